From an optimization exercise on the open Yosys and OpenROAD flow, aimed at small area and a short achievable clock period; shortcuts taken in it are not production practice.
RTL that was checked went through simulation tests only; none was proved equivalent to the original.
The runs stand in the order in which they began. Some may have run side by side, so a run need not build on the results above it, and the first need not be the original design.
The series may have gaps, and a smaller design here may also do less where the tests do not look.
For runs 3 to 12, 17, 18, 24, 33 and 34, only the layout was checked, not whether the RTL still works.
Power is estimated from default activity; no workload was simulated.

==> design/flow/design.v <==
module register(data_out, data_in, clk, en, valid_out, rst);
	output reg [31:0] data_out;
	output reg valid_out;
	input [31:0] data_in;
	input clk,en,rst;
	always @(posedge clk)
	begin
	if (rst==1'b1 || en == 1'b0) begin
		data_out <= 32'b0;
		valid_out <= 1'b0;
		end
		else begin
		  	data_out <= data_in;
			valid_out <= 1'b1;
        end
	end
endmodule
module Floatmulti (data_out,x,y,valid_in,valid_out,clk,rst);
output reg [31:0] data_out;
output reg valid_out;
input [31:0] x,y;
input valid_in;
input clk, rst;
 reg [47:0] mz;
 reg [23:0] mx,my;
 reg [31:0] res;
 always @(*)
 begin
	res = 32'b0;
	mx = {1'b1,x[22:0]};
	my = {1'b1,y[22:0]};
	mz = mx * my;
	if (x[30:23] != 8'd0 && y[30:23] != 8'd0)
	begin
		if (x[31] == y[31] ) begin
			res[31] = 0;
			end
			else begin
			res[31] = 1;
			end
			res[30:23] = x [30:23] + y [30:23] - 8'd127;
			if (mz[47] == 0)
			begin
				res[22:0] = mz[45:23];
			end
			else
			begin
				res[30:23] = res[30:23] + 1;
				res[22:0] = mz[46:24];
			end
	end
 end
 always @(posedge clk)
 begin
	if (valid_in==1'b1)
		data_out <= res;
	else
		data_out <= 32'b0;
	valid_out <= valid_in & ~rst;
 end
endmodule
module Floatadder(data_out,x,y,valid_inx,valid_iny,valid_out,clk,rst);
  input [31:0] x,y;
  input clk, rst, valid_inx, valid_iny;
  output reg valid_out;
  output reg [31:0] data_out;
reg [7:0] ex, ey;
reg [23:0] mx, my;
reg [24:0] mout;
reg [7:0] bias;
reg [31:0] res;
always @(*)
begin
  res = 32'b0;
  bias = 8'd0;
  mout = 25'd0;
  mx = {1'd1, x[22:0]};
  my = {1'd1, y[22:0]};
  ex = x[30:23];
  ey = y[30:23];
if (ey == 8'd0)
  res = x;
else if (ex == 8'd0)
  res = y;
else begin
if (ex < ey) 
  begin
    bias = ey - ex;
    ex = ey;
    mx = mx >> bias;
  end
else 
  begin
    bias = ex - ey;
    ey = ex;
    my = my >> bias;
  end
if (x[31]==y[31]) 
  begin
    mout = mx + my;
    res[31] = x[31];
  end
else
    if (mx > my)
      begin
        mout = mx - my;
        res[31] = x[31];
      end
else
  if (mx < my) 
    begin
      mout = my - mx;
      res[31]= y[31];
    end
else
  begin
    mout = mx - my;
    res[31] = 1'd0;
  end
    if (mout[24] == 1) begin		
				res[22:0] = mout[23:1];
				res[30:23] = ex+8'd1;
		end
		else if(mout[23] == 1) begin 					
				res[22:0] = mout[22:0];
				res[30:23] = ex;
		end
		else if (mout[22] == 1) begin
					res[22:0] = {mout[21:0],1'd0};
					res[30:23] = ex - 1;
				end
		else if (mout[21] == 1) begin
					res[22:0] = {mout[20:0],2'd0};
					res[30:23] = ex - 2;	
				end
		else if (mout[20] == 1) begin
					res[22:0] = {mout[19:0],3'd0};
					res[30:23] = ex - 3;	
				end
		else if (mout[19] == 1) begin
					res[22:0] = {mout[18:0],4'd0};
					res[30:23] = ex - 4;
				end
		else if (mout[18] == 1) begin
					res[22:0] = {mout[17:0],5'd0};
					res[30:23] = ex - 5;
				end
		else if (mout[17] == 1) begin
					res[22:0] = {mout[16:0],6'd0};
					res[30:23] = ex - 6;
				end		
		else if (mout[16] == 1) begin
					res[22:0] = {mout[15:0],7'd0};
					res[30:23] = ex - 7;
				end		
		else if (mout[15] == 1) begin
					res[22:0] = {mout[14:0],8'd0};
					res[30:23] = ex - 8;
				end
		else if (mout[14] == 1) begin
					res[22:0] = {mout[13:0],9'd0};
					res[30:23] = ex - 9;
				end
		else if (mout[13] == 1) begin
					res[22:0] = {mout[12:0],10'd0};
					res[30:23] = ex - 10;
				end
		else if (mout[12] == 1) begin
					res[22:0] = {mout[11:0],11'd0};
					res[30:23] = ex - 11;
				end
		else if (mout[11] == 1) begin
					res[22:0] = {mout[10:0],12'd0};
					res[30:23] = ex - 12;
				end
		else if (mout[10] == 1) begin
					res[22:0] = {mout[9:0],13'd0};
					res[30:23] = ex - 13;
				end
		else if (mout[9] == 1) begin
					res[22:0] = {mout[8:0],14'd0};
					res[30:23] = ex - 14;
				end
		else if (mout[8] == 1) begin
					res[22:0] = {mout[7:0],15'd0};
					res[30:23] = ex - 15;
				end
		else if (mout[7] == 1) begin
					res[22:0] = {mout[6:0],16'd0};
					res[30:23] = ex - 16;
				end
		else if (mout[6] == 1) begin
					res[22:0] = {mout[5:0],17'd0};
					res[30:23] = ex - 17;
				end
		else if (mout[5] == 1) begin
					res[22:0] = {mout[4:0],18'd0};
					res[30:23] = ex - 18;
				end
		else if (mout[4] == 1) begin
					res[22:0] = {mout[3:0],19'd0};
					res[30:23] = ex - 19;
				end
		else if (mout[3] == 1) begin
					res[22:0] = {mout[2:0],20'd0};
					res[30:23] = ex - 20;
				end
		else if (mout[2] == 1) begin
					res[22:0] = {mout[1:0],21'd0};
					res[30:23] = ex - 21;
				end
		else if (mout[1] == 1) begin
					res[22:0] = {mout[0],22'd0};
					res[30:23] = ex - 22;
				end
		else if (mout[0] == 1) begin
					res[22:0] = {23'd0};
					res[30:23] = ex - 23;
				end
		else res[30:0] = 0;	
end
end
always @(posedge clk)
begin
if ((valid_inx == 1'b1) && (valid_iny == 1'b1))
  data_out <= res;
else
  data_out <= 32'b0;
valid_out <= valid_inx & valid_iny & ~rst;
end
endmodule
module ALU (r,g,b,clk,rst,valid_inr,valid_ing,valid_inb,gray,valid_gray);
input [31:0] r,g,b;
input clk, rst, valid_inr,valid_ing,valid_inb;
wire valid_outmulr, valid_outmulg, valid_outmulb;
wire valid_out, valid_bd;
output [31:0] gray;
output valid_gray;
wire [31:0] rout,gout,bout,bout_d,t;
Floatmulti multir (rout, 32'b00111110100110010001011010000111, r, valid_inr, valid_outmulr, clk, rst);
Floatmulti multig (gout, 32'b00111111000101100100010110100010, g, valid_ing, valid_outmulg, clk, rst);
Floatmulti multib (bout, 32'b00111101111010010111100011010101, b, valid_inb, valid_outmulb, clk, rst);
register regbd(bout_d, bout, clk, valid_outmulb, valid_bd, rst);
Floatadder addrg(t, gout, rout, valid_outmulg, valid_outmulr, valid_out, clk, rst);
Floatadder addrgb(gray, bout_d , t, valid_bd, valid_out, valid_gray, clk, rst);
endmodule
module RGBtoGray (r, g, b, valid_in, clk , rst , grayout, valid_out);
  input [31:0] r,g,b;
  wire [31:0] rout, gout, bout;
  input valid_in, clk, rst;
  output [31:0] grayout;
  output valid_out;
  wire valid_outr,valid_outg,valid_outb;
register regr(rout,r,clk,valid_in,valid_outr, rst);
register regg(gout,g,clk,valid_in,valid_outg, rst);
register regb(bout,b,clk,valid_in,valid_outb, rst);
ALU ALU1(rout,gout,bout,clk,rst,valid_outr,valid_outg,valid_outb, grayout, valid_out);
endmodule
==> design/flow/run.sh <==
#!/bin/bash
# synth_recipe.tcl (not shown) runs the flow's synth.tcl, then flattens the netlist and writes it again
# the make line also repeats each setting of config.mk as NAME=value (left out here)
make -C /OpenROAD-flow-scripts/flow DESIGN_CONFIG=/design/flow/config.mk WORK_HOME=/design/flow/orfs CLKGATE_MAP_FILE= SYNTH_SCRIPT=/design/flow/synth_recipe.tcl finish
==> design/flow/config.mk <==
export PLATFORM = sky130hd
export DESIGN_NAME = RGBtoGray
export DESIGN_NICKNAME = RGBtoGray
export VERILOG_FILES = /design/flow/design.v
export SDC_FILE = /design/flow/constraint.sdc
export NUM_CORES = 4
export LEC_CHECK = 0
export CAP_MARGIN = 20
export CORE_MARGIN = 2
export CORE_UTILIZATION = 40
export PLACE_DENSITY = 0.6
export SLEW_MARGIN = 20
==> design/flow/constraint.sdc <==
create_clock -name core_clock -period 12.0 [get_ports {clk}]
set_input_delay 2.4000 -clock core_clock [delete_from_list [all_inputs] [get_ports {clk}]]
set_output_delay 2.4000 -clock core_clock [all_outputs]
set_load 0.01 [all_outputs]
==> results of run 1 <==
[power by group through the flow]
stage          Sequential [mW]  Combinational (mW)  Clock, mW
6_report                  1.26                10.4       1.25
5_1_grt                   1.26                11.1       1.31
4_1_cts                   1.25                9.96       1.28
3_5_place_dp              1.27                9.89          0
3_3_place_gp              1.27                9.86          0
2_1_floorplan             1.15                6.86          0
[worst max path at each step]
| stage | endpoint | slack, ns | depth (start not counted) |
|---|---|---|---|
| after floorplan | ALU1.multib.data_out[17] | 4.13 | 31 |
| final | ALU1.addrgb.data_out[11] | 1.36 | 31 |
| after global routing | ALU1.addrgb.data_out[11] | 0.97 | 31 |
| after global placement | ALU1.addrgb.data_out[11] | 1.73 | 29 |
| after CTS | ALU1.addrgb.data_out[11] | 1.67 | 29 |
| after detailed placement | ALU1.addrgb.data_out[11] | 1.64 | 29 |
[per-stage QoR]
stage / hold WS [ns] / setup WS [ns]
3_5_place_dp: 0.4113 / 1.640
2_1_floorplan: 0.4057 / 4.131
4_1_cts: 0.3898 / 1.667
3_3_place_gp: 0.4087 / 1.729
5_1_grt: 0.4076 / 0.9706
6_report: 0.3787 / 1.356
[flip-flops by register name, summed over array words and instances, names as in the netlist]
| signal | count |
|---|---|
| ALU1.addrg.data_out | 32 |
| ALU1.multib.valid_out | 1 |
| ALU1.multir.data_out | 32 |
| ALU1.regbd.data_out | 32 |
| regb.data_out | 32 |
| ALU1.addrgb.valid_out | 1 |
| ALU1.addrgb.data_out | 32 |
| regr.data_out | 32 |
| ALU1.addrg.valid_out | 1 |
| regb.valid_out | 1 |
| regg.data_out | 32 |
| ALU1.multig.data_out | 32 |
| ALU1.multib.data_out | 32 |
[worst reg2reg max path: cells and delay by family (launching register included)]
kind / cells / cell delay [ns]
compound gates: 18 / 5.92
simple gates: 7 / 2.09
buf+inv: 3 / 0.89
flops: 1 / 0.42
fa+ha+maj: 3 / 1.19
[metal layers]
metal,part of all wire,track usage,vias to the layer above
met5,0.00025,0,-
met4,0.053,0.1410,8
met3,0.11,0.07290,847
met2,0.43,0.4718,3805
met1,0.41,0.4077,30990
li1,-,-,28730
[cell type report]
| type | count | area (sq um) |
|---|---|---|
| Clock inverter | 21 | 225.2 |
| Antenna cell | 5 | 12.51 |
| Timing Repair Buffer | 316 | 2713 |
| Fill cell | 16490 | 92080 |
| Sequential cell | 292 | 5846 |
| Clock buffer | 48 | 1092 |
| Tap cell | 2175 | 2721 |
| Multi-Input combinational cell | 6348 | 53530 |
| Inverter | 1115 | 4185 |
[cell usage in the layout, fill, tap and decap left out, drive strengths merged, types with 73 or more instances in the layout]
cell	instances
ha	1000
nor3	195
a21oi	572
inv	1115
nand3	163
a21o	98
dfxtp	292
fa	546
nand2	658
xnor2	199
o221ai	88
and2	170
buf	185
nor2	510
o211ai	112
clkdlybuf4s50	131
a31oi	112
o21ai	426
mux2i	73
a211oi	127
[kinds of logic (layout without fill, tap and decap cells)]
kind of cell             count (synthesis)  count (layout)
multiplexers                           132             132
XOR/XNOR                               256             256
AO/OA/AOI/OAI                         2296            2296
flip-flops                             292             292
buffers and inverters                 1633            1500
adder cells (fa/ha/maj)               1546            1546
other                                    0               5
AND/OR/NAND/NOR                       2118            2118
==> flow_summary_export.csv, run 1 <==
group,metric,value,unit
timing,post-route-period-util,0.8870,
timing,final_max_slew_viol_count,0,
synthesis,netlist_area,65200,sq um
clock_network,htree_levels,2,
power_and_ir_drop,switching_share,0.5859,
floorplanning,die-area,166200,sq um
synthesis,synthCells,8273,
setup_path,reg2reg_slack,1.36,ns
floorplanning,chipHeight,407.7,um
routing,detail-route-antenna-nets,0,
floorplanning,io_pins,132,
place,detailed_place_hpwl,201.6,mm
min_path,min_to,"ALU1.regbd.data_out[20]",
synthesis,yosysWarnings,3,
setup_path,cp-startpoint,"ALU1.regbd.data_out[23]",
clock_network,cts_tree,"yes",
global_routing,antenna_found_initial,12,
power_and_ir_drop,power_frac_comb,0.805,
global_routing,grt_start_max_net_pins,62,
synthesis,yosys.area.top_type,"ha_1",
synthesis,synth_common_cells,"inv_1, ha_1, nand2_1, a21oi_1, fa_1",
finish,nets,9758,
synthesis,synth_top_family_by_area,"adder cells",
clock_network,cts-root-buf,"clkbuf_16",
setup_path,r2r_cells,31,
setup_path,path_max_fanout,20,
synthesis,synthMuxAreaShare,0.02779,
setup_path,crit_family,"compound AO/OA/AOI/OAI gates",
finish,drive_gt1_frac,0.05688,
timing,clock.fmax,93.95,MHz
setup_path,r2r_end,"ALU1.addrgb.data_out[11]",
routing,viasPerCell,6.238,
setup_path,worstPathRequired,12.53,ns
synthesis,yosys.area.top_type_share,0.1919,
place,gp_congestion,1.066,
timing,rsz0062_at_grt,"false",
clock_network,numCtsBuffers,40,
synthesis,synth.most_common_cell,"inv_1",
timing,timing.setup.tns,0,ns
timing,hold_viol,0,
power_and_ir_drop,internal_power,5.332,mW
power_and_ir_drop,p_per_area,183.1,nW/um^2
timing,finalSetupViolCount,0,
clock_network,insertion_delay,0.66,ns
global_routing,grt_pass1_vias,62530,
synthesis,async_reset_ff_frac,0,
timing,relSlewSlack,0.2102,
outcome,outcome,"finished clean",
synthesis,synth.distinct_cells,107,
synthesis,synth-simple-area-share,0.1546,
routing,routed_wl,265.2,mm
floorplanning,rows,148,
timing,finalCriticalPeriod,10.64,ns
power_and_ir_drop,clkPwrFrac,0.097,
routing,drc,0,
clock_network,clkTransAtPathRegs,0.07,ns
power_and_ir_drop,max-vdd-ir-drop,0.0001545,V
place,postPlaceCellArea,68970,sq um
power_and_ir_drop,p_leak,33.10,nW
synthesis,syn_nets,9918,
finish,final_area,70320,sq um
clock_network,cts_setup_buffers,0,
setup_path,cp-start-kind,"flip-flop",
finish,fin_cells,10320,
synthesis,synth_area_leaders,"ha_1, fa_1, dfxtp_1, inv_1, a21oi_1",
synthesis,synth_xor_area_frac,0.03485,
synthesis,synth-edff-count,0,
floorplanning,floorplan.core_area,162400,sq um
floorplanning,fp.dieW,407.7,um
place,portBuffers,131,
setup_path,max_stage_delay,0.93,ns
setup_path,endpoint_kind,"flip-flop",
clock_network,clock_path_buffers,3,
routing,drt-initial-drc-count,7709,
power_and_ir_drop,p_switching,7.546,mW
synthesis,ys.flop_type,"dfxtp_1",
run,drv_cap,0,
synthesis,ys_seq_area_frac,0.08965,
floorplanning,initial_utilization,0.4015,
power_and_ir_drop,p_total,12.88,mW
synthesis,synth_compound_area_frac,0.2375,
routing,wl_per_cell,25.70,um
min_path,whs_path_depth,1,
routing,vias,64380,
routing,first_pass_iters,8,
clock_network,cts_sinks,292,
timing,worst_pin_slew,1.182,ns
min_path,hold_start,"ALU1.multib.data_out[20]",
clock_network,holdBufCountCts,0,
setup_path,r2r_start,"ALU1.regbd.data_out[23]",
global_routing,grtUsageTotal,0.3075,
synthesis,avgSynthCellArea,7.881,sq um
timing,skew,0.05326,ns
power_and_ir_drop,p_seq_frac,0.098,
global_routing,grt_overflow_total,0,
min_path,min_path_type,"flip-flop to flip-flop",
clock_network,cts_resized,0,
setup_path,critical_path_class,"flip-flop to flip-flop",
finish,fin_util,0.4330,
synthesis,synth_seq_cells,292,
setup_path,worst-path-buf-inv,3,
global_routing,grt_pass1_wl,396.9,mm
finish,area_growth,7.852,%
synthesis,synthAdderAreaFrac,0.3595,
place,placed_cells,10250,
setup_path,slowest_stage,"nand2_1",
setup_path,cp.arrival,11.17,ns
==> run 2: changes to the inputs <==
==> design/flow/design.v (replaced) <==
module mul_R(input [22:0] f, output [24:0] p);
  wire [22:0] fn = ~f;
  wire w1;
  wire w2;
  assign {w2,w1} = f[21] + f[17];
  wire w3;
  wire w4;
  assign {w4,w3} = f[22] + f[18] + fn[16];
  wire w5;
  wire w6;
  assign {w6,w5} = fn[16] + f[13];
  wire w7;
  wire w8;
  assign {w8,w7} = fn[17] + f[14] + f[10];
  wire w9;
  wire w10;
  assign {w10,w9} = fn[18] + f[15] + f[11];
  wire w11;
  wire w12;
  assign {w12,w11} = fn[19] + f[16] + f[12];
  wire w13;
  wire w14;
  assign {w14,w13} = fn[10] + fn[8] + f[6];
  wire w15;
  wire w16;
  assign {w16,w15} = fn[20] + f[17] + f[13];
  wire w17;
  wire w18;
  assign {w18,w17} = fn[11] + fn[9] + f[7];
  wire w19;
  wire w20;
  assign {w20,w19} = fn[21] + f[18] + f[14];
  wire w21;
  wire w22;
  assign {w22,w21} = fn[12] + fn[10] + f[8];
  wire w23;
  wire w24;
  assign {w24,w23} = f[5] + fn[2];
  wire w25;
  wire w26;
  assign {w26,w25} = fn[22] + f[19] + f[15];
  wire w27;
  wire w28;
  assign {w28,w27} = fn[13] + fn[11] + f[9];
  wire w29;
  wire w30;
  assign {w30,w29} = f[6] + fn[3] + f[1];
  wire w31;
  wire w32;
  assign {w32,w31} = f[20] + f[16] + fn[14];
  wire w33;
  wire w34;
  assign {w34,w33} = fn[12] + f[10] + f[7];
  wire w35;
  wire w36;
  assign {w36,w35} = fn[4] + f[2] + f[0];
  wire w37;
  wire w38;
  assign {w38,w37} = w1 + fn[15] + fn[13];
  wire w39;
  wire w40;
  assign {w40,w39} = f[11] + f[8] + fn[5];
  wire w41;
  wire w42;
  assign {w42,w41} = f[3] + f[1] + 1'b1;
  wire w43;
  wire w44;
  assign {w44,w43} = w2 + w3 + fn[14];
  wire w45;
  wire w46;
  assign {w46,w45} = f[12] + f[9] + fn[6];
  wire w47;
  wire w48;
  assign {w48,w47} = f[4] + f[2] + 1'b1;
  wire w49;
  wire w50;
  assign {w50,w49} = w4 + f[19] + fn[17];
  wire w51;
  wire w52;
  assign {w52,w51} = fn[15] + f[13] + f[10];
  wire w53;
  wire w54;
  assign {w54,w53} = fn[7] + f[5] + f[3];
  wire w55;
  wire w56;
  assign {w56,w55} = f[20] + fn[18] + fn[16];
  wire w57;
  wire w58;
  assign {w58,w57} = f[14] + f[11] + fn[8];
  wire w59;
  wire w60;
  assign {w60,w59} = f[6] + f[4];
  wire w61;
  wire w62;
  assign {w62,w61} = f[21] + fn[19] + fn[17];
  wire w63;
  wire w64;
  assign {w64,w63} = f[15] + f[12] + fn[9];
  wire w65;
  wire w66;
  assign {w66,w65} = f[7] + f[5];
  wire w67;
  wire w68;
  assign {w68,w67} = f[22] + fn[20] + fn[18];
  wire w69;
  wire w70;
  assign {w70,w69} = f[16] + f[13] + fn[10];
  wire w71;
  wire w72;
  assign {w72,w71} = f[8] + f[6];
  wire w73;
  wire w74;
  assign {w74,w73} = fn[21] + fn[19] + f[17];
  wire w75;
  wire w76;
  assign {w76,w75} = f[14] + fn[11] + f[9];
  wire w77;
  wire w78;
  assign {w78,w77} = f[7] + 1'b1;
  wire w79;
  wire w80;
  assign {w80,w79} = fn[22] + fn[20] + f[18];
  wire w81;
  wire w82;
  assign {w82,w81} = f[15] + fn[12] + f[10];
  wire w83;
  wire w84;
  assign {w84,w83} = fn[21] + f[19] + f[16];
  wire w85;
  wire w86;
  assign {w86,w85} = fn[22] + f[20] + f[17];
  wire w87;
  wire w88;
  assign {w88,w87} = f[21] + f[18];
  wire w89;
  wire w90;
  assign {w90,w89} = fn[9] + f[6];
  wire w91;
  wire w92;
  assign {w92,w91} = fn[10] + f[7];
  wire w93;
  wire w94;
  assign {w94,w93} = fn[11] + f[8] + f[4];
  wire w95;
  wire w96;
  assign {w96,w95} = fn[2] + fn[0];
  wire w97;
  wire w98;
  assign {w98,w97} = fn[12] + f[9] + f[5];
  wire w99;
  wire w100;
  assign {w100,w99} = fn[3] + fn[1];
  wire w101;
  wire w102;
  assign {w102,w101} = fn[13] + f[10] + f[6];
  wire w103;
  wire w104;
  assign {w104,w103} = fn[4] + fn[2] + f[0];
  wire w105;
  wire w106;
  assign {w106,w105} = fn[14] + f[11] + f[7];
  wire w107;
  wire w108;
  assign {w108,w107} = fn[5] + fn[3] + f[1];
  wire w109;
  wire w110;
  assign {w110,w109} = fn[15] + f[12] + f[8];
  wire w111;
  wire w112;
  assign {w112,w111} = fn[6] + fn[4] + f[2];
  wire w113;
  wire w114;
  assign {w114,w113} = w5 + f[9] + fn[7];
  wire w115;
  wire w116;
  assign {w116,w115} = fn[5] + f[3] + f[0];
  wire w117;
  wire w118;
  assign {w118,w117} = w6 + w7 + fn[8];
  wire w119;
  wire w120;
  assign {w120,w119} = fn[6] + f[4] + f[1];
  wire w121;
  wire w122;
  assign {w122,w121} = w8 + w9 + fn[9];
  wire w123;
  wire w124;
  assign {w124,w123} = fn[7] + f[5] + f[2];
  wire w125;
  wire w126;
  assign {w126,w125} = w10 + w11 + w13;
  wire w127;
  wire w128;
  assign {w128,w127} = f[3] + fn[0] + 1'b1;
  wire w129;
  wire w130;
  assign {w130,w129} = w12 + w14 + w15;
  wire w131;
  wire w132;
  assign {w132,w131} = w17 + f[4] + fn[1];
  wire w133;
  wire w134;
  assign {w134,w133} = w16 + w18 + w19;
  wire w135;
  wire w136;
  assign {w136,w135} = w21 + w23 + f[0];
  wire w137;
  wire w138;
  assign {w138,w137} = w20 + w22 + w24;
  wire w139;
  wire w140;
  assign {w140,w139} = w25 + w27 + w29;
  wire w141;
  wire w142;
  assign {w142,w141} = w26 + w28 + w30;
  wire w143;
  wire w144;
  assign {w144,w143} = w31 + w33 + w35;
  wire w145;
  wire w146;
  assign {w146,w145} = w32 + w34 + w36;
  wire w147;
  wire w148;
  assign {w148,w147} = w37 + w39 + w41;
  wire w149;
  wire w150;
  assign {w150,w149} = w38 + w40 + w42;
  wire w151;
  wire w152;
  assign {w152,w151} = w43 + w45 + w47;
  wire w153;
  wire w154;
  assign {w154,w153} = w44 + w46 + w48;
  wire w155;
  wire w156;
  assign {w156,w155} = w49 + w51 + w53;
  wire w157;
  wire w158;
  assign {w158,w157} = w50 + w52 + w54;
  wire w159;
  wire w160;
  assign {w160,w159} = w55 + w57 + w59;
  wire w161;
  wire w162;
  assign {w162,w161} = w56 + w58 + w60;
  wire w163;
  wire w164;
  assign {w164,w163} = w61 + w63 + w65;
  wire w165;
  wire w166;
  assign {w166,w165} = w62 + w64 + w66;
  wire w167;
  wire w168;
  assign {w168,w167} = w67 + w69 + w71;
  wire w169;
  wire w170;
  assign {w170,w169} = w68 + w70 + w72;
  wire w171;
  wire w172;
  assign {w172,w171} = w73 + w75 + w77;
  wire w173;
  wire w174;
  assign {w174,w173} = w74 + w76 + w78;
  wire w175;
  wire w176;
  assign {w176,w175} = w79 + w81 + f[8];
  wire w177;
  wire w178;
  assign {w178,w177} = w80 + w82 + w83;
  wire w179;
  wire w180;
  assign {w180,w179} = fn[13] + f[11] + f[9];
  wire w181;
  wire w182;
  assign {w182,w181} = w84 + w85 + fn[14];
  wire w183;
  wire w184;
  assign {w184,w183} = f[12] + f[10] + 1'b1;
  wire w185;
  wire w186;
  assign {w186,w185} = w86 + w87 + fn[15];
  wire w187;
  wire w188;
  assign {w188,w187} = f[13] + f[11] + 1'b1;
  wire w189;
  wire w190;
  assign {w190,w189} = w88 + f[22] + f[19];
  wire w191;
  wire w192;
  assign {w192,w191} = fn[16] + f[14] + f[12];
  wire w193;
  wire w194;
  assign {w194,w193} = f[20] + fn[17] + f[15];
  wire w195;
  wire w196;
  assign {w196,w195} = f[21] + fn[18];
  wire w197;
  wire w198;
  assign {w198,w197} = f[22] + fn[19];
  wire w199;
  wire w200;
  assign {w200,w199} = fn[20] + f[18];
  wire w201;
  wire w202;
  assign {w202,w201} = w89 + f[2];
  wire w203;
  wire w204;
  assign {w204,w203} = w90 + w91 + f[3];
  wire w205;
  wire w206;
  assign {w206,w205} = w92 + w93 + w95;
  wire w207;
  wire w208;
  assign {w208,w207} = w94 + w96 + w97;
  wire w209;
  wire w210;
  assign {w210,w209} = w98 + w100 + w101;
  wire w211;
  wire w212;
  assign {w212,w211} = w102 + w104 + w105;
  wire w213;
  wire w214;
  assign {w214,w213} = w106 + w108 + w109;
  wire w215;
  wire w216;
  assign {w216,w215} = w110 + w112 + w113;
  wire w217;
  wire w218;
  assign {w218,w217} = w114 + w116 + w117;
  wire w219;
  wire w220;
  assign {w220,w219} = w118 + w120 + w121;
  wire w221;
  wire w222;
  assign {w222,w221} = w122 + w124 + w125;
  wire w223;
  wire w224;
  assign {w224,w223} = w126 + w128 + w129;
  wire w225;
  wire w226;
  assign {w226,w225} = w130 + w132 + w133;
  wire w227;
  wire w228;
  assign {w228,w227} = w134 + w136 + w137;
  wire w229;
  wire w230;
  assign {w230,w229} = w138 + w140 + w141;
  wire w231;
  wire w232;
  assign {w232,w231} = w142 + w144 + w145;
  wire w233;
  wire w234;
  assign {w234,w233} = w146 + w148 + w149;
  wire w235;
  wire w236;
  assign {w236,w235} = w150 + w152 + w153;
  wire w237;
  wire w238;
  assign {w238,w237} = w154 + w156 + w157;
  wire w239;
  wire w240;
  assign {w240,w239} = w158 + w160 + w161;
  wire w241;
  wire w242;
  assign {w242,w241} = w162 + w164 + w165;
  wire w243;
  wire w244;
  assign {w244,w243} = w166 + w168 + w169;
  wire w245;
  wire w246;
  assign {w246,w245} = w170 + w172 + w173;
  wire w247;
  wire w248;
  assign {w248,w247} = w174 + w176 + w177;
  wire w249;
  wire w250;
  assign {w250,w249} = w178 + w180 + w181;
  wire w251;
  wire w252;
  assign {w252,w251} = w182 + w184 + w185;
  wire w253;
  wire w254;
  assign {w254,w253} = w186 + w188 + w189;
  wire w255;
  wire w256;
  assign {w256,w255} = w190 + w192 + w193;
  wire w257;
  wire w258;
  assign {w258,w257} = w194 + w195 + f[16];
  wire w259;
  wire w260;
  assign {w260,w259} = w196 + w197 + f[17];
  wire w261;
  wire w262;
  assign {w262,w261} = w198 + w199 + f[16];
  wire w263;
  wire w264;
  assign {w264,w263} = w200 + fn[21] + f[19];
  wire w265;
  wire w266;
  assign {w266,w265} = fn[22] + f[20];
  wire w267;
  wire w268;
  assign {w268,w267} = fn[7] + f[4];
  wire w269;
  wire w270;
  assign {w270,w269} = fn[8] + f[5] + f[1];
  wire w271;
  wire w272;
  assign {w272,w271} = w201 + fn[0] + 1'b1;
  wire w273;
  wire w274;
  assign {w274,w273} = w202 + w203 + fn[1];
  wire w275;
  wire w276;
  assign {w276,w275} = w204 + w205 + 1'b1;
  wire w277;
  wire w278;
  assign {w278,w277} = w206 + w207 + w99;
  wire w279;
  wire w280;
  assign {w280,w279} = w208 + w209 + w103;
  wire w281;
  wire w282;
  assign {w282,w281} = w210 + w211 + w107;
  wire w283;
  wire w284;
  assign {w284,w283} = w212 + w213 + w111;
  wire w285;
  wire w286;
  assign {w286,w285} = w214 + w215 + w115;
  wire w287;
  wire w288;
  assign {w288,w287} = w216 + w217 + w119;
  wire w289;
  wire w290;
  assign {w290,w289} = w218 + w219 + w123;
  wire w291;
  wire w292;
  assign {w292,w291} = w220 + w221 + w127;
  wire w293;
  wire w294;
  assign {w294,w293} = w222 + w223 + w131;
  wire w295;
  wire w296;
  assign {w296,w295} = w224 + w225 + w135;
  wire w297;
  wire w298;
  assign {w298,w297} = w226 + w227 + w139;
  wire w299;
  wire w300;
  assign {w300,w299} = w228 + w229 + w143;
  wire w301;
  wire w302;
  assign {w302,w301} = w230 + w231 + w147;
  wire w303;
  wire w304;
  assign {w304,w303} = w232 + w233 + w151;
  wire w305;
  wire w306;
  assign {w306,w305} = w234 + w235 + w155;
  wire w307;
  wire w308;
  assign {w308,w307} = w236 + w237 + w159;
  wire w309;
  wire w310;
  assign {w310,w309} = w238 + w239 + w163;
  wire w311;
  wire w312;
  assign {w312,w311} = w240 + w241 + w167;
  wire w313;
  wire w314;
  assign {w314,w313} = w242 + w243 + w171;
  wire w315;
  wire w316;
  assign {w316,w315} = w244 + w245 + w175;
  wire w317;
  wire w318;
  assign {w318,w317} = w246 + w247 + w179;
  wire w319;
  wire w320;
  assign {w320,w319} = w248 + w249 + w183;
  wire w321;
  wire w322;
  assign {w322,w321} = w250 + w251 + w187;
  wire w323;
  wire w324;
  assign {w324,w323} = w252 + w253 + w191;
  wire w325;
  wire w326;
  assign {w326,w325} = w254 + w255 + f[13];
  wire w327;
  wire w328;
  assign {w328,w327} = w256 + w257 + f[14];
  wire w329;
  wire w330;
  assign {w330,w329} = w258 + w259 + f[15];
  wire w331;
  wire w332;
  assign {w332,w331} = w260 + w261 + 1'b1;
  wire w333;
  wire w334;
  assign {w334,w333} = w262 + w263 + f[17];
  wire w335;
  wire w336;
  assign {w336,w335} = w264 + w265 + f[18];
  wire w337;
  wire w338;
  assign {w338,w337} = w266 + f[21] + f[19];
  wire w339;
  wire w340;
  assign {w340,w339} = f[22] + f[20] + 1'b1;
  wire [47:0] ra = {1'b0,1'b1,f[22],w340,w338,w336,w334,w332,w330,w328,w326,w324,w322,w320,w318,w316,w314,w312,w310,w308,w306,w304,w302,w300,w298,w296,w294,w292,w290,w288,w286,w284,w282,w280,w278,w276,w274,w272,w270,w268,w267,fn[6],fn[5],fn[4],fn[3],fn[2],fn[1],fn[0]};
  wire [47:0] rb = {1'b0,1'b0,1'b0,f[21],w339,w337,w335,w333,w331,w329,w327,w325,w323,w321,w319,w317,w315,w313,w311,w309,w307,w305,w303,w301,w299,w297,w295,w293,w291,w289,w287,w285,w283,w281,w279,w277,w275,w273,w271,w269,f[0],f[3],f[2],f[1],f[0],1'b0,1'b0,1'b1};
  wire [47:0] s = ra + rb;
  assign p = s[47:23];
endmodule
module mul_G(input [22:0] f, output [24:0] p);
  wire [22:0] fn = ~f;
  wire w1;
  wire w2;
  assign {w2,w1} = f[22] + f[18];
  wire w3;
  wire w4;
  assign {w4,w3} = f[19] + fn[17] + fn[15];
  wire w5;
  wire w6;
  assign {w6,w5} = f[20] + fn[18];
  wire w7;
  wire w8;
  assign {w8,w7} = f[21] + fn[19];
  wire w9;
  wire w10;
  assign {w10,w9} = f[22] + fn[20];
  wire w11;
  wire w12;
  assign {w12,w11} = fn[21] + fn[19];
  wire w13;
  wire w14;
  assign {w14,w13} = f[16] + f[12] + fn[10];
  wire w15;
  wire w16;
  assign {w16,w15} = f[17] + f[13] + fn[11];
  wire w17;
  wire w18;
  assign {w18,w17} = f[18] + f[14] + fn[12];
  wire w19;
  wire w20;
  assign {w20,w19} = fn[10] + f[8] + f[5];
  wire w21;
  wire w22;
  assign {w22,w21} = f[19] + f[15] + fn[13];
  wire w23;
  wire w24;
  assign {w24,w23} = fn[11] + f[9] + f[6];
  wire w25;
  wire w26;
  assign {w26,w25} = f[20] + f[16] + fn[14];
  wire w27;
  wire w28;
  assign {w28,w27} = fn[12] + f[10] + f[7];
  wire w29;
  wire w30;
  assign {w30,w29} = fn[4] + fn[2];
  wire w31;
  wire w32;
  assign {w32,w31} = f[21] + f[17] + fn[15];
  wire w33;
  wire w34;
  assign {w34,w33} = fn[13] + f[11] + f[8];
  wire w35;
  wire w36;
  assign {w36,w35} = fn[5] + fn[3] + f[1];
  wire w37;
  wire w38;
  assign {w38,w37} = w1 + fn[16] + fn[14];
  wire w39;
  wire w40;
  assign {w40,w39} = f[12] + f[9] + fn[6];
  wire w41;
  wire w42;
  assign {w42,w41} = fn[4] + f[2] + f[0];
  wire w43;
  wire w44;
  assign {w44,w43} = w2 + w3 + f[13];
  wire w45;
  wire w46;
  assign {w46,w45} = f[10] + fn[7] + fn[5];
  wire w47;
  wire w48;
  assign {w48,w47} = f[3] + f[1] + 1'b1;
  wire w49;
  wire w50;
  assign {w50,w49} = w4 + w5 + fn[16];
  wire w51;
  wire w52;
  assign {w52,w51} = f[14] + f[11] + fn[8];
  wire w53;
  wire w54;
  assign {w54,w53} = fn[6] + f[4] + f[2];
  wire w55;
  wire w56;
  assign {w56,w55} = w6 + w7 + fn[17];
  wire w57;
  wire w58;
  assign {w58,w57} = f[15] + f[12] + fn[9];
  wire w59;
  wire w60;
  assign {w60,w59} = fn[7] + f[5] + f[3];
  wire w61;
  wire w62;
  assign {w62,w61} = w8 + w9 + fn[18];
  wire w63;
  wire w64;
  assign {w64,w63} = f[16] + f[13] + fn[10];
  wire w65;
  wire w66;
  assign {w66,w65} = fn[8] + f[6] + f[4];
  wire w67;
  wire w68;
  assign {w68,w67} = w10 + w11 + f[17];
  wire w69;
  wire w70;
  assign {w70,w69} = f[14] + fn[11] + fn[9];
  wire w71;
  wire w72;
  assign {w72,w71} = f[7] + f[5] + 1'b1;
  wire w73;
  wire w74;
  assign {w74,w73} = w12 + fn[22] + fn[20];
  wire w75;
  wire w76;
  assign {w76,w75} = f[18] + f[15] + fn[12];
  wire w77;
  wire w78;
  assign {w78,w77} = fn[10] + f[8] + f[6];
  wire w79;
  wire w80;
  assign {w80,w79} = fn[21] + f[19] + f[16];
  wire w81;
  wire w82;
  assign {w82,w81} = fn[13] + fn[11] + f[9];
  wire w83;
  wire w84;
  assign {w84,w83} = fn[22] + f[20] + f[17];
  wire w85;
  wire w86;
  assign {w86,w85} = fn[14] + fn[12] + f[10];
  wire w87;
  wire w88;
  assign {w88,w87} = f[21] + f[18] + fn[15];
  wire w89;
  wire w90;
  assign {w90,w89} = fn[13] + f[11];
  wire w91;
  wire w92;
  assign {w92,w91} = f[22] + f[19] + fn[16];
  wire w93;
  wire w94;
  assign {w94,w93} = f[8] + f[4];
  wire w95;
  wire w96;
  assign {w96,w95} = f[9] + f[5];
  wire w97;
  wire w98;
  assign {w98,w97} = f[10] + f[6] + fn[4];
  wire w99;
  wire w100;
  assign {w100,w99} = f[11] + f[7] + fn[5];
  wire w101;
  wire w102;
  assign {w102,w101} = f[12] + f[8] + fn[6];
  wire w103;
  wire w104;
  assign {w104,w103} = f[13] + f[9] + fn[7];
  wire w105;
  wire w106;
  assign {w106,w105} = fn[5] + f[3];
  wire w107;
  wire w108;
  assign {w108,w107} = f[14] + f[10] + fn[8];
  wire w109;
  wire w110;
  assign {w110,w109} = fn[6] + f[4] + f[1];
  wire w111;
  wire w112;
  assign {w112,w111} = f[15] + f[11] + fn[9];
  wire w113;
  wire w114;
  assign {w114,w113} = fn[7] + f[5] + f[2];
  wire w115;
  wire w116;
  assign {w116,w115} = w13 + fn[8] + f[6];
  wire w117;
  wire w118;
  assign {w118,w117} = f[3] + fn[0] + 1'b1;
  wire w119;
  wire w120;
  assign {w120,w119} = w14 + w15 + fn[9];
  wire w121;
  wire w122;
  assign {w122,w121} = f[7] + f[4] + fn[1];
  wire w123;
  wire w124;
  assign {w124,w123} = w16 + w17 + w19;
  wire w125;
  wire w126;
  assign {w126,w125} = fn[2] + fn[0] + 1'b1;
  wire w127;
  wire w128;
  assign {w128,w127} = w18 + w20 + w21;
  wire w129;
  wire w130;
  assign {w130,w129} = w23 + fn[3] + fn[1];
  wire w131;
  wire w132;
  assign {w132,w131} = w22 + w24 + w25;
  wire w133;
  wire w134;
  assign {w134,w133} = w27 + w29 + f[0];
  wire w135;
  wire w136;
  assign {w136,w135} = w26 + w28 + w30;
  wire w137;
  wire w138;
  assign {w138,w137} = w31 + w33 + w35;
  wire w139;
  wire w140;
  assign {w140,w139} = w32 + w34 + w36;
  wire w141;
  wire w142;
  assign {w142,w141} = w37 + w39 + w41;
  wire w143;
  wire w144;
  assign {w144,w143} = w38 + w40 + w42;
  wire w145;
  wire w146;
  assign {w146,w145} = w43 + w45 + w47;
  wire w147;
  wire w148;
  assign {w148,w147} = w44 + w46 + w48;
  wire w149;
  wire w150;
  assign {w150,w149} = w49 + w51 + w53;
  wire w151;
  wire w152;
  assign {w152,w151} = w50 + w52 + w54;
  wire w153;
  wire w154;
  assign {w154,w153} = w55 + w57 + w59;
  wire w155;
  wire w156;
  assign {w156,w155} = w56 + w58 + w60;
  wire w157;
  wire w158;
  assign {w158,w157} = w61 + w63 + w65;
  wire w159;
  wire w160;
  assign {w160,w159} = w62 + w64 + w66;
  wire w161;
  wire w162;
  assign {w162,w161} = w67 + w69 + w71;
  wire w163;
  wire w164;
  assign {w164,w163} = w68 + w70 + w72;
  wire w165;
  wire w166;
  assign {w166,w165} = w73 + w75 + w77;
  wire w167;
  wire w168;
  assign {w168,w167} = w74 + w76 + w78;
  wire w169;
  wire w170;
  assign {w170,w169} = w79 + w81 + f[7];
  wire w171;
  wire w172;
  assign {w172,w171} = w80 + w82 + w83;
  wire w173;
  wire w174;
  assign {w174,w173} = w85 + f[8] + 1'b1;
  wire w175;
  wire w176;
  assign {w176,w175} = w84 + w86 + w87;
  wire w177;
  wire w178;
  assign {w178,w177} = w89 + f[9] + 1'b1;
  wire w179;
  wire w180;
  assign {w180,w179} = w88 + w90 + w91;
  wire w181;
  wire w182;
  assign {w182,w181} = fn[14] + f[12] + f[10];
  wire w183;
  wire w184;
  assign {w184,w183} = w92 + f[20] + fn[17];
  wire w185;
  wire w186;
  assign {w186,w185} = fn[15] + f[13] + f[11];
  wire w187;
  wire w188;
  assign {w188,w187} = f[21] + fn[18] + fn[16];
  wire w189;
  wire w190;
  assign {w190,w189} = f[14] + f[12];
  wire w191;
  wire w192;
  assign {w192,w191} = f[22] + fn[19] + fn[17];
  wire w193;
  wire w194;
  assign {w194,w193} = f[15] + f[13];
  wire w195;
  wire w196;
  assign {w196,w195} = fn[20] + fn[18] + f[16];
  wire w197;
  wire w198;
  assign {w198,w197} = f[14] + 1'b1;
  wire w199;
  wire w200;
  assign {w200,w199} = fn[21] + fn[19] + f[17];
  wire w201;
  wire w202;
  assign {w202,w201} = fn[22] + fn[20];
  wire w203;
  wire w204;
  assign {w204,w203} = f[6] + f[2];
  wire w205;
  wire w206;
  assign {w206,w205} = f[7] + f[3];
  wire w207;
  wire w208;
  assign {w208,w207} = w93 + fn[2] + fn[0];
  wire w209;
  wire w210;
  assign {w210,w209} = w94 + w95 + fn[3];
  wire w211;
  wire w212;
  assign {w212,w211} = w96 + w97 + fn[2];
  wire w213;
  wire w214;
  assign {w214,w213} = w98 + w99 + fn[3];
  wire w215;
  wire w216;
  assign {w216,w215} = w100 + w101 + fn[4];
  wire w217;
  wire w218;
  assign {w218,w217} = w102 + w103 + w105;
  wire w219;
  wire w220;
  assign {w220,w219} = w104 + w106 + w107;
  wire w221;
  wire w222;
  assign {w222,w221} = w108 + w110 + w111;
  wire w223;
  wire w224;
  assign {w224,w223} = w112 + w114 + w115;
  wire w225;
  wire w226;
  assign {w226,w225} = w116 + w118 + w119;
  wire w227;
  wire w228;
  assign {w228,w227} = w120 + w122 + w123;
  wire w229;
  wire w230;
  assign {w230,w229} = w124 + w126 + w127;
  wire w231;
  wire w232;
  assign {w232,w231} = w128 + w130 + w131;
  wire w233;
  wire w234;
  assign {w234,w233} = w132 + w134 + w135;
  wire w235;
  wire w236;
  assign {w236,w235} = w136 + w138 + w139;
  wire w237;
  wire w238;
  assign {w238,w237} = w140 + w142 + w143;
  wire w239;
  wire w240;
  assign {w240,w239} = w144 + w146 + w147;
  wire w241;
  wire w242;
  assign {w242,w241} = w148 + w150 + w151;
  wire w243;
  wire w244;
  assign {w244,w243} = w152 + w154 + w155;
  wire w245;
  wire w246;
  assign {w246,w245} = w156 + w158 + w159;
  wire w247;
  wire w248;
  assign {w248,w247} = w160 + w162 + w163;
  wire w249;
  wire w250;
  assign {w250,w249} = w164 + w166 + w167;
  wire w251;
  wire w252;
  assign {w252,w251} = w168 + w170 + w171;
  wire w253;
  wire w254;
  assign {w254,w253} = w172 + w174 + w175;
  wire w255;
  wire w256;
  assign {w256,w255} = w176 + w178 + w179;
  wire w257;
  wire w258;
  assign {w258,w257} = w180 + w182 + w183;
  wire w259;
  wire w260;
  assign {w260,w259} = w184 + w186 + w187;
  wire w261;
  wire w262;
  assign {w262,w261} = w188 + w190 + w191;
  wire w263;
  wire w264;
  assign {w264,w263} = w192 + w194 + w195;
  wire w265;
  wire w266;
  assign {w266,w265} = w196 + w198 + w199;
  wire w267;
  wire w268;
  assign {w268,w267} = w200 + w201 + f[18];
  wire w269;
  wire w270;
  assign {w270,w269} = w202 + fn[21] + f[19];
  wire w271;
  wire w272;
  assign {w272,w271} = fn[22] + f[20] + f[18];
  wire w273;
  wire w274;
  assign {w274,w273} = f[21] + f[19];
  wire w275;
  wire w276;
  assign {w276,w275} = w203 + fn[0];
  wire w277;
  wire w278;
  assign {w278,w277} = w204 + w205 + fn[1];
  wire w279;
  wire w280;
  assign {w280,w279} = w206 + w207 + 1'b1;
  wire w281;
  wire w282;
  assign {w282,w281} = w208 + w209 + fn[1];
  wire w283;
  wire w284;
  assign {w284,w283} = w210 + w211 + f[0];
  wire w285;
  wire w286;
  assign {w286,w285} = w212 + w213 + f[1];
  wire w287;
  wire w288;
  assign {w288,w287} = w214 + w215 + f[2];
  wire w289;
  wire w290;
  assign {w290,w289} = w216 + w217 + f[0];
  wire w291;
  wire w292;
  assign {w292,w291} = w218 + w219 + w109;
  wire w293;
  wire w294;
  assign {w294,w293} = w220 + w221 + w113;
  wire w295;
  wire w296;
  assign {w296,w295} = w222 + w223 + w117;
  wire w297;
  wire w298;
  assign {w298,w297} = w224 + w225 + w121;
  wire w299;
  wire w300;
  assign {w300,w299} = w226 + w227 + w125;
  wire w301;
  wire w302;
  assign {w302,w301} = w228 + w229 + w129;
  wire w303;
  wire w304;
  assign {w304,w303} = w230 + w231 + w133;
  wire w305;
  wire w306;
  assign {w306,w305} = w232 + w233 + w137;
  wire w307;
  wire w308;
  assign {w308,w307} = w234 + w235 + w141;
  wire w309;
  wire w310;
  assign {w310,w309} = w236 + w237 + w145;
  wire w311;
  wire w312;
  assign {w312,w311} = w238 + w239 + w149;
  wire w313;
  wire w314;
  assign {w314,w313} = w240 + w241 + w153;
  wire w315;
  wire w316;
  assign {w316,w315} = w242 + w243 + w157;
  wire w317;
  wire w318;
  assign {w318,w317} = w244 + w245 + w161;
  wire w319;
  wire w320;
  assign {w320,w319} = w246 + w247 + w165;
  wire w321;
  wire w322;
  assign {w322,w321} = w248 + w249 + w169;
  wire w323;
  wire w324;
  assign {w324,w323} = w250 + w251 + w173;
  wire w325;
  wire w326;
  assign {w326,w325} = w252 + w253 + w177;
  wire w327;
  wire w328;
  assign {w328,w327} = w254 + w255 + w181;
  wire w329;
  wire w330;
  assign {w330,w329} = w256 + w257 + w185;
  wire w331;
  wire w332;
  assign {w332,w331} = w258 + w259 + w189;
  wire w333;
  wire w334;
  assign {w334,w333} = w260 + w261 + w193;
  wire w335;
  wire w336;
  assign {w336,w335} = w262 + w263 + w197;
  wire w337;
  wire w338;
  assign {w338,w337} = w264 + w265 + f[15];
  wire w339;
  wire w340;
  assign {w340,w339} = w266 + w267 + f[16];
  wire w341;
  wire w342;
  assign {w342,w341} = w268 + w269 + f[17];
  wire w343;
  wire w344;
  assign {w344,w343} = w270 + w271 + 1'b1;
  wire w345;
  wire w346;
  assign {w346,w345} = w272 + w273 + 1'b1;
  wire w347;
  wire w348;
  assign {w348,w347} = w274 + f[22] + f[20];
  wire [47:0] ra = {1'b0,1'b1,f[22],w348,w346,w344,w342,w340,w338,w336,w334,w332,w330,w328,w326,w324,w322,w320,w318,w316,w314,w312,w310,w308,w306,w304,w302,w300,w298,w296,w294,w292,w290,w288,w286,w284,w282,w280,w278,w276,w275,f[5],f[4],f[3],f[2],f[1],f[0],1'b0};
  wire [47:0] rb = {1'b0,1'b0,1'b0,f[21],w347,w345,w343,w341,w339,w337,w335,w333,w331,w329,w327,w325,w323,w321,w319,w317,w315,w313,w311,w309,w307,w305,w303,w301,w299,w297,w295,w293,w291,w289,w287,w285,w283,w281,w279,w277,1'b1,f[1],f[0],1'b0,1'b0,1'b0,1'b0,1'b0};
  wire [47:0] s = ra + rb;
  assign p = s[47:23];
endmodule
module mul_B(input [22:0] f, output [24:0] p);
  wire [22:0] fn = ~f;
  wire w1;
  wire w2;
  assign {w2,w1} = f[21] + f[19] + f[17];
  wire w3;
  wire w4;
  assign {w4,w3} = f[22] + f[20] + f[18];
  wire w5;
  wire w6;
  assign {w6,w5} = f[21] + f[19] + fn[17];
  wire w7;
  wire w8;
  assign {w8,w7} = f[22] + f[20] + fn[18];
  wire w9;
  wire w10;
  assign {w10,w9} = f[21] + fn[19] + f[17];
  wire w11;
  wire w12;
  assign {w12,w11} = f[22] + fn[20];
  wire w13;
  wire w14;
  assign {w14,w13} = fn[21] + f[19];
  wire w15;
  wire w16;
  assign {w16,w15} = f[11] + f[9];
  wire w17;
  wire w18;
  assign {w18,w17} = f[12] + f[10];
  wire w19;
  wire w20;
  assign {w20,w19} = f[13] + f[11];
  wire w21;
  wire w22;
  assign {w22,w21} = f[14] + f[12];
  wire w23;
  wire w24;
  assign {w24,w23} = f[15] + f[13] + f[11];
  wire w25;
  wire w26;
  assign {w26,w25} = fn[9] + f[7];
  wire w27;
  wire w28;
  assign {w28,w27} = f[16] + f[14] + f[12];
  wire w29;
  wire w30;
  assign {w30,w29} = fn[10] + f[8];
  wire w31;
  wire w32;
  assign {w32,w31} = f[17] + f[15] + f[13];
  wire w33;
  wire w34;
  assign {w34,w33} = fn[11] + f[9] + fn[6];
  wire w35;
  wire w36;
  assign {w36,w35} = f[18] + f[16] + f[14];
  wire w37;
  wire w38;
  assign {w38,w37} = fn[12] + f[10] + fn[7];
  wire w39;
  wire w40;
  assign {w40,w39} = f[19] + f[17] + f[15];
  wire w41;
  wire w42;
  assign {w42,w41} = fn[13] + f[11] + fn[8];
  wire w43;
  wire w44;
  assign {w44,w43} = fn[4] + f[2];
  wire w45;
  wire w46;
  assign {w46,w45} = f[20] + f[18] + f[16];
  wire w47;
  wire w48;
  assign {w48,w47} = fn[14] + f[12] + fn[9];
  wire w49;
  wire w50;
  assign {w50,w49} = fn[5] + f[3] + f[1];
  wire w51;
  wire w52;
  assign {w52,w51} = w1 + fn[15] + f[13];
  wire w53;
  wire w54;
  assign {w54,w53} = fn[10] + fn[6] + f[4];
  wire w55;
  wire w56;
  assign {w56,w55} = f[2] + fn[0] + 1'b1;
  wire w57;
  wire w58;
  assign {w58,w57} = w2 + w3 + fn[16];
  wire w59;
  wire w60;
  assign {w60,w59} = f[14] + fn[11] + fn[7];
  wire w61;
  wire w62;
  assign {w62,w61} = f[5] + f[3] + fn[1];
  wire w63;
  wire w64;
  assign {w64,w63} = w4 + w5 + f[15];
  wire w65;
  wire w66;
  assign {w66,w65} = fn[12] + fn[8] + f[6];
  wire w67;
  wire w68;
  assign {w68,w67} = f[4] + fn[2] + 1'b1;
  wire w69;
  wire w70;
  assign {w70,w69} = w6 + w7 + f[16];
  wire w71;
  wire w72;
  assign {w72,w71} = fn[13] + fn[9] + f[7];
  wire w73;
  wire w74;
  assign {w74,w73} = f[5] + fn[3] + f[0];
  wire w75;
  wire w76;
  assign {w76,w75} = w8 + w9 + fn[14];
  wire w77;
  wire w78;
  assign {w78,w77} = fn[10] + f[8] + f[6];
  wire w79;
  wire w80;
  assign {w80,w79} = fn[4] + f[1] + 1'b1;
  wire w81;
  wire w82;
  assign {w82,w81} = w10 + w11 + f[18];
  wire w83;
  wire w84;
  assign {w84,w83} = fn[15] + fn[11] + f[9];
  wire w85;
  wire w86;
  assign {w86,w85} = f[7] + fn[5] + f[2];
  wire w87;
  wire w88;
  assign {w88,w87} = w12 + w13 + fn[16];
  wire w89;
  wire w90;
  assign {w90,w89} = fn[12] + f[10] + f[8];
  wire w91;
  wire w92;
  assign {w92,w91} = fn[6] + f[3] + 1'b1;
  wire w93;
  wire w94;
  assign {w94,w93} = w14 + fn[22] + f[20];
  wire w95;
  wire w96;
  assign {w96,w95} = fn[17] + fn[13] + f[11];
  wire w97;
  wire w98;
  assign {w98,w97} = f[9] + fn[7] + f[4];
  wire w99;
  wire w100;
  assign {w100,w99} = f[21] + fn[18] + fn[14];
  wire w101;
  wire w102;
  assign {w102,w101} = f[12] + f[10] + fn[8];
  wire w103;
  wire w104;
  assign {w104,w103} = f[22] + fn[19] + fn[15];
  wire w105;
  wire w106;
  assign {w106,w105} = f[13] + f[11] + fn[9];
  wire w107;
  wire w108;
  assign {w108,w107} = fn[20] + fn[16] + f[14];
  wire w109;
  wire w110;
  assign {w110,w109} = fn[21] + fn[17];
  wire w111;
  wire w112;
  assign {w112,w111} = fn[22] + fn[18];
  wire w113;
  wire w114;
  assign {w114,w113} = f[6] + f[4];
  wire w115;
  wire w116;
  assign {w116,w115} = f[7] + f[5];
  wire w117;
  wire w118;
  assign {w118,w117} = f[8] + f[6] + f[4];
  wire w119;
  wire w120;
  assign {w120,w119} = f[9] + f[7] + f[5];
  wire w121;
  wire w122;
  assign {w122,w121} = f[10] + f[8] + f[6];
  wire w123;
  wire w124;
  assign {w124,w123} = w15 + f[7] + fn[5];
  wire w125;
  wire w126;
  assign {w126,w125} = f[3] + fn[0];
  wire w127;
  wire w128;
  assign {w128,w127} = w16 + w17 + f[8];
  wire w129;
  wire w130;
  assign {w130,w129} = fn[6] + f[4] + fn[1];
  wire w131;
  wire w132;
  assign {w132,w131} = w18 + w19 + f[9];
  wire w133;
  wire w134;
  assign {w134,w133} = fn[7] + f[5] + fn[2];
  wire w135;
  wire w136;
  assign {w136,w135} = w20 + w21 + f[10];
  wire w137;
  wire w138;
  assign {w138,w137} = fn[8] + f[6] + fn[3];
  wire w139;
  wire w140;
  assign {w140,w139} = w22 + w23 + w25;
  wire w141;
  wire w142;
  assign {w142,w141} = fn[4] + fn[0] + 1'b1;
  wire w143;
  wire w144;
  assign {w144,w143} = w24 + w26 + w27;
  wire w145;
  wire w146;
  assign {w146,w145} = w29 + fn[5] + fn[1];
  wire w147;
  wire w148;
  assign {w148,w147} = w28 + w30 + w31;
  wire w149;
  wire w150;
  assign {w150,w149} = w33 + fn[2] + f[0];
  wire w151;
  wire w152;
  assign {w152,w151} = w32 + w34 + w35;
  wire w153;
  wire w154;
  assign {w154,w153} = w37 + fn[3] + f[1];
  wire w155;
  wire w156;
  assign {w156,w155} = w36 + w38 + w39;
  wire w157;
  wire w158;
  assign {w158,w157} = w41 + w43 + f[0];
  wire w159;
  wire w160;
  assign {w160,w159} = w40 + w42 + w44;
  wire w161;
  wire w162;
  assign {w162,w161} = w45 + w47 + w49;
  wire w163;
  wire w164;
  assign {w164,w163} = w46 + w48 + w50;
  wire w165;
  wire w166;
  assign {w166,w165} = w51 + w53 + w55;
  wire w167;
  wire w168;
  assign {w168,w167} = w52 + w54 + w56;
  wire w169;
  wire w170;
  assign {w170,w169} = w57 + w59 + w61;
  wire w171;
  wire w172;
  assign {w172,w171} = w58 + w60 + w62;
  wire w173;
  wire w174;
  assign {w174,w173} = w63 + w65 + w67;
  wire w175;
  wire w176;
  assign {w176,w175} = w64 + w66 + w68;
  wire w177;
  wire w178;
  assign {w178,w177} = w69 + w71 + w73;
  wire w179;
  wire w180;
  assign {w180,w179} = w70 + w72 + w74;
  wire w181;
  wire w182;
  assign {w182,w181} = w75 + w77 + w79;
  wire w183;
  wire w184;
  assign {w184,w183} = w76 + w78 + w80;
  wire w185;
  wire w186;
  assign {w186,w185} = w81 + w83 + w85;
  wire w187;
  wire w188;
  assign {w188,w187} = w82 + w84 + w86;
  wire w189;
  wire w190;
  assign {w190,w189} = w87 + w89 + w91;
  wire w191;
  wire w192;
  assign {w192,w191} = w88 + w90 + w92;
  wire w193;
  wire w194;
  assign {w194,w193} = w93 + w95 + w97;
  wire w195;
  wire w196;
  assign {w196,w195} = w94 + w96 + w98;
  wire w197;
  wire w198;
  assign {w198,w197} = w99 + w101 + f[5];
  wire w199;
  wire w200;
  assign {w200,w199} = w100 + w102 + w103;
  wire w201;
  wire w202;
  assign {w202,w201} = w105 + f[6] + 1'b1;
  wire w203;
  wire w204;
  assign {w204,w203} = w104 + w106 + w107;
  wire w205;
  wire w206;
  assign {w206,w205} = f[12] + fn[10] + f[7];
  wire w207;
  wire w208;
  assign {w208,w207} = w108 + w109 + f[15];
  wire w209;
  wire w210;
  assign {w210,w209} = f[13] + fn[11] + f[8];
  wire w211;
  wire w212;
  assign {w212,w211} = w110 + w111 + f[16];
  wire w213;
  wire w214;
  assign {w214,w213} = f[14] + fn[12] + f[9];
  wire w215;
  wire w216;
  assign {w216,w215} = w112 + fn[19] + f[17];
  wire w217;
  wire w218;
  assign {w218,w217} = f[15] + fn[13] + f[10];
  wire w219;
  wire w220;
  assign {w220,w219} = fn[20] + f[18] + f[16];
  wire w221;
  wire w222;
  assign {w222,w221} = fn[14] + f[11] + 1'b1;
  wire w223;
  wire w224;
  assign {w224,w223} = fn[21] + f[19] + f[17];
  wire w225;
  wire w226;
  assign {w226,w225} = fn[15] + f[12] + 1'b1;
  wire w227;
  wire w228;
  assign {w228,w227} = fn[22] + f[20] + f[18];
  wire w229;
  wire w230;
  assign {w230,w229} = fn[16] + f[13] + 1'b1;
  wire w231;
  wire w232;
  assign {w232,w231} = f[21] + f[19] + fn[17];
  wire w233;
  wire w234;
  assign {w234,w233} = f[14] + 1'b1;
  wire w235;
  wire w236;
  assign {w236,w235} = f[22] + f[20] + fn[18];
  wire w237;
  wire w238;
  assign {w238,w237} = w113 + f[2];
  wire w239;
  wire w240;
  assign {w240,w239} = w114 + w115 + f[3];
  wire w241;
  wire w242;
  assign {w242,w241} = w116 + w117 + fn[2];
  wire w243;
  wire w244;
  assign {w244,w243} = w118 + w119 + fn[3];
  wire w245;
  wire w246;
  assign {w246,w245} = w120 + w121 + fn[4];
  wire w247;
  wire w248;
  assign {w248,w247} = w122 + w123 + w125;
  wire w249;
  wire w250;
  assign {w250,w249} = w124 + w126 + w127;
  wire w251;
  wire w252;
  assign {w252,w251} = w128 + w130 + w131;
  wire w253;
  wire w254;
  assign {w254,w253} = w132 + w134 + w135;
  wire w255;
  wire w256;
  assign {w256,w255} = w136 + w138 + w139;
  wire w257;
  wire w258;
  assign {w258,w257} = w140 + w142 + w143;
  wire w259;
  wire w260;
  assign {w260,w259} = w144 + w146 + w147;
  wire w261;
  wire w262;
  assign {w262,w261} = w148 + w150 + w151;
  wire w263;
  wire w264;
  assign {w264,w263} = w152 + w154 + w155;
  wire w265;
  wire w266;
  assign {w266,w265} = w156 + w158 + w159;
  wire w267;
  wire w268;
  assign {w268,w267} = w160 + w162 + w163;
  wire w269;
  wire w270;
  assign {w270,w269} = w164 + w166 + w167;
  wire w271;
  wire w272;
  assign {w272,w271} = w168 + w170 + w171;
  wire w273;
  wire w274;
  assign {w274,w273} = w172 + w174 + w175;
  wire w275;
  wire w276;
  assign {w276,w275} = w176 + w178 + w179;
  wire w277;
  wire w278;
  assign {w278,w277} = w180 + w182 + w183;
  wire w279;
  wire w280;
  assign {w280,w279} = w184 + w186 + w187;
  wire w281;
  wire w282;
  assign {w282,w281} = w188 + w190 + w191;
  wire w283;
  wire w284;
  assign {w284,w283} = w192 + w194 + w195;
  wire w285;
  wire w286;
  assign {w286,w285} = w196 + w198 + w199;
  wire w287;
  wire w288;
  assign {w288,w287} = w200 + w202 + w203;
  wire w289;
  wire w290;
  assign {w290,w289} = w204 + w206 + w207;
  wire w291;
  wire w292;
  assign {w292,w291} = w208 + w210 + w211;
  wire w293;
  wire w294;
  assign {w294,w293} = w212 + w214 + w215;
  wire w295;
  wire w296;
  assign {w296,w295} = w216 + w218 + w219;
  wire w297;
  wire w298;
  assign {w298,w297} = w220 + w222 + w223;
  wire w299;
  wire w300;
  assign {w300,w299} = w224 + w226 + w227;
  wire w301;
  wire w302;
  assign {w302,w301} = w228 + w230 + w231;
  wire w303;
  wire w304;
  assign {w304,w303} = w232 + w234 + w235;
  wire w305;
  wire w306;
  assign {w306,w305} = w236 + f[21] + fn[19];
  wire w307;
  wire w308;
  assign {w308,w307} = f[22] + fn[20];
  wire w309;
  wire w310;
  assign {w310,w309} = fn[21] + f[18];
  wire w311;
  wire w312;
  assign {w312,w311} = f[4] + f[2];
  wire w313;
  wire w314;
  assign {w314,w313} = f[5] + f[3] + f[1];
  wire w315;
  wire w316;
  assign {w316,w315} = w237 + fn[0] + 1'b1;
  wire w317;
  wire w318;
  assign {w318,w317} = w238 + w239 + fn[1];
  wire w319;
  wire w320;
  assign {w320,w319} = w240 + w241 + f[0];
  wire w321;
  wire w322;
  assign {w322,w321} = w242 + w243 + f[1];
  wire w323;
  wire w324;
  assign {w324,w323} = w244 + w245 + f[2];
  wire w325;
  wire w326;
  assign {w326,w325} = w246 + w247 + 1'b1;
  wire w327;
  wire w328;
  assign {w328,w327} = w248 + w249 + w129;
  wire w329;
  wire w330;
  assign {w330,w329} = w250 + w251 + w133;
  wire w331;
  wire w332;
  assign {w332,w331} = w252 + w253 + w137;
  wire w333;
  wire w334;
  assign {w334,w333} = w254 + w255 + w141;
  wire w335;
  wire w336;
  assign {w336,w335} = w256 + w257 + w145;
  wire w337;
  wire w338;
  assign {w338,w337} = w258 + w259 + w149;
  wire w339;
  wire w340;
  assign {w340,w339} = w260 + w261 + w153;
  wire w341;
  wire w342;
  assign {w342,w341} = w262 + w263 + w157;
  wire w343;
  wire w344;
  assign {w344,w343} = w264 + w265 + w161;
  wire w345;
  wire w346;
  assign {w346,w345} = w266 + w267 + w165;
  wire w347;
  wire w348;
  assign {w348,w347} = w268 + w269 + w169;
  wire w349;
  wire w350;
  assign {w350,w349} = w270 + w271 + w173;
  wire w351;
  wire w352;
  assign {w352,w351} = w272 + w273 + w177;
  wire w353;
  wire w354;
  assign {w354,w353} = w274 + w275 + w181;
  wire w355;
  wire w356;
  assign {w356,w355} = w276 + w277 + w185;
  wire w357;
  wire w358;
  assign {w358,w357} = w278 + w279 + w189;
  wire w359;
  wire w360;
  assign {w360,w359} = w280 + w281 + w193;
  wire w361;
  wire w362;
  assign {w362,w361} = w282 + w283 + w197;
  wire w363;
  wire w364;
  assign {w364,w363} = w284 + w285 + w201;
  wire w365;
  wire w366;
  assign {w366,w365} = w286 + w287 + w205;
  wire w367;
  wire w368;
  assign {w368,w367} = w288 + w289 + w209;
  wire w369;
  wire w370;
  assign {w370,w369} = w290 + w291 + w213;
  wire w371;
  wire w372;
  assign {w372,w371} = w292 + w293 + w217;
  wire w373;
  wire w374;
  assign {w374,w373} = w294 + w295 + w221;
  wire w375;
  wire w376;
  assign {w376,w375} = w296 + w297 + w225;
  wire w377;
  wire w378;
  assign {w378,w377} = w298 + w299 + w229;
  wire w379;
  wire w380;
  assign {w380,w379} = w300 + w301 + w233;
  wire w381;
  wire w382;
  assign {w382,w381} = w302 + w303 + f[15];
  wire w383;
  wire w384;
  assign {w384,w383} = w304 + w305 + f[16];
  wire w385;
  wire w386;
  assign {w386,w385} = w306 + w307 + f[17];
  wire w387;
  wire w388;
  assign {w388,w387} = w308 + w309 + 1'b1;
  wire w389;
  wire w390;
  assign {w390,w389} = w310 + fn[22] + f[19];
  wire [47:0] ra = {1'b0,f[22],f[21],w390,w388,w386,w384,w382,w380,w378,w376,w374,w372,w370,w368,w366,w364,w362,w360,w358,w356,w354,w352,w350,w348,w346,w344,w342,w340,w338,w336,w334,w332,w330,w328,w326,w324,w322,w320,w318,w316,w314,w312,w311,f[3],f[2],f[1],f[0]};
  wire [47:0] rb = {1'b0,1'b1,1'b1,f[20],w389,w387,w385,w383,w381,w379,w377,w375,w373,w371,w369,w367,w365,w363,w361,w359,w357,w355,w353,w351,w349,w347,w345,w343,w341,w339,w337,w335,w333,w331,w329,w327,w325,w323,w321,w319,w317,w315,w313,f[0],f[1],f[0],1'b0,1'b0};
  wire [47:0] s = ra + rb;
  assign p = s[47:23];
endmodule
module fadd_u(input sx, input [7:0] ex, input [22:0] fx, input zx,
              input sy, input [7:0] ey, input [22:0] fy, input zy,
              output so, output [7:0] eo, output [22:0] fo, output zo);
  wire [31:0] cmp = {1'b0, ex, fx} - {1'b0, ey, fy};
  wire ylt = cmp[31];                   
  wire ybig = ~zy & (zx | ylt);
  wire [7:0] dxy = ex - ey;
  wire [7:0] dyx = ey - ex;
  wire [7:0] d = ybig ? dyx : dxy;
  wire [7:0] el = ybig ? ey : ex;
  wire [22:0] fl = ybig ? fy : fx;
  wire [22:0] fs = ybig ? fx : fy;
  wire sl = ybig ? sy : sx;
  wire kill = zx | zy | (d[7:5] != 3'd0) | (d[4:3] == 2'b11);
  wire [23:0] ms0 = {1'b1, fs} >> d[4:0];
  wire [23:0] ms = kill ? 24'd0 : ms0;
  wire sub = sx ^ sy;
  wire [24:0] m = sub ? ({1'b0, 1'b1, fl} - {1'b0, ms}) : ({1'b0, 1'b1, fl} + {1'b0, ms});
  wire mz = (m == 25'd0);
  wire [23:0] n0 = m[23:0];
  wire z16 = (n0[23:8] == 16'd0);
  wire [23:0] n1 = z16 ? {n0[7:0], 16'd0} : n0;
  wire z8 = (n1[23:16] == 8'd0);
  wire [23:0] n2 = z8 ? {n1[15:0], 8'd0} : n1;
  wire z4 = (n2[23:20] == 4'd0);
  wire [23:0] n3 = z4 ? {n2[19:0], 4'd0} : n2;
  wire z2 = (n3[23:22] == 2'd0);
  wire [23:0] n4 = z2 ? {n3[21:0], 2'd0} : n3;
  wire z1 = ~n4[23];
  wire [23:0] n5 = z1 ? {n4[22:0], 1'b0} : n4;
  wire [4:0] lz = {z16, z8, z4, z2, z1};
  assign fo = m[24] ? m[23:1] : n5[22:0];
  assign eo = m[24] ? el + 8'd1 : (mz ? 8'd0 : el - {3'd0, lz});
  assign so = mz ? 1'b0 : sl;
  assign zo = (zx & zy) | (~zx & ~zy & (eo == 8'd0));
endmodule
module RGBtoGray (r, g, b, valid_in, clk, rst, grayout, valid_out);
  input [31:0] r, g, b;
  input valid_in, clk, rst;
  output [31:0] grayout;
  output valid_out;
  reg [31:0] r1;
  always @(posedge clk) r1 <= r;
  reg [31:0] g1;
  always @(posedge clk) g1 <= g;
  reg [31:0] b1;
  always @(posedge clk) b1 <= b;
  wire [24:0] pR;
  mul_R umR(.f(r1[22:0]), .p(pR));
  wire hR = (r1[22:0] >= 23'd5639165);
  wire [7:0] eR = r1[30:23] + 8'd254 + {7'd0, hR};
  wire [22:0] fR = hR ? pR[23:1] : pR[22:0];
  wire sR = r1[31];
  wire ziR = (r1[30:23] == 8'd0);
  wire [24:0] pG;
  mul_G umG(.f(g1[22:0]), .p(pG));
  wire hG = (g1[22:0] >= 23'd5902036);
  wire [7:0] eG = g1[30:23] + 8'd255 + {7'd0, hG};
  wire [22:0] fG = hG ? pG[23:1] : pG[22:0];
  wire sG = g1[31];
  wire ziG = (g1[30:23] == 8'd0);
  wire [24:0] pB;
  mul_B umB(.f(b1[22:0]), .p(pB));
  wire hB = (b1[22:0] >= 23'd809428);
  wire [7:0] eB = b1[30:23] + 8'd252 + {7'd0, hB};
  wire [22:0] fB = hB ? pB[23:1] : pB[22:0];
  wire sB = b1[31];
  wire ziB = (b1[30:23] == 8'd0);
  wire zR = ziR | (eR == 8'd0);
  wire zG = ziG | (eG == 8'd0);
  wire [31:0] pb = ziB ? 32'd0 : {sB, eB, fB};
  reg [32:0] r2;
  always @(posedge clk) r2 <= {zR,sR,eR,fR};
  reg [32:0] g2;
  always @(posedge clk) g2 <= {zG,sG,eG,fG};
  reg [31:0] b2;
  always @(posedge clk) b2 <= pb;
  wire ts, tz; wire [7:0] te; wire [22:0] tf;
  fadd_u a1(.sx(g2[31]), .ex(g2[30:23]), .fx(g2[22:0]), .zx(g2[32]),
            .sy(r2[31]), .ey(r2[30:23]), .fy(r2[22:0]), .zy(r2[32]), .so(ts), .eo(te), .fo(tf), .zo(tz));
  reg [32:0] t3;
  always @(posedge clk) t3 <= {tz,ts,te,tf};
  reg [31:0] b3;
  always @(posedge clk) b3 <= b2;
  wire gs; wire [7:0] ge; wire [22:0] gf;
  fadd_u a2(.sx(b3[31]), .ex(b3[30:23]), .fx(b3[22:0]), .zx(b3[30:23]==8'd0),
            .sy(t3[31]), .ey(t3[30:23]), .fy(t3[22:0]), .zy(t3[32]), .so(gs), .eo(ge), .fo(gf), .zo());
  reg [31:0] o4;
  always @(posedge clk) o4 <= {gs,ge,gf};
  assign grayout = o4;
  reg [3:0] vp;
  always @(posedge clk) vp <= rst ? 4'd0 : {vp[2:0], valid_in};
  assign valid_out = vp[3];
endmodule
--- a/design/flow/config.mk
+++ b/design/flow/config.mk
@@ -5,6 +5,7 @@
 export SDC_FILE = /design/flow/constraint.sdc
 export NUM_CORES = 4
 export LEC_CHECK = 0
+export ABC_AREA = 1
 export CAP_MARGIN = 20
 export CORE_MARGIN = 2
 export CORE_UTILIZATION = 40
==> flow_summary_export.csv, run 2 <==
group,metric,value,unit
synthesis,syn_nets,5841,
min_path,hold_start,"b2[9]",
setup_path,r2r_cells,63,
routing,wl_per_cell,16.72,um
finish,mostFrequentLayoutCell,"nand2_1",
floorplanning,die-area,96750,sq um
synthesis,ys.flop_type,"dfxtp_1",
place,gp_congestion,0.9228,
floorplanning,io_pins,132,
floorplanning,chipHeight,311.1,um
setup_path,slowest_stage,"fa_1",
global_routing,gr-usage-met1,0.3109,
synthesis,synthCells,4932,
synthesis,synth.most_common_cell,"nand2_1",
routing,drt-initial-drc-count,2512,
synthesis,synth_area_leaders,"fa_1, dfxtp_1, ha_1, nand2_1, inv_1",
run,drv_cap,0,
timing,worst_pin_slew,1.109,ns
finish,multiInputGateArea,27900,sq um
timing,final_max_slew_viol_count,0,
clock_network,cts-root-buf,"clkbuf_16",
finish,area_growth,10.17,%
synthesis,synth-edff-count,0,
clock_network,clock_path_buffers,3,
finish,final_cell_mix,"nand2_1, inv_1, nand3_1, fa_1, ha_1",
global_routing,grt.busiest_layer,"met2",
synthesis,async_reset_ff_frac,0,
timing,whs,0.3226,ns
synthesis,avgSynthCellArea,7.646,sq um
timing,clock.fmax,92.10,MHz
finish,fill_cells,9566,
finish,top_regs,"g2 x33, r2 x33, t3 x33",
clock_network,htree_levels,2,
timing,rsz0062_at_grt,"false",
timing,finalSetupViolCount,0,
clock_network,cts_tree,"yes",
place,detailed_place_hpwl,87.16,mm
setup_path,critical_path.most_common_cell,"nand2_1",
global_routing,grt_overflow_total,0,
timing,skew,0.03538,ns
finish,seq_area,5906,sq um
setup_path,max_stage_delay,0.47,ns
outcome,outcome,"finished clean",
setup_path,reg2reg_slack,1.14,ns
clock_network,holdBufCountCts,0,
floorplanning,rows,112,
global_routing,gr-usage-met2,0.3419,
setup_path,cp-start-kind,"flip-flop",
setup_path,worstPathRequired,12.46,ns
synthesis,synth_common_cells,"nand2_1, inv_1, nand3_1, fa_1, ha_1",
setup_path,r2r_start,"b3[23]",
synthesis,yosys.area.top_type,"fa_1",
timing,relSlewSlack,0.2530,
timing,finalCriticalPeriod,10.86,ns
global_routing,grt_use_met3,0.03506,
routing,routed_wl,105.0,mm
finish,n_antenna_cell,0,
setup_path,critical_path_class,"flip-flop to flip-flop",
synthesis,yosysWarnings,1,
setup_path,r2r_end,"o4[29]",
synthesis,netlist_area,37710,sq um
clock_network,insertion_delay,0.62,ns
finish,drive_gt1_frac,0.05075,
routing,vias,31820,
synthesis,synth.distinct_cells,72,
routing,first_pass_iters,5,
floorplanning,initial_utilization,0.4041,
global_routing,grt_pass1_vias,31720,
floorplanning,fp.dieW,311.1,um
min_path,min_path_type,"flip-flop to flip-flop",
finish,fin_util,0.4452,
min_path,min_to,"b3[9]",
synthesis,synth_seq_cells,295,
min_path,whs_path_depth,0,
place,portBuffers,131,
routing,viasPerCell,5.068,
routing,drc,0,
clock_network,cts_sinks,295,
global_routing,grtUsageTotal,0.2183,
floorplanning,floorplan.core_area,93330,sq um
global_routing,grt_start_max_net_pins,80,
synthesis,ys_seq_area_frac,0.1566,
global_routing,grt_pass1_wl,170.1,mm
clock_network,numCtsBuffers,39,
setup_path,path_max_fanout,33,
finish,nets,5907,
setup_path,cp.arrival,11.32,ns
routing,detail-route-antenna-nets,0,
synthesis,yosys.area.top_type_share,0.2447,
timing,timing.setup.tns,0,ns
global_routing,antenna_found_initial,0,
timing,hold_viol,0,
clock_network,clkTransAtPathRegs,0.06,ns
setup_path,endpoint_kind,"flip-flop",
timing,post-route-period-util,0.9049,
run 2: cell types whose count changed after synthesis, sizes merged, moves of 113 or more:
cell	previous run	this run
o21ai	426	279
nand2	658	1085
nand3	163	573
ha	1000	349
and2	170	3
inv	1108	844
nor2	510	214
xnor2	199	58
nor3	195	21
clkbuf	399	54
a21oi	572	247
a211oi	127	14
run 2: cells by family after synthesis:
group | count (synthesis) | synth area share
multiplexers | 8 | 0.002123
buffers and inverters | 986 | 0.1053
XOR/XNOR | 165 | 0.03832
AO/OA/AOI/OAI | 644 | 0.09568
AND/OR/NAND/NOR | 2024 | 0.2415
flip-flops | 295 | 0.1566
adder cells (fa/ha/maj) | 810 | 0.3605
run 2: worst max path at each step:
stage	from	to	slack (ns)
floorplan	r2[26]	t3[32]	3.36
global placement	b3[23]	o4[30]	0.69
detailed placement	t3[26]	o4[30]	0.50
CTS	t3[26]	o4[30]	0.49
global route	b3[23]	o4[29]	0.007
finish	b3[23]	o4[29]	1.14
run 2: critical path: cells and delay by family, from the launching register on:
family | cells | cell delay (ns)
adders and majority gates | 6 | 2.03
xor gates and xnor gates | 1 | 0.22
and+or+nand+nor | 28 | 4.01
AOI/OAI and AO/OA | 19 | 2.72
buffers and inverters | 9 | 1.30
DFF | 1 | 0.38
run 2: metal layers:
layer | routed length (um) | vias to the layer above | part of all wire
li1 | - | 15900 | -
met1 | 50610 | 14900 | 0.48
met2 | 45550 | 879 | 0.43
met3 | 5987 | 146 | 0.057
met4 | 2864 | 0 | 0.027
met5 | 0 | - | 0
run 2: layout make-up:
type                       count  area share
timing repair buffer         163     0.03773
clock buffer                  51     0.02650
sequential                   295      0.1421
multi-input combinational   3652      0.6715
clock inverter                17    0.007589
inverter                     847     0.07673
tap                         1254     0.03776
run 2: per-stage QoR:
step           area, sq um  cells  setup slack [ns]
5_1_grt              41550   6279          0.006536
3_3_place_gp         39980   6198            0.6878
2_1_floorplan        37710   4932             3.361
4_1_cts              41390   6266            0.4876
3_5_place_dp         39980   6198            0.5005
6_report             41550   6279             1.142
run 2: what timing repair did:
item                       in CTS  in global routing
resized for setup               0                 15
buffers inserted                0                 11
setup endpoints to repair       0                  8
Power of run 2 is not shown: default switching activity piles up to over one toggle a cycle in this logic, so the estimate is an artifact.
--- run 3: outline of the changes from run 2 ---
design/flow/design.v: 1732 -> 2494 lines; modules unchanged: 0
  mul_R: edited, 517 -> 519 lines, not shown
  mul_G: edited, 529 -> 531 lines
  mul_B: edited, 592 -> 594 lines, not shown
  mul_R_ct: new, 45 lines, not shown
  mul_R_ad: new, 92 lines, not shown
  mul_G_ct: new, 45 lines, not shown
  mul_G_ad: new, 92 lines, not shown
  mul_B_ct: new, 45 lines, not shown
  mul_B_ad: new, 92 lines, not shown
  a1_ct31: new, 61 lines, not shown
  a2_ct31: new, 61 lines, not shown
  add8: new, 25 lines
  add24: new, 89 lines, not shown
  RGBtoGray: edited, 58 -> 203 lines, shown in part
  removed: fadd_u
==> module mul_G, changes in run 3 <==
@@ -524,6 +524,8 @@
   assign {w348,w347} = w274 + f[22] + f[20];
   wire [47:0] ra = {1'b0,1'b1,f[22],w348,w346,w344,w342,w340,w338,w336,w334,w332,w330,w328,w326,w324,w322,w320,w318,w316,w314,w312,w310,w308,w306,w304,w302,w300,w298,w296,w294,w292,w290,w288,w286,w284,w282,w280,w278,w276,w275,f[5],f[4],f[3],f[2],f[1],f[0],1'b0};
   wire [47:0] rb = {1'b0,1'b0,1'b0,f[21],w347,w345,w343,w341,w339,w337,w335,w333,w331,w329,w327,w325,w323,w321,w319,w317,w315,w313,w311,w309,w307,w305,w303,w301,w299,w297,w295,w293,w291,w289,w287,w285,w283,w281,w279,w277,1'b1,f[1],f[0],1'b0,1'b0,1'b0,1'b0,1'b0};
-  wire [47:0] s = ra + rb;
-  assign p = s[47:23];
+  wire cl;
+  mul_G_ct ulo(.a(ra[22:0]), .b(rb[22:0]), .ci(1'b0), .co(cl));
+  wire chi;
+  mul_G_ad uhi(.a(ra[47:23]), .b(rb[47:23]), .ci(cl), .s(p), .co(chi));
 endmodule
==> module add8 as of run 3 <==
module add8(input [7:0] a, input [7:0] b, input ci, output [7:0] s, output co);
  wire [7:0] p = a ^ b;
  wire [7:0] g = a & b;
  wire G0c = g[0] | (p[0] & ci);
  wire G1 = g[1] | (p[1] & G0c);
  wire G2 = g[3] | (p[3] & g[2]);
  wire P2 = p[3] & p[2];
  wire G3 = g[5] | (p[5] & g[4]);
  wire P3 = p[5] & p[4];
  wire G4 = g[7] | (p[7] & g[6]);
  wire P4 = p[7] & p[6];
  wire G5 = g[2] | (p[2] & G1);
  wire G6 = G2 | (P2 & G1);
  wire G7 = g[6] | (p[6] & G3);
  wire P7 = p[6] & P3;
  wire G8 = G4 | (P4 & G3);
  wire P8 = P4 & P3;
  wire G9 = g[4] | (p[4] & G6);
  wire G10 = G3 | (P3 & G6);
  wire G11 = G7 | (P7 & G6);
  wire G12 = G8 | (P8 & G6);
  wire [7:0] c = {G11,G10,G9,G6,G5,G1,G0c,ci};
  assign s = p ^ c;
  assign co = G12;
endmodule
==> module RGBtoGray, changes in run 3, first 52 of 248 lines <==
@@ -3,56 +3,201 @@
   input valid_in, clk, rst;
   output [31:0] grayout;
   output valid_out;
-  reg [31:0] r1;
-  always @(posedge clk) r1 <= r;
-  reg [31:0] g1;
-  always @(posedge clk) g1 <= g;
-  reg [31:0] b1;
-  always @(posedge clk) b1 <= b;
+  reg [31:0] r_q1;
+  always @(posedge clk) r_q1 <= r;
+  reg [31:0] g_q1;
+  always @(posedge clk) g_q1 <= g;
+  reg [31:0] b_q1;
+  always @(posedge clk) b_q1 <= b;
   wire [24:0] pR;
-  mul_R umR(.f(r1[22:0]), .p(pR));
-  wire hR = (r1[22:0] >= 23'd5639165);
-  wire [7:0] eR = r1[30:23] + 8'd254 + {7'd0, hR};
+  mul_R umR(.f(r_q1[22:0]), .p(pR));
+  wire hR = (r_q1[22:0] >= 23'd5639165);
+  wire [7:0] eR = r_q1[30:23] + 8'd254 + {7'd0, hR};
   wire [22:0] fR = hR ? pR[23:1] : pR[22:0];
-  wire sR = r1[31];
-  wire ziR = (r1[30:23] == 8'd0);
+  wire [0:0] sR = r_q1[31];
+  wire [0:0] ziR = (r_q1[30:23] == 8'd0);
   wire [24:0] pG;
-  mul_G umG(.f(g1[22:0]), .p(pG));
-  wire hG = (g1[22:0] >= 23'd5902036);
-  wire [7:0] eG = g1[30:23] + 8'd255 + {7'd0, hG};
+  mul_G umG(.f(g_q1[22:0]), .p(pG));
+  wire hG = (g_q1[22:0] >= 23'd5902036);
+  wire [7:0] eG = g_q1[30:23] + 8'd255 + {7'd0, hG};
   wire [22:0] fG = hG ? pG[23:1] : pG[22:0];
-  wire sG = g1[31];
-  wire ziG = (g1[30:23] == 8'd0);
+  wire [0:0] sG = g_q1[31];
+  wire [0:0] ziG = (g_q1[30:23] == 8'd0);
   wire [24:0] pB;
-  mul_B umB(.f(b1[22:0]), .p(pB));
-  wire hB = (b1[22:0] >= 23'd809428);
-  wire [7:0] eB = b1[30:23] + 8'd252 + {7'd0, hB};
+  mul_B umB(.f(b_q1[22:0]), .p(pB));
+  wire hB = (b_q1[22:0] >= 23'd809428);
+  wire [7:0] eB = b_q1[30:23] + 8'd252 + {7'd0, hB};
   wire [22:0] fB = hB ? pB[23:1] : pB[22:0];
-  wire sB = b1[31];
-  wire ziB = (b1[30:23] == 8'd0);
-  wire zR = ziR | (eR == 8'd0);
-  wire zG = ziG | (eG == 8'd0);
==> flow_summary_export.csv, run 3 <==
group,metric,value,unit
setup_path,cp.arrival,7.96,ns
timing,finalSetupViolCount,0,
clock_network,cts_setup_buffers,0,
finish,mostFrequentLayoutCell,"nand2_1",
synthesis,syn_nets,5439,
global_routing,grtUsageTotal,0.2016,
setup_path,r2r_cells,27,
finish,fill_cells,9178,
clock_network,insertion_delay,0.64,ns
clock_network,htree_levels,2,
routing,drc,0,
setup_path,path_max_fanout,7,
place,gp_congestion,0.9197,
routing,detail-route-antenna-nets,0,
synthesis,ys.flop_type,"dfxtp_1",
global_routing,grt_pass1_vias,28760,
min_path,hold_start,"eB2_q2[1]",
timing,post-route-period-util,0.6186,
finish,n_antenna_cell,0,
timing,finalCriticalPeriod,7.424,ns
routing,vias,28090,
run,drv_cap,0,
setup_path,critical_path_class,"flip-flop to flip-flop",
synthesis,synthCells,4503,
setup_path,worstPathRequired,12.54,ns
clock_network,cts_sinks,402,
min_path,min_to,"eB2_q3[1]",
synthesis,yosys.area.top_type,"fa_1",
place,portBuffers,131,
floorplanning,rows,111,
timing,timing.setup.tns,0,ns
floorplanning,fp.dieW,309.3,um
routing,drt-initial-drc-count,1723,
synthesis,netlist_area,37280,sq um
synthesis,yosys.area.top_type_share,0.2679,
finish,nets,5515,
clock_network,clkTransAtPathRegs,0.07,ns
global_routing,grt_pass1_wl,152.8,mm
global_routing,grt_overflow_total,0,
clock_network,cts-root-buf,"clkbuf_16",
outcome,outcome,"finished clean",
setup_path,r2r_start,"b_q1[19]",
synthesis,synth.most_common_cell,"nand2_1",
setup_path,endpoint_kind,"flip-flop",
synthesis,synth_seq_cells,402,
synthesis,async_reset_ff_frac,0,
global_routing,antenna_found_initial,0,
synthesis,synth.distinct_cells,66,
routing,routed_wl,92.97,mm
timing,relSlewSlack,0.2765,
clock_network,clock_path_buffers,3,
floorplanning,io_pins,132,
synthesis,avgSynthCellArea,8.279,sq um
synthesis,synth_area_leaders,"fa_1, dfxtp_1, ha_1, nand2_1, inv_1",
finish,area_growth,11.05,%
timing,skew,0.01535,ns
routing,first_pass_iters,5,
clock_network,cts_resized,0,
floorplanning,die-area,95660,sq um
timing,hold_viol,0,
timing,rsz0062_at_grt,"false",
global_routing,grt_start_max_net_pins,88,
setup_path,cp-start-kind,"flip-flop",
routing,wl_per_cell,15.86,um
floorplanning,chipHeight,309.3,um
setup_path,reg2reg_slack,4.58,ns
floorplanning,initial_utilization,0.4049,
min_path,whs_path_depth,0,
finish,drive_gt1_frac,0.04332,
min_path,min_path_type,"flip-flop to flip-flop",
place,detailed_place_hpwl,76.50,mm
synthesis,synth_common_cells,"nand2_1, inv_1, fa_1, dfxtp_1, nand3_1",
synthesis,synth-edff-count,0,
routing,viasPerCell,4.793,
clock_network,holdBufCountCts,0,
timing,clock.fmax,134.7,MHz
setup_path,r2r_end,"fB2_q2[17]",
clock_network,numCtsBuffers,48,
clock_network,cts_tree,"yes",
synthesis,ys_seq_area_frac,0.2159,
synthesis,yosysWarnings,1,
timing,final_max_slew_viol_count,0,
floorplanning,floorplan.core_area,92080,sq um
timing,worst_pin_slew,1.085,ns
finish,final_cell_mix,"nand2_1, inv_1, fa_1, dfxtp_1, nand3_1",
-- run 3: kinds of logic (layout without fill, tap and decap cells) --
family / Yosys count / in the layout / share of synthesized area
AO/OA/AOI/OAI: 479 / 479 / 0.07262
XOR/XNOR: 140 / 140 / 0.03339
adder cells (fa/ha/maj): 837 / 837 / 0.3814
buffers and inverters: 942 / 1056 / 0.09934
flip-flops: 402 / 402 / 0.2159
multiplexers: 8 / 8 / 0.002215
AND/OR/NAND/NOR: 1695 / 1695 / 0.1952
-- run 3: worst max-delay path, cell delays in order, from the launching register on --
cell      delay (ns)
dfxtp_1         0.64
inv_1           0.28
fa_1            0.56
fa_1            0.41
fa_1            0.50
fa_1            0.50
fa_1            0.49
inv_1           0.04
ha_1            0.29
nand3_1         0.09
nor3_1          0.05
a221o_1         0.34
fa_1            0.39
fa_1            0.42
nand3_1         0.10
nand2_1         0.10
nand3_1         0.10
nand2_1         0.08
a21o_1          0.19
nand2_1         0.06
nand2_1         0.10
a21boi_0        0.43
o21ai_0         0.27
fa_1            0.43
xnor2_1         0.22
a21oi_1         0.09
o21ai_0         0.09
inv_1           0.06
-- run 3: metal layers --
layer,track usage,routed length [um],vias to the layer above
li1,-,-,14180
met2,0.3253,41700,621
met3,0.03217,4776,116
met1,0.2812,44210,13170
met5,0,0,-
met4,0.05362,2277,0
-- run 3: cell type report --
cell class,count,area [sq um],area share
Tap cell,1243,1555,0.03757
Clock inverter,28,427.9,0.01034
Inverter,825,3100,0.07489
Sequential cell,402,8048,0.1944
Multi-Input combinational cell,3159,25550,0.6172
Clock buffer,60,1316,0.03179
Timing Repair Buffer,143,1401,0.03385
-- run 3: worst max-delay path by stage --
stage	startpoint	end	slack, ns
2_1_floorplan	b_q1[17]	fB2_q2[17]	5.37
3_3_place_gp	b_q1[15]	fB2_q2[17]	4.67
3_5_place_dp	b_q1[17]	fB2_q2[17]	4.56
4_1_cts	b_q1[15]	fB2_q2[17]	4.57
5_1_grt	eG_q2[0]	a1_m_q3[23]	3.99
6_report	b_q1[19]	fB2_q2[17]	4.58
-- run 3: metrics by stage --
stage | std cells | cell area, sq um | hold WS, ns | util | setup slack (ns)
floorplan | 4503 | 37280 | 0.3096 | - | 5.368
global placement | 5772 | 39660 | 0.3108 | 0.4307 | 4.672
detailed placement | 5772 | 39660 | 0.3121 | 0.4307 | 4.563
CTS | 5860 | 41400 | 0.3260 | 0.4496 | 4.565
global route | 5860 | 41400 | 0.3286 | 0.4496 | 3.991
finish | 5860 | 41400 | 0.3256 | 0.4496 | 4.576
Power of run 3 is not shown: the default activity estimate is doubtful for this run.
==> run 4: changes to the inputs <==
--- a/design/flow/design.v
+++ b/design/flow/design.v
@@ -2373,15 +2373,16 @@
   wire [23:0] a1_a4 = a1_d[3] ? {8'b0, a1_a3[23:8]} : a1_a3;
   wire [23:0] a1_a5 = a1_d[4] ? {16'b0, a1_a4[23:16]} : a1_a4;
   wire [23:0] a1_ms = a1_kill ? 24'd0 : a1_a5;
-  wire [23:0] a1_ma; wire a1_mc;
-  add24 a1_uadd(.a({1'b1, a1_fl}), .b(a1_ms ^ {24{a1_sub}}), .ci(a1_sub), .s(a1_ma), .co(a1_mc));
-  wire [24:0] a1_m = {a1_mc & ~a1_sub, a1_ma};
   reg [7:0] a1_el_q3;
   always @(posedge clk) a1_el_q3 <= a1_el;
-  reg [24:0] a1_m_q3;
-  always @(posedge clk) a1_m_q3 <= a1_m;
+  reg [22:0] a1_fl_q3;
+  always @(posedge clk) a1_fl_q3 <= a1_fl;
+  reg [23:0] a1_ms_q3;
+  always @(posedge clk) a1_ms_q3 <= a1_ms;
   reg [0:0] a1_sl_q3;
   always @(posedge clk) a1_sl_q3 <= a1_sl;
+  reg [0:0] a1_sub_q3;
+  always @(posedge clk) a1_sub_q3 <= a1_sub;
   reg [0:0] a1_zxy_q3;
   always @(posedge clk) a1_zxy_q3 <= a1_zxy;
   reg [0:0] a1_nz_q3;
@@ -2394,7 +2395,10 @@
   always @(posedge clk) fB2_q3 <= fB2_q2;
   reg [0:0] zB_q3;
   always @(posedge clk) zB_q3 <= zB_q2;
-  wire [23:0] a1_n0 = a1_m_q3[23:0];
+  wire [23:0] a1_ma; wire a1_mc;
+  add24 a1_uadd(.a({1'b1, a1_fl_q3}), .b(a1_ms_q3 ^ {24{a1_sub_q3}}), .ci(a1_sub_q3), .s(a1_ma), .co(a1_mc));
+  wire [24:0] a1_m = {a1_mc & ~a1_sub_q3, a1_ma};
+  wire [23:0] a1_n0 = a1_m[23:0];
   wire a1_z16 = (a1_n0[23:8] == 16'd0);
   wire [23:0] a1_n1 = a1_z16 ? {a1_n0[7:0], 16'd0} : a1_n0;
   wire a1_z8 = (a1_n1[23:16] == 8'd0);
@@ -2405,23 +2409,23 @@
   wire [23:0] a1_n4 = a1_z2 ? {a1_n3[21:0], 2'd0} : a1_n3;
   wire a1_z1 = ~a1_n4[23];
   wire [23:0] a1_n5 = a1_z1 ? {a1_n4[22:0], 1'b0} : a1_n4;
-  wire [0:0] a1_mz = ~a1_m_q3[24] & ~a1_n4[23] & ~a1_n4[22];
-  wire [22:0] a1_fo = a1_m_q3[24] ? a1_m_q3[23:1] : a1_n5[22:0];
-  wire [7:0] a1_lzn = a1_m_q3[24] ? 8'd0 : {3'b111, ~a1_z16, ~a1_z8, ~a1_z4, ~a1_z2, ~a1_z1};
-  wire [7:0] a1_eadd; wire a1_eco;
-  add8 a1_uexp(.a(a1_el_q3), .b(a1_lzn), .ci(1'b1), .s(a1_eadd), .co(a1_eco));
-  wire [7:0] a1_eo = a1_mz ? 8'd0 : a1_eadd;
-  wire [0:0] a1_so = a1_mz ? 1'b0 : a1_sl_q3;
-  wire [22:0] a1_fo2 = a1_fo;
-  wire [0:0] a1_zo = a1_zxy_q3 | (a1_nz_q3 & (a1_eo == 8'd0));
-  reg [0:0] a1_so_q4;
-  always @(posedge clk) a1_so_q4 <= a1_so;
-  reg [7:0] a1_eo_q4;
-  always @(posedge clk) a1_eo_q4 <= a1_eo;
-  reg [22:0] a1_fo2_q4;
-  always @(posedge clk) a1_fo2_q4 <= a1_fo2;
-  reg [0:0] a1_zo_q4;
-  always @(posedge clk) a1_zo_q4 <= a1_zo;
+  wire [0:0] a1_mz = ~a1_m[24] & ~a1_n4[23] & ~a1_n4[22];
+  wire [22:0] a1_fo = a1_m[24] ? a1_m[23:1] : a1_n5[22:0];
+  wire [7:0] a1_lzn = a1_m[24] ? 8'd0 : {3'b111, ~a1_z16, ~a1_z8, ~a1_z4, ~a1_z2, ~a1_z1};
+  reg [7:0] a1_el_q4;
+  always @(posedge clk) a1_el_q4 <= a1_el_q3;
+  reg [7:0] a1_lzn_q4;
+  always @(posedge clk) a1_lzn_q4 <= a1_lzn;
+  reg [22:0] a1_fo_q4;
+  always @(posedge clk) a1_fo_q4 <= a1_fo;
+  reg [0:0] a1_mz_q4;
+  always @(posedge clk) a1_mz_q4 <= a1_mz;
+  reg [0:0] a1_sl_q4;
+  always @(posedge clk) a1_sl_q4 <= a1_sl_q3;
+  reg [0:0] a1_zxy_q4;
+  always @(posedge clk) a1_zxy_q4 <= a1_zxy_q3;
+  reg [0:0] a1_nz_q4;
+  always @(posedge clk) a1_nz_q4 <= a1_nz_q3;
   reg [0:0] sB2_q4;
   always @(posedge clk) sB2_q4 <= sB2_q3;
   reg [7:0] eB2_q4;
@@ -2430,21 +2434,43 @@
   always @(posedge clk) fB2_q4 <= fB2_q3;
   reg [0:0] zB_q4;
   always @(posedge clk) zB_q4 <= zB_q3;
+  wire [7:0] a1_eadd; wire a1_eco;
+  add8 a1_uexp(.a(a1_el_q4), .b(a1_lzn_q4), .ci(1'b1), .s(a1_eadd), .co(a1_eco));
+  wire [7:0] a1_eo = a1_mz_q4 ? 8'd0 : a1_eadd;
+  wire [0:0] a1_so = a1_mz_q4 ? 1'b0 : a1_sl_q4;
+  wire [22:0] a1_fo2 = a1_fo_q4;
+  wire [0:0] a1_zo = a1_zxy_q4 | (a1_nz_q4 & (a1_eo == 8'd0));
+  reg [0:0] a1_so_q5;
+  always @(posedge clk) a1_so_q5 <= a1_so;
+  reg [7:0] a1_eo_q5;
+  always @(posedge clk) a1_eo_q5 <= a1_eo;
+  reg [22:0] a1_fo2_q5;
+  always @(posedge clk) a1_fo2_q5 <= a1_fo2;
+  reg [0:0] a1_zo_q5;
+  always @(posedge clk) a1_zo_q5 <= a1_zo;
+  reg [0:0] sB2_q5;
+  always @(posedge clk) sB2_q5 <= sB2_q4;
+  reg [7:0] eB2_q5;
+  always @(posedge clk) eB2_q5 <= eB2_q4;
+  reg [22:0] fB2_q5;
+  always @(posedge clk) fB2_q5 <= fB2_q4;
+  reg [0:0] zB_q5;
+  always @(posedge clk) zB_q5 <= zB_q4;
   wire a2_cmpc;
-  a2_ct31 a2_ucmp(.a({eB2_q4, fB2_q4}), .b(~{a1_eo_q4, a1_fo2_q4}), .ci(1'b1), .co(a2_cmpc));
-  wire [0:0] a2_ybig = ~a1_zo_q4 & (zB_q4 | ~a2_cmpc);
+  a2_ct31 a2_ucmp(.a({eB2_q5, fB2_q5}), .b(~{a1_eo_q5, a1_fo2_q5}), .ci(1'b1), .co(a2_cmpc));
+  wire [0:0] a2_ybig = ~a1_zo_q5 & (zB_q5 | ~a2_cmpc);
   wire [7:0] a2_dxy, a2_dyx; wire a2_cxy, a2_cyx;
-  add8 a2_usxy(.a(eB2_q4), .b(~a1_eo_q4), .ci(1'b1), .s(a2_dxy), .co(a2_cxy));
-  add8 a2_usyx(.a(a1_eo_q4), .b(~eB2_q4), .ci(1'b1), .s(a2_dyx), .co(a2_cyx));
+  add8 a2_usxy(.a(eB2_q5), .b(~a1_eo_q5), .ci(1'b1), .s(a2_dxy), .co(a2_cxy));
+  add8 a2_usyx(.a(a1_eo_q5), .b(~eB2_q5), .ci(1'b1), .s(a2_dyx), .co(a2_cyx));
   wire [7:0] a2_d = ~a2_cxy ? a2_dyx : a2_dxy;
-  wire [7:0] a2_el = a2_ybig ? a1_eo_q4 : eB2_q4;
-  wire [22:0] a2_fl = a2_ybig ? a1_fo2_q4 : fB2_q4;
-  wire [22:0] a2_fs = a2_ybig ? fB2_q4 : a1_fo2_q4;
-  wire [0:0] a2_sl = a2_ybig ? a1_so_q4 : sB2_q4;
-  wire [0:0] a2_sub = sB2_q4 ^ a1_so_q4;
-  wire [0:0] a2_zxy = zB_q4 & a1_zo_q4;
-  wire [0:0] a2_nz = ~zB_q4 & ~a1_zo_q4;
-  wire [0:0] a2_kill = zB_q4 | a1_zo_q4 | (a2_d[7:5] != 3'd0) | (a2_d[4:3] == 2'b11);
+  wire [7:0] a2_el = a2_ybig ? a1_eo_q5 : eB2_q5;
+  wire [22:0] a2_fl = a2_ybig ? a1_fo2_q5 : fB2_q5;
+  wire [22:0] a2_fs = a2_ybig ? fB2_q5 : a1_fo2_q5;
+  wire [0:0] a2_sl = a2_ybig ? a1_so_q5 : sB2_q5;
+  wire [0:0] a2_sub = sB2_q5 ^ a1_so_q5;
+  wire [0:0] a2_zxy = zB_q5 & a1_zo_q5;
+  wire [0:0] a2_nz = ~zB_q5 & ~a1_zo_q5;
+  wire [0:0] a2_kill = zB_q5 | a1_zo_q5 | (a2_d[7:5] != 3'd0) | (a2_d[4:3] == 2'b11);
   wire [23:0] a2_a0 = {1'b1, a2_fs};
   wire [23:0] a2_a1 = a2_d[0] ? {1'b0, a2_a0[23:1]} : a2_a0;
   wire [23:0] a2_a2 = a2_d[1] ? {2'b0, a2_a1[23:2]} : a2_a1;
@@ -2452,20 +2478,24 @@
   wire [23:0] a2_a4 = a2_d[3] ? {8'b0, a2_a3[23:8]} : a2_a3;
   wire [23:0] a2_a5 = a2_d[4] ? {16'b0, a2_a4[23:16]} : a2_a4;
   wire [23:0] a2_ms = a2_kill ? 24'd0 : a2_a5;
+  reg [7:0] a2_el_q6;
+  always @(posedge clk) a2_el_q6 <= a2_el;
+  reg [22:0] a2_fl_q6;
+  always @(posedge clk) a2_fl_q6 <= a2_fl;
+  reg [23:0] a2_ms_q6;
+  always @(posedge clk) a2_ms_q6 <= a2_ms;
+  reg [0:0] a2_sl_q6;
+  always @(posedge clk) a2_sl_q6 <= a2_sl;
+  reg [0:0] a2_sub_q6;
+  always @(posedge clk) a2_sub_q6 <= a2_sub;
+  reg [0:0] a2_zxy_q6;
+  always @(posedge clk) a2_zxy_q6 <= a2_zxy;
+  reg [0:0] a2_nz_q6;
+  always @(posedge clk) a2_nz_q6 <= a2_nz;
   wire [23:0] a2_ma; wire a2_mc;
-  add24 a2_uadd(.a({1'b1, a2_fl}), .b(a2_ms ^ {24{a2_sub}}), .ci(a2_sub), .s(a2_ma), .co(a2_mc));
-  wire [24:0] a2_m = {a2_mc & ~a2_sub, a2_ma};
-  reg [7:0] a2_el_q5;
-  always @(posedge clk) a2_el_q5 <= a2_el;
-  reg [24:0] a2_m_q5;
-  always @(posedge clk) a2_m_q5 <= a2_m;
-  reg [0:0] a2_sl_q5;
-  always @(posedge clk) a2_sl_q5 <= a2_sl;
-  reg [0:0] a2_zxy_q5;
-  always @(posedge clk) a2_zxy_q5 <= a2_zxy;
-  reg [0:0] a2_nz_q5;
-  always @(posedge clk) a2_nz_q5 <= a2_nz;
-  wire [23:0] a2_n0 = a2_m_q5[23:0];
+  add24 a2_uadd(.a({1'b1, a2_fl_q6}), .b(a2_ms_q6 ^ {24{a2_sub_q6}}), .ci(a2_sub_q6), .s(a2_ma), .co(a2_mc));
+  wire [24:0] a2_m = {a2_mc & ~a2_sub_q6, a2_ma};
+  wire [23:0] a2_n0 = a2_m[23:0];
   wire a2_z16 = (a2_n0[23:8] == 16'd0);
   wire [23:0] a2_n1 = a2_z16 ? {a2_n0[7:0], 16'd0} : a2_n0;
   wire a2_z8 = (a2_n1[23:16] == 8'd0);
@@ -2476,19 +2506,33 @@
   wire [23:0] a2_n4 = a2_z2 ? {a2_n3[21:0], 2'd0} : a2_n3;
   wire a2_z1 = ~a2_n4[23];
   wire [23:0] a2_n5 = a2_z1 ? {a2_n4[22:0], 1'b0} : a2_n4;
-  wire [0:0] a2_mz = ~a2_m_q5[24] & ~a2_n4[23] & ~a2_n4[22];
-  wire [22:0] a2_fo = a2_m_q5[24] ? a2_m_q5[23:1] : a2_n5[22:0];
-  wire [7:0] a2_lzn = a2_m_q5[24] ? 8'd0 : {3'b111, ~a2_z16, ~a2_z8, ~a2_z4, ~a2_z2, ~a2_z1};
+  wire [0:0] a2_mz = ~a2_m[24] & ~a2_n4[23] & ~a2_n4[22];
+  wire [22:0] a2_fo = a2_m[24] ? a2_m[23:1] : a2_n5[22:0];
+  wire [7:0] a2_lzn = a2_m[24] ? 8'd0 : {3'b111, ~a2_z16, ~a2_z8, ~a2_z4, ~a2_z2, ~a2_z1};
+  reg [7:0] a2_el_q7;
+  always @(posedge clk) a2_el_q7 <= a2_el_q6;
+  reg [7:0] a2_lzn_q7;
+  always @(posedge clk) a2_lzn_q7 <= a2_lzn;
+  reg [22:0] a2_fo_q7;
+  always @(posedge clk) a2_fo_q7 <= a2_fo;
+  reg [0:0] a2_mz_q7;
+  always @(posedge clk) a2_mz_q7 <= a2_mz;
+  reg [0:0] a2_sl_q7;
+  always @(posedge clk) a2_sl_q7 <= a2_sl_q6;
+  reg [0:0] a2_zxy_q7;
+  always @(posedge clk) a2_zxy_q7 <= a2_zxy_q6;
+  reg [0:0] a2_nz_q7;
+  always @(posedge clk) a2_nz_q7 <= a2_nz_q6;
   wire [7:0] a2_eadd; wire a2_eco;
-  add8 a2_uexp(.a(a2_el_q5), .b(a2_lzn), .ci(1'b1), .s(a2_eadd), .co(a2_eco));
-  wire [7:0] a2_eo = a2_mz ? 8'd0 : a2_eadd;
-  wire [0:0] a2_so = a2_mz ? 1'b0 : a2_sl_q5;
-  wire [22:0] a2_fo2 = a2_fo;
+  add8 a2_uexp(.a(a2_el_q7), .b(a2_lzn_q7), .ci(1'b1), .s(a2_eadd), .co(a2_eco));
+  wire [7:0] a2_eo = a2_mz_q7 ? 8'd0 : a2_eadd;
+  wire [0:0] a2_so = a2_mz_q7 ? 1'b0 : a2_sl_q7;
+  wire [22:0] a2_fo2 = a2_fo_q7;
   wire [31:0] gout = {a2_so, a2_eo, a2_fo2};
-  reg [31:0] gout_q6;
-  always @(posedge clk) gout_q6 <= gout;
-  assign grayout = gout_q6;
-  reg [5:0] vp;
-  always @(posedge clk) vp <= rst ? 6'd0 : {vp[4:0], valid_in};
-  assign valid_out = vp[5];
+  reg [31:0] gout_q8;
+  always @(posedge clk) gout_q8 <= gout;
+  assign grayout = gout_q8;
+  reg [7:0] vp;
+  always @(posedge clk) vp <= rst ? 8'd0 : {vp[6:0], valid_in};
+  assign valid_out = vp[7];
 endmodule
==> flow_summary_export.csv, run 4 <==
group,metric,value,unit
outcome,outcome,"finished clean",
clock_network,clock_path_buffers,3,
floorplanning,floorplan.core_area,100300,sq um
setup_path,path_max_fanout,7,
place,postPlaceCellArea,43170,sq um
clock_network,numCtsBuffers,66,
place,detailed_place_hpwl,78.67,mm
timing,post-route-period-util,0.6502,
synthesis,avgSynthCellArea,8.599,sq um
synthesis,async_reset_ff_frac,0,
clock_network,clkTransAtPathRegs,0.06,ns
synthesis,ys_seq_area_frac,0.2782,
global_routing,antenna_found_initial,2,
routing,viasPerCell,4.771,
min_path,min_path_type,"flip-flop to flip-flop",
place,portBuffers,131,
synthesis,yosysWarnings,1,
place,gp_congestion,0.9371,
finish,seq_area,11270,sq um
floorplanning,initial_utilization,0.4040,
timing,finalSetupViolCount,0,
global_routing,grt_start_max_net_pins,91,
run,drv_cap,0,
place,dp_slack,4.145,ns
clock_network,cts_resized,0,
floorplanning,chipHeight,322.3,um
clock_network,cts-root-buf,"clkbuf_16",
routing,first_pass_iters,5,
timing,hold_viol,0,
finish,area_growth,12.14,%
finish,nets,5751,
timing,final_max_slew_viol_count,0,
finish,fin_cells,6225,
timing,skew,0.03076,ns
synthesis,synth_common_cells,"nand2_1, inv_1, dfxtp_1, fa_1, nand3_1",
timing,timing.setup.tns,0,ns
synthesis,syn_nets,5648,
place,placed_cells,6104,
routing,routed_wl,95.53,mm
timing,clock.fmax,128.2,MHz
setup_path,critical_path_class,"flip-flop to flip-flop",
floorplanning,io_pins,132,
setup_path,max_stage_delay,0.65,ns
finish,mostFrequentLayoutCell,"nand2_1",
synthesis,ys.flop_type,"dfxtp_1",
floorplanning,fp.dieW,322.3,um
clock_network,holdBufCountCts,0,
synthesis,synth.distinct_cells,63,
clock_network,cts_sinks,563,
global_routing,grtUsageTotal,0.1917,
floorplanning,die-area,103900,sq um
clock_network,cts_tree,"yes",
setup_path,cp-start-kind,"flip-flop",
clock_network,insertion_delay,0.63,ns
setup_path,cp.arrival,8.32,ns
finish,final_cell_mix,"nand2_1, inv_1, dfxtp_1, fa_1, nand3_1",
setup_path,endpoint_kind,"flip-flop",
setup_path,slowest_stage,"dfxtp_1",
synthesis,netlist_area,40520,sq um
routing,detail-route-antenna-nets,0,
timing,relSlewSlack,0.3639,
timing,worst_pin_slew,0.9542,ns
clock_network,htree_levels,3,
timing,finalCriticalPeriod,7.803,ns
synthesis,synth_area_leaders,"dfxtp_1, fa_1, ha_1, nand2_1, inv_1",
routing,drc,0,
setup_path,worstPathRequired,12.52,ns
routing,vias,29700,
synthesis,synth.most_common_cell,"nand2_1",
routing,wl_per_cell,15.35,um
finish,fill_cells,9839,
setup_path,critical_path.most_common_cell,"fa_1",
finish,drive_gt1_frac,0.04787,
global_routing,grt_overflow_total,0,
global_routing,grt_pass1_vias,30330,
routing,drt-initial-drc-count,2216,
clock_network,cts_setup_buffers,0,
global_routing,grt_pass1_wl,158.5,mm
synthesis,yosys.area.top_type_share,0.2782,
synthesis,synthCells,4712,
floorplanning,rows,116,
finish,multiInputGateArea,25700,sq um
synthesis,synth-edff-count,0,
timing,rsz0062_at_grt,"false",
synthesis,yosys.area.top_type,"dfxtp_1",
finish,final_area,45430,sq um
synthesis,synth_seq_cells,563,
timing,setup_ws,4.197,ns
[run 4: area by class of cell]
| class | instances | share of cell area |
|---|---|---|
| Timing Repair Buffer | 145 | 0.03117 |
| Sequential cell | 563 | 0.2481 |
| Clock inverter | 36 | 0.01035 |
| Inverter | 823 | 0.06799 |
| Antenna cell | 1 | 0.00005508 |
| Multi-Input combinational cell | 3216 | 0.5656 |
| Clock buffer | 84 | 0.03938 |
| Tap cell | 1357 | 0.03737 |
[run 4: critical path: cells and delay by family, from the launching register on]
family	cells	cell delay, ns
adder cells (fa/ha/maj)	9	3.99
AO/OA/AOI/OAI	8	1.68
AND/OR/NAND/NOR	10	0.78
flip-flops	1	0.65
buffers and inverters	3	0.39
XOR/XNOR	1	0.20
[run 4: logic make-up after synthesis]
| family | share of synthesized area |
|---|---|
| AND/OR/NAND/NOR | 0.1907 |
| AO/OA/AOI/OAI | 0.06155 |
| multiplexers | 0.0005558 |
| flip-flops | 0.2782 |
| buffers and inverters | 0.08807 |
| XOR/XNOR | 0.03002 |
| adder cells (fa/ha/maj) | 0.3509 |
[run 4: per-layer routing]
layer  vias up  GRT usage  part of all wire
met5         -          0                 0
met1     14000     0.2694              0.48
li1      14880          -                 -
met4         0    0.05161             0.024
met3       128    0.02938             0.050
met2       690     0.3075              0.45
[run 4: worst paths after layout]
path	slack, ns	to	depth (start not counted)	from
max	4.20	fB2_q2[17]	31	b_q1[17]
max reg2reg	4.20	fB2_q2[17]	31	b_q1[17]
min reg2reg	0.30	fB2_q5[9]	0	fB2_q4[9]
min	0.30	fB2_q5[9]	0	fB2_q4[9]
[run 4: per-stage QoR]
stage	utilization	hold WS, ns
2_1_floorplan	-	0.3096
3_3_place_gp	0.4305	0.3102
3_5_place_dp	0.4305	0.3121
4_1_cts	0.4530	0.2941
5_1_grt	0.4530	0.3118
6_report	0.4530	0.2991
Power of run 4 is not shown: the default activity estimate is doubtful for this run.
==> run 5: changes to the inputs <==
==> design/flow/design.v: back to that of run 3 <==
--- a/design/flow/config.mk
+++ b/design/flow/config.mk
@@ -10,4 +10,5 @@
 export CORE_MARGIN = 2
 export CORE_UTILIZATION = 40
 export PLACE_DENSITY = 0.6
+export SETUP_SLACK_MARGIN = 5
 export SLEW_MARGIN = 20
==> flow_summary_export.csv, run 5 <==
group,metric,value,unit
finish,nets,5576,
setup_path,cp-startpoint,"b_q1[17]",
timing,finalCriticalPeriod,6.573,ns
timing,clock.fmax,152.1,MHz
synthesis,synth_common_cells,"nand2_1, inv_1, fa_1, dfxtp_1, nand3_1",
timing,skew,0.01554,ns
clock_network,cts-root-buf,"clkbuf_16",
synthesis,yosys.area.top_type_share,0.2679,
timing,worst_pin_slew,0.9277,ns
floorplanning,fp.dieW,309.3,um
synthesis,async_reset_ff_frac,0,
global_routing,grt_overflow_total,0,
setup_path,crit_family,"adder cells",
synthesis,synth.distinct_cells,66,
floorplanning,initial_utilization,0.4049,
synthesis,ys_seq_area_frac,0.2159,
routing,routed_wl,93.55,mm
min_path,min_path_type,"flip-flop to flip-flop",
timing,relSlewSlack,0.3815,
finish,final_cell_mix,"nand2_1, inv_1, fa_1, nand3_1, dfxtp_1",
routing,wl_per_cell,15.80,um
finish,n_antenna_cell,0,
clock_network,htree_levels,2,
finish,mostFrequentLayoutCell,"nand2_1",
floorplanning,chipHeight,309.3,um
setup_path,endpoint_kind,"flip-flop",
routing,vias,28340,
synthesis,yosys.area.top_type,"fa_1",
clock_network,insertion_delay,0.64,ns
setup_path,critical_path.most_common_cell,"fa_1",
synthesis,synth_area_leaders,"fa_1, dfxtp_1, ha_1, nand2_1, inv_1",
routing,detail-route-antenna-nets,0,
run,drv_cap,0,
setup_path,path_max_fanout,6,
clock_network,clock_path_buffers,3,
clock_network,clkTransAtPathRegs,0.06,ns
floorplanning,rows,111,
synthesis,netlist_area,37280,sq um
floorplanning,io_pins,132,
global_routing,antenna_found_initial,0,
timing,whs,0.3255,ns
timing,post-route-period-util,0.5477,
synthesis,synth-edff-count,0,
setup_path,max_stage_delay,0.54,ns
synthesis,syn_nets,5439,
synthesis,yosysWarnings,1,
floorplanning,die-area,95660,sq um
routing,drt-initial-drc-count,1822,
synthesis,avgSynthCellArea,8.279,sq um
setup_path,critical_path_class,"flip-flop to flip-flop",
global_routing,grt_pass1_vias,28770,
synthesis,synth.most_common_cell,"nand2_1",
routing,viasPerCell,4.787,
timing,final_max_slew_viol_count,0,
global_routing,grt_start_max_net_pins,88,
clock_network,numCtsBuffers,48,
place,gp_congestion,0.9197,
place,detailed_place_hpwl,76.50,mm
setup_path,cp-start-kind,"flip-flop",
place,postPlaceCellArea,39660,sq um
setup_path,worst-path-buf-inv,3,
finish,drive_gt1_frac,0.07033,
timing,timing.setup.tns,0,ns
timing,rsz0062_at_grt,"false",
synthesis,synthCells,4503,
outcome,outcome,"finished clean",
min_path,hold_start,"eB2_q2[1]",
routing,first_pass_iters,9,
routing,drc,0,
setup_path,worstPathRequired,12.53,ns
synthesis,synth_seq_cells,402,
floorplanning,floorplan.core_area,92080,sq um
clock_network,cts_tree,"yes",
synthesis,ys.flop_type,"dfxtp_1",
setup_path,slowest_stage,"fa_1",
global_routing,grt_pass1_wl,152.8,mm
clock_network,cts_sinks,402,
setup_path,r2r_start,"b_q1[17]",
timing,finalSetupViolCount,0,
finish,area_growth,12.95,%
place,portBuffers,131,
finish,final_area,42110,sq um
global_routing,grtUsageTotal,0.2017,
clock_network,holdBufCountCts,0,
setup_path,cp.arrival,7.11,ns
timing,hold_viol,0,
[run 5: changes by cell type in the layout (fill, tap and decap cells not counted), moves of 16 or more]
cell | before | now
dfxtp_2 | 0 | 22
clkbuf_16 | 66 | 48
dfxtp_1 | 563 | 365
nand3_1 | 401 | 371
buf_4 | 14 | 71
clkinvlp_4 | 5 | 21
inv_1 | 805 | 777
nand2_1 | 1035 | 995
[run 5: cell type report]
class	instances	area, sq um
inverters	825	3172
well taps	1243	1555
flip-flops and latches	402	8132
multi-input cells	3160	25640
clock inverters	28	427.9
repair buffers	203	1864
clock buffers	60	1316
fillers	9108	49970
[run 5: per-layer routing]
layer / global-route usage / part of all wire
met1: 0.2811 / 0.47
met2: 0.3256 / 0.45
met3: 0.03217 / 0.051
met4: 0.05362 / 0.024
met5: 0 / 0
[run 5: per-stage QoR]
stage	instances	utilization	setup WS [ns]
after floorplan	4503	-	5.368
after global placement	5772	0.4307	4.672
after detailed placement	5772	0.4307	4.563
after CTS	5863	0.4502	4.900
after global routing	5921	0.4573	5.013
final	5921	0.4573	5.427
[run 5: path summary, 6_finish.rpt]
check                                   to  slack [ns]  cells after the start
worst max register to register  fB2_q2[17]        5.43                     27
worst max-delay path            fB2_q2[17]        5.43                     27
worst min register to register   eB2_q3[1]        0.33                      0
worst min-delay path             eB2_q3[1]        0.33                      0
[run 5: repair_timing]
item | CTS | global route
setup buffers | 3 | 57
gates cloned | 0 | 1
gates resized for setup | 19 | 75
endpoints found under the setup margin | 20 | 50
pin swaps | 0 | 2
[run 5: logic make-up (layout without fill, tap and decap cells)]
family / count (synthesis) / after routing / share of synthesized area
and+or+nand+nor: 1695 / 1695 / 0.1952
buffers and inverters: 942 / 1116 / 0.09934
adders and majority gates: 837 / 837 / 0.3814
AOI/OAI and AO/OA: 479 / 479 / 0.07262
DFF: 402 / 402 / 0.2159
xor gates and xnor gates: 140 / 141 / 0.03339
muxes: 8 / 8 / 0.002215
Power of run 5 is not shown: the default activity estimate is doubtful for this run.
==> run 6: too many edits to list; what changed since run 5 <==
design/flow/design.v: 2494 -> 2400 lines; modules unchanged: 5
  mul_R: edited, 519 -> 519 lines, not shown
  mul_G: edited, 531 -> 531 lines
  mul_B: edited, 594 -> 594 lines
  add25: new, 92 lines, not shown
  a1_ct23: new, 45 lines, not shown
  a2_ct23: new, 45 lines, not shown
  RGBtoGray: edited, 203 -> 325 lines, shown in part
  removed: mul_R_ad, mul_G_ad, mul_B_ad, a1_ct31, a2_ct31
==> module mul_G, changes in run 6 <==
@@ -1,4 +1,4 @@
-module mul_G(input [22:0] f, output [24:0] p);
+module mul_G(input [22:0] f, output [24:0] ha, output [24:0] hb, output cl);
   wire [22:0] fn = ~f;
   wire w1;
   wire w2;
@@ -524,8 +524,8 @@
   assign {w348,w347} = w274 + f[22] + f[20];
   wire [47:0] ra = {1'b0,1'b1,f[22],w348,w346,w344,w342,w340,w338,w336,w334,w332,w330,w328,w326,w324,w322,w320,w318,w316,w314,w312,w310,w308,w306,w304,w302,w300,w298,w296,w294,w292,w290,w288,w286,w284,w282,w280,w278,w276,w275,f[5],f[4],f[3],f[2],f[1],f[0],1'b0};
   wire [47:0] rb = {1'b0,1'b0,1'b0,f[21],w347,w345,w343,w341,w339,w337,w335,w333,w331,w329,w327,w325,w323,w321,w319,w317,w315,w313,w311,w309,w307,w305,w303,w301,w299,w297,w295,w293,w291,w289,w287,w285,w283,w281,w279,w277,1'b1,f[1],f[0],1'b0,1'b0,1'b0,1'b0,1'b0};
-  wire cl;
+  wire [22:0] cs;
   mul_G_ct ulo(.a(ra[22:0]), .b(rb[22:0]), .ci(1'b0), .co(cl));
-  wire chi;
-  mul_G_ad uhi(.a(ra[47:23]), .b(rb[47:23]), .ci(cl), .s(p), .co(chi));
+  assign ha = ra[47:23];
+  assign hb = rb[47:23];
 endmodule
==> module mul_B, changes in run 6 <==
@@ -1,4 +1,4 @@
-module mul_B(input [22:0] f, output [24:0] p);
+module mul_B(input [22:0] f, output [24:0] ha, output [24:0] hb, output cl);
   wire [22:0] fn = ~f;
   wire w1;
   wire w2;
@@ -587,8 +587,8 @@
   assign {w390,w389} = w310 + fn[22] + f[19];
   wire [47:0] ra = {1'b0,f[22],f[21],w390,w388,w386,w384,w382,w380,w378,w376,w374,w372,w370,w368,w366,w364,w362,w360,w358,w356,w354,w352,w350,w348,w346,w344,w342,w340,w338,w336,w334,w332,w330,w328,w326,w324,w322,w320,w318,w316,w314,w312,w311,f[3],f[2],f[1],f[0]};
   wire [47:0] rb = {1'b0,1'b1,1'b1,f[20],w389,w387,w385,w383,w381,w379,w377,w375,w373,w371,w369,w367,w365,w363,w361,w359,w357,w355,w353,w351,w349,w347,w345,w343,w341,w339,w337,w335,w333,w331,w329,w327,w325,w323,w321,w319,w317,w315,w313,f[0],f[1],f[0],1'b0,1'b0};
-  wire cl;
+  wire [22:0] cs;
   mul_B_ct ulo(.a(ra[22:0]), .b(rb[22:0]), .ci(1'b0), .co(cl));
-  wire chi;
-  mul_B_ad uhi(.a(ra[47:23]), .b(rb[47:23]), .ci(cl), .s(p), .co(chi));
+  assign ha = ra[47:23];
+  assign hb = rb[47:23];
 endmodule
==> module RGBtoGray, changes in run 6, first 43 of 452 lines <==
@@ -9,101 +9,172 @@
   always @(posedge clk) g_q1 <= g;
   reg [31:0] b_q1;
   always @(posedge clk) b_q1 <= b;
-  wire [24:0] pR;
-  mul_R umR(.f(r_q1[22:0]), .p(pR));
-  wire hR = (r_q1[22:0] >= 23'd5639165);
+  wire [24:0] haR, hbR; wire clR;
+  mul_R umR(.f(r_q1[22:0]), .ha(haR), .hb(hbR), .cl(clR));
+  wire [0:0] hR = (r_q1[22:0] >= 23'd5639165);
   wire [7:0] eR = r_q1[30:23] + 8'd254 + {7'd0, hR};
-  wire [22:0] fR = hR ? pR[23:1] : pR[22:0];
   wire [0:0] sR = r_q1[31];
   wire [0:0] ziR = (r_q1[30:23] == 8'd0);
-  wire [24:0] pG;
-  mul_G umG(.f(g_q1[22:0]), .p(pG));
-  wire hG = (g_q1[22:0] >= 23'd5902036);
+  wire [24:0] haG, hbG; wire clG;
+  mul_G umG(.f(g_q1[22:0]), .ha(haG), .hb(hbG), .cl(clG));
+  wire [0:0] hG = (g_q1[22:0] >= 23'd5902036);
   wire [7:0] eG = g_q1[30:23] + 8'd255 + {7'd0, hG};
-  wire [22:0] fG = hG ? pG[23:1] : pG[22:0];
   wire [0:0] sG = g_q1[31];
   wire [0:0] ziG = (g_q1[30:23] == 8'd0);
-  wire [24:0] pB;
-  mul_B umB(.f(b_q1[22:0]), .p(pB));
-  wire hB = (b_q1[22:0] >= 23'd809428);
+  wire [24:0] haB, hbB; wire clB;
+  mul_B umB(.f(b_q1[22:0]), .ha(haB), .hb(hbB), .cl(clB));
+  wire [0:0] hB = (b_q1[22:0] >= 23'd809428);
   wire [7:0] eB = b_q1[30:23] + 8'd252 + {7'd0, hB};
-  wire [22:0] fB = hB ? pB[23:1] : pB[22:0];
   wire [0:0] sB = b_q1[31];
   wire [0:0] ziB = (b_q1[30:23] == 8'd0);
   wire [0:0] zR = ziR | (eR == 8'd0);
   wire [0:0] zG = ziG | (eG == 8'd0);
-  wire [0:0] sB2 = ziB ? 1'b0 : sB;
-  wire [7:0] eB2 = ziB ? 8'd0 : eB;
-  wire [22:0] fB2 = ziB ? 23'd0 : fB;
+  wire [7:0] a1_dxy, a1_dyx; wire a1_cxy, a1_cyx;
+  add8 a1_usxy(.a(eG), .b(~eR), .ci(1'b1), .s(a1_dxy), .co(a1_cxy));
+  add8 a1_usyx(.a(eR), .b(~eG), .ci(1'b1), .s(a1_dyx), .co(a1_cyx));
+  wire [0:0] a1_exlt = ~a1_cxy;
--- a/design/flow/config.mk
+++ b/design/flow/config.mk
@@ -10,5 +10,4 @@
 export CORE_MARGIN = 2
 export CORE_UTILIZATION = 40
 export PLACE_DENSITY = 0.6
-export SETUP_SLACK_MARGIN = 5
 export SLEW_MARGIN = 20
==> flow_summary_export.csv, run 6 <==
group,metric,value,unit
clock_network,htree_levels,3,
finish,final_cell_mix,"nand2_1, inv_1, dfxtp_1, fa_1, o21ai_0",
synthesis,syn_nets,5976,
synthesis,synth_common_cells,"nand2_1, inv_1, dfxtp_1, fa_1, o21ai_0",
clock_network,clkTransAtPathRegs,0.06,ns
setup_path,crit_family,"simple AND/OR/NAND/NOR gates",
routing,drc,0,
setup_path,max_stage_delay,0.44,ns
setup_path,critical_path.most_common_cell,"nand2_1",
timing,finalCriticalPeriod,5.686,ns
floorplanning,rows,123,
finish,nets,6075,
global_routing,antenna_found_initial,1,
timing,timing.setup.tns,0,ns
synthesis,synthCells,5043,
synthesis,synth-edff-count,0,
timing,clock.fmax,175.9,MHz
synthesis,async_reset_ff_frac,0,
routing,wl_per_cell,15.34,um
synthesis,avgSynthCellArea,8.976,sq um
place,detailed_place_hpwl,82.33,mm
setup_path,cp-startpoint,"a1_sub_q4",
global_routing,grt_pass1_wl,169.7,mm
floorplanning,floorplan.core_area,112300,sq um
synthesis,yosysWarnings,1,
outcome,outcome,"finished clean",
routing,drt-initial-drc-count,1626,
clock_network,cts_sinks,767,
routing,routed_wl,102.9,mm
finish,area_growth,12.61,%
min_path,min_path_type,"flip-flop to flip-flop",
setup_path,worst-path-buf-inv,6,
setup_path,r2r_start,"a1_sub_q4",
timing,relSlewSlack,0.2979,
setup_path,slowest_stage,"nand2_1",
global_routing,grtUsageTotal,0.1824,
global_routing,grt_pass1_vias,31840,
timing,worst_pin_slew,1.052,ns
clock_network,cts_resized,0,
clock_network,insertion_delay,0.66,ns
global_routing,grt_overflow_total,0,
routing,vias,31370,
synthesis,synth.distinct_cells,63,
floorplanning,io_pins,132,
routing,detail-route-antenna-nets,0,
routing,viasPerCell,4.676,
setup_path,crit_end,"a1_fo_q5[14]",
synthesis,ys.flop_type,"dfxtp_1",
synthesis,yosys.area.top_type,"dfxtp_1",
clock_network,clock_path_buffers,3,
setup_path,r2r_cells,32,
timing,final_max_slew_viol_count,0,
setup_path,critical_path_class,"flip-flop to flip-flop",
setup_path,cp-start-kind,"flip-flop",
timing,rsz0062_at_grt,"false",
setup_path,path_max_fanout,25,
synthesis,ys_seq_area_frac,0.3392,
floorplanning,chipHeight,340.4,um
setup_path,worstPathRequired,12.60,ns
setup_path,cp.arrival,6.29,ns
clock_network,cts_setup_buffers,0,
clock_network,cts-root-buf,"clkbuf_16",
setup_path,crit_cells,32,
place,gp_congestion,0.9112,
finish,drive_gt1_frac,0.04647,
synthesis,netlist_area,45270,sq um
clock_network,holdBufCountCts,0,
timing,hold_viol,0,
floorplanning,die-area,115900,sq um
synthesis,synth.most_common_cell,"nand2_1",
finish,mostFrequentLayoutCell,"nand2_1",
floorplanning,fp.dieW,340.4,um
setup_path,endpoint_kind,"flip-flop",
floorplanning,initial_utilization,0.4029,
timing,skew,0.05250,ns
clock_network,numCtsBuffers,84,
synthesis,synth_seq_cells,767,
setup_path,reg2reg_slack,6.31,ns
timing,finalSetupViolCount,0,
synthesis,yosys.area.top_type_share,0.3392,
routing,first_pass_iters,5,
synthesis,synth_area_leaders,"dfxtp_1, fa_1, ha_1, nand2_1, inv_1",
run,drv_cap,0,
timing,post-route-period-util,0.4738,
place,portBuffers,131,
setup_path,r2r_end,"a1_fo_q5[14]",
clock_network,cts_tree,"yes",
global_routing,grt_start_max_net_pins,103,
-- run 6: cell count changes in the layout (fill, tap and decap cells not counted), sizes merged, moves of 7 or more --
cell,before,now
nand2,1025,1079
nand3,375,151
mux2i,6,14
dfxtp,402,767
clkbuf,60,113
inv,806,909
mux2,2,18
buf,72,13
clkinvlp,21,5
clkinv,19,26
nor2,206,227
o21ai,226,383
o211ai,17,36
-- run 6: worst register-to-register path: cells and delay by family (launching register included) --
| family | cells | cell delay, ns |
|---|---|---|
| buffers and inverters | 6 | 0.93 |
| adder cells (fa/ha/maj) | 2 | 0.65 |
| AO/OA/AOI/OAI | 2 | 0.61 |
| flip-flops | 1 | 0.30 |
| XOR/XNOR | 2 | 0.42 |
| AND/OR/NAND/NOR | 20 | 2.75 |
-- run 6: cells by family (layout without fill, tap and decap cells) --
group | Yosys count | after routing | share of synthesized area
AND/OR/NAND/NOR | 1557 | 1557 | 0.1423
flip-flops | 767 | 767 | 0.3392
other | 0 | 1 | 0
XOR/XNOR | 142 | 142 | 0.02781
multiplexers | 32 | 32 | 0.007573
buffers and inverters | 1042 | 1207 | 0.08806
adder cells (fa/ha/maj) | 834 | 834 | 0.3133
AO/OA/AOI/OAI | 669 | 669 | 0.08181
-- run 6: per-layer routing --
layer  global-route usage  vias up  routed length [um]
li1                     -    15820                   -
met1               0.2516    14790               48580
met4              0.04681        0                2145
met5                    0        -                   0
met3              0.02826      140                4702
met2               0.2991      620               47470
-- run 6: per-stage QoR --
step | std cells | setup slack (ns) | utilization | instance area, sq um | hold WS [ns]
2_1_floorplan | 5043 | 7.263 | - | 45270 | 0.3096
6_report | 6709 | 6.314 | 0.4538 | 50980 | 0.3089
5_1_grt | 6708 | 5.631 | 0.4537 | 50980 | 0.3265
3_3_place_gp | 6555 | 6.457 | 0.4273 | 48000 | 0.3102
3_5_place_dp | 6555 | 6.342 | 0.4273 | 48000 | 0.3121
4_1_cts | 6707 | 6.357 | 0.4535 | 50950 | 0.3056
-- run 6: how the worst min path moves through the flow --
stage / depth (start not counted) / from / endpoint
global route: 0 / fB2_q4[5] / fB2_q5[5]
detailed placement: 0 / a1_eq_q2 / a1_eq_q3
finish: 0 / fB2_q5[22] / fB2_q6[22]
global placement: 0 / eB2_q3[4] / eB2_q4[4]
floorplan: 0 / a1_d_q2[0] / a1_d_q3[0]
CTS: 0 / fB2_q5[22] / fB2_q6[22]
-- run 6: cell type report --
type	count	area, sq um
multi-input combinational	3234	25950
inverter	911	3420
tap	1500	1877
clock inverter	39	540.5
sequential	767	15350
fill	10950	61370
timing repair buffer	144	1429
clock buffer	113	2406
antenna	1	2.502
Power of run 6 is not shown: the default activity estimate is doubtful for this run.
==> run 7: changes to the inputs <==
--- a/design/flow/design.v
+++ b/design/flow/design.v
@@ -2111,48 +2111,40 @@
   wire [0:0] a1_eq = a1_cxy & a1_cyx;
   wire [7:0] a1_d = ~a1_cxy ? a1_dyx : a1_dxy;
   wire [0:0] zB = ziB | (eB == 8'd0);
-  reg [24:0] haR_q2;
-  always @(posedge clk) haR_q2 <= haR;
-  reg [24:0] hbR_q2;
-  always @(posedge clk) hbR_q2 <= hbR;
-  reg [0:0] clR_q2;
-  always @(posedge clk) clR_q2 <= clR;
-  reg [0:0] hR_q2;
-  always @(posedge clk) hR_q2 <= hR;
-  reg [7:0] eR_q2;
-  always @(posedge clk) eR_q2 <= eR;
+  wire [24:0] pR; wire pcR;
+  add25 uadR(.a(haR), .b(hbR), .ci(clR), .s(pR), .co(pcR));
+  wire [22:0] fR = hR ? pR[23:1] : pR[22:0];
+  wire [24:0] pG; wire pcG;
+  add25 uadG(.a(haG), .b(hbG), .ci(clG), .s(pG), .co(pcG));
+  wire [22:0] fG = hG ? pG[23:1] : pG[22:0];
+  wire [24:0] pB; wire pcB;
+  add25 uadB(.a(haB), .b(hbB), .ci(clB), .s(pB), .co(pcB));
+  wire [22:0] fB = hB ? pB[23:1] : pB[22:0];
+  wire [0:0] sB2 = ziB ? 1'b0 : sB;
+  wire [7:0] eB2 = ziB ? 8'd0 : eB;
+  wire [22:0] fB2 = ziB ? 23'd0 : fB;
   reg [0:0] sR_q2;
   always @(posedge clk) sR_q2 <= sR;
-  reg [24:0] haG_q2;
-  always @(posedge clk) haG_q2 <= haG;
-  reg [24:0] hbG_q2;
-  always @(posedge clk) hbG_q2 <= hbG;
-  reg [0:0] clG_q2;
-  always @(posedge clk) clG_q2 <= clG;
-  reg [0:0] hG_q2;
-  always @(posedge clk) hG_q2 <= hG;
-  reg [7:0] eG_q2;
-  always @(posedge clk) eG_q2 <= eG;
-  reg [0:0] sG_q2;
-  always @(posedge clk) sG_q2 <= sG;
-  reg [24:0] haB_q2;
-  always @(posedge clk) haB_q2 <= haB;
-  reg [24:0] hbB_q2;
-  always @(posedge clk) hbB_q2 <= hbB;
-  reg [0:0] clB_q2;
-  always @(posedge clk) clB_q2 <= clB;
-  reg [0:0] hB_q2;
-  always @(posedge clk) hB_q2 <= hB;
-  reg [7:0] eB_q2;
-  always @(posedge clk) eB_q2 <= eB;
-  reg [0:0] sB_q2;
-  always @(posedge clk) sB_q2 <= sB;
-  reg [0:0] ziB_q2;
-  always @(posedge clk) ziB_q2 <= ziB;
+  reg [7:0] eR_q2;
+  always @(posedge clk) eR_q2 <= eR;
+  reg [22:0] fR_q2;
+  always @(posedge clk) fR_q2 <= fR;
   reg [0:0] zR_q2;
   always @(posedge clk) zR_q2 <= zR;
+  reg [0:0] sG_q2;
+  always @(posedge clk) sG_q2 <= sG;
+  reg [7:0] eG_q2;
+  always @(posedge clk) eG_q2 <= eG;
+  reg [22:0] fG_q2;
+  always @(posedge clk) fG_q2 <= fG;
   reg [0:0] zG_q2;
   always @(posedge clk) zG_q2 <= zG;
+  reg [0:0] sB2_q2;
+  always @(posedge clk) sB2_q2 <= sB2;
+  reg [7:0] eB2_q2;
+  always @(posedge clk) eB2_q2 <= eB2;
+  reg [22:0] fB2_q2;
+  always @(posedge clk) fB2_q2 <= fB2;
   reg [0:0] zB_q2;
   always @(posedge clk) zB_q2 <= zB;
   reg [7:0] a1_d_q2;
@@ -2161,95 +2153,49 @@
   always @(posedge clk) a1_exlt_q2 <= a1_exlt;
   reg [0:0] a1_eq_q2;
   always @(posedge clk) a1_eq_q2 <= a1_eq;
-  wire [24:0] pR; wire pcR;
-  add25 uadR(.a(haR_q2), .b(hbR_q2), .ci(clR_q2), .s(pR), .co(pcR));
-  wire [22:0] fR = hR_q2 ? pR[23:1] : pR[22:0];
-  wire [24:0] pG; wire pcG;
-  add25 uadG(.a(haG_q2), .b(hbG_q2), .ci(clG_q2), .s(pG), .co(pcG));
-  wire [22:0] fG = hG_q2 ? pG[23:1] : pG[22:0];
-  wire [24:0] pB; wire pcB;
-  add25 uadB(.a(haB_q2), .b(hbB_q2), .ci(clB_q2), .s(pB), .co(pcB));
-  wire [22:0] fB = hB_q2 ? pB[23:1] : pB[22:0];
-  wire [0:0] sB2 = ziB_q2 ? 1'b0 : sB_q2;
-  wire [7:0] eB2 = ziB_q2 ? 8'd0 : eB_q2;
-  wire [22:0] fB2 = ziB_q2 ? 23'd0 : fB;
-  reg [0:0] sR_q3;
-  always @(posedge clk) sR_q3 <= sR_q2;
-  reg [7:0] eR_q3;
-  always @(posedge clk) eR_q3 <= eR_q2;
-  reg [22:0] fR_q3;
-  always @(posedge clk) fR_q3 <= fR;
-  reg [0:0] zR_q3;
-  always @(posedge clk) zR_q3 <= zR_q2;
-  reg [0:0] sG_q3;
-  always @(posedge clk) sG_q3 <= sG_q2;
-  reg [7:0] eG_q3;
-  always @(posedge clk) eG_q3 <= eG_q2;
-  reg [22:0] fG_q3;
-  always @(posedge clk) fG_q3 <= fG;
-  reg [0:0] zG_q3;
-  always @(posedge clk) zG_q3 <= zG_q2;
-  reg [0:0] sB2_q3;
-  always @(posedge clk) sB2_q3 <= sB2;
-  reg [7:0] eB2_q3;
-  always @(posedge clk) eB2_q3 <= eB2;
-  reg [22:0] fB2_q3;
-  always @(posedge clk) fB2_q3 <= fB2;
-  reg [0:0] zB_q3;
-  always @(posedge clk) zB_q3 <= zB_q2;
-  reg [7:0] a1_d_q3;
-  always @(posedge clk) a1_d_q3 <= a1_d_q2;
-  reg [0:0] a1_exlt_q3;
-  always @(posedge clk) a1_exlt_q3 <= a1_exlt_q2;
-  reg [0:0] a1_eq_q3;
-  always @(posedge clk) a1_eq_q3 <= a1_eq_q2;
-  wire [0:0] a1_sely = ~zR_q3 & (zG_q3 | a1_exlt_q3);
-  wire [7:0] a1_el = a1_sely ? eR_q3 : eG_q3;
-  wire [22:0] a1_flE = a1_sely ? fR_q3 : fG_q3;
-  wire [22:0] a1_fsE = a1_sely ? fG_q3 : fR_q3;
-  wire [0:0] a1_nz = ~zG_q3 & ~zR_q3;
-  wire [0:0] a1_zxy = zG_q3 & zR_q3;
+  wire [0:0] a1_sely = ~zR_q2 & (zG_q2 | a1_exlt_q2);
+  wire [7:0] a1_el = a1_sely ? eR_q2 : eG_q2;
+  wire [22:0] a1_flE = a1_sely ? fR_q2 : fG_q2;
+  wire [22:0] a1_fsE = a1_sely ? fG_q2 : fR_q2;
+  wire [0:0] a1_nz = ~zG_q2 & ~zR_q2;
+  wire [0:0] a1_zxy = zG_q2 & zR_q2;
   wire a1_fxge;
-  a1_ct23 a1_ucmp(.a(fG_q3), .b(~fR_q3), .ci(1'b1), .co(a1_fxge));
-  wire [0:0] a1_swm = a1_nz & a1_eq_q3 & ~a1_fxge;
-  wire [0:0] a1_sl = (a1_sely | a1_swm) ? sR_q3 : sG_q3;
-  wire [0:0] a1_sub = sG_q3 ^ sR_q3;
-  wire [0:0] a1_kill = zG_q3 | zR_q3 | (a1_d_q3[7:5] != 3'd0) | (a1_d_q3[4:3] == 2'b11);
+  a1_ct23 a1_ucmp(.a(fG_q2), .b(~fR_q2), .ci(1'b1), .co(a1_fxge));
+  wire [0:0] a1_swm = a1_nz & a1_eq_q2 & ~a1_fxge;
+  wire [0:0] a1_sl = (a1_sely | a1_swm) ? sR_q2 : sG_q2;
+  wire [0:0] a1_sub = sG_q2 ^ sR_q2;
+  wire [0:0] a1_kill = zG_q2 | zR_q2 | (a1_d_q2[7:5] != 3'd0) | (a1_d_q2[4:3] == 2'b11);
   wire [23:0] a1_a0 = {1'b1, a1_fsE};
-  wire [23:0] a1_a1 = a1_d_q3[0] ? {1'b0, a1_a0[23:1]} : a1_a0;
-  wire [23:0] a1_a2 = a1_d_q3[1] ? {2'b0, a1_a1[23:2]} : a1_a1;
-  wire [23:0] a1_a3 = a1_d_q3[2] ? {4'b0, a1_a2[23:4]} : a1_a2;
-  wire [23:0] a1_a4 = a1_d_q3[3] ? {8'b0, a1_a3[23:8]} : a1_a3;
-  wire [23:0] a1_a5 = a1_d_q3[4] ? {16'b0, a1_a4[23:16]} : a1_a4;
+  wire [23:0] a1_a1 = a1_d_q2[0] ? {1'b0, a1_a0[23:1]} : a1_a0;
+  wire [23:0] a1_a2 = a1_d_q2[1] ? {2'b0, a1_a1[23:2]} : a1_a1;
+  wire [23:0] a1_a3 = a1_d_q2[2] ? {4'b0, a1_a2[23:4]} : a1_a2;
+  wire [23:0] a1_a4 = a1_d_q2[3] ? {8'b0, a1_a3[23:8]} : a1_a3;
+  wire [23:0] a1_a5 = a1_d_q2[4] ? {16'b0, a1_a4[23:16]} : a1_a4;
   wire [23:0] a1_msE = a1_kill ? 24'd0 : a1_a5;
   wire [22:0] a1_fl = a1_swm ? a1_msE[22:0] : a1_flE;
   wire [23:0] a1_ms = a1_swm ? {1'b1, a1_flE} : a1_msE;
-  reg [7:0] a1_el_q4;
-  always @(posedge clk) a1_el_q4 <= a1_el;
-  reg [22:0] a1_fl_q4;
-  always @(posedge clk) a1_fl_q4 <= a1_fl;
-  reg [23:0] a1_ms_q4;
-  always @(posedge clk) a1_ms_q4 <= a1_ms;
-  reg [0:0] a1_sl_q4;
-  always @(posedge clk) a1_sl_q4 <= a1_sl;
-  reg [0:0] a1_sub_q4;
-  always @(posedge clk) a1_sub_q4 <= a1_sub;
-  reg [0:0] a1_zxy_q4;
-  always @(posedge clk) a1_zxy_q4 <= a1_zxy;
-  reg [0:0] a1_nz_q4;
-  always @(posedge clk) a1_nz_q4 <= a1_nz;
-  reg [0:0] sB2_q4;
-  always @(posedge clk) sB2_q4 <= sB2_q3;
-  reg [7:0] eB2_q4;
-  always @(posedge clk) eB2_q4 <= eB2_q3;
-  reg [22:0] fB2_q4;
-  always @(posedge clk) fB2_q4 <= fB2_q3;
-  reg [0:0] zB_q4;
-  always @(posedge clk) zB_q4 <= zB_q3;
   wire [23:0] a1_ma; wire a1_mc;
-  add24 a1_uadd(.a({1'b1, a1_fl_q4}), .b(a1_ms_q4 ^ {24{a1_sub_q4}}), .ci(a1_sub_q4), .s(a1_ma), .co(a1_mc));
-  wire [24:0] a1_m = {a1_mc & ~a1_sub_q4, a1_ma};
-  wire [23:0] a1_n0 = a1_m[23:0];
+  add24 a1_uadd(.a({1'b1, a1_fl}), .b(a1_ms ^ {24{a1_sub}}), .ci(a1_sub), .s(a1_ma), .co(a1_mc));
+  wire [24:0] a1_m = {a1_mc & ~a1_sub, a1_ma};
+  reg [7:0] a1_el_q3;
+  always @(posedge clk) a1_el_q3 <= a1_el;
+  reg [24:0] a1_m_q3;
+  always @(posedge clk) a1_m_q3 <= a1_m;
+  reg [0:0] a1_sl_q3;
+  always @(posedge clk) a1_sl_q3 <= a1_sl;
+  reg [0:0] a1_zxy_q3;
+  always @(posedge clk) a1_zxy_q3 <= a1_zxy;
+  reg [0:0] a1_nz_q3;
+  always @(posedge clk) a1_nz_q3 <= a1_nz;
+  reg [0:0] sB2_q3;
+  always @(posedge clk) sB2_q3 <= sB2_q2;
+  reg [7:0] eB2_q3;
+  always @(posedge clk) eB2_q3 <= eB2_q2;
+  reg [22:0] fB2_q3;
+  always @(posedge clk) fB2_q3 <= fB2_q2;
+  reg [0:0] zB_q3;
+  always @(posedge clk) zB_q3 <= zB_q2;
+  wire [23:0] a1_n0 = a1_m_q3[23:0];
   wire a1_z16 = (a1_n0[23:8] == 16'd0);
   wire [23:0] a1_n1 = a1_z16 ? {a1_n0[7:0], 16'd0} : a1_n0;
   wire a1_z8 = (a1_n1[23:16] == 8'd0);
@@ -2260,104 +2206,78 @@
   wire [23:0] a1_n4 = a1_z2 ? {a1_n3[21:0], 2'd0} : a1_n3;
   wire a1_z1 = ~a1_n4[23];
   wire [23:0] a1_n5 = a1_z1 ? {a1_n4[22:0], 1'b0} : a1_n4;
-  wire [0:0] a1_mz = ~a1_m[24] & ~a1_n4[23] & ~a1_n4[22];
-  wire [22:0] a1_fo = a1_m[24] ? a1_m[23:1] : a1_n5[22:0];
-  wire [7:0] a1_lzn = a1_m[24] ? 8'd0 : {3'b111, ~a1_z16, ~a1_z8, ~a1_z4, ~a1_z2, ~a1_z1};
-  reg [7:0] a1_el_q5;
-  always @(posedge clk) a1_el_q5 <= a1_el_q4;
-  reg [7:0] a1_lzn_q5;
-  always @(posedge clk) a1_lzn_q5 <= a1_lzn;
-  reg [22:0] a1_fo_q5;
-  always @(posedge clk) a1_fo_q5 <= a1_fo;
-  reg [0:0] a1_mz_q5;
-  always @(posedge clk) a1_mz_q5 <= a1_mz;
-  reg [0:0] a1_sl_q5;
-  always @(posedge clk) a1_sl_q5 <= a1_sl_q4;
-  reg [0:0] a1_zxy_q5;
-  always @(posedge clk) a1_zxy_q5 <= a1_zxy_q4;
-  reg [0:0] a1_nz_q5;
-  always @(posedge clk) a1_nz_q5 <= a1_nz_q4;
-  reg [0:0] sB2_q5;
-  always @(posedge clk) sB2_q5 <= sB2_q4;
-  reg [7:0] eB2_q5;
-  always @(posedge clk) eB2_q5 <= eB2_q4;
-  reg [22:0] fB2_q5;
-  always @(posedge clk) fB2_q5 <= fB2_q4;
-  reg [0:0] zB_q5;
-  always @(posedge clk) zB_q5 <= zB_q4;
+  wire [0:0] a1_mz = ~a1_m_q3[24] & ~a1_n4[23] & ~a1_n4[22];
+  wire [22:0] a1_fo = a1_m_q3[24] ? a1_m_q3[23:1] : a1_n5[22:0];
+  wire [7:0] a1_lzn = a1_m_q3[24] ? 8'd0 : {3'b111, ~a1_z16, ~a1_z8, ~a1_z4, ~a1_z2, ~a1_z1};
   wire [7:0] a1_eadd; wire a1_eco;
-  add8 a1_uexp(.a(a1_el_q5), .b(a1_lzn_q5), .ci(1'b1), .s(a1_eadd), .co(a1_eco));
-  wire [7:0] a1_eo = a1_mz_q5 ? 8'd0 : a1_eadd;
-  wire [0:0] a1_so = a1_mz_q5 ? 1'b0 : a1_sl_q5;
-  wire [22:0] a1_fo2 = a1_fo_q5;
-  wire [0:0] a1_zo = a1_zxy_q5 | (a1_nz_q5 & (a1_eo == 8'd0));
+  add8 a1_uexp(.a(a1_el_q3), .b(a1_lzn), .ci(1'b1), .s(a1_eadd), .co(a1_eco));
+  wire [7:0] a1_eo = a1_mz ? 8'd0 : a1_eadd;
+  wire [0:0] a1_so = a1_mz ? 1'b0 : a1_sl_q3;
+  wire [22:0] a1_fo2 = a1_fo;
+  wire [0:0] a1_zo = a1_zxy_q3 | (a1_nz_q3 & (a1_eo == 8'd0));
   wire [7:0] a2_dxy, a2_dyx; wire a2_cxy, a2_cyx;
-  add8 a2_usxy(.a(eB2_q5), .b(~a1_eo), .ci(1'b1), .s(a2_dxy), .co(a2_cxy));
-  add8 a2_usyx(.a(a1_eo), .b(~eB2_q5), .ci(1'b1), .s(a2_dyx), .co(a2_cyx));
+  add8 a2_usxy(.a(eB2_q3), .b(~a1_eo), .ci(1'b1), .s(a2_dxy), .co(a2_cxy));
+  add8 a2_usyx(.a(a1_eo), .b(~eB2_q3), .ci(1'b1), .s(a2_dyx), .co(a2_cyx));
   wire [0:0] a2_exlt = ~a2_cxy;
   wire [0:0] a2_eq = a2_cxy & a2_cyx;
   wire [7:0] a2_d = ~a2_cxy ? a2_dyx : a2_dxy;
-  reg [0:0] a1_so_q6;
-  always @(posedge clk) a1_so_q6 <= a1_so;
-  reg [7:0] a1_eo_q6;
-  always @(posedge clk) a1_eo_q6 <= a1_eo;
-  reg [22:0] a1_fo2_q6;
-  always @(posedge clk) a1_fo2_q6 <= a1_fo2;
-  reg [0:0] a1_zo_q6;
-  always @(posedge clk) a1_zo_q6 <= a1_zo;
-  reg [0:0] sB2_q6;
-  always @(posedge clk) sB2_q6 <= sB2_q5;
-  reg [7:0] eB2_q6;
-  always @(posedge clk) eB2_q6 <= eB2_q5;
-  reg [22:0] fB2_q6;
-  always @(posedge clk) fB2_q6 <= fB2_q5;
-  reg [0:0] zB_q6;
-  always @(posedge clk) zB_q6 <= zB_q5;
-  reg [7:0] a2_d_q6;
-  always @(posedge clk) a2_d_q6 <= a2_d;
-  reg [0:0] a2_exlt_q6;
-  always @(posedge clk) a2_exlt_q6 <= a2_exlt;
-  reg [0:0] a2_eq_q6;
-  always @(posedge clk) a2_eq_q6 <= a2_eq;
-  wire [0:0] a2_sely = ~a1_zo_q6 & (zB_q6 | a2_exlt_q6);
-  wire [7:0] a2_el = a2_sely ? a1_eo_q6 : eB2_q6;
-  wire [22:0] a2_flE = a2_sely ? a1_fo2_q6 : fB2_q6;
-  wire [22:0] a2_fsE = a2_sely ? fB2_q6 : a1_fo2_q6;
-  wire [0:0] a2_nz = ~zB_q6 & ~a1_zo_q6;
-  wire [0:0] a2_zxy = zB_q6 & a1_zo_q6;
+  reg [0:0] a1_so_q4;
+  always @(posedge clk) a1_so_q4 <= a1_so;
+  reg [7:0] a1_eo_q4;
+  always @(posedge clk) a1_eo_q4 <= a1_eo;
+  reg [22:0] a1_fo2_q4;
+  always @(posedge clk) a1_fo2_q4 <= a1_fo2;
+  reg [0:0] a1_zo_q4;
+  always @(posedge clk) a1_zo_q4 <= a1_zo;
+  reg [0:0] sB2_q4;
+  always @(posedge clk) sB2_q4 <= sB2_q3;
+  reg [7:0] eB2_q4;
+  always @(posedge clk) eB2_q4 <= eB2_q3;
+  reg [22:0] fB2_q4;
+  always @(posedge clk) fB2_q4 <= fB2_q3;
+  reg [0:0] zB_q4;
+  always @(posedge clk) zB_q4 <= zB_q3;
+  reg [7:0] a2_d_q4;
+  always @(posedge clk) a2_d_q4 <= a2_d;
+  reg [0:0] a2_exlt_q4;
+  always @(posedge clk) a2_exlt_q4 <= a2_exlt;
+  reg [0:0] a2_eq_q4;
+  always @(posedge clk) a2_eq_q4 <= a2_eq;
+  wire [0:0] a2_sely = ~a1_zo_q4 & (zB_q4 | a2_exlt_q4);
+  wire [7:0] a2_el = a2_sely ? a1_eo_q4 : eB2_q4;
+  wire [22:0] a2_flE = a2_sely ? a1_fo2_q4 : fB2_q4;
+  wire [22:0] a2_fsE = a2_sely ? fB2_q4 : a1_fo2_q4;
+  wire [0:0] a2_nz = ~zB_q4 & ~a1_zo_q4;
+  wire [0:0] a2_zxy = zB_q4 & a1_zo_q4;
   wire a2_fxge;
-  a2_ct23 a2_ucmp(.a(fB2_q6), .b(~a1_fo2_q6), .ci(1'b1), .co(a2_fxge));
-  wire [0:0] a2_swm = a2_nz & a2_eq_q6 & ~a2_fxge;
-  wire [0:0] a2_sl = (a2_sely | a2_swm) ? a1_so_q6 : sB2_q6;
-  wire [0:0] a2_sub = sB2_q6 ^ a1_so_q6;
-  wire [0:0] a2_kill = zB_q6 | a1_zo_q6 | (a2_d_q6[7:5] != 3'd0) | (a2_d_q6[4:3] == 2'b11);
+  a2_ct23 a2_ucmp(.a(fB2_q4), .b(~a1_fo2_q4), .ci(1'b1), .co(a2_fxge));
+  wire [0:0] a2_swm = a2_nz & a2_eq_q4 & ~a2_fxge;
+  wire [0:0] a2_sl = (a2_sely | a2_swm) ? a1_so_q4 : sB2_q4;
+  wire [0:0] a2_sub = sB2_q4 ^ a1_so_q4;
+  wire [0:0] a2_kill = zB_q4 | a1_zo_q4 | (a2_d_q4[7:5] != 3'd0) | (a2_d_q4[4:3] == 2'b11);
   wire [23:0] a2_a0 = {1'b1, a2_fsE};
-  wire [23:0] a2_a1 = a2_d_q6[0] ? {1'b0, a2_a0[23:1]} : a2_a0;
-  wire [23:0] a2_a2 = a2_d_q6[1] ? {2'b0, a2_a1[23:2]} : a2_a1;
-  wire [23:0] a2_a3 = a2_d_q6[2] ? {4'b0, a2_a2[23:4]} : a2_a2;
-  wire [23:0] a2_a4 = a2_d_q6[3] ? {8'b0, a2_a3[23:8]} : a2_a3;
-  wire [23:0] a2_a5 = a2_d_q6[4] ? {16'b0, a2_a4[23:16]} : a2_a4;
+  wire [23:0] a2_a1 = a2_d_q4[0] ? {1'b0, a2_a0[23:1]} : a2_a0;
+  wire [23:0] a2_a2 = a2_d_q4[1] ? {2'b0, a2_a1[23:2]} : a2_a1;
+  wire [23:0] a2_a3 = a2_d_q4[2] ? {4'b0, a2_a2[23:4]} : a2_a2;
+  wire [23:0] a2_a4 = a2_d_q4[3] ? {8'b0, a2_a3[23:8]} : a2_a3;
+  wire [23:0] a2_a5 = a2_d_q4[4] ? {16'b0, a2_a4[23:16]} : a2_a4;
   wire [23:0] a2_msE = a2_kill ? 24'd0 : a2_a5;
   wire [22:0] a2_fl = a2_swm ? a2_msE[22:0] : a2_flE;
   wire [23:0] a2_ms = a2_swm ? {1'b1, a2_flE} : a2_msE;
-  reg [7:0] a2_el_q7;
-  always @(posedge clk) a2_el_q7 <= a2_el;
-  reg [22:0] a2_fl_q7;
-  always @(posedge clk) a2_fl_q7 <= a2_fl;
-  reg [23:0] a2_ms_q7;
-  always @(posedge clk) a2_ms_q7 <= a2_ms;
-  reg [0:0] a2_sl_q7;
-  always @(posedge clk) a2_sl_q7 <= a2_sl;
-  reg [0:0] a2_sub_q7;
-  always @(posedge clk) a2_sub_q7 <= a2_sub;
-  reg [0:0] a2_zxy_q7;
-  always @(posedge clk) a2_zxy_q7 <= a2_zxy;
-  reg [0:0] a2_nz_q7;
-  always @(posedge clk) a2_nz_q7 <= a2_nz;
   wire [23:0] a2_ma; wire a2_mc;
-  add24 a2_uadd(.a({1'b1, a2_fl_q7}), .b(a2_ms_q7 ^ {24{a2_sub_q7}}), .ci(a2_sub_q7), .s(a2_ma), .co(a2_mc));
-  wire [24:0] a2_m = {a2_mc & ~a2_sub_q7, a2_ma};
-  wire [23:0] a2_n0 = a2_m[23:0];
+  add24 a2_uadd(.a({1'b1, a2_fl}), .b(a2_ms ^ {24{a2_sub}}), .ci(a2_sub), .s(a2_ma), .co(a2_mc));
+  wire [24:0] a2_m = {a2_mc & ~a2_sub, a2_ma};
+  reg [7:0] a2_el_q5;
+  always @(posedge clk) a2_el_q5 <= a2_el;
+  reg [24:0] a2_m_q5;
+  always @(posedge clk) a2_m_q5 <= a2_m;
+  reg [0:0] a2_sl_q5;
+  always @(posedge clk) a2_sl_q5 <= a2_sl;
+  reg [0:0] a2_zxy_q5;
+  always @(posedge clk) a2_zxy_q5 <= a2_zxy;
+  reg [0:0] a2_nz_q5;
+  always @(posedge clk) a2_nz_q5 <= a2_nz;
+  wire [23:0] a2_n0 = a2_m_q5[23:0];
   wire a2_z16 = (a2_n0[23:8] == 16'd0);
   wire [23:0] a2_n1 = a2_z16 ? {a2_n0[7:0], 16'd0} : a2_n0;
   wire a2_z8 = (a2_n1[23:16] == 8'd0);
@@ -2368,33 +2288,19 @@
   wire [23:0] a2_n4 = a2_z2 ? {a2_n3[21:0], 2'd0} : a2_n3;
   wire a2_z1 = ~a2_n4[23];
   wire [23:0] a2_n5 = a2_z1 ? {a2_n4[22:0], 1'b0} : a2_n4;
-  wire [0:0] a2_mz = ~a2_m[24] & ~a2_n4[23] & ~a2_n4[22];
-  wire [22:0] a2_fo = a2_m[24] ? a2_m[23:1] : a2_n5[22:0];
-  wire [7:0] a2_lzn = a2_m[24] ? 8'd0 : {3'b111, ~a2_z16, ~a2_z8, ~a2_z4, ~a2_z2, ~a2_z1};
-  reg [7:0] a2_el_q8;
-  always @(posedge clk) a2_el_q8 <= a2_el_q7;
-  reg [7:0] a2_lzn_q8;
-  always @(posedge clk) a2_lzn_q8 <= a2_lzn;
-  reg [22:0] a2_fo_q8;
-  always @(posedge clk) a2_fo_q8 <= a2_fo;
-  reg [0:0] a2_mz_q8;
-  always @(posedge clk) a2_mz_q8 <= a2_mz;
-  reg [0:0] a2_sl_q8;
-  always @(posedge clk) a2_sl_q8 <= a2_sl_q7;
-  reg [0:0] a2_zxy_q8;
-  always @(posedge clk) a2_zxy_q8 <= a2_zxy_q7;
-  reg [0:0] a2_nz_q8;
-  always @(posedge clk) a2_nz_q8 <= a2_nz_q7;
+  wire [0:0] a2_mz = ~a2_m_q5[24] & ~a2_n4[23] & ~a2_n4[22];
+  wire [22:0] a2_fo = a2_m_q5[24] ? a2_m_q5[23:1] : a2_n5[22:0];
+  wire [7:0] a2_lzn = a2_m_q5[24] ? 8'd0 : {3'b111, ~a2_z16, ~a2_z8, ~a2_z4, ~a2_z2, ~a2_z1};
   wire [7:0] a2_eadd; wire a2_eco;
-  add8 a2_uexp(.a(a2_el_q8), .b(a2_lzn_q8), .ci(1'b1), .s(a2_eadd), .co(a2_eco));
-  wire [7:0] a2_eo = a2_mz_q8 ? 8'd0 : a2_eadd;
-  wire [0:0] a2_so = a2_mz_q8 ? 1'b0 : a2_sl_q8;
-  wire [22:0] a2_fo2 = a2_fo_q8;
+  add8 a2_uexp(.a(a2_el_q5), .b(a2_lzn), .ci(1'b1), .s(a2_eadd), .co(a2_eco));
+  wire [7:0] a2_eo = a2_mz ? 8'd0 : a2_eadd;
+  wire [0:0] a2_so = a2_mz ? 1'b0 : a2_sl_q5;
+  wire [22:0] a2_fo2 = a2_fo;
   wire [31:0] gout = {a2_so, a2_eo, a2_fo2};
-  reg [31:0] gout_q9;
-  always @(posedge clk) gout_q9 <= gout;
-  assign grayout = gout_q9;
-  reg [8:0] vp;
-  always @(posedge clk) vp <= rst ? 9'd0 : {vp[7:0], valid_in};
-  assign valid_out = vp[8];
+  reg [31:0] gout_q6;
+  always @(posedge clk) gout_q6 <= gout;
+  assign grayout = gout_q6;
+  reg [5:0] vp;
+  always @(posedge clk) vp <= rst ? 6'd0 : {vp[4:0], valid_in};
+  assign valid_out = vp[5];
 endmodule
==> design/flow/flow/run.sh (new file) <==
#!/bin/bash
set -euo pipefail
bash standard.sh SETUP_SLACK_MARGIN=7.5 finish > standard_flow.log 2>&1
==> design/flow/standard.sh (new file) <==
#!/bin/bash
# synth_recipe.tcl (not shown) runs the flow's synth.tcl, then flattens the netlist and writes it again
# the make line also repeats each setting of config.mk as NAME=value (left out here)
make -C /OpenROAD-flow-scripts/flow DESIGN_CONFIG=/design/flow/config.mk WORK_HOME=/design/flow/orfs CLKGATE_MAP_FILE= SYNTH_SCRIPT=/design/flow/synth_recipe.tcl "${@:-finish}"
removed: design/flow/run.sh
==> flow_summary_export.csv, run 7 <==
group,metric,value,unit
outcome,outcome,"finished clean",
floorplanning,chipHeight,310.5,um
clock_network,numCtsBuffers,50,
setup_path,max_stage_delay,0.60,ns
synthesis,async_reset_ff_frac,0,
setup_path,path_max_fanout,4,
timing,rsz0062_at_grt,"true",
place,gp_congestion,0.9438,
routing,detail-route-antenna-nets,0,
place,portBuffers,131,
setup_path,slowest_stage,"fa_2",
finish,nets,5790,
clock_network,cts_sinks,422,
synthesis,syn_nets,5430,
setup_path,critical_path_class,"flip-flop to flip-flop",
timing,final_max_slew_viol_count,0,
min_path,min_path_type,"flip-flop to flip-flop",
finish,area_growth,24.89,%
floorplanning,fp.dieW,310.5,um
routing,routed_wl,104.6,mm
timing,timing.setup.tns,0,ns
timing,hold_viol,0,
floorplanning,die-area,96420,sq um
global_routing,grtUsageTotal,0.2101,
clock_network,holdBufCountCts,0,
synthesis,synth_common_cells,"nand2_1, inv_1, fa_1, dfxtp_1, o21ai_0",
synthesis,ys_seq_area_frac,0.2248,
global_routing,antenna_found_initial,0,
finish,final_cell_mix,"nand2_1, inv_1, fa_1, dfxtp_1, ha_1",
finish,mostFrequentLayoutCell,"nand2_1",
finish,drive_gt1_frac,0.1986,
place,detailed_place_hpwl,79.26,mm
finish,n_antenna_cell,0,
floorplanning,io_pins,132,
synthesis,yosys.area.top_type,"fa_1",
global_routing,grt_pass1_vias,29710,
setup_path,crit_family,"adder cells",
run,drv_cap,0,
global_routing,grt_pass1_wl,160.7,mm
finish,multiInputGateArea,27350,sq um
floorplanning,floorplan.core_area,93190,sq um
synthesis,synthCells,4496,
clock_network,cts-root-buf,"clkbuf_16",
finish,seq_area,8685,sq um
timing,clock.fmax,169.0,MHz
synthesis,synth.distinct_cells,57,
timing,skew,0.03657,ns
finish,fin_cells,6149,
routing,vias,30080,
synthesis,synth-edff-count,0,
timing,relSlewSlack,0.4017,
setup_path,crit_cells,27,
finish,fin_util,0.5037,
setup_path,critical_path.most_common_cell,"fa_2",
clock_network,htree_levels,2,
setup_path,worstPathRequired,12.54,ns
routing,wl_per_cell,17.01,um
setup_path,endpoint_kind,"flip-flop",
setup_path,worst-path-buf-inv,3,
synthesis,synth_seq_cells,422,
clock_network,clkTransAtPathRegs,0.06,ns
synthesis,avgSynthCellArea,8.358,sq um
synthesis,synth_area_leaders,"fa_1, dfxtp_1, ha_1, nand2_1, inv_1",
synthesis,yosys.area.top_type_share,0.2658,
floorplanning,initial_utilization,0.4033,
timing,finalSetupViolCount,0,
routing,drc,0,
synthesis,synth.most_common_cell,"nand2_1",
clock_network,cts_tree,"yes",
global_routing,grt_start_max_net_pins,52,
routing,first_pass_iters,6,
setup_path,r2r_cells,27,
timing,worst_pin_slew,0.8963,ns
clock_network,clock_path_buffers,3,
place,placed_cells,5766,
min_path,whs_path_depth,0,
setup_path,cp.arrival,6.46,ns
synthesis,netlist_area,37580,sq um
synthesis,ys.flop_type,"dfxtp_1",
timing,post-route-period-util,0.4932,
synthesis,yosysWarnings,1,
timing,finalCriticalPeriod,5.918,ns
clock_network,insertion_delay,0.65,ns
finish,fill_cells,8788,
routing,viasPerCell,4.892,
floorplanning,rows,112,
setup_path,cp-start-kind,"flip-flop",
global_routing,grt_overflow_total,0,
routing,drt-initial-drc-count,1845,
## run 7: cell types whose count changed after synthesis, sizes merged, moves of 7 or more
| cell | change |
|---|---|
| dfxtp | -345 |
| nand2 | -153 |
| inv | -72 |
| a21oi | +35 |
| nand3 | -32 |
| xor2 | +32 |
| nor2 | +13 |
| o21ai | +12 |
| xnor2 | -8 |
| nand3b | -7 |
## run 7: metal layers
metal | part of all wire | global-route usage | vias up | wire length, um
met5 | 0 | 0 | - | 0
met4 | 0.033 | 0.06498 | 0 | 3497
met3 | 0.054 | 0.03244 | 164 | 5609
met2 | 0.47 | 0.3508 | 783 | 49390
met1 | 0.44 | 0.2798 | 14390 | 46110
li1 | - | - | 14740 | -
## run 7: per-stage QoR
step           cell area, sq um  setup slack (ns)  hold WS (ns)
2_1_floorplan             37960             6.305        0.3096
3_3_place_gp              40420             5.588        0.3113
3_5_place_dp              40420             5.479        0.3121
4_1_cts                   44440             5.866        0.3171
5_1_grt                   46940             5.795        0.3285
6_report                  46940             6.082        0.3251
## run 7: cells by family after synthesis
family | Yosys count | synth area share
AND/OR/NAND/NOR | 1363 | 0.1483
buffers and inverters | 963 | 0.09812
adder cells (fa/ha/maj) | 835 | 0.3777
AO/OA/AOI/OAI | 712 | 0.1025
flip-flops | 422 | 0.2248
XOR/XNOR | 166 | 0.03869
multiplexers | 35 | 0.009855
## run 7: path summary, 6_finish.rpt
path / from / to / slack [ns]
max: b_q1[21] / fB2_q2[17] / 6.08
min reg2reg: eB2_q2[1] / eB2_q3[1] / 0.33
max reg2reg: b_q1[21] / fB2_q2[17] / 6.08
min: eB2_q2[1] / eB2_q3[1] / 0.33
## run 7: repair_timing
item	4_1_cts	5_1_grt
gates resized for setup	332	363
gates cloned	17	11
setup buffers	131	133
pin swaps	137	189
setup endpoints to repair	128	111
## run 7: layout make-up
cell class,instances,area share
multi-input combinational,3116,0.5828
sequential,422,0.1850
timing repair buffer,423,0.08760
inverter,837,0.07230
tap,1254,0.03343
clock buffer,59,0.02911
clock inverter,32,0.008930
timing repair inverter,6,0.0007997
Power of run 7 is not shown: the default activity estimate is doubtful for this run.
==> run 8: changes to the inputs <==
==> design/flow/run.sh (new file) <==
#!/bin/bash
# synth_recipe.tcl (not shown) runs the flow's synth.tcl, then flattens the netlist and writes it again
# the make line also repeats each setting of config.mk as NAME=value (left out here)
make -C /OpenROAD-flow-scripts/flow DESIGN_CONFIG=/design/flow/config.mk WORK_HOME=/design/flow/orfs CLKGATE_MAP_FILE= SYNTH_SCRIPT=/design/flow/synth_recipe.tcl finish
removed: design/flow/flow/run.sh
removed: design/flow/standard.sh
==> flow_summary_export.csv, run 8 <==
group,metric,value,unit
synthesis,synth_seq_cells,422,
routing,drt-initial-drc-count,1772,
finish,final_area,41760,sq um
synthesis,synth.distinct_cells,57,
routing,drc,0,
timing,final_max_slew_viol_count,0,
synthesis,synth-simple-area-share,0.1483,
setup_path,cp-startpoint,"b_q1[17]",
routing,detail-route-antenna-nets,0,
timing,worst_pin_slew,0.8727,ns
floorplanning,floorplan.core_area,93190,sq um
synthesis,synth-edff-count,0,
timing,finalCriticalPeriod,7.073,ns
clock_network,insertion_delay,0.64,ns
clock_network,cts_resized,0,
global_routing,grt_pass1_vias,28570,
synthesis,synthAdderAreaFrac,0.3777,
setup_path,cp.arrival,7.58,ns
clock_network,cts_tree,"yes",
timing,clock.fmax,141.4,MHz
setup_path,worstPathRequired,12.51,ns
synthesis,synth_xor_area_frac,0.03869,
floorplanning,fp.dieW,310.5,um
setup_path,crit_end,"fB2_q2[17]",
finish,n_antenna_cell,0,
synthesis,ys.flop_type,"dfxtp_1",
synthesis,synth_top_family_by_area,"adder cells",
synthesis,syn_nets,5430,
min_path,min_path_type,"flip-flop to flip-flop",
routing,vias,28150,
routing,first_pass_iters,5,
timing,finalSetupViolCount,0,
routing,wl_per_cell,16.29,um
finish,fin_util,0.4481,
synthesis,async_reset_ff_frac,0,
global_routing,grt_start_max_net_pins,103,
finish,nets,5499,
timing,hold_viol,0,
run,drv_cap,0,
global_routing,grtUsageTotal,0.2012,
clock_network,cts_setup_buffers,0,
clock_network,numCtsBuffers,50,
setup_path,endpoint_kind,"flip-flop",
floorplanning,die-area,96420,sq um
finish,drive_gt1_frac,0.03713,
synthesis,synthCells,4496,
synthesis,avgSynthCellArea,8.358,sq um
finish,mostFrequentLayoutCell,"nand2_1",
setup_path,r2r_end,"fB2_q2[17]",
setup_path,critical_path_class,"flip-flop to flip-flop",
timing,skew,0.02969,ns
floorplanning,initial_utilization,0.4033,
routing,routed_wl,95.46,mm
place,portBuffers,131,
timing,whs,0.3059,ns
finish,final_cell_mix,"nand2_1, inv_1, fa_1, dfxtp_1, o21ai_0",
clock_network,cts_sinks,422,
setup_path,reg2reg_slack,4.93,ns
synthesis,yosys.area.top_type,"fa_1",
routing,viasPerCell,4.803,
setup_path,path_max_fanout,7,
timing,post-route-period-util,0.5894,
synthesis,yosys.area.top_type_share,0.2658,
synthesis,synth_area_leaders,"fa_1, dfxtp_1, ha_1, nand2_1, inv_1",
outcome,outcome,"finished clean",
clock_network,htree_levels,2,
timing,relSlewSlack,0.4182,
setup_path,r2r_cells,27,
setup_path,cp-start-kind,"flip-flop",
finish,area_growth,11.11,%
clock_network,holdBufCountCts,0,
synthesis,synth.most_common_cell,"nand2_1",
synthesis,netlist_area,37580,sq um
place,postPlaceCellArea,40040,sq um
synthesis,ys_seq_area_frac,0.2248,
synthesis,synthMuxAreaShare,0.009855,
global_routing,grt_overflow_total,0,
floorplanning,chipHeight,310.5,um
clock_network,clkTransAtPathRegs,0.06,ns
global_routing,antenna_found_initial,0,
synthesis,synth_common_cells,"nand2_1, inv_1, fa_1, dfxtp_1, o21ai_0",
clock_network,cts-root-buf,"clkbuf_16",
timing,rsz0062_at_grt,"false",
floorplanning,rows,112,
clock_network,clock_path_buffers,3,
floorplanning,io_pins,132,
setup_path,r2r_start,"b_q1[17]",
global_routing,grt_pass1_wl,154.6,mm
place,gp_congestion,0.9477,
synthesis,synth_compound_area_frac,0.1025,
place,detailed_place_hpwl,80.32,mm
synthesis,yosysWarnings,1,
timing,timing.setup.tns,0,ns
[run 8: cell type report]
cell class                 instances  area (sq um)
fill                            9277         51430
multi-input combinational       3111         25480
sequential                       422          8448
inverter                         837          3148
tap                             1254          1569
clock buffer                      65          1429
timing repair buffer             143          1401
clock inverter                    28         282.8
[run 8: cell families after synthesis]
| kind of cell | count (synthesis) |
|---|---|
| AO/OA/AOI/OAI | 712 |
| flip-flops | 422 |
| XOR/XNOR | 166 |
| buffers and inverters | 963 |
| multiplexers | 35 |
| AND/OR/NAND/NOR | 1363 |
| adder cells (fa/ha/maj) | 835 |
[run 8: per-layer routing]
metal | global-route usage | share of wire | up-vias
met3 | 0.02717 | 0.043 | 105
met4 | 0.05086 | 0.023 | 0
met2 | 0.3386 | 0.48 | 594
met5 | 0 | 0 | -
li1 | - | - | 14150
met1 | 0.2726 | 0.46 | 13300
[run 8: worst max-delay path, stage by stage, from the launching register on]
cell and delay [ns]:
dfxtp_1 0.63, inv_1 0.25, fa_1 0.59, fa_1 0.41, fa_1 0.50, fa_1 0.52
fa_1 0.49, inv_1 0.05, ha_1 0.28, nand3_1 0.12, nor3_1 0.05, nand2_1 0.06
o211ai_1 0.19, fa_1 0.45, fa_1 0.43, nand3_1 0.11, nand2_1 0.09, nand2_1 0.07
nand2_1 0.08, nand2_1 0.08, a21oi_1 0.11, a21oi_1 0.28, o21ai_0 0.22, fa_1 0.42
xor2_1 0.16, o21ai_0 0.15, o21bai_1 0.12, inv_1 0.06
[run 8: per-stage QoR]
stage,cells,setup WS (ns)
6_report,5860,4.927
3_3_place_gp,5767,5.078
3_5_place_dp,5767,4.924
2_1_floorplan,4496,5.722
5_1_grt,5860,4.335
4_1_cts,5860,4.899
[run 8: worst min path at each step]
stage,slack [ns],cells past startpoint,end,from
2_1_floorplan,0.31,0,eB2_q3[0],eB2_q2[0]
3_3_place_gp,0.31,0,fB2_q4[9],fB2_q3[9]
3_5_place_dp,0.31,0,eB2_q3[0],eB2_q2[0]
5_1_grt,0.31,0,fB2_q4[16],fB2_q3[16]
4_1_cts,0.30,0,fB2_q3[15],fB2_q2[15]
6_report,0.31,0,fB2_q3[15],fB2_q2[15]
Power of run 8 is not shown: the default activity estimate is doubtful for this run.
==> run 9: changes to the inputs <==
--- a/design/flow/config.mk
+++ b/design/flow/config.mk
@@ -8,6 +8,7 @@
 export ABC_AREA = 1
 export CAP_MARGIN = 20
 export CORE_MARGIN = 2
-export CORE_UTILIZATION = 40
-export PLACE_DENSITY = 0.6
+export CORE_UTILIZATION = 65
+export PLACE_DENSITY = 0.8
+export SETUP_SLACK_MARGIN = 5
 export SLEW_MARGIN = 20
==> flow_summary_export.csv, run 9 <==
group,metric,value,unit
outcome,outcome,"finished clean",
clock_network,cts-root-buf,"clkbuf_16",
synthesis,syn_nets,5430,
synthesis,async_reset_ff_frac,0,
synthesis,synth-edff-count,0,
setup_path,r2r_cells,30,
routing,wl_met3,5.427,mm
synthesis,synth_seq_cells,422,
setup_path,cp-start-kind,"flip-flop",
timing,post-route-period-util,0.5552,
clock_network,clkTransAtPathRegs,0.06,ns
setup_path,path_max_fanout,6,
synthesis,yosysWarnings,1,
place,postPlaceCellArea,39420,sq um
finish,mostFrequentLayoutCell,"nand2_1",
clock_network,clock_path_buffers,3,
setup_path,endpoint_kind,"flip-flop",
routing,drc,0,
place,detailed_place_hpwl,75.16,mm
synthesis,synthAdderAreaFrac,0.3777,
timing,finalCriticalPeriod,6.663,ns
setup_path,cp.arrival,7.13,ns
synthesis,ys_seq_area_frac,0.2248,
setup_path,max_stage_delay,0.55,ns
timing,whs,0.3132,ns
timing,skew,0.04952,ns
synthesis,yosys.area.top_type_share,0.2658,
global_routing,antenna_found_initial,4,
timing,finalSetupViolCount,0,
synthesis,synth_area_leaders,"fa_1, dfxtp_1, ha_1, nand2_1, inv_1",
synthesis,synth.most_common_cell,"nand2_1",
synthesis,synthCells,4496,
synthesis,avgSynthCellArea,8.358,sq um
routing,maxUsedRoutingLayer,"met5",
synthesis,synthMuxAreaShare,0.009855,
setup_path,crit_cells,30,
floorplanning,fp.dieW,244.4,um
clock_network,cts_sinks,422,
setup_path,crit_family,"adder cells",
setup_path,worstPathRequired,12.47,ns
place,gp_congestion,0.9710,
synthesis,netlist_area,37580,sq um
timing,clock.fmax,150.1,MHz
floorplanning,chipHeight,244.4,um
timing,timing.setup.tns,0,ns
clock_network,cts_tree,"yes",
finish,final_area,41450,sq um
floorplanning,io_pins,132,
clock_network,numCtsBuffers,47,
timing,rsz0062_at_grt,"true",
finish,area_growth,10.31,%
global_routing,grt_start_max_net_pins,103,
routing,viasPerCell,5.436,
run,drv_cap,0,
routing,first_pass_iters,6,
floorplanning,floorplan.core_area,57480,sq um
timing,final_max_slew_viol_count,0,
synthesis,synth_top_family_by_area,"adder cells",
global_routing,grt_pass1_wl,150.0,mm
routing,routed_wl,93.45,mm
synthesis,ys.flop_type,"dfxtp_1",
routing,wl_per_cell,17.31,um
synthesis,synth-simple-area-share,0.1483,
min_path,whs_path_depth,0,
floorplanning,rows,88,
clock_network,insertion_delay,0.61,ns
place,portBuffers,131,
global_routing,grt_pass1_vias,29440,
finish,fin_util,0.7213,
finish,final_cell_mix,"nand2_1, inv_1, fa_1, dfxtp_1, o21ai_0",
setup_path,critical_path_class,"flip-flop to flip-flop",
finish,nets,5534,
setup_path,slowest_stage,"fa_1",
synthesis,synth.distinct_cells,57,
finish,drive_gt1_frac,0.05351,
routing,drt-initial-drc-count,2383,
finish,n_antenna_cell,0,
routing,wl_met2,45.26,mm
global_routing,grt_overflow_total,0,
synthesis,synth_xor_area_frac,0.03869,
clock_network,htree_levels,2,
routing,m1WireLength,39.35,mm
floorplanning,initial_utilization,0.6538,
timing,relSlewSlack,0.4330,
timing,worst_pin_slew,0.8493,ns
synthesis,synth_common_cells,"nand2_1, inv_1, fa_1, dfxtp_1, o21ai_0",
timing,hold_viol,0,
global_routing,grtUsageTotal,0.3177,
synthesis,synth_compound_area_frac,0.1025,
min_path,min_path_type,"flip-flop to flip-flop",
setup_path,worst-path-buf-inv,3,
routing,detail-route-antenna-nets,0,
floorplanning,die-area,59750,sq um
routing,vias,29360,
synthesis,yosys.area.top_type,"fa_1",
==> run 9: cell count changes in the layout (fill, tap and decap cells not counted), moves of 2 or more <==
cell / delta
nor2_2: +2
dfxtp_2: +25
clkbuf_16: -3
inv_1: -14
dfxtp_1: -26
nor2_1: -2
clkinvlp_4: +19
clkinv_4: -5
clkbuf_1: -3
clkinv_8: -3
inv_6: -2
bufinv_16: +2
buf_4: +37
==> run 9: cell families after synthesis <==
logic type,count (synthesis)
buffers and inverters,963
AND/OR/NAND/NOR,1363
AO/OA/AOI/OAI,712
adder cells (fa/ha/maj),835
flip-flops,422
XOR/XNOR,166
multiplexers,35
==> run 9: layout make-up <==
type	instances	area, sq um
clock buffer	59	1343
tap	765	957.2
timing repair buffer	180	1679
fill	4447	16020
clock inverter	25	289.0
inverter	837	3201
sequential	422	8483
multi-input combinational	3112	25500
==> run 9: worst register-to-register path, delay by kind of cell (launching register included) <==
family                   cells  cell delay (ns)
flip-flops                   1             0.48
AO/OA/AOI/OAI                7             0.97
adder cells (fa/ha/maj)      8             3.62
XOR/XNOR                     1             0.18
AND/OR/NAND/NOR             11             0.94
buffers and inverters        3             0.38
==> run 9: metrics by stage <==
step                      cells  setup WS [ns]
after detailed placement   5277          5.033
after global placement     5277          5.146
after CTS                  5361          5.038
final                      5400          5.337
after global routing       5400          4.948
after floorplan            4496          5.722
==> run 9: worst paths after layout <==
check            start        end  slack (ns)
max            g_q1[5]  fG_q2[17]        5.34
min          fB2_q2[9]  fB2_q3[9]        0.31
max reg2reg    g_q1[5]  fG_q2[17]        5.34
min reg2reg  fB2_q2[9]  fB2_q3[9]        0.31
==> run 9: metal layers <==
metal | track usage | up-vias
met3 | 0.03347 | 210
met2 | 0.5417 | 977
li1 | - | 14200
met5 | 0 | -
met4 | 0.1148 | 2
met1 | 0.4218 | 13960
==> run 9: repair_timing <==
item,CTS,global route
setup endpoints to repair,0,34
gates resized for setup,0,50
buffers inserted,0,38
endpoints found under the hold margin,0,0
hold buffers,0,0
Power of run 9 is not shown: the default activity estimate is doubtful for this run.
==> run 10: changes to the inputs <==
==> design/flow/design.v: back to that of run 6 <==
==> design/flow/flow/run.sh (new file) <==
#!/bin/bash
set -euo pipefail
bash standard.sh SETUP_SLACK_MARGIN=7.5 finish > standard_flow.log 2>&1
==> design/flow/standard.sh (new file) <==
#!/bin/bash
# synth_recipe.tcl (not shown) runs the flow's synth.tcl, then flattens the netlist and writes it again
# the make line also repeats each setting of config.mk as NAME=value (left out here)
make -C /OpenROAD-flow-scripts/flow DESIGN_CONFIG=/design/flow/config.mk WORK_HOME=/design/flow/orfs CLKGATE_MAP_FILE= SYNTH_SCRIPT=/design/flow/synth_recipe.tcl "${@:-finish}"
--- a/design/flow/config.mk
+++ b/design/flow/config.mk
@@ -8,7 +8,6 @@
 export ABC_AREA = 1
 export CAP_MARGIN = 20
 export CORE_MARGIN = 2
-export CORE_UTILIZATION = 65
-export PLACE_DENSITY = 0.8
-export SETUP_SLACK_MARGIN = 5
+export CORE_UTILIZATION = 40
+export PLACE_DENSITY = 0.6
 export SLEW_MARGIN = 20
removed: design/flow/run.sh
==> flow_summary_export.csv, run 10 <==
group,metric,value,unit
outcome,outcome,"finished clean",
routing,detail-route-antenna-nets,0,
setup_path,r2r_cells,33,
floorplanning,chipHeight,340.4,um
setup_path,max_stage_delay,0.53,ns
floorplanning,initial_utilization,0.4029,
setup_path,crit_end,"a2_fo_q8[6]",
floorplanning,rows,123,
timing,relSlewSlack,0.2882,
finish,area_growth,20.08,%
timing,skew,0.03604,ns
timing,timing.setup.tns,0,ns
routing,drt-initial-drc-count,1894,
routing,drc,0,
setup_path,critical_path.most_common_cell,"nand2_1",
finish,mostFrequentLayoutCell,"nand2_1",
global_routing,grtUsageTotal,0.1882,
place,gp_congestion,0.9034,
global_routing,grt_pass1_wl,174.9,mm
synthesis,ys_seq_area_frac,0.3392,
synthesis,synth_common_cells,"nand2_1, inv_1, dfxtp_1, fa_1, o21ai_0",
run,drv_cap,0,
timing,final_max_slew_viol_count,0,
clock_network,clkTransAtPathRegs,0.06,ns
setup_path,slowest_stage,"fa_2",
place,detailed_place_hpwl,82.04,mm
finish,nets,6249,
clock_network,insertion_delay,0.68,ns
synthesis,avgSynthCellArea,8.976,sq um
routing,first_pass_iters,6,
setup_path,crit_family,"simple AND/OR/NAND/NOR gates",
synthesis,synth-edff-count,0,
floorplanning,floorplan.core_area,112300,sq um
global_routing,antenna_found_initial,1,
routing,viasPerCell,4.757,
place,portBuffers,131,
setup_path,worst-path-buf-inv,7,
setup_path,endpoint_kind,"flip-flop",
floorplanning,io_pins,132,
timing,post-route-period-util,0.4102,
timing,clock.fmax,203.2,MHz
clock_network,htree_levels,3,
routing,routed_wl,109.8,mm
floorplanning,fp.dieW,340.4,um
timing,rsz0062_at_grt,"true",
finish,drive_gt1_frac,0.1307,
setup_path,critical_path_class,"flip-flop to flip-flop",
synthesis,netlist_area,45270,sq um
timing,finalSetupViolCount,0,
global_routing,grt_start_max_net_pins,93,
setup_path,crit_cells,33,
setup_path,reg2reg_slack,7.08,ns
routing,vias,32730,
floorplanning,die-area,115900,sq um
timing,hold_viol,0,
synthesis,synth.most_common_cell,"nand2_1",
synthesis,synth_seq_cells,767,
setup_path,worstPathRequired,12.62,ns
timing,finalCriticalPeriod,4.922,ns
clock_network,cts_tree,"yes",
synthesis,yosys.area.top_type,"dfxtp_1",
routing,wl_per_cell,15.96,um
clock_network,cts_sinks,767,
global_routing,grt_pass1_vias,33120,
setup_path,r2r_start,"a2_sub_q7",
clock_network,cts-root-buf,"clkbuf_16",
synthesis,yosysWarnings,1,
synthesis,syn_nets,5976,
synthesis,synth.distinct_cells,63,
timing,worst_pin_slew,1.066,ns
synthesis,synthCells,5043,
synthesis,ys.flop_type,"dfxtp_1",
global_routing,grt_overflow_total,0,
setup_path,cp.arrival,5.54,ns
clock_network,holdBufCountCts,0,
setup_path,path_max_fanout,6,
setup_path,cp-startpoint,"a2_sub_q7",
min_path,min_path_type,"flip-flop to flip-flop",
setup_path,cp-start-kind,"flip-flop",
clock_network,numCtsBuffers,84,
clock_network,clock_path_buffers,3,
synthesis,async_reset_ff_frac,0,
synthesis,yosys.area.top_type_share,0.3392,
finish,final_cell_mix,"nand2_1, inv_1, dfxtp_1, fa_1, o21ai_0",
setup_path,r2r_end,"a2_fo_q8[6]",
finish,fill_cells,10600,
synthesis,synth_area_leaders,"dfxtp_1, fa_1, ha_1, nand2_1, inv_1",
## run 10: cell count changes after synthesis, sizes merged, moves of 5 or more
cell,delta
o31ai,-5
o21ai,-12
mux2i,-5
a211oi,+5
dfxtp,+345
nor2,-13
nand2,+153
nand3,+32
xnor2,+8
a21oi,-35
xor2,-32
inv,+72
nand3b,+7
## run 10: through the flow
| stage | setup slack [ns] | cells | util | hold slack, ns | cell area, sq um |
|---|---|---|---|---|---|
| 2_1_floorplan | 7.502 | 5043 | - | 0.3096 | 45280 |
| 3_3_place_gp | 6.459 | 6555 | 0.4273 | 0.3098 | 48000 |
| 3_5_place_dp | 6.313 | 6555 | 0.4273 | 0.3121 | 48000 |
| 4_1_cts | 7.126 | 6817 | 0.4701 | 0.3030 | 52820 |
| 5_1_grt | 6.759 | 6880 | 0.4838 | 0.3087 | 54360 |
| 6_report | 7.078 | 6881 | 0.4839 | 0.3084 | 54360 |
## run 10: layout make-up
| type | count | area, sq um | share of cell area |
|---|---|---|---|
| clock inverters | 50 | 663.1 | 0.01220 |
| well taps | 1500 | 1877 | 0.03453 |
| flip-flops and latches | 767 | 15420 | 0.2837 |
| clock buffers | 100 | 2212 | 0.04070 |
| repair inverters | 3 | 25.02 | 0.0004604 |
| diodes | 1 | 2.502 | 0.00004604 |
| repair buffers | 295 | 3082 | 0.05669 |
| inverters | 911 | 3503 | 0.06445 |
| multi-input cells | 3254 | 27570 | 0.5072 |
## run 10: worst min-delay path by stage
stage	startpoint	end	slack (ns)	cells past startpoint
after global placement	fB2_q4[11]	fB2_q5[11]	0.31	0
final	eB2_q4[5]	eB2_q5[5]	0.31	0
after CTS	fB2_q5[0]	fB2_q6[0]	0.30	0
after detailed placement	a1_d_q2[2]	a1_d_q3[2]	0.31	0
after floorplan	a1_d_q2[0]	a1_d_q3[0]	0.31	0
after global routing	fB2_q5[0]	fB2_q6[0]	0.31	0
## run 10: per-layer routing
metal,track usage,routed length (um)
met5,0,0
met4,0.05011,2921
met3,0.03223,5865
met2,0.3129,51560
met1,0.2534,49480
## run 10: cell families (layout without fill, tap and decap cells)
group                    after synthesis  in the layout  synth area share
other                                  0              1                 0
multiplexers                          32             32          0.007573
buffers and inverters               1042           1359           0.08806
AO/OA/AOI/OAI                        669            671           0.08181
adder cells (fa/ha/maj)              834            834            0.3133
XOR/XNOR                             142            142           0.02781
AND/OR/NAND/NOR                     1557           1575            0.1423
flip-flops                           767            767            0.3392
## run 10: timing repair
action	in CTS	in global routing
resized for setup	221	264
setup endpoints to repair	66	66
cloned	21	10
setup buffers	91	51
pin swaps	81	102
Power of run 10 is not shown: the default activity estimate is doubtful for this run.
==> run 11: changes to the inputs <==
--- a/design/flow/design.v
+++ b/design/flow/design.v
@@ -2249,28 +2249,10 @@
   wire [23:0] a1_ma; wire a1_mc;
   add24 a1_uadd(.a({1'b1, a1_fl_q4}), .b(a1_ms_q4 ^ {24{a1_sub_q4}}), .ci(a1_sub_q4), .s(a1_ma), .co(a1_mc));
   wire [24:0] a1_m = {a1_mc & ~a1_sub_q4, a1_ma};
-  wire [23:0] a1_n0 = a1_m[23:0];
-  wire a1_z16 = (a1_n0[23:8] == 16'd0);
-  wire [23:0] a1_n1 = a1_z16 ? {a1_n0[7:0], 16'd0} : a1_n0;
-  wire a1_z8 = (a1_n1[23:16] == 8'd0);
-  wire [23:0] a1_n2 = a1_z8 ? {a1_n1[15:0], 8'd0} : a1_n1;
-  wire a1_z4 = (a1_n2[23:20] == 4'd0);
-  wire [23:0] a1_n3 = a1_z4 ? {a1_n2[19:0], 4'd0} : a1_n2;
-  wire a1_z2 = (a1_n3[23:22] == 2'd0);
-  wire [23:0] a1_n4 = a1_z2 ? {a1_n3[21:0], 2'd0} : a1_n3;
-  wire a1_z1 = ~a1_n4[23];
-  wire [23:0] a1_n5 = a1_z1 ? {a1_n4[22:0], 1'b0} : a1_n4;
-  wire [0:0] a1_mz = ~a1_m[24] & ~a1_n4[23] & ~a1_n4[22];
-  wire [22:0] a1_fo = a1_m[24] ? a1_m[23:1] : a1_n5[22:0];
-  wire [7:0] a1_lzn = a1_m[24] ? 8'd0 : {3'b111, ~a1_z16, ~a1_z8, ~a1_z4, ~a1_z2, ~a1_z1};
   reg [7:0] a1_el_q5;
   always @(posedge clk) a1_el_q5 <= a1_el_q4;
-  reg [7:0] a1_lzn_q5;
-  always @(posedge clk) a1_lzn_q5 <= a1_lzn;
-  reg [22:0] a1_fo_q5;
-  always @(posedge clk) a1_fo_q5 <= a1_fo;
-  reg [0:0] a1_mz_q5;
-  always @(posedge clk) a1_mz_q5 <= a1_mz;
+  reg [24:0] a1_m_q5;
+  always @(posedge clk) a1_m_q5 <= a1_m;
   reg [0:0] a1_sl_q5;
   always @(posedge clk) a1_sl_q5 <= a1_sl_q4;
   reg [0:0] a1_zxy_q5;
@@ -2285,26 +2267,34 @@
   always @(posedge clk) fB2_q5 <= fB2_q4;
   reg [0:0] zB_q5;
   always @(posedge clk) zB_q5 <= zB_q4;
-  wire [7:0] a1_eadd; wire a1_eco;
-  add8 a1_uexp(.a(a1_el_q5), .b(a1_lzn_q5), .ci(1'b1), .s(a1_eadd), .co(a1_eco));
-  wire [7:0] a1_eo = a1_mz_q5 ? 8'd0 : a1_eadd;
-  wire [0:0] a1_so = a1_mz_q5 ? 1'b0 : a1_sl_q5;
-  wire [22:0] a1_fo2 = a1_fo_q5;
-  wire [0:0] a1_zo = a1_zxy_q5 | (a1_nz_q5 & (a1_eo == 8'd0));
-  wire [7:0] a2_dxy, a2_dyx; wire a2_cxy, a2_cyx;
-  add8 a2_usxy(.a(eB2_q5), .b(~a1_eo), .ci(1'b1), .s(a2_dxy), .co(a2_cxy));
-  add8 a2_usyx(.a(a1_eo), .b(~eB2_q5), .ci(1'b1), .s(a2_dyx), .co(a2_cyx));
-  wire [0:0] a2_exlt = ~a2_cxy;
-  wire [0:0] a2_eq = a2_cxy & a2_cyx;
-  wire [7:0] a2_d = ~a2_cxy ? a2_dyx : a2_dxy;
-  reg [0:0] a1_so_q6;
-  always @(posedge clk) a1_so_q6 <= a1_so;
-  reg [7:0] a1_eo_q6;
-  always @(posedge clk) a1_eo_q6 <= a1_eo;
-  reg [22:0] a1_fo2_q6;
-  always @(posedge clk) a1_fo2_q6 <= a1_fo2;
-  reg [0:0] a1_zo_q6;
-  always @(posedge clk) a1_zo_q6 <= a1_zo;
+  wire [23:0] a1_n0 = a1_m_q5[23:0];
+  wire a1_z16 = (a1_n0[23:8] == 16'd0);
+  wire [23:0] a1_n1 = a1_z16 ? {a1_n0[7:0], 16'd0} : a1_n0;
+  wire a1_z8 = (a1_n1[23:16] == 8'd0);
+  wire [23:0] a1_n2 = a1_z8 ? {a1_n1[15:0], 8'd0} : a1_n1;
+  wire a1_z4 = (a1_n2[23:20] == 4'd0);
+  wire [23:0] a1_n3 = a1_z4 ? {a1_n2[19:0], 4'd0} : a1_n2;
+  wire a1_z2 = (a1_n3[23:22] == 2'd0);
+  wire [23:0] a1_n4 = a1_z2 ? {a1_n3[21:0], 2'd0} : a1_n3;
+  wire a1_z1 = ~a1_n4[23];
+  wire [23:0] a1_n5 = a1_z1 ? {a1_n4[22:0], 1'b0} : a1_n4;
+  wire [0:0] a1_mz = ~a1_m_q5[24] & ~a1_n4[23] & ~a1_n4[22];
+  wire [22:0] a1_fo = a1_m_q5[24] ? a1_m_q5[23:1] : a1_n5[22:0];
+  wire [7:0] a1_lzn = a1_m_q5[24] ? 8'd0 : {3'b111, ~a1_z16, ~a1_z8, ~a1_z4, ~a1_z2, ~a1_z1};
+  reg [7:0] a1_el_q6;
+  always @(posedge clk) a1_el_q6 <= a1_el_q5;
+  reg [7:0] a1_lzn_q6;
+  always @(posedge clk) a1_lzn_q6 <= a1_lzn;
+  reg [22:0] a1_fo_q6;
+  always @(posedge clk) a1_fo_q6 <= a1_fo;
+  reg [0:0] a1_mz_q6;
+  always @(posedge clk) a1_mz_q6 <= a1_mz;
+  reg [0:0] a1_sl_q6;
+  always @(posedge clk) a1_sl_q6 <= a1_sl_q5;
+  reg [0:0] a1_zxy_q6;
+  always @(posedge clk) a1_zxy_q6 <= a1_zxy_q5;
+  reg [0:0] a1_nz_q6;
+  always @(posedge clk) a1_nz_q6 <= a1_nz_q5;
   reg [0:0] sB2_q6;
   always @(posedge clk) sB2_q6 <= sB2_q5;
   reg [7:0] eB2_q6;
@@ -2313,51 +2303,89 @@
   always @(posedge clk) fB2_q6 <= fB2_q5;
   reg [0:0] zB_q6;
   always @(posedge clk) zB_q6 <= zB_q5;
-  reg [7:0] a2_d_q6;
-  always @(posedge clk) a2_d_q6 <= a2_d;
-  reg [0:0] a2_exlt_q6;
-  always @(posedge clk) a2_exlt_q6 <= a2_exlt;
-  reg [0:0] a2_eq_q6;
-  always @(posedge clk) a2_eq_q6 <= a2_eq;
-  wire [0:0] a2_sely = ~a1_zo_q6 & (zB_q6 | a2_exlt_q6);
-  wire [7:0] a2_el = a2_sely ? a1_eo_q6 : eB2_q6;
-  wire [22:0] a2_flE = a2_sely ? a1_fo2_q6 : fB2_q6;
-  wire [22:0] a2_fsE = a2_sely ? fB2_q6 : a1_fo2_q6;
-  wire [0:0] a2_nz = ~zB_q6 & ~a1_zo_q6;
-  wire [0:0] a2_zxy = zB_q6 & a1_zo_q6;
+  wire [7:0] a1_eadd; wire a1_eco;
+  add8 a1_uexp(.a(a1_el_q6), .b(a1_lzn_q6), .ci(1'b1), .s(a1_eadd), .co(a1_eco));
+  wire [7:0] a1_eo = a1_mz_q6 ? 8'd0 : a1_eadd;
+  wire [0:0] a1_so = a1_mz_q6 ? 1'b0 : a1_sl_q6;
+  wire [22:0] a1_fo2 = a1_fo_q6;
+  wire [0:0] a1_zo = a1_zxy_q6 | (a1_nz_q6 & (a1_eo == 8'd0));
+  wire [7:0] a2_dxy, a2_dyx; wire a2_cxy, a2_cyx;
+  add8 a2_usxy(.a(eB2_q6), .b(~a1_eo), .ci(1'b1), .s(a2_dxy), .co(a2_cxy));
+  add8 a2_usyx(.a(a1_eo), .b(~eB2_q6), .ci(1'b1), .s(a2_dyx), .co(a2_cyx));
+  wire [0:0] a2_exlt = ~a2_cxy;
+  wire [0:0] a2_eq = a2_cxy & a2_cyx;
+  wire [7:0] a2_d = ~a2_cxy ? a2_dyx : a2_dxy;
+  reg [0:0] a1_so_q7;
+  always @(posedge clk) a1_so_q7 <= a1_so;
+  reg [7:0] a1_eo_q7;
+  always @(posedge clk) a1_eo_q7 <= a1_eo;
+  reg [22:0] a1_fo2_q7;
+  always @(posedge clk) a1_fo2_q7 <= a1_fo2;
+  reg [0:0] a1_zo_q7;
+  always @(posedge clk) a1_zo_q7 <= a1_zo;
+  reg [0:0] sB2_q7;
+  always @(posedge clk) sB2_q7 <= sB2_q6;
+  reg [7:0] eB2_q7;
+  always @(posedge clk) eB2_q7 <= eB2_q6;
+  reg [22:0] fB2_q7;
+  always @(posedge clk) fB2_q7 <= fB2_q6;
+  reg [0:0] zB_q7;
+  always @(posedge clk) zB_q7 <= zB_q6;
+  reg [7:0] a2_d_q7;
+  always @(posedge clk) a2_d_q7 <= a2_d;
+  reg [0:0] a2_exlt_q7;
+  always @(posedge clk) a2_exlt_q7 <= a2_exlt;
+  reg [0:0] a2_eq_q7;
+  always @(posedge clk) a2_eq_q7 <= a2_eq;
+  wire [0:0] a2_sely = ~a1_zo_q7 & (zB_q7 | a2_exlt_q7);
+  wire [7:0] a2_el = a2_sely ? a1_eo_q7 : eB2_q7;
+  wire [22:0] a2_flE = a2_sely ? a1_fo2_q7 : fB2_q7;
+  wire [22:0] a2_fsE = a2_sely ? fB2_q7 : a1_fo2_q7;
+  wire [0:0] a2_nz = ~zB_q7 & ~a1_zo_q7;
+  wire [0:0] a2_zxy = zB_q7 & a1_zo_q7;
   wire a2_fxge;
-  a2_ct23 a2_ucmp(.a(fB2_q6), .b(~a1_fo2_q6), .ci(1'b1), .co(a2_fxge));
-  wire [0:0] a2_swm = a2_nz & a2_eq_q6 & ~a2_fxge;
-  wire [0:0] a2_sl = (a2_sely | a2_swm) ? a1_so_q6 : sB2_q6;
-  wire [0:0] a2_sub = sB2_q6 ^ a1_so_q6;
-  wire [0:0] a2_kill = zB_q6 | a1_zo_q6 | (a2_d_q6[7:5] != 3'd0) | (a2_d_q6[4:3] == 2'b11);
+  a2_ct23 a2_ucmp(.a(fB2_q7), .b(~a1_fo2_q7), .ci(1'b1), .co(a2_fxge));
+  wire [0:0] a2_swm = a2_nz & a2_eq_q7 & ~a2_fxge;
+  wire [0:0] a2_sl = (a2_sely | a2_swm) ? a1_so_q7 : sB2_q7;
+  wire [0:0] a2_sub = sB2_q7 ^ a1_so_q7;
+  wire [0:0] a2_kill = zB_q7 | a1_zo_q7 | (a2_d_q7[7:5] != 3'd0) | (a2_d_q7[4:3] == 2'b11);
   wire [23:0] a2_a0 = {1'b1, a2_fsE};
-  wire [23:0] a2_a1 = a2_d_q6[0] ? {1'b0, a2_a0[23:1]} : a2_a0;
-  wire [23:0] a2_a2 = a2_d_q6[1] ? {2'b0, a2_a1[23:2]} : a2_a1;
-  wire [23:0] a2_a3 = a2_d_q6[2] ? {4'b0, a2_a2[23:4]} : a2_a2;
-  wire [23:0] a2_a4 = a2_d_q6[3] ? {8'b0, a2_a3[23:8]} : a2_a3;
-  wire [23:0] a2_a5 = a2_d_q6[4] ? {16'b0, a2_a4[23:16]} : a2_a4;
+  wire [23:0] a2_a1 = a2_d_q7[0] ? {1'b0, a2_a0[23:1]} : a2_a0;
+  wire [23:0] a2_a2 = a2_d_q7[1] ? {2'b0, a2_a1[23:2]} : a2_a1;
+  wire [23:0] a2_a3 = a2_d_q7[2] ? {4'b0, a2_a2[23:4]} : a2_a2;
+  wire [23:0] a2_a4 = a2_d_q7[3] ? {8'b0, a2_a3[23:8]} : a2_a3;
+  wire [23:0] a2_a5 = a2_d_q7[4] ? {16'b0, a2_a4[23:16]} : a2_a4;
   wire [23:0] a2_msE = a2_kill ? 24'd0 : a2_a5;
   wire [22:0] a2_fl = a2_swm ? a2_msE[22:0] : a2_flE;
   wire [23:0] a2_ms = a2_swm ? {1'b1, a2_flE} : a2_msE;
-  reg [7:0] a2_el_q7;
-  always @(posedge clk) a2_el_q7 <= a2_el;
-  reg [22:0] a2_fl_q7;
-  always @(posedge clk) a2_fl_q7 <= a2_fl;
-  reg [23:0] a2_ms_q7;
-  always @(posedge clk) a2_ms_q7 <= a2_ms;
-  reg [0:0] a2_sl_q7;
-  always @(posedge clk) a2_sl_q7 <= a2_sl;
-  reg [0:0] a2_sub_q7;
-  always @(posedge clk) a2_sub_q7 <= a2_sub;
-  reg [0:0] a2_zxy_q7;
-  always @(posedge clk) a2_zxy_q7 <= a2_zxy;
-  reg [0:0] a2_nz_q7;
-  always @(posedge clk) a2_nz_q7 <= a2_nz;
+  reg [7:0] a2_el_q8;
+  always @(posedge clk) a2_el_q8 <= a2_el;
+  reg [22:0] a2_fl_q8;
+  always @(posedge clk) a2_fl_q8 <= a2_fl;
+  reg [23:0] a2_ms_q8;
+  always @(posedge clk) a2_ms_q8 <= a2_ms;
+  reg [0:0] a2_sl_q8;
+  always @(posedge clk) a2_sl_q8 <= a2_sl;
+  reg [0:0] a2_sub_q8;
+  always @(posedge clk) a2_sub_q8 <= a2_sub;
+  reg [0:0] a2_zxy_q8;
+  always @(posedge clk) a2_zxy_q8 <= a2_zxy;
+  reg [0:0] a2_nz_q8;
+  always @(posedge clk) a2_nz_q8 <= a2_nz;
   wire [23:0] a2_ma; wire a2_mc;
-  add24 a2_uadd(.a({1'b1, a2_fl_q7}), .b(a2_ms_q7 ^ {24{a2_sub_q7}}), .ci(a2_sub_q7), .s(a2_ma), .co(a2_mc));
-  wire [24:0] a2_m = {a2_mc & ~a2_sub_q7, a2_ma};
-  wire [23:0] a2_n0 = a2_m[23:0];
+  add24 a2_uadd(.a({1'b1, a2_fl_q8}), .b(a2_ms_q8 ^ {24{a2_sub_q8}}), .ci(a2_sub_q8), .s(a2_ma), .co(a2_mc));
+  wire [24:0] a2_m = {a2_mc & ~a2_sub_q8, a2_ma};
+  reg [7:0] a2_el_q9;
+  always @(posedge clk) a2_el_q9 <= a2_el_q8;
+  reg [24:0] a2_m_q9;
+  always @(posedge clk) a2_m_q9 <= a2_m;
+  reg [0:0] a2_sl_q9;
+  always @(posedge clk) a2_sl_q9 <= a2_sl_q8;
+  reg [0:0] a2_zxy_q9;
+  always @(posedge clk) a2_zxy_q9 <= a2_zxy_q8;
+  reg [0:0] a2_nz_q9;
+  always @(posedge clk) a2_nz_q9 <= a2_nz_q8;
+  wire [23:0] a2_n0 = a2_m_q9[23:0];
   wire a2_z16 = (a2_n0[23:8] == 16'd0);
   wire [23:0] a2_n1 = a2_z16 ? {a2_n0[7:0], 16'd0} : a2_n0;
   wire a2_z8 = (a2_n1[23:16] == 8'd0);
@@ -2368,33 +2396,31 @@
   wire [23:0] a2_n4 = a2_z2 ? {a2_n3[21:0], 2'd0} : a2_n3;
   wire a2_z1 = ~a2_n4[23];
   wire [23:0] a2_n5 = a2_z1 ? {a2_n4[22:0], 1'b0} : a2_n4;
-  wire [0:0] a2_mz = ~a2_m[24] & ~a2_n4[23] & ~a2_n4[22];
-  wire [22:0] a2_fo = a2_m[24] ? a2_m[23:1] : a2_n5[22:0];
-  wire [7:0] a2_lzn = a2_m[24] ? 8'd0 : {3'b111, ~a2_z16, ~a2_z8, ~a2_z4, ~a2_z2, ~a2_z1};
-  reg [7:0] a2_el_q8;
-  always @(posedge clk) a2_el_q8 <= a2_el_q7;
-  reg [7:0] a2_lzn_q8;
-  always @(posedge clk) a2_lzn_q8 <= a2_lzn;
-  reg [22:0] a2_fo_q8;
-  always @(posedge clk) a2_fo_q8 <= a2_fo;
-  reg [0:0] a2_mz_q8;
-  always @(posedge clk) a2_mz_q8 <= a2_mz;
-  reg [0:0] a2_sl_q8;
-  always @(posedge clk) a2_sl_q8 <= a2_sl_q7;
-  reg [0:0] a2_zxy_q8;
-  always @(posedge clk) a2_zxy_q8 <= a2_zxy_q7;
-  reg [0:0] a2_nz_q8;
-  always @(posedge clk) a2_nz_q8 <= a2_nz_q7;
+  wire [0:0] a2_mz = ~a2_m_q9[24] & ~a2_n4[23] & ~a2_n4[22];
+  wire [22:0] a2_fo = a2_m_q9[24] ? a2_m_q9[23:1] : a2_n5[22:0];
+  wire [7:0] a2_lzn = a2_m_q9[24] ? 8'd0 : {3'b111, ~a2_z16, ~a2_z8, ~a2_z4, ~a2_z2, ~a2_z1};
+  reg [7:0] a2_el_q10;
+  always @(posedge clk) a2_el_q10 <= a2_el_q9;
+  reg [7:0] a2_lzn_q10;
+  always @(posedge clk) a2_lzn_q10 <= a2_lzn;
+  reg [22:0] a2_fo_q10;
+  always @(posedge clk) a2_fo_q10 <= a2_fo;
+  reg [0:0] a2_mz_q10;
+  always @(posedge clk) a2_mz_q10 <= a2_mz;
+  reg [0:0] a2_sl_q10;
+  always @(posedge clk) a2_sl_q10 <= a2_sl_q9;
+  reg [0:0] a2_zxy_q10;
+  always @(posedge clk) a2_zxy_q10 <= a2_zxy_q9;
+  reg [0:0] a2_nz_q10;
+  always @(posedge clk) a2_nz_q10 <= a2_nz_q9;
   wire [7:0] a2_eadd; wire a2_eco;
-  add8 a2_uexp(.a(a2_el_q8), .b(a2_lzn_q8), .ci(1'b1), .s(a2_eadd), .co(a2_eco));
-  wire [7:0] a2_eo = a2_mz_q8 ? 8'd0 : a2_eadd;
-  wire [0:0] a2_so = a2_mz_q8 ? 1'b0 : a2_sl_q8;
-  wire [22:0] a2_fo2 = a2_fo_q8;
+  add8 a2_uexp(.a(a2_el_q10), .b(a2_lzn_q10), .ci(1'b1), .s(a2_eadd), .co(a2_eco));
+  wire [7:0] a2_eo = a2_mz_q10 ? 8'd0 : a2_eadd;
+  wire [0:0] a2_so = a2_mz_q10 ? 1'b0 : a2_sl_q10;
+  wire [22:0] a2_fo2 = a2_fo_q10;
   wire [31:0] gout = {a2_so, a2_eo, a2_fo2};
-  reg [31:0] gout_q9;
-  always @(posedge clk) gout_q9 <= gout;
-  assign grayout = gout_q9;
-  reg [8:0] vp;
-  always @(posedge clk) vp <= rst ? 9'd0 : {vp[7:0], valid_in};
-  assign valid_out = vp[8];
+  assign grayout = gout;
+  reg [9:0] vp;
+  always @(posedge clk) vp <= rst ? 10'd0 : {vp[8:0], valid_in};
+  assign valid_out = vp[9];
 endmodule
==> design/flow/flow/run.sh (replaced) <==
#!/bin/bash
set -euo pipefail
bash standard.sh SETUP_SLACK_MARGIN=7 finish > standard_flow.log 2>&1
==> flow_summary_export.csv, run 11 <==
group,metric,value,unit
outcome,outcome,"finished clean",
setup_path,cp.arrival,2.46,ns
clock_network,clkTransAtPathRegs,0.07,ns
global_routing,antenna_found_initial,1,
synthesis,ys_seq_area_frac,0.3586,
floorplanning,fp.dieW,346.2,um
finish,mostFrequentLayoutCell,"nand2_1",
clock_network,cts-root-buf,"clkbuf_16",
global_routing,grt_pass1_vias,32060,
power_and_ir_drop,max-vdd-ir-drop,0.0001356,V
floorplanning,rows,125,
floorplanning,initial_utilization,0.4031,
min_path,min_path_type,"flip-flop to flip-flop",
setup_path,cp-start-kind,"flip-flop",
synthesis,synth_area_leaders,"dfxtp_1, fa_1, ha_1, nand2_1, inv_1",
timing,finalSetupViolCount,0,
synthesis,synth.distinct_cells,60,
finish,nets,6154,
timing,hold_viol,0,
power_and_ir_drop,p_switching,6.086,mW
place,portBuffers,131,
finish,final_cell_mix,"nand2_1, inv_1, dfxtp_1, fa_1, o21ai_0",
global_routing,grt_start_max_net_pins,97,
clock_network,holdBufCountCts,0,
synthesis,ys.flop_type,"dfxtp_1",
place,detailed_place_hpwl,83.29,mm
finish,area_growth,13.01,%
setup_path,path_max_fanout,2,
clock_network,insertion_delay,0.69,ns
finish,seq_area,16800,sq um
clock_network,htree_levels,3,
routing,wl_per_cell,15.14,um
setup_path,worstPathRequired,9.60,ns
finish,fill_cells,11130,
place,dp_slack,6.873,ns
setup_path,endpoint_kind,"output pin",
timing,clock.fmax,205.7,MHz
finish,multiInputGateArea,26070,sq um
power_and_ir_drop,clkPwrFrac,0.204,
power_and_ir_drop,internal_power,8.377,mW
routing,vias,31610,
power_and_ir_drop,p_seq_frac,0.309,
timing,post-route-period-util,0.4051,
synthesis,synth-edff-count,0,
routing,drc,0,
synthesis,async_reset_ff_frac,0,
synthesis,synth.most_common_cell,"nand2_1",
synthesis,yosys.area.top_type_share,0.3586,
timing,timing.setup.tns,0,ns
clock_network,clock_path_buffers,3,
floorplanning,floorplan.core_area,116200,sq um
setup_path,critical_path_class,"flip-flop to output pin",
synthesis,synth_seq_cells,839,
finish,top_regs,"b_q1 x32, g_q1 x32, r_q1 x32",
floorplanning,die-area,119900,sq um
routing,drt-initial-drc-count,1585,
global_routing,grt_pass1_wl,167.7,mm
run,drv_cap,0,
place,gp_congestion,0.9256,
routing,routed_wl,103.2,mm
clock_network,numCtsBuffers,91,
clock_network,cts_tree,"yes",
floorplanning,io_pins,132,
timing,finalCriticalPeriod,4.862,ns
synthesis,yosys.area.top_type,"dfxtp_1",
routing,detail-route-antenna-nets,0,
floorplanning,chipHeight,346.2,um
synthesis,syn_nets,6047,
synthesis,yosysWarnings,1,
clock_network,cts_sinks,839,
power_and_ir_drop,p_leak,25.48,nW
finish,n_antenna_cell,0,
power_and_ir_drop,switching_share,0.4208,
timing,whs,0.3118,ns
timing,worst_pin_slew,0.9766,ns
global_routing,grtUsageTotal,0.1750,
synthesis,synth_common_cells,"nand2_1, inv_1, dfxtp_1, fa_1, o21ai_0",
timing,setup_ws,7.138,ns
timing,relSlewSlack,0.3449,
power_and_ir_drop,p_per_area,273.2,nW/um^2
synthesis,netlist_area,46840,sq um
global_routing,grt_overflow_total,0,
routing,first_pass_iters,7,
routing,viasPerCell,4.635,
power_and_ir_drop,power_frac_comb,0.487,
timing,skew,0.08163,ns
synthesis,avgSynthCellArea,9.159,sq um
timing,rsz0062_at_grt,"true",
synthesis,synthCells,5114,
finish,drive_gt1_frac,0.05779,
timing,final_max_slew_viol_count,0,
==> run 11: cell count changes in the layout (fill, tap and decap cells not counted), sizes merged, moves of 8 or more <==
cell,previous run,this run
dfxtp,767,839
inv,901,909
clkbuf,104,117
buf,160,21
nand4,32,16
nand2,1086,1061
xor2,106,114
==> run 11: layout make-up <==
cell class	instances	area share
clock buffers	115	0.04718
repair buffers	151	0.02742
inverters	914	0.06521
multi-input cells	3224	0.4926
well taps	1524	0.03602
clock inverters	52	0.01416
flip-flops and latches	839	0.3174
==> run 11: final timing paths <==
path / from / endpoint / slack (ns) / depth (start not counted)
worst max-delay path: a2_el_q10[0] / grayout[26] / 7.14 / 7
worst min-delay path: a2_el_q9[2] / a2_el_q10[2] / 0.31 / 0
worst min register to register: a2_el_q9[2] / a2_el_q10[2] / 0.31 / 0
worst max register to register: g_q1[3] / a1_d_q2[6] / 7.46 / 21
==> run 11: metrics by stage <==
stage / total power [mW] / instance area [sq um] / util / instances
CTS: 14.64 / 52790 / 0.4543 / 6811
detailed placement: 11.61 / 49530 / 0.4263 / 6644
finish: 14.46 / 52930 / 0.4555 / 6819
global placement: 11.49 / 49530 / 0.4263 / 6644
floorplan: 9.612 / 46840 / - / 5114
global route: 15.97 / 52930 / 0.4555 / 6819
==> run 11: what timing repair did <==
action                     in CTS  in global routing
setup endpoints to repair      12                 14
gates resized for setup        13                 31
gates cloned                    0                  0
setup buffers                   0                  7
pin swaps                       2                  7
==> run 11: routing by layer <==
layer,global-route usage,routed length [um],up-vias,part of all wire
met4,0.06550,3828,2,0.037
met5,0,18,-,0.00017
met3,0.02879,4076,209,0.039
met1,0.2264,46960,14780,0.45
met2,0.2937,48350,599,0.47
li1,-,-,16010,-
==> run 11: power groups by stage <==
stage / registers (mW) / clock network (mW) / logic [mW]
final: 4.47 / 2.95 / 7.04
after global routing: 4.59 / 3.16 / 8.22
after CTS: 4.48 / 3.05 / 7.10
after detailed placement: 4.54 / 0 / 7.07
after global placement: 4.53 / 0 / 6.96
after floorplan: 4.27 / 0 / 5.34
==> run 11: logic make-up after synthesis <==
logic type,Yosys count,synth area share
buf+inv,1051,0.08690
compound gates,660,0.07755
fa+ha+maj,834,0.3028
flops,839,0.3586
simple gates,1541,0.1373
xor+xnor,150,0.02805
mux,39,0.008842
==> run 11: worst max-delay path, cell delays in order (launching register included) <==
cell and delay (ns):
dfxtp_1 0.31, inv_1 0.04, ha_2 0.18, fa_2 0.39, fa_1 0.39, xor2_1 0.16, nor2_1 0.09, clkdlybuf4s15_1 0.24
==> run 12: changes to the inputs <==
==> design/flow/flow/run.sh (replaced) <==
#!/bin/bash
set -euo pipefail
bash standard.sh SETUP_SLACK_MARGIN=8 finish > standard_flow.log 2>&1
==> flow_summary_export.csv, run 12 <==
group,metric,value,unit
setup_path,cp-start-kind,"flip-flop",
routing,routed_wl,105.4,mm
synthesis,synthMuxAreaShare,0.008842,
clock_network,clkTransAtPathRegs,0.06,ns
finish,n_antenna_cell,0,
clock_network,clock_path_buffers,3,
setup_path,reg2reg_slack,8.07,ns
timing,relSlewSlack,0.3308,
clock_network,htree_levels,3,
clock_network,holdBufCountCts,0,
synthesis,async_reset_ff_frac,0,
synthesis,ys_seq_area_frac,0.3586,
routing,vias,32080,
routing,viasPerCell,4.635,
clock_network,cts_tree,"yes",
synthesis,netlist_area,46840,sq um
power_and_ir_drop,power_frac_comb,0.489,
timing,post-route-period-util,0.4077,
timing,clock.fmax,204.4,MHz
setup_path,r2r_cells,22,
setup_path,r2r_end,"a1_d_q2[3]",
synthesis,yosys.area.top_type,"dfxtp_1",
clock_network,cts_sinks,839,
global_routing,grt_pass1_vias,32250,
clock_network,cts-root-buf,"clkbuf_16",
timing,final_max_slew_viol_count,0,
finish,top_regs,"b_q1 x32, g_q1 x32, r_q1 x32",
clock_network,numCtsBuffers,92,
min_path,min_path_type,"flip-flop to flip-flop",
global_routing,grt_pass1_wl,170.3,mm
synthesis,synth.most_common_cell,"nand2_1",
synthesis,synth_top_family_by_area,"adder cells",
power_and_ir_drop,switching_share,0.4199,
global_routing,grt_start_max_net_pins,97,
setup_path,critical_path_class,"flip-flop to output pin",
global_routing,antenna_found_initial,0,
synthesis,synth-edff-count,0,
floorplanning,floorplan.core_area,116200,sq um
routing,first_pass_iters,7,
floorplanning,io_pins,132,
floorplanning,die-area,119900,sq um
setup_path,r2r_start,"g_q1[2]",
timing,worst_pin_slew,0.9947,ns
finish,nets,6254,
synthesis,synth-simple-area-share,0.1373,
place,portBuffers,131,
routing,drc,0,
routing,drt-initial-drc-count,1749,
power_and_ir_drop,p_switching,6.147,mW
finish,drive_gt1_frac,0.1021,
outcome,outcome,"finished clean",
timing,hold_viol,0,
min_path,hold_start,"fB2_q6[8]",
clock_network,insertion_delay,0.69,ns
synthesis,yosys.area.top_type_share,0.3586,
global_routing,grt_overflow_total,0,
power_and_ir_drop,p_per_area,269.2,nW/um^2
synthesis,synthAdderAreaFrac,0.3028,
synthesis,synthCells,5114,
synthesis,synth_area_leaders,"dfxtp_1, fa_1, ha_1, nand2_1, inv_1",
place,dp_slack,6.944,ns
min_path,min_to,"fB2_q7[8]",
floorplanning,initial_utilization,0.4031,
floorplanning,fp.dieW,346.2,um
synthesis,synth.distinct_cells,60,
place,gp_congestion,0.9287,
finish,mostFrequentLayoutCell,"nand2_1",
power_and_ir_drop,clkPwrFrac,0.205,
setup_path,path_max_fanout,2,
synthesis,synth_xor_area_frac,0.02805,
global_routing,grtUsageTotal,0.1774,
setup_path,worstPathRequired,9.60,ns
synthesis,ys.flop_type,"dfxtp_1",
power_and_ir_drop,internal_power,8.494,mW
finish,area_growth,16.12,%
power_and_ir_drop,max-vdd-ir-drop,0.0001617,V
floorplanning,rows,125,
synthesis,avgSynthCellArea,9.159,sq um
timing,rsz0062_at_grt,"true",
synthesis,syn_nets,6047,
synthesis,synth_compound_area_frac,0.07755,
power_and_ir_drop,p_leak,25.94,nW
routing,detail-route-antenna-nets,0,
synthesis,synth_common_cells,"nand2_1, inv_1, dfxtp_1, fa_1, o21ai_0",
synthesis,synth_seq_cells,839,
finish,final_cell_mix,"nand2_1, inv_1, dfxtp_1, fa_1, o21ai_0",
synthesis,yosysWarnings,1,
routing,wl_per_cell,15.23,um
timing,skew,0.04825,ns
place,detailed_place_hpwl,83.80,mm
setup_path,endpoint_kind,"output pin",
timing,timing.setup.tns,0,ns
timing,finalSetupViolCount,0,
min_path,whs_path_depth,0,
timing,finalCriticalPeriod,4.892,ns
setup_path,cp.arrival,2.49,ns
run,drv_cap,0,
finish,fin_cells,6922,
place,placed_cells,6642,
power_and_ir_drop,p_seq_frac,0.306,
timing,whs,0.2907,ns
floorplanning,chipHeight,346.2,um
timing,setup_ws,7.108,ns
## run 12: worst max-delay path by stage
stage | start | endpoint | slack [ns]
floorplan | a2_el_q10[3] | grayout[30] | 8.00
global placement | g_q1[2] | a1_d_q2[7] | 7.05
detailed placement | g_q1[2] | a1_d_q2[3] | 6.94
CTS | a2_el_q10[0] | grayout[30] | 7.00
global route | a2_el_q10[0] | grayout[30] | 6.98
finish | a2_lzn_q10[0] | grayout[26] | 7.11
## run 12: cells by family (layout without fill, tap and decap cells)
family / after synthesis / after routing
mux: 39 / 39
flops: 839 / 839
compound gates: 660 / 660
buf+inv: 1051 / 1335
simple gates: 1541 / 1541
xor+xnor: 150 / 150
fa+ha+maj: 834 / 834
## run 12: routing by layer
layer  vias to the layer above  wire, um  GRT usage
met1                     15070     47520     0.2317
met4                         0      2668    0.05374
met2                       608     51010     0.3024
met5                         -         0          0
li1                      16240         -          -
met3                       162      4227    0.02713
## run 12: critical path: stages (launching register included)
cell	delay, ns
dfxtp_2	0.32
inv_2	0.04
ha_4	0.15
fa_2	0.36
buf_4	0.15
buf_6	0.10
fa_2	0.32
xor2_1	0.14
nor2_1	0.10
buf_2	0.14
## run 12: metrics by stage
stage / utilization / power (mW) / area, sq um
2_1_floorplan: - / 9.623 / 46850
3_3_place_gp: 0.4263 / 11.52 / 49530
3_5_place_dp: 0.4263 / 11.64 / 49530
4_1_cts: 0.4596 / 14.74 / 53410
5_1_grt: 0.4680 / 16.12 / 54390
6_report: 0.4680 / 14.64 / 54390
## run 12: cell type report
class / instances / area (sq um)
Fill cell: 10950 / 61820
Multi-Input combinational cell: 3224 / 26490
Sequential cell: 839 / 16920
Inverter: 914 / 3550
Clock buffer: 120 / 2567
Timing Repair Buffer: 250 / 2195
Tap cell: 1524 / 1907
Clock inverter: 51 / 757.0
## run 12: timing repair
item                                    4_1_cts  5_1_grt
pin swaps                                    19       52
resized for setup                           136      121
endpoints found under the setup margin       30       28
buffers inserted                             36       73
## run 12: power groups by stage
stage / combinational [mW] / sequential, mW / clock (mW)
floorplan: 5.35 / 4.27 / 0
global placement: 6.98 / 4.53 / 0
detailed placement: 7.10 / 4.54 / 0
CTS: 7.15 / 4.49 / 3.10
global route: 8.31 / 4.60 / 3.21
finish: 7.16 / 4.48 / 3.00
==> run 13: changes to the inputs <==
--- a/design/flow/design.v
+++ b/design/flow/design.v
@@ -2104,12 +2104,6 @@
   wire [0:0] ziB = (b_q1[30:23] == 8'd0);
   wire [0:0] zR = ziR | (eR == 8'd0);
   wire [0:0] zG = ziG | (eG == 8'd0);
-  wire [7:0] a1_dxy, a1_dyx; wire a1_cxy, a1_cyx;
-  add8 a1_usxy(.a(eG), .b(~eR), .ci(1'b1), .s(a1_dxy), .co(a1_cxy));
-  add8 a1_usyx(.a(eR), .b(~eG), .ci(1'b1), .s(a1_dyx), .co(a1_cyx));
-  wire [0:0] a1_exlt = ~a1_cxy;
-  wire [0:0] a1_eq = a1_cxy & a1_cyx;
-  wire [7:0] a1_d = ~a1_cxy ? a1_dyx : a1_dxy;
   wire [0:0] zB = ziB | (eB == 8'd0);
   reg [24:0] haR_q2;
   always @(posedge clk) haR_q2 <= haR;
@@ -2155,12 +2149,12 @@
   always @(posedge clk) zG_q2 <= zG;
   reg [0:0] zB_q2;
   always @(posedge clk) zB_q2 <= zB;
-  reg [7:0] a1_d_q2;
-  always @(posedge clk) a1_d_q2 <= a1_d;
-  reg [0:0] a1_exlt_q2;
-  always @(posedge clk) a1_exlt_q2 <= a1_exlt;
-  reg [0:0] a1_eq_q2;
-  always @(posedge clk) a1_eq_q2 <= a1_eq;
+  wire [7:0] a1_dxy, a1_dyx; wire a1_cxy, a1_cyx;
+  add8 a1_usxy(.a(eG_q2), .b(~eR_q2), .ci(1'b1), .s(a1_dxy), .co(a1_cxy));
+  add8 a1_usyx(.a(eR_q2), .b(~eG_q2), .ci(1'b1), .s(a1_dyx), .co(a1_cyx));
+  wire [0:0] a1_exlt = ~a1_cxy;
+  wire [0:0] a1_eq = a1_cxy & a1_cyx;
+  wire [7:0] a1_d = ~a1_cxy ? a1_dyx : a1_dxy;
   wire [24:0] pR; wire pcR;
   add25 uadR(.a(haR_q2), .b(hbR_q2), .ci(clR_q2), .s(pR), .co(pcR));
   wire [22:0] fR = hR_q2 ? pR[23:1] : pR[22:0];
@@ -2198,11 +2192,11 @@
   reg [0:0] zB_q3;
   always @(posedge clk) zB_q3 <= zB_q2;
   reg [7:0] a1_d_q3;
-  always @(posedge clk) a1_d_q3 <= a1_d_q2;
+  always @(posedge clk) a1_d_q3 <= a1_d;
   reg [0:0] a1_exlt_q3;
-  always @(posedge clk) a1_exlt_q3 <= a1_exlt_q2;
+  always @(posedge clk) a1_exlt_q3 <= a1_exlt;
   reg [0:0] a1_eq_q3;
-  always @(posedge clk) a1_eq_q3 <= a1_eq_q2;
+  always @(posedge clk) a1_eq_q3 <= a1_eq;
   wire [0:0] a1_sely = ~zR_q3 & (zG_q3 | a1_exlt_q3);
   wire [7:0] a1_el = a1_sely ? eR_q3 : eG_q3;
   wire [22:0] a1_flE = a1_sely ? fR_q3 : fG_q3;
@@ -2419,8 +2413,10 @@
   wire [0:0] a2_so = a2_mz_q10 ? 1'b0 : a2_sl_q10;
   wire [22:0] a2_fo2 = a2_fo_q10;
   wire [31:0] gout = {a2_so, a2_eo, a2_fo2};
-  assign grayout = gout;
-  reg [9:0] vp;
-  always @(posedge clk) vp <= rst ? 10'd0 : {vp[8:0], valid_in};
-  assign valid_out = vp[9];
+  reg [31:0] gout_q11;
+  always @(posedge clk) gout_q11 <= gout;
+  assign grayout = gout_q11;
+  reg [10:0] vp;
+  always @(posedge clk) vp <= rst ? 11'd0 : {vp[9:0], valid_in};
+  assign valid_out = vp[10];
 endmodule
==> design/flow/flow/run.sh (replaced) <==
#!/bin/bash
set -euo pipefail
bash standard.sh SETUP_SLACK_MARGIN=7.5 finish > standard_flow.log 2>&1
==> flow_summary_export.csv, run 13 <==
group,metric,value,unit
synthesis,synth.most_common_cell,"nand2_1",
timing,finalSetupViolCount,0,
setup_path,cp-startpoint,"b_q1[19]",
setup_path,cp-start-kind,"flip-flop",
synthesis,syn_nets,5997,
timing,hold_viol,0,
timing,finalCriticalPeriod,4.202,ns
clock_network,holdBufCountCts,0,
setup_path,cp.arrival,4.80,ns
synthesis,ys_seq_area_frac,0.3665,
setup_path,r2r_cells,10,
finish,mostFrequentLayoutCell,"nand2_1",
setup_path,r2r_end,"clB_q2",
min_path,min_path_type,"flip-flop to flip-flop",
clock_network,insertion_delay,0.71,ns
timing,rsz0062_at_grt,"false",
clock_network,cts_sinks,862,
clock_network,cts_tree,"yes",
timing,timing.setup.tns,0,ns
setup_path,r2r_start,"b_q1[19]",
floorplanning,die-area,120500,sq um
floorplanning,initial_utilization,0.4041,
global_routing,antenna_found_initial,2,
power_and_ir_drop,p_per_area,274.8,nW/um^2
synthesis,avgSynthCellArea,9.296,sq um
floorplanning,fp.dieW,347.1,um
synthesis,synth-edff-count,0,
outcome,outcome,"finished clean",
synthesis,netlist_area,47090,sq um
finish,drive_gt1_frac,0.05057,
routing,viasPerCell,4.623,
routing,drt-initial-drc-count,1559,
clock_network,numCtsBuffers,94,
global_routing,grt_overflow_total,0,
finish,fin_cells,6784,
finish,final_cell_mix,"nand2_1, inv_1, dfxtp_1, fa_1, ha_1",
timing,worst_pin_slew,1.066,ns
synthesis,synth.distinct_cells,59,
global_routing,grtUsageTotal,0.1752,
synthesis,yosysWarnings,1,
place,detailed_place_hpwl,82.94,mm
clock_network,clkTransAtPathRegs,0.07,ns
floorplanning,floorplan.core_area,116500,sq um
power_and_ir_drop,p_leak,25.58,nW
setup_path,endpoint_kind,"flip-flop",
min_path,whs_path_depth,0,
global_routing,grt_pass1_wl,168.4,mm
routing,wl_per_cell,15.20,um
routing,vias,31370,
clock_network,clock_path_buffers,3,
timing,post-route-period-util,0.3501,
synthesis,ys.flop_type,"dfxtp_1",
floorplanning,io_pins,132,
routing,drc,0,
run,drv_cap,0,
place,gp_congestion,0.9056,
global_routing,grt_start_max_net_pins,93,
finish,fin_util,0.4568,
synthesis,synthCells,5065,
timing,final_max_slew_viol_count,0,
clock_network,cts_setup_buffers,0,
synthesis,yosys.area.top_type,"dfxtp_1",
setup_path,reg2reg_slack,7.80,ns
routing,first_pass_iters,5,
setup_path,worstPathRequired,12.60,ns
timing,relSlewSlack,0.2829,
routing,detail-route-antenna-nets,0,
power_and_ir_drop,max-vdd-ir-drop,0.0001574,V
clock_network,cts-root-buf,"clkbuf_16",
floorplanning,rows,125,
clock_network,cts_resized,0,
setup_path,critical_path_class,"flip-flop to flip-flop",
synthesis,yosys.area.top_type_share,0.3665,
synthesis,async_reset_ff_frac,0,
place,portBuffers,131,
timing,clock.fmax,238.0,MHz
finish,area_growth,13.04,%
timing,skew,0.06585,ns
min_path,hold_start,"fB2_q4[3]",
floorplanning,chipHeight,347.1,um
routing,routed_wl,103.1,mm
setup_path,path_max_fanout,7,
clock_network,htree_levels,3,
synthesis,synth_seq_cells,862,
min_path,min_to,"fB2_q5[3]",
global_routing,grt_pass1_vias,31840,
finish,n_antenna_cell,0,
finish,nets,6112,
place,placed_cells,6607,
synthesis,synth_common_cells,"nand2_1, inv_1, dfxtp_1, fa_1, ha_1",
synthesis,synth_area_leaders,"dfxtp_1, fa_1, ha_1, nand2_1, inv_1",
[run 13: critical path, stage by stage (launching register included)]
cell and delay, ns:
dfxtp_1 0.54, inv_1 0.26, fa_1 0.57, fa_1 0.43, fa_1 0.51, inv_1 0.05
fa_1 0.56, fa_1 0.44, ha_1 0.32, nand3_1 0.07, o41ai_1 0.34
[run 13: worst max-delay path by stage]
| stage | endpoint | slack, ns | cells past startpoint |
|---|---|---|---|
| floorplan | clB_q2 | 8.05 | 10 |
| global placement | clB_q2 | 7.68 | 10 |
| detailed placement | clB_q2 | 7.61 | 10 |
| CTS | clB_q2 | 7.62 | 10 |
| global route | clB_q2 | 7.58 | 10 |
| finish | clB_q2 | 7.80 | 10 |
[run 13: kinds of logic (layout without fill, tap and decap cells)]
family	after synthesis	in the layout	share of synthesized area
and+or+nand+nor	1513	1513	0.1344
buffers and inverters	1018	1213	0.08485
DFF	862	862	0.3665
adders and majority gates	833	833	0.3007
AOI/OAI and AO/OA	637	637	0.07435
xor gates and xnor gates	156	156	0.02902
muxes	46	46	0.01020
[run 13: cell type report]
class / instances / area, sq um
Clock inverter: 51 / 744.5
Tap cell: 1524 / 1907
Sequential cell: 862 / 17260
Inverter: 893 / 3357
Multi-Input combinational cell: 3185 / 25860
Fill cell: 11200 / 63290
Clock buffer: 125 / 2679
Timing Repair Buffer: 144 / 1426
[run 13: report_power, final]
group	internal [mW]	leakage [nW]	switching, mW	total [mW]
combinational	2.71	16.7	4.21	6.92
clock	1.84	1.66	1.24	3.07
sequential	4.00	7.24	0.628	4.63
[run 13: per-layer routing]
metal | routed length [um] | global-route usage | share of wire
met5 | 0 | 0 | 0
met4 | 2617 | 0.04871 | 0.025
met3 | 4514 | 0.03450 | 0.044
met1 | 46970 | 0.2285 | 0.46
met2 | 48980 | 0.2950 | 0.48
[run 13: metrics by stage]
step | setup WS [ns] | hold slack [ns] | total power [mW] | instance area [sq um]
6_report | 7.798 | 0.2747 | 14.63 | 53230
3_5_place_dp | 7.614 | 0.3121 | 11.68 | 49780
2_1_floorplan | 8.053 | 0.3096 | 9.725 | 47090
3_3_place_gp | 7.677 | 0.3103 | 11.56 | 49780
4_1_cts | 7.617 | 0.2783 | 14.84 | 53200
5_1_grt | 7.578 | 0.2814 | 16.12 | 53230
==> run 14: changes to the inputs <==
==> design/flow/flow/run.sh (replaced) <==
#!/bin/bash
# 1. the standard synthesis (standard.sh synth), unchanged.
# 2. flow/invpush.py: full adders are self-dual, so an fa cell can take complemented inputs and
#    give complemented outputs; it flips fa cells where that needs fewer inverters. Registers,
#    ports and every register's and port's logic function stay as synthesis made them.
set -euo pipefail
R=orfs/results/${FLOW_PLATFORM}/RGBtoGray/base
bash standard.sh SETUP_SLACK_MARGIN=7.5 synth > synth.log 2>&1
python3 flow/invpush.py $R/1_2_yosys.v $R/1_2_yosys.inv.v > invpush.log 2>&1
mv $R/1_2_yosys.inv.v $R/1_2_yosys.v
rm -f $R/1_synth.odb
bash standard.sh SETUP_SLACK_MARGIN=7.5 finish > standard_flow.log 2>&1
==> design/flow/flow/invpush.py (new file) <==
#!/usr/bin/env python3
"""Push inverters through full-adder cells in a flat sky130 netlist written by Yosys.
A full adder is self-dual: FA(~a,~b,~c) = (~sum, ~cout). Each fa cell may be flipped to take
complemented inputs and give complemented outputs; the flips are chosen greedily to need the
fewest inverters. The logic function of every net that is a port or a register pin is unchanged.
Usage: invpush.py IN.v OUT.v"""
import re, sys
from collections import defaultdict

src = open(sys.argv[1]).read()
inst_re = re.compile(r'^  (sky130_fd_sc_hd__\w+) (\S+)\s+\((.*?)\n  \);\n', re.S | re.M)
pin_re = re.compile(r'\.(\w+)\(([^()]*)\)')
OUTS = {'X', 'Y', 'Q', 'Q_N', 'SUM', 'COUT', 'HI', 'LO'}
insts = []
for m in inst_re.finditer(src):
    typ, name, body = m.group(1), m.group(2), m.group(3)
    pins = [(p, n.strip()) for p, n in pin_re.findall(body)]
    insts.append(dict(typ=typ, name=name, pins=pins, span=m.span()))
# ports
ports = set()
for m in re.finditer(r'^\s*(input|output)\s+(\[\d+:\d+\])?\s*(\S+);', src, re.M):
    w, n = m.group(2), m.group(3)
    if w:
        hi, lo = map(int, w[1:-1].split(':'))
        for i in range(min(hi, lo), max(hi, lo) + 1): ports.add(f"{n}[{i}]")
    ports.add(n)
def is_inv(t): return re.match(r'sky130_fd_sc_hd__(clk)?inv_\d+$', t) is not None
def is_fa(t): return re.match(r'sky130_fd_sc_hd__fa_\d+$', t) is not None
driver = {}
for k, it in enumerate(insts):
    for p, n in it['pins']:
        if p in OUTS: driver[n] = (k, p)
inv_in = {}
for k, it in enumerate(insts):
    if is_inv(it['typ']):
        d = dict(it['pins']); inv_in[d['Y']] = d['A']
# protected inverters: output is a port
def base(n):
    pol = 0
    seen = 0
    while n in inv_in and n not in ports and seen < 100:
        n = inv_in[n]; pol ^= 1; seen += 1
    return n, pol
removable = set()
for k, it in enumerate(insts):
    if is_inv(it['typ']):
        y = dict(it['pins'])['Y']
        if y not in ports: removable.add(k)
# loads: (inst k, pin p) for input pins of non-removable cells, on net n -> (base, pol)
loads = []
for k, it in enumerate(insts):
    if k in removable: continue
    for p, n in it['pins']:
        if p in OUTS: continue
        if n.startswith("1'") or n == '': continue
        b, pol = base(n)
        loads.append((k, p, b, pol))
fa = [k for k, it in enumerate(insts) if is_fa(it['typ'])
      and not any(p in OUTS and n in ports for p, n in it['pins'])]
flip = defaultdict(int)
def drvflip(b):
    d = driver.get(b)
    return flip[d[0]] if d and is_fa(insts[d[0]]['typ']) else 0
# per base: list of (load k, pol)
byb = defaultdict(list)
for k, p, b, pol in loads: byb[b].append((k, pol))
fa_in = defaultdict(set); fa_out = defaultdict(set)
for k, p, b, pol in loads:
    if is_fa(insts[k]['typ']): fa_in[k].add(b)
for b, (k, p) in driver.items():
    if is_fa(insts[k]['typ']): fa_out[k].add(b)
def cost_b(b):
    av = drvflip(b)
    return 1 if any((pol ^ flip[k]) != av for k, pol in byb[b]) else 0
def local(k):
    return sum(cost_b(b) for b in fa_in[k] | fa_out[k])
before = sum(cost_b(b) for b in byb)
for it_ in range(20):
    changed = 0
    for k in fa:
        c0 = local(k); flip[k] ^= 1; c1 = local(k)
        if c1 < c0: changed += 1
        else: flip[k] ^= 1
    if not changed: break
after = sum(cost_b(b) for b in byb)
# rewrite
newinv = {}
cnt = [0]
def inv_net(b):
    if b not in newinv:
        cnt[0] += 1
        newinv[b] = f"_invp{cnt[0]}_"
    return newinv[b]
repl = {}
for k, p, b, pol in loads:
    need = pol ^ flip[k]
    repl[(k, p)] = b if need == drvflip(b) else inv_net(b)
def esc(n):
    return n + ' ' if n.startswith('\\') else n
out = []
pos = 0
for k, it in enumerate(insts):
    s, e = it['span']
    out.append(src[pos:s]); pos = e
    if k in removable: continue
    lines = [f"  {it['typ']} {esc(it['name'])} ("]
    pl = []
    for p, n in it['pins']:
        pl.append(f"    .{p}({esc(repl.get((k, p), n))})")
    lines.append(",\n".join(pl))
    lines.append("  );\n")
    out.append("\n".join(lines))
rest = src[pos:]
extra = []
for b, n in newinv.items():
    extra.append(f"  sky130_fd_sc_hd__inv_1 {n}c (\n    .A({esc(b)}),\n    .Y({n})\n  );\n")
rest = rest.replace("endmodule", "".join(extra) + "endmodule", 1)
out.append(rest)
text = "".join(out)
decl = "".join(f"  wire {n};\n" for n in newinv.values())
text = re.sub(r'(module RGBtoGray\([^)]*\);\n)', lambda m: m.group(1) + decl, text, count=1)
open(sys.argv[2], 'w').write(text)
sys.stderr.write(f"invpush: inverters {len(removable)} -> {len(newinv)} (model {before} -> {after}), flipped {sum(flip[k] for k in fa)} of {len(fa)} fa\n")
==> flow_summary_export.csv, run 14 <==
group,metric,value,unit
outcome,outcome,"finished clean",
clock_network,clock_path_buffers,3,
setup_path,reg2reg_slack,7.80,ns
floorplanning,die-area,118200,sq um
timing,finalSetupViolCount,0,
clock_network,cts_tree,"yes",
setup_path,critical_path_class,"flip-flop to flip-flop",
place,gp_congestion,0.9296,
timing,timing.setup.tns,0,ns
setup_path,cp-start-kind,"flip-flop",
floorplanning,chipHeight,343.8,um
routing,drt-initial-drc-count,1576,
finish,mostFrequentLayoutCell,"nand2_1",
finish,n_antenna_cell,0,
finish,drive_gt1_frac,0.05088,
routing,routed_wl,101.8,mm
timing,clock.fmax,238.2,MHz
routing,detail-route-antenna-nets,0,
min_path,whs_path_depth,0,
setup_path,cp.arrival,4.75,ns
synthesis,synthCells,4823,
routing,first_pass_iters,5,
floorplanning,fp.dieW,343.8,um
clock_network,htree_levels,3,
global_routing,grtUsageTotal,0.1773,
synthesis,netlist_area,46170,sq um
setup_path,max_stage_delay,0.56,ns
floorplanning,initial_utilization,0.4038,
setup_path,r2r_cells,10,
min_path,min_path_type,"flip-flop to flip-flop",
setup_path,crit_chain,"inv_1 -> fa_1 -> fa_1 -> fa_1 -> fa_1 -> fa_1 -> inv_1 -> ha_1 -> nand3_1 -> o41ai_1",
clock_network,cts-root-buf,"clkbuf_16",
clock_network,insertion_delay,0.68,ns
power_and_ir_drop,p_leak,24.33,nW
place,placed_cells,6351,
routing,drc,0,
clock_network,cts_resized,0,
global_routing,grt_pass1_vias,31460,
timing,post-route-period-util,0.3499,
power_and_ir_drop,power_frac_comb,0.467,
setup_path,r2r_end,"clB_q2",
global_routing,grt_pass1_wl,166.3,mm
timing,relSlewSlack,0.4012,
timing,final_max_slew_viol_count,0,
power_and_ir_drop,switching_share,0.4102,
setup_path,worstPathRequired,12.55,ns
finish,multiInputGateArea,25860,sq um
synthesis,syn_nets,5755,
clock_network,cts_sinks,862,
setup_path,endpoint_kind,"flip-flop",
power_and_ir_drop,p_switching,5.967,mW
routing,vias,30630,
global_routing,grt_overflow_total,0,
finish,final_cell_mix,"nand2_1, dfxtp_1, inv_1, fa_1, ha_1",
finish,nets,5868,
clock_network,numCtsBuffers,95,
floorplanning,floorplan.core_area,114300,sq um
power_and_ir_drop,max-vdd-ir-drop,0.0001483,V
setup_path,crit_family,"adder cells",
finish,fin_util,0.4573,
clock_network,clkTransAtPathRegs,0.06,ns
setup_path,path_max_fanout,7,
clock_network,holdBufCountCts,0,
run,drv_cap,0,
floorplanning,rows,124,
routing,wl_per_cell,15.60,um
setup_path,critical_path.most_common_cell,"fa_1",
min_path,min_to,"a1_fo2_q7[18]",
finish,fin_cells,6524,
timing,rsz0062_at_grt,"false",
setup_path,worst-path-buf-inv,2,
timing,hold_viol,0,
place,detailed_place_hpwl,81.86,mm
min_path,hold_start,"a1_fo_q6[18]",
setup_path,r2r_start,"b_q1[19]",
timing,worst_pin_slew,0.8981,ns
timing,finalCriticalPeriod,4.198,ns
setup_path,slowest_stage,"fa_1",
global_routing,antenna_found_initial,2,
global_routing,grt_start_max_net_pins,103,
synthesis,avgSynthCellArea,9.574,sq um
finish,fill_cells,10750,
routing,viasPerCell,4.694,
finish,seq_area,17260,sq um
synthesis,yosysWarnings,1,
floorplanning,io_pins,132,
clock_network,cts_setup_buffers,0,
power_and_ir_drop,internal_power,8.579,mW
power_and_ir_drop,p_per_area,278.2,nW/um^2
timing,skew,0.03393,ns
finish,area_growth,13.24,%
power_and_ir_drop,clkPwrFrac,0.213,
power_and_ir_drop,p_seq_frac,0.320,
place,portBuffers,131,
## run 14: area by class of cell
class                           count  area share
Timing Repair Buffer              141     0.02651
Sequential cell                   862      0.3301
Clock buffer                      115     0.04942
Multi-Input combinational cell   3185      0.4945
Tap cell                         1512     0.03618
Clock inverter                     58     0.01654
Inverter                          651     0.04674
## run 14: metrics by stage
| stage | power (mW) | hold slack, ns | setup WS [ns] | cell area (sq um) |
|---|---|---|---|---|
| after floorplan | 9.692 | 0.3096 | 8.071 | 46170 |
| after global placement | 11.44 | 0.3105 | 7.745 | 48840 |
| after detailed placement | 11.57 | 0.3121 | 7.674 | 48840 |
| after CTS | 14.75 | 0.3056 | 7.661 | 52280 |
| after global routing | 16.04 | 0.3061 | 7.582 | 52290 |
| final | 14.55 | 0.3029 | 7.802 | 52290 |
## run 14: power by group through the flow
| stage | clock network [mW] | logic (mW) | registers (mW) |
|---|---|---|---|
| after global routing | 3.32 | 7.95 | 4.77 |
| after CTS | 3.20 | 6.88 | 4.67 |
| after global placement | 0 | 6.73 | 4.72 |
| after detailed placement | 0 | 6.84 | 4.73 |
| after floorplan | 0 | 5.25 | 4.44 |
| final | 3.10 | 6.79 | 4.65 |
## run 14: worst max path at each step
stage / endpoint / slack [ns] / cells after the start / startpoint
2_1_floorplan: clB_q2 / 8.07 / 10 / b_q1[17]
3_3_place_gp: clB_q2 / 7.75 / 10 / b_q1[17]
3_5_place_dp: clB_q2 / 7.67 / 10 / b_q1[17]
4_1_cts: clB_q2 / 7.66 / 10 / b_q1[17]
5_1_grt: clB_q2 / 7.58 / 10 / b_q1[19]
6_report: clB_q2 / 7.80 / 10 / b_q1[19]
## run 14: per-layer routing
metal / share of wire / vias up / global-route usage
met5: 0 / - / 0
met4: 0.032 / 0 / 0.06468
met3: 0.038 / 164 / 0.02713
met2: 0.48 / 558 / 0.3034
met1: 0.45 / 14470 / 0.2267
li1: - / 15430 / -
## run 14: worst register-to-register path, stage by stage (launching register included)
cell and delay, ns:
dfxtp_1 0.55, inv_1 0.26, fa_1 0.56, fa_1 0.43, fa_1 0.50, fa_1 0.51, fa_1 0.54, inv_1 0.06
ha_1 0.28, nand3_1 0.07, o41ai_1 0.34
==> run 15: changes to the inputs <==
--- a/design/flow/flow/run.sh
+++ b/design/flow/flow/run.sh
@@ -5,8 +5,8 @@
 #    ports and every register's and port's logic function stay as synthesis made them.
 set -euo pipefail
 R=orfs/results/${FLOW_PLATFORM}/RGBtoGray/base
-bash standard.sh SETUP_SLACK_MARGIN=7.5 synth > synth.log 2>&1
+bash standard.sh SETUP_SLACK_MARGIN=8.0 synth > synth.log 2>&1
 python3 flow/invpush.py $R/1_2_yosys.v $R/1_2_yosys.inv.v > invpush.log 2>&1
 mv $R/1_2_yosys.inv.v $R/1_2_yosys.v
 rm -f $R/1_synth.odb
-bash standard.sh SETUP_SLACK_MARGIN=7.5 finish > standard_flow.log 2>&1
+bash standard.sh SETUP_SLACK_MARGIN=8.0 finish > standard_flow.log 2>&1
==> flow_summary_export.csv, run 15 <==
group,metric,value,unit
place,gp_congestion,0.9296,
finish,seq_area,17290,sq um
floorplanning,chipHeight,343.8,um
min_path,min_to,"a1_fo2_q7[18]",
setup_path,r2r_start,"b_q1[19]",
timing,whs,0.3039,ns
setup_path,worstPathRequired,12.55,ns
global_routing,grt_start_max_net_pins,103,
global_routing,grt_pass1_vias,31460,
floorplanning,initial_utilization,0.4038,
synthesis,avgSynthCellArea,9.574,sq um
floorplanning,fp.dieW,343.8,um
min_path,min_path_type,"flip-flop to flip-flop",
routing,first_pass_iters,6,
routing,routed_wl,102.0,mm
power_and_ir_drop,internal_power,8.585,mW
synthesis,yosysWarnings,1,
timing,setup_ws,8.061,ns
timing,final_max_slew_viol_count,0,
timing,timing.setup.tns,0,ns
setup_path,critical_path_class,"flip-flop to flip-flop",
power_and_ir_drop,max-vdd-ir-drop,0.0001492,V
clock_network,cts_tree,"yes",
run,drv_cap,0,
routing,viasPerCell,4.688,
clock_network,clock_path_buffers,3,
clock_network,htree_levels,3,
finish,fill_cells,10750,
power_and_ir_drop,p_switching,5.974,mW
power_and_ir_drop,switching_share,0.4103,
place,detailed_place_hpwl,81.86,mm
finish,area_growth,13.90,%
power_and_ir_drop,p_seq_frac,0.320,
clock_network,cts_sinks,862,
min_path,hold_start,"a1_fo_q6[18]",
clock_network,insertion_delay,0.67,ns
global_routing,antenna_found_initial,2,
power_and_ir_drop,p_per_area,276.8,nW/um^2
finish,drive_gt1_frac,0.06327,
setup_path,path_max_fanout,7,
setup_path,cp-start-kind,"flip-flop",
timing,relSlewSlack,0.3960,
timing,hold_viol,0,
finish,nets,5898,
floorplanning,die-area,118200,sq um
setup_path,endpoint_kind,"flip-flop",
floorplanning,io_pins,132,
power_and_ir_drop,clkPwrFrac,0.213,
timing,clock.fmax,253.9,MHz
power_and_ir_drop,p_total,14.56,mW
setup_path,cp.arrival,4.49,ns
synthesis,syn_nets,5755,
floorplanning,floorplan.core_area,114300,sq um
finish,final_area,52590,sq um
place,portBuffers,131,
place,postPlaceCellArea,48840,sq um
outcome,outcome,"finished clean",
clock_network,holdBufCountCts,0,
timing,finalSetupViolCount,0,
global_routing,grt_overflow_total,0,
synthesis,netlist_area,46170,sq um
power_and_ir_drop,p_leak,24.49,nW
clock_network,clkTransAtPathRegs,0.06,ns
routing,drt-initial-drc-count,1588,
finish,final_cell_mix,"nand2_1, dfxtp_1, inv_1, fa_1, ha_1",
finish,n_antenna_cell,0,
finish,mostFrequentLayoutCell,"nand2_1",
floorplanning,rows,124,
clock_network,numCtsBuffers,95,
timing,skew,0.03328,ns
min_path,whs_path_depth,0,
global_routing,grt_pass1_wl,166.3,mm
setup_path,r2r_cells,10,
setup_path,r2r_end,"clB_q2",
timing,worst_pin_slew,0.9060,ns
routing,detail-route-antenna-nets,0,
routing,wl_per_cell,15.57,um
finish,multiInputGateArea,25860,sq um
clock_network,cts-root-buf,"clkbuf_16",
timing,finalCriticalPeriod,3.939,ns
place,dp_slack,7.674,ns
setup_path,reg2reg_slack,8.06,ns
synthesis,synthCells,4823,
routing,drc,0,
timing,post-route-period-util,0.3282,
routing,vias,30730,
power_and_ir_drop,power_frac_comb,0.467,
global_routing,grtUsageTotal,0.1773,
timing,rsz0062_at_grt,"true",
[run 15: cell count changes in the layout (fill, tap and decap cells not counted), sizes merged]
cell	change
buf	+30
clkinvlp	+9
inv	-9
clkdlybuf4s50	-6
dlymetal6s2s	+5
dlygate4sd2	+1
[run 15: power groups by stage]
stage                     logic, mW  clock network, mW  registers, mW
after floorplan                5.25                  0           4.44
after global placement         6.73                  0           4.72
after detailed placement       6.84                  0           4.73
after CTS                      6.88               3.20           4.67
after global routing           7.96               3.32           4.77
final                          6.80               3.10           4.65
[run 15: final cells by class]
cell class	instances	share of cell area
flip-flops and latches	862	0.3288
well taps	1512	0.03597
clock inverters	58	0.01644
clock buffers	115	0.04913
multi-input cells	3185	0.4917
inverters	651	0.04711
repair buffers	171	0.03086
[run 15: critical path, cell delays in order (launching register included)]
cell and delay (ns):
dfxtp_4 0.42, clkinvlp_4 0.16, fa_1 0.53, fa_1 0.43
fa_1 0.50, fa_1 0.51, fa_1 0.54, inv_1 0.06
ha_1 0.28, nand3_1 0.07, o41ai_1 0.34
[run 15: per-stage QoR]
stage / utilization / cells
finish: 0.4599 / 6554
global route: 0.4599 / 6554
CTS: 0.4573 / 6524
detailed placement: 0.4271 / 6351
global placement: 0.4271 / 6351
floorplan: - / 4823
[run 15: repair_timing]
action,CTS,global route
setup endpoints to repair,4,12
buffers inserted,0,30
resized for setup,8,37
hold endpoints to repair,0,0
[run 15: per-layer routing]
layer / vias to the layer above / global-route usage / routed length (um) / part of all wire
met2: 572 / 0.3035 / 49190 / 0.48
li1: 15490 / - / - / -
met4: 0 / 0.06468 / 3332 / 0.033
met1: 14500 / 0.2271 / 45580 / 0.45
met3: 164 / 0.02647 / 3934 / 0.039
met5: - / 0 / 0 / 0
[run 15: worst max path at each step]
stage              from      to  slack, ns  depth (start not counted)
3_5_place_dp   b_q1[17]  clB_q2       7.67                         10
4_1_cts        b_q1[19]  clB_q2       7.97                         10
2_1_floorplan  b_q1[17]  clB_q2       8.07                         10
6_report       b_q1[19]  clB_q2       8.06                         10
5_1_grt        b_q1[19]  clB_q2       7.89                         10
3_3_place_gp   b_q1[17]  clB_q2       7.75                         10
==> run 16: changes to the inputs <==
--- a/design/flow/flow/run.sh
+++ b/design/flow/flow/run.sh
@@ -5,8 +5,8 @@
 #    ports and every register's and port's logic function stay as synthesis made them.
 set -euo pipefail
 R=orfs/results/${FLOW_PLATFORM}/RGBtoGray/base
-bash standard.sh SETUP_SLACK_MARGIN=8.0 synth > synth.log 2>&1
+bash standard.sh SETUP_SLACK_MARGIN=7.5 synth > synth.log 2>&1
 python3 flow/invpush.py $R/1_2_yosys.v $R/1_2_yosys.inv.v > invpush.log 2>&1
 mv $R/1_2_yosys.inv.v $R/1_2_yosys.v
 rm -f $R/1_synth.odb
-bash standard.sh SETUP_SLACK_MARGIN=8.0 finish > standard_flow.log 2>&1
+bash standard.sh SETUP_SLACK_MARGIN=7.5 finish > standard_flow.log 2>&1
--- a/design/flow/config.mk
+++ b/design/flow/config.mk
@@ -9,5 +9,6 @@
 export CAP_MARGIN = 20
 export CORE_MARGIN = 2
 export CORE_UTILIZATION = 40
+export CTS_BUF_LIST = sky130_fd_sc_hd__clkbuf_4
 export PLACE_DENSITY = 0.6
 export SLEW_MARGIN = 20
==> flow_summary_export.csv, run 16 <==
group,metric,value,unit
setup_path,worst-path-buf-inv,1,
synthesis,netlist_area,46170,sq um
finish,fin_util,0.4517,
setup_path,crit_family,"buffers and inverters",
setup_path,cp.arrival,1.91,ns
timing,finalSetupViolCount,0,
finish,fin_cells,6750,
timing,timing.setup.tns,0,ns
floorplanning,floorplan.core_area,114300,sq um
global_routing,grtUsageTotal,0.1793,
synthesis,yosysWarnings,1,
power_and_ir_drop,p_leak,24.42,nW
routing,detail-route-antenna-nets,0,
timing,rsz0062_at_grt,"false",
clock_network,cts-root-buf,"clkbuf_4",
timing,final_max_slew_viol_count,0,
power_and_ir_drop,max-vdd-ir-drop,0.0001028,V
clock_network,cts_setup_buffers,0,
outcome,outcome,"finished clean",
run,drv_cap,0,
routing,drc,0,
setup_path,critical_path_class,"flip-flop to output pin",
clock_network,holdBufCountCts,0,
synthesis,syn_nets,5755,
clock_network,insertion_delay,1.15,ns
global_routing,grt_pass1_wl,167.0,mm
finish,drive_gt1_frac,0.08219,
setup_path,slowest_stage,"clkdlybuf4s50_1",
synthesis,avgSynthCellArea,9.574,sq um
min_path,min_path_type,"flip-flop to flip-flop",
floorplanning,io_pins,132,
routing,viasPerCell,4.643,
finish,area_growth,11.86,%
timing,worst_pin_slew,0.8977,ns
routing,drt-initial-drc-count,1579,
floorplanning,chipHeight,343.8,um
routing,first_pass_iters,5,
finish,final_cell_mix,"nand2_1, dfxtp_1, inv_1, fa_1, ha_1",
clock_network,cts_tree,"yes",
global_routing,grt_pass1_vias,32340,
finish,mostFrequentLayoutCell,"nand2_1",
routing,wl_per_cell,15.13,um
global_routing,antenna_found_initial,4,
setup_path,worstPathRequired,9.60,ns
clock_network,cts_sinks,862,
floorplanning,die-area,118200,sq um
clock_network,numCtsBuffers,218,
global_routing,grt_start_max_net_pins,103,
timing,clock.fmax,232.2,MHz
power_and_ir_drop,p_per_area,268.1,nW/um^2
floorplanning,initial_utilization,0.4038,
timing,post-route-period-util,0.3589,
floorplanning,fp.dieW,343.8,um
place,portBuffers,131,
floorplanning,rows,124,
timing,finalCriticalPeriod,4.307,ns
global_routing,grt_overflow_total,0,
timing,hold_viol,0,
clock_network,htree_levels,4,
setup_path,cp-start-kind,"flip-flop",
place,detailed_place_hpwl,81.86,mm
routing,routed_wl,102.1,mm
setup_path,endpoint_kind,"output pin",
clock_network,cts_resized,32,
place,placed_cells,6351,
setup_path,max_stage_delay,0.52,ns
synthesis,synthCells,4823,
timing,skew,0.09327,ns
clock_network,clkTransAtPathRegs,0.06,ns
clock_network,clock_path_buffers,3,
finish,nets,5991,
finish,fill_cells,11000,
setup_path,path_max_fanout,1,
routing,vias,31340,
timing,relSlewSlack,0.4015,
place,gp_congestion,0.9296,
setup_path,crit_chain,"clkdlybuf4s50_1",
-- run 16: cell types whose count changed in the layout (fill, tap and decap cells not counted), sizes merged, moves of 9 or more --
cell           before  now
clkinv             23   75
clkbuf            115  303
clkinvlp           19    1
inv               652  661
clkdlybuf4s50     125   99
buf                40   10
bufinv             15    4
dlygate4sd2         1   32
-- run 16: final cells by class --
class                           count  area, sq um  share of cell area
Multi-Input combinational cell   3185        25860              0.5006
Sequential cell                   862        17260              0.3341
Inverter                          651         2444             0.04731
Clock buffer                      303         2275             0.04404
Tap cell                         1512         1892             0.03663
Timing Repair Buffer              141         1346             0.02607
Clock inverter                     90        563.0             0.01090
Antenna cell                        6        15.01           0.0002907
-- run 16: where the power goes --
part / switching [mW] / internal (mW) / leakage (nW)
clock network: 1.19 / 1.27 / 1.68
logic: 4.09 / 2.66 / 15.5
registers: 0.643 / 4.00 / 7.24
total: 5.92 / 7.93 / 24.4
-- run 16: path summary, 6_finish.rpt --
path / start / end / slack (ns) / cells after the start
worst max-delay path: vp[10] / valid_out / 7.69 / 1
worst min-delay path: fB2_q6[18] / fB2_q7[18] / 0.25 / 0
worst max register to register: b_q1[19] / clB_q2 / 7.76 / 10
worst min register to register: fB2_q6[18] / fB2_q7[18] / 0.25 / 0
-- run 16: per-stage QoR --
stage / worst slack, ns / hold slack [ns] / cell area, sq um / power (mW)
floorplan: 8.071 / 0.3096 / 46170 / 9.692
global placement: 7.745 / 0.3105 / 48840 / 11.44
detailed placement: 7.674 / 0.3121 / 48840 / 11.57
CTS: 7.511 / 0.2590 / 51630 / 14.08
global route: 7.493 / 0.2914 / 51650 / 15.40
finish: 7.693 / 0.2500 / 51650 / 13.85
-- run 16: metal layers --
metal,up-vias,part of all wire,track usage
li1,15840,-,-
met4,0,0.036,0.07906
met3,177,0.043,0.03597
met1,14660,0.44,0.2229
met5,-,0,0
met2,664,0.48,0.3015
==> run 17: changes to the inputs <==
--- a/design/flow/design.v
+++ b/design/flow/design.v
@@ -2274,10 +2274,10 @@
   wire [23:0] a1_n5 = a1_z1 ? {a1_n4[22:0], 1'b0} : a1_n4;
   wire [0:0] a1_mz = ~a1_m_q5[24] & ~a1_n4[23] & ~a1_n4[22];
   wire [22:0] a1_fo = a1_m_q5[24] ? a1_m_q5[23:1] : a1_n5[22:0];
-  wire [7:0] a1_lzn = a1_m_q5[24] ? 8'd0 : {3'b111, ~a1_z16, ~a1_z8, ~a1_z4, ~a1_z2, ~a1_z1};
+  wire [5:0] a1_lzn = {a1_m_q5[24], ~a1_z16, ~a1_z8, ~a1_z4, ~a1_z2, ~a1_z1};
   reg [7:0] a1_el_q6;
   always @(posedge clk) a1_el_q6 <= a1_el_q5;
-  reg [7:0] a1_lzn_q6;
+  reg [5:0] a1_lzn_q6;
   always @(posedge clk) a1_lzn_q6 <= a1_lzn;
   reg [22:0] a1_fo_q6;
   always @(posedge clk) a1_fo_q6 <= a1_fo;
@@ -2298,7 +2298,7 @@
   reg [0:0] zB_q6;
   always @(posedge clk) zB_q6 <= zB_q5;
   wire [7:0] a1_eadd; wire a1_eco;
-  add8 a1_uexp(.a(a1_el_q6), .b(a1_lzn_q6), .ci(1'b1), .s(a1_eadd), .co(a1_eco));
+  add8 a1_uexp(.a(a1_el_q6), .b(a1_lzn_q6[5] ? 8'd0 : {3'b111, a1_lzn_q6[4:0]}), .ci(1'b1), .s(a1_eadd), .co(a1_eco));
   wire [7:0] a1_eo = a1_mz_q6 ? 8'd0 : a1_eadd;
   wire [0:0] a1_so = a1_mz_q6 ? 1'b0 : a1_sl_q6;
   wire [22:0] a1_fo2 = a1_fo_q6;
@@ -2362,10 +2362,6 @@
   always @(posedge clk) a2_sl_q8 <= a2_sl;
   reg [0:0] a2_sub_q8;
   always @(posedge clk) a2_sub_q8 <= a2_sub;
-  reg [0:0] a2_zxy_q8;
-  always @(posedge clk) a2_zxy_q8 <= a2_zxy;
-  reg [0:0] a2_nz_q8;
-  always @(posedge clk) a2_nz_q8 <= a2_nz;
   wire [23:0] a2_ma; wire a2_mc;
   add24 a2_uadd(.a({1'b1, a2_fl_q8}), .b(a2_ms_q8 ^ {24{a2_sub_q8}}), .ci(a2_sub_q8), .s(a2_ma), .co(a2_mc));
   wire [24:0] a2_m = {a2_mc & ~a2_sub_q8, a2_ma};
@@ -2375,10 +2371,6 @@
   always @(posedge clk) a2_m_q9 <= a2_m;
   reg [0:0] a2_sl_q9;
   always @(posedge clk) a2_sl_q9 <= a2_sl_q8;
-  reg [0:0] a2_zxy_q9;
-  always @(posedge clk) a2_zxy_q9 <= a2_zxy_q8;
-  reg [0:0] a2_nz_q9;
-  always @(posedge clk) a2_nz_q9 <= a2_nz_q8;
   wire [23:0] a2_n0 = a2_m_q9[23:0];
   wire a2_z16 = (a2_n0[23:8] == 16'd0);
   wire [23:0] a2_n1 = a2_z16 ? {a2_n0[7:0], 16'd0} : a2_n0;
@@ -2392,10 +2384,10 @@
   wire [23:0] a2_n5 = a2_z1 ? {a2_n4[22:0], 1'b0} : a2_n4;
   wire [0:0] a2_mz = ~a2_m_q9[24] & ~a2_n4[23] & ~a2_n4[22];
   wire [22:0] a2_fo = a2_m_q9[24] ? a2_m_q9[23:1] : a2_n5[22:0];
-  wire [7:0] a2_lzn = a2_m_q9[24] ? 8'd0 : {3'b111, ~a2_z16, ~a2_z8, ~a2_z4, ~a2_z2, ~a2_z1};
+  wire [5:0] a2_lzn = {a2_m_q9[24], ~a2_z16, ~a2_z8, ~a2_z4, ~a2_z2, ~a2_z1};
   reg [7:0] a2_el_q10;
   always @(posedge clk) a2_el_q10 <= a2_el_q9;
-  reg [7:0] a2_lzn_q10;
+  reg [5:0] a2_lzn_q10;
   always @(posedge clk) a2_lzn_q10 <= a2_lzn;
   reg [22:0] a2_fo_q10;
   always @(posedge clk) a2_fo_q10 <= a2_fo;
@@ -2403,12 +2395,8 @@
   always @(posedge clk) a2_mz_q10 <= a2_mz;
   reg [0:0] a2_sl_q10;
   always @(posedge clk) a2_sl_q10 <= a2_sl_q9;
-  reg [0:0] a2_zxy_q10;
-  always @(posedge clk) a2_zxy_q10 <= a2_zxy_q9;
-  reg [0:0] a2_nz_q10;
-  always @(posedge clk) a2_nz_q10 <= a2_nz_q9;
   wire [7:0] a2_eadd; wire a2_eco;
-  add8 a2_uexp(.a(a2_el_q10), .b(a2_lzn_q10), .ci(1'b1), .s(a2_eadd), .co(a2_eco));
+  add8 a2_uexp(.a(a2_el_q10), .b(a2_lzn_q10[5] ? 8'd0 : {3'b111, a2_lzn_q10[4:0]}), .ci(1'b1), .s(a2_eadd), .co(a2_eco));
   wire [7:0] a2_eo = a2_mz_q10 ? 8'd0 : a2_eadd;
   wire [0:0] a2_so = a2_mz_q10 ? 1'b0 : a2_sl_q10;
   wire [22:0] a2_fo2 = a2_fo_q10;
--- a/design/flow/flow/run.sh
+++ b/design/flow/flow/run.sh
@@ -5,8 +5,8 @@
 #    ports and every register's and port's logic function stay as synthesis made them.
 set -euo pipefail
 R=orfs/results/${FLOW_PLATFORM}/RGBtoGray/base
-bash standard.sh SETUP_SLACK_MARGIN=7.5 synth > synth.log 2>&1
+bash standard.sh SETUP_SLACK_MARGIN=8 'BUFFER_PORTS_ARGS=-buffer_cell sky130_fd_sc_hd__buf_1' synth > synth.log 2>&1
 python3 flow/invpush.py $R/1_2_yosys.v $R/1_2_yosys.inv.v > invpush.log 2>&1
 mv $R/1_2_yosys.inv.v $R/1_2_yosys.v
 rm -f $R/1_synth.odb
-bash standard.sh SETUP_SLACK_MARGIN=7.5 finish > standard_flow.log 2>&1
+bash standard.sh SETUP_SLACK_MARGIN=8 'BUFFER_PORTS_ARGS=-buffer_cell sky130_fd_sc_hd__buf_1' finish > standard_flow.log 2>&1
--- a/design/flow/config.mk
+++ b/design/flow/config.mk
@@ -9,6 +9,5 @@
 export CAP_MARGIN = 20
 export CORE_MARGIN = 2
 export CORE_UTILIZATION = 40
-export CTS_BUF_LIST = sky130_fd_sc_hd__clkbuf_4
 export PLACE_DENSITY = 0.6
 export SLEW_MARGIN = 20
==> flow_summary_export.csv, run 17 <==
group,metric,value,unit
outcome,outcome,"finished clean",
global_routing,grt_pass1_vias,31300,
global_routing,antenna_found_initial,0,
power_and_ir_drop,p_total,14.50,mW
setup_path,worstPathRequired,12.56,ns
clock_network,cts_sinks,862,
clock_network,htree_levels,3,
place,postPlaceCellArea,48070,sq um
timing,finalCriticalPeriod,3.849,ns
routing,vias,31180,
power_and_ir_drop,p_per_area,279.1,nW/um^2
routing,detail-route-antenna-nets,0,
finish,n_antenna_cell,0,
timing,post-route-period-util,0.3207,
timing,skew,0.05616,ns
power_and_ir_drop,p_switching,6.053,mW
synthesis,avgSynthCellArea,9.475,sq um
clock_network,numCtsBuffers,93,
setup_path,path_max_fanout,7,
finish,area_growth,12.60,%
clock_network,clkTransAtPathRegs,0.06,ns
floorplanning,die-area,118100,sq um
routing,drc,0,
synthesis,synthCells,4871,
setup_path,max_stage_delay,0.56,ns
floorplanning,chipHeight,343.7,um
timing,final_max_slew_viol_count,0,
power_and_ir_drop,internal_power,8.451,mW
clock_network,cts-root-buf,"clkbuf_16",
place,portBuffers,131,
power_and_ir_drop,power_frac_comb,0.469,
global_routing,grt_overflow_total,0,
global_routing,grt_pass1_wl,166.0,mm
clock_network,holdBufCountCts,0,
synthesis,yosysWarnings,1,
finish,final_cell_mix,"nand2_1, dfxtp_1, inv_1, fa_1, ha_1",
routing,wl_per_cell,15.53,um
place,detailed_place_hpwl,81.30,mm
floorplanning,initial_utilization,0.4036,
floorplanning,fp.dieW,343.7,um
run,drv_cap,0,
setup_path,critical_path_class,"flip-flop to flip-flop",
clock_network,insertion_delay,0.70,ns
global_routing,grt_start_max_net_pins,103,
power_and_ir_drop,switching_share,0.4173,
setup_path,cp-start-kind,"flip-flop",
timing,clock.fmax,259.8,MHz
min_path,min_path_type,"flip-flop to flip-flop",
finish,mostFrequentLayoutCell,"nand2_1",
clock_network,clock_path_buffers,3,
synthesis,netlist_area,46150,sq um
finish,drive_gt1_frac,0.06591,
timing,hold_viol,0,
setup_path,endpoint_kind,"flip-flop",
floorplanning,floorplan.core_area,114300,sq um
routing,viasPerCell,4.716,
power_and_ir_drop,max-vdd-ir-drop,0.0001434,V
clock_network,cts_tree,"yes",
setup_path,reg2reg_slack,8.15,ns
routing,first_pass_iters,5,
finish,final_area,51970,sq um
power_and_ir_drop,p_leak,24.23,nW
timing,worst_pin_slew,1.027,ns
routing,drt-initial-drc-count,1679,
setup_path,slowest_stage,"nor3_1",
synthesis,syn_nets,5803,
timing,relSlewSlack,0.3144,
power_and_ir_drop,clkPwrFrac,0.211,
timing,finalSetupViolCount,0,
finish,nets,5952,
floorplanning,rows,124,
floorplanning,io_pins,132,
routing,routed_wl,102.6,mm
power_and_ir_drop,p_seq_frac,0.319,
timing,rsz0062_at_grt,"true",
place,placed_cells,6391,
global_routing,grtUsageTotal,0.1776,
timing,timing.setup.tns,0,ns
timing,whs,0.2829,ns
setup_path,cp.arrival,4.40,ns
place,gp_congestion,0.8948,
finish,fin_cells,6610,
setup_path,crit_chain,"inv_1 -> nand2_1 -> ha_1 -> fa_1 -> fa_1 -> inv_1 -> nor2_1 -> nor3_1 -> inv_1 -> ha_1 -> a31oi_1 -> nand2_1 -> nand2_1 -> nand2_2 -> o21ai_1 -> o211ai_1 -> xor2_1",
==> run 17: critical path: cells and delay by family (launching register included) <==
kind,cells,cell delay [ns]
compound gates,3,0.53
buf+inv,3,0.36
xor+xnor,1,0.15
flops,1,0.34
simple gates,6,0.97
fa+ha+maj,4,1.36
==> run 17: path summary, 6_finish.rpt <==
| path | start | to | cells past startpoint |
|---|---|---|---|
| setup reg to reg | a1_lzn_q6[5] | a2_d_q7[7] | 17 |
| hold / removal | fB2_q4[5] | fB2_q5[5] | 0 |
| setup / recovery | a1_lzn_q6[5] | a2_d_q7[7] | 17 |
| hold reg to reg | fB2_q4[5] | fB2_q5[5] | 0 |
==> run 17: timing repair <==
action                                  in CTS  in global routing
pin swaps                                    0                  1
endpoints found under the setup margin       6                 31
setup buffers                                2                 44
resized for setup                           17                 53
==> run 17: power by group through the flow <==
stage / Clock [mW] / Combinational (mW) / Sequential (mW)
global placement: 0 / 6.70 / 4.68
detailed placement: 0 / 6.80 / 4.70
CTS: 3.17 / 6.85 / 4.65
floorplan: 0 / 5.23 / 4.42
finish: 3.06 / 6.81 / 4.63
global route: 3.28 / 7.96 / 4.75
==> run 17: per-layer routing <==
layer / vias to the layer above / wire (um) / track usage
met1: 14790 / 46940 / 0.2359
li1: 15650 / - / -
met3: 166 / 3671 / 0.02525
met4: 0 / 2800 / 0.05231
met5: - / 0 / 0
met2: 575 / 49240 / 0.3007
==> run 17: through the flow <==
stage	util	worst slack, ns
after floorplan	-	8.000
after detailed placement	0.4204	7.616
final	0.4545	8.151
after global placement	0.4204	7.674
after CTS	0.4504	8.001
after global routing	0.4545	7.893
==> run 17: layout make-up <==
cell class / count / area (sq um)
inverter: 669 / 2584
clock buffer: 117 / 2547
timing repair buffer: 187 / 912.1
sequential: 862 / 17310
clock inverter: 56 / 837.1
fill: 10980 / 62370
multi-input combinational: 3207 / 25890
tap: 1512 / 1892
==> run 18: changes to the inputs <==
--- a/design/flow/config.mk
+++ b/design/flow/config.mk
@@ -9,5 +9,6 @@
 export CAP_MARGIN = 20
 export CORE_MARGIN = 2
 export CORE_UTILIZATION = 40
+export CTS_BUF_LIST = sky130_fd_sc_hd__clkbuf_4
 export PLACE_DENSITY = 0.6
 export SLEW_MARGIN = 20
==> flow_summary_export.csv, run 18 <==
group,metric,value,unit
setup_path,cp.arrival,1.56,ns
clock_network,htree_levels,4,
setup_path,max_stage_delay,0.32,ns
routing,routed_wl,103.2,mm
finish,drive_gt1_frac,0.1050,
clock_network,clock_path_buffers,3,
clock_network,insertion_delay,1.20,ns
power_and_ir_drop,max-vdd-ir-drop,0.0001109,V
setup_path,path_max_fanout,1,
routing,vias,31890,
finish,area_growth,11.65,%
global_routing,grt_start_max_net_pins,103,
place,placed_cells,6391,
synthesis,avgSynthCellArea,9.475,sq um
global_routing,grt_pass1_vias,32330,
global_routing,grtUsageTotal,0.1795,
power_and_ir_drop,p_total,13.92,mW
setup_path,worstPathRequired,9.60,ns
setup_path,r2r_end,"clB_q2",
floorplanning,floorplan.core_area,114300,sq um
timing,rsz0062_at_grt,"true",
routing,wl_per_cell,15.12,um
finish,fill_cells,11120,
global_routing,antenna_found_initial,4,
timing,post-route-period-util,0.3300,
place,portBuffers,131,
finish,multiInputGateArea,25890,sq um
setup_path,slowest_stage,"dfxtp_2",
timing,timing.setup.tns,0,ns
clock_network,numCtsBuffers,222,
place,detailed_place_hpwl,81.30,mm
synthesis,syn_nets,5803,
synthesis,yosysWarnings,1,
setup_path,crit_chain,"buf_6",
clock_network,clkTransAtPathRegs,0.08,ns
routing,viasPerCell,4.670,
clock_network,cts_tree,"yes",
floorplanning,initial_utilization,0.4036,
timing,worst_pin_slew,1.068,ns
power_and_ir_drop,p_per_area,270.1,nW/um^2
setup_path,r2r_cells,11,
timing,whs,0.2950,ns
finish,final_cell_mix,"nand2_1, dfxtp_1, inv_1, fa_1, ha_1",
min_path,whs_path_depth,0,
finish,mostFrequentLayoutCell,"nand2_1",
setup_path,critical_path_class,"flip-flop to output pin",
routing,drt-initial-drc-count,1611,
floorplanning,rows,124,
power_and_ir_drop,p_leak,24.37,nW
timing,skew,0.1058,ns
finish,seq_area,17330,sq um
setup_path,cp-start-kind,"flip-flop",
min_path,hold_start,"sG_q2",
finish,nets,6082,
place,gp_congestion,0.8948,
floorplanning,chipHeight,343.7,um
routing,drc,0,
timing,relSlewSlack,0.2870,
finish,fin_cells,6828,
setup_path,worst-path-buf-inv,1,
finish,fin_util,0.4507,
floorplanning,io_pins,132,
setup_path,endpoint_kind,"output pin",
synthesis,netlist_area,46150,sq um
timing,final_max_slew_viol_count,0,
timing,finalCriticalPeriod,3.960,ns
global_routing,grt_overflow_total,0,
routing,detail-route-antenna-nets,0,
min_path,min_to,"sG_q3",
setup_path,crit_family,"flip-flops",
min_path,min_path_type,"flip-flop to flip-flop",
timing,finalSetupViolCount,0,
global_routing,grt_pass1_wl,166.9,mm
clock_network,cts_sinks,862,
setup_path,reg2reg_slack,8.17,ns
floorplanning,die-area,118100,sq um
clock_network,cts-root-buf,"clkbuf_4",
floorplanning,fp.dieW,343.7,um
synthesis,synthCells,4871,
timing,clock.fmax,252.5,MHz
setup_path,r2r_start,"b_q1[19]",
routing,first_pass_iters,6,
timing,hold_viol,0,
run,drv_cap,0,
outcome,outcome,"finished clean",
[run 18: timing repair]
action / 4_1_cts / 5_1_grt
buffers inserted: 1 / 46
gates resized for setup: 52 / 88
hold buffers: 0 / 0
pin swaps: 0 / 2
endpoints found under the setup margin: 39 / 70
[run 18: per-stage QoR]
step / cell area (sq um) / setup slack, ns
after floorplan: 46150 / 8.000
after global placement: 48070 / 7.674
after detailed placement: 48070 / 7.616
after CTS: 50910 / 7.852
after global routing: 51520 / 7.830
final: 51530 / 8.040
[run 18: metal layers]
layer / vias to the layer above / global-route usage / wire length (um)
met5: - / 0 / 11
met4: 2 / 0.06104 / 2548
met3: 177 / 0.03863 / 4621
met2: 646 / 0.2998 / 49740
met1: 15020 / 0.2301 / 46290
li1: 16050 / - / -
[run 18: area by class of cell]
cell class / count / share of cell area
antenna: 9 / 0.0004370
clock buffer: 290 / 0.04225
clock inverter: 91 / 0.01097
inverter: 669 / 0.05009
multi-input combinational: 3207 / 0.5024
sequential: 862 / 0.3362
tap: 1512 / 0.03671
timing repair buffer: 188 / 0.02095
[run 18: worst max path at each step]
stage	start	cells after the start	slack (ns)	to
finish	gout_q11[26]	1	8.04	grayout[26]
global route	gout_q11[20]	1	7.83	grayout[20]
CTS	gout_q11[26]	1	7.85	grayout[26]
detailed placement	a1_lzn_q6[5]	16	7.62	a2_d_q7[7]
global placement	a1_lzn_q6[5]	16	7.67	a2_d_q7[7]
floorplan	b_q1[17]	11	8.00	clB_q2
[run 18: power by group]
group | switching (mW) | total (mW) | leakage [nW] | internal [mW]
Clock | 1.19 | 2.43 | 1.62 | 1.24
Sequential | 0.642 | 4.64 | 7.24 | 4.00
Combinational | 4.16 | 6.85 | 15.5 | 2.69
## Run 19: large edit since run 18, in outline
design/flow/design.v: 2410 -> 2398 lines; modules unchanged: 8
  mul_R: edited, 519 -> 519 lines, not shown
  mul_G: edited, 531 -> 531 lines, not shown
  mul_B: edited, 594 -> 594 lines, shown in part
  RGBtoGray: edited, 335 -> 323 lines, not shown
==> module mul_B, changes in run 19, first 68 of 420 lines <==
@@ -2,166 +2,166 @@
   wire [22:0] fn = ~f;
   wire w1;
   wire w2;
-  assign {w2,w1} = f[21] + f[19] + f[17];
+  assign {w2,w1} = fn[15] + fn[10] + fn[6];
   wire w3;
   wire w4;
-  assign {w4,w3} = f[22] + f[20] + f[18];
+  assign {w4,w3} = fn[16] + fn[11] + fn[7];
   wire w5;
   wire w6;
-  assign {w6,w5} = f[21] + f[19] + fn[17];
+  assign {w6,w5} = fn[17] + fn[12] + fn[8];
   wire w7;
   wire w8;
-  assign {w8,w7} = f[22] + f[20] + fn[18];
+  assign {w8,w7} = fn[18] + fn[13] + fn[9];
   wire w9;
   wire w10;
-  assign {w10,w9} = f[21] + fn[19] + f[17];
+  assign {w10,w9} = fn[19] + fn[14] + fn[10];
   wire w11;
   wire w12;
-  assign {w12,w11} = f[22] + fn[20];
+  assign {w12,w11} = fn[20] + fn[15];
   wire w13;
   wire w14;
-  assign {w14,w13} = fn[21] + f[19];
+  assign {w14,w13} = fn[21] + fn[16];
   wire w15;
   wire w16;
-  assign {w16,w15} = f[11] + f[9];
+  assign {w16,w15} = fn[5] + fn[0];
   wire w17;
   wire w18;
-  assign {w18,w17} = f[12] + f[10];
+  assign {w18,w17} = fn[6] + fn[1];
   wire w19;
   wire w20;
-  assign {w20,w19} = f[13] + f[11];
+  assign {w20,w19} = fn[7] + fn[2];
   wire w21;
   wire w22;
-  assign {w22,w21} = f[14] + f[12];
+  assign {w22,w21} = fn[8] + fn[3];
   wire w23;
   wire w24;
-  assign {w24,w23} = f[15] + f[13] + f[11];
+  assign {w24,w23} = fn[9] + fn[4] + fn[0];
   wire w25;
   wire w26;
-  assign {w26,w25} = fn[9] + f[7];
+  assign {w26,w25} = f[15] + f[13];
   wire w27;
   wire w28;
-  assign {w28,w27} = f[16] + f[14] + f[12];
+  assign {w28,w27} = fn[10] + fn[5] + fn[1];
   wire w29;
   wire w30;
-  assign {w30,w29} = fn[10] + f[8];
+  assign {w30,w29} = f[16] + f[14];
   wire w31;
   wire w32;
-  assign {w32,w31} = f[17] + f[15] + f[13];
+  assign {w32,w31} = fn[11] + fn[6] + fn[2];
   wire w33;
   wire w34;
--- a/design/flow/flow/invpush.py
+++ b/design/flow/flow/invpush.py
@@ -82,6 +82,25 @@
         if c1 < c0: changed += 1
         else: flip[k] ^= 1
     if not changed: break
+# then a short deterministic annealing run from the greedy result, keeping the best
+import random, math
+rng = random.Random(12345)
+cur = sum(cost_b(b) for b in byb)
+best = cur; best_flip = {k: flip[k] for k in fa}
+T = 1.0
+steps = 400 * len(fa) if fa else 0
+for st in range(steps):
+    k = fa[rng.randrange(len(fa))]
+    c0 = local(k); flip[k] ^= 1; c1 = local(k)
+    dlt = c1 - c0
+    if dlt <= 0 or rng.random() < math.exp(-dlt / T):
+        cur += dlt
+        if cur < best:
+            best = cur; best_flip = {k2: flip[k2] for k2 in fa}
+    else:
+        flip[k] ^= 1
+    T = max(0.05, 1.0 * (1 - st / steps))
+for k in fa: flip[k] = best_flip[k]
 after = sum(cost_b(b) for b in byb)
 # rewrite
 newinv = {}
--- a/design/flow/config.mk
+++ b/design/flow/config.mk
@@ -9,6 +9,8 @@
 export CAP_MARGIN = 20
 export CORE_MARGIN = 2
 export CORE_UTILIZATION = 40
-export CTS_BUF_LIST = sky130_fd_sc_hd__clkbuf_4
+export CTS_BUF_LIST = sky130_fd_sc_hd__clkbuf_8
+export CTS_CLUSTER_DIAMETER = 40
+export CTS_CLUSTER_SIZE = 10
 export PLACE_DENSITY = 0.6
 export SLEW_MARGIN = 20
==> flow_summary_export.csv, run 19 <==
group,metric,value,unit
outcome,outcome,"finished clean",
routing,drc,0,
floorplanning,fp.dieW,341.8,um
setup_path,r2r_start,"r_q1[10]",
run,drv_cap,0,
routing,vias,31200,
floorplanning,initial_utilization,0.4046,
power_and_ir_drop,max-vdd-ir-drop,0.0001172,V
power_and_ir_drop,p_per_area,278.9,nW/um^2
timing,clock.fmax,259.6,MHz
floorplanning,io_pins,132,
floorplanning,rows,123,
routing,wl_met2,47.85,mm
global_routing,grt_pass1_vias,31760,
finish,nets,5911,
routing,wl_met3,4.918,mm
place,gp_congestion,0.9210,
finish,multiInputGateArea,26020,sq um
timing,finalSetupViolCount,0,
place,postPlaceCellArea,47550,sq um
finish,seq_area,17220,sq um
finish,final_cell_mix,"nand2_1, dfxtp_1, inv_1, fa_1, ha_1",
routing,drt-initial-drc-count,1648,
clock_network,numCtsBuffers,134,
clock_network,htree_levels,4,
place,portBuffers,131,
routing,m1WireLength,46.95,mm
synthesis,netlist_area,45640,sq um
finish,fill_cells,10970,
clock_network,cts_sinks,856,
synthesis,avgSynthCellArea,9.494,sq um
setup_path,cp-startpoint,"r_q1[10]",
timing,finalCriticalPeriod,3.852,ns
setup_path,critical_path_class,"flip-flop to flip-flop",
finish,area_growth,11.39,%
synthesis,synthCells,4807,
global_routing,grtUsageTotal,0.1812,
clock_network,clkTransAtPathRegs,0.07,ns
routing,viasPerCell,4.746,
global_routing,antenna_found_initial,5,
clock_network,cts_tree,"yes",
setup_path,endpoint_kind,"flip-flop",
timing,rsz0062_at_grt,"false",
routing,routed_wl,102.6,mm
setup_path,path_max_fanout,7,
finish,final_area,50840,sq um
min_path,min_path_type,"flip-flop to flip-flop",
routing,first_pass_iters,5,
timing,post-route-period-util,0.3210,
global_routing,grt_overflow_total,0,
synthesis,yosysWarnings,1,
floorplanning,floorplan.core_area,112800,sq um
routing,detail-route-antenna-nets,0,
setup_path,crit_end,"clR_q2",
clock_network,cts-root-buf,"clkbuf_8",
setup_path,r2r_cells,11,
timing,timing.setup.tns,0,ns
routing,wl_per_cell,15.61,um
timing,final_max_slew_viol_count,0,
global_routing,grt_start_max_net_pins,103,
setup_path,r2r_end,"clR_q2",
finish,drive_gt1_frac,0.07512,
setup_path,worstPathRequired,12.70,ns
floorplanning,chipHeight,341.8,um
timing,hold_viol,0,
setup_path,cp-start-kind,"flip-flop",
routing,maxUsedRoutingLayer,"met4",
min_path,whs_path_depth,0,
global_routing,grt_pass1_wl,167.9,mm
synthesis,syn_nets,5736,
power_and_ir_drop,p_leak,23.48,nW
place,detailed_place_hpwl,81.52,mm
timing,relSlewSlack,0.2905,
floorplanning,die-area,116800,sq um
clock_network,clock_path_buffers,3,
setup_path,cp.arrival,4.55,ns
setup_path,reg2reg_slack,8.15,ns
timing,skew,0.04222,ns
clock_network,insertion_delay,0.83,ns
timing,worst_pin_slew,1.063,ns
finish,mostFrequentLayoutCell,"nand2_1",
## run 19: what timing repair did
item                       CTS  global route
hold buffers                 0             0
setup endpoints to repair   12            32
setup buffers                1            29
pin swaps                    0             4
gates resized for setup     34            50
## run 19: power by group
part | switching, mW | internal [mW] | total (mW)
sequential | 0.657 | 3.97 | 4.63
clock | 1.21 | 1.40 | 2.61
combinational | 4.25 | 2.69 | 6.94
total | 6.12 | 8.06 | 14.2
## run 19: layout make-up
class | count | area share
timing repair buffer | 175 | 0.01617
antenna | 2 | 0.00009844
multi-input combinational | 3282 | 0.5117
clock inverter | 81 | 0.01703
tap | 1500 | 0.03692
inverter | 533 | 0.04002
clock buffer | 145 | 0.03925
sequential | 856 | 0.3388
## run 19: worst max-delay path: stages (launching register included)
cell	delay, ns
dfxtp_2	0.52
clkinvlp_4	0.23
fa_1	0.53
fa_1	0.45
fa_1	0.58
fa_1	0.42
ha_1	0.30
a21oi_1	0.15
o21a_1	0.14
nor2_1	0.05
a211oi_1	0.24
nand3_1	0.12
## run 19: through the flow
step | hold slack (ns) | total power, mW | setup slack (ns) | util | std cells
CTS | 0.3116 | 14.32 | 7.995 | 0.4475 | 6543
global placement | 0.3106 | 11.49 | 7.514 | 0.4215 | 6316
floorplan | 0.3096 | 9.699 | 8.163 | - | 4807
detailed placement | 0.3121 | 11.60 | 7.390 | 0.4215 | 6316
global route | 0.3094 | 15.69 | 7.994 | 0.4507 | 6574
finish | 0.3120 | 14.18 | 8.148 | 0.4507 | 6574
## run 19: worst min-delay path by stage
| stage | startpoint | end |
|---|---|---|
| after floorplan | a1_el_q4[0] | a1_el_q5[0] |
| after global placement | fB2_q3[9] | fB2_q4[9] |
| after detailed placement | a2_sl_q9 | a2_sl_q10 |
| after CTS | a2_el_q9[1] | a2_el_q10[1] |
| after global routing | a2_el_q9[1] | a2_el_q10[1] |
| final | a1_el_q4[6] | a1_el_q5[6] |
## run 19: layer usage
metal	GRT usage	up-vias
li1	-	15670
met1	0.2395	14710
met2	0.2963	644
met3	0.03456	176
met4	0.06443	0
met5	0	-
==> run 20: changes to the inputs <==
--- a/design/flow/config.mk
+++ b/design/flow/config.mk
@@ -10,7 +10,7 @@
 export CORE_MARGIN = 2
 export CORE_UTILIZATION = 40
 export CTS_BUF_LIST = sky130_fd_sc_hd__clkbuf_8
-export CTS_CLUSTER_DIAMETER = 40
-export CTS_CLUSTER_SIZE = 10
+export CTS_CLUSTER_DIAMETER = 45
+export CTS_CLUSTER_SIZE = 12
 export PLACE_DENSITY = 0.6
 export SLEW_MARGIN = 20
==> flow_summary_export.csv, run 20 <==
group,metric,value,unit
place,gp_congestion,0.9210,
setup_path,r2r_cells,11,
clock_network,cts_tree,"yes",
global_routing,grt_pass1_vias,31560,
floorplanning,rows,123,
clock_network,holdBufCountCts,0,
finish,fill_cells,11000,
floorplanning,initial_utilization,0.4046,
min_path,min_to,"gout_q11[0]",
place,portBuffers,131,
setup_path,worst-path-buf-inv,1,
power_and_ir_drop,max-vdd-ir-drop,0.0001126,V
floorplanning,floorplan.core_area,112800,sq um
place,postPlaceCellArea,47550,sq um
place,detailed_place_hpwl,81.52,mm
setup_path,r2r_start,"r_q1[10]",
timing,hold_viol,0,
global_routing,grtUsageTotal,0.1797,
timing,final_max_slew_viol_count,0,
routing,viasPerCell,4.750,
timing,clock.fmax,260.4,MHz
finish,nets,5883,
setup_path,cp-start-kind,"flip-flop",
min_path,hold_start,"a2_fo_q10[0]",
timing,relSlewSlack,0.2858,
power_and_ir_drop,p_total,13.82,mW
global_routing,grt_pass1_wl,167.1,mm
floorplanning,io_pins,132,
floorplanning,die-area,116800,sq um
finish,area_growth,10.20,%
routing,wl_per_cell,15.64,um
setup_path,crit_chain,"clkinvlp_4 -> fa_1 -> fa_1 -> fa_1 -> fa_1 -> ha_1 -> a21oi_1 -> o21a_1 -> nor2_1 -> a211oi_1 -> nand3_1",
setup_path,slowest_stage,"fa_1",
finish,mostFrequentLayoutCell,"nand2_1",
clock_network,cts_sinks,856,
outcome,outcome,"finished clean",
setup_path,endpoint_kind,"flip-flop",
routing,maxUsedRoutingLayer,"met4",
finish,final_cell_mix,"nand2_1, dfxtp_1, inv_1, fa_1, ha_1",
setup_path,reg2reg_slack,8.16,ns
setup_path,r2r_end,"clR_q2",
routing,first_pass_iters,6,
routing,wl_met2,47.28,mm
setup_path,crit_family,"adder cells",
finish,multiInputGateArea,26000,sq um
routing,detail-route-antenna-nets,0,
timing,setup_ws,8.159,ns
setup_path,max_stage_delay,0.58,ns
routing,routed_wl,102.2,mm
floorplanning,chipHeight,341.8,um
min_path,whs_path_depth,0,
floorplanning,fp.dieW,341.8,um
finish,fin_cells,6534,
synthesis,synthCells,4807,
routing,wl_met3,5.086,mm
finish,drive_gt1_frac,0.06659,
power_and_ir_drop,p_per_area,274.7,nW/um^2
power_and_ir_drop,p_leak,23.20,nW
setup_path,critical_path_class,"flip-flop to flip-flop",
finish,fin_util,0.4458,
global_routing,grt_overflow_total,0,
setup_path,path_max_fanout,7,
timing,rsz0062_at_grt,"true",
routing,drt-initial-drc-count,1810,
setup_path,critical_path.most_common_cell,"fa_1",
place,placed_cells,6316,
synthesis,syn_nets,5736,
run,drv_cap,0,
timing,finalCriticalPeriod,3.841,ns
routing,drc,0,
clock_network,htree_levels,3,
finish,final_area,50290,sq um
timing,post-route-period-util,0.3201,
global_routing,antenna_found_initial,7,
clock_network,insertion_delay,0.77,ns
timing,skew,0.03648,ns
synthesis,yosysWarnings,1,
routing,vias,31040,
setup_path,cp.arrival,4.48,ns
global_routing,grt_start_max_net_pins,103,
place,dp_slack,7.390,ns
timing,worst_pin_slew,1.070,ns
setup_path,worstPathRequired,12.64,ns
finish,seq_area,17220,sq um
timing,whs,0.3225,ns
clock_network,clkTransAtPathRegs,0.07,ns
clock_network,clock_path_buffers,3,
min_path,min_path_type,"flip-flop to flip-flop",
synthesis,avgSynthCellArea,9.494,sq um
routing,m1WireLength,46.53,mm
timing,timing.setup.tns,0,ns
clock_network,cts-root-buf,"clkbuf_8",
synthesis,netlist_area,45640,sq um
clock_network,numCtsBuffers,110,
timing,finalSetupViolCount,0,
run 20: routing by layer:
layer / vias up / GRT usage
met5: - / 0
met4: 0 / 0.06287
met3: 183 / 0.03228
met2: 654 / 0.2933
met1: 14600 / 0.2394
li1: 15600 / -
run 20: report_power, final:
part / internal [mW] / switching, mW
clock: 1.13 / 1.15
combinational: 2.68 / 4.24
sequential: 3.97 / 0.655
total: 7.77 / 6.04
run 20: worst max path at each step:
stage,slack (ns),to,from,cells after the start
after floorplan,8.16,clB_q2,b_q1[10],10
after global placement,7.51,a2_d_q7[7],a1_lzn_q6[5],18
after detailed placement,7.39,a2_d_q7[7],a1_lzn_q6[5],18
after CTS,7.98,a2_d_q7[7],a1_lzn_q6[5],21
after global routing,7.89,a2_d_q7[7],a1_lzn_q6[5],21
final,8.16,clR_q2,r_q1[10],11
run 20: layout make-up:
class	instances	share of cell area
inverter	533	0.04038
clock buffer	117	0.03202
antenna	3	0.0001493
sequential	856	0.3424
clock inverter	72	0.01495
tap	1500	0.03732
multi-input combinational	3282	0.5170
timing repair buffer	171	0.01575
run 20: repair_timing:
item | in CTS | in global routing
setup buffers | 1 | 25
pin swaps | 0 | 2
resized for setup | 36 | 44
setup endpoints to repair | 12 | 34
run 20: worst register-to-register path: stages, from the launching register on:
cell        delay [ns]
dfxtp_2           0.52
clkinvlp_4        0.23
fa_1              0.53
fa_1              0.45
fa_1              0.59
fa_1              0.42
ha_1              0.30
a21oi_1           0.15
o21a_1            0.14
nor2_1            0.05
a211oi_1          0.23
nand3_1           0.12
==> run 21: changes to the inputs <==
--- a/design/flow/config.mk
+++ b/design/flow/config.mk
@@ -10,7 +10,7 @@
 export CORE_MARGIN = 2
 export CORE_UTILIZATION = 40
 export CTS_BUF_LIST = sky130_fd_sc_hd__clkbuf_8
-export CTS_CLUSTER_DIAMETER = 45
-export CTS_CLUSTER_SIZE = 12
+export CTS_CLUSTER_DIAMETER = 55
+export CTS_CLUSTER_SIZE = 20
 export PLACE_DENSITY = 0.6
 export SLEW_MARGIN = 20
==> flow_summary_export.csv, run 21 <==
group,metric,value,unit
synthesis,yosysWarnings,1,
floorplanning,fp.dieW,341.8,um
timing,rsz0062_at_grt,"false",
clock_network,cts_tree,"yes",
global_routing,grtUsageTotal,0.1792,
finish,final_cell_mix,"nand2_1, dfxtp_1, inv_1, fa_1, ha_1",
timing,worst_pin_slew,1.052,ns
setup_path,path_max_fanout,8,
global_routing,grt_pass1_vias,31350,
clock_network,htree_levels,3,
setup_path,worstPathRequired,12.64,ns
place,placed_cells,6316,
global_routing,grt_use_met3,0.03022,
global_routing,grt_pass1_wl,166.7,mm
timing,final_max_slew_viol_count,0,
routing,detail-route-antenna-nets,0,
synthesis,synthCells,4807,
place,portBuffers,131,
routing,first_pass_iters,6,
routing,drc,0,
timing,finalSetupViolCount,0,
clock_network,clkTransAtPathRegs,0.10,ns
finish,seq_area,17230,sq um
routing,routed_wl,102.0,mm
finish,mostFrequentLayoutCell,"nand2_1",
floorplanning,floorplan.core_area,112800,sq um
power_and_ir_drop,p_total,13.65,mW
clock_network,numCtsBuffers,90,
setup_path,cp.arrival,4.49,ns
power_and_ir_drop,max-vdd-ir-drop,0.0001265,V
clock_network,cts_sinks,856,
finish,drive_gt1_frac,0.06589,
floorplanning,rows,123,
synthesis,syn_nets,5736,
finish,fill_cells,10980,
finish,multiInputGateArea,26010,sq um
floorplanning,chipHeight,341.8,um
setup_path,critical_path_class,"flip-flop to flip-flop",
floorplanning,initial_utilization,0.4046,
place,detailed_place_hpwl,81.52,mm
place,gp_congestion,0.9210,
timing,timing.setup.tns,0,ns
routing,drt-initial-drc-count,1693,
setup_path,endpoint_kind,"flip-flop",
timing,hold_viol,0,
min_path,min_path_type,"flip-flop to flip-flop",
finish,area_growth,9.713,%
routing,wl_per_cell,15.67,um
power_and_ir_drop,p_leak,23.03,nW
floorplanning,die-area,116800,sq um
routing,vias,30930,
timing,post-route-period-util,0.3211,
timing,skew,0.04782,ns
clock_network,insertion_delay,0.75,ns
synthesis,avgSynthCellArea,9.494,sq um
global_routing,gr-usage-met2,0.2944,
finish,fin_cells,6509,
global_routing,grt.busiest_layer,"met2",
floorplanning,io_pins,132,
timing,relSlewSlack,0.2976,
routing,viasPerCell,4.752,
setup_path,cp-start-kind,"flip-flop",
clock_network,cts-root-buf,"clkbuf_8",
outcome,outcome,"finished clean",
timing,clock.fmax,259.5,MHz
global_routing,grt_start_max_net_pins,103,
run,drv_cap,0,
clock_network,clock_path_buffers,3,
global_routing,antenna_found_initial,4,
global_routing,gr-usage-met1,0.2393,
finish,nets,5866,
power_and_ir_drop,p_per_area,272.6,nW/um^2
timing,finalCriticalPeriod,3.854,ns
synthesis,netlist_area,45640,sq um
global_routing,grt_overflow_total,0,
run 21: layout make-up:
class | instances | share of cell area
timing repair buffer | 174 | 0.01627
tap | 1500 | 0.03748
clock buffer | 100 | 0.02749
clock inverter | 63 | 0.01459
antenna | 1 | 0.00004998
sequential | 856 | 0.3440
multi-input combinational | 3282 | 0.5195
inverter | 533 | 0.04063
run 21: power by group:
group          total, mW  switching [mW]  internal, mW
sequential          4.62           0.655          3.97
combinational       6.93            4.24          2.69
clock               2.09            1.17         0.922
run 21: timing repair:
item,4_1_cts,5_1_grt
pin swaps,1,4
buffers inserted,1,28
hold buffers,0,0
gates resized for setup,34,53
setup endpoints to repair,12,41
run 21: worst paths after layout:
| check | slack (ns) | cells past startpoint | from | end |
|---|---|---|---|---|
| min reg2reg | 0.30 | 0 | fB2_q4[8] | fB2_q5[8] |
| max | 8.15 | 11 | r_q1[18] | clR_q2 |
| max reg2reg | 8.15 | 11 | r_q1[18] | clR_q2 |
| min | 0.30 | 0 | fB2_q4[8] | fB2_q5[8] |
run 21: worst max-delay path, cell delays in order (launching register included):
cell	delay (ns)
dfxtp_2	0.52
inv_1	0.22
fa_1	0.62
fa_1	0.45
fa_1	0.46
fa_1	0.49
ha_1	0.30
a21oi_1	0.15
o21a_1	0.14
nor2_1	0.05
a211oi_1	0.23
nand3_1	0.12
run 21: routing by layer:
metal  part of all wire  vias to the layer above
met4              0.032                        0
met2               0.46                      613
met1               0.46                    14610
met3              0.046                      157
met5                  0                        -
li1                   -                    15560
run 21: through the flow:
stage | hold slack (ns) | instance area [sq um] | util | setup WS [ns]
2_1_floorplan | 0.3096 | 45640 | - | 8.163
5_1_grt | 0.2920 | 50070 | 0.4439 | 8.001
4_1_cts | 0.2894 | 49730 | 0.4408 | 8.001
6_report | 0.3023 | 50070 | 0.4439 | 8.146
3_5_place_dp | 0.3121 | 47550 | 0.4215 | 7.390
3_3_place_gp | 0.3106 | 47550 | 0.4215 | 7.514
==> run 22: changes to the inputs <==
--- a/design/flow/config.mk
+++ b/design/flow/config.mk
@@ -10,7 +10,7 @@
 export CORE_MARGIN = 2
 export CORE_UTILIZATION = 40
 export CTS_BUF_LIST = sky130_fd_sc_hd__clkbuf_8
-export CTS_CLUSTER_DIAMETER = 55
-export CTS_CLUSTER_SIZE = 20
+export CTS_CLUSTER_DIAMETER = 50
+export CTS_CLUSTER_SIZE = 16
 export PLACE_DENSITY = 0.6
 export SLEW_MARGIN = 20
==> flow_summary_export.csv, run 22 <==
group,metric,value,unit
outcome,outcome,"finished clean",
timing,skew,0.05103,ns
power_and_ir_drop,p_per_area,273.4,nW/um^2
min_path,min_path_type,"flip-flop to flip-flop",
routing,vias,31050,
finish,mostFrequentLayoutCell,"nand2_1",
floorplanning,rows,123,
global_routing,grt_pass1_wl,167.1,mm
floorplanning,floorplan.core_area,112800,sq um
setup_path,crit_chain,"inv_1 -> fa_1 -> fa_1 -> fa_1 -> fa_1 -> ha_1 -> a21oi_1 -> o21a_1 -> nor2_1 -> a211oi_1 -> nand3_1",
timing,rsz0062_at_grt,"false",
clock_network,cts_sinks,856,
place,detailed_place_hpwl,81.52,mm
timing,setup_ws,8.150,ns
synthesis,syn_nets,5736,
routing,detail-route-antenna-nets,0,
finish,area_growth,9.943,%
place,dp_slack,7.390,ns
power_and_ir_drop,p_leak,23.10,nW
place,gp_congestion,0.9210,
routing,drc,0,
clock_network,cts-root-buf,"clkbuf_8",
floorplanning,die-area,116800,sq um
timing,worst_pin_slew,1.059,ns
finish,nets,5872,
finish,final_cell_mix,"nand2_1, dfxtp_1, inv_1, fa_1, ha_1",
global_routing,grtUsageTotal,0.1795,
floorplanning,chipHeight,341.8,um
synthesis,synthCells,4807,
clock_network,htree_levels,3,
setup_path,max_stage_delay,0.59,ns
setup_path,cp-start-kind,"flip-flop",
floorplanning,io_pins,132,
routing,first_pass_iters,5,
timing,finalSetupViolCount,0,
global_routing,grt_pass1_vias,31520,
global_routing,grt_start_max_net_pins,103,
floorplanning,initial_utilization,0.4046,
routing,wl_per_cell,15.65,um
timing,finalCriticalPeriod,3.850,ns
timing,timing.setup.tns,0,ns
run,drv_cap,0,
timing,hold_viol,0,
floorplanning,fp.dieW,341.8,um
synthesis,avgSynthCellArea,9.494,sq um
routing,routed_wl,102.1,mm
synthesis,netlist_area,45640,sq um
finish,fill_cells,11010,
setup_path,critical_path_class,"flip-flop to flip-flop",
timing,relSlewSlack,0.2933,
setup_path,cp.arrival,4.48,ns
clock_network,clock_path_buffers,3,
setup_path,path_max_fanout,7,
synthesis,yosysWarnings,1,
setup_path,worstPathRequired,12.63,ns
clock_network,insertion_delay,0.78,ns
clock_network,numCtsBuffers,98,
finish,drive_gt1_frac,0.06616,
place,portBuffers,131,
global_routing,grt_overflow_total,0,
timing,final_max_slew_viol_count,0,
timing,clock.fmax,259.7,MHz
global_routing,antenna_found_initial,6,
clock_network,clkTransAtPathRegs,0.09,ns
power_and_ir_drop,max-vdd-ir-drop,0.0001127,V
routing,drt-initial-drc-count,1747,
timing,post-route-period-util,0.3208,
setup_path,endpoint_kind,"flip-flop",
routing,viasPerCell,4.763,
clock_network,holdBufCountCts,0,
clock_network,cts_tree,"yes",
setup_path,slowest_stage,"fa_1",
setup_path,critical_path.most_common_cell,"fa_1",
run 22: what timing repair did:
action	4_1_cts	5_1_grt
endpoints found under the setup margin	12	37
setup buffers	1	26
gates resized for setup	33	55
pin swaps	1	3
run 22: stage by stage:
stage / area, sq um / util / power (mW) / hold slack [ns] / std cells
after global placement: 47550 / 0.4215 / 11.49 / 0.3106 / 6316
after detailed placement: 47550 / 0.4215 / 11.60 / 0.3121 / 6316
final: 50180 / 0.4448 / 13.72 / 0.3185 / 6520
after global routing: 50180 / 0.4448 / 15.22 / 0.3201 / 6519
after floorplan: 45640 / - / 9.699 / 0.3096 / 4807
after CTS: 49850 / 0.4419 / 13.87 / 0.3197 / 6492
run 22: worst paths after layout:
check	start	endpoint	slack (ns)	depth (start not counted)
max	r_q1[6]	clR_q2	8.15	11
min	a2_fo_q10[14]	gout_q11[14]	0.32	0
max reg2reg	r_q1[6]	clR_q2	8.15	11
min reg2reg	a2_fo_q10[14]	gout_q11[14]	0.32	0
run 22: power by group:
| part | total, mW | switching (mW) | leakage [nW] | internal [mW] |
|---|---|---|---|---|
| logic | 6.93 | 4.24 | 14.8 | 2.68 |
| clock network | 2.17 | 1.18 | 1.13 | 0.991 |
| registers | 4.62 | 0.656 | 7.20 | 3.97 |
| total | 13.7 | 6.08 | 23.1 | 7.64 |
run 22: final cells by class:
class / count / area [sq um] / area share
multi-input combinational: 3282 / 26000 / 0.5182
inverter: 533 / 2031 / 0.04047
clock inverter: 72 / 814.5 / 0.01623
antenna: 2 / 5.005 / 0.00009974
timing repair buffer: 172 / 799.5 / 0.01593
tap: 1500 / 1877 / 0.03740
clock buffer: 103 / 1418 / 0.02825
sequential: 856 / 17230 / 0.3434
run 22: critical path: cells and delay by family (launching register included):
kind | cells | cell delay [ns]
compound gates | 3 | 0.51
fa+ha+maj | 5 | 2.31
buf+inv | 1 | 0.23
flops | 1 | 0.52
simple gates | 2 | 0.17
run 22: per-layer routing:
metal,up-vias,track usage,share of wire
li1,15570,-,-
met1,14720,0.2388,0.45
met2,587,0.2950,0.47
met3,177,0.03111,0.049
met4,0,0.06167,0.032
met5,-,0,0
==> run 23: changes to the inputs <==
--- a/design/flow/config.mk
+++ b/design/flow/config.mk
@@ -8,9 +8,9 @@
 export ABC_AREA = 1
 export CAP_MARGIN = 20
 export CORE_MARGIN = 2
-export CORE_UTILIZATION = 40
+export CORE_UTILIZATION = 55
 export CTS_BUF_LIST = sky130_fd_sc_hd__clkbuf_8
 export CTS_CLUSTER_DIAMETER = 50
 export CTS_CLUSTER_SIZE = 16
-export PLACE_DENSITY = 0.6
+export PLACE_DENSITY = 0.75
 export SLEW_MARGIN = 20
==> flow_summary_export.csv, run 23 <==
group,metric,value,unit
synthesis,avgSynthCellArea,9.494,sq um
power_and_ir_drop,max-vdd-ir-drop,0.0001594,V
routing,drc,0,
setup_path,worstPathRequired,12.65,ns
clock_network,cts_sinks,856,
floorplanning,io_pins,132,
finish,nets,5852,
routing,routed_wl,100.3,mm
timing,final_max_slew_viol_count,0,
timing,setup_ws,8.174,ns
power_and_ir_drop,p_leak,23.03,nW
synthesis,syn_nets,5736,
routing,wl_per_cell,16.54,um
timing,skew,0.04805,ns
routing,drt-initial-drc-count,2197,
finish,final_area,49390,sq um
power_and_ir_drop,p_per_area,277.8,nW/um^2
place,placed_cells,5886,
clock_network,htree_levels,3,
timing,clock.fmax,261.4,MHz
place,gp_congestion,0.9387,
setup_path,path_max_fanout,6,
setup_path,reg2reg_slack,8.17,ns
floorplanning,floorplan.core_area,82110,sq um
finish,mostFrequentLayoutCell,"nand2_1",
timing,hold_viol,0,
min_path,min_path_type,"flip-flop to flip-flop",
place,dp_slack,7.631,ns
clock_network,clkTransAtPathRegs,0.08,ns
timing,post-route-period-util,0.3189,
finish,fin_cells,6062,
routing,detail-route-antenna-nets,0,
floorplanning,rows,105,
timing,finalSetupViolCount,0,
global_routing,grt_start_max_net_pins,103,
clock_network,insertion_delay,0.76,ns
finish,final_cell_mix,"nand2_1, dfxtp_1, inv_1, fa_1, ha_1",
global_routing,grt_overflow_total,0,
floorplanning,fp.dieW,292.1,um
place,portBuffers,131,
global_routing,grtUsageTotal,0.2398,
global_routing,grt_pass1_vias,31410,
setup_path,r2r_cells,9,
clock_network,cts_tree,"yes",
timing,rsz0062_at_grt,"true",
routing,vias,31430,
routing,first_pass_iters,5,
floorplanning,die-area,85300,sq um
floorplanning,initial_utilization,0.5558,
finish,seq_area,17200,sq um
timing,timing.setup.tns,0,ns
setup_path,cp.arrival,4.48,ns
timing,worst_pin_slew,1.009,ns
setup_path,critical_path_class,"flip-flop to flip-flop",
timing,whs,0.3018,ns
setup_path,r2r_start,"r_q1[13]",
routing,viasPerCell,5.185,
global_routing,grt_pass1_wl,162.3,mm
outcome,outcome,"finished clean",
setup_path,cp-start-kind,"flip-flop",
setup_path,cp-startpoint,"r_q1[13]",
power_and_ir_drop,p_total,13.72,mW
setup_path,endpoint_kind,"flip-flop",
clock_network,numCtsBuffers,90,
finish,multiInputGateArea,25990,sq um
synthesis,synthCells,4807,
run,drv_cap,0,
clock_network,clock_path_buffers,3,
timing,finalCriticalPeriod,3.826,ns
clock_network,cts-root-buf,"clkbuf_8",
setup_path,crit_end,"clR_q2",
finish,drive_gt1_frac,0.05851,
finish,fill_cells,6928,
place,postPlaceCellArea,47030,sq um
global_routing,antenna_found_initial,1,
finish,area_growth,8.227,%
synthesis,yosysWarnings,1,
setup_path,r2r_end,"clR_q2",
floorplanning,chipHeight,292.1,um
timing,relSlewSlack,0.3261,
synthesis,netlist_area,45640,sq um
place,detailed_place_hpwl,79.72,mm
finish,fin_util,0.6016,
-- run 23: worst max-delay path, cell delays in order, from the launching register on --
cell and delay (ns):
dfxtp_1 0.77, inv_1 0.37, fa_1 0.59, fa_1 0.57, fa_1 0.42, ha_1 0.31
nand4_1 0.09, o221ai_1 0.35, nand4_1 0.15, nand3_1 0.12
-- run 23: area by class of cell --
type / count / share of cell area
Antenna cell: 1 / 0.00005066
Clock buffer: 97 / 0.02703
Clock inverter: 63 / 0.01601
Inverter: 533 / 0.04073
Multi-Input combinational cell: 3282 / 0.5262
Sequential cell: 856 / 0.3481
Tap cell: 1070 / 0.02710
Timing Repair Buffer: 160 / 0.01477
-- run 23: routing by layer --
layer	vias to the layer above	track usage	wire, um
li1	15490	-	-
met1	14900	0.3170	44040
met2	842	0.3999	47780
met3	201	0.03844	5010
met4	0	0.08637	3450
met5	-	0	0
-- run 23: where the power goes --
group          internal, mW  total, mW  switching [mW]
clock                  1.03       2.12            1.10
sequential             3.97       4.66           0.686
combinational          2.71       6.94            4.24
total                  7.70       13.7            6.02
-- run 23: worst min-delay path by stage --
| stage | cells past startpoint | start | end |
|---|---|---|---|
| CTS | 0 | a1_fo_q6[12] | a1_fo2_q7[12] |
| global route | 0 | fB2_q4[5] | fB2_q5[5] |
| detailed placement | 0 | a1_el_q5[7] | a1_el_q6[7] |
| floorplan | 0 | a1_el_q4[0] | a1_el_q5[0] |
| finish | 0 | a1_fo_q6[12] | a1_fo2_q7[12] |
| global placement | 0 | fB2_q5[13] | fB2_q6[13] |
-- run 23: what timing repair did --
action | CTS | global route
resized for setup | 16 | 46
setup buffers | 1 | 14
pin swaps | 0 | 2
hold buffers | 0 | 0
setup endpoints to repair | 6 | 31
gates cloned | 0 | 0
==> run 24: changes to the inputs <==
--- a/design/flow/design.v
+++ b/design/flow/design.v
@@ -1643,7 +1643,7 @@
   assign hb = rb[47:23];
 endmodule
 module mul_R_ct(input [22:0] a, input [22:0] b, input ci, output co);
-  wire [22:0] p = a ^ b;
+  wire [22:0] p = a | b;
   wire [22:0] g = a & b;
   wire G0c = g[0] | (p[0] & ci);
   wire T1 = g[1] | (p[1] & G0c);
@@ -1688,7 +1688,7 @@
   assign co = T22;
 endmodule
 module mul_G_ct(input [22:0] a, input [22:0] b, input ci, output co);
-  wire [22:0] p = a ^ b;
+  wire [22:0] p = a | b;
   wire [22:0] g = a & b;
   wire G0c = g[0] | (p[0] & ci);
   wire T1 = g[1] | (p[1] & G0c);
@@ -1733,7 +1733,7 @@
   assign co = T22;
 endmodule
 module mul_B_ct(input [22:0] a, input [22:0] b, input ci, output co);
-  wire [22:0] p = a ^ b;
+  wire [22:0] p = a | b;
   wire [22:0] g = a & b;
   wire G0c = g[0] | (p[0] & ci);
   wire T1 = g[1] | (p[1] & G0c);
@@ -1870,7 +1870,7 @@
   assign co = G54;
 endmodule
 module a1_ct23(input [22:0] a, input [22:0] b, input ci, output co);
-  wire [22:0] p = a ^ b;
+  wire [22:0] p = a | b;
   wire [22:0] g = a & b;
   wire G0c = g[0] | (p[0] & ci);
   wire T1 = g[1] | (p[1] & G0c);
@@ -1915,7 +1915,7 @@
   assign co = T22;
 endmodule
 module a2_ct23(input [22:0] a, input [22:0] b, input ci, output co);
-  wire [22:0] p = a ^ b;
+  wire [22:0] p = a | b;
   wire [22:0] g = a & b;
   wire G0c = g[0] | (p[0] & ci);
   wire T1 = g[1] | (p[1] & G0c);
--- a/design/flow/config.mk
+++ b/design/flow/config.mk
@@ -8,9 +8,9 @@
 export ABC_AREA = 1
 export CAP_MARGIN = 20
 export CORE_MARGIN = 2
-export CORE_UTILIZATION = 55
+export CORE_UTILIZATION = 60
 export CTS_BUF_LIST = sky130_fd_sc_hd__clkbuf_8
 export CTS_CLUSTER_DIAMETER = 50
 export CTS_CLUSTER_SIZE = 16
-export PLACE_DENSITY = 0.75
+export PLACE_DENSITY = 0.8
 export SLEW_MARGIN = 20
==> flow_summary_export.csv, run 24 <==
group,metric,value,unit
power_and_ir_drop,p_leak,22.60,nW
clock_network,cts_sinks,856,
run,drv_cap,0,
power_and_ir_drop,switching_share,0.4404,
floorplanning,io_pins,132,
routing,routed_wl,98.98,mm
synthesis,netlist_area,45060,sq um
finish,mostFrequentLayoutCell,"nand2_1",
routing,drc,0,
routing,drt-initial-drc-count,2340,
place,portBuffers,131,
global_routing,grt_overflow_total,0,
synthesis,syn_nets,5645,
timing,finalSetupViolCount,0,
global_routing,grt_start_max_net_pins,99,
timing,finalCriticalPeriod,3.864,ns
finish,nets,5782,
routing,wl_met3,6.063,mm
clock_network,cts_tree,"yes",
setup_path,critical_path.most_common_cell,"fa_1",
power_and_ir_drop,p_per_area,275.7,nW/um^2
clock_network,cts-root-buf,"clkbuf_8",
floorplanning,die-area,77310,sq um
floorplanning,chipHeight,278.1,um
setup_path,endpoint_kind,"flip-flop",
setup_path,cp-start-kind,"flip-flop",
place,dp_slack,7.660,ns
finish,drive_gt1_frac,0.06279,
clock_network,clock_path_buffers,3,
timing,relSlewSlack,0.3509,
routing,m1WireLength,41.69,mm
timing,whs,0.3184,ns
clock_network,insertion_delay,0.73,ns
power_and_ir_drop,clkPwrFrac,0.158,
finish,final_area,48840,sq um
timing,worst_pin_slew,0.9723,ns
floorplanning,rows,100,
setup_path,max_stage_delay,0.72,ns
power_and_ir_drop,p_seq_frac,0.346,
timing,timing.setup.tns,0,ns
routing,vias,31840,
floorplanning,fp.dieW,278.1,um
routing,detail-route-antenna-nets,0,
timing,final_max_slew_viol_count,0,
floorplanning,floorplan.core_area,74450,sq um
clock_network,htree_levels,3,
routing,wl_met2,47.33,mm
synthesis,synthCells,4814,
synthesis,yosysWarnings,1,
timing,hold_viol,0,
min_path,min_path_type,"flip-flop to flip-flop",
global_routing,grt_pass1_vias,31570,
synthesis,avgSynthCellArea,9.361,sq um
outcome,outcome,"finished clean",
global_routing,grtUsageTotal,0.2603,
finish,fill_cells,5823,
finish,final_cell_mix,"nand2_1, dfxtp_1, inv_1, fa_1, o21ai_0",
setup_path,crit_chain,"inv_1 -> fa_1 -> fa_1 -> fa_1 -> fa_1 -> nor2_1 -> inv_1 -> o211ai_1 -> a2bb2oi_1 -> nand3_1 -> a21o_1",
power_and_ir_drop,internal_power,7.535,mW
routing,viasPerCell,5.316,
finish,area_growth,8.388,%
setup_path,path_max_fanout,8,
place,detailed_place_hpwl,77.09,mm
timing,clock.fmax,258.8,MHz
setup_path,critical_path_class,"flip-flop to flip-flop",
setup_path,cp.arrival,4.49,ns
setup_path,r2r_start,"g_q1[11]",
setup_path,worstPathRequired,12.63,ns
routing,first_pass_iters,6,
setup_path,reg2reg_slack,8.14,ns
power_and_ir_drop,p_switching,5.930,mW
finish,multiInputGateArea,25330,sq um
power_and_ir_drop,power_frac_comb,0.495,
min_path,hold_start,"eB2_q5[4]",
global_routing,grt_pass1_wl,160.8,mm
finish,seq_area,17180,sq um
timing,rsz0062_at_grt,"true",
timing,setup_ws,8.136,ns
power_and_ir_drop,max-vdd-ir-drop,0.0001625,V
floorplanning,initial_utilization,0.6053,
timing,skew,0.04295,ns
routing,wl_per_cell,16.52,um
place,postPlaceCellArea,46270,sq um
setup_path,r2r_cells,11,
setup_path,r2r_end,"clG_q2",
clock_network,clkTransAtPathRegs,0.09,ns
timing,post-route-period-util,0.3220,
min_path,min_to,"eB2_q6[4]",
global_routing,antenna_found_initial,5,
clock_network,holdBufCountCts,0,
min_path,whs_path_depth,0,
clock_network,numCtsBuffers,90,
setup_path,slowest_stage,"dfxtp_1",
place,gp_congestion,0.9685,
routing,maxUsedRoutingLayer,"met4",
==> run 24: stage by stage <==
step,cells,total power [mW],utilization
global placement,5787,11.07,0.6215
detailed placement,5787,11.26,0.6215
global route,5989,14.76,0.6560
CTS,5947,13.46,0.6506
finish,5990,13.47,0.6561
floorplan,4814,9.568,-
==> run 24: power by group through the flow <==
stage                     combinational, mW  clock (mW)  sequential [mW]
after floorplan                        5.15           0             4.42
after global placement                 6.37           0             4.70
after detailed placement               6.54           0             4.73
after CTS                              6.61        2.18             4.66
after global routing                   7.69        2.30             4.76
final                                  6.67        2.13             4.67
==> run 24: metal layers <==
metal,track usage,up-vias
li1,-,15550
met1,0.3355,15000
met2,0.4382,1062
met3,0.04642,228
met4,0.1009,0
met5,0,-
==> run 24: cell type report <==
class | instances | area share
multi-input cells | 3268 | 0.5185
flip-flops and latches | 856 | 0.3518
inverters | 554 | 0.04355
clock buffers | 96 | 0.02705
well taps | 969 | 0.02482
repair buffers | 181 | 0.01775
clock inverters | 62 | 0.01632
diodes | 4 | 0.0002049
==> run 24: what timing repair did <==
| item | 4_1_cts | 5_1_grt |
|---|---|---|
| setup buffers | 2 | 39 |
| pin swaps | 0 | 4 |
| resized for setup | 18 | 40 |
| setup endpoints to repair | 5 | 23 |
==> run 24: worst max-delay path, delay by kind of cell (launching register included) <==
family	cells	cell delay, ns
compound gates	3	0.46
fa+ha+maj	4	2.02
buf+inv	2	0.35
flops	1	0.72
simple gates	2	0.22
==> run 24: worst max-delay path by stage <==
stage / end / startpoint / cells past startpoint / slack, ns
after global routing: a2_d_q7[7] / a1_lzn_q6[5] / 21 / 7.76
after detailed placement: a2_d_q7[7] / a1_lzn_q6[5] / 21 / 7.66
after CTS: a2_d_q7[7] / a1_lzn_q6[5] / 21 / 7.98
after global placement: clB_q2 / b_q1[9] / 13 / 7.74
after floorplan: clB_q2 / b_q1[9] / 13 / 8.17
final: clG_q2 / g_q1[11] / 11 / 8.14
==> run 25: changes to the inputs <==
--- a/design/flow/design.v
+++ b/design/flow/design.v
@@ -2211,8 +2211,8 @@
   wire [23:0] a1_a4 = a1_d_q3[3] ? {8'b0, a1_a3[23:8]} : a1_a3;
   wire [23:0] a1_a5 = a1_d_q3[4] ? {16'b0, a1_a4[23:16]} : a1_a4;
   wire [23:0] a1_msE = a1_kill ? 24'd0 : a1_a5;
-  wire [22:0] a1_fl = a1_swm ? a1_msE[22:0] : a1_flE;
-  wire [23:0] a1_ms = a1_swm ? {1'b1, a1_flE} : a1_msE;
+  wire [22:0] a1_fl = a1_flE;
+  wire [23:0] a1_ms = a1_msE;
   reg [7:0] a1_el_q4;
   always @(posedge clk) a1_el_q4 <= a1_el;
   reg [22:0] a1_fl_q4;
@@ -2227,6 +2227,8 @@
   always @(posedge clk) a1_zxy_q4 <= a1_zxy;
   reg [0:0] a1_nz_q4;
   always @(posedge clk) a1_nz_q4 <= a1_nz;
+  reg [0:0] a1_swm_q4;
+  always @(posedge clk) a1_swm_q4 <= a1_swm;
   reg [0:0] sB2_q4;
   always @(posedge clk) sB2_q4 <= sB2_q3;
   reg [7:0] eB2_q4;
@@ -2234,7 +2236,7 @@
   reg [22:0] fB2_q4;
   always @(posedge clk) fB2_q4 <= fB2_q3;
   wire [23:0] a1_ma; wire a1_mc;
-  add24 a1_uadd(.a({1'b1, a1_fl_q4}), .b(a1_ms_q4 ^ {24{a1_sub_q4}}), .ci(a1_sub_q4), .s(a1_ma), .co(a1_mc));
+  add24 a1_uadd(.a({1'b1, a1_fl_q4}), .b(a1_ms_q4 ^ {24{a1_sub_q4}}), .ci(a1_sub_q4 & ~a1_swm_q4), .s(a1_ma), .co(a1_mc));
   wire [24:0] a1_m = {a1_mc & ~a1_sub_q4, a1_ma};
   reg [7:0] a1_el_q5;
   always @(posedge clk) a1_el_q5 <= a1_el_q4;
@@ -2246,13 +2248,15 @@
   always @(posedge clk) a1_zxy_q5 <= a1_zxy_q4;
   reg [0:0] a1_nz_q5;
   always @(posedge clk) a1_nz_q5 <= a1_nz_q4;
+  reg [0:0] a1_swm_q5;
+  always @(posedge clk) a1_swm_q5 <= a1_swm_q4;
   reg [0:0] sB2_q5;
   always @(posedge clk) sB2_q5 <= sB2_q4;
   reg [7:0] eB2_q5;
   always @(posedge clk) eB2_q5 <= eB2_q4;
   reg [22:0] fB2_q5;
   always @(posedge clk) fB2_q5 <= fB2_q4;
-  wire [23:0] a1_n0 = a1_m_q5[23:0];
+  wire [23:0] a1_n0 = a1_m_q5[23:0] ^ {24{a1_swm_q5}};
   wire a1_z16 = (a1_n0[23:8] == 16'd0);
   wire [23:0] a1_n1 = a1_z16 ? {a1_n0[7:0], 16'd0} : a1_n0;
   wire a1_z8 = (a1_n1[23:16] == 8'd0);
@@ -2338,8 +2342,8 @@
   wire [23:0] a2_a4 = a2_d_q7[3] ? {8'b0, a2_a3[23:8]} : a2_a3;
   wire [23:0] a2_a5 = a2_d_q7[4] ? {16'b0, a2_a4[23:16]} : a2_a4;
   wire [23:0] a2_msE = a2_kill ? 24'd0 : a2_a5;
-  wire [22:0] a2_fl = a2_swm ? a2_msE[22:0] : a2_flE;
-  wire [23:0] a2_ms = a2_swm ? {1'b1, a2_flE} : a2_msE;
+  wire [22:0] a2_fl = a2_flE;
+  wire [23:0] a2_ms = a2_msE;
   reg [7:0] a2_el_q8;
   always @(posedge clk) a2_el_q8 <= a2_el;
   reg [22:0] a2_fl_q8;
@@ -2350,8 +2354,10 @@
   always @(posedge clk) a2_sl_q8 <= a2_sl;
   reg [0:0] a2_sub_q8;
   always @(posedge clk) a2_sub_q8 <= a2_sub;
+  reg [0:0] a2_swm_q8;
+  always @(posedge clk) a2_swm_q8 <= a2_swm;
   wire [23:0] a2_ma; wire a2_mc;
-  add24 a2_uadd(.a({1'b1, a2_fl_q8}), .b(a2_ms_q8 ^ {24{a2_sub_q8}}), .ci(a2_sub_q8), .s(a2_ma), .co(a2_mc));
+  add24 a2_uadd(.a({1'b1, a2_fl_q8}), .b(a2_ms_q8 ^ {24{a2_sub_q8}}), .ci(a2_sub_q8 & ~a2_swm_q8), .s(a2_ma), .co(a2_mc));
   wire [24:0] a2_m = {a2_mc & ~a2_sub_q8, a2_ma};
   reg [7:0] a2_el_q9;
   always @(posedge clk) a2_el_q9 <= a2_el_q8;
@@ -2359,7 +2365,9 @@
   always @(posedge clk) a2_m_q9 <= a2_m;
   reg [0:0] a2_sl_q9;
   always @(posedge clk) a2_sl_q9 <= a2_sl_q8;
-  wire [23:0] a2_n0 = a2_m_q9[23:0];
+  reg [0:0] a2_swm_q9;
+  always @(posedge clk) a2_swm_q9 <= a2_swm_q8;
+  wire [23:0] a2_n0 = a2_m_q9[23:0] ^ {24{a2_swm_q9}};
   wire a2_z16 = (a2_n0[23:8] == 16'd0);
   wire [23:0] a2_n1 = a2_z16 ? {a2_n0[7:0], 16'd0} : a2_n0;
   wire a2_z8 = (a2_n1[23:16] == 8'd0);
==> flow_summary_export.csv, run 25 <==
group,metric,value,unit
global_routing,grt_overflow_total,0,
timing,post-route-period-util,0.3283,
synthesis,avgSynthCellArea,9.517,sq um
synthesis,synthCells,4677,
floorplanning,rows,99,
timing,skew,0.04255,ns
min_path,whs_path_depth,0,
min_path,min_path_type,"flip-flop to flip-flop",
routing,drc,0,
finish,fill_cells,5561,
finish,mostFrequentLayoutCell,"nand2_1",
global_routing,grtUsageTotal,0.2568,
setup_path,worstPathRequired,12.61,ns
finish,final_cell_mix,"nand2_1, dfxtp_1, inv_1, fa_1, o21ai_0",
floorplanning,floorplan.core_area,73210,sq um
routing,vias,31120,
power_and_ir_drop,p_leak,22.40,nW
floorplanning,initial_utilization,0.6080,
min_path,min_to,"fB2_q5[10]",
timing,finalSetupViolCount,0,
floorplanning,chipHeight,276.4,um
setup_path,path_max_fanout,5,
timing,final_max_slew_viol_count,0,
place,portBuffers,131,
timing,rsz0062_at_grt,"false",
timing,timing.setup.tns,0,ns
place,postPlaceCellArea,45740,sq um
setup_path,cp-start-kind,"flip-flop",
floorplanning,die-area,76370,sq um
timing,hold_viol,0,
clock_network,numCtsBuffers,86,
setup_path,reg2reg_slack,8.06,ns
floorplanning,fp.dieW,276.4,um
min_path,hold_start,"fB2_q4[10]",
synthesis,syn_nets,5510,
routing,drt-initial-drc-count,2188,
routing,viasPerCell,5.314,
floorplanning,io_pins,132,
finish,area_growth,8.490,%
setup_path,r2r_end,"clB_q2",
synthesis,netlist_area,44510,sq um
timing,finalCriticalPeriod,3.940,ns
global_routing,grt_pass1_wl,157.3,mm
global_routing,grt_start_max_net_pins,97,
outcome,outcome,"finished clean",
finish,final_area,48290,sq um
routing,routed_wl,97.64,mm
setup_path,r2r_cells,12,
clock_network,clock_path_buffers,3,
timing,clock.fmax,253.8,MHz
power_and_ir_drop,p_per_area,278.7,nW/um^2
clock_network,cts_tree,"yes",
setup_path,critical_path_class,"flip-flop to flip-flop",
synthesis,yosysWarnings,1,
setup_path,r2r_start,"b_q1[11]",
routing,wl_per_cell,16.67,um
finish,drive_gt1_frac,0.06781,
routing,first_pass_iters,8,
place,detailed_place_hpwl,74.90,mm
clock_network,cts_sinks,860,
clock_network,cts-root-buf,"clkbuf_8",
clock_network,clkTransAtPathRegs,0.09,ns
clock_network,htree_levels,3,
finish,nets,5668,
timing,relSlewSlack,0.4363,
place,gp_congestion,0.9484,
global_routing,antenna_found_initial,2,
setup_path,cp.arrival,4.55,ns
run,drv_cap,0,
global_routing,grt_pass1_vias,31340,
routing,detail-route-antenna-nets,0,
power_and_ir_drop,max-vdd-ir-drop,0.0001467,V
timing,worst_pin_slew,0.8444,ns
setup_path,endpoint_kind,"flip-flop",
clock_network,insertion_delay,0.72,ns
## run 25: worst max-delay path by stage
stage | start | to | slack, ns
6_report | b_q1[11] | clB_q2 | 8.06
5_1_grt | b_q1[7] | clB_q2 | 7.92
4_1_cts | r_q1[7] | clR_q2 | 8.02
3_5_place_dp | a2_swm_q9 | a2_fo_q10[12] | 7.36
3_3_place_gp | a2_swm_q9 | a2_fo_q10[8] | 7.24
2_1_floorplan | a2_sub_q8 | a2_m_q9[17] | 8.20
## run 25: critical path: stages, from the launching register on
cell and delay, ns:
dfxtp_1 0.60, clkinvlp_4 0.27, fa_1 0.55, fa_1 0.47, fa_1 0.49, fa_1 0.46, nor2_1 0.18, nor2_1 0.09
o21ai_0 0.14, a21oi_1 0.09, a211oi_1 0.19, o31ai_1 0.14, a21o_1 0.17
## run 25: what timing repair did
item	in CTS	in global routing
hold buffers	0	0
pin swaps	0	7
hold endpoints to repair	0	0
setup endpoints to repair	55	66
gates resized for setup	32	52
setup buffers	4	43
gates cloned	0	3
## run 25: layer usage
metal,part of all wire,routed length (um),track usage
met1,0.42,40730,0.3276
met2,0.47,46330,0.4291
met3,0.063,6191,0.05036
met4,0.045,4374,0.1075
met5,0.00012,12,0
## run 25: area by class of cell
| type | count | area (sq um) | area share |
|---|---|---|---|
| antenna | 1 | 2.502 | 0.00005182 |
| clock buffer | 94 | 1294 | 0.02679 |
| clock inverter | 55 | 648.1 | 0.01342 |
| inverter | 573 | 2215 | 0.04586 |
| multi-input combinational | 3127 | 24720 | 0.5119 |
| sequential | 860 | 17290 | 0.3581 |
| tap | 959 | 1200 | 0.02485 |
| timing repair buffer | 187 | 922.1 | 0.01910 |
## run 25: through the flow
stage	total power, mW	instances	hold slack (ns)	worst slack, ns	util
after detailed placement	11.28	5656	0.3121	7.357	0.6248
after floorplan	9.550	4677	0.3096	8.200	-
after global placement	11.04	5656	0.3096	7.244	0.6248
final	13.46	5856	0.3119	8.060	0.6596
after CTS	13.38	5809	0.3121	8.016	0.6526
after global routing	14.70	5856	0.3208	7.922	0.6596
## run 25: power by group
group | internal [mW] | switching (mW) | total, mW
registers | 3.96 | 0.676 | 4.64
logic | 2.61 | 4.21 | 6.82
clock network | 0.914 | 1.08 | 2.00
total | 7.49 | 5.97 | 13.5
==> run 26: changes to the inputs <==
==> design/flow/flow/run.sh (replaced) <==
#!/bin/bash
# 1. the standard synthesis (standard.sh synth), unchanged.
# 2. flow/invpush.py: full adders are self-dual, so an fa cell can take complemented inputs and
#    give complemented outputs; it flips fa cells where that needs fewer inverters. Registers,
#    ports and every register's and port's logic function stay as synthesis made them.
set -euo pipefail
R=orfs/results/${FLOW_PLATFORM}/RGBtoGray/base
bash standard.sh SETUP_SLACK_MARGIN=8.5 'BUFFER_PORTS_ARGS=-buffer_cell sky130_fd_sc_hd__buf_1' synth > synth.log 2>&1
python3 flow/invpush.py $R/1_2_yosys.v $R/1_2_yosys.inv.v > invpush.log 2>&1
mv $R/1_2_yosys.inv.v $R/1_2_yosys.v
rm -f $R/1_synth.odb
bash standard.sh SETUP_SLACK_MARGIN=8.5 'BUFFER_PORTS_ARGS=-buffer_cell sky130_fd_sc_hd__buf_1' finish > standard_flow.log 2>&1
==> flow_summary_export.csv, run 26 <==
group,metric,value,unit
place,detailed_place_hpwl,75.76,mm
timing,post-route-period-util,0.3005,
place,portBuffers,131,
timing,rsz0062_at_grt,"true",
outcome,outcome,"finished clean",
setup_path,cp-start-kind,"flip-flop",
timing,finalCriticalPeriod,3.606,ns
floorplanning,initial_utilization,0.6080,
min_path,hold_start,"fB2_q6[0]",
clock_network,insertion_delay,0.73,ns
floorplanning,die-area,76370,sq um
timing,finalSetupViolCount,0,
min_path,min_path_type,"flip-flop to flip-flop",
setup_path,worstPathRequired,12.61,ns
place,dp_slack,7.737,ns
place,gp_congestion,0.9837,
run,drv_cap,0,
synthesis,netlist_area,44510,sq um
global_routing,antenna_found_initial,1,
timing,setup_ws,8.394,ns
timing,timing.setup.tns,0,ns
setup_path,critical_path_class,"flip-flop to flip-flop",
power_and_ir_drop,p_leak,23.13,nW
clock_network,htree_levels,3,
finish,area_growth,13.19,%
routing,vias,32330,
timing,hold_viol,0,
setup_path,r2r_start,"b_q1[13]",
min_path,min_to,"fB2_q7[0]",
setup_path,cp.arrival,4.21,ns
routing,detail-route-antenna-nets,0,
global_routing,grtUsageTotal,0.2681,
timing,skew,0.03940,ns
routing,drc,0,
clock_network,clkTransAtPathRegs,0.09,ns
finish,fill_cells,5281,
routing,wl_per_cell,17.54,um
clock_network,numCtsBuffers,86,
setup_path,endpoint_kind,"flip-flop",
finish,drive_gt1_frac,0.1371,
finish,final_cell_mix,"nand2_1, dfxtp_1, inv_1, fa_1, o21ai_0",
clock_network,holdBufCountCts,0,
clock_network,cts_tree,"yes",
clock_network,cts_sinks,860,
power_and_ir_drop,max-vdd-ir-drop,0.0001558,V
timing,final_max_slew_viol_count,0,
power_and_ir_drop,p_per_area,281.5,nW/um^2
global_routing,grt_overflow_total,0,
clock_network,cts-root-buf,"clkbuf_8",
finish,multiInputGateArea,25390,sq um
global_routing,grt_pass1_wl,163.9,mm
floorplanning,rows,99,
finish,nets,5804,
global_routing,grt_start_max_net_pins,97,
timing,relSlewSlack,0.3891,
synthesis,avgSynthCellArea,9.517,sq um
global_routing,grt_pass1_vias,32200,
floorplanning,fp.dieW,276.4,um
routing,viasPerCell,5.395,
routing,routed_wl,105.1,mm
timing,worst_pin_slew,0.9079,ns
floorplanning,floorplan.core_area,73210,sq um
synthesis,synthCells,4677,
setup_path,path_max_fanout,2,
finish,mostFrequentLayoutCell,"nand2_1",
synthesis,syn_nets,5510,
clock_network,clock_path_buffers,3,
setup_path,r2r_end,"clB_q2",
floorplanning,chipHeight,276.4,um
timing,clock.fmax,277.3,MHz
setup_path,r2r_cells,12,
routing,drt-initial-drc-count,2565,
routing,first_pass_iters,9,
synthesis,yosysWarnings,1,
min_path,whs_path_depth,0,
floorplanning,io_pins,132,
finish,seq_area,17430,sq um
setup_path,reg2reg_slack,8.39,ns
-- run 26: report_power, final --
group	switching (mW)	internal, mW	leakage, nW
clock	1.10	0.857	0.971
sequential	0.664	3.96	7.24
combinational	4.58	3.02	14.9
-- run 26: worst max-delay path, stage by stage, from the launching register on --
cell        delay, ns
dfxtp_4          0.40
clkinvlp_4       0.11
fa_1             0.52
fa_1             0.53
fa_1             0.53
fa_1             0.53
nor2_2           0.16
nor2_1           0.09
o21ai_2          0.10
a21oi_2          0.06
a211oi_2         0.18
o31ai_2          0.11
a21o_1           0.16
-- run 26: worst max-delay path by stage --
stage / from / end / slack [ns]
after floorplan: a2_sub_q8 / a2_m_q9[17] / 8.43
after detailed placement: a1_swm_q5 / a1_fo_q6[17] / 7.74
after global placement: a2_swm_q9 / a2_fo_q10[8] / 7.77
final: b_q1[13] / clB_q2 / 8.39
after CTS: b_q1[0] / clB_q2 / 8.37
after global routing: b_q1[13] / clB_q2 / 8.26
-- run 26: per-stage QoR --
| stage | std cells | total power, mW | instance area [sq um] | hold WS (ns) | utilization |
|---|---|---|---|---|---|
| finish | 5992 | 14.18 | 50380 | 0.3129 | 0.6882 |
| global route | 5992 | 15.45 | 50380 | 0.3132 | 0.6882 |
| CTS | 5879 | 13.54 | 48720 | 0.3083 | 0.6655 |
| detailed placement | 5659 | 11.31 | 45780 | 0.3121 | 0.6254 |
| global placement | 5659 | 11.06 | 45780 | 0.3096 | 0.6254 |
| floorplan | 4677 | 9.553 | 44530 | 0.3096 | - |
-- run 26: repair_timing --
action / CTS / global route
pin swaps: 14 / 85
buffers inserted: 68 / 101
cloned: 3 / 11
endpoints found under the setup margin: 148 / 150
gates resized for setup: 205 / 206
-- run 26: layer usage --
layer  part of all wire  routed length [um]  track usage
met5                  0                   0            0
met4              0.050                5207       0.1216
met3              0.074                7822      0.05433
met2               0.48               50860       0.4521
met1               0.39               41230       0.3332
-- run 26: layout make-up --
cell class | count | share of cell area
repair buffers | 315 | 0.04212
multi-input cells | 3135 | 0.5040
well taps | 959 | 0.02382
diodes | 1 | 0.00004967
inverters | 573 | 0.04622
clock buffers | 94 | 0.02568
flip-flops and latches | 860 | 0.3460
clock inverters | 55 | 0.01212
==> run 27: changes to the inputs <==
==> design/flow/flow/run.sh (replaced) <==
#!/bin/bash
# 1. the standard synthesis (standard.sh synth), unchanged.
# 2. flow/invpush.py: full adders are self-dual, so an fa cell can take complemented inputs and
#    give complemented outputs; it flips fa cells where that needs fewer inverters. Registers,
#    ports and every register's and port's logic function stay as synthesis made them.
set -euo pipefail
R=orfs/results/${FLOW_PLATFORM}/RGBtoGray/base
bash standard.sh SETUP_SLACK_MARGIN=8.75 'BUFFER_PORTS_ARGS=-buffer_cell sky130_fd_sc_hd__buf_1' synth > synth.log 2>&1
python3 flow/invpush.py $R/1_2_yosys.v $R/1_2_yosys.inv.v > invpush.log 2>&1
mv $R/1_2_yosys.inv.v $R/1_2_yosys.v
rm -f $R/1_synth.odb
bash standard.sh SETUP_SLACK_MARGIN=8.75 'BUFFER_PORTS_ARGS=-buffer_cell sky130_fd_sc_hd__buf_1' finish > standard_flow.log 2>&1
==> flow_summary_export.csv, run 27 <==
group,metric,value,unit
timing,whs,0.3073,ns
routing,drt-initial-drc-count,2726,
timing,worst_pin_slew,0.8588,ns
min_path,min_path_type,"flip-flop to flip-flop",
floorplanning,rows,99,
timing,timing.setup.tns,0,ns
timing,post-route-period-util,0.3026,
clock_network,numCtsBuffers,87,
place,portBuffers,131,
routing,detail-route-antenna-nets,0,
outcome,outcome,"finished clean",
place,postPlaceCellArea,45900,sq um
timing,rsz0062_at_grt,"true",
timing,finalCriticalPeriod,3.632,ns
setup_path,critical_path_class,"flip-flop to flip-flop",
timing,relSlewSlack,0.4275,
timing,final_max_slew_viol_count,0,
synthesis,netlist_area,44510,sq um
routing,vias,33670,
floorplanning,initial_utilization,0.6080,
synthesis,avgSynthCellArea,9.517,sq um
routing,viasPerCell,5.504,
clock_network,cts-root-buf,"clkbuf_8",
routing,routed_wl,114.3,mm
place,placed_cells,5657,
place,detailed_place_hpwl,75.55,mm
clock_network,holdBufCountCts,0,
finish,nets,5931,
floorplanning,fp.dieW,276.4,um
floorplanning,chipHeight,276.4,um
timing,finalSetupViolCount,0,
finish,drive_gt1_frac,0.2059,
global_routing,grt_pass1_vias,32740,
global_routing,grt_start_max_net_pins,103,
global_routing,grtUsageTotal,0.2732,
setup_path,cp.arrival,4.25,ns
run,drv_cap,0,
routing,wl_per_cell,18.68,um
clock_network,cts_sinks,860,
timing,skew,0.03924,ns
clock_network,clkTransAtPathRegs,0.09,ns
timing,clock.fmax,275.4,MHz
clock_network,insertion_delay,0.74,ns
clock_network,cts_tree,"yes",
finish,fin_cells,6118,
setup_path,r2r_cells,13,
clock_network,clock_path_buffers,3,
floorplanning,die-area,76370,sq um
global_routing,antenna_found_initial,1,
floorplanning,floorplan.core_area,73210,sq um
synthesis,yosysWarnings,1,
setup_path,cp-start-kind,"flip-flop",
setup_path,worstPathRequired,12.62,ns
finish,area_growth,18.53,%
finish,final_area,52760,sq um
finish,final_cell_mix,"nand2_1, dfxtp_1, inv_1, fa_1, o21ai_0",
routing,drc,0,
global_routing,grt_overflow_total,0,
place,gp_congestion,0.9638,
clock_network,htree_levels,3,
min_path,whs_path_depth,0,
floorplanning,io_pins,132,
setup_path,path_max_fanout,7,
routing,first_pass_iters,6,
global_routing,grt_pass1_wl,166.9,mm
synthesis,syn_nets,5510,
timing,hold_viol,0,
finish,mostFrequentLayoutCell,"nand2_1",
synthesis,synthCells,4677,
setup_path,endpoint_kind,"flip-flop",
## run 27: repair_timing
item	in CTS	in global routing
setup buffers	118	162
setup endpoints to repair	189	177
gates resized for setup	269	454
cloned	8	23
pin swaps	73	228
## run 27: worst paths after layout
| path | startpoint | end | slack (ns) |
|---|---|---|---|
| hold / removal | a2_fo_q10[8] | gout_q11[8] | 0.31 |
| setup / recovery | b_q1[4] | clB_q2 | 8.37 |
| hold reg to reg | a2_fo_q10[8] | gout_q11[8] | 0.31 |
| setup reg to reg | b_q1[4] | clB_q2 | 8.37 |
## run 27: area by class of cell
| type | count | area (sq um) |
|---|---|---|
| Multi-Input combinational cell | 3149 | 26590 |
| Fill cell | 4866 | 20450 |
| Sequential cell | 860 | 17470 |
| Timing Repair Buffer | 427 | 3231 |
| Inverter | 573 | 2366 |
| Clock buffer | 93 | 1280 |
| Tap cell | 959 | 1200 |
| Clock inverter | 56 | 615.6 |
| Antenna cell | 1 | 2.502 |
## run 27: metal layers
metal	track usage	vias up	part of all wire
met3	0.05053	524	0.072
li1	-	15580	-
met4	0.1195	0	0.062
met1	0.3395	16010	0.38
met5	0	-	0
met2	0.4666	1565	0.49
## run 27: through the flow
stage               setup slack, ns  utilization
detailed placement            7.728       0.6270
global route                  8.248       0.7207
CTS                           8.396       0.6775
finish                        8.368       0.7207
floorplan                     8.693            -
global placement              7.848       0.6270
## run 27: critical path, stage by stage, from the launching register on
cell      delay, ns
dfxtp_4        0.40
inv_8          0.07
fa_1           0.50
fa_1           0.57
fa_1           0.43
fa_1           0.48
inv_2          0.09
nand2_2        0.07
o21ai_2        0.09
nor3_2         0.07
a311oi_1       0.25
a21boi_2       0.24
o31ai_2        0.09
a21o_1         0.16
Power of run 27 is not shown: the default activity estimate is doubtful for this run.
==> run 28: changes to the inputs <==
==> design/flow/flow/run.sh (replaced) <==
#!/bin/bash
# 1. the standard synthesis (standard.sh synth), unchanged.
# 2. flow/invpush.py: full adders are self-dual, so an fa cell can take complemented inputs and
#    give complemented outputs; it flips fa cells where that needs fewer inverters. Registers,
#    ports and every register's and port's logic function stay as synthesis made them.
set -euo pipefail
R=orfs/results/${FLOW_PLATFORM}/RGBtoGray/base
bash standard.sh SETUP_SLACK_MARGIN=8.5 'BUFFER_PORTS_ARGS=-buffer_cell sky130_fd_sc_hd__buf_1' synth > synth.log 2>&1
python3 flow/invpush.py $R/1_2_yosys.v $R/1_2_yosys.inv.v > invpush.log 2>&1
mv $R/1_2_yosys.inv.v $R/1_2_yosys.v
rm -f $R/1_synth.odb
bash standard.sh SETUP_SLACK_MARGIN=8.5 'BUFFER_PORTS_ARGS=-buffer_cell sky130_fd_sc_hd__buf_1' finish > standard_flow.log 2>&1
--- a/design/flow/config.mk
+++ b/design/flow/config.mk
@@ -8,9 +8,9 @@
 export ABC_AREA = 1
 export CAP_MARGIN = 20
 export CORE_MARGIN = 2
-export CORE_UTILIZATION = 60
+export CORE_UTILIZATION = 70
 export CTS_BUF_LIST = sky130_fd_sc_hd__clkbuf_8
 export CTS_CLUSTER_DIAMETER = 50
 export CTS_CLUSTER_SIZE = 16
-export PLACE_DENSITY = 0.8
+export PLACE_DENSITY = 0.88
 export SLEW_MARGIN = 20
==> flow_summary_export.csv, run 28 <==
group,metric,value,unit
outcome,outcome,"finished clean",
setup_path,worstPathRequired,12.66,ns
synthesis,avgSynthCellArea,9.517,sq um
routing,drc,0,
timing,worst_pin_slew,0.9009,ns
place,gp_congestion,0.9977,
timing,clock.fmax,261.5,MHz
floorplanning,floorplan.core_area,62970,sq um
finish,drive_gt1_frac,0.1395,
floorplanning,chipHeight,256.2,um
place,portBuffers,131,
timing,final_max_slew_viol_count,0,
setup_path,cp.arrival,4.49,ns
floorplanning,initial_utilization,0.7069,
clock_network,cts-root-buf,"clkbuf_8",
floorplanning,rows,92,
clock_network,cts_sinks,860,
setup_path,critical_path_class,"flip-flop to flip-flop",
timing,skew,0.05733,ns
finish,area_growth,12.74,%
timing,rsz0062_at_grt,"true",
clock_network,cts_tree,"yes",
routing,first_pass_iters,10,
synthesis,yosysWarnings,1,
routing,routed_wl,131.2,mm
timing,post-route-period-util,0.3187,
setup_path,endpoint_kind,"flip-flop",
routing,vias,35380,
clock_network,insertion_delay,0.77,ns
timing,finalSetupViolCount,0,
global_routing,antenna_found_initial,2,
finish,nets,5814,
finish,final_cell_mix,"nand2_1, dfxtp_1, inv_1, fa_1, o21ai_0",
clock_network,clkTransAtPathRegs,0.10,ns
synthesis,syn_nets,5510,
synthesis,netlist_area,44510,sq um
global_routing,grt_pass1_wl,182.6,mm
floorplanning,io_pins,132,
global_routing,grt_overflow_total,0,
setup_path,cp-start-kind,"flip-flop",
clock_network,htree_levels,3,
setup_path,path_max_fanout,3,
global_routing,grt_pass1_vias,34370,
floorplanning,fp.dieW,256.2,um
timing,hold_viol,0,
global_routing,grtUsageTotal,0.3577,
routing,viasPerCell,6.019,
floorplanning,die-area,65620,sq um
global_routing,grt_start_max_net_pins,103,
timing,timing.setup.tns,0,ns
timing,relSlewSlack,0.3986,
place,detailed_place_hpwl,78.77,mm
min_path,min_path_type,"flip-flop to flip-flop",
routing,detail-route-antenna-nets,0,
finish,mostFrequentLayoutCell,"nand2_1",
routing,drt-initial-drc-count,4261,
run,drv_cap,0,
synthesis,synthCells,4677,
timing,finalCriticalPeriod,3.824,ns
clock_network,holdBufCountCts,0,
routing,wl_per_cell,22.32,um
clock_network,numCtsBuffers,81,
clock_network,clock_path_buffers,3,
-- run 28: routing by layer --
layer	GRT usage	up-vias	routed length, um
met5	0	-	25
met4	0.2162	4	11430
met3	0.08408	1038	14960
met2	0.6021	2660	60480
met1	0.4169	16350	44330
li1	-	15330	-
-- run 28: worst paths after layout --
check / startpoint / endpoint / slack [ns] / cells after the start
worst min-delay path: a1_fo_q6[7] / a1_fo2_q7[7] / 0.30 / 0
worst max register to register: g_q1[10] / clG_q2 / 8.18 / 11
worst min register to register: a1_fo_q6[7] / a1_fo2_q7[7] / 0.30 / 0
worst max-delay path: g_q1[10] / clG_q2 / 8.18 / 11
-- run 28: cell type report --
class	instances	area, sq um
multi-input cells	3139	25450
flip-flops and latches	860	17450
fillers	3594	12780
inverters	573	2359
repair buffers	326	2138
clock buffers	84	1156
well taps	846	1059
clock inverters	49	566.8
diodes	2	5.005
-- run 28: worst max-delay path, cell delays in order, from the launching register on --
cell and delay [ns]:
dfxtp_4 0.38, clkinvlp_4 0.27, fa_1 0.57, fa_1 0.60
fa_1 0.46, fa_1 0.53, buf_4 0.18, nand2_1 0.10
o21ai_1 0.10, a31oi_2 0.23, o21ai_4 0.12, a21o_1 0.17
-- run 28: metrics by stage --
step	util	hold WS (ns)	setup slack (ns)	cells	cell area, sq um
after floorplan	-	0.3096	8.433	4677	44530
after global placement	0.7243	0.3097	7.296	5542	45610
after detailed placement	0.7244	0.3121	7.376	5542	45610
after CTS	0.7723	0.2897	8.385	5766	48630
after global routing	0.7969	0.3212	8.127	5877	50180
final	0.7970	0.3022	8.176	5879	50180
-- run 28: timing repair --
action,in CTS,in global routing
gates resized for setup,236,189
endpoints found under the setup margin,173,167
pin swaps,24,78
setup buffers,87,99
cloned,4,12
Power of run 28 is not shown: the default activity estimate is doubtful for this run.
==> run 29: changes to the inputs <==
==> design/flow/flow/run.sh (replaced) <==
#!/bin/bash
# 1. the standard synthesis (standard.sh synth), unchanged.
# 2. flow/invpush.py: full adders are self-dual, so an fa cell can take complemented inputs and
#    give complemented outputs; it flips fa cells where that needs fewer inverters.
# 3. flow/reabc.ys: ABC re-maps the remaining combinational cells (area script flow/reabc.script);
#    fa, ha and flip-flop cells are kept, so registers keep their names and cell types.
set -euo pipefail
R=orfs/results/${FLOW_PLATFORM}/RGBtoGray/base
LIB=${FLOW_HOME}/platforms/${FLOW_PLATFORM}/lib/sky130_fd_sc_hd__tt_025C_1v80.lib
YOSYS=$(command -v yosys || echo ${FLOW_HOME}/../tools/install/yosys/bin/yosys)
bash standard.sh SETUP_SLACK_MARGIN=8.5 'BUFFER_PORTS_ARGS=-buffer_cell sky130_fd_sc_hd__buf_1' synth > synth.log 2>&1
python3 flow/invpush.py $R/1_2_yosys.v $R/1_2_yosys.inv.v > invpush.log 2>&1
sed "s#@LIB@#$LIB#g; s#@IN@#$R/1_2_yosys.inv.v#; s#@OUT@#$R/1_2_yosys.abc.v#; s#@SCRIPT@#flow/reabc.script#" flow/reabc.ys > reabc_run.ys
$YOSYS -s reabc_run.ys > reabc.log 2>&1
mv $R/1_2_yosys.abc.v $R/1_2_yosys.v
rm -f $R/1_synth.odb
bash standard.sh SETUP_SLACK_MARGIN=8.5 'BUFFER_PORTS_ARGS=-buffer_cell sky130_fd_sc_hd__buf_1' finish > standard_flow.log 2>&1
==> design/flow/flow/reabc.script (new file) <==
strash
&get -n
&st
&dch -f
&nf -R 1000
&put
topo
stime -c
buffer -c
upsize -c
dnsize -c
==> design/flow/flow/reabc.ys (new file) <==
# Re-map the combinational cells of the synthesized netlist with ABC (script reabc.script).
# Full adders, half adders, flip-flops and tie cells stay as they are, so every register keeps
# its name and cell type. @LIB@, @IN@, @OUT@, @SCRIPT@ are filled in by run.sh.
read_liberty -ignore_miss_func -ignore_miss_dir @LIB@
read_verilog @IN@
hierarchy -top RGBtoGray
setattr -mod -set keep_hierarchy 1 sky130_fd_sc_hd__fa_* sky130_fd_sc_hd__ha_* sky130_fd_sc_hd__df* sky130_fd_sc_hd__conb_*
flatten
opt_clean
abc -liberty @LIB@ -dont_use sky130_fd_sc_hd__probe_p_8 -dont_use sky130_fd_sc_hd__probec_p_8 -dont_use sky130_fd_sc_hd__lpflow_bleeder_1 -dont_use sky130_fd_sc_hd__lpflow_clkbufkapwr_1 -dont_use sky130_fd_sc_hd__lpflow_clkbufkapwr_16 -dont_use sky130_fd_sc_hd__lpflow_clkbufkapwr_2 -dont_use sky130_fd_sc_hd__lpflow_clkbufkapwr_4 -dont_use sky130_fd_sc_hd__lpflow_clkbufkapwr_8 -dont_use sky130_fd_sc_hd__lpflow_clkinvkapwr_1 -dont_use sky130_fd_sc_hd__lpflow_clkinvkapwr_16 -dont_use sky130_fd_sc_hd__lpflow_clkinvkapwr_2 -dont_use sky130_fd_sc_hd__lpflow_clkinvkapwr_4 -dont_use sky130_fd_sc_hd__lpflow_clkinvkapwr_8 -dont_use sky130_fd_sc_hd__lpflow_decapkapwr_12 -dont_use sky130_fd_sc_hd__lpflow_decapkapwr_3 -dont_use sky130_fd_sc_hd__lpflow_decapkapwr_4 -dont_use sky130_fd_sc_hd__lpflow_decapkapwr_6 -dont_use sky130_fd_sc_hd__lpflow_decapkapwr_8 -dont_use sky130_fd_sc_hd__lpflow_inputiso0n_1 -dont_use sky130_fd_sc_hd__lpflow_inputiso0p_1 -dont_use sky130_fd_sc_hd__lpflow_inputiso1n_1 -dont_use sky130_fd_sc_hd__lpflow_inputiso1p_1 -dont_use sky130_fd_sc_hd__lpflow_inputisolatch_1 -dont_use sky130_fd_sc_hd__lpflow_isobufsrc_1 -dont_use sky130_fd_sc_hd__lpflow_isobufsrc_16 -dont_use sky130_fd_sc_hd__lpflow_isobufsrc_2 -dont_use sky130_fd_sc_hd__lpflow_isobufsrc_4 -dont_use sky130_fd_sc_hd__lpflow_isobufsrc_8 -dont_use sky130_fd_sc_hd__lpflow_isobufsrckapwr_16 -dont_use sky130_fd_sc_hd__lpflow_lsbuf_lh_hl_isowell_tap_1 -dont_use sky130_fd_sc_hd__lpflow_lsbuf_lh_hl_isowell_tap_2 -dont_use sky130_fd_sc_hd__lpflow_lsbuf_lh_hl_isowell_tap_4 -dont_use sky130_fd_sc_hd__lpflow_lsbuf_lh_isowell_4 -dont_use sky130_fd_sc_hd__lpflow_lsbuf_lh_isowell_tap_1 -dont_use sky130_fd_sc_hd__lpflow_lsbuf_lh_isowell_tap_2 -dont_use sky130_fd_sc_hd__lpflow_lsbuf_lh_isowell_tap_4  -script @SCRIPT@
opt_clean
hierarchy -top RGBtoGray
delete sky130_fd_sc_hd__*
write_verilog -noattr -noexpr @OUT@
--- a/design/flow/config.mk
+++ b/design/flow/config.mk
@@ -8,9 +8,9 @@
 export ABC_AREA = 1
 export CAP_MARGIN = 20
 export CORE_MARGIN = 2
-export CORE_UTILIZATION = 70
+export CORE_UTILIZATION = 60
 export CTS_BUF_LIST = sky130_fd_sc_hd__clkbuf_8
 export CTS_CLUSTER_DIAMETER = 50
 export CTS_CLUSTER_SIZE = 16
-export PLACE_DENSITY = 0.88
+export PLACE_DENSITY = 0.8
 export SLEW_MARGIN = 20
==> flow_summary_export.csv, run 29 <==
group,metric,value,unit
outcome,outcome,"finished clean",
timing,timing.setup.tns,0,ns
routing,routed_wl,105.0,mm
floorplanning,rows,97,
routing,vias,29630,
global_routing,grt_pass1_wl,158.7,mm
finish,fin_util,0.7306,
clock_network,cts_tree,"yes",
run,drv_cap,0,
routing,viasPerCell,5.700,
global_routing,grt_start_max_net_pins,65,
timing,rsz0062_at_grt,"true",
routing,first_pass_iters,12,
timing,post-route-period-util,0.3316,
routing,drt-initial-drc-count,2289,
setup_path,r2r_end,"a2_fo_q10[15]",
clock_network,insertion_delay,0.72,ns
global_routing,grtUsageTotal,0.2746,
timing,finalCriticalPeriod,3.979,ns
place,dp_slack,5.972,ns
finish,final_cell_mix,"dfxtp_1, fa_1, nor2_1, nand2_1, inv_1",
timing,clock.fmax,251.3,MHz
synthesis,syn_nets,4568,
floorplanning,fp.dieW,269.8,um
place,detailed_place_hpwl,69.85,mm
setup_path,endpoint_kind,"flip-flop",
setup_path,worstPathRequired,12.58,ns
place,gp_congestion,0.9547,
timing,worst_pin_slew,1.273,ns
clock_network,clock_path_buffers,3,
timing,skew,0.02518,ns
floorplanning,io_pins,132,
synthesis,synthCells,3735,
place,portBuffers,131,
synthesis,netlist_area,42380,sq um
min_path,min_to,"gout_q11[0]",
timing,hold_viol,0,
global_routing,grt_pass1_vias,30300,
timing,whs,0.3143,ns
floorplanning,chipHeight,269.8,um
setup_path,critical_path_class,"flip-flop to flip-flop",
global_routing,antenna_found_initial,2,
clock_network,numCtsBuffers,87,
setup_path,cp-start-kind,"flip-flop",
setup_path,path_max_fanout,7,
min_path,hold_start,"a2_fo_q10[0]",
synthesis,yosysWarnings,1,
setup_path,r2r_start,"a2_swm_q9",
floorplanning,initial_utilization,0.6052,
finish,multiInputGateArea,26310,sq um
clock_network,htree_levels,3,
finish,fill_cells,4632,
timing,setup_ws,8.021,ns
timing,relSlewSlack,0.1503,
routing,wl_per_cell,20.20,um
finish,drive_gt1_frac,0.2252,
clock_network,cts-root-buf,"clkbuf_8",
clock_network,cts_sinks,860,
global_routing,grt_overflow_total,0,
clock_network,clkTransAtPathRegs,0.09,ns
synthesis,avgSynthCellArea,11.35,sq um
min_path,min_path_type,"flip-flop to flip-flop",
timing,finalSetupViolCount,0,
timing,final_max_slew_viol_count,0,
min_path,whs_path_depth,0,
finish,mostFrequentLayoutCell,"dfxtp_1",
finish,area_growth,20.72,%
finish,nets,5032,
routing,drc,0,
clock_network,holdBufCountCts,0,
setup_path,cp.arrival,4.56,ns
setup_path,reg2reg_slack,8.02,ns
floorplanning,floorplan.core_area,70030,sq um
routing,detail-route-antenna-nets,0,
floorplanning,die-area,72780,sq um
finish,seq_area,17430,sq um
setup_path,r2r_cells,17,
==> run 29: changes by cell type in the layout (fill, tap and decap cells not counted), moves of 24 or more <==
cell     change
buf_6       +33
mux2i_1     +55
nand2_1    -776
a21oi_1     +62
mux2i_4     +42
o21ai_0    -189
buf_4       +38
nor2b_1     +44
a21oi_2     +24
inv_1      -279
nand3_1    -104
==> run 29: worst max-delay path by stage <==
stage	start	end
after floorplan	a2_sub_q8	a2_m_q9[24]
after global placement	a2_swm_q9	a2_fo_q10[2]
after detailed placement	a2_swm_q9	a2_fo_q10[2]
after CTS	a2_sub_q8	a2_m_q9[23]
after global routing	a2_swm_q9	a2_fo_q10[12]
final	a2_swm_q9	a2_fo_q10[15]
==> run 29: repair_timing <==
action	4_1_cts	5_1_grt
cloned	15	9
resized for setup	362	299
buffers inserted	168	100
pin swaps	105	125
setup endpoints to repair	176	160
==> run 29: through the flow <==
stage | instances | area [sq um]
2_1_floorplan | 3735 | 42830
3_3_place_gp | 4758 | 44260
3_5_place_dp | 4758 | 44260
4_1_cts | 5089 | 48950
5_1_grt | 5199 | 51160
6_report | 5199 | 51160
==> run 29: layout make-up <==
class | instances | area share
clock inverters | 56 | 0.01142
multi-input cells | 2547 | 0.5142
well taps | 940 | 0.02299
repair inverters | 1 | 0.0001223
repair buffers | 415 | 0.06089
clock buffers | 92 | 0.02475
inverters | 287 | 0.02489
flip-flops and latches | 860 | 0.3407
diodes | 1 | 0.00004891
==> run 29: worst max-delay path, cell delays in order (launching register included) <==
cell and delay (ns):
dfxtp_4 0.43, xor2_4 0.18, or4_4 0.56, nor4_4 0.33
buf_6 0.20, mux2i_4 0.09, nor4_4 0.33, and2_4 0.28
a21oi_4 0.10, nand4_4 0.14, inv_2 0.07, a21boi_4 0.17
inv_4 0.08, buf_12 0.13, nor2_4 0.12, buf_6 0.18
mux2i_4 0.29, o221ai_2 0.15
==> run 29: per-layer routing <==
metal  wire length, um  vias to the layer above  GRT usage
li1                  -                    13500          -
met1             42010                    14430     0.3522
met2             50410                     1298     0.4588
met3              7137                      398    0.04934
met4              5465                        2     0.1192
met5                10                        -          0
Power of run 29 is not shown: the default activity estimate is doubtful for this run.
==> run 30: changes to the inputs <==
==> design/flow/flow/reabc.script (replaced) <==
strash
dch -f
map -B 0.9
topo
stime -c
buffer -c
upsize -c
dnsize -c
==> flow_summary_export.csv, run 30 <==
group,metric,value,unit
setup_path,crit_chain,"inv_2 -> fa_1 -> fa_1 -> fa_1 -> fa_1 -> nor2_2 -> nor3_2 -> a221o_1 -> o21bai_1 -> nand2_1 -> nand2_1",
floorplanning,die-area,75950,sq um
clock_network,holdBufCountCts,0,
setup_path,critical_path_class,"flip-flop to flip-flop",
routing,first_pass_iters,8,
timing,finalSetupViolCount,0,
timing,hold_viol,0,
finish,fill_cells,5291,
min_path,whs_path_depth,0,
timing,clock.fmax,273.4,MHz
global_routing,grtUsageTotal,0.2749,
clock_network,cts_sinks,860,
routing,vias,32510,
timing,finalCriticalPeriod,3.657,ns
clock_network,cts-root-buf,"clkbuf_8",
timing,whs,0.3105,ns
timing,rsz0062_at_grt,"true",
timing,skew,0.02864,ns
finish,fin_util,0.6881,
global_routing,grt_pass1_wl,163.8,mm
place,gp_congestion,0.9698,
min_path,min_to,"gout_q11[13]",
floorplanning,io_pins,132,
synthesis,syn_nets,5449,
routing,drt-initial-drc-count,2626,
synthesis,yosysWarnings,1,
timing,final_max_slew_viol_count,0,
outcome,outcome,"finished clean",
setup_path,path_max_fanout,6,
floorplanning,chipHeight,275.6,um
routing,detail-route-antenna-nets,0,
clock_network,clock_path_buffers,3,
finish,multiInputGateArea,25110,sq um
power_and_ir_drop,p_leak,23.23,nW
min_path,hold_start,"a2_fo_q10[13]",
setup_path,r2r_start,"b_q1[13]",
setup_path,max_stage_delay,0.58,ns
floorplanning,initial_utilization,0.6066,
setup_path,critical_path.most_common_cell,"fa_1",
setup_path,slowest_stage,"fa_1",
synthesis,netlist_area,44260,sq um
floorplanning,rows,99,
finish,final_cell_mix,"nand2_1, dfxtp_1, inv_1, fa_1, o21ai_0",
routing,viasPerCell,5.427,
place,portBuffers,131,
floorplanning,floorplan.core_area,72960,sq um
place,detailed_place_hpwl,77.98,mm
setup_path,r2r_end,"clB_q2",
setup_path,r2r_cells,11,
global_routing,grt_start_max_net_pins,95,
global_routing,grt_overflow_total,0,
setup_path,cp-start-kind,"flip-flop",
routing,drc,0,
routing,routed_wl,109.9,mm
setup_path,reg2reg_slack,8.34,ns
min_path,min_path_type,"flip-flop to flip-flop",
clock_network,insertion_delay,0.72,ns
synthesis,synthCells,4616,
clock_network,clkTransAtPathRegs,0.09,ns
timing,worst_pin_slew,1.112,ns
setup_path,endpoint_kind,"flip-flop",
finish,drive_gt1_frac,0.1336,
power_and_ir_drop,max-vdd-ir-drop,0.0002792,V
finish,area_growth,13.43,%
clock_network,htree_levels,3,
finish,nets,5808,
run,drv_cap,0,
global_routing,antenna_found_initial,1,
setup_path,worstPathRequired,12.60,ns
floorplanning,fp.dieW,275.6,um
synthesis,avgSynthCellArea,9.588,sq um
global_routing,grt_pass1_vias,31820,
clock_network,numCtsBuffers,83,
timing,timing.setup.tns,0,ns
finish,mostFrequentLayoutCell,"nand2_1",
clock_network,cts_tree,"yes",
setup_path,cp.arrival,4.26,ns
timing,relSlewSlack,0.2579,
timing,post-route-period-util,0.3048,
power_and_ir_drop,p_per_area,277.1,nW/um^2
finish,seq_area,17480,sq um
routing,wl_per_cell,18.35,um
run 30: worst max-delay path, delay by kind of cell (launching register included):
family / cells / cell delay (ns)
buffers and inverters: 1 / 0.21
AOI/OAI and AO/OA: 2 / 0.52
adders and majority gates: 4 / 2.11
and+or+nand+nor: 4 / 0.37
DFF: 1 / 0.36
run 30: cell type report:
| class | instances | share of cell area |
|---|---|---|
| Inverter | 566 | 0.04564 |
| Timing Repair Buffer | 340 | 0.04651 |
| Tap cell | 959 | 0.02390 |
| Clock buffer | 84 | 0.02303 |
| Multi-Input combinational cell | 3124 | 0.5002 |
| Antenna cell | 2 | 0.00009970 |
| Sequential cell | 860 | 0.3482 |
| Clock inverter | 55 | 0.01236 |
run 30: timing repair:
item | in CTS | in global routing
gates resized for setup | 177 | 206
pin swaps | 20 | 57
cloned | 5 | 5
setup buffers | 49 | 151
endpoints found under the setup margin | 141 | 142
run 30: worst max-delay path by stage:
stage / from / endpoint / slack (ns) / cells past startpoint
after global routing: a1_lzn_q6[5] / a2_d_q7[7] / 8.20 / 25
after CTS: b_q1[9] / clB_q2 / 8.28 / 15
after global placement: a1_swm_q5 / a1_fo_q6[10] / 7.85 / 20
after detailed placement: a1_swm_q5 / a1_fo_q6[15] / 7.71 / 20
final: b_q1[13] / clB_q2 / 8.34 / 11
after floorplan: a1_lzn_q6[5] / a2_d_q7[7] / 8.41 / 25
run 30: metrics by stage:
stage / area [sq um] / instances / power [mW] / setup WS (ns)
2_1_floorplan: 44290 / 4616 / 9.423 / 8.409
3_3_place_gp: 45670 / 5639 / 10.96 / 7.853
3_5_place_dp: 45670 / 5639 / 11.17 / 7.708
4_1_cts: 48270 / 5832 / 13.31 / 8.275
5_1_grt: 50200 / 5988 / 15.08 / 8.204
6_report: 50200 / 5990 / 13.91 / 8.343
run 30: routing by layer:
metal | GRT usage | share of wire | vias to the layer above
met5 | 0 | 0 | -
met4 | 0.1165 | 0.056 | 0
met3 | 0.05263 | 0.075 | 430
met2 | 0.4696 | 0.49 | 1438
met1 | 0.3419 | 0.38 | 15290
li1 | - | - | 15350
run 30: power by group:
group,internal [mW],total (mW),switching [mW]
Clock,0.838,1.91,1.07
Combinational,2.89,7.39,4.50
Sequential,3.96,4.61,0.653
==> run 31: changes to the inputs <==
==> design/flow/flow/run.sh (replaced) <==
#!/bin/bash
# 1. the standard synthesis (standard.sh synth), unchanged.
# 2. flow/invpush.py: full adders are self-dual, so an fa cell can take complemented inputs and
#    give complemented outputs; it flips fa cells where that needs fewer inverters. Registers,
#    ports and every register's and port's logic function stay as synthesis made them.
set -euo pipefail
R=orfs/results/${FLOW_PLATFORM}/RGBtoGray/base
bash standard.sh SETUP_SLACK_MARGIN=8.4 'BUFFER_PORTS_ARGS=-buffer_cell sky130_fd_sc_hd__buf_1' synth > synth.log 2>&1
python3 flow/invpush.py $R/1_2_yosys.v $R/1_2_yosys.inv.v > invpush.log 2>&1
mv $R/1_2_yosys.inv.v $R/1_2_yosys.v
rm -f $R/1_synth.odb
bash standard.sh SETUP_SLACK_MARGIN=8.4 'BUFFER_PORTS_ARGS=-buffer_cell sky130_fd_sc_hd__buf_1' finish > standard_flow.log 2>&1
--- a/design/flow/config.mk
+++ b/design/flow/config.mk
@@ -10,7 +10,7 @@
 export CORE_MARGIN = 2
 export CORE_UTILIZATION = 60
 export CTS_BUF_LIST = sky130_fd_sc_hd__clkbuf_8
-export CTS_CLUSTER_DIAMETER = 50
-export CTS_CLUSTER_SIZE = 16
+export CTS_CLUSTER_DIAMETER = 55
+export CTS_CLUSTER_SIZE = 20
 export PLACE_DENSITY = 0.8
 export SLEW_MARGIN = 20
removed: design/flow/flow/reabc.script
removed: design/flow/flow/reabc.ys
==> flow_summary_export.csv, run 31 <==
group,metric,value,unit
routing,routed_wl,107.4,mm
setup_path,r2r_cells,13,
floorplanning,rows,99,
setup_path,path_max_fanout,3,
timing,timing.setup.tns,0,ns
run,drv_cap,0,
synthesis,synthCells,4677,
min_path,hold_start,"a1_el_q4[2]",
timing,relSlewSlack,0.4313,
global_routing,antenna_found_initial,4,
place,detailed_place_hpwl,75.33,mm
setup_path,r2r_start,"b_q1[2]",
timing,post-route-period-util,0.3089,
setup_path,cp.arrival,4.30,ns
clock_network,numCtsBuffers,73,
synthesis,syn_nets,5510,
routing,viasPerCell,5.422,
setup_path,cp-start-kind,"flip-flop",
global_routing,grtUsageTotal,0.2617,
synthesis,netlist_area,44510,sq um
finish,nets,5789,
timing,hold_viol,0,
power_and_ir_drop,p_total,13.80,mW
place,gp_congestion,0.9896,
global_routing,grt_start_max_net_pins,101,
setup_path,slowest_stage,"fa_1",
finish,drive_gt1_frac,0.1159,
min_path,min_path_type,"flip-flop to flip-flop",
global_routing,grt_overflow_total,0,
synthesis,yosysWarnings,1,
power_and_ir_drop,p_per_area,277.9,nW/um^2
place,dp_slack,7.711,ns
clock_network,cts_sinks,860,
routing,detail-route-antenna-nets,0,
timing,final_max_slew_viol_count,0,
setup_path,r2r_end,"clB_q2",
synthesis,avgSynthCellArea,9.517,sq um
clock_network,clkTransAtPathRegs,0.09,ns
routing,drc,0,
timing,skew,0.03211,ns
timing,finalCriticalPeriod,3.707,ns
place,portBuffers,131,
floorplanning,die-area,76370,sq um
finish,fin_util,0.6785,
clock_network,clock_path_buffers,3,
finish,final_cell_mix,"nand2_1, dfxtp_1, inv_1, fa_1, o21ai_0",
setup_path,max_stage_delay,0.60,ns
min_path,min_to,"a1_el_q5[2]",
timing,worst_pin_slew,0.8518,ns
finish,fill_cells,5353,
routing,first_pass_iters,6,
clock_network,insertion_delay,0.71,ns
routing,wl_per_cell,18.01,um
clock_network,cts-root-buf,"clkbuf_8",
outcome,outcome,"finished clean",
setup_path,reg2reg_slack,8.29,ns
power_and_ir_drop,max-vdd-ir-drop,0.0001698,V
setup_path,crit_chain,"clkinvlp_4 -> buf_4 -> fa_1 -> fa_1 -> fa_1 -> fa_1 -> nor2_1 -> nor2_1 -> o21ai_2 -> a21oi_1 -> a211oi_2 -> o31ai_2 -> a21o_1",
floorplanning,io_pins,132,
timing,rsz0062_at_grt,"true",
finish,final_area,49670,sq um
setup_path,critical_path.most_common_cell,"fa_1",
power_and_ir_drop,p_leak,22.87,nW
finish,area_growth,11.60,%
timing,clock.fmax,269.8,MHz
global_routing,grt_pass1_vias,31780,
setup_path,worstPathRequired,12.59,ns
floorplanning,floorplan.core_area,73210,sq um
floorplanning,fp.dieW,276.4,um
finish,mostFrequentLayoutCell,"nand2_1",
clock_network,cts_tree,"yes",
clock_network,htree_levels,3,
floorplanning,chipHeight,276.4,um
routing,drt-initial-drc-count,2440,
min_path,whs_path_depth,0,
global_routing,grt_pass1_wl,160.2,mm
setup_path,critical_path_class,"flip-flop to flip-flop",
routing,vias,32340,
setup_path,endpoint_kind,"flip-flop",
timing,setup_ws,8.293,ns
clock_network,holdBufCountCts,0,
timing,finalSetupViolCount,0,
floorplanning,initial_utilization,0.6080,
place,postPlaceCellArea,45770,sq um
[run 31: power by group]
part           internal (mW)  leakage (nW)  switching [mW]
clock network          0.703         0.795            1.08
logic                   2.87          14.8            4.54
registers               3.96          7.24           0.646
[run 31: final cells by class]
class / count / area [sq um] / area share
tap: 959 / 1200 / 0.02416
clock inverter: 49 / 566.8 / 0.01141
clock buffer: 75 / 1032 / 0.02078
antenna: 1 / 2.502 / 0.00005038
multi-input combinational: 3140 / 25160 / 0.5064
sequential: 860 / 17410 / 0.3504
timing repair buffer: 308 / 2003 / 0.04033
inverter: 573 / 2306 / 0.04642
[run 31: critical path, delay by kind of cell (launching register included)]
family                     cells  cell delay [ns]
DFF                            1             0.37
buffers and inverters          2             0.29
adders and majority gates      4             2.14
and+or+nand+nor                2             0.18
AOI/OAI and AO/OA              5             0.63
[run 31: metal layers]
layer | GRT usage | part of all wire | wire, um | vias to the layer above
met4 | 0.1108 | 0.051 | 5453 | 4
li1 | - | - | - | 15250
met3 | 0.05104 | 0.072 | 7787 | 424
met1 | 0.3210 | 0.39 | 41430 | 15320
met2 | 0.4513 | 0.49 | 52710 | 1338
met5 | 0 | 0.00034 | 36 | -
[run 31: through the flow]
step                      hold slack (ns)  cells
after floorplan                    0.3096   4677
after CTS                          0.3276   5836
after global routing               0.3257   5965
after detailed placement           0.3121   5659
after global placement             0.3096   5659
final                              0.3229   5965
[run 31: worst max path at each step]
stage | from | slack, ns | end | cells after the start
4_1_cts | b_q1[9] | 8.32 | clB_q2 | 13
5_1_grt | b_q1[8] | 8.22 | clB_q2 | 11
2_1_floorplan | a2_sub_q8 | 8.38 | a2_m_q9[17] | 19
6_report | b_q1[2] | 8.29 | clB_q2 | 13
3_3_place_gp | a2_swm_q9 | 7.71 | a2_fo_q10[9] | 21
3_5_place_dp | a1_swm_q5 | 7.71 | a1_fo_q6[2] | 18
[run 31: what timing repair did]
| action | in CTS | in global routing |
|---|---|---|
| buffers inserted | 50 | 112 |
| endpoints found under the setup margin | 129 | 103 |
| gates cloned | 3 | 16 |
| gates resized for setup | 162 | 141 |
| pin swaps | 12 | 50 |
==> run 32: changes to the inputs <==
==> design/flow/flow/run.sh (replaced) <==
#!/bin/bash
# 1. the standard synthesis (standard.sh synth), unchanged.
# 2. flow/invpush.py: full adders are self-dual, so an fa cell can take complemented inputs and
#    give complemented outputs; it flips fa cells where that needs fewer inverters. Registers,
#    ports and every register's and port's logic function stay as synthesis made them.
set -euo pipefail
R=orfs/results/${FLOW_PLATFORM}/RGBtoGray/base
bash standard.sh SETUP_SLACK_MARGIN=8.6 'BUFFER_PORTS_ARGS=-buffer_cell sky130_fd_sc_hd__buf_1' synth > synth.log 2>&1
python3 flow/invpush.py $R/1_2_yosys.v $R/1_2_yosys.inv.v > invpush.log 2>&1
mv $R/1_2_yosys.inv.v $R/1_2_yosys.v
rm -f $R/1_synth.odb
bash standard.sh SETUP_SLACK_MARGIN=8.6 'BUFFER_PORTS_ARGS=-buffer_cell sky130_fd_sc_hd__buf_1' finish > standard_flow.log 2>&1
--- a/design/flow/config.mk
+++ b/design/flow/config.mk
@@ -10,7 +10,7 @@
 export CORE_MARGIN = 2
 export CORE_UTILIZATION = 60
 export CTS_BUF_LIST = sky130_fd_sc_hd__clkbuf_8
-export CTS_CLUSTER_DIAMETER = 55
-export CTS_CLUSTER_SIZE = 20
+export CTS_CLUSTER_DIAMETER = 50
+export CTS_CLUSTER_SIZE = 16
 export PLACE_DENSITY = 0.8
 export SLEW_MARGIN = 20
==> flow_summary_export.csv, run 32 <==
group,metric,value,unit
outcome,outcome,"finished clean",
timing,clock.fmax,278.8,MHz
synthesis,netlist_area,44510,sq um
min_path,min_path_type,"flip-flop to flip-flop",
floorplanning,floorplan.core_area,73210,sq um
floorplanning,chipHeight,276.4,um
power_and_ir_drop,p_total,14.26,mW
global_routing,grt_pass1_wl,165.9,mm
global_routing,grt_start_max_net_pins,101,
clock_network,clock_path_buffers,3,
setup_path,r2r_cells,12,
power_and_ir_drop,clkPwrFrac,0.138,
finish,area_growth,13.62,%
setup_path,cp.arrival,4.18,ns
clock_network,insertion_delay,0.72,ns
setup_path,endpoint_kind,"flip-flop",
power_and_ir_drop,p_per_area,281.9,nW/um^2
clock_network,numCtsBuffers,86,
power_and_ir_drop,p_switching,6.405,mW
timing,finalSetupViolCount,0,
finish,final_cell_mix,"nand2_1, dfxtp_1, inv_1, fa_1, o21ai_0",
synthesis,yosysWarnings,1,
clock_network,cts-root-buf,"clkbuf_8",
place,detailed_place_hpwl,76.68,mm
global_routing,grtUsageTotal,0.2716,
timing,worst_pin_slew,0.8511,ns
timing,hold_viol,0,
power_and_ir_drop,p_leak,23.17,nW
place,portBuffers,131,
synthesis,syn_nets,5510,
floorplanning,initial_utilization,0.6080,
routing,drc,0,
finish,fill_cells,5237,
clock_network,cts_tree,"yes",
timing,final_max_slew_viol_count,0,
place,gp_congestion,0.9430,
routing,viasPerCell,5.420,
floorplanning,io_pins,132,
finish,mostFrequentLayoutCell,"nand2_1",
clock_network,holdBufCountCts,0,
global_routing,antenna_found_initial,1,
floorplanning,die-area,76370,sq um
setup_path,max_stage_delay,0.57,ns
run,drv_cap,0,
global_routing,grt_pass1_vias,32570,
routing,detail-route-antenna-nets,0,
power_and_ir_drop,max-vdd-ir-drop,0.0001863,V
timing,skew,0.03037,ns
global_routing,grt_overflow_total,0,
finish,drive_gt1_frac,0.1412,
timing,finalCriticalPeriod,3.587,ns
finish,nets,5824,
floorplanning,rows,99,
synthesis,synthCells,4677,
power_and_ir_drop,switching_share,0.4493,
routing,vias,32580,
timing,rsz0062_at_grt,"true",
timing,timing.setup.tns,0,ns
setup_path,crit_chain,"clkinvlp_4 -> buf_4 -> ha_1 -> fa_1 -> fa_1 -> fa_1 -> a22oi_1 -> nor3_2 -> a311oi_1 -> a21boi_2 -> o31ai_2 -> a21o_1",
setup_path,slowest_stage,"fa_1",
routing,wl_per_cell,17.74,um
min_path,whs_path_depth,0,
place,dp_slack,7.727,ns
power_and_ir_drop,p_seq_frac,0.326,
timing,relSlewSlack,0.4273,
clock_network,clkTransAtPathRegs,0.09,ns
routing,first_pass_iters,8,
setup_path,critical_path_class,"flip-flop to flip-flop",
clock_network,cts_sinks,860,
routing,drt-initial-drc-count,2580,
floorplanning,fp.dieW,276.4,um
routing,routed_wl,106.6,mm
clock_network,htree_levels,3,
setup_path,critical_path.most_common_cell,"fa_1",
setup_path,cp-start-kind,"flip-flop",
setup_path,path_max_fanout,3,
timing,post-route-period-util,0.2989,
timing,setup_ws,8.413,ns
power_and_ir_drop,power_frac_comb,0.536,
setup_path,worstPathRequired,12.59,ns
synthesis,avgSynthCellArea,9.517,sq um
power_and_ir_drop,internal_power,7.851,mW
[run 32: repair_timing]
action	4_1_cts	5_1_grt
gates cloned	5	16
setup buffers	76	108
setup endpoints to repair	187	156
endpoints found under the hold margin	0	0
gates resized for setup	216	196
pin swaps	28	84
[run 32: final timing paths]
kind	startpoint	end	slack, ns
worst max-delay path	b_q1[7]	clB_q2	8.41
worst min-delay path	fB2_q6[20]	fB2_q7[20]	0.32
worst max register to register	b_q1[7]	clB_q2	8.41
worst min register to register	fB2_q6[20]	fB2_q7[20]	0.32
[run 32: final cells by class]
type                            instances  area (sq um)  area share
Multi-Input combinational cell       3142         25470      0.5036
Timing Repair Buffer                  328          2211     0.04372
Antenna cell                            1         2.502  0.00004948
Inverter                              573          2345     0.04636
Clock buffer                           94          1294     0.02558
Clock inverter                         53         598.1     0.01183
Tap cell                              959          1200     0.02373
Sequential cell                       860         17450      0.3451
[run 32: power groups by stage]
stage	Combinational [mW]	Sequential [mW]	Clock (mW)
after floorplan	5.17	4.40	0
after CTS	6.98	4.64	2.01
after global routing	8.61	4.75	2.12
final	7.64	4.65	1.97
after global placement	6.39	4.68	0
after detailed placement	6.62	4.71	0
[run 32: critical path, delay by kind of cell, from the launching register on]
family                   cells  cell delay [ns]
AND/OR/NAND/NOR              1             0.07
flip-flops                   1             0.39
AO/OA/AOI/OAI                5             0.98
adder cells (fa/ha/maj)      4             1.75
buffers and inverters        2             0.29
[run 32: per-layer routing]
metal,wire [um],part of all wire,vias up,GRT usage
met5,0,0,-,0
met4,5319,0.050,0,0.1201
met3,6962,0.065,408,0.04597
met2,51900,0.49,1368,0.4654
met1,42410,0.40,15430,0.3387
li1,-,-,15370,-
[run 32: through the flow]
stage | std cells | util | hold slack (ns) | instance area [sq um]
4_1_cts | 5885 | 0.6675 | 0.3177 | 48860
3_3_place_gp | 5657 | 0.6257 | 0.3099 | 45800
6_report | 6010 | 0.6908 | 0.3172 | 50570
2_1_floorplan | 4677 | - | 0.3096 | 44580
5_1_grt | 6010 | 0.6908 | 0.3289 | 50570
3_5_place_dp | 5657 | 0.6257 | 0.3121 | 45810
==> run 33: changes to the inputs <==
--- a/design/flow/design.v
+++ b/design/flow/design.v
@@ -1,4 +1,4 @@
-module mul_R(input [22:0] f, output [24:0] ha, output [24:0] hb, output cl);
+module mul_R(input [22:0] f, output [24:0] ha, output [24:0] hb, output [2:0] cl);
   wire [22:0] fn = ~f;
   wire w1;
   wire w2;
@@ -513,11 +513,15 @@
   wire [47:0] ra = {1'b0,1'b1,f[22],w340,w338,w336,w334,w332,w330,w328,w326,w324,w322,w320,w318,w316,w314,w312,w310,w308,w306,w304,w302,w300,w298,w296,w294,w292,w290,w288,w286,w284,w282,w280,w278,w276,w274,w272,w270,w268,w267,fn[6],fn[5],fn[4],fn[3],fn[2],fn[1],fn[0]};
   wire [47:0] rb = {1'b0,1'b0,1'b0,f[21],w339,w337,w335,w333,w331,w329,w327,w325,w323,w321,w319,w317,w315,w313,w311,w309,w307,w305,w303,w301,w299,w297,w295,w293,w291,w289,w287,w285,w283,w281,w279,w277,w275,w273,w271,w269,f[0],f[3],f[2],f[1],f[0],1'b0,1'b0,1'b1};
   wire [22:0] cs;
-  mul_R_ct ulo(.a(ra[22:0]), .b(rb[22:0]), .ci(1'b0), .co(cl));
+  wire clo, chg;
+  mul_R_ctl ulo(.a(ra[11:0]), .b(rb[11:0]), .ci(1'b0), .co(clo));
+  mul_R_cth uhi(.a(ra[22:12]), .b(rb[22:12]), .ci(1'b0), .co(chg));
+  wire chp = &(ra[22:12] | rb[22:12]);
+  assign cl = {chg, chp, clo};
   assign ha = ra[47:23];
   assign hb = rb[47:23];
 endmodule
-module mul_G(input [22:0] f, output [24:0] ha, output [24:0] hb, output cl);
+module mul_G(input [22:0] f, output [24:0] ha, output [24:0] hb, output [2:0] cl);
   wire [22:0] fn = ~f;
   wire w1;
   wire w2;
@@ -1044,11 +1048,15 @@
   wire [47:0] ra = {1'b0,1'b1,f[22],w348,w346,w344,w342,w340,w338,w336,w334,w332,w330,w328,w326,w324,w322,w320,w318,w316,w314,w312,w310,w308,w306,w304,w302,w300,w298,w296,w294,w292,w290,w288,w286,w284,w282,w280,w278,w276,w275,f[5],f[4],f[3],f[2],f[1],f[0],1'b0};
   wire [47:0] rb = {1'b0,1'b0,1'b0,f[21],w347,w345,w343,w341,w339,w337,w335,w333,w331,w329,w327,w325,w323,w321,w319,w317,w315,w313,w311,w309,w307,w305,w303,w301,w299,w297,w295,w293,w291,w289,w287,w285,w283,w281,w279,w277,1'b1,f[1],f[0],1'b0,1'b0,1'b0,1'b0,1'b0};
   wire [22:0] cs;
-  mul_G_ct ulo(.a(ra[22:0]), .b(rb[22:0]), .ci(1'b0), .co(cl));
+  wire clo, chg;
+  mul_G_ctl ulo(.a(ra[11:0]), .b(rb[11:0]), .ci(1'b0), .co(clo));
+  mul_G_cth uhi(.a(ra[22:12]), .b(rb[22:12]), .ci(1'b0), .co(chg));
+  wire chp = &(ra[22:12] | rb[22:12]);
+  assign cl = {chg, chp, clo};
   assign ha = ra[47:23];
   assign hb = rb[47:23];
 endmodule
-module mul_B(input [22:0] f, output [24:0] ha, output [24:0] hb, output cl);
+module mul_B(input [22:0] f, output [24:0] ha, output [24:0] hb, output [2:0] cl);
   wire [22:0] fn = ~f;
   wire w1;
   wire w2;
@@ -1638,13 +1646,17 @@
   wire [47:0] ra = {1'b0,f[22],f[21],w390,w388,w386,w384,w382,w380,w378,w376,w374,w372,w370,w368,w366,w364,w362,w360,w358,w356,w354,w352,w350,w348,w346,w344,w342,w340,w338,w336,w334,w332,w330,w328,w326,w324,w322,w320,w318,w316,w314,w312,w311,f[3],f[2],f[1],f[0]};
   wire [47:0] rb = {1'b0,1'b1,1'b1,f[20],w389,w387,w385,w383,w381,w379,w377,w375,w373,w371,w369,w367,w365,w363,w361,w359,w357,w355,w353,w351,w349,w347,w345,w343,w341,w339,w337,w335,w333,w331,w329,w327,w325,w323,w321,w319,w317,w315,w313,f[0],f[1],f[0],1'b0,1'b0};
   wire [22:0] cs;
-  mul_B_ct ulo(.a(ra[22:0]), .b(rb[22:0]), .ci(1'b0), .co(cl));
+  wire clo, chg;
+  mul_B_ctl ulo(.a(ra[11:0]), .b(rb[11:0]), .ci(1'b0), .co(clo));
+  mul_B_cth uhi(.a(ra[22:12]), .b(rb[22:12]), .ci(1'b0), .co(chg));
+  wire chp = &(ra[22:12] | rb[22:12]);
+  assign cl = {chg, chp, clo};
   assign ha = ra[47:23];
   assign hb = rb[47:23];
 endmodule
-module mul_R_ct(input [22:0] a, input [22:0] b, input ci, output co);
-  wire [22:0] p = a | b;
-  wire [22:0] g = a & b;
+module mul_R_ctl(input [11:0] a, input [11:0] b, input ci, output co);
+  wire [11:0] p = a | b;
+  wire [11:0] g = a & b;
   wire G0c = g[0] | (p[0] & ci);
   wire T1 = g[1] | (p[1] & G0c);
   wire T2 = g[3] | (p[3] & g[2]);
@@ -1657,39 +1669,40 @@
   wire Q5 = p[9] & p[8];
   wire T6 = g[11] | (p[11] & g[10]);
   wire Q6 = p[11] & p[10];
-  wire T7 = g[13] | (p[13] & g[12]);
-  wire Q7 = p[13] & p[12];
-  wire T8 = g[15] | (p[15] & g[14]);
-  wire Q8 = p[15] & p[14];
-  wire T9 = g[17] | (p[17] & g[16]);
-  wire Q9 = p[17] & p[16];
-  wire T10 = g[19] | (p[19] & g[18]);
-  wire Q10 = p[19] & p[18];
-  wire T11 = g[21] | (p[21] & g[20]);
-  wire Q11 = p[21] & p[20];
-  wire T12 = T2 | (Q2 & T1);
-  wire T13 = T4 | (Q4 & T3);
-  wire Q13 = Q4 & Q3;
-  wire T14 = T6 | (Q6 & T5);
-  wire Q14 = Q6 & Q5;
-  wire T15 = T8 | (Q8 & T7);
-  wire Q15 = Q8 & Q7;
-  wire T16 = T10 | (Q10 & T9);
-  wire Q16 = Q10 & Q9;
-  wire T17 = g[22] | (p[22] & T11);
-  wire Q17 = p[22] & Q11;
-  wire T18 = T13 | (Q13 & T12);
-  wire T19 = T15 | (Q15 & T14);
-  wire Q19 = Q15 & Q14;
-  wire T20 = T17 | (Q17 & T16);
-  wire Q20 = Q17 & Q16;
-  wire T21 = T19 | (Q19 & T18);
-  wire T22 = T20 | (Q20 & T21);
-  assign co = T22;
+  wire T7 = T2 | (Q2 & T1);
+  wire T8 = T4 | (Q4 & T3);
+  wire Q8 = Q4 & Q3;
+  wire T9 = T6 | (Q6 & T5);
+  wire Q9 = Q6 & Q5;
+  wire T10 = T8 | (Q8 & T7);
+  wire T11 = T9 | (Q9 & T10);
+  assign co = T11;
 endmodule
-module mul_G_ct(input [22:0] a, input [22:0] b, input ci, output co);
-  wire [22:0] p = a | b;
-  wire [22:0] g = a & b;
+module mul_R_cth(input [10:0] a, input [10:0] b, input ci, output co);
+  wire [10:0] p = a | b;
+  wire [10:0] g = a & b;
+  wire G0c = g[0] | (p[0] & ci);
+  wire T1 = g[1] | (p[1] & G0c);
+  wire T2 = g[3] | (p[3] & g[2]);
+  wire Q2 = p[3] & p[2];
+  wire T3 = g[5] | (p[5] & g[4]);
+  wire Q3 = p[5] & p[4];
+  wire T4 = g[7] | (p[7] & g[6]);
+  wire Q4 = p[7] & p[6];
+  wire T5 = g[9] | (p[9] & g[8]);
+  wire Q5 = p[9] & p[8];
+  wire T6 = T2 | (Q2 & T1);
+  wire T7 = T4 | (Q4 & T3);
+  wire Q7 = Q4 & Q3;
+  wire T8 = g[10] | (p[10] & T5);
+  wire Q8 = p[10] & Q5;
+  wire T9 = T7 | (Q7 & T6);
+  wire T10 = T8 | (Q8 & T9);
+  assign co = T10;
+endmodule
+module mul_G_ctl(input [11:0] a, input [11:0] b, input ci, output co);
+  wire [11:0] p = a | b;
+  wire [11:0] g = a & b;
   wire G0c = g[0] | (p[0] & ci);
   wire T1 = g[1] | (p[1] & G0c);
   wire T2 = g[3] | (p[3] & g[2]);
@@ -1702,39 +1715,40 @@
   wire Q5 = p[9] & p[8];
   wire T6 = g[11] | (p[11] & g[10]);
   wire Q6 = p[11] & p[10];
-  wire T7 = g[13] | (p[13] & g[12]);
-  wire Q7 = p[13] & p[12];
-  wire T8 = g[15] | (p[15] & g[14]);
-  wire Q8 = p[15] & p[14];
-  wire T9 = g[17] | (p[17] & g[16]);
-  wire Q9 = p[17] & p[16];
-  wire T10 = g[19] | (p[19] & g[18]);
-  wire Q10 = p[19] & p[18];
-  wire T11 = g[21] | (p[21] & g[20]);
-  wire Q11 = p[21] & p[20];
-  wire T12 = T2 | (Q2 & T1);
-  wire T13 = T4 | (Q4 & T3);
-  wire Q13 = Q4 & Q3;
-  wire T14 = T6 | (Q6 & T5);
-  wire Q14 = Q6 & Q5;
-  wire T15 = T8 | (Q8 & T7);
-  wire Q15 = Q8 & Q7;
-  wire T16 = T10 | (Q10 & T9);
-  wire Q16 = Q10 & Q9;
-  wire T17 = g[22] | (p[22] & T11);
-  wire Q17 = p[22] & Q11;
-  wire T18 = T13 | (Q13 & T12);
-  wire T19 = T15 | (Q15 & T14);
-  wire Q19 = Q15 & Q14;
-  wire T20 = T17 | (Q17 & T16);
-  wire Q20 = Q17 & Q16;
-  wire T21 = T19 | (Q19 & T18);
-  wire T22 = T20 | (Q20 & T21);
-  assign co = T22;
+  wire T7 = T2 | (Q2 & T1);
+  wire T8 = T4 | (Q4 & T3);
+  wire Q8 = Q4 & Q3;
+  wire T9 = T6 | (Q6 & T5);
+  wire Q9 = Q6 & Q5;
+  wire T10 = T8 | (Q8 & T7);
+  wire T11 = T9 | (Q9 & T10);
+  assign co = T11;
 endmodule
-module mul_B_ct(input [22:0] a, input [22:0] b, input ci, output co);
-  wire [22:0] p = a | b;
-  wire [22:0] g = a & b;
+module mul_G_cth(input [10:0] a, input [10:0] b, input ci, output co);
+  wire [10:0] p = a | b;
+  wire [10:0] g = a & b;
+  wire G0c = g[0] | (p[0] & ci);
+  wire T1 = g[1] | (p[1] & G0c);
+  wire T2 = g[3] | (p[3] & g[2]);
+  wire Q2 = p[3] & p[2];
+  wire T3 = g[5] | (p[5] & g[4]);
+  wire Q3 = p[5] & p[4];
+  wire T4 = g[7] | (p[7] & g[6]);
+  wire Q4 = p[7] & p[6];
+  wire T5 = g[9] | (p[9] & g[8]);
+  wire Q5 = p[9] & p[8];
+  wire T6 = T2 | (Q2 & T1);
+  wire T7 = T4 | (Q4 & T3);
+  wire Q7 = Q4 & Q3;
+  wire T8 = g[10] | (p[10] & T5);
+  wire Q8 = p[10] & Q5;
+  wire T9 = T7 | (Q7 & T6);
+  wire T10 = T8 | (Q8 & T9);
+  assign co = T10;
+endmodule
+module mul_B_ctl(input [11:0] a, input [11:0] b, input ci, output co);
+  wire [11:0] p = a | b;
+  wire [11:0] g = a & b;
   wire G0c = g[0] | (p[0] & ci);
   wire T1 = g[1] | (p[1] & G0c);
   wire T2 = g[3] | (p[3] & g[2]);
@@ -1747,35 +1761,36 @@
   wire Q5 = p[9] & p[8];
   wire T6 = g[11] | (p[11] & g[10]);
   wire Q6 = p[11] & p[10];
-  wire T7 = g[13] | (p[13] & g[12]);
-  wire Q7 = p[13] & p[12];
-  wire T8 = g[15] | (p[15] & g[14]);
-  wire Q8 = p[15] & p[14];
-  wire T9 = g[17] | (p[17] & g[16]);
-  wire Q9 = p[17] & p[16];
-  wire T10 = g[19] | (p[19] & g[18]);
-  wire Q10 = p[19] & p[18];
-  wire T11 = g[21] | (p[21] & g[20]);
-  wire Q11 = p[21] & p[20];
-  wire T12 = T2 | (Q2 & T1);
-  wire T13 = T4 | (Q4 & T3);
-  wire Q13 = Q4 & Q3;
-  wire T14 = T6 | (Q6 & T5);
-  wire Q14 = Q6 & Q5;
-  wire T15 = T8 | (Q8 & T7);
-  wire Q15 = Q8 & Q7;
-  wire T16 = T10 | (Q10 & T9);
-  wire Q16 = Q10 & Q9;
-  wire T17 = g[22] | (p[22] & T11);
-  wire Q17 = p[22] & Q11;
-  wire T18 = T13 | (Q13 & T12);
-  wire T19 = T15 | (Q15 & T14);
-  wire Q19 = Q15 & Q14;
-  wire T20 = T17 | (Q17 & T16);
-  wire Q20 = Q17 & Q16;
-  wire T21 = T19 | (Q19 & T18);
-  wire T22 = T20 | (Q20 & T21);
-  assign co = T22;
+  wire T7 = T2 | (Q2 & T1);
+  wire T8 = T4 | (Q4 & T3);
+  wire Q8 = Q4 & Q3;
+  wire T9 = T6 | (Q6 & T5);
+  wire Q9 = Q6 & Q5;
+  wire T10 = T8 | (Q8 & T7);
+  wire T11 = T9 | (Q9 & T10);
+  assign co = T11;
+endmodule
+module mul_B_cth(input [10:0] a, input [10:0] b, input ci, output co);
+  wire [10:0] p = a | b;
+  wire [10:0] g = a & b;
+  wire G0c = g[0] | (p[0] & ci);
+  wire T1 = g[1] | (p[1] & G0c);
+  wire T2 = g[3] | (p[3] & g[2]);
+  wire Q2 = p[3] & p[2];
+  wire T3 = g[5] | (p[5] & g[4]);
+  wire Q3 = p[5] & p[4];
+  wire T4 = g[7] | (p[7] & g[6]);
+  wire Q4 = p[7] & p[6];
+  wire T5 = g[9] | (p[9] & g[8]);
+  wire Q5 = p[9] & p[8];
+  wire T6 = T2 | (Q2 & T1);
+  wire T7 = T4 | (Q4 & T3);
+  wire Q7 = Q4 & Q3;
+  wire T8 = g[10] | (p[10] & T5);
+  wire Q8 = p[10] & Q5;
+  wire T9 = T7 | (Q7 & T6);
+  wire T10 = T8 | (Q8 & T9);
+  assign co = T10;
 endmodule
 module add25(input [24:0] a, input [24:0] b, input ci, output [24:0] s, output co);
   wire [24:0] p = a ^ b;
@@ -2084,19 +2099,19 @@
   always @(posedge clk) g_q1 <= g;
   reg [31:0] b_q1;
   always @(posedge clk) b_q1 <= b;
-  wire [24:0] haR, hbR; wire clR;
+  wire [24:0] haR, hbR; wire [2:0] clR;
   mul_R umR(.f(r_q1[22:0]), .ha(haR), .hb(hbR), .cl(clR));
   wire [0:0] hR = (r_q1[22:0] >= 23'd5639165);
   wire [7:0] eR = r_q1[30:23] + 8'd254 + {7'd0, hR};
   wire [0:0] sR = r_q1[31];
   wire [0:0] ziR = (r_q1[30:23] == 8'd0);
-  wire [24:0] haG, hbG; wire clG;
+  wire [24:0] haG, hbG; wire [2:0] clG;
   mul_G umG(.f(g_q1[22:0]), .ha(haG), .hb(hbG), .cl(clG));
   wire [0:0] hG = (g_q1[22:0] >= 23'd5902036);
   wire [7:0] eG = g_q1[30:23] + 8'd255 + {7'd0, hG};
   wire [0:0] sG = g_q1[31];
   wire [0:0] ziG = (g_q1[30:23] == 8'd0);
-  wire [24:0] haB, hbB; wire clB;
+  wire [24:0] haB, hbB; wire [2:0] clB;
   mul_B umB(.f(b_q1[22:0]), .ha(haB), .hb(hbB), .cl(clB));
   wire [0:0] hB = (b_q1[22:0] >= 23'd809428);
   wire [7:0] eB = b_q1[30:23] + 8'd252 + {7'd0, hB};
@@ -2108,7 +2123,7 @@
   always @(posedge clk) haR_q2 <= haR;
   reg [24:0] hbR_q2;
   always @(posedge clk) hbR_q2 <= hbR;
-  reg [0:0] clR_q2;
+  reg [2:0] clR_q2;
   always @(posedge clk) clR_q2 <= clR;
   reg [0:0] hR_q2;
   always @(posedge clk) hR_q2 <= hR;
@@ -2120,7 +2135,7 @@
   always @(posedge clk) haG_q2 <= haG;
   reg [24:0] hbG_q2;
   always @(posedge clk) hbG_q2 <= hbG;
-  reg [0:0] clG_q2;
+  reg [2:0] clG_q2;
   always @(posedge clk) clG_q2 <= clG;
   reg [0:0] hG_q2;
   always @(posedge clk) hG_q2 <= hG;
@@ -2132,7 +2147,7 @@
   always @(posedge clk) haB_q2 <= haB;
   reg [24:0] hbB_q2;
   always @(posedge clk) hbB_q2 <= hbB;
-  reg [0:0] clB_q2;
+  reg [2:0] clB_q2;
   always @(posedge clk) clB_q2 <= clB;
   reg [0:0] hB_q2;
   always @(posedge clk) hB_q2 <= hB;
@@ -2153,13 +2168,13 @@
   wire [0:0] a1_eq = a1_cxy & a1_cyx;
   wire [7:0] a1_d = ~a1_cxy ? a1_dyx : a1_dxy;
   wire [24:0] pR; wire pcR;
-  add25 uadR(.a(haR_q2), .b(hbR_q2), .ci(clR_q2), .s(pR), .co(pcR));
+  add25 uadR(.a(haR_q2), .b(hbR_q2), .ci((clR_q2[2] | (clR_q2[1] & clR_q2[0]))), .s(pR), .co(pcR));
   wire [22:0] fR = hR_q2 ? pR[23:1] : pR[22:0];
   wire [24:0] pG; wire pcG;
-  add25 uadG(.a(haG_q2), .b(hbG_q2), .ci(clG_q2), .s(pG), .co(pcG));
+  add25 uadG(.a(haG_q2), .b(hbG_q2), .ci((clG_q2[2] | (clG_q2[1] & clG_q2[0]))), .s(pG), .co(pcG));
   wire [22:0] fG = hG_q2 ? pG[23:1] : pG[22:0];
   wire [24:0] pB; wire pcB;
-  add25 uadB(.a(haB_q2), .b(hbB_q2), .ci(clB_q2), .s(pB), .co(pcB));
+  add25 uadB(.a(haB_q2), .b(hbB_q2), .ci((clB_q2[2] | (clB_q2[1] & clB_q2[0]))), .s(pB), .co(pcB));
   wire [22:0] fB = hB_q2 ? pB[23:1] : pB[22:0];
   wire [0:0] sB2 = ziB_q2 ? 1'b0 : sB_q2;
   wire [7:0] eB2 = ziB_q2 ? 8'd0 : eB_q2;
==> design/flow/flow/run.sh (replaced) <==
#!/bin/bash
# 1. the standard synthesis (standard.sh synth), unchanged.
# 2. flow/invpush.py: full adders are self-dual, so an fa cell can take complemented inputs and
#    give complemented outputs; it flips fa cells where that needs fewer inverters. Registers,
#    ports and every register's and port's logic function stay as synthesis made them.
set -euo pipefail
R=orfs/results/${FLOW_PLATFORM}/RGBtoGray/base
bash standard.sh SETUP_SLACK_MARGIN=8.5 'BUFFER_PORTS_ARGS=-buffer_cell sky130_fd_sc_hd__buf_1' synth > synth.log 2>&1
python3 flow/invpush.py $R/1_2_yosys.v $R/1_2_yosys.inv.v > invpush.log 2>&1
mv $R/1_2_yosys.inv.v $R/1_2_yosys.v
rm -f $R/1_synth.odb
bash standard.sh SETUP_SLACK_MARGIN=8.5 'BUFFER_PORTS_ARGS=-buffer_cell sky130_fd_sc_hd__buf_1' finish > standard_flow.log 2>&1
==> flow_summary_export.csv, run 33 <==
group,metric,value,unit
routing,drc,0,
setup_path,cp-start-kind,"flip-flop",
global_routing,grt_start_max_net_pins,103,
global_routing,grt_pass1_vias,32410,
timing,timing.setup.tns,0,ns
routing,first_pass_iters,6,
power_and_ir_drop,internal_power,7.779,mW
min_path,whs_path_depth,0,
synthesis,avgSynthCellArea,9.522,sq um
routing,wl_per_cell,17.68,um
setup_path,r2r_start,"r_q1[10]",
place,dp_slack,7.310,ns
synthesis,synthCells,4687,
timing,rsz0062_at_grt,"true",
floorplanning,initial_utilization,0.6025,
timing,worst_pin_slew,1.345,ns
finish,fill_cells,5481,
setup_path,endpoint_kind,"flip-flop",
timing,setup_ws,8.357,ns
floorplanning,io_pins,132,
finish,seq_area,17580,sq um
finish,area_growth,13.57,%
finish,nets,5835,
finish,final_cell_mix,"nand2_1, dfxtp_1, inv_1, fa_1, o21ai_0",
global_routing,grt_overflow_total,0,
clock_network,clkTransAtPathRegs,0.10,ns
run,drv_cap,0,
place,gp_congestion,0.9905,
timing,clock.fmax,274.5,MHz
synthesis,syn_nets,5522,
min_path,hold_start,"a1_el_q5[2]",
min_path,min_to,"a1_el_q6[2]",
min_path,min_path_type,"flip-flop to flip-flop",
setup_path,reg2reg_slack,8.36,ns
floorplanning,die-area,76580,sq um
power_and_ir_drop,switching_share,0.4495,
clock_network,htree_levels,3,
timing,finalSetupViolCount,0,
setup_path,cp.arrival,4.19,ns
place,portBuffers,131,
floorplanning,floorplan.core_area,74070,sq um
power_and_ir_drop,max-vdd-ir-drop,0.0001872,V
clock_network,insertion_delay,0.75,ns
setup_path,r2r_end,"clR_q2[2]",
timing,post-route-period-util,0.3036,
global_routing,antenna_found_initial,2,
timing,relSlewSlack,0.1023,
finish,final_area,50690,sq um
clock_network,cts-root-buf,"clkbuf_8",
power_and_ir_drop,p_per_area,278.8,nW/um^2
timing,finalCriticalPeriod,3.643,ns
synthesis,yosysWarnings,1,
power_and_ir_drop,p_seq_frac,0.332,
clock_network,clock_path_buffers,3,
clock_network,cts_sinks,866,
finish,multiInputGateArea,25390,sq um
routing,detail-route-antenna-nets,0,
setup_path,critical_path_class,"flip-flop to flip-flop",
power_and_ir_drop,p_switching,6.352,mW
power_and_ir_drop,p_leak,23.19,nW
timing,final_max_slew_viol_count,0,
timing,skew,0.03766,ns
global_routing,grtUsageTotal,0.2738,
floorplanning,chipHeight,276.7,um
floorplanning,fp.dieW,276.7,um
outcome,outcome,"finished clean",
routing,drt-initial-drc-count,2499,
routing,viasPerCell,5.364,
clock_network,numCtsBuffers,89,
place,postPlaceCellArea,45880,sq um
power_and_ir_drop,clkPwrFrac,0.142,
setup_path,worstPathRequired,12.55,ns
routing,routed_wl,106.6,mm
finish,drive_gt1_frac,0.1365,
clock_network,holdBufCountCts,0,
routing,vias,32360,
clock_network,cts_tree,"yes",
global_routing,grt_pass1_wl,166.5,mm
synthesis,netlist_area,44630,sq um
floorplanning,rows,100,
power_and_ir_drop,power_frac_comb,0.526,
finish,mostFrequentLayoutCell,"nand2_1",
place,detailed_place_hpwl,76.54,mm
setup_path,path_max_fanout,4,
timing,hold_viol,0,
setup_path,r2r_cells,11,
run 33: timing repair:
item | 4_1_cts | 5_1_grt
pin swaps | 20 | 74
setup buffers | 111 | 69
resized for setup | 253 | 163
endpoints found under the setup margin | 161 | 153
gates cloned | 5 | 18
run 33: metrics by stage:
step                      instances  hold slack, ns  total power, mW  utilization
after global routing           6033          0.3162            15.39       0.6843
final                          6033          0.3166            14.13       0.6843
after global placement         5675          0.3097            11.08       0.6194
after CTS                      5945          0.3152            13.63       0.6669
after floorplan                4687          0.3096            9.559            -
after detailed placement       5675          0.3121            11.32       0.6195
run 33: power groups by stage:
stage	sequential [mW]	combinational, mW	clock, mW
6_report	4.69	7.43	2.01
5_1_grt	4.80	8.41	2.18
4_1_cts	4.69	6.89	2.06
3_5_place_dp	4.77	6.55	0
3_3_place_gp	4.74	6.35	0
2_1_floorplan	4.43	5.13	0
run 33: layout make-up:
type	count	share of cell area
multi-input combinational	3136	0.5009
inverter	582	0.04703
antenna	1	0.00004937
timing repair buffer	324	0.04263
clock inverter	58	0.01239
timing repair inverter	1	0.0001481
clock buffer	96	0.02607
sequential	866	0.3468
tap	969	0.02392
run 33: worst max-delay path by stage:
stage / depth (start not counted) / from / end
global placement: 20 / a2_swm_q9 / a2_fo_q10[18]
CTS: 1 / gout_q11[1] / grayout[1]
detailed placement: 20 / a2_swm_q9 / a2_fo_q10[10]
global route: 21 / a1_lzn_q6[5] / a2_d_q7[7]
finish: 11 / r_q1[10] / clR_q2[2]
floorplan: 19 / a2_sub_q8 / a2_m_q9[17]
run 33: layer usage:
metal,share of wire,global-route usage,wire [um],vias up
li1,-,-,-,15410
met1,0.40,0.3447,42340,15250
met2,0.48,0.4642,51140,1328
met3,0.075,0.04969,7946,369
met4,0.049,0.1196,5195,2
met5,0.00012,0,13,-
run 33: worst max-delay path, cell delays in order (launching register included):
cell	delay, ns
dfxtp_4	0.38
clkinvlp_4	0.15
buf_4	0.17
fa_1	0.46
fa_1	0.56
fa_1	0.45
fa_1	0.52
buf_4	0.17
nor2_1	0.14
a21oi_1	0.08
o21ai_1	0.19
o211ai_1	0.21
==> run 34: changes to the inputs <==
--- a/design/flow/design.v
+++ b/design/flow/design.v
@@ -1,4 +1,4 @@
-module mul_R(input [22:0] f, output [24:0] ha, output [24:0] hb, output [2:0] cl);
+module mul_R(input [22:0] f, output [24:0] ha, output [24:0] hb, output cl);
   wire [22:0] fn = ~f;
   wire w1;
   wire w2;
@@ -513,15 +513,11 @@
   wire [47:0] ra = {1'b0,1'b1,f[22],w340,w338,w336,w334,w332,w330,w328,w326,w324,w322,w320,w318,w316,w314,w312,w310,w308,w306,w304,w302,w300,w298,w296,w294,w292,w290,w288,w286,w284,w282,w280,w278,w276,w274,w272,w270,w268,w267,fn[6],fn[5],fn[4],fn[3],fn[2],fn[1],fn[0]};
   wire [47:0] rb = {1'b0,1'b0,1'b0,f[21],w339,w337,w335,w333,w331,w329,w327,w325,w323,w321,w319,w317,w315,w313,w311,w309,w307,w305,w303,w301,w299,w297,w295,w293,w291,w289,w287,w285,w283,w281,w279,w277,w275,w273,w271,w269,f[0],f[3],f[2],f[1],f[0],1'b0,1'b0,1'b1};
   wire [22:0] cs;
-  wire clo, chg;
-  mul_R_ctl ulo(.a(ra[11:0]), .b(rb[11:0]), .ci(1'b0), .co(clo));
-  mul_R_cth uhi(.a(ra[22:12]), .b(rb[22:12]), .ci(1'b0), .co(chg));
-  wire chp = &(ra[22:12] | rb[22:12]);
-  assign cl = {chg, chp, clo};
+  mul_R_ct ulo(.a(ra[22:0]), .b(rb[22:0]), .ci(1'b0), .co(cl));
   assign ha = ra[47:23];
   assign hb = rb[47:23];
 endmodule
-module mul_G(input [22:0] f, output [24:0] ha, output [24:0] hb, output [2:0] cl);
+module mul_G(input [22:0] f, output [24:0] ha, output [24:0] hb, output cl);
   wire [22:0] fn = ~f;
   wire w1;
   wire w2;
@@ -1048,15 +1044,11 @@
   wire [47:0] ra = {1'b0,1'b1,f[22],w348,w346,w344,w342,w340,w338,w336,w334,w332,w330,w328,w326,w324,w322,w320,w318,w316,w314,w312,w310,w308,w306,w304,w302,w300,w298,w296,w294,w292,w290,w288,w286,w284,w282,w280,w278,w276,w275,f[5],f[4],f[3],f[2],f[1],f[0],1'b0};
   wire [47:0] rb = {1'b0,1'b0,1'b0,f[21],w347,w345,w343,w341,w339,w337,w335,w333,w331,w329,w327,w325,w323,w321,w319,w317,w315,w313,w311,w309,w307,w305,w303,w301,w299,w297,w295,w293,w291,w289,w287,w285,w283,w281,w279,w277,1'b1,f[1],f[0],1'b0,1'b0,1'b0,1'b0,1'b0};
   wire [22:0] cs;
-  wire clo, chg;
-  mul_G_ctl ulo(.a(ra[11:0]), .b(rb[11:0]), .ci(1'b0), .co(clo));
-  mul_G_cth uhi(.a(ra[22:12]), .b(rb[22:12]), .ci(1'b0), .co(chg));
-  wire chp = &(ra[22:12] | rb[22:12]);
-  assign cl = {chg, chp, clo};
+  mul_G_ct ulo(.a(ra[22:0]), .b(rb[22:0]), .ci(1'b0), .co(cl));
   assign ha = ra[47:23];
   assign hb = rb[47:23];
 endmodule
-module mul_B(input [22:0] f, output [24:0] ha, output [24:0] hb, output [2:0] cl);
+module mul_B(input [22:0] f, output [24:0] ha, output [24:0] hb, output cl);
   wire [22:0] fn = ~f;
   wire w1;
   wire w2;
@@ -1646,17 +1638,13 @@
   wire [47:0] ra = {1'b0,f[22],f[21],w390,w388,w386,w384,w382,w380,w378,w376,w374,w372,w370,w368,w366,w364,w362,w360,w358,w356,w354,w352,w350,w348,w346,w344,w342,w340,w338,w336,w334,w332,w330,w328,w326,w324,w322,w320,w318,w316,w314,w312,w311,f[3],f[2],f[1],f[0]};
   wire [47:0] rb = {1'b0,1'b1,1'b1,f[20],w389,w387,w385,w383,w381,w379,w377,w375,w373,w371,w369,w367,w365,w363,w361,w359,w357,w355,w353,w351,w349,w347,w345,w343,w341,w339,w337,w335,w333,w331,w329,w327,w325,w323,w321,w319,w317,w315,w313,f[0],f[1],f[0],1'b0,1'b0};
   wire [22:0] cs;
-  wire clo, chg;
-  mul_B_ctl ulo(.a(ra[11:0]), .b(rb[11:0]), .ci(1'b0), .co(clo));
-  mul_B_cth uhi(.a(ra[22:12]), .b(rb[22:12]), .ci(1'b0), .co(chg));
-  wire chp = &(ra[22:12] | rb[22:12]);
-  assign cl = {chg, chp, clo};
+  mul_B_ct ulo(.a(ra[22:0]), .b(rb[22:0]), .ci(1'b0), .co(cl));
   assign ha = ra[47:23];
   assign hb = rb[47:23];
 endmodule
-module mul_R_ctl(input [11:0] a, input [11:0] b, input ci, output co);
-  wire [11:0] p = a | b;
-  wire [11:0] g = a & b;
+module mul_R_ct(input [22:0] a, input [22:0] b, input ci, output co);
+  wire [22:0] p = a | b;
+  wire [22:0] g = a & b;
   wire G0c = g[0] | (p[0] & ci);
   wire T1 = g[1] | (p[1] & G0c);
   wire T2 = g[3] | (p[3] & g[2]);
@@ -1669,40 +1657,39 @@
   wire Q5 = p[9] & p[8];
   wire T6 = g[11] | (p[11] & g[10]);
   wire Q6 = p[11] & p[10];
-  wire T7 = T2 | (Q2 & T1);
-  wire T8 = T4 | (Q4 & T3);
-  wire Q8 = Q4 & Q3;
-  wire T9 = T6 | (Q6 & T5);
-  wire Q9 = Q6 & Q5;
-  wire T10 = T8 | (Q8 & T7);
-  wire T11 = T9 | (Q9 & T10);
-  assign co = T11;
-endmodule
-module mul_R_cth(input [10:0] a, input [10:0] b, input ci, output co);
-  wire [10:0] p = a | b;
-  wire [10:0] g = a & b;
-  wire G0c = g[0] | (p[0] & ci);
-  wire T1 = g[1] | (p[1] & G0c);
-  wire T2 = g[3] | (p[3] & g[2]);
-  wire Q2 = p[3] & p[2];
-  wire T3 = g[5] | (p[5] & g[4]);
-  wire Q3 = p[5] & p[4];
-  wire T4 = g[7] | (p[7] & g[6]);
-  wire Q4 = p[7] & p[6];
-  wire T5 = g[9] | (p[9] & g[8]);
-  wire Q5 = p[9] & p[8];
-  wire T6 = T2 | (Q2 & T1);
-  wire T7 = T4 | (Q4 & T3);
-  wire Q7 = Q4 & Q3;
-  wire T8 = g[10] | (p[10] & T5);
-  wire Q8 = p[10] & Q5;
-  wire T9 = T7 | (Q7 & T6);
-  wire T10 = T8 | (Q8 & T9);
-  assign co = T10;
+  wire T7 = g[13] | (p[13] & g[12]);
+  wire Q7 = p[13] & p[12];
+  wire T8 = g[15] | (p[15] & g[14]);
+  wire Q8 = p[15] & p[14];
+  wire T9 = g[17] | (p[17] & g[16]);
+  wire Q9 = p[17] & p[16];
+  wire T10 = g[19] | (p[19] & g[18]);
+  wire Q10 = p[19] & p[18];
+  wire T11 = g[21] | (p[21] & g[20]);
+  wire Q11 = p[21] & p[20];
+  wire T12 = T2 | (Q2 & T1);
+  wire T13 = T4 | (Q4 & T3);
+  wire Q13 = Q4 & Q3;
+  wire T14 = T6 | (Q6 & T5);
+  wire Q14 = Q6 & Q5;
+  wire T15 = T8 | (Q8 & T7);
+  wire Q15 = Q8 & Q7;
+  wire T16 = T10 | (Q10 & T9);
+  wire Q16 = Q10 & Q9;
+  wire T17 = g[22] | (p[22] & T11);
+  wire Q17 = p[22] & Q11;
+  wire T18 = T13 | (Q13 & T12);
+  wire T19 = T15 | (Q15 & T14);
+  wire Q19 = Q15 & Q14;
+  wire T20 = T17 | (Q17 & T16);
+  wire Q20 = Q17 & Q16;
+  wire T21 = T19 | (Q19 & T18);
+  wire T22 = T20 | (Q20 & T21);
+  assign co = T22;
 endmodule
-module mul_G_ctl(input [11:0] a, input [11:0] b, input ci, output co);
-  wire [11:0] p = a | b;
-  wire [11:0] g = a & b;
+module mul_G_ct(input [22:0] a, input [22:0] b, input ci, output co);
+  wire [22:0] p = a | b;
+  wire [22:0] g = a & b;
   wire G0c = g[0] | (p[0] & ci);
   wire T1 = g[1] | (p[1] & G0c);
   wire T2 = g[3] | (p[3] & g[2]);
@@ -1715,40 +1702,39 @@
   wire Q5 = p[9] & p[8];
   wire T6 = g[11] | (p[11] & g[10]);
   wire Q6 = p[11] & p[10];
-  wire T7 = T2 | (Q2 & T1);
-  wire T8 = T4 | (Q4 & T3);
-  wire Q8 = Q4 & Q3;
-  wire T9 = T6 | (Q6 & T5);
-  wire Q9 = Q6 & Q5;
-  wire T10 = T8 | (Q8 & T7);
-  wire T11 = T9 | (Q9 & T10);
-  assign co = T11;
-endmodule
-module mul_G_cth(input [10:0] a, input [10:0] b, input ci, output co);
-  wire [10:0] p = a | b;
-  wire [10:0] g = a & b;
-  wire G0c = g[0] | (p[0] & ci);
-  wire T1 = g[1] | (p[1] & G0c);
-  wire T2 = g[3] | (p[3] & g[2]);
-  wire Q2 = p[3] & p[2];
-  wire T3 = g[5] | (p[5] & g[4]);
-  wire Q3 = p[5] & p[4];
-  wire T4 = g[7] | (p[7] & g[6]);
-  wire Q4 = p[7] & p[6];
-  wire T5 = g[9] | (p[9] & g[8]);
-  wire Q5 = p[9] & p[8];
-  wire T6 = T2 | (Q2 & T1);
-  wire T7 = T4 | (Q4 & T3);
-  wire Q7 = Q4 & Q3;
-  wire T8 = g[10] | (p[10] & T5);
-  wire Q8 = p[10] & Q5;
-  wire T9 = T7 | (Q7 & T6);
-  wire T10 = T8 | (Q8 & T9);
-  assign co = T10;
+  wire T7 = g[13] | (p[13] & g[12]);
+  wire Q7 = p[13] & p[12];
+  wire T8 = g[15] | (p[15] & g[14]);
+  wire Q8 = p[15] & p[14];
+  wire T9 = g[17] | (p[17] & g[16]);
+  wire Q9 = p[17] & p[16];
+  wire T10 = g[19] | (p[19] & g[18]);
+  wire Q10 = p[19] & p[18];
+  wire T11 = g[21] | (p[21] & g[20]);
+  wire Q11 = p[21] & p[20];
+  wire T12 = T2 | (Q2 & T1);
+  wire T13 = T4 | (Q4 & T3);
+  wire Q13 = Q4 & Q3;
+  wire T14 = T6 | (Q6 & T5);
+  wire Q14 = Q6 & Q5;
+  wire T15 = T8 | (Q8 & T7);
+  wire Q15 = Q8 & Q7;
+  wire T16 = T10 | (Q10 & T9);
+  wire Q16 = Q10 & Q9;
+  wire T17 = g[22] | (p[22] & T11);
+  wire Q17 = p[22] & Q11;
+  wire T18 = T13 | (Q13 & T12);
+  wire T19 = T15 | (Q15 & T14);
+  wire Q19 = Q15 & Q14;
+  wire T20 = T17 | (Q17 & T16);
+  wire Q20 = Q17 & Q16;
+  wire T21 = T19 | (Q19 & T18);
+  wire T22 = T20 | (Q20 & T21);
+  assign co = T22;
 endmodule
-module mul_B_ctl(input [11:0] a, input [11:0] b, input ci, output co);
-  wire [11:0] p = a | b;
-  wire [11:0] g = a & b;
+module mul_B_ct(input [22:0] a, input [22:0] b, input ci, output co);
+  wire [22:0] p = a | b;
+  wire [22:0] g = a & b;
   wire G0c = g[0] | (p[0] & ci);
   wire T1 = g[1] | (p[1] & G0c);
   wire T2 = g[3] | (p[3] & g[2]);
@@ -1761,36 +1747,35 @@
   wire Q5 = p[9] & p[8];
   wire T6 = g[11] | (p[11] & g[10]);
   wire Q6 = p[11] & p[10];
-  wire T7 = T2 | (Q2 & T1);
-  wire T8 = T4 | (Q4 & T3);
-  wire Q8 = Q4 & Q3;
-  wire T9 = T6 | (Q6 & T5);
-  wire Q9 = Q6 & Q5;
-  wire T10 = T8 | (Q8 & T7);
-  wire T11 = T9 | (Q9 & T10);
-  assign co = T11;
-endmodule
-module mul_B_cth(input [10:0] a, input [10:0] b, input ci, output co);
-  wire [10:0] p = a | b;
-  wire [10:0] g = a & b;
-  wire G0c = g[0] | (p[0] & ci);
-  wire T1 = g[1] | (p[1] & G0c);
-  wire T2 = g[3] | (p[3] & g[2]);
-  wire Q2 = p[3] & p[2];
-  wire T3 = g[5] | (p[5] & g[4]);
-  wire Q3 = p[5] & p[4];
-  wire T4 = g[7] | (p[7] & g[6]);
-  wire Q4 = p[7] & p[6];
-  wire T5 = g[9] | (p[9] & g[8]);
-  wire Q5 = p[9] & p[8];
-  wire T6 = T2 | (Q2 & T1);
-  wire T7 = T4 | (Q4 & T3);
-  wire Q7 = Q4 & Q3;
-  wire T8 = g[10] | (p[10] & T5);
-  wire Q8 = p[10] & Q5;
-  wire T9 = T7 | (Q7 & T6);
-  wire T10 = T8 | (Q8 & T9);
-  assign co = T10;
+  wire T7 = g[13] | (p[13] & g[12]);
+  wire Q7 = p[13] & p[12];
+  wire T8 = g[15] | (p[15] & g[14]);
+  wire Q8 = p[15] & p[14];
+  wire T9 = g[17] | (p[17] & g[16]);
+  wire Q9 = p[17] & p[16];
+  wire T10 = g[19] | (p[19] & g[18]);
+  wire Q10 = p[19] & p[18];
+  wire T11 = g[21] | (p[21] & g[20]);
+  wire Q11 = p[21] & p[20];
+  wire T12 = T2 | (Q2 & T1);
+  wire T13 = T4 | (Q4 & T3);
+  wire Q13 = Q4 & Q3;
+  wire T14 = T6 | (Q6 & T5);
+  wire Q14 = Q6 & Q5;
+  wire T15 = T8 | (Q8 & T7);
+  wire Q15 = Q8 & Q7;
+  wire T16 = T10 | (Q10 & T9);
+  wire Q16 = Q10 & Q9;
+  wire T17 = g[22] | (p[22] & T11);
+  wire Q17 = p[22] & Q11;
+  wire T18 = T13 | (Q13 & T12);
+  wire T19 = T15 | (Q15 & T14);
+  wire Q19 = Q15 & Q14;
+  wire T20 = T17 | (Q17 & T16);
+  wire Q20 = Q17 & Q16;
+  wire T21 = T19 | (Q19 & T18);
+  wire T22 = T20 | (Q20 & T21);
+  assign co = T22;
 endmodule
 module add25(input [24:0] a, input [24:0] b, input ci, output [24:0] s, output co);
   wire [24:0] p = a ^ b;
@@ -2099,19 +2084,19 @@
   always @(posedge clk) g_q1 <= g;
   reg [31:0] b_q1;
   always @(posedge clk) b_q1 <= b;
-  wire [24:0] haR, hbR; wire [2:0] clR;
+  wire [24:0] haR, hbR; wire [0:0] clR;
   mul_R umR(.f(r_q1[22:0]), .ha(haR), .hb(hbR), .cl(clR));
   wire [0:0] hR = (r_q1[22:0] >= 23'd5639165);
   wire [7:0] eR = r_q1[30:23] + 8'd254 + {7'd0, hR};
   wire [0:0] sR = r_q1[31];
   wire [0:0] ziR = (r_q1[30:23] == 8'd0);
-  wire [24:0] haG, hbG; wire [2:0] clG;
+  wire [24:0] haG, hbG; wire [0:0] clG;
   mul_G umG(.f(g_q1[22:0]), .ha(haG), .hb(hbG), .cl(clG));
   wire [0:0] hG = (g_q1[22:0] >= 23'd5902036);
   wire [7:0] eG = g_q1[30:23] + 8'd255 + {7'd0, hG};
   wire [0:0] sG = g_q1[31];
   wire [0:0] ziG = (g_q1[30:23] == 8'd0);
-  wire [24:0] haB, hbB; wire [2:0] clB;
+  wire [24:0] haB, hbB; wire [0:0] clB;
   mul_B umB(.f(b_q1[22:0]), .ha(haB), .hb(hbB), .cl(clB));
   wire [0:0] hB = (b_q1[22:0] >= 23'd809428);
   wire [7:0] eB = b_q1[30:23] + 8'd252 + {7'd0, hB};
@@ -2123,7 +2108,7 @@
   always @(posedge clk) haR_q2 <= haR;
   reg [24:0] hbR_q2;
   always @(posedge clk) hbR_q2 <= hbR;
-  reg [2:0] clR_q2;
+  reg [0:0] clR_q2;
   always @(posedge clk) clR_q2 <= clR;
   reg [0:0] hR_q2;
   always @(posedge clk) hR_q2 <= hR;
@@ -2135,7 +2120,7 @@
   always @(posedge clk) haG_q2 <= haG;
   reg [24:0] hbG_q2;
   always @(posedge clk) hbG_q2 <= hbG;
-  reg [2:0] clG_q2;
+  reg [0:0] clG_q2;
   always @(posedge clk) clG_q2 <= clG;
   reg [0:0] hG_q2;
   always @(posedge clk) hG_q2 <= hG;
@@ -2147,7 +2132,7 @@
   always @(posedge clk) haB_q2 <= haB;
   reg [24:0] hbB_q2;
   always @(posedge clk) hbB_q2 <= hbB;
-  reg [2:0] clB_q2;
+  reg [0:0] clB_q2;
   always @(posedge clk) clB_q2 <= clB;
   reg [0:0] hB_q2;
   always @(posedge clk) hB_q2 <= hB;
@@ -2168,13 +2153,13 @@
   wire [0:0] a1_eq = a1_cxy & a1_cyx;
   wire [7:0] a1_d = ~a1_cxy ? a1_dyx : a1_dxy;
   wire [24:0] pR; wire pcR;
-  add25 uadR(.a(haR_q2), .b(hbR_q2), .ci((clR_q2[2] | (clR_q2[1] & clR_q2[0]))), .s(pR), .co(pcR));
+  add25 uadR(.a(haR_q2), .b(hbR_q2), .ci(clR_q2), .s(pR), .co(pcR));
   wire [22:0] fR = hR_q2 ? pR[23:1] : pR[22:0];
   wire [24:0] pG; wire pcG;
-  add25 uadG(.a(haG_q2), .b(hbG_q2), .ci((clG_q2[2] | (clG_q2[1] & clG_q2[0]))), .s(pG), .co(pcG));
+  add25 uadG(.a(haG_q2), .b(hbG_q2), .ci(clG_q2), .s(pG), .co(pcG));
   wire [22:0] fG = hG_q2 ? pG[23:1] : pG[22:0];
   wire [24:0] pB; wire pcB;
-  add25 uadB(.a(haB_q2), .b(hbB_q2), .ci((clB_q2[2] | (clB_q2[1] & clB_q2[0]))), .s(pB), .co(pcB));
+  add25 uadB(.a(haB_q2), .b(hbB_q2), .ci(clB_q2), .s(pB), .co(pcB));
   wire [22:0] fB = hB_q2 ? pB[23:1] : pB[22:0];
   wire [0:0] sB2 = ziB_q2 ? 1'b0 : sB_q2;
   wire [7:0] eB2 = ziB_q2 ? 8'd0 : eB_q2;
--- a/design/flow/config.mk
+++ b/design/flow/config.mk
@@ -9,8 +9,8 @@
 export CAP_MARGIN = 20
 export CORE_MARGIN = 2
 export CORE_UTILIZATION = 60
-export CTS_BUF_LIST = sky130_fd_sc_hd__clkbuf_8
-export CTS_CLUSTER_DIAMETER = 50
-export CTS_CLUSTER_SIZE = 16
+export CTS_BUF_LIST = sky130_fd_sc_hd__clkbuf_16
+export CTS_CLUSTER_DIAMETER = 60
+export CTS_CLUSTER_SIZE = 25
 export PLACE_DENSITY = 0.8
 export SLEW_MARGIN = 20
==> flow_summary_export.csv, run 34 <==
group,metric,value,unit
outcome,outcome,"finished clean",
global_routing,grtUsageTotal,0.2702,
synthesis,yosysWarnings,1,
clock_network,insertion_delay,0.66,ns
timing,final_max_slew_viol_count,0,
timing,rsz0062_at_grt,"true",
finish,area_growth,13.58,%
setup_path,path_max_fanout,5,
min_path,min_path_type,"flip-flop to flip-flop",
finish,fill_cells,5212,
setup_path,r2r_start,"b_q1[1]",
timing,hold_viol,0,
routing,wl_met2,52.73,mm
timing,relSlewSlack,0.3600,
clock_network,clkTransAtPathRegs,0.08,ns
setup_path,r2r_cells,11,
floorplanning,io_pins,132,
global_routing,antenna_found_initial,2,
routing,detail-route-antenna-nets,0,
finish,mostFrequentLayoutCell,"nand2_1",
global_routing,grt_overflow_total,0,
synthesis,netlist_area,44510,sq um
timing,post-route-period-util,0.3103,
synthesis,avgSynthCellArea,9.517,sq um
setup_path,cp.arrival,4.31,ns
floorplanning,chipHeight,276.4,um
timing,finalCriticalPeriod,3.723,ns
routing,drt-initial-drc-count,2749,
place,portBuffers,131,
place,gp_congestion,0.9837,
setup_path,r2r_end,"clB_q2",
timing,timing.setup.tns,0,ns
floorplanning,initial_utilization,0.6080,
clock_network,htree_levels,2,
routing,drc,0,
floorplanning,fp.dieW,276.4,um
run,drv_cap,0,
finish,nets,5772,
timing,skew,0.03216,ns
clock_network,cts_tree,"yes",
routing,routed_wl,108.3,mm
setup_path,crit_end,"clB_q2",
timing,finalSetupViolCount,0,
routing,wl_met3,7.842,mm
clock_network,holdBufCountCts,0,
floorplanning,floorplan.core_area,73210,sq um
timing,worst_pin_slew,0.9512,ns
floorplanning,die-area,76370,sq um
global_routing,grt_pass1_wl,165.1,mm
place,detailed_place_hpwl,75.76,mm
finish,final_cell_mix,"nand2_1, dfxtp_1, inv_1, fa_1, o21ai_0",
synthesis,syn_nets,5510,
setup_path,endpoint_kind,"flip-flop",
finish,drive_gt1_frac,0.1291,
global_routing,grt_pass1_vias,32160,
setup_path,reg2reg_slack,8.28,ns
routing,wl_per_cell,18.23,um
floorplanning,rows,99,
setup_path,cp-start-kind,"flip-flop",
power_and_ir_drop,max-vdd-ir-drop,0.0001735,V
global_routing,grt_start_max_net_pins,97,
setup_path,cp-startpoint,"b_q1[1]",
routing,m1WireLength,42.12,mm
routing,maxUsedRoutingLayer,"met5",
clock_network,cts-root-buf,"clkbuf_16",
clock_network,numCtsBuffers,59,
clock_network,clock_path_buffers,3,
synthesis,synthCells,4677,
routing,vias,32470,
power_and_ir_drop,p_leak,23.15,nW
timing,clock.fmax,268.6,MHz
setup_path,worstPathRequired,12.59,ns
routing,first_pass_iters,6,
clock_network,cts_sinks,860,
finish,fin_util,0.6905,
routing,viasPerCell,5.465,
setup_path,critical_path_class,"flip-flop to flip-flop",
power_and_ir_drop,p_per_area,286.6,nW/um^2
-- run 34: changes by cell type in the layout (fill, tap and decap cells not counted), sizes merged, moves of 4 or more --
cell | before | now
o22ai | 26 | 22
clkbuf | 98 | 64
clkinv | 28 | 17
clkinvlp | 56 | 40
nand3 | 133 | 138
buf | 321 | 304
nand2 | 1057 | 1081
or2 | 11 | 7
o21ai | 343 | 339
inv | 554 | 558
nor2 | 288 | 284
mux2i | 12 | 17
a31oi | 25 | 21
dfxtp | 866 | 860
-- run 34: repair_timing --
| item | 4_1_cts | 5_1_grt |
|---|---|---|
| pin swaps | 17 | 83 |
| buffers inserted | 70 | 91 |
| resized for setup | 208 | 194 |
| gates cloned | 5 | 12 |
| setup endpoints to repair | 148 | 146 |
-- run 34: cell type report --
class / count / area [sq um] / share of cell area
diodes: 1 / 2.502 / 0.00004950
clock inverters: 42 / 596.8 / 0.01181
clock buffers: 61 / 1526 / 0.03020
repair buffers: 307 / 2056 / 0.04067
well taps: 959 / 1200 / 0.02374
inverters: 573 / 2331 / 0.04611
flip-flops and latches: 860 / 17420 / 0.3446
multi-input cells: 3138 / 25420 / 0.5028
-- run 34: how the worst min path moves through the flow --
stage	from	to	cells past startpoint
2_1_floorplan	a1_el_q4[0]	a1_el_q5[0]	0
3_3_place_gp	fB2_q5[21]	fB2_q6[21]	0
3_5_place_dp	a1_sl_q5	a1_sl_q6	0
4_1_cts	a1_fo_q6[20]	a1_fo2_q7[20]	0
5_1_grt	a1_fo_q6[20]	a1_fo2_q7[20]	0
6_report	a1_fo_q6[20]	a1_fo2_q7[20]	0
-- run 34: critical path: stages, from the launching register on --
cell,delay (ns)
dfxtp_4,0.43
clkinvlp_4,0.20
fa_1,0.56
fa_1,0.46
fa_1,0.51
fa_1,0.62
nor2_2,0.07
nor2_2,0.17
o21ai_2,0.10
buf_4,0.14
o31ai_2,0.26
a21o_1,0.14
-- run 34: stage by stage --
stage,hold slack (ns),cells,power [mW],setup slack [ns],cell area (sq um)
floorplan,0.3096,4677,9.553,8.433,44530
global placement,0.3096,5659,11.06,7.773,45780
detailed placement,0.3121,5659,11.31,7.737,45780
CTS,0.3172,5837,13.79,8.323,48990
global route,0.3185,5940,15.70,8.148,50550
finish,0.3045,5941,14.49,8.277,50550
-- run 34: per-layer routing --
metal  vias to the layer above  GRT usage
met3                       401    0.05603
met4                         2     0.1167
met1                     15410     0.3348
met5                         -          0
met2                      1407     0.4588
li1                      15250          -
-- run 34: where the power goes --
group	switching [mW]	total [mW]	internal [mW]
Sequential	0.671	4.63	3.96
Combinational	4.67	7.68	3.02
Clock	1.15	2.17	1.02

==> afterwards: timing with drivers on the ports <==
The results above use ideal ports. As a check the final layouts listed here were re-extracted and re-timed, cells and wires unchanged. Step 1 sets driving cells, clkbuf_16 on the clock port and buf_2 on the other inputs (assumed; they add their load-dependent delay and slew). Step 2 moves the port delays by t, midway between the first and last clock arrival at a register: inputs arrive t later, outputs are due t later. That takes back most of the time a late clock gives input paths. a / b / c = no drivers / after step 1 / after step 2; a / b = the first two.
run | shift t [ns] | slack for setup (ns) | worst data-port slew with drivers (ns)
run 1 | 0.704 | 1.356 / 1.356 / 1.356 | 0.07
run 2 | 0.665 | 1.142 / 1.142 / 1.142 | 0.06
run 3 | 0.696 | 4.576 / 4.576 / 4.576 | 0.05
run 4 | 0.678 | 4.197 / 4.197 / 4.197 | 0.06
run 5 | 0.695 | 5.427 / 5.427 / 5.427 | 0.05
run 6 | 0.703 | 6.314 / 6.314 / 6.314 | 0.06
run 7 | 0.691 | 6.082 / 6.082 / 6.082 | 0.07
run 8 | 0.687 | 4.927 / 4.927 / 4.927 | 0.07
run 9 | 0.653 | 5.337 / 5.337 / 5.337 | 0.06
run 10 | 0.726 | 7.078 / 7.078 / 7.078 | 0.05
run 11 | 0.716 | 7.138 / 7.073 / 7.464 | 0.05
run 12 | 0.734 | 7.108 / 7.040 / 7.774 | 0.06
run 13 | 0.742 | 7.798 / 7.798 / 7.798 | 0.07
run 14 | 0.727 | 7.802 / 7.802 / 7.802 | 0.06
run 15 | 0.726 | 8.061 / 8.000 / 8.061 | 0.06
run 16 | 1.177 | 7.693 / 7.623 / 7.765 | 0.05
run 17 | 0.740 | 8.151 / 8.151 / 8.151 | 0.09
run 18 | 1.198 | 8.040 / 7.975 / 8.168 | 0.09
run 19 | 0.876 | 8.148 / 8.148 / 8.148 | 0.06
run 20 | 0.824 | 8.159 / 8.159 / 8.159 | 0.06
run 21 | 0.789 | 8.146 / 8.146 / 8.146 | 0.06
run 22 | 0.816 | 8.150 / 8.150 / 8.150 | 0.06
run 23 | 0.795 | 8.174 / 8.174 / 8.174 | 0.05
run 24 | 0.772 | 8.136 / 8.136 / 8.136 | 0.09
run 25 | 0.762 | 8.060 / 8.060 / 8.060 | 0.04
run 26 | 0.768 | 8.394 / 8.377 / 8.394 | 0.05
run 27 | 0.778 | 8.368 / 8.357 / 8.368 | 0.04
run 28 | 0.808 | 8.176 / 8.176 / 8.176 | 0.06
run 29 | 0.768 | 8.021 / 8.021 / 8.021 | 0.04
run 30 | 0.774 | 8.343 / 8.343 / 8.343 | 0.05
run 31 | 0.758 | 8.293 / 8.293 / 8.293 | 0.04
run 32 | 0.768 | 8.413 / 8.381 / 8.413 | 0.04
run 33 | 0.790 | 8.357 / 8.350 / 8.357 | 0.04
run 34 | 0.705 | 8.277 / 8.277 / 8.277 | 0.04
After both steps setup and hold are still met in every run listed.
